What follows belongs to an exercise in optimizing a design on an open flow for small area; a production flow would make more cautious choices. Where RTL was checked, it was by simulation tests only, not by an equivalence proof against the original. Order is by start time. A run may have started before the one above it ended, and the first run may already hold edits. The series may have gaps, and a smaller design here may also do less where the tests do not look. For runs 2, 3 and 6, only the layout was checked, not whether the RTL still works. The flow treats the clock pin as an ideal source, which a real chip does not have. Power is estimated from default activity; no workload was simulated.

### run.sh
#!/bin/bash
# synth_recipe.tcl (not shown) runs the flow's synth.tcl, then flattens the netlist and writes it again
# the make line also repeats each setting of config.mk as NAME=value (left out here)
make -C /OpenROAD-flow-scripts/flow DESIGN_CONFIG=/design/flow/config.mk WORK_HOME=/design/flow/orfs CLKGATE_MAP_FILE= SYNTH_SCRIPT=/design/flow/synth_recipe.tcl finish
### config.mk
export PLATFORM = sky130hd
export DESIGN_NAME = sdram
export DESIGN_NICKNAME = sdram
export VERILOG_FILES = /design/flow/design.v
export SDC_FILE = /design/flow/constraint.sdc
export NUM_CORES = 4
export LEC_CHECK = 0
export CAP_MARGIN = 20
export CORE_MARGIN = 2
export CORE_UTILIZATION = 40
export SLEW_MARGIN = 20
### constraint.sdc
create_clock -name core_clock -period 20.0 [get_ports {clk}]
set_input_delay 4.0000 -clock core_clock [delete_from_list [all_inputs] [get_ports {clk}]]
set_output_delay 4.0000 -clock core_clock [all_outputs]
set_load 0.01 [all_outputs]
### design.v
module sdram #(parameter FREQ = 50000000) (
  input  logic clk,
  input  logic reset,
  input  logic        read,
  input  logic        write,
  input  logic [1:0]  wr_strb,
  input  logic [25:0] addr,   
  output logic        cmd_ready,
  input  logic [15:0] data_write,
  output logic [15:0] data_read,
  output logic        data_read_val,
  output logic        sdram_cs,         
  output logic [1:0]  sdram_bank,       
  output logic [12:0] sdram_addr,       
  output logic        sdram_ras,        
  output logic        sdram_cas,        
  output logic        sdram_we,         
  input  logic [15:0] sdram_data_in,    
  output logic [15:0] sdram_data_out,   
  output logic        sdram_drive_data  
);
  localparam [12:0] MODE = 13'h0223;
  localparam [4:0]
    S_IDLE  = 5'd0,
    S_PRE   = 5'd1,    
    S_PW    = 5'd2,    
    S_ACT   = 5'd3,    
    S_AW    = 5'd4,    
    S_RD    = 5'd5,
    S_RB    = 5'd6,    
    S_WR    = 5'd7,
    S_P0    = 5'd8,    
    S_P1    = 5'd9,    
    S_F0    = 5'd10,   
    S_F1    = 5'd11,   
    S_W3    = 5'd12,   
    S_IP    = 5'd16,   
    S_POD   = 5'd17,   
    S_IP0   = 5'd18,
    S_IP1   = 5'd19,
    S_IW1   = 5'd20,
    S_IM0   = 5'd21,
    S_IM1   = 5'd22,
    S_IW2   = 5'd23,
    S_IAR1  = 5'd24,
    S_IW3   = 5'd25,
    S_IAR2  = 5'd26;
  logic [4:0]  st;
  logic [4:0]  cnt;
  logic [8:0]  timer;
  logic        pending;
  logic        busy, rd_b;
  logic [25:0] addr_b;
  logic [15:0] data_b;
  logic [1:0]  strb_b;
  logic        op_b, hit_b;    
  logic [7:0]  open_rows;
  logic [12:0] rows [7:0];
  wire        chip_b = addr_b[25];
  wire [1:0]  bank_b = addr_b[24:23];
  wire [12:0] row_b  = addr_b[22:10];
  wire [9:0]  col_b  = addr_b[9:0];
  wire [2:0]  ib     = addr[25:23];
  wire poc  = ~st[4];
  wire done = (st == S_WR) | ((st == S_RB) & (cnt == 0));
  assign cmd_ready = (~busy | done) & poc;
  assign data_read = sdram_data_in;
  assign data_read_val = (st == S_RB) & (cnt == 5);
  wire live_op  = open_rows[ib];
  wire live_hit = rows[ib] == addr[22:10];
  wire idle = (st == S_IDLE);
  wire d_v  = idle ? busy  : (read | write);
  wire d_op = idle ? op_b  : live_op;
  wire d_h  = idle ? hit_b : live_hit;
  wire d_r  = idle ? rd_b  : read;
  logic [4:0] dec;
  always_comb begin
    if (pending)
      dec = (|open_rows) ? S_P0 : S_F0;
    else if (d_v)
      dec = ~d_op ? S_ACT : ~d_h ? S_PRE : d_r ? S_RD : S_WR;
    else
      dec = S_IDLE;
  end
  always_ff @(posedge clk) begin
    if (reset)
      st <= S_IP;
    else
      case (st)
        S_IDLE: st <= dec;
        S_PRE:  st <= S_PW;
        S_PW:   st <= S_ACT;
        S_ACT:  st <= S_AW;
        S_AW:   st <= rd_b ? S_RD : S_WR;
        S_RD:   st <= S_RB;
        S_RB:   if (cnt == 0) st <= dec;
        S_WR:   st <= dec;
        S_P0:   st <= S_P1;
        S_P1:   st <= S_F0;
        S_F0:   st <= S_F1;
        S_F1:   st <= S_W3;
        S_W3:   if (cnt == 0) st <= S_IDLE;
        S_IP:   st <= S_POD;
        S_POD:  if (cnt == 5'd25 && timer == 9'd165) st <= S_IP0;
        S_IP0:  st <= S_IP1;
        S_IP1:  st <= S_IW1;
        S_IW1:  st <= S_IM0;
        S_IM0:  st <= S_IM1;
        S_IM1:  st <= S_IW2;
        S_IW2:  st <= S_IAR1;
        S_IAR1: st <= S_IW3;
        S_IW3:  if (cnt == 0) st <= S_IAR2;
        S_IAR2: st <= S_W3;
        default: st <= S_IDLE;
      endcase
    case (st)
      S_IP:   cnt <= 0;
      S_POD:  if (timer == 0) cnt <= cnt + 1;
      S_RD:   cnt <= 6;
      S_F1, S_IAR1, S_IAR2: cnt <= 2;
      default: cnt <= cnt - 1;
    endcase
  end
  always_ff @(posedge clk) begin
    if (reset || timer == 0)
      timer <= 9'd390;
    else
      timer <= timer - 1;
    if (reset)
      pending <= 0;
    else if (timer == 0)
      pending <= 1;
    else if (st == S_F1)
      pending <= 0;
  end
  always_ff @(posedge clk) begin
    if (reset)
      busy <= 0;
    else if (cmd_ready)
      busy <= read | write;
    if (cmd_ready) begin
      rd_b   <= read;
      addr_b <= addr;
      data_b <= data_write;
      strb_b <= wr_strb;
      hit_b  <= live_hit;
    end
    if (st == S_P0 || st == S_P1)
      op_b <= 0;
    else if (cmd_ready)
      op_b <= live_op;
  end
  always_ff @(posedge clk) begin
    if (reset)
      open_rows <= '0;
    else
      case (st)
        S_ACT: open_rows[{chip_b, bank_b}] <= 1'b1;
        S_PRE: open_rows[{chip_b, bank_b}] <= 1'b0;
        S_P0:  open_rows[3:0] <= '0;
        S_P1:  open_rows[7:4] <= '0;
        default: ;
      endcase
    if (st == S_ACT)
      rows[{chip_b, bank_b}] <= row_b;
  end
  always_comb begin
    {sdram_ras, sdram_cas, sdram_we} = 3'b111;
    sdram_cs = 1'b0;
    sdram_bank = 2'b00;
    sdram_addr = 13'd0;
    sdram_drive_data = 1'b0;
    sdram_data_out = 16'd0;
    case (st)
      S_PRE: begin
        {sdram_ras, sdram_cas, sdram_we} = 3'b010;
        sdram_cs = chip_b;
        sdram_bank = bank_b;
      end
      S_ACT: begin
        {sdram_ras, sdram_cas, sdram_we} = 3'b011;
        sdram_cs = chip_b;
        sdram_bank = bank_b;
        sdram_addr = row_b;
      end
      S_RD: begin
        {sdram_ras, sdram_cas, sdram_we} = 3'b101;
        sdram_cs = chip_b;
        sdram_bank = bank_b;
        sdram_addr = {3'b000, col_b};
      end
      S_WR: begin
        {sdram_ras, sdram_cas, sdram_we} = 3'b100;
        sdram_cs = chip_b;
        sdram_bank = bank_b;
        sdram_addr = {strb_b, 1'b0, col_b};
        sdram_data_out = data_b;
        sdram_drive_data = 1'b1;
      end
      S_P0, S_IP0: begin
        {sdram_ras, sdram_cas, sdram_we} = 3'b010;
        sdram_addr[10] = 1'b1;
      end
      S_P1, S_IP1: begin
        {sdram_ras, sdram_cas, sdram_we} = 3'b010;
        sdram_cs = 1'b1;
        sdram_addr[10] = 1'b1;
      end
      S_F0, S_IAR1, S_IAR2: begin
        {sdram_ras, sdram_cas, sdram_we} = 3'b001;
      end
      S_F1: begin
        {sdram_ras, sdram_cas, sdram_we} = 3'b001;
        sdram_cs = 1'b1;
      end
      S_IM0: begin
        {sdram_ras, sdram_cas, sdram_we} = 3'b000;
        sdram_addr = MODE;
      end
      S_IM1: begin
        {sdram_ras, sdram_cas, sdram_we} = 3'b000;
        sdram_cs = 1'b1;
        sdram_addr = MODE;
      end
      default: ;
    endcase
  end
endmodule
==> qor.log, run 1 <==
qor: floorplanning.die_h 147 um
qor: global_route.via_count_of_the_first_global_routing_pass 5207
qor: synthesis.synthDominantAreaCellType sky130_fd_sc_hd__edfxtp_1
qor: global_route.grt_pass1_wl 28.6 mm
qor: setup_path.path_class primary input to output pin
qor: route.wl_per_cell 19.6 um
qor: cells_and_area.area_growth_syn_to_layout 20.3%
qor: clock_network.clock_latency 440 ps
qor: global_route.globalRouteOverflowTotal 0
qor: synthesis.ys.flop_type sky130_fd_sc_hd__edfxtp_1
qor: setup_path.cp_max_fo 1
qor: sta.slew_viol_final 0
qor: sta.timing_hold_violations_final 0
qor: floorplanning.num_rows 52
qor: floorplanning.die-area 21600 um^2
qor: synthesis.synth-edff-count 155
qor: setup_path.critPathCaptureType output pin
qor: setup_path.worst_setup_path_start_kind primary input
qor: clock_network.cts_resized 0
qor: power.max-vdd-ir-drop 0.0000708 V
qor: clock_network.tritoncts built
qor: setup_path.critPathRequiredTime 16000 ps
qor: power.cellLeakagePower 3.31 nW
qor: job.drv.max_cap_violation_count 0
qor: power.internal-power 772 uW
qor: clock_network.tritoncts.num_buffers 17
qor: sta.timing.fmax 125 MHz
qor: power.power.switching_fraction 0.306
qor: place.dp_hpwl 11.2 mm
qor: place.numPortBuffers 85
qor: sta.setup_viol_count_final 0
qor: cells_and_area.final_layout_size_suffix_gt1_frac 0.126
qor: clock_network.cts-root-buf sky130_fd_sc_hd__clkbuf_16
qor: sta.finalClockSkew 18.4 ps
qor: global_route.grt_start_max_net_pins 49
qor: synthesis.synth_seq_area_share 0.631
qor: floorplanning.initial_utilization 0.406
qor: power.relative_contribution_of_sequential_cells_to_total_power 0.452
qor: synthesis.count_of_mapped_cells_out_of_synthesis 567
qor: sta.post-route-min-period 8000 ps
qor: synthesis.yosys.cell_types.count 67
qor: sta.setup-tns-final 0 ps
qor: sta.worstMarginPinSlew 975 ps
qor: synthesis.avgSynthCellArea 14.4 um^2
qor: clock_network.cts.reportedPaths.clkPinSlew 70 ps
qor: place.dp_worst_setup_slack 12000 ps
qor: power.power.net_switching 340 uW
qor: route.total_number_of_vias 4997
qor: hold_path.worst_hold_path.num_cells 1
qor: sta.part_of_the_cycle_the_worst_path_needs 0.400
qor: hold_path.holdCritPathClass flop to flop
qor: power.power_frac_clock 0.309
qor: sta.fin_ws 12000 ps
qor: clock_network.max-clock-path-buffers 2
qor: route.via_per_inst 5.43
qor: hold_path.worstHoldEndpoint timer[0]
qor: synthesis.synthArstFlopShare 0
qor: synthesis.synthTopCellsByArea sky130_fd_sc_hd__edfxtp_1 57%, sky130_fd_sc_hd__dfxtp_1 6.1%, sky130_fd_sc_hd__mux4_2 5.5%, sky130_fd_sc_hd__mux4_1 2.6%, sky130_fd_sc_hd__xor2_1 2.3%
qor: setup_path.rr_worst_depth 7
qor: route.route.final.wire_length 18.0 mm
qor: clock_network.postCtsSetupBuffers 0
qor: cells_and_area.commonest_non_fill_non_tap_cells_in_the_layout 155 x sky130_fd_sc_hd__edfxtp_1, 84 x sky130_fd_sc_hd__clkdlybuf4s50_1, 36 x sky130_fd_sc_hd__nor2_1
qor: floorplanning.floorplan.core_area 20100 um^2
qor: synthesis.synth_top_cell_area_share 0.570
qor: route.drt_first_pass_iters 5
qor: cells_and_area.n_antenna_cell 0
qor: synthesis.synth.ff_latch_count 180
qor: route.remaining_number_of_nets_flagged_by_the_antenna_check_after_routing 0
qor: setup_path.worstReg2RegEnd rows[7][11]
qor: route.drcViolationCount 0
qor: route.drtIter0Drc 411
qor: floorplanning.die_w 147 um
qor: cells_and_area.finish.net_count 710
qor: sta.max_slew_margin 0.349
qor: setup_path.r2r_setup_slack 16890 ps
qor: floorplanning.ioPinCount 118
qor: sta.rsz0062_at_grt false
qor: cells_and_area.most_frequent_standard_cell_in_the_layout_excluding_fill_and_tap_cells sky130_fd_sc_hd__edfxtp_1
qor: hold_path.timing.hold.worst.start timer[0]
qor: global_route.tot_gr_track_use 0.175
qor: power.power.share.combinational 0.238
qor: run_status.status timing/DRC/antenna clean
qor: place.place.gp.congestion 0.834
qor: clock_network.level_count_of_the_clock_h_tree 4
qor: power.total_power 1.11 mW
qor: setup_path.worst_ep_arrival_time 4000 ps
qor: global_route.antenna_found_initial 0
qor: setup_path.r2r-start st[0]
qor: clock_network.cts.sinks 180
qor: clock_network.cts_hold_repair.buffers 0
qor: power.pwr_density_cell 113 nW/um^2
qor: synthesis.synth_area 8170 um^2
qor: synthesis.ys_warn_count 1
==> metrics by stage <==
| step | cells | hold slack, ps | instance area [um^2] | utilization |
|---|---|---|---|---|
| 2_1_floorplan | 567 | 452 | 8170 | - |
| 3_3_place_gp | 888 | 472 | 9200 | 0.458 |
| 3_5_place_dp | 888 | 486 | 9200 | 0.458 |
| 4_1_cts | 920 | 501 | 9820 | 0.488 |
| 5_1_grt | 920 | 524 | 9820 | 0.488 |
| 6_report | 920 | 508 | 9820 | 0.488 |
==> logic make-up (layout without fill, tap and decap cells) <==
group / after synthesis / after routing / share of synthesized area
AO/OA/AOI/OAI: 98 / 98 / 0.0815
multiplexers: 45 / 45 / 0.102
adder cells (fa/ha/maj): 9 / 9 / 0.0147
flip-flops: 180 / 180 / 0.631
buffers and inverters: 57 / 140 / 0.0403
AND/OR/NAND/NOR: 149 / 149 / 0.0993
XOR/XNOR: 29 / 29 / 0.0311
==> cell type report <==
cell class	count	area, um^2
Clock buffer	17	425
Clock inverter	15	186
Fill cell	1683	10300
Inverter	10	37.5
Multi-Input combinational cell	330	2740
Sequential cell	180	5150
Tap cell	270	338
Timing Repair Buffer	98	943
==> state kept, by name (all words and copies together), names as in the netlist <==
signal	count
op_b	1
st	5
open_rows	8
cnt	5
rd_b	1
timer	9
data_b	16
rows	104
strb_b	2
hit_b	1
busy	1
pending	1
addr_b	26
==> power groups by stage <==
stage	combinational, mW	sequential (mW)	clock (mW)
2_1_floorplan	0.188	0.502	0
3_3_place_gp	0.260	0.509	0
3_5_place_dp	0.264	0.511	0
4_1_cts	0.265	0.504	0.354
5_1_grt	0.293	0.509	0.370
6_report	0.265	0.503	0.344
==> worst max path at each step <==
stage | from | endpoint | slack [ps] | cells past startpoint
floorplan | sdram_data_in[0] | data_read[0] | 11880 | 1
global placement | sdram_data_in[10] | data_read[10] | 12000 | 0
detailed placement | sdram_data_in[10] | data_read[10] | 12000 | 0
CTS | sdram_data_in[10] | data_read[10] | 12000 | 0
global route | sdram_data_in[12] | data_read[12] | 12000 | 0
finish | sdram_data_in[12] | data_read[12] | 12000 | 0
==> layer usage <==
| metal | up-vias | GRT usage | routed length, um |
|---|---|---|---|
| li1 | 2327 | - | - |
| met1 | 2452 | 0.240 | 8210 |
| met2 | 192 | 0.266 | 8350 |
| met3 | 26 | 0.0543 | 1160 |
| met4 | 0 | 0.0617 | 325 |
| met5 | - | 0 | 0 |
==> cell usage after synthesis (all sizes together), types with 8 or more instances <==
cell,n
ha,8
xnor2,8
inv,10
mux2i,16
nand2b,10
edfxtp,155
xor2,21
nor3,15
buf,28
a21oi,30
dfxtp,25
o21ai,18
nand2,20
a22o,10
nor2,38
and2,18
mux4,28
clkbuf,19
==> run 2: changes to the inputs <==
--- a/design.v
+++ b/design.v
@@ -46,4 +46,5 @@
     S_IW3   = 5'd25,
     S_IAR2  = 5'd26;
+  localparam [8:0] T_END = 9'h005, T_POD = 9'h04b;
   logic [4:0]  st;
   logic [4:0]  cnt;
@@ -51,5 +52,6 @@
   logic        pending;
   logic        busy, rd_b;
-  logic [25:0] addr_b;
+  logic [2:0]  cb_b;      
+  logic [9:0]  col_b;
   logic [15:0] data_b;
   logic [1:0]  strb_b;
@@ -57,9 +59,8 @@
   logic [7:0]  open_rows;
   logic [12:0] rows [7:0];
-  wire        chip_b = addr_b[25];
-  wire [1:0]  bank_b = addr_b[24:23];
-  wire [12:0] row_b  = addr_b[22:10];
-  wire [9:0]  col_b  = addr_b[9:0];
+  wire        chip_b = cb_b[2];
+  wire [1:0]  bank_b = cb_b[1:0];
   wire [2:0]  ib     = addr[25:23];
+  wire tz   = (timer == T_END);
   wire poc  = ~st[4];
   wire done = (st == S_WR) | ((st == S_RB) & (cnt == 0));
@@ -67,6 +68,8 @@
   assign data_read = sdram_data_in;
   assign data_read_val = (st == S_RB) & (cnt == 5);
+  wire [2:0]  ridx = (st == S_ACT) ? cb_b : ib;
+  wire [12:0] rrow = rows[ridx];
   wire live_op  = open_rows[ib];
-  wire live_hit = rows[ib] == addr[22:10];
+  wire live_hit = rrow == addr[22:10];
   wire idle = (st == S_IDLE);
   wire d_v  = idle ? busy  : (read | write);
@@ -102,5 +105,5 @@
         S_W3:   if (cnt == 0) st <= S_IDLE;
         S_IP:   st <= S_POD;
-        S_POD:  if (cnt == 5'd25 && timer == 9'd165) st <= S_IP0;
+        S_POD:  if (cnt == 0 && timer == T_POD) st <= S_IP0;
         S_IP0:  st <= S_IP1;
         S_IP1:  st <= S_IW1;
@@ -115,6 +118,6 @@
       endcase
     case (st)
-      S_IP:   cnt <= 0;
-      S_POD:  if (timer == 0) cnt <= cnt + 1;
+      S_IP:   cnt <= 5'd25;
+      S_POD:  if (tz) cnt <= cnt - 1;
       S_RD:   cnt <= 6;
       S_F1, S_IAR1, S_IAR2: cnt <= 2;
@@ -123,11 +126,11 @@
   end
   always_ff @(posedge clk) begin
-    if (reset || timer == 0)
-      timer <= 9'd390;
-    else
-      timer <= timer - 1;
+    if (reset || tz)
+      timer <= 9'h1ff;
+    else
+      timer <= {timer[7:0], timer[8] ^ timer[4]};
     if (reset)
       pending <= 0;
-    else if (timer == 0)
+    else if (tz)
       pending <= 1;
     else if (st == S_F1)
@@ -141,5 +144,6 @@
     if (cmd_ready) begin
       rd_b   <= read;
-      addr_b <= addr;
+      cb_b   <= addr[25:23];
+      col_b  <= addr[9:0];
       data_b <= data_write;
       strb_b <= wr_strb;
@@ -156,12 +160,12 @@
     else
       case (st)
-        S_ACT: open_rows[{chip_b, bank_b}] <= 1'b1;
-        S_PRE: open_rows[{chip_b, bank_b}] <= 1'b0;
+        S_ACT: open_rows[cb_b] <= 1'b1;
+        S_PRE: open_rows[cb_b] <= 1'b0;
         S_P0:  open_rows[3:0] <= '0;
         S_P1:  open_rows[7:4] <= '0;
         default: ;
       endcase
-    if (st == S_ACT)
-      rows[{chip_b, bank_b}] <= row_b;
+    if (cmd_ready && (read || write))
+      rows[ib] <= addr[22:10];
   end
   always_comb begin
@@ -182,5 +186,5 @@
         sdram_cs = chip_b;
         sdram_bank = bank_b;
-        sdram_addr = row_b;
+        sdram_addr = rrow;
       end
       S_RD: begin
--- a/config.mk
+++ b/config.mk
@@ -6,6 +6,9 @@
 export NUM_CORES = 4
 export LEC_CHECK = 0
+export ABC_AREA = 1
 export CAP_MARGIN = 20
 export CORE_MARGIN = 2
 export CORE_UTILIZATION = 40
+export CTS_BUF_LIST = sky130_fd_sc_hd__clkbuf_8
+export CTS_CLUSTER_SIZE = 20
 export SLEW_MARGIN = 20
==> run 2 against run 1 <==
  * Highest routed layer unchanged
  * Sequential power fell by 18%
  * Hold slack worse by 75 ps
  * Fmax fell by 25%
  * Largest cell class unchanged
  * Area after synthesis is 4.2% lower
  * Power down 26%
  * Via count is 17% higher
  * Final cell count rose by 25%
  * Combinational power is 45% lower
==> qor.log, run 2 <==
qor: synthesis.synth.top_cells.by_count 197 x sky130_fd_sc_hd__nand2_1, 142 x sky130_fd_sc_hd__edfxtp_1, 95 x sky130_fd_sc_hd__nand3_1, 93 x sky130_fd_sc_hd__nor2_1, 86 x sky130_fd_sc_hd__inv_1 [was 155 x sky130_fd_sc_hd__edfxtp_1, 38 x sky130_fd_sc_hd__nor2_1, 30 x sky130_fd_sc_hd__a21oi_1, 25 x sky130_fd_sc_hd__dfxtp_1, 21 x sky130_fd_sc_hd__xor2_1]
qor: global_route.grt_pass1_wl 30.4 mm [was 28.6 mm]
qor: global_route.tot_gr_track_use 0.197 [was 0.175]
qor: synthesis.yosys.cell_types.count 41 [was 67]
qor: synthesis.ys.flop_type sky130_fd_sc_hd__edfxtp_1 [unchanged]
qor: sta.post-route-min-period 10710 ps [was 8000 ps]
qor: power.pwr_density_cell 89.2 nW/um^2 [was 113 nW/um^2]
qor: setup_path.critPathCaptureType output pin [unchanged]
qor: setup_path.critPathRequiredTime 16000 ps [about the same]
qor: clock_network.tritoncts built [unchanged]
qor: sta.setup_viol_count_final 0 [unchanged]
qor: synthesis.mux_contribution_to_synthesized_area 0 [was 0.102]
qor: route.remaining_number_of_nets_flagged_by_the_antenna_check_after_routing 0 [unchanged]
qor: run_status.status timing/DRC/antenna clean [unchanged]
qor: power.total_power 823 uW [was 1.11 mW]
qor: synthesis.synth-edff-count 142 [was 155]
qor: synthesis.synth_seq_area_share 0.609 [was 0.631]
qor: hold_path.holdCritPathClass flop to flop [unchanged]
qor: cells_and_area.commonest_non_fill_non_tap_cells_in_the_layout 197 x sky130_fd_sc_hd__nand2_1, 142 x sky130_fd_sc_hd__edfxtp_1, 95 x sky130_fd_sc_hd__nand3_1 [was 155 x sky130_fd_sc_hd__edfxtp_1, 84 x sky130_fd_sc_hd__clkdlybuf4s50_1, 36 x sky130_fd_sc_hd__nor2_1]
qor: sta.finalClockSkew 12.7 ps [was 18.4 ps]
qor: clock_network.max-clock-path-buffers 2 [unchanged]
qor: power.max-vdd-ir-drop 0.0000448 V [was 0.0000708 V]
qor: sta.timing.fmax 93.4 MHz [was 125 MHz]
qor: synthesis.count_of_mapped_cells_out_of_synthesis 802 [was 567]
qor: setup_path.worstPathCellList clkdlybuf4s50_1, inv_1, nand2_2, nand2_1, buf_4, nand2_1, nand3_1, nand3_1, nand2_1, nand2_1, o211ai_1, clkdlybuf4s50_1
qor: floorplanning.ioPinCount 118 [unchanged]
qor: clock_network.cts_resized 0 [unchanged]
qor: synthesis.avgSynthCellArea 9.75 um^2 [was 14.4 um^2]
qor: route.wl_per_cell 16.9 um [was 19.6 um]
qor: global_route.grt_start_max_net_pins 49 [unchanged]
qor: setup_path.slowest_delay 580 ps
qor: route.drtIter0Drc 429 [was 411]
qor: cells_and_area.n_antenna_cell 0 [unchanged]
qor: place.place.gp.congestion 0.898 [was 0.834]
qor: floorplanning.die_h 144 um [was 147 um]
qor: synthesis.synth_compound_gate_area_share 0.0597 [was 0.0815]
qor: synthesis.ys_warn_count 1 [unchanged]
qor: hold_path.timing.hold.worst.start timer[5] [was timer[0]]
qor: cells_and_area.fillerInstances 1812 [was 1683]
qor: route.drt_first_pass_iters 5 [unchanged]
qor: setup_path.r2r-start st[0] [unchanged]
qor: clock_network.postCtsSetupBuffers 0 [unchanged]
qor: cells_and_area.largest_register rows [unchanged]
qor: clock_network.clock_latency 470 ps [was 440 ps]
qor: floorplanning.die-area 20700 um^2 [was 21600 um^2]
qor: sta.part_of_the_cycle_the_worst_path_needs 0.535 [was 0.400]
qor: setup_path.worst_path_max_delay_cell sky130_fd_sc_hd__clkdlybuf4s50_1
qor: global_route.antenna_found_initial 0 [unchanged]
qor: setup_path.critPathLaunch addr[23] [was sdram_data_in[12]]
qor: floorplanning.floorplan.core_area 19300 um^2 [was 20100 um^2]
qor: synthesis.synthArstFlopShare 0 [unchanged]
qor: cells_and_area.most_frequent_standard_cell_in_the_layout_excluding_fill_and_tap_cells sky130_fd_sc_hd__nand2_1 [was sky130_fd_sc_hd__edfxtp_1]
qor: sta.timing_hold_violations_final 0 [unchanged]
qor: sta.slew_viol_final 0 [unchanged]
qor: job.drv.max_cap_violation_count 0 [unchanged]
qor: route.drcViolationCount 0 [unchanged]
qor: clock_network.cts-root-buf sky130_fd_sc_hd__clkbuf_8 [was sky130_fd_sc_hd__clkbuf_16]
qor: synthesis.synth_most_common_cell sky130_fd_sc_hd__nand2_1 [was sky130_fd_sc_hd__edfxtp_1]
qor: global_route.globalRouteOverflowTotal 0 [unchanged]
qor: clock_network.cts.reportedPaths.clkPinSlew 100 ps [was 70 ps]
qor: hold_path.worstHoldEndpoint timer[6] [was timer[0]]
qor: sta.max_slew_margin 0.313 [was 0.349]
qor: route.route.final.wire_length 19.4 mm [was 18.0 mm]
qor: cells_and_area.largest_register_ffs 104 [unchanged]
qor: synthesis.synthDominantAreaCellType sky130_fd_sc_hd__edfxtp_1 [unchanged]
qor: setup_path.r2r_setup_slack 15780 ps [was 16890 ps]
qor: global_route.via_count_of_the_first_global_routing_pass 5580 [was 5207]
qor: sta.rsz0062_at_grt false [unchanged]
qor: clock_network.level_count_of_the_clock_h_tree 4 [unchanged]
qor: cells_and_area.area_growth_syn_to_layout 18.0% [was 20.3%]
qor: power.cellLeakagePower 3.62 nW [was 3.31 nW]
qor: setup_path.worst_setup_path_start_kind primary input [unchanged]
qor: setup_path.cp_max_fo 48 [was 1]
qor: synthesis.yosys.area_share.xor_xnor 0.00448 [was 0.0311]
qor: synthesis.synth_top_cell_area_share 0.545 [was 0.570]
qor: setup_path.path_class primary input to output pin [unchanged]
qor: cells_and_area.final_layout_size_suffix_gt1_frac 0.0699 [was 0.126]
qor: route.total_number_of_vias 5837 [was 4997]
qor: setup_path.worstReg2RegEnd rows[3][12] [was rows[7][11]]
qor: synthesis.dominant_combinational_cell_family_by_area_after_synthesis simple AND/OR/NAND/NOR gates [was multiplexers]
qor: clock_network.tritoncts.num_buffers 17 [unchanged]
qor: floorplanning.die_w 144 um [was 147 um]
qor: synthesis.synthTopCellsByArea sky130_fd_sc_hd__edfxtp_1 55%, sky130_fd_sc_hd__nand2_1 9.5%, sky130_fd_sc_hd__dfxtp_1 6.4%, sky130_fd_sc_hd__nand3_1 6.1%, sky130_fd_sc_hd__nor2_1 4.5% [was sky130_fd_sc_hd__edfxtp_1 57%, sky130_fd_sc_hd__dfxtp_1 6.1%, sky130_fd_sc_hd__mux4_2 5.5%, sky130_fd_sc_hd__mux4_1 2.6%, sky130_fd_sc_hd__xor2_1 2.3%]
qor: clock_network.cts_hold_repair.buffers 0 [unchanged]
qor: place.dp_hpwl 12.9 mm [was 11.2 mm]
qor: synthesis.synth-simple-area-share 0.240 [was 0.0993]
qor: setup_path.worst_ep_arrival_time 6710 ps [was 4000 ps]
qor: hold_path.worst_hold_path.num_cells 2 [was 1]
qor: clock_network.cts.sinks 167 [was 180]
qor: floorplanning.initial_utilization 0.405 [was 0.406]
qor: synthesis.synth.ff_latch_count 167 [was 180]
qor: sta.worstMarginPinSlew 1030 ps [was 975 ps]
qor: synthesis.post_synth_fa_ha_maj_area_fraction 0.00960 [was 0.0147]
qor: setup_path.critical_path.most_common_cell sky130_fd_sc_hd__nand2_1
qor: synthesis.synth_area 7820 um^2 [was 8170 um^2]
qor: setup_path.rr_worst_depth 10 [was 7]
qor: route.via_per_inst 5.07 [was 5.43]
qor: place.numPortBuffers 85 [unchanged]
qor: cells_and_area.finish.net_count 944 [was 710]
qor: floorplanning.num_rows 51 [was 52]
qor: sta.setup-tns-final 0 ps [unchanged]
qor: cells_and_area.reg_top3 rows (104), data_b (16), col_b (10) [was rows (104), addr_b (26), data_b (16)]
[run 2: changes by cell type after synthesis, moves of 8 or more]
cell / change
sky130_fd_sc_hd__edfxtp_1: -13
sky130_fd_sc_hd__a21oi_1: -16
sky130_fd_sc_hd__mux4_1: -8
sky130_fd_sc_hd__nor2_1: +55
sky130_fd_sc_hd__nand2_1: +177
sky130_fd_sc_hd__and2_1: -17
sky130_fd_sc_hd__nand3_1: +89
sky130_fd_sc_hd__xor2_1: -20
sky130_fd_sc_hd__mux4_2: -20
sky130_fd_sc_hd__clkbuf_1: -12
sky130_fd_sc_hd__mux2i_1: -16
sky130_fd_sc_hd__nand2b_1: -10
sky130_fd_sc_hd__inv_1: +76
[run 2: area by class of cell]
cell class | count | area, um^2 | area share
well taps | 265 | 332 | 0.0359
clock inverters | 14 | 188 | 0.0203
clock buffers | 18 | 248 | 0.0268
multi-input cells | 508 | 2470 | 0.267
inverters | 88 | 330 | 0.0358
repair buffers | 92 | 903 | 0.0978
flip-flops and latches | 167 | 4760 | 0.516
[run 2: where the power goes]
group	switching (mW)	internal, mW	total (mW)	leakage, nW
Sequential	0.0126	0.402	0.414	1.48
Combinational	0.0914	0.0533	0.145	1.91
Clock	0.134	0.131	0.264	0.224
Total	0.238	0.586	0.823	3.62
[run 2: worst max-delay path, delay by kind of cell]
| kind | cells | cell delay [ps] |
|---|---|---|
| buffers and inverters | 4 | 1770 |
| AND/OR/NAND/NOR | 7 | 750 |
| AO/OA/AOI/OAI | 1 | 170 |
[run 2: metrics by stage]
stage | std cells | cell area, um^2 | worst slack [ps] | hold WS, ps | util
after global placement | 1120 | 8800 | 9370 | 413 | 0.455
after global routing | 1152 | 9230 | 9080 | 470 | 0.478
after CTS | 1152 | 9230 | 9330 | 438 | 0.478
after floorplan | 802 | 7820 | 10870 | 400 | -
final | 1152 | 9230 | 9290 | 433 | 0.478
after detailed placement | 1120 | 8800 | 9340 | 421 | 0.455
[run 2: per-layer routing]
layer / vias to the layer above / track usage / part of all wire
met5: - / 0 / 0
met4: 0 / 0.0645 / 0.015
met3: 31 / 0.0457 / 0.057
met2: 188 / 0.327 / 0.48
met1: 2770 / 0.257 / 0.45
li1: 2848 / - / -
[run 2: how the worst max path moves through the flow]
stage          slack [ps]        endpoint
2_1_floorplan       10870   sdram_addr[0]
3_3_place_gp         9370  sdram_addr[10]
3_5_place_dp         9340  sdram_addr[10]
4_1_cts              9330  sdram_addr[10]
5_1_grt              9080  sdram_addr[10]
6_report             9290  sdram_addr[10]
[run 2: cells by family (layout without fill, tap and decap cells)]
| logic type | after synthesis | count (layout) |
|---|---|---|
| and+or+nand+nor | 432 | 432 |
| adders and majority gates | 6 | 6 |
| AOI/OAI and AO/OA | 66 | 66 |
| DFF | 167 | 167 |
| xor gates and xnor gates | 4 | 4 |
| buffers and inverters | 127 | 212 |
==> run 3: changes to the inputs <==
==> flow/run.sh (new file) <==
#!/bin/bash
# Standard ORFS layout (standard.sh), with two changes:
#  - port buffers use the smallest buffer cell instead of the one
#    buffer_ports picks by default;
#  - CTS without dummy loads, built from clkbuf_8.
set -o pipefail
export BUFFER_PORTS_ARGS="-buffer_cell sky130_fd_sc_hd__buf_1"
export CTS_ARGS="-sink_clustering_enable -repair_clock_nets -buf_list sky130_fd_sc_hd__clkbuf_8 -sink_clustering_size 20 -dont_use_dummy_load"
bash standard.sh finish > standard.log 2>&1
==> standard.sh (new file) <==
#!/bin/bash
# synth_recipe.tcl (not shown) runs the flow's synth.tcl, then flattens the netlist and writes it again
# the make line also repeats each setting of config.mk as NAME=value (left out here)
make -C /OpenROAD-flow-scripts/flow DESIGN_CONFIG=/design/flow/config.mk WORK_HOME=/design/flow/orfs CLKGATE_MAP_FILE= SYNTH_SCRIPT=/design/flow/synth_recipe.tcl "${@:-finish}"
removed: run.sh
==> run 3 against run 2 <==
  * Sequential power about the same
  * Non-clock buffer count increased by 4
  * Final cell count decreased by 0.95%
  * Critical endpoint is now sdram_addr[9]
  * Register-to-register slack got worse by 170 ps
  * Clock skew increased by 21 ps
  * Synthesized cell count unchanged
  * Sequential cell count unchanged
  * Via count decreased by 1.3%
==> qor.log, run 3 <==
qor: cells_and_area.reg_top3 rows (104), data_b (16), col_b (10) [unchanged]
qor: cells_and_area.most_frequent_standard_cell_in_the_layout_excluding_fill_and_tap_cells sky130_fd_sc_hd__nand2_1 [unchanged]
qor: synthesis.synth-edff-count 142 [unchanged]
qor: sta.worstMarginPinSlew 852 ps [was 1030 ps]
qor: power.internal-power 517 uW [was 586 uW]
qor: place.numPortBuffers 85 [unchanged]
qor: power.power_frac_clock 0.246 [was 0.321]
qor: route.drtIter0Drc 401 [was 429]
qor: run_status.status timing/DRC/antenna clean [unchanged]
qor: synthesis.count_of_mapped_cells_out_of_synthesis 802 [unchanged]
qor: floorplanning.floorplan.core_area 19300 um^2 [unchanged]
qor: clock_network.cts-root-buf sky130_fd_sc_hd__clkbuf_8 [unchanged]
qor: route.via_per_inst 5.05 [was 5.07]
qor: synthesis.synth.top_cells.by_count 197 x sky130_fd_sc_hd__nand2_1, 142 x sky130_fd_sc_hd__edfxtp_1, 95 x sky130_fd_sc_hd__nand3_1, 93 x sky130_fd_sc_hd__nor2_1, 86 x sky130_fd_sc_hd__inv_1 [unchanged]
qor: floorplanning.initial_utilization 0.405 [unchanged]
qor: hold_path.holdCritPathClass flop to flop [unchanged]
qor: power.max-vdd-ir-drop 0.0000450 V [was 0.0000448 V]
qor: floorplanning.num_rows 51 [unchanged]
qor: synthesis.avgSynthCellArea 9.75 um^2 [unchanged]
qor: global_route.via_count_of_the_first_global_routing_pass 5539 [was 5580]
qor: clock_network.cts_resized 0 [unchanged]
qor: route.drcViolationCount 0 [unchanged]
qor: job.drv.max_cap_violation_count 0 [unchanged]
qor: clock_network.clock_latency 450 ps [was 470 ps]
qor: setup_path.worst_path_max_delay_cell sky130_fd_sc_hd__a221o_1 [was sky130_fd_sc_hd__clkdlybuf4s50_1]
qor: sta.rsz0062_at_grt false [unchanged]
qor: power.power.share.combinational 0.182 [was 0.176]
qor: setup_path.slowest_delay 320 ps [was 580 ps]
qor: cells_and_area.largest_register rows [unchanged]
qor: synthesis.synth_most_common_cell sky130_fd_sc_hd__nand2_1 [unchanged]
qor: global_route.globalRouteOverflowTotal 0 [unchanged]
qor: route.wl_per_cell 17.0 um [was 16.9 um]
qor: place.placement.cell_area 8290 um^2 [was 8800 um^2]
qor: cells_and_area.largest_register_ffs 104 [unchanged]
qor: sta.timing_hold_violations_final 0 [unchanged]
qor: cells_and_area.n_antenna_cell 0 [unchanged]
qor: synthesis.synthDominantAreaCellType sky130_fd_sc_hd__edfxtp_1 [unchanged]
qor: route.drt_first_pass_iters 7 [was 5]
qor: sta.setup_viol_count_final 0 [unchanged]
qor: clock_network.max-clock-path-buffers 2 [unchanged]
qor: synthesis.ys.flop_type sky130_fd_sc_hd__edfxtp_1 [unchanged]
qor: synthesis.synth_top_cell_area_share 0.545 [unchanged]
qor: clock_network.tritoncts.num_buffers 17 [unchanged]
qor: synthesis.synth_seq_area_share 0.609 [unchanged]
qor: synthesis.synth_area 7820 um^2 [unchanged]
qor: setup_path.critPathCaptureType output pin [unchanged]
qor: synthesis.synthArstFlopShare 0 [unchanged]
qor: sta.max_slew_margin 0.430 [was 0.313]
qor: power.pwr_density_cell 85.0 nW/um^2 [was 89.2 nW/um^2]
qor: setup_path.worst_setup_path_start_kind primary input [unchanged]
qor: floorplanning.ioPinCount 118 [unchanged]
qor: sta.setup-tns-final 0 ps [unchanged]
qor: power.cellLeakagePower 3.33 nW [was 3.62 nW]
qor: synthesis.synthTopCellsByArea sky130_fd_sc_hd__edfxtp_1 55%, sky130_fd_sc_hd__nand2_1 9.5%, sky130_fd_sc_hd__dfxtp_1 6.4%, sky130_fd_sc_hd__nand3_1 6.1%, sky130_fd_sc_hd__nor2_1 4.5% [unchanged]
qor: sta.post-route-min-period 9900 ps [was 10710 ps]
qor: power.relative_contribution_of_sequential_cells_to_total_power 0.572 [was 0.503]
qor: clock_network.cts.reportedPaths.clkPinSlew 90 ps [was 100 ps]
qor: route.route.final.wire_length 19.4 mm [about the same]
qor: cells_and_area.final_layout_size_suffix_gt1_frac 0.0537 [was 0.0699]
qor: clock_network.cts.sinks 167 [unchanged]
qor: route.total_number_of_vias 5759 [was 5837]
qor: setup_path.cp_max_fo 48 [unchanged]
qor: cells_and_area.finish.net_count 948 [was 944]
qor: synthesis.yosys.cell_types.count 41 [unchanged]
qor: clock_network.postCtsSetupBuffers 0 [unchanged]
qor: clock_network.tritoncts built [unchanged]
qor: place.place.gp.congestion 0.894 [was 0.898]
qor: sta.slew_viol_final 0 [unchanged]
qor: power.power.net_switching 207 uW [was 238 uW]
qor: synthesis.ys_warn_count 1 [unchanged]
qor: setup_path.r2r_setup_slack 15610 ps [was 15780 ps]
qor: setup_path.worst_ep_arrival_time 5900 ps [was 6710 ps]
qor: sta.timing.fmax 101 MHz [was 93.4 MHz]
qor: sta.finalClockSkew 33.9 ps [was 12.7 ps]
qor: route.remaining_number_of_nets_flagged_by_the_antenna_check_after_routing 0 [unchanged]
qor: power.power.switching_fraction 0.286 [was 0.289]
qor: cells_and_area.commonest_non_fill_non_tap_cells_in_the_layout 197 x sky130_fd_sc_hd__nand2_1, 142 x sky130_fd_sc_hd__edfxtp_1, 95 x sky130_fd_sc_hd__nand3_1 [unchanged]
qor: setup_path.critical_path.most_common_cell sky130_fd_sc_hd__nand2_1 [unchanged]
qor: global_route.antenna_found_initial 0 [unchanged]
qor: setup_path.worstPathCellList buf_1, inv_1, nand2_2, nand2_1, buf_4, nand2_1, nand3_1, nand3_1, nand2_1, a221o_1, buf_1 [was clkdlybuf4s50_1, inv_1, nand2_2, nand2_1, buf_4, nand2_1, nand3_1, nand3_1, nand2_1, nand2_1, o211ai_1, clkdlybuf4s50_1]
qor: floorplanning.die_h 144 um [unchanged]
qor: floorplanning.die_w 144 um [unchanged]
qor: cells_and_area.final_area 8520 um^2 [was 9230 um^2]
qor: global_route.grt_start_max_net_pins 49 [unchanged]
qor: place.dp_hpwl 13.2 mm [was 12.9 mm]
qor: setup_path.path_class primary input to output pin [unchanged]
qor: clock_network.cts_hold_repair.buffers 0 [unchanged]
qor: synthesis.synth.ff_latch_count 167 [unchanged]
qor: floorplanning.die-area 20700 um^2 [unchanged]
qor: sta.part_of_the_cycle_the_worst_path_needs 0.495 [was 0.535]
qor: setup_path.critPathRequiredTime 16000 ps [about the same]
qor: cells_and_area.area_growth_syn_to_layout 8.91% [was 18.0%]
qor: clock_network.level_count_of_the_clock_h_tree 4 [unchanged]
qor: global_route.tot_gr_track_use 0.196 [was 0.197]
qor: global_route.grt_pass1_wl 30.4 mm [about the same]
run 3: cell counts after synthesis:
No cell type changed its count.
run 3: layer usage:
layer	global-route usage	part of all wire	up-vias
li1	-	-	2835
met1	0.257	0.45	2728
met2	0.326	0.48	166
met3	0.0380	0.048	30
met4	0.0676	0.022	0
met5	0	0	-
run 3: cells by family after synthesis:
group                      after synthesis  synth area share
adders and majority gates                6           0.00960
DFF                                    167             0.609
buffers and inverters                  127            0.0768
and+or+nand+nor                        432             0.240
AOI/OAI and AO/OA                       66            0.0597
xor gates and xnor gates                 4           0.00448
run 3: power groups by stage:
| stage | clock network, mW | registers (mW) | logic [mW] |
|---|---|---|---|
| 2_1_floorplan | 0 | 0.418 | 0.0970 |
| 3_3_place_gp | 0 | 0.422 | 0.131 |
| 3_5_place_dp | 0 | 0.422 | 0.131 |
| 4_1_cts | 0.183 | 0.415 | 0.132 |
| 5_1_grt | 0.193 | 0.417 | 0.150 |
| 6_report | 0.178 | 0.415 | 0.132 |
run 3: final timing paths:
check	startpoint	to	depth (start not counted)
min reg2reg	timer[7]	timer[8]	2
max reg2reg	st[0]	rows[1][2]	11
min	timer[7]	timer[8]	2
max	addr[23]	sdram_addr[9]	11
run 3: critical path: cells and delay by family:
family	cells	cell delay, ps
buffers and inverters	4	870
AOI/OAI and AO/OA	1	320
and+or+nand+nor	6	660
run 3: area by class of cell:
class                      count  area, um^2
multi-input combinational    508        2460
tap                          265         332
clock buffer                  17         234
inverter                      88         330
timing repair buffer          96         402
fill                        1878       10800
sequential                   167        4760
run 3: metrics by stage:
stage	setup slack (ps)	utilization	hold WS (ps)	total power, mW	cells
finish	10100	0.441	445	0.724	1141
global placement	10140	0.429	410	0.554	1124
floorplan	10870	-	400	0.515	802
detailed placement	10100	0.429	416	0.554	1124
global route	9800	0.441	477	0.760	1141
CTS	10110	0.441	449	0.729	1141
==> run 4: changes to the inputs <==
==> design.v (replaced) <==
module sdram_rowbit (
  input  logic [7:0] sel,
  input  logic [7:0] d,
  input  logic       r,
  output logic       m,
  output logic       eq
);
  assign m  = |(sel & d);
  assign eq = ~(m ^ r);
endmodule
module sdram #(parameter FREQ = 50000000) (
  input  logic clk,
  input  logic reset,
  input  logic        read,
  input  logic        write,
  input  logic [1:0]  wr_strb,
  input  logic [25:0] addr,   
  output logic        cmd_ready,
  input  logic [15:0] data_write,
  output logic [15:0] data_read,
  output logic        data_read_val,
  output logic        sdram_cs,         
  output logic [1:0]  sdram_bank,       
  output logic [12:0] sdram_addr,       
  output logic        sdram_ras,        
  output logic        sdram_cas,        
  output logic        sdram_we,         
  input  logic [15:0] sdram_data_in,    
  output logic [15:0] sdram_data_out,   
  output logic        sdram_drive_data  
);
  localparam [12:0] MODE = 13'h0223;
  localparam [4:0]
    S_IDLE = 5'b00000,
    S_PW   = 5'b00001,    
    S_AW   = 5'b00010,    
    S_RB   = 5'b00011,    
    S_PRE  = 5'b00100,
    S_ACT  = 5'b00101,
    S_RD   = 5'b00110,
    S_WR   = 5'b00111,
    S_P0   = 5'b01000,    
    S_P1   = 5'b01001,    
    S_F0   = 5'b01010,    
    S_F1   = 5'b01011,    
    S_IPR  = 5'b01100,
    S_IA   = 5'b01101,
    S_IR   = 5'b01110,
    S_W3   = 5'b01111,    
    S_IP   = 5'b10000,    
    S_POD  = 5'b10001,    
    S_IP0  = 5'b11000,
    S_IP1  = 5'b11001,
    S_IW1  = 5'b10010,
    S_IM0  = 5'b10100,
    S_IM1  = 5'b10101,
    S_IW2  = 5'b10011,
    S_IAR1 = 5'b11010,
    S_IW3  = 5'b10110,
    S_IAR2 = 5'b11011;
  localparam [8:0] T_END = 9'h005, T_POD = 9'h04b;
  logic [4:0]  st;
  logic [4:0]  cnt;
  logic [8:0]  timer;
  logic        pending;
  logic        busy, rd_b;
  logic [2:0]  cb_b;      
  logic [9:0]  col_b;
  logic [15:0] data_b;
  logic [1:0]  strb_b;    
  logic [7:0]  open_rows;
  logic [12:0] rows [7:0];
  wire tz   = (timer == T_END);
  wire poc  = ~st[4];
  wire done = (st == S_WR) | ((st == S_RB) & (cnt == 0));
  wire take = cmd_ready & (read | write);
  assign cmd_ready = (~busy | done) & poc;
  assign data_read = sdram_data_in;
  assign data_read_val = (st == S_RB) & (cnt == 5);
  wire        bsel = (st == S_ACT) | (st == S_PRE);
  wire [2:0]  ridx = bsel ? cb_b : addr[25:23];
  logic [7:0] sel;
  always_comb
    for (int i = 0; i < 8; i++)
      sel[i] = (ridx == i);
  logic [12:0] rrow, req;
  for (genvar g = 0; g < 13; g++) begin : g_row
    sdram_rowbit u_bit (
      .sel(sel),
      .d({rows[7][g], rows[6][g], rows[5][g], rows[4][g],
          rows[3][g], rows[2][g], rows[1][g], rows[0][g]}),
      .r(addr[10 + g]),
      .m(rrow[g]),
      .eq(req[g])
    );
  end
  wire live_op  = |(sel & open_rows);
  wire live_hit = &req;
  logic [4:0] dec;
  always_comb begin
    if (pending)
      dec = (|open_rows) ? S_P0 : S_F0;
    else if (read | write)
      dec = ~live_op ? S_ACT : ~live_hit ? S_PRE : read ? S_RD : S_WR;
    else
      dec = S_IDLE;
  end
  always_ff @(posedge clk) begin
    if (reset)
      st <= S_IP;
    else
      case (st)
        S_IDLE: st <= (~pending & (read | write)) ? (dec[1] ? S_IR : (dec | 5'b01000)) : dec;
        S_IPR, S_IA, S_IR:
                if (pending) st <= (|open_rows) ? S_P0 : S_F0;
                else if (st == S_IR) st <= rd_b ? S_RD : S_WR;
                else st <= st & 5'b10111;
        S_PRE:  st <= S_PW;
        S_PW:   st <= S_ACT;
        S_ACT:  st <= S_AW;
        S_AW:   st <= rd_b ? S_RD : S_WR;
        S_RD:   st <= S_RB;
        S_RB:   if (cnt == 0) st <= dec;
        S_WR:   st <= dec;
        S_P0:   st <= S_P1;
        S_P1:   st <= S_F0;
        S_F0:   st <= S_F1;
        S_F1:   st <= S_W3;
        S_W3:   if (cnt == 0) st <= (busy | take) ? S_IA : S_IDLE;
        S_IP:   st <= S_POD;
        S_POD:  if (cnt == 0 && timer == T_POD) st <= S_IP0;
        S_IP0:  st <= S_IP1;
        S_IP1:  st <= S_IW1;
        S_IW1:  st <= S_IM0;
        S_IM0:  st <= S_IM1;
        S_IM1:  st <= S_IW2;
        S_IW2:  st <= S_IAR1;
        S_IAR1: st <= S_IW3;
        S_IW3:  if (cnt == 0) st <= S_IAR2;
        S_IAR2: st <= S_W3;
        default: st <= S_IDLE;
      endcase
    case (st)
      S_IP:   cnt <= 5'd25;
      S_POD:  if (tz) cnt <= cnt - 1;
      S_RD:   cnt <= 5'd6;
      S_F1, S_IAR1, S_IAR2: cnt <= 5'd2;
      default: cnt <= cnt - 1;
    endcase
  end
  always_ff @(posedge clk) begin
    if (reset || tz)
      timer <= 9'h1ff;
    else
      timer <= {timer[7:0], timer[8] ^ timer[4]};
    if (reset)
      pending <= 0;
    else if (tz)
      pending <= 1;
    else if (st == S_F1)
      pending <= 0;
  end
  always_ff @(posedge clk) begin
    if (reset)
      busy <= 0;
    else if (cmd_ready)
      busy <= read | write;
    if (cmd_ready) begin
      rd_b   <= read;
      cb_b   <= addr[25:23];
      col_b  <= addr[9:0];
      data_b <= data_write;
      strb_b <= read ? 2'b00 : wr_strb;
    end
  end
  always_ff @(posedge clk) begin
    if (reset)
      open_rows <= '0;
    else
      for (int i = 0; i < 8; i++)
        if (st == S_ACT && sel[i])
          open_rows[i] <= 1'b1;
        else if ((st == S_PRE && sel[i]) || (st == S_P0 && i < 4) || (st == S_P1 && i >= 4))
          open_rows[i] <= 1'b0;
    for (int i = 0; i < 8; i++)
      if (take && sel[i])
        rows[i] <= addr[22:10];
  end
  wire s_act = (st == S_ACT);
  wire s_rw  = (st == S_RD) | (st == S_WR);
  wire s_wr  = (st == S_WR);
  wire s_bc  = (st[4:2] == 3'b001);                        
  wire s_pa  = (st == S_P0) | (st == S_P1) | (st == S_IP0) | (st == S_IP1);
  wire s_rf  = (st == S_F0) | (st == S_F1) | (st == S_IAR1) | (st == S_IAR2);
  wire s_md  = (st == S_IM0) | (st == S_IM1);
  wire s_cs1 = (st == S_P1) | (st == S_IP1) | (st == S_F1) | (st == S_IM1);
  assign sdram_ras = ~((st == S_PRE) | s_act | s_pa | s_rf | s_md);
  assign sdram_cas = ~(s_rw | s_rf | s_md);
  assign sdram_we  = ~((st == S_PRE) | s_pa | s_wr | s_md);
  assign sdram_cs  = s_bc ? cb_b[2] : s_cs1;
  assign sdram_bank = s_bc ? cb_b[1:0] : 2'b00;
  assign sdram_addr = s_act ? rrow :
                      s_rw  ? {strb_b, 1'b0, col_b} :
                      s_md  ? MODE :
                      {2'b00, s_pa, 10'd0};
  assign sdram_data_out = s_wr ? data_b : 16'd0;
  assign sdram_drive_data = s_wr;
endmodule
==> flow/run.sh (replaced) <==
#!/bin/bash
# Standard ORFS layout (standard.sh) with these changes:
#  - port buffers use the smallest buffer cell instead of the one
#    buffer_ports picks by default;
#  - before placement's repair_design, every combinational cell is swapped
#    for the smallest cell of its family (flow/downsize.tcl); repair_design
#    then fixes any slew or load violation this causes;
#  - CTS without dummy loads, built from clkbuf_8.
# Each tool's output goes to standard.log here (ORFS keeps per-step logs
# under orfs/logs).
set -o pipefail
here=$(pwd)
export BUFFER_PORTS_ARGS="-buffer_cell sky130_fd_sc_hd__buf_1"
export PRE_RESIZE_TCL="$here/flow/downsize.tcl"
export CTS_ARGS="-sink_clustering_enable -repair_clock_nets -buf_list sky130_fd_sc_hd__clkbuf_8 -sink_clustering_size 20 -dont_use_dummy_load"
bash standard.sh finish > standard.log 2>&1
==> flow/downsize.tcl (new file) <==
# Swap each combinational cell for the smallest cell of its family (same
# function, lower drive); repair_design afterwards fixes slew and load.
set db [ord::get_db]
proc ds_dont_use {name} {
  foreach p $::env(DONT_USE_CELLS) { if {[string match $p $name]} { return 1 } }
  return 0
}
array set ds_best {}
foreach lib [$db getLibs] {
  foreach m [$lib getMasters] {
    set n [$m getName]
    if {![regexp {^(sky130_fd_sc_hd__[a-z0-9]+)_([0-9]+)$} $n -> base drv]} continue
    if {[ds_dont_use $n]} continue
    set a [expr {[$m getWidth] * [$m getHeight]}]
    if {![info exists ds_best($base)] || $a < [lindex $ds_best($base) 1]} {
      set ds_best($base) [list $n $a]
    }
  }
}
set ds_count 0
foreach inst [[ord::get_db_block] getInsts] {
  set m [$inst getMaster]
  set n [$m getName]
  if {![regexp {^(sky130_fd_sc_hd__[a-z0-9]+)_([0-9]+)$} $n -> base drv]} continue
  if {[regexp {^sky130_fd_sc_hd__(df|edf|sdf|dl|tap|conb|fill|decap|diode|clk)} $n]} continue
  if {![info exists ds_best($base)]} continue
  lassign $ds_best($base) bn ba
  if {$bn ne $n && $ba < [$m getWidth] * [$m getHeight]} {
    replace_cell [$inst getName] $bn
    incr ds_count
  }
}
puts "downsize: replaced $ds_count cells"
--- a/config.mk
+++ b/config.mk
@@ -6,9 +6,8 @@
 export NUM_CORES = 4
 export LEC_CHECK = 0
-export ABC_AREA = 1
 export CAP_MARGIN = 20
 export CORE_MARGIN = 2
 export CORE_UTILIZATION = 40
-export CTS_BUF_LIST = sky130_fd_sc_hd__clkbuf_8
-export CTS_CLUSTER_SIZE = 20
 export SLEW_MARGIN = 20
+export SYNTH_HIERARCHICAL = 1
+export SYNTH_MINIMUM_KEEP_SIZE = 0
==> run 4 against run 3 <==
  * Sequential power fell by 2%
  * Synthesized cell count fell by 28%
  * First-iteration DRC count rose by 41%
  * Final area fell by 5.9%
  * Critical endpoint is now sdram_addr[1]
  * Wire length fell by 0.60%
  * Non-clock buffer count rose by 9
==> qor.log, run 4 <==
qor: run_status.status timing/DRC/antenna clean [unchanged]
qor: place.numPortBuffers 85 [unchanged]
qor: global_route.grt_start_max_net_pins 32 [was 49]
qor: cells_and_area.reg_top3 rows (104), data_b (16), col_b (10) [unchanged]
qor: global_route.globalRouteOverflowTotal 0 [unchanged]
qor: floorplanning.initial_utilization 0.409 [was 0.405]
qor: cells_and_area.area_growth_syn_to_layout 4.55% [was 8.91%]
qor: floorplanning.num_rows 50 [was 51]
qor: sta.finalClockSkew 26.3 ps [was 33.9 ps]
qor: route.wl_per_cell 21.7 um [was 17.0 um]
qor: setup_path.path_class primary input to output pin [unchanged]
qor: route.route.final.wire_length 19.3 mm [was 19.4 mm]
qor: synthesis.synth.top_cells.by_count 141 x sky130_fd_sc_hd__edfxtp_1, 52 x sky130_fd_sc_hd__a22oi_2, 41 x sky130_fd_sc_hd__nor2_1, 36 x sky130_fd_sc_hd__nand2_1, 24 x sky130_fd_sc_hd__dfxtp_1 [was 197 x sky130_fd_sc_hd__nand2_1, 142 x sky130_fd_sc_hd__edfxtp_1, 95 x sky130_fd_sc_hd__nand3_1, 93 x sky130_fd_sc_hd__nor2_1, 86 x sky130_fd_sc_hd__inv_1]
qor: setup_path.r2r_setup_slack 15030 ps [was 15610 ps]
qor: route.via_per_inst 5.85 [was 5.05]
qor: clock_network.level_count_of_the_clock_h_tree 4 [unchanged]
qor: setup_path.worst_setup_path_start_kind primary input [unchanged]
qor: power.total_power 732 uW [was 724 uW]
qor: cells_and_area.final_area 8020 um^2 [was 8520 um^2]
qor: power.internal-power 518 uW [was 517 uW]
qor: hold_path.holdCritPathClass flop to flop [unchanged]
qor: sta.timing.hold.ws 473 ps [was 445 ps]
qor: floorplanning.die_h 142 um [was 144 um]
qor: setup_path.worstPathCellList buf_1, nand2_1, mux2_2, nor2_1, buf_1, a22oi_1, nand4_1, a22oi_1, nand2_1, buf_1 [was buf_1, inv_1, nand2_2, nand2_1, buf_4, nand2_1, nand3_1, nand3_1, nand2_1, a221o_1, buf_1]
qor: clock_network.tritoncts built [unchanged]
qor: power.cellLeakagePower 2.43 nW [was 3.33 nW]
qor: cells_and_area.multiInputGateArea 2310 um^2 [was 2460 um^2]
qor: power.relative_contribution_of_sequential_cells_to_total_power 0.558 [was 0.572]
qor: setup_path.cp_max_fo 10 [was 48]
qor: global_route.antenna_found_initial 0 [unchanged]
qor: synthesis.count_of_mapped_cells_out_of_synthesis 576 [was 802]
qor: synthesis.synthTopCellsByArea sky130_fd_sc_hd__edfxtp_1 55%, sky130_fd_sc_hd__a22oi_2 8.5%, sky130_fd_sc_hd__dfxtp_1 6.3%, sky130_fd_sc_hd__nand4_2 2.1%, sky130_fd_sc_hd__nor2_1 2.0% [was sky130_fd_sc_hd__edfxtp_1 55%, sky130_fd_sc_hd__nand2_1 9.5%, sky130_fd_sc_hd__dfxtp_1 6.4%, sky130_fd_sc_hd__nand3_1 6.1%, sky130_fd_sc_hd__nor2_1 4.5%]
qor: cells_and_area.largest_register_ffs 104 [unchanged]
qor: clock_network.cts.reportedPaths.clkPinSlew 60 ps [was 90 ps]
qor: power.pwr_density_cell 91.3 nW/um^2 [was 85.0 nW/um^2]
qor: cells_and_area.commonest_non_fill_non_tap_cells_in_the_layout 141 x sky130_fd_sc_hd__edfxtp_1, 100 x sky130_fd_sc_hd__buf_1, 57 x sky130_fd_sc_hd__a22oi_1 [was 197 x sky130_fd_sc_hd__nand2_1, 142 x sky130_fd_sc_hd__edfxtp_1, 95 x sky130_fd_sc_hd__nand3_1]
qor: route.drcViolationCount 0 [unchanged]
qor: synthesis.synthDominantAreaCellType sky130_fd_sc_hd__edfxtp_1 [unchanged]
qor: setup_path.critPathRequiredTime 16000 ps [about the same]
qor: route.total_number_of_vias 5212 [was 5759]
qor: sta.post-route-min-period 10630 ps [was 9900 ps]
qor: global_route.grt_pass1_wl 29.6 mm [was 30.4 mm]
qor: sta.timing.fmax 94.1 MHz [was 101 MHz]
qor: clock_network.cts.sinks 165 [was 167]
qor: cells_and_area.layout.core_utilization 0.427 [was 0.441]
qor: sta.max_slew_margin 0.275 [was 0.430]
qor: setup_path.slowest_delay 740 ps [was 320 ps]
qor: cells_and_area.seqCellArea 4710 um^2 [was 4760 um^2]
qor: floorplanning.ioPinCount 118 [unchanged]
qor: sta.setup-tns-final 0 ps [unchanged]
qor: place.placement.cell_area 7780 um^2 [was 8290 um^2]
qor: global_route.via_count_of_the_first_global_routing_pass 5227 [was 5539]
qor: sta.setup_viol_count_final 0 [unchanged]
qor: synthesis.synthArstFlopShare 0 [unchanged]
qor: sta.fin_ws 9370 ps [was 10100 ps]
qor: clock_network.tritoncts.num_buffers 17 [unchanged]
qor: sta.slew_viol_final 0 [unchanged]
qor: clock_network.cts-root-buf sky130_fd_sc_hd__clkbuf_8 [unchanged]
qor: cells_and_area.n_antenna_cell 0 [unchanged]
qor: synthesis.synth_top_cell_area_share 0.552 [was 0.545]
qor: synthesis.synth.ff_latch_count 165 [was 167]
qor: global_route.tot_gr_track_use 0.193 [was 0.196]
qor: setup_path.worst_path_max_delay_cell sky130_fd_sc_hd__nor2_1 [was sky130_fd_sc_hd__a221o_1]
qor: route.drt_first_pass_iters 5 [was 7]
qor: synthesis.ys.flop_type sky130_fd_sc_hd__edfxtp_1 [unchanged]
qor: setup_path.worst-path-buf-inv 3 [was 4]
qor: synthesis.synth-edff-count 141 [was 142]
qor: place.place.detailed.instances 874 [was 1124]
qor: job.drv.max_cap_violation_count 0 [unchanged]
qor: clock_network.cts_hold_repair.buffers 0 [unchanged]
qor: sta.rsz0062_at_grt false [unchanged]
qor: sta.timing_hold_violations_final 0 [unchanged]
qor: clock_network.cts_resized 0 [unchanged]
qor: clock_network.postCtsSetupBuffers 0 [unchanged]
qor: place.dp_worst_setup_slack 9470 ps [was 10100 ps]
qor: synthesis.ys_warn_count 8 [was 1]
qor: clock_network.max-clock-path-buffers 2 [unchanged]
qor: cells_and_area.largest_register rows [unchanged]
qor: cells_and_area.fillerInstances 1782 [was 1878]
qor: floorplanning.floorplan.core_area 18800 um^2 [was 19300 um^2]
qor: power.max-vdd-ir-drop 0.0000485 V [was 0.0000450 V]
qor: sta.part_of_the_cycle_the_worst_path_needs 0.531 [was 0.495]
qor: synthesis.synth_most_common_cell sky130_fd_sc_hd__edfxtp_1 [was sky130_fd_sc_hd__nand2_1]
qor: sta.worstMarginPinSlew 1060 ps [was 852 ps]
qor: floorplanning.die-area 20300 um^2 [was 20700 um^2]
qor: setup_path.worst_path_dominant_cell_family simple AND/OR/NAND/NOR gates [was buffers and inverters]
qor: place.dp_hpwl 13.1 mm [was 13.2 mm]
qor: power.power.net_switching 214 uW [was 207 uW]
qor: cells_and_area.most_frequent_standard_cell_in_the_layout_excluding_fill_and_tap_cells sky130_fd_sc_hd__edfxtp_1 [was sky130_fd_sc_hd__nand2_1]
qor: floorplanning.die_w 142 um [was 144 um]
qor: power.power.switching_fraction 0.293 [was 0.286]
qor: cells_and_area.post_layout_instance_count_excluding_filler_cells 891 [was 1141]
qor: setup_path.critPathCaptureType output pin [unchanged]
qor: clock_network.clock_latency 460 ps [was 450 ps]
qor: route.remaining_number_of_nets_flagged_by_the_antenna_check_after_routing 0 [unchanged]
qor: place.place.gp.congestion 0.893 [was 0.894]
qor: synthesis.avgSynthCellArea 13.3 um^2 [was 9.75 um^2]
qor: power.power_frac_clock 0.245 [was 0.246]
qor: synthesis.synth_area 7670 um^2 [was 7820 um^2]
qor: cells_and_area.final_layout_size_suffix_gt1_frac 0.0487 [was 0.0537]
qor: route.drtIter0Drc 566 [was 401]
qor: setup_path.critical_path.most_common_cell sky130_fd_sc_hd__buf_1 [was sky130_fd_sc_hd__nand2_1]
qor: synthesis.yosys.cell_types.count 65 [was 41]
qor: setup_path.worst_ep_arrival_time 6630 ps [was 5900 ps]
qor: synthesis.synth_seq_area_share 0.615 [was 0.609]
qor: power.power.share.combinational 0.197 [was 0.182]
qor: cells_and_area.finish.net_count 725 [was 948]
## run 4: final cells by class
| type | count | area share |
|---|---|---|
| Timing Repair Buffer | 105 | 0.0531 |
| Sequential cell | 165 | 0.588 |
| Multi-Input combinational cell | 360 | 0.288 |
| Tap cell | 234 | 0.0365 |
| Clock buffer | 17 | 0.0292 |
| Inverter | 10 | 0.00468 |
## run 4: worst paths after layout
path            start            end  cells past startpoint
max          addr[24]  sdram_addr[1]                     10
min          timer[2]       timer[3]                      1
max reg2reg     st[4]          st[0]                     16
min reg2reg  timer[2]       timer[3]                      1
## run 4: cell families (layout without fill, tap and decap cells)
logic type / Yosys count / after routing / synth area share
AND/OR/NAND/NOR: 184 / 184 / 0.139
adder cells (fa/ha/maj): 3 / 3 / 0.00457
AO/OA/AOI/OAI: 147 / 147 / 0.175
multiplexers: 9 / 9 / 0.0137
buffers and inverters: 51 / 132 / 0.0341
XOR/XNOR: 17 / 17 / 0.0194
flip-flops: 165 / 165 / 0.615
## run 4: modules after synthesis, one instance, submodules excluded
module | cells | copies in the design | cell area [um^2] | flip-flops and latches
sdram | 498 | 1 | 6740 | 165
sdram_rowbit | 6 | 13 | 71.3 | 0
## run 4: power groups by stage
stage | Combinational, mW | Sequential [mW] | Clock (mW)
6_report | 0.145 | 0.408 | 0.179
5_1_grt | 0.159 | 0.410 | 0.197
4_1_cts | 0.143 | 0.407 | 0.183
3_5_place_dp | 0.142 | 0.415 | 0
3_3_place_gp | 0.148 | 0.415 | 0
2_1_floorplan | 0.117 | 0.406 | 0
## run 4: per-layer routing
layer | wire length [um] | vias to the layer above | track usage
li1 | - | 2376 | -
met4 | 535 | 0 | 0.0771
met5 | 0 | - | 0
met1 | 8230 | 2567 | 0.253
met2 | 9390 | 221 | 0.309
met3 | 1170 | 48 | 0.0481
## run 4: worst reg2reg max path: cells and delay by family, from the launching register on
family,cells,cell delay (ps)
compound gates,3,450
xor+xnor,1,170
simple gates,7,2250
flops,1,300
buf+inv,4,1260
mux,1,420
==> run 5: changes to the inputs <==
==> flow/run.sh (replaced) <==
#!/bin/bash
# Standard ORFS layout (standard.sh) with these changes:
#  - port buffers use the smallest buffer cell instead of the one
#    buffer_ports picks by default;
#  - before placement's repair_design, every combinational cell is swapped
#    for the smallest cell of its family (flow/downsize.tcl); repair_design
#    then fixes any slew or load violation this causes;
#  - CTS without dummy loads, built from clkbuf_4 and clkbuf_8;
#  - the buffers synthesis inserted are removed at floorplan.
# Each tool's output goes to standard.log here (ORFS keeps per-step logs
# under orfs/logs).
set -o pipefail
here=$(pwd)
export BUFFER_PORTS_ARGS="-buffer_cell sky130_fd_sc_hd__buf_1"
export PRE_RESIZE_TCL="$here/flow/downsize.tcl"
export CTS_ARGS='-sink_clustering_enable -repair_clock_nets -buf_list {sky130_fd_sc_hd__clkbuf_4 sky130_fd_sc_hd__clkbuf_8} -sink_clustering_size 16 -dont_use_dummy_load'
export REMOVE_ABC_BUFFERS=1
bash standard.sh finish > standard.log 2>&1
--- a/config.mk
+++ b/config.mk
@@ -6,8 +6,8 @@
 export NUM_CORES = 4
 export LEC_CHECK = 0
-export CAP_MARGIN = 20
+export CAP_MARGIN = 10
 export CORE_MARGIN = 2
 export CORE_UTILIZATION = 40
-export SLEW_MARGIN = 20
+export SLEW_MARGIN = 10
 export SYNTH_HIERARCHICAL = 1
 export SYNTH_MINIMUM_KEEP_SIZE = 0
==> run 5 against run 4 <==
  * Power decreased by 0.47%
  * Sequential power decreased by 2%
  * Fmax increased by 1.8%
  * Die area unchanged
==> qor.log, run 5 <==
qor: synthesis.synth_seq_area_share 0.615 [unchanged]
qor: sta.timing_hold_violations_final 0 [unchanged]
qor: cells_and_area.reg_top3 rows (104), data_b (16), col_b (10) [unchanged]
qor: setup_path.r2r-start st[2] [was st[4]]
qor: sta.setup-tns-final 0 ps [unchanged]
qor: sta.part_of_the_cycle_the_worst_path_needs 0.522 [was 0.531]
qor: power.power.net_switching 211 uW [was 214 uW]
qor: power.internal-power 517 uW [was 518 uW]
qor: sta.setup_viol_count_final 0 [unchanged]
qor: global_route.tot_gr_track_use 0.186 [was 0.193]
qor: clock_network.max-clock-path-buffers 2 [unchanged]
qor: hold_path.worst_hold_path.num_cells 1 [unchanged]
qor: setup_path.worstReg2RegEnd st[0] [unchanged]
qor: floorplanning.ioPinCount 118 [unchanged]
qor: synthesis.synthArstFlopShare 0 [unchanged]
qor: route.route.final.wire_length 18.6 mm [was 19.3 mm]
qor: sta.slew_viol_final 0 [unchanged]
qor: floorplanning.num_rows 50 [unchanged]
qor: global_route.antenna_found_initial 0 [unchanged]
qor: setup_path.rr_worst_depth 14 [was 16]
qor: synthesis.synth.ff_latch_count 165 [unchanged]
qor: setup_path.worst_setup_path_start_kind primary input [unchanged]
qor: global_route.globalRouteOverflowTotal 0 [unchanged]
qor: synthesis.post_synth_fa_ha_maj_area_fraction 0.00457 [unchanged]
qor: run_status.status timing/DRC/antenna clean [unchanged]
qor: synthesis.synth_compound_gate_area_share 0.175 [unchanged]
qor: floorplanning.floorplan.core_area 18800 um^2 [unchanged]
qor: clock_network.cts.sinks 165 [unchanged]
qor: place.place.gp.congestion 0.847 [was 0.893]
qor: clock_network.tritoncts.num_buffers 17 [unchanged]
qor: cells_and_area.most_frequent_standard_cell_in_the_layout_excluding_fill_and_tap_cells sky130_fd_sc_hd__edfxtp_1 [unchanged]
qor: clock_network.cts-root-buf sky130_fd_sc_hd__clkbuf_8 [unchanged]
qor: hold_path.holdCritPathClass flop to flop [unchanged]
qor: cells_and_area.largest_register rows [unchanged]
qor: synthesis.synthTopCellsByArea sky130_fd_sc_hd__edfxtp_1 55%, sky130_fd_sc_hd__a22oi_2 8.5%, sky130_fd_sc_hd__dfxtp_1 6.3%, sky130_fd_sc_hd__nand4_2 2.1%, sky130_fd_sc_hd__nor2_1 2.0% [unchanged]
qor: power.power.share.combinational 0.205 [was 0.197]
qor: route.via_per_inst 5.72 [was 5.85]
qor: route.drt_first_pass_iters 5 [unchanged]
qor: cells_and_area.area_growth_syn_to_layout 4.36% [was 4.55%]
qor: sta.finalClockSkew 36.6 ps [was 26.3 ps]
qor: synthesis.synth-edff-count 141 [unchanged]
qor: hold_path.worstHoldEndpoint timer[6] [was timer[3]]
qor: global_route.via_count_of_the_first_global_routing_pass 4923 [was 5227]
qor: power.power.switching_fraction 0.290 [was 0.293]
qor: synthesis.mux_contribution_to_synthesized_area 0.0137 [unchanged]
qor: route.drtIter0Drc 423 [was 566]
qor: clock_network.cts_resized 0 [unchanged]
qor: synthesis.dominant_combinational_cell_family_by_area_after_synthesis compound AO/OA/AOI/OAI gates [unchanged]
qor: clock_network.cts_hold_repair.buffers 0 [unchanged]
qor: global_route.grt_pass1_wl 28.5 mm [was 29.6 mm]
qor: setup_path.path_class primary input to output pin [unchanged]
qor: floorplanning.die-area 20300 um^2 [unchanged]
qor: power.pwr_density_cell 91.1 nW/um^2 [was 91.3 nW/um^2]
qor: cells_and_area.commonest_non_fill_non_tap_cells_in_the_layout 141 x sky130_fd_sc_hd__edfxtp_1, 104 x sky130_fd_sc_hd__buf_1, 57 x sky130_fd_sc_hd__a22oi_1 [was 141 x sky130_fd_sc_hd__edfxtp_1, 100 x sky130_fd_sc_hd__buf_1, 57 x sky130_fd_sc_hd__a22oi_1]
qor: setup_path.critPathCaptureType output pin [unchanged]
qor: floorplanning.initial_utilization 0.409 [unchanged]
qor: sta.post-route-min-period 10440 ps [was 10630 ps]
qor: cells_and_area.largest_register_ffs 104 [unchanged]
qor: floorplanning.die_h 142 um [unchanged]
qor: hold_path.timing.hold.worst.start timer[5] [was timer[2]]
qor: place.dp_hpwl 12.1 mm [was 13.1 mm]
qor: setup_path.cp_max_fo 15 [was 10]
qor: setup_path.worst_ep_arrival_time 6440 ps [was 6630 ps]
qor: floorplanning.die_w 142 um [unchanged]
qor: synthesis.ys.flop_type sky130_fd_sc_hd__edfxtp_1 [unchanged]
qor: cells_and_area.n_antenna_cell 0 [unchanged]
qor: global_route.grt_start_max_net_pins 35 [was 32]
qor: route.drcViolationCount 0 [unchanged]
qor: job.drv.max_cap_violation_count 0 [unchanged]
qor: clock_network.tritoncts built [unchanged]
qor: synthesis.synth_top_cell_area_share 0.552 [unchanged]
qor: synthesis.yosys.cell_types.count 65 [unchanged]
qor: synthesis.ys_warn_count 8 [unchanged]
qor: power.cellLeakagePower 2.42 nW [was 2.43 nW]
qor: clock_network.cts.reportedPaths.clkPinSlew 80 ps [was 60 ps]
qor: synthesis.yosys.area_share.xor_xnor 0.0194 [unchanged]
qor: cells_and_area.final_layout_size_suffix_gt1_frac 0.0441 [was 0.0487]
qor: power.max-vdd-ir-drop 0.0000490 V [was 0.0000485 V]
qor: synthesis.synth_most_common_cell sky130_fd_sc_hd__edfxtp_1 [unchanged]
qor: place.numPortBuffers 85 [unchanged]
qor: route.remaining_number_of_nets_flagged_by_the_antenna_check_after_routing 0 [unchanged]
qor: setup_path.critPathRequiredTime 16000 ps [about the same]
qor: clock_network.clock_latency 460 ps [about the same]
qor: power.relative_contribution_of_sequential_cells_to_total_power 0.551 [was 0.558]
qor: cells_and_area.finish.net_count 726 [was 725]
qor: power.total_power 729 uW [was 732 uW]
qor: synthesis.count_of_mapped_cells_out_of_synthesis 576 [unchanged]
qor: synthesis.synthDominantAreaCellType sky130_fd_sc_hd__edfxtp_1 [unchanged]
qor: synthesis.synth_area 7670 um^2 [unchanged]
qor: route.total_number_of_vias 5098 [was 5212]
qor: setup_path.r2r_setup_slack 14270 ps [was 15030 ps]
qor: clock_network.postCtsSetupBuffers 0 [unchanged]
qor: synthesis.synth.top_cells.by_count 141 x sky130_fd_sc_hd__edfxtp_1, 52 x sky130_fd_sc_hd__a22oi_2, 41 x sky130_fd_sc_hd__nor2_1, 36 x sky130_fd_sc_hd__nand2_1, 24 x sky130_fd_sc_hd__dfxtp_1 [unchanged]
qor: sta.worstMarginPinSlew 1270 ps [was 1060 ps]
qor: clock_network.level_count_of_the_clock_h_tree 4 [unchanged]
qor: power.power_frac_clock 0.245 [about the same]
qor: cells_and_area.fillerInstances 1798 [was 1782]
qor: sta.timing.fmax 95.8 MHz [was 94.1 MHz]
qor: synthesis.synth-simple-area-share 0.139 [unchanged]
qor: route.wl_per_cell 20.8 um [was 21.7 um]
qor: cells_and_area.layout.core_utilization 0.426 [was 0.427]
qor: sta.rsz0062_at_grt false [unchanged]
qor: sta.max_slew_margin 0.153 [was 0.275]
qor: synthesis.avgSynthCellArea 13.3 um^2 [unchanged]
==> run 5: cell families after synthesis <==
family | Yosys count
and+or+nand+nor | 184
AOI/OAI and AO/OA | 147
xor gates and xnor gates | 17
muxes | 9
buffers and inverters | 51
adders and majority gates | 3
DFF | 165
==> run 5: cell type report <==
class / count / area (um^2) / area share
repair buffers: 106 / 410 / 0.0513
inverters: 10 / 37.5 / 0.00469
multi-input cells: 360 / 2310 / 0.289
well taps: 234 / 293 / 0.0366
flip-flops and latches: 165 / 4710 / 0.589
clock buffers: 17 / 234 / 0.0292
==> run 5: per-stage QoR <==
| stage | worst slack [ps] | hold WS [ps] | instance area, um^2 | cells |
|---|---|---|---|---|
| after CTS | 9570 | 449 | 8000 | 892 |
| after floorplan | 10280 | 411 | 7440 | 535 |
| final | 9560 | 443 | 8000 | 892 |
| after global routing | 9340 | 461 | 8000 | 892 |
| after detailed placement | 9600 | 434 | 7770 | 875 |
| after global placement | 9800 | 425 | 8240 | 874 |
==> run 5: power by group through the flow <==
stage	logic (mW)	clock network, mW	registers, mW
2_1_floorplan	0.100	0	0.415
3_3_place_gp	0.155	0	0.409
3_5_place_dp	0.147	0	0.409
4_1_cts	0.148	0.184	0.401
5_1_grt	0.164	0.196	0.403
6_report	0.149	0.178	0.401
==> run 5: worst max path at each step <==
| stage | start | endpoint | slack (ps) |
|---|---|---|---|
| final | addr[24] | sdram_addr[9] | 9560 |
| after global routing | addr[23] | sdram_addr[9] | 9340 |
| after CTS | addr[24] | sdram_addr[9] | 9570 |
| after detailed placement | addr[24] | sdram_addr[10] | 9600 |
| after global placement | addr[24] | sdram_addr[9] | 9800 |
| after floorplan | addr[25] | sdram_addr[0] | 10280 |
==> run 5: per-module statistics from Yosys (local to each module, per instance) <==
module	flops+latches	area, um^2	times used	cells
sdram	165	6740	1	498
sdram_rowbit	0	71.3	13	6
==> run 5: worst max-delay path, cell delays in order <==
cell and delay, ps:
sky130_fd_sc_hd__buf_1 310, sky130_fd_sc_hd__nor2b_1 190, sky130_fd_sc_hd__mux2i_1 150, sky130_fd_sc_hd__nor2_1 150, sky130_fd_sc_hd__buf_1 780, sky130_fd_sc_hd__a22oi_1 270, sky130_fd_sc_hd__nand4_1 210, sky130_fd_sc_hd__a22oi_1 90
sky130_fd_sc_hd__nand2_1 120, sky130_fd_sc_hd__buf_1 170
==> run 5: layer usage <==
metal  track usage  wire length, um
met1         0.258             8490
met2         0.292             8720
met3        0.0461             1170
met4        0.0516              204
met5             0                0
==> run 6: changes to the inputs <==
--- a/design.v
+++ b/design.v
@@ -1,2 +1,8 @@
+module sdram_aoi222 (input logic a, b, c, d, e, f, output logic y);
+  assign y = ~((a & b) | (c & d) | (e & f));
+endmodule
+module sdram_aoi22 (input logic a, b, c, d, output logic y);
+  assign y = ~((a & b) | (c & d));
+endmodule
 module sdram_rowbit (
   input  logic [7:0] sel,
@@ -6,5 +12,9 @@
   output logic       eq
 );
-  assign m  = |(sel & d);
+  logic y0, y1, y2;
+  sdram_aoi222 u0 (.a(sel[0]), .b(d[0]), .c(sel[1]), .d(d[1]), .e(sel[2]), .f(d[2]), .y(y0));
+  sdram_aoi222 u1 (.a(sel[3]), .b(d[3]), .c(sel[4]), .d(d[4]), .e(sel[5]), .f(d[5]), .y(y1));
+  sdram_aoi22  u2 (.a(sel[6]), .b(d[6]), .c(sel[7]), .d(d[7]), .y(y2));
+  assign m  = ~(y0 & y1 & y2);
   assign eq = ~(m ^ r);
 endmodule
@@ -32,34 +42,36 @@
   localparam [12:0] MODE = 13'h0223;
   localparam [4:0]
-    S_IDLE = 5'b00000,
-    S_PW   = 5'b00001,    
-    S_AW   = 5'b00010,    
-    S_RB   = 5'b00011,    
-    S_PRE  = 5'b00100,
-    S_ACT  = 5'b00101,
-    S_RD   = 5'b00110,
-    S_WR   = 5'b00111,
-    S_P0   = 5'b01000,    
-    S_P1   = 5'b01001,    
-    S_F0   = 5'b01010,    
-    S_F1   = 5'b01011,    
-    S_IPR  = 5'b01100,
-    S_IA   = 5'b01101,
-    S_IR   = 5'b01110,
-    S_W3   = 5'b01111,    
-    S_IP   = 5'b10000,    
-    S_POD  = 5'b10001,    
-    S_IP0  = 5'b11000,
-    S_IP1  = 5'b11001,
-    S_IW1  = 5'b10010,
-    S_IM0  = 5'b10100,
-    S_IM1  = 5'b10101,
-    S_IW2  = 5'b10011,
-    S_IAR1 = 5'b11010,
-    S_IW3  = 5'b10110,
-    S_IAR2 = 5'b11011;
+    S_IDLE = 5'd0,
+    S_PW = 5'd1,
+    S_AW = 5'd2,
+    S_RB = 5'd3,
+    S_PRE = 5'd4,
+    S_ACT = 5'd5,
+    S_RD = 5'd6,
+    S_WR = 5'd7,
+    S_P0 = 5'd8,
+    S_P1 = 5'd9,
+    S_F0 = 5'd10,
+    S_F1 = 5'd11,
+    S_IPR = 5'd12,
+    S_IA = 5'd13,
+    S_IR = 5'd14,
+    S_W3 = 5'd15,
+    S_IP = 5'd16,
+    S_POD = 5'd17,
+    S_IP0 = 5'd24,
+    S_IP1 = 5'd25,
+    S_IW1 = 5'd18,
+    S_IM0 = 5'd20,
+    S_IM1 = 5'd22,
+    S_IW2 = 5'd19,
+    S_IAR1 = 5'd26,
+    S_IW3 = 5'd21,
+    S_IAR2 = 5'd27;
   localparam [8:0] T_END = 9'h005, T_POD = 9'h04b;
   logic [4:0]  st;
+  localparam [4:0] C_END = 5'd1, C_VAL = 5'd21, C_2 = 5'd8, C_6 = 5'd26, C_25 = 5'd11;
   logic [4:0]  cnt;
+  wire  [4:0]  cstep = {cnt[3:0], cnt[4] ^ cnt[2]};
   logic [8:0]  timer;
   logic        pending;
@@ -72,11 +84,13 @@
   logic [12:0] rows [7:0];
   wire tz   = (timer == T_END);
-  wire poc  = ~st[4];
-  wire done = (st == S_WR) | ((st == S_RB) & (cnt == 0));
+  wire poc  = ~((st == S_IP) | (st == S_POD) | (st == S_IP0) | (st == S_IP1) |
+                (st == S_IW1) | (st == S_IM0) | (st == S_IM1) | (st == S_IW2) |
+                (st == S_IAR1) | (st == S_IW3) | (st == S_IAR2));
+  wire done = (st == S_WR) | ((st == S_RB) & (cnt == C_END));
   wire take = cmd_ready & (read | write);
   assign cmd_ready = (~busy | done) & poc;
   assign data_read = sdram_data_in;
-  assign data_read_val = (st == S_RB) & (cnt == 5);
-  wire        bsel = (st == S_ACT) | (st == S_PRE);
+  assign data_read_val = (st == S_RB) & (cnt == C_VAL);
+  wire        bsel = (st == S_ACT);
   wire [2:0]  ridx = bsel ? cb_b : addr[25:23];
   logic [7:0] sel;
@@ -111,9 +125,10 @@
     else
       case (st)
-        S_IDLE: st <= (~pending & (read | write)) ? (dec[1] ? S_IR : (dec | 5'b01000)) : dec;
-        S_IPR, S_IA, S_IR:
-                if (pending) st <= (|open_rows) ? S_P0 : S_F0;
-                else if (st == S_IR) st <= rd_b ? S_RD : S_WR;
-                else st <= st & 5'b10111;
+        S_IDLE: st <= pending ? dec :
+                      ~(read | write) ? S_IDLE :
+                      ~live_op ? S_IA : ~live_hit ? S_IPR : S_IR;
+        S_IA:   st <= pending ? ((|open_rows) ? S_P0 : S_F0) : S_ACT;
+        S_IPR:  st <= pending ? ((|open_rows) ? S_P0 : S_F0) : S_PRE;
+        S_IR:   st <= pending ? ((|open_rows) ? S_P0 : S_F0) : rd_b ? S_RD : S_WR;
         S_PRE:  st <= S_PW;
         S_PW:   st <= S_ACT;
@@ -121,5 +136,5 @@
         S_AW:   st <= rd_b ? S_RD : S_WR;
         S_RD:   st <= S_RB;
-        S_RB:   if (cnt == 0) st <= dec;
+        S_RB:   if (cnt == C_END) st <= dec;
         S_WR:   st <= dec;
         S_P0:   st <= S_P1;
@@ -127,7 +142,7 @@
         S_F0:   st <= S_F1;
         S_F1:   st <= S_W3;
-        S_W3:   if (cnt == 0) st <= (busy | take) ? S_IA : S_IDLE;
+        S_W3:   if (cnt == C_END) st <= (busy | take) ? S_IA : S_IDLE;
         S_IP:   st <= S_POD;
-        S_POD:  if (cnt == 0 && timer == T_POD) st <= S_IP0;
+        S_POD:  if (cnt == C_END && timer == T_POD) st <= S_IP0;
         S_IP0:  st <= S_IP1;
         S_IP1:  st <= S_IW1;
@@ -137,14 +152,14 @@
         S_IW2:  st <= S_IAR1;
         S_IAR1: st <= S_IW3;
-        S_IW3:  if (cnt == 0) st <= S_IAR2;
+        S_IW3:  if (cnt == C_END) st <= S_IAR2;
         S_IAR2: st <= S_W3;
         default: st <= S_IDLE;
       endcase
     case (st)
-      S_IP:   cnt <= 5'd25;
-      S_POD:  if (tz) cnt <= cnt - 1;
-      S_RD:   cnt <= 5'd6;
-      S_F1, S_IAR1, S_IAR2: cnt <= 5'd2;
-      default: cnt <= cnt - 1;
+      S_IP:   cnt <= C_25;
+      S_POD:  if (tz) cnt <= cstep;
+      S_RD:   cnt <= C_6;
+      S_F1, S_IAR1, S_IAR2: cnt <= C_2;
+      default: cnt <= cstep;
     endcase
   end
@@ -181,5 +196,5 @@
         if (st == S_ACT && sel[i])
           open_rows[i] <= 1'b1;
-        else if ((st == S_PRE && sel[i]) || (st == S_P0 && i < 4) || (st == S_P1 && i >= 4))
+        else if ((st == S_P0 && i < 4) || (st == S_P1 && i >= 4))
           open_rows[i] <= 1'b0;
     for (int i = 0; i < 8; i++)
@@ -190,5 +205,5 @@
   wire s_rw  = (st == S_RD) | (st == S_WR);
   wire s_wr  = (st == S_WR);
-  wire s_bc  = (st[4:2] == 3'b001);                        
+  wire s_bc  = (st == S_PRE) | s_act | s_rw;                 
   wire s_pa  = (st == S_P0) | (st == S_P1) | (st == S_IP0) | (st == S_IP1);
   wire s_rf  = (st == S_F0) | (st == S_F1) | (st == S_IAR1) | (st == S_IAR2);
==> run 6 against run 5 <==
  * Still clean on timing, DRC and antenna
  * Die area shrank 5.3%
  * Via count shrank 1.6%
  * Register-to-register slack gained 250 ps
  * Utilization grew 1.0 points
  * Global-route usage grew 0.58 points
  * Largest power group unchanged
  * Sequential cell count is the same
  * Fmax shrank 1.6%
  * Synthesized cell count shrank 5.9%
==> qor.log, run 6 <==
qor: cells_and_area.largest_register_ffs 104 [unchanged]
qor: setup_path.critPathCaptureType output pin [unchanged]
qor: clock_network.cts_resized 0 [unchanged]
qor: job.drv.max_cap_violation_count 0 [unchanged]
qor: floorplanning.die-area 19200 um^2 [was 20300 um^2]
qor: synthesis.avgSynthCellArea 13.4 um^2 [was 13.3 um^2]
qor: synthesis.synthArstFlopShare 0 [unchanged]
qor: setup_path.worst_path_max_delay_cell sky130_fd_sc_hd__nor2_1 [was sky130_fd_sc_hd__buf_1]
qor: route.total_number_of_vias 5014 [was 5098]
qor: floorplanning.die_h 139 um [was 142 um]
qor: power.pwr_density_cell 105 nW/um^2 [was 91.1 nW/um^2]
qor: floorplanning.floorplan.core_area 17800 um^2 [was 18800 um^2]
qor: route.wl_per_cell 21.6 um [was 20.8 um]
qor: synthesis.synthDominantAreaCellType sky130_fd_sc_hd__edfxtp_1 [unchanged]
qor: sta.max_slew_margin 0.133 [was 0.153]
qor: route.via_per_inst 5.93 [was 5.72]
qor: setup_path.slowest_delay 1050 ps [was 780 ps]
qor: cells_and_area.largest_register rows [unchanged]
qor: setup_path.r2r-start st[2] [unchanged]
qor: place.dp_hpwl 12.2 mm [was 12.1 mm]
qor: floorplanning.initial_utilization 0.406 [was 0.409]
qor: sta.part_of_the_cycle_the_worst_path_needs 0.531 [was 0.522]
qor: cells_and_area.n_antenna_cell 0 [unchanged]
qor: global_route.grt_start_max_net_pins 33 [was 35]
qor: synthesis.yosys.area_share.xor_xnor 0.0181 [was 0.0194]
qor: synthesis.synth_seq_area_share 0.650 [was 0.615]
qor: setup_path.cp_max_fo 13 [was 15]
qor: synthesis.synth.ff_latch_count 165 [unchanged]
qor: clock_network.level_count_of_the_clock_h_tree 4 [unchanged]
qor: setup_path.critPathRequiredTime 16000 ps [about the same]
qor: setup_path.worstPathCellList buf_1, nor3b_1, a31oi_1, nor2_1, a222oi_1, nand3_1, a22o_1, a21oi_1, nor2_1, buf_1 [was buf_1, nor2b_1, mux2i_1, nor2_1, buf_1, a22oi_1, nand4_1, a22oi_1, nand2_1, buf_1]
qor: synthesis.synth_compound_gate_area_share 0.146 [was 0.175]
qor: cells_and_area.multiInputGateArea 2130 um^2 [was 2310 um^2]
qor: cells_and_area.area_growth_syn_to_layout 7.41% [was 4.36%]
qor: clock_network.max-clock-path-buffers 2 [unchanged]
qor: global_route.globalRouteOverflowTotal 0 [unchanged]
qor: synthesis.synth.top_cells.by_count 141 x sky130_fd_sc_hd__edfxtp_1, 51 x sky130_fd_sc_hd__nor2_1, 29 x sky130_fd_sc_hd__a21oi_1, 26 x sky130_fd_sc_hd__a222oi_1, 26 x sky130_fd_sc_hd__nand2_1 [was 141 x sky130_fd_sc_hd__edfxtp_1, 52 x sky130_fd_sc_hd__a22oi_2, 41 x sky130_fd_sc_hd__nor2_1, 36 x sky130_fd_sc_hd__nand2_1, 24 x sky130_fd_sc_hd__dfxtp_1]
qor: sta.timing_hold_violations_final 0 [unchanged]
qor: place.numPortBuffers 85 [unchanged]
qor: synthesis.synth_area 7250 um^2 [was 7670 um^2]
qor: floorplanning.ioPinCount 118 [unchanged]
qor: global_route.antenna_found_initial 0 [unchanged]
qor: setup_path.worst_ep_arrival_time 6620 ps [was 6440 ps]
qor: synthesis.ys_warn_count 8 [unchanged]
qor: floorplanning.die_w 139 um [was 142 um]
qor: hold_path.timing.hold.worst.start timer[7] [was timer[5]]
qor: synthesis.synth_top_cell_area_share 0.584 [was 0.552]
qor: route.route.final.wire_length 18.3 mm [was 18.6 mm]
qor: clock_network.tritoncts.num_buffers 17 [unchanged]
qor: synthesis.ys.flop_type sky130_fd_sc_hd__edfxtp_1 [unchanged]
qor: synthesis.synth_most_common_cell sky130_fd_sc_hd__edfxtp_1 [unchanged]
qor: setup_path.path_class primary input to output pin [unchanged]
qor: synthesis.synth-simple-area-share 0.130 [was 0.139]
qor: clock_network.cts-root-buf sky130_fd_sc_hd__clkbuf_8 [unchanged]
qor: floorplanning.num_rows 49 [was 50]
qor: clock_network.tritoncts built [unchanged]
qor: synthesis.synthTopCellsByArea sky130_fd_sc_hd__edfxtp_1 58%, sky130_fd_sc_hd__dfxtp_1 6.6%, sky130_fd_sc_hd__a222oi_1 3.6%, sky130_fd_sc_hd__nor2_1 2.6%, sky130_fd_sc_hd__a22oi_2 2.2% [was sky130_fd_sc_hd__edfxtp_1 55%, sky130_fd_sc_hd__a22oi_2 8.5%, sky130_fd_sc_hd__dfxtp_1 6.3%, sky130_fd_sc_hd__nand4_2 2.1%, sky130_fd_sc_hd__nor2_1 2.0%]
qor: cells_and_area.seqCellArea 4710 um^2 [unchanged]
qor: cells_and_area.finish.net_count 683 [was 726]
qor: synthesis.dominant_combinational_cell_family_by_area_after_synthesis compound AO/OA/AOI/OAI gates [unchanged]
qor: sta.worstMarginPinSlew 1300 ps [was 1270 ps]
qor: setup_path.critPathLaunch addr[23] [was addr[24]]
qor: sta.post-route-min-period 10620 ps [was 10440 ps]
qor: power.cellLeakagePower 2.42 nW [about the same]
qor: global_route.via_count_of_the_first_global_routing_pass 4940 [was 4923]
qor: sta.rsz0062_at_grt false [unchanged]
qor: run_status.status timing/DRC/antenna clean [unchanged]
qor: sta.setup_viol_count_final 0 [unchanged]
qor: route.drcViolationCount 0 [unchanged]
qor: sta.timing.fmax 94.2 MHz [was 95.8 MHz]
qor: clock_network.cts.reportedPaths.clkPinSlew 100 ps [was 80 ps]
qor: sta.setup-tns-final 0 ps [unchanged]
qor: sta.slew_viol_final 0 [unchanged]
qor: synthesis.yosys.cell_types.count 62 [was 65]
qor: cells_and_area.final_layout_size_suffix_gt1_frac 0.0519 [was 0.0441]
qor: global_route.grt_pass1_wl 28.2 mm [was 28.5 mm]
qor: global_route.tot_gr_track_use 0.192 [was 0.186]
qor: cells_and_area.fillerInstances 1636 [was 1798]
qor: clock_network.clock_latency 460 ps [about the same]
qor: setup_path.worst_setup_path_start_kind primary input [unchanged]
qor: synthesis.mux_contribution_to_synthesized_area 0.0192 [was 0.0137]
qor: synthesis.synth-edff-count 141 [unchanged]
qor: clock_network.postCtsSetupBuffers 0 [unchanged]
qor: place.place.gp.congestion 0.885 [was 0.847]
qor: route.drt_first_pass_iters 6 [was 5]
qor: power.max-vdd-ir-drop 0.0000665 V [was 0.0000490 V]
qor: power.total_power 819 uW [was 729 uW]
qor: cells_and_area.most_frequent_standard_cell_in_the_layout_excluding_fill_and_tap_cells sky130_fd_sc_hd__edfxtp_1 [unchanged]
qor: synthesis.count_of_mapped_cells_out_of_synthesis 542 [was 576]
qor: synthesis.post_synth_fa_ha_maj_area_fraction 0 [was 0.00457]
qor: clock_network.cts_hold_repair.buffers 0 [unchanged]
qor: clock_network.cts.sinks 165 [unchanged]
qor: sta.finalClockSkew 34.7 ps [was 36.6 ps]
qor: cells_and_area.commonest_non_fill_non_tap_cells_in_the_layout 141 x sky130_fd_sc_hd__edfxtp_1, 95 x sky130_fd_sc_hd__buf_1, 49 x sky130_fd_sc_hd__nor2_1 [was 141 x sky130_fd_sc_hd__edfxtp_1, 104 x sky130_fd_sc_hd__buf_1, 57 x sky130_fd_sc_hd__a22oi_1]
qor: route.remaining_number_of_nets_flagged_by_the_antenna_check_after_routing 0 [unchanged]
qor: route.drtIter0Drc 599 [was 423]
qor: hold_path.holdCritPathClass flop to flop [unchanged]
qor: cells_and_area.reg_top3 rows (104), data_b (16), col_b (10) [unchanged]
==> run 6: report_power, final <==
part	internal [mW]	leakage, nW	switching [mW]
combinational	0.0667	0.818	0.137
clock	0.0750	0.122	0.101
sequential	0.415	1.48	0.0246
==> run 6: kinds of logic (layout without fill, tap and decap cells) <==
group                     Yosys count  count (layout)
DFF                               165             165
xor gates and xnor gates           15              15
AOI/OAI and AO/OA                 134             134
muxes                               8               8
and+or+nand+nor                   172             172
buffers and inverters              48             123
==> run 6: per-stage QoR <==
stage / util / std cells / hold WS, ps / area (um^2) / worst slack [ps]
after floorplan: - / 502 / 416 / 7020 / 10240
after global placement: 0.433 / 827 / 425 / 7720 / 9580
after detailed placement: 0.423 / 829 / 443 / 7550 / 9480
after CTS: 0.436 / 846 / 465 / 7780 / 9460
after global routing: 0.436 / 846 / 477 / 7780 / 9200
final: 0.436 / 846 / 463 / 7780 / 9380
==> run 6: path summary, 6_finish.rpt <==
check	endpoint	slack, ps	cells after the start
max	sdram_addr[5]	9380	10
min	timer[8]	460	1
max reg2reg	st[1]	14520	12
min reg2reg	timer[8]	460	1
==> run 6: metal layers <==
layer | wire length [um] | GRT usage
met1 | 7870 | 0.269
met3 | 1510 | 0.0525
met5 | 0 | 0
met2 | 8640 | 0.295
met4 | 296 | 0.0601
==> run 6: layout make-up <==
type / count / share of cell area
Clock buffer: 17 / 0.0301
Multi-Input combinational cell: 329 / 0.273
Inverter: 8 / 0.00386
Tap cell: 229 / 0.0368
Timing Repair Buffer: 98 / 0.0503
Sequential cell: 165 / 0.606
==> run 6: critical path, delay by kind of cell <==
kind,cells,cell delay [ps]
buf+inv,2,400
compound gates,4,610
simple gates,4,1590
==> run 6: per-module statistics from Yosys (local to each module, per instance) <==
module        area, um^2  flops+latches
sdram_aoi222        10.0              0
sdram               6580            165
sdram_rowbit        18.8              0
sdram_aoi22         12.5              0
==> run 7: changes to the inputs <==
--- a/design.v
+++ b/design.v
@@ -190,5 +190,5 @@
   end
   always_ff @(posedge clk) begin
-    if (reset)
+    if (reset || st == S_P0)
       open_rows <= '0;
     else
@@ -196,6 +196,4 @@
         if (st == S_ACT && sel[i])
           open_rows[i] <= 1'b1;
-        else if ((st == S_P0 && i < 4) || (st == S_P1 && i >= 4))
-          open_rows[i] <= 1'b0;
     for (int i = 0; i < 8; i++)
       if (take && sel[i])
==> run 7 against run 6 <==
  * Global-route usage grew 0.087 points
  * Via count fell by 0.18%
  * Clock power about the same
  * Still clean
  * Combinational power is 24% lower
  * Clock skew fell by 11 ps
  * Die area decreased by 0.92%
  * Largest power group unchanged
  * Final cell count fell by 0.83%
  * Wire length down 2.1%
  * Hold slack lost 12 ps
  * Sequential share of layout area grew 0.088 points
  * Critical path type unchanged
  * Area after synthesis down 0.95%
  * Register-to-register slack lost 430 ps
==> qor.log, run 7 <==
qor: run_status.status timing/DRC/antenna clean [unchanged]
qor: clock_network.level_count_of_the_clock_h_tree 4 [unchanged]
qor: sta.part_of_the_cycle_the_worst_path_needs 0.525 [was 0.531]
qor: synthesis.yosys.cell_types.count 59 [was 62]
qor: sta.setup_viol_count_final 0 [unchanged]
qor: setup_path.cp_max_fo 13 [unchanged]
qor: global_route.globalRouteOverflowTotal 0 [unchanged]
qor: global_route.antenna_found_initial 0 [unchanged]
qor: global_route.tot_gr_track_use 0.193 [was 0.192]
qor: global_route.grt_start_max_net_pins 33 [unchanged]
qor: sta.timing_hold_violations_final 0 [unchanged]
qor: hold_path.worst_hold_path.num_cells 1 [unchanged]
qor: setup_path.path_class primary input to output pin [unchanged]
qor: cells_and_area.final_layout_size_suffix_gt1_frac 0.0570 [was 0.0519]
qor: setup_path.critPathLaunch addr[23] [unchanged]
qor: floorplanning.die_w 138 um [was 139 um]
qor: sta.finalClockSkew 24.2 ps [was 34.7 ps]
qor: setup_path.worst-path-buf-inv 2 [unchanged]
qor: clock_network.tritoncts.num_buffers 17 [unchanged]
qor: synthesis.synth.ff_latch_count 165 [unchanged]
qor: route.drt_first_pass_iters 5 [was 6]
qor: synthesis.synth_seq_area_share 0.657 [was 0.650]
qor: synthesis.synthDominantAreaCellType sky130_fd_sc_hd__edfxtp_1 [unchanged]
qor: clock_network.postCtsSetupBuffers 0 [unchanged]
qor: floorplanning.ioPinCount 118 [unchanged]
qor: setup_path.r2r-start st[2] [unchanged]
qor: clock_network.clock_latency 450 ps [was 460 ps]
qor: place.place.detailed.instances 822 [was 829]
qor: setup_path.worst_path_max_delay_cell sky130_fd_sc_hd__nor2_1 [unchanged]
qor: clock_network.cts.reportedPaths.clkPinSlew 70 ps [was 100 ps]
qor: cells_and_area.commonest_non_fill_non_tap_cells_in_the_layout 141 x sky130_fd_sc_hd__edfxtp_1, 98 x sky130_fd_sc_hd__buf_1, 52 x sky130_fd_sc_hd__nor2_1 [was 141 x sky130_fd_sc_hd__edfxtp_1, 95 x sky130_fd_sc_hd__buf_1, 49 x sky130_fd_sc_hd__nor2_1]
qor: sta.setup-tns-final 0 ps [unchanged]
qor: synthesis.synth.top_cells.by_count 141 x sky130_fd_sc_hd__edfxtp_1, 54 x sky130_fd_sc_hd__nor2_1, 26 x sky130_fd_sc_hd__a222oi_1, 24 x sky130_fd_sc_hd__dfxtp_1, 19 x sky130_fd_sc_hd__and2_1 [was 141 x sky130_fd_sc_hd__edfxtp_1, 51 x sky130_fd_sc_hd__nor2_1, 29 x sky130_fd_sc_hd__a21oi_1, 26 x sky130_fd_sc_hd__a222oi_1, 26 x sky130_fd_sc_hd__nand2_1]
qor: setup_path.worst_ep_arrival_time 6490 ps [was 6620 ps]
qor: cells_and_area.most_frequent_standard_cell_in_the_layout_excluding_fill_and_tap_cells sky130_fd_sc_hd__edfxtp_1 [unchanged]
qor: cells_and_area.reg_top3 rows (104), data_b (16), col_b (10) [unchanged]
qor: route.drtIter0Drc 689 [was 599]
qor: clock_network.max-clock-path-buffers 2 [unchanged]
qor: floorplanning.die-area 19000 um^2 [was 19200 um^2]
qor: hold_path.timing.hold.worst.start timer[5] [was timer[7]]
qor: setup_path.critPathCaptureType output pin [unchanged]
qor: synthesis.count_of_mapped_cells_out_of_synthesis 531 [was 542]
qor: power.cellLeakagePower 2.42 nW [about the same]
qor: route.via_per_inst 5.97 [was 5.93]
qor: synthesis.ys_warn_count 8 [unchanged]
qor: cells_and_area.layout.core_utilization 0.446 [was 0.436]
qor: synthesis.synthArstFlopShare 0 [unchanged]
qor: route.drcViolationCount 0 [unchanged]
qor: place.numPortBuffers 85 [unchanged]
qor: clock_network.cts.sinks 165 [unchanged]
qor: clock_network.cts-root-buf sky130_fd_sc_hd__clkbuf_8 [unchanged]
qor: cells_and_area.post_layout_instance_count_excluding_filler_cells 839 [was 846]
qor: setup_path.worst_path_dominant_cell_family simple AND/OR/NAND/NOR gates [unchanged]
qor: hold_path.holdCritPathClass flop to flop [unchanged]
qor: route.remaining_number_of_nets_flagged_by_the_antenna_check_after_routing 0 [unchanged]
qor: sta.slew_viol_final 0 [unchanged]
qor: setup_path.worstPathCellList buf_1, nor3b_1, a31oi_1, nor2_1, a222oi_1, nand3_1, nand3_1, a21oi_1, buf_1 [was buf_1, nor3b_1, a31oi_1, nor2_1, a222oi_1, nand3_1, a22o_1, a21oi_1, nor2_1, buf_1]
qor: clock_network.cts_hold_repair.buffers 0 [unchanged]
qor: cells_and_area.n_antenna_cell 0 [unchanged]
qor: floorplanning.num_rows 48 [was 49]
qor: clock_network.cts_resized 0 [unchanged]
qor: synthesis.synth_area 7180 um^2 [was 7250 um^2]
qor: setup_path.rr_worst_depth 14 [was 12]
qor: place.dp_hpwl 12.0 mm [was 12.2 mm]
qor: sta.timing.fmax 95.3 MHz [was 94.2 MHz]
qor: floorplanning.die_h 138 um [was 139 um]
qor: synthesis.synth-edff-count 141 [unchanged]
qor: synthesis.ys.flop_type sky130_fd_sc_hd__edfxtp_1 [unchanged]
qor: route.route.final.wire_length 17.9 mm [was 18.3 mm]
qor: synthesis.synth_top_cell_area_share 0.590 [was 0.584]
qor: cells_and_area.largest_register_ffs 104 [unchanged]
qor: power.pwr_density_cell 97.1 nW/um^2 [was 105 nW/um^2]
qor: cells_and_area.largest_register rows [unchanged]
qor: global_route.via_count_of_the_first_global_routing_pass 4712 [was 4940]
qor: floorplanning.floorplan.core_area 17400 um^2 [was 17800 um^2]
qor: setup_path.critPathRequiredTime 16000 ps [about the same]
qor: sta.rsz0062_at_grt false [unchanged]
qor: power.total_power 755 uW [was 819 uW]
qor: setup_path.worst_setup_path_start_kind primary input [unchanged]
qor: sta.worstMarginPinSlew 1270 ps [was 1300 ps]
qor: clock_network.tritoncts built [unchanged]
qor: power.max-vdd-ir-drop 0.0000418 V [was 0.0000665 V]
qor: cells_and_area.finish.net_count 680 [was 683]
qor: synthesis.synthTopCellsByArea sky130_fd_sc_hd__edfxtp_1 59%, sky130_fd_sc_hd__dfxtp_1 6.7%, sky130_fd_sc_hd__a222oi_1 3.6%, sky130_fd_sc_hd__nor2_1 2.8%, sky130_fd_sc_hd__a22oi_2 2.3% [was sky130_fd_sc_hd__edfxtp_1 58%, sky130_fd_sc_hd__dfxtp_1 6.6%, sky130_fd_sc_hd__a222oi_1 3.6%, sky130_fd_sc_hd__nor2_1 2.6%, sky130_fd_sc_hd__a22oi_2 2.2%]
qor: place.place.gp.congestion 0.838 [was 0.885]
qor: synthesis.synth_most_common_cell sky130_fd_sc_hd__edfxtp_1 [unchanged]
qor: route.wl_per_cell 21.4 um [was 21.6 um]
qor: synthesis.avgSynthCellArea 13.5 um^2 [was 13.4 um^2]
qor: setup_path.number_of_logic_stages_on_the_critical_path_including_buffering 9 [was 10]
qor: route.total_number_of_vias 5005 [was 5014]
qor: setup_path.slowest_delay 1000 ps [was 1050 ps]
qor: sta.max_slew_margin 0.151 [was 0.133]
qor: job.drv.max_cap_violation_count 0 [unchanged]
qor: cells_and_area.area_growth_syn_to_layout 8.28% [was 7.41%]
qor: global_route.grt_pass1_wl 27.0 mm [was 28.2 mm]
qor: floorplanning.initial_utilization 0.412 [was 0.406]
qor: sta.post-route-min-period 10490 ps [was 10620 ps]
run 7: cell types whose count changed in the layout (fill, tap and decap cells not counted), sizes merged, moves of 4 or more:
cell	delta
a21oi	-12
a221o	+4
a22o	-4
a22oi	-4
buf	+5
mux4	-4
nand2	-12
nand2b	+6
nor2b	+4
nor3	+5
nor4	-5
o22ai	+4
or3	-4
run 7: final cells by class:
| class | instances | area [um^2] |
|---|---|---|
| flip-flops and latches | 165 | 4710 |
| inverters | 6 | 22.5 |
| well taps | 225 | 282 |
| multi-input cells | 322 | 2100 |
| fillers | 1598 | 9640 |
| clock buffers | 17 | 234 |
| repair buffers | 104 | 425 |
run 7: layer usage:
metal / wire length (um) / track usage / share of wire / vias to the layer above
met2: 8420 / 0.291 / 0.47 / 244
li1: - / - / - / 2243
met3: 1390 / 0.0493 / 0.077 / 34
met4: 435 / 0.0862 / 0.024 / 0
met1: 7690 / 0.263 / 0.43 / 2484
met5: 0 / 0 / 0 / -
run 7: logic make-up after synthesis:
logic type	after synthesis	share of synthesized area
multiplexers	9	0.0132
XOR/XNOR	16	0.0195
flip-flops	165	0.657
AO/OA/AOI/OAI	136	0.153
buffers and inverters	44	0.0319
AND/OR/NAND/NOR	161	0.126
run 7: per-module statistics from Yosys (local to each module, per instance):
module / copies in the design / cells / cell area, um^2
sdram_aoi22: 13 / 1 / 12.5
sdram_rowbit: 13 / 2 / 18.8
sdram_aoi222: 26 / 1 / 10.0
sdram: 1 / 466 / 6510
run 7: worst paths after layout:
kind                                  endpoint  slack [ps]
worst max-delay path            sdram_addr[10]        9510
worst min-delay path                  timer[6]         450
worst max register to register           st[1]       14090
worst min register to register        timer[6]         450
run 7: power by group:
group	internal, mW	switching, mW	total, mW
Sequential	0.401	0.0230	0.424
Clock	0.0750	0.100	0.175
Combinational	0.0554	0.100	0.156
Total	0.531	0.223	0.755
run 7: through the flow:
stage	setup slack (ps)	hold slack (ps)	cell area, um^2
final	9510	451	7770
after CTS	9560	454	7770
after global routing	9270	483	7770
after detailed placement	9570	432	7540
after floorplan	10260	412	6970
after global placement	9730	421	7720
run 7: worst reg2reg max path: stages (launching register included):
cell	delay [ps]
sky130_fd_sc_hd__dfxtp_1	310
sky130_fd_sc_hd__buf_1	700
sky130_fd_sc_hd__nand2b_1	450
sky130_fd_sc_hd__nor4_1	260
sky130_fd_sc_hd__buf_2	650
sky130_fd_sc_hd__and3_1	330
sky130_fd_sc_hd__nor2_1	120
sky130_fd_sc_hd__nor2_1	920
sky130_fd_sc_hd__a222oi_1	300
sky130_fd_sc_hd__nand3_1	190
sky130_fd_sc_hd__xnor2_1	160
sky130_fd_sc_hd__nand4_1	180
sky130_fd_sc_hd__or4_1	620
sky130_fd_sc_hd__or4_1	500
sky130_fd_sc_hd__a21oi_1	150
==> run 8: changes to the inputs <==
==> design.v (replaced) <==
module sdram_a211o (A1, A2, B1, C1, X);
  input A1;
  input A2;
  input B1;
  input C1;
  output X;
  assign X = (A1&A2) | (B1) | (C1);
endmodule
module sdram_a211oi (A1, A2, B1, C1, Y);
  input A1;
  input A2;
  input B1;
  input C1;
  output Y;
  assign Y = (~A1&~B1&~C1) | (~A2&~B1&~C1);
endmodule
module sdram_a21o (A1, A2, B1, X);
  input A1;
  input A2;
  input B1;
  output X;
  assign X = (A1&A2) | (B1);
endmodule
module sdram_a21oi (A1, A2, B1, Y);
  input A1;
  input A2;
  input B1;
  output Y;
  assign Y = (~A1&~B1) | (~A2&~B1);
endmodule
module sdram_a221oi (A1, A2, B1, B2, C1, Y);
  input A1;
  input A2;
  input B1;
  input B2;
  input C1;
  output Y;
  assign Y = (~A1&~B1&~C1) | (~A1&~B2&~C1) | (~A2&~B1&~C1) | (~A2&~B2&~C1);
endmodule
module sdram_a222oi (A1, A2, B1, B2, C1, C2, Y);
  input A1;
  input A2;
  input B1;
  input B2;
  input C1;
  input C2;
  output Y;
  assign Y = (~A1&~B1&~C1) | (~A1&~B1&~C2) | (~A1&~B2&~C1) | (~A2&~B1&~C1) | (~A1&~B2&~C2) | (~A2&~B1&~C2) | (~A2&~B2&~C1) | (~A2&~B2&~C2);
endmodule
module sdram_a22oi (A1, A2, B1, B2, Y);
  input A1;
  input A2;
  input B1;
  input B2;
  output Y;
  assign Y = (~A1&~B1) | (~A1&~B2) | (~A2&~B1) | (~A2&~B2);
endmodule
module sdram_a311oi (A1, A2, A3, B1, C1, Y);
  input A1;
  input A2;
  input A3;
  input B1;
  input C1;
  output Y;
  assign Y = (~A1&~B1&~C1) | (~A2&~B1&~C1) | (~A3&~B1&~C1);
endmodule
module sdram_a31o (A1, A2, A3, B1, X);
  input A1;
  input A2;
  input A3;
  input B1;
  output X;
  assign X = (A1&A2&A3) | (B1);
endmodule
module sdram_a31oi (A1, A2, A3, B1, Y);
  input A1;
  input A2;
  input A3;
  input B1;
  output Y;
  assign Y = (~A1&~B1) | (~A2&~B1) | (~A3&~B1);
endmodule
module sdram_and2 (A, B, X);
  input A;
  input B;
  output X;
  assign X = (A&B);
endmodule
module sdram_and3 (A, B, C, X);
  input A;
  input B;
  input C;
  output X;
  assign X = (A&B&C);
endmodule
module sdram_and4 (A, B, C, D, X);
  input A;
  input B;
  input C;
  input D;
  output X;
  assign X = (A&B&C&D);
endmodule
module sdram_and4b (A_N, B, C, D, X);
  input A_N;
  input B;
  input C;
  input D;
  output X;
  assign X = (~A_N&B&C&D);
endmodule
module sdram_clkinv (A, Y);
  input A;
  output Y;
  assign Y = (~A);
endmodule
module sdram_mux2i (A0, A1, S, Y);
  input A0;
  input A1;
  input S;
  output Y;
  assign Y = (~A0&~S) | (~A1&S);
endmodule
module sdram_nand2 (A, B, Y);
  input A;
  input B;
  output Y;
  assign Y = (~A) | (~B);
endmodule
module sdram_nand2b (A_N, B, Y);
  input A_N;
  input B;
  output Y;
  assign Y = (A_N) | (~B);
endmodule
module sdram_nand3 (A, B, C, Y);
  input A;
  input B;
  input C;
  output Y;
  assign Y = (~A) | (~B) | (~C);
endmodule
module sdram_nand3b (A_N, B, C, Y);
  input A_N;
  input B;
  input C;
  output Y;
  assign Y = (A_N) | (~B) | (~C);
endmodule
module sdram_nand4 (A, B, C, D, Y);
  input A;
  input B;
  input C;
  input D;
  output Y;
  assign Y = (~A) | (~B) | (~C) | (~D);
endmodule
module sdram_nor2 (A, B, Y);
  input A;
  input B;
  output Y;
  assign Y = (~A&~B);
endmodule
module sdram_nor2b (A, B_N, Y);
  input A;
  input B_N;
  output Y;
  assign Y = (~A&B_N);
endmodule
module sdram_nor3 (A, B, C, Y);
  input A;
  input B;
  input C;
  output Y;
  assign Y = (~A&~B&~C);
endmodule
module sdram_nor3b (A, B, C_N, Y);
  input A;
  input B;
  input C_N;
  output Y;
  assign Y = (~A&~B&C_N);
endmodule
module sdram_nor4 (A, B, C, D, Y);
  input A;
  input B;
  input C;
  input D;
  output Y;
  assign Y = (~A&~B&~C&~D);
endmodule
module sdram_o211ai (A1, A2, B1, C1, Y);
  input A1;
  input A2;
  input B1;
  input C1;
  output Y;
  assign Y = (~A1&~A2) | (~B1) | (~C1);
endmodule
module sdram_o21ai (A1, A2, B1, Y);
  input A1;
  input A2;
  input B1;
  output Y;
  assign Y = (~A1&~A2) | (~B1);
endmodule
module sdram_o21bai (A1, A2, B1_N, Y);
  input A1;
  input A2;
  input B1_N;
  output Y;
  assign Y = (~A1&~A2) | (B1_N);
endmodule
module sdram_o22ai (A1, A2, B1, B2, Y);
  input A1;
  input A2;
  input B1;
  input B2;
  output Y;
  assign Y = (~B1&~B2) | (~A1&~A2);
endmodule
module sdram_o311ai (A1, A2, A3, B1, C1, Y);
  input A1;
  input A2;
  input A3;
  input B1;
  input C1;
  output Y;
  assign Y = (~A1&~A2&~A3) | (~B1) | (~C1);
endmodule
module sdram_or2 (A, B, X);
  input A;
  input B;
  output X;
  assign X = (A) | (B);
endmodule
module sdram_or3 (A, B, C, X);
  input A;
  input B;
  input C;
  output X;
  assign X = (A) | (B) | (C);
endmodule
module sdram_or4 (A, B, C, D, X);
  input A;
  input B;
  input C;
  input D;
  output X;
  assign X = (A) | (B) | (C) | (D);
endmodule
module sdram_xnor2 (A, B, Y);
  input A;
  input B;
  output Y;
  assign Y = (~A&~B) | (A&B);
endmodule
module sdram_xor2 (A, B, X);
  input A;
  input B;
  output X;
  assign X = (A&~B) | (~A&B);
endmodule
module sdram #(parameter FREQ = 50000000) (clk, reset, read, write, wr_strb, addr, cmd_ready, data_write, data_read, data_read_val, sdram_cs, sdram_bank, sdram_addr, sdram_ras, sdram_cas, sdram_we, sdram_data_in, sdram_data_out, sdram_drive_data);
  input clk;
  wire clk;
  input reset;
  wire reset;
  input read;
  wire read;
  input write;
  wire write;
  input [1:0] wr_strb;
  wire [1:0] wr_strb;
  input [25:0] addr;
  wire [25:0] addr;
  output cmd_ready;
  wire cmd_ready;
  input [15:0] data_write;
  wire [15:0] data_write;
  output [15:0] data_read;
  wire [15:0] data_read;
  output data_read_val;
  wire data_read_val;
  output sdram_cs;
  wire sdram_cs;
  output [1:0] sdram_bank;
  wire [1:0] sdram_bank;
  output [12:0] sdram_addr;
  wire [12:0] sdram_addr;
  output sdram_ras;
  wire sdram_ras;
  output sdram_cas;
  wire sdram_cas;
  output sdram_we;
  wire sdram_we;
  input [15:0] sdram_data_in;
  wire [15:0] sdram_data_in;
  output [15:0] sdram_data_out;
  wire [15:0] sdram_data_out;
  output sdram_drive_data;
  wire sdram_drive_data;
  wire _000_;
  wire _001_;
  wire _002_;
  wire _003_;
  wire _004_;
  wire _005_;
  wire _006_;
  wire _007_;
  wire _008_;
  wire _009_;
  wire _010_;
  wire _011_;
  wire _012_;
  wire _013_;
  wire _014_;
  wire _015_;
  wire _016_;
  wire _017_;
  wire _018_;
  wire _019_;
  wire _020_;
  wire _021_;
  wire _022_;
  wire _023_;
  wire _024_;
  wire _025_;
  wire _026_;
  wire _027_;
  wire _028_;
  wire _029_;
  wire _030_;
  wire _031_;
  wire _032_;
  wire _033_;
  wire _034_;
  wire _035_;
  wire _036_;
  wire _037_;
  wire _038_;
  wire _039_;
  wire _040_;
  wire _041_;
  wire _042_;
  wire _043_;
  wire _044_;
  wire _045_;
  wire _046_;
  wire _047_;
  wire _048_;
  wire _049_;
  wire _050_;
  wire _051_;
  wire _052_;
  wire _053_;
  wire _054_;
  wire _055_;
  wire _056_;
  wire _057_;
  wire _058_;
  wire _059_;
  wire _060_;
  wire _061_;
  wire _062_;
  wire _063_;
  wire _064_;
  wire _065_;
  wire _066_;
  wire _067_;
  wire _068_;
  wire _069_;
  wire _070_;
  wire _071_;
  wire _072_;
  wire _073_;
  wire _074_;
  wire _075_;
  wire _076_;
  wire _077_;
  wire _078_;
  wire _079_;
  wire _080_;
  wire _081_;
  wire _082_;
  wire _083_;
  wire _084_;
  wire _085_;
  wire _086_;
  wire _087_;
  wire _088_;
  wire _089_;
  wire _090_;
  wire _091_;
  wire _092_;
  wire _093_;
  wire _094_;
  wire _095_;
  wire _096_;
  wire _097_;
  wire _098_;
  wire _099_;
  wire _100_;
  wire _101_;
  wire _102_;
  wire _103_;
  wire _104_;
  wire _105_;
  wire _106_;
  wire _107_;
  wire _108_;
  wire _109_;
  wire _110_;
  wire _111_;
  wire _112_;
  wire _113_;
  wire _114_;
  wire _115_;
  wire _116_;
  wire _117_;
  wire _118_;
  wire _119_;
  wire _120_;
  wire _121_;
  wire _122_;
  wire _123_;
  wire _124_;
  wire _125_;
  wire _126_;
  wire _127_;
  wire _128_;
  wire _129_;
  wire _130_;
  wire _131_;
  wire _132_;
  wire _133_;
  wire _134_;
  wire _135_;
  wire _136_;
  wire _137_;
  wire _138_;
  wire _139_;
  wire _140_;
  wire _141_;
  wire _142_;
  wire _143_;
  wire _144_;
  wire _145_;
  wire _146_;
  wire _147_;
  wire _148_;
  wire _149_;
  wire _150_;
  wire _151_;
  wire _152_;
  wire _153_;
  wire _154_;
  wire _155_;
  wire _156_;
  wire _157_;
  wire _158_;
  wire _159_;
  wire _160_;
  wire _161_;
  wire _162_;
  wire _163_;
  wire _164_;
  wire _165_;
  wire _166_;
  wire _167_;
  wire _168_;
  wire _169_;
  wire _170_;
  wire _171_;
  wire _172_;
  wire _173_;
  wire _174_;
  wire _175_;
  wire _176_;
  wire _177_;
  wire _178_;
  wire _179_;
  wire _180_;
  wire _181_;
  wire _182_;
  wire _183_;
  wire _184_;
  wire _185_;
  wire _186_;
  wire _187_;
  wire _188_;
  wire _189_;
  wire _190_;
  wire _191_;
  wire _192_;
  wire _193_;
  wire _194_;
  wire _195_;
  wire _196_;
  wire _197_;
  wire _198_;
  wire _199_;
  wire _200_;
  wire _201_;
  wire _202_;
  wire _203_;
  wire _204_;
  wire _205_;
  wire _206_;
  wire _207_;
  wire _208_;
  wire _209_;
  wire _210_;
  wire _211_;
  wire _212_;
  wire _213_;
  wire _214_;
  wire _215_;
  wire _216_;
  wire _217_;
  wire _218_;
  wire _219_;
  wire _220_;
  wire _221_;
  wire _222_;
  wire _223_;
  wire _224_;
  wire _225_;
  wire _226_;
  wire _227_;
  wire _228_;
  wire _229_;
  wire _230_;
  wire _231_;
  wire _232_;
  wire _233_;
  wire _234_;
  wire _235_;
  wire _236_;
  wire _237_;
  wire _238_;
  wire _239_;
  wire _240_;
  wire _241_;
  wire _242_;
  wire _243_;
  wire _244_;
  wire _245_;
  wire _246_;
  wire _247_;
  wire _248_;
  wire _249_;
  wire _250_;
  wire _251_;
  wire _252_;
  wire _253_;
  wire _254_;
  wire _255_;
  wire _256_;
  wire _257_;
  wire _258_;
  wire _259_;
  wire _260_;
  wire _261_;
  wire _262_;
  wire _263_;
  wire _264_;
  wire [4:0] _265_;
  logic busy;
  logic [2:0] cb_b;
  logic [4:0] cnt;
  logic [9:0] col_b;
  logic [15:0] data_b;
  logic [3:0] dec;
  logic [7:0] \g_row[0].u_bit.d ;
  logic [7:0] \g_row[10].u_bit.d ;
  logic [7:0] \g_row[11].u_bit.d ;
  logic [7:0] \g_row[12].u_bit.d ;
  logic [7:0] \g_row[1].u_bit.d ;
  logic [7:0] \g_row[2].u_bit.d ;
  logic [7:0] \g_row[3].u_bit.d ;
  logic [7:0] \g_row[4].u_bit.d ;
  logic [7:0] \g_row[5].u_bit.d ;
  logic [7:0] \g_row[6].u_bit.d ;
  logic [7:0] \g_row[7].u_bit.d ;
  logic [7:0] \g_row[8].u_bit.d ;
  logic [7:0] \g_row[9].u_bit.d ;
  logic [7:0] open_rows;
  logic rd_b;
  logic [4:0] st;
  logic [1:0] strb_b;
  logic [8:0] timer;
  sdram_clkinv _266_ (.A(dec[3]), .Y(_035_));
  sdram_clkinv _267_ (.A(st[2]), .Y(_036_));
  sdram_nor2 _268_ (.A(st[0]), .B(st[1]), .Y(_037_));
  sdram_nor2b _269_ (.A(st[2]), .B_N(st[3]), .Y(_038_));
  sdram_nand2 _270_ (.A(_036_), .B(st[3]), .Y(_039_));
  sdram_nand2 _271_ (.A(st[4]), .B(_038_), .Y(_040_));
  sdram_nand2 _272_ (.A(_037_), .B(_038_), .Y(_041_));
  sdram_nor2 _273_ (.A(st[2]), .B(st[3]), .Y(_042_));
  sdram_nand2 _274_ (.A(st[4]), .B(_042_), .Y(_043_));
  sdram_nand2b _275_ (.A_N(st[1]), .B(st[0]), .Y(_044_));
  sdram_nor2 _276_ (.A(_043_), .B(_044_), .Y(_045_));
  sdram_a31oi _277_ (.A1(st[4]), .A2(_036_), .A3(_037_), .B1(_045_), .Y(_046_));
  sdram_nor2 _278_ (.A(_036_), .B(st[3]), .Y(_047_));
  sdram_nand2b _279_ (.A_N(st[3]), .B(st[2]), .Y(_048_));
  sdram_nand2 _280_ (.A(st[4]), .B(_047_), .Y(_049_));
  sdram_nand2b _281_ (.A_N(st[0]), .B(st[1]), .Y(_050_));
  sdram_nor2 _282_ (.A(_049_), .B(_050_), .Y(_051_));
  sdram_nor2 _283_ (.A(st[0]), .B(_049_), .Y(_052_));
  sdram_o22ai _284_ (.A1(_040_), .A2(_044_), .B1(_049_), .B2(st[0]), .Y(_053_));
  sdram_nor2 _285_ (.A(_044_), .B(_049_), .Y(_054_));
  sdram_nand2 _286_ (.A(st[0]), .B(st[1]), .Y(_055_));
  sdram_nor2 _287_ (.A(_043_), .B(_055_), .Y(_056_));
  sdram_nor2 _288_ (.A(_054_), .B(_056_), .Y(_057_));
  sdram_nor3b _289_ (.A(st[2]), .B(_050_), .C_N(st[4]), .Y(_058_));
  sdram_nor2 _290_ (.A(_053_), .B(_058_), .Y(_059_));
  sdram_nand3 _291_ (.A(_046_), .B(_057_), .C(_059_), .Y(_060_));
  sdram_nor2 _292_ (.A(st[4]), .B(_055_), .Y(_061_));
  sdram_or3 _293_ (.A(st[4]), .B(st[3]), .C(_055_), .X(_062_));
  sdram_nand2b _294_ (.A_N(cnt[1]), .B(cnt[0]), .Y(_063_));
  sdram_or4 _295_ (.A(cnt[4]), .B(cnt[2]), .C(cnt[3]), .D(_063_), .X(_064_));
  sdram_nand2 _296_ (.A(_042_), .B(_061_), .Y(_065_));
  sdram_nand2 _297_ (.A(_047_), .B(_061_), .Y(_066_));
  sdram_clkinv _298_ (.A(_066_), .Y(sdram_drive_data));
  sdram_o211ai _299_ (.A1(_064_), .A2(_065_), .B1(_066_), .C1(busy), .Y(_067_));
  sdram_nand3 _300_ (.A(st[0]), .B(st[1]), .C(_038_), .Y(_068_));
  sdram_o21ai _301_ (.A1(_040_), .A2(_055_), .B1(_067_), .Y(_069_));
  sdram_nor2 _302_ (.A(_060_), .B(_069_), .Y(cmd_ready));
  sdram_o211ai _303_ (.A1(st[4]), .A2(st[0]), .B1(st[1]), .C1(_038_), .Y(_070_));
  sdram_or2 _304_ (.A(st[4]), .B(_050_), .X(_071_));
  sdram_nor2 _305_ (.A(_048_), .B(_071_), .Y(_072_));
  sdram_a31oi _306_ (.A1(st[4]), .A2(_037_), .A3(_042_), .B1(_072_), .Y(_073_));
  sdram_and2 _307_ (.A(_070_), .B(_073_), .X(_074_));
  sdram_nand2 _308_ (.A(cnt[4]), .B(cnt[2]), .Y(_075_));
  sdram_o21ai _309_ (.A1(cnt[4]), .A2(cnt[2]), .B1(_074_), .Y(_076_));
  sdram_a21oi _310_ (.A1(cnt[4]), .A2(cnt[2]), .B1(_076_), .Y(_077_));
  sdram_a31o _311_ (.A1(st[4]), .A2(_037_), .A3(_042_), .B1(_077_), .X(_265_[0]));
  sdram_and3 _312_ (.A(cnt[1]), .B(_070_), .C(_073_), .X(_265_[2]));
  sdram_a21o _313_ (.A1(cnt[3]), .A2(_074_), .B1(_072_), .X(_265_[4]));
  sdram_nand2b _314_ (.A_N(cnt[2]), .B(_074_), .Y(_265_[3]));
  sdram_and3 _315_ (.A(data_b[14]), .B(_047_), .C(_061_), .X(sdram_data_out[14]));
  sdram_and3 _316_ (.A(data_b[13]), .B(_047_), .C(_061_), .X(sdram_data_out[13]));
  sdram_and3 _317_ (.A(data_b[12]), .B(_047_), .C(_061_), .X(sdram_data_out[12]));
  sdram_and3 _318_ (.A(data_b[11]), .B(_047_), .C(_061_), .X(sdram_data_out[11]));
  sdram_and3 _319_ (.A(data_b[10]), .B(_047_), .C(_061_), .X(sdram_data_out[10]));
  sdram_and3 _320_ (.A(data_b[9]), .B(_047_), .C(_061_), .X(sdram_data_out[9]));
  sdram_and3 _321_ (.A(data_b[8]), .B(_047_), .C(_061_), .X(sdram_data_out[8]));
  sdram_and3 _322_ (.A(data_b[7]), .B(_047_), .C(_061_), .X(sdram_data_out[7]));
  sdram_and3 _323_ (.A(data_b[6]), .B(_047_), .C(_061_), .X(sdram_data_out[6]));
  sdram_and3 _324_ (.A(data_b[5]), .B(_047_), .C(_061_), .X(sdram_data_out[5]));
  sdram_and3 _325_ (.A(data_b[4]), .B(_047_), .C(_061_), .X(sdram_data_out[4]));
  sdram_and3 _326_ (.A(data_b[3]), .B(_047_), .C(_061_), .X(sdram_data_out[3]));
  sdram_and3 _327_ (.A(data_b[2]), .B(_047_), .C(_061_), .X(sdram_data_out[2]));
  sdram_and3 _328_ (.A(data_b[1]), .B(_047_), .C(_061_), .X(sdram_data_out[1]));
  sdram_and3 _329_ (.A(data_b[0]), .B(_047_), .C(_061_), .X(sdram_data_out[0]));
  sdram_nor2 _330_ (.A(st[4]), .B(_044_), .Y(_078_));
  sdram_nor3 _331_ (.A(st[4]), .B(_044_), .C(_048_), .Y(_079_));
  sdram_nand2 _332_ (.A(_047_), .B(_078_), .Y(_080_));
  sdram_o21ai _333_ (.A1(_048_), .A2(_071_), .B1(_066_), .Y(_081_));
  sdram_nand2 _334_ (.A(strb_b[0]), .B(_081_), .Y(_082_));
  sdram_nand2 _335_ (.A(cb_b[2]), .B(_079_), .Y(_083_));
  sdram_nand2 _336_ (.A(addr[25]), .B(_080_), .Y(_084_));
  sdram_mux2i _337_ (.A0(addr[25]), .A1(cb_b[2]), .S(_079_), .Y(_085_));
  sdram_nand2 _338_ (.A(_083_), .B(_084_), .Y(_086_));
  sdram_mux2i _339_ (.A0(addr[23]), .A1(cb_b[0]), .S(_079_), .Y(_087_));
  sdram_mux2i _340_ (.A0(addr[24]), .A1(cb_b[1]), .S(_079_), .Y(_088_));
  sdram_nor3 _341_ (.A(_085_), .B(_087_), .C(_088_), .Y(_089_));
  sdram_nand2b _342_ (.A_N(_088_), .B(_087_), .Y(_090_));
  sdram_nor2 _343_ (.A(_085_), .B(_090_), .Y(_091_));
  sdram_a22oi _344_ (.A1(\g_row[11].u_bit.d [7]), .A2(_089_), .B1(_091_), .B2(\g_row[11].u_bit.d [6]), .Y(_092_));
  sdram_nor2 _345_ (.A(_086_), .B(_090_), .Y(_093_));
  sdram_nand2b _346_ (.A_N(_087_), .B(_088_), .Y(_094_));
  sdram_nor2 _347_ (.A(_085_), .B(_094_), .Y(_095_));
  sdram_nand2 _348_ (.A(_087_), .B(_088_), .Y(_096_));
  sdram_nor2 _349_ (.A(_086_), .B(_096_), .Y(_097_));
  sdram_nor2 _350_ (.A(_086_), .B(_094_), .Y(_098_));
  sdram_nor2 _351_ (.A(_085_), .B(_096_), .Y(_099_));
  sdram_nor3 _352_ (.A(_086_), .B(_087_), .C(_088_), .Y(_100_));
  sdram_a222oi _353_ (.A1(\g_row[11].u_bit.d [0]), .A2(_097_), .B1(_098_), .B2(\g_row[11].u_bit.d [1]), .C1(\g_row[11].u_bit.d [2]), .C2(_093_), .Y(_101_));
  sdram_a222oi _354_ (.A1(\g_row[11].u_bit.d [5]), .A2(_095_), .B1(_099_), .B2(\g_row[11].u_bit.d [4]), .C1(\g_row[11].u_bit.d [3]), .C2(_100_), .Y(_102_));
  sdram_and3 _355_ (.A(_092_), .B(_101_), .C(_102_), .X(_103_));
  sdram_o21ai _356_ (.A1(_080_), .A2(_103_), .B1(_082_), .Y(sdram_addr[11]));
  sdram_a22oi _357_ (.A1(\g_row[10].u_bit.d [7]), .A2(_089_), .B1(_091_), .B2(\g_row[10].u_bit.d [6]), .Y(_104_));
  sdram_a222oi _358_ (.A1(\g_row[10].u_bit.d [0]), .A2(_097_), .B1(_098_), .B2(\g_row[10].u_bit.d [1]), .C1(\g_row[10].u_bit.d [2]), .C2(_093_), .Y(_105_));
  sdram_a222oi _359_ (.A1(\g_row[10].u_bit.d [5]), .A2(_095_), .B1(_099_), .B2(\g_row[10].u_bit.d [4]), .C1(\g_row[10].u_bit.d [3]), .C2(_100_), .Y(_106_));
  sdram_and3 _360_ (.A(_104_), .B(_105_), .C(_106_), .X(_107_));
  sdram_nor2 _361_ (.A(st[1]), .B(_039_), .Y(_108_));
  sdram_o22ai _362_ (.A1(st[1]), .A2(_039_), .B1(_080_), .B2(_107_), .Y(sdram_addr[10]));
  sdram_a21oi _363_ (.A1(col_b[9]), .A2(_081_), .B1(_052_), .Y(_109_));
  sdram_a22oi _364_ (.A1(\g_row[9].u_bit.d [7]), .A2(_089_), .B1(_091_), .B2(\g_row[9].u_bit.d [6]), .Y(_110_));
  sdram_a222oi _365_ (.A1(\g_row[9].u_bit.d [0]), .A2(_097_), .B1(_098_), .B2(\g_row[9].u_bit.d [1]), .C1(\g_row[9].u_bit.d [2]), .C2(_093_), .Y(_111_));
  sdram_a222oi _366_ (.A1(\g_row[9].u_bit.d [5]), .A2(_095_), .B1(_099_), .B2(\g_row[9].u_bit.d [4]), .C1(\g_row[9].u_bit.d [3]), .C2(_100_), .Y(_112_));
  sdram_and3 _367_ (.A(_110_), .B(_111_), .C(_112_), .X(_113_));
  sdram_o21ai _368_ (.A1(_080_), .A2(_113_), .B1(_109_), .Y(sdram_addr[9]));
  sdram_nand2 _369_ (.A(col_b[8]), .B(_081_), .Y(_114_));
  sdram_a22oi _370_ (.A1(\g_row[8].u_bit.d [7]), .A2(_089_), .B1(_091_), .B2(\g_row[8].u_bit.d [6]), .Y(_115_));
  sdram_a222oi _371_ (.A1(\g_row[8].u_bit.d [0]), .A2(_097_), .B1(_098_), .B2(\g_row[8].u_bit.d [1]), .C1(\g_row[8].u_bit.d [2]), .C2(_093_), .Y(_116_));
  sdram_a222oi _372_ (.A1(\g_row[8].u_bit.d [5]), .A2(_095_), .B1(_099_), .B2(\g_row[8].u_bit.d [4]), .C1(\g_row[8].u_bit.d [3]), .C2(_100_), .Y(_117_));
  sdram_and3 _373_ (.A(_115_), .B(_116_), .C(_117_), .X(_118_));
  sdram_o21ai _374_ (.A1(_080_), .A2(_118_), .B1(_114_), .Y(sdram_addr[8]));
  sdram_nand2 _375_ (.A(col_b[7]), .B(_081_), .Y(_119_));
  sdram_a22oi _376_ (.A1(\g_row[7].u_bit.d [7]), .A2(_089_), .B1(_091_), .B2(\g_row[7].u_bit.d [6]), .Y(_120_));
  sdram_a222oi _377_ (.A1(\g_row[7].u_bit.d [0]), .A2(_097_), .B1(_098_), .B2(\g_row[7].u_bit.d [1]), .C1(\g_row[7].u_bit.d [2]), .C2(_093_), .Y(_121_));
  sdram_a222oi _378_ (.A1(\g_row[7].u_bit.d [5]), .A2(_095_), .B1(_099_), .B2(\g_row[7].u_bit.d [4]), .C1(\g_row[7].u_bit.d [3]), .C2(_100_), .Y(_122_));
  sdram_and3 _379_ (.A(_120_), .B(_121_), .C(_122_), .X(_123_));
  sdram_o21ai _380_ (.A1(_080_), .A2(_123_), .B1(_119_), .Y(sdram_addr[7]));
  sdram_nand2 _381_ (.A(col_b[6]), .B(_081_), .Y(_124_));
  sdram_a222oi _382_ (.A1(\g_row[6].u_bit.d [0]), .A2(_097_), .B1(_098_), .B2(\g_row[6].u_bit.d [1]), .C1(\g_row[6].u_bit.d [2]), .C2(_093_), .Y(_125_));
  sdram_a222oi _383_ (.A1(\g_row[6].u_bit.d [5]), .A2(_095_), .B1(_099_), .B2(\g_row[6].u_bit.d [4]), .C1(\g_row[6].u_bit.d [3]), .C2(_100_), .Y(_126_));
  sdram_nand2 _384_ (.A(_125_), .B(_126_), .Y(_127_));
  sdram_a221oi _385_ (.A1(\g_row[6].u_bit.d [7]), .A2(_089_), .B1(_091_), .B2(\g_row[6].u_bit.d [6]), .C1(_127_), .Y(_128_));
  sdram_o21ai _386_ (.A1(_080_), .A2(_128_), .B1(_124_), .Y(sdram_addr[6]));
  sdram_a21oi _387_ (.A1(col_b[5]), .A2(_081_), .B1(_052_), .Y(_129_));
  sdram_a222oi _388_ (.A1(\g_row[5].u_bit.d [0]), .A2(_097_), .B1(_098_), .B2(\g_row[5].u_bit.d [1]), .C1(\g_row[5].u_bit.d [2]), .C2(_093_), .Y(_130_));
  sdram_a222oi _389_ (.A1(\g_row[5].u_bit.d [5]), .A2(_095_), .B1(_099_), .B2(\g_row[5].u_bit.d [4]), .C1(\g_row[5].u_bit.d [3]), .C2(_100_), .Y(_131_));
  sdram_nand2 _390_ (.A(_130_), .B(_131_), .Y(_132_));
  sdram_a221oi _391_ (.A1(\g_row[5].u_bit.d [7]), .A2(_089_), .B1(_091_), .B2(\g_row[5].u_bit.d [6]), .C1(_132_), .Y(_133_));
  sdram_o21ai _392_ (.A1(_080_), .A2(_133_), .B1(_129_), .Y(sdram_addr[5]));
  sdram_nand2 _393_ (.A(col_b[4]), .B(_081_), .Y(_134_));
  sdram_a22oi _394_ (.A1(\g_row[4].u_bit.d [7]), .A2(_089_), .B1(_091_), .B2(\g_row[4].u_bit.d [6]), .Y(_135_));
  sdram_a222oi _395_ (.A1(\g_row[4].u_bit.d [0]), .A2(_097_), .B1(_098_), .B2(\g_row[4].u_bit.d [1]), .C1(\g_row[4].u_bit.d [2]), .C2(_093_), .Y(_136_));
  sdram_a222oi _396_ (.A1(\g_row[4].u_bit.d [5]), .A2(_095_), .B1(_099_), .B2(\g_row[4].u_bit.d [4]), .C1(\g_row[4].u_bit.d [3]), .C2(_100_), .Y(_137_));
  sdram_and3 _397_ (.A(_135_), .B(_136_), .C(_137_), .X(_138_));
  sdram_o21ai _398_ (.A1(_080_), .A2(_138_), .B1(_134_), .Y(sdram_addr[4]));
  sdram_nand2 _399_ (.A(col_b[3]), .B(_081_), .Y(_139_));
  sdram_a22oi _400_ (.A1(\g_row[3].u_bit.d [7]), .A2(_089_), .B1(_091_), .B2(\g_row[3].u_bit.d [6]), .Y(_140_));
  sdram_a222oi _401_ (.A1(\g_row[3].u_bit.d [0]), .A2(_097_), .B1(_098_), .B2(\g_row[3].u_bit.d [1]), .C1(\g_row[3].u_bit.d [2]), .C2(_093_), .Y(_141_));
  sdram_a222oi _402_ (.A1(\g_row[3].u_bit.d [5]), .A2(_095_), .B1(_099_), .B2(\g_row[3].u_bit.d [4]), .C1(\g_row[3].u_bit.d [3]), .C2(_100_), .Y(_142_));
  sdram_and3 _403_ (.A(_140_), .B(_141_), .C(_142_), .X(_143_));
  sdram_o21ai _404_ (.A1(_080_), .A2(_143_), .B1(_139_), .Y(sdram_addr[3]));
  sdram_nand2 _405_ (.A(col_b[2]), .B(_081_), .Y(_144_));
  sdram_a22oi _406_ (.A1(\g_row[2].u_bit.d [7]), .A2(_089_), .B1(_091_), .B2(\g_row[2].u_bit.d [6]), .Y(_145_));
  sdram_a222oi _407_ (.A1(\g_row[2].u_bit.d [0]), .A2(_097_), .B1(_098_), .B2(\g_row[2].u_bit.d [1]), .C1(\g_row[2].u_bit.d [2]), .C2(_093_), .Y(_146_));
  sdram_a222oi _408_ (.A1(\g_row[2].u_bit.d [5]), .A2(_095_), .B1(_099_), .B2(\g_row[2].u_bit.d [4]), .C1(\g_row[2].u_bit.d [3]), .C2(_100_), .Y(_147_));
  sdram_and3 _409_ (.A(_145_), .B(_146_), .C(_147_), .X(_148_));
  sdram_o21ai _410_ (.A1(_080_), .A2(_148_), .B1(_144_), .Y(sdram_addr[2]));
  sdram_a21oi _411_ (.A1(col_b[1]), .A2(_081_), .B1(_052_), .Y(_149_));
  sdram_a222oi _412_ (.A1(\g_row[1].u_bit.d [0]), .A2(_097_), .B1(_098_), .B2(\g_row[1].u_bit.d [1]), .C1(\g_row[1].u_bit.d [2]), .C2(_093_), .Y(_150_));
  sdram_a222oi _413_ (.A1(\g_row[1].u_bit.d [5]), .A2(_095_), .B1(_099_), .B2(\g_row[1].u_bit.d [4]), .C1(\g_row[1].u_bit.d [3]), .C2(_100_), .Y(_151_));
  sdram_nand2 _414_ (.A(_150_), .B(_151_), .Y(_152_));
  sdram_a221oi _415_ (.A1(\g_row[1].u_bit.d [7]), .A2(_089_), .B1(_091_), .B2(\g_row[1].u_bit.d [6]), .C1(_152_), .Y(_153_));
  sdram_o21ai _416_ (.A1(_080_), .A2(_153_), .B1(_149_), .Y(sdram_addr[1]));
  sdram_a21oi _417_ (.A1(col_b[0]), .A2(_081_), .B1(_052_), .Y(_154_));
  sdram_a222oi _418_ (.A1(\g_row[0].u_bit.d [0]), .A2(_097_), .B1(_098_), .B2(\g_row[0].u_bit.d [1]), .C1(\g_row[0].u_bit.d [2]), .C2(_093_), .Y(_155_));
  sdram_a222oi _419_ (.A1(\g_row[0].u_bit.d [5]), .A2(_095_), .B1(_099_), .B2(\g_row[0].u_bit.d [4]), .C1(\g_row[0].u_bit.d [3]), .C2(_100_), .Y(_156_));
  sdram_nand2 _420_ (.A(_155_), .B(_156_), .Y(_157_));
  sdram_a221oi _421_ (.A1(\g_row[0].u_bit.d [7]), .A2(_089_), .B1(_091_), .B2(\g_row[0].u_bit.d [6]), .C1(_157_), .Y(_158_));
  sdram_o21ai _422_ (.A1(_080_), .A2(_158_), .B1(_154_), .Y(sdram_addr[0]));
  sdram_nor4 _423_ (.A(st[4]), .B(st[0]), .C(st[1]), .D(_048_), .Y(_159_));
  sdram_nor2 _424_ (.A(st[4]), .B(_048_), .Y(_160_));
  sdram_and2 _425_ (.A(cb_b[0]), .B(_160_), .X(sdram_bank[0]));
  sdram_nand2 _426_ (.A(cnt[0]), .B(_070_), .Y(_161_));
  sdram_nand2 _427_ (.A(_073_), .B(_161_), .Y(_265_[1]));
  sdram_and3 _428_ (.A(data_b[15]), .B(_047_), .C(_061_), .X(sdram_data_out[15]));
  sdram_nand2 _429_ (.A(strb_b[1]), .B(_081_), .Y(_162_));
  sdram_a22oi _430_ (.A1(\g_row[12].u_bit.d [6]), .A2(_091_), .B1(_093_), .B2(\g_row[12].u_bit.d [2]), .Y(_163_));
  sdram_a222oi _431_ (.A1(\g_row[12].u_bit.d [7]), .A2(_089_), .B1(_099_), .B2(\g_row[12].u_bit.d [4]), .C1(\g_row[12].u_bit.d [3]), .C2(_100_), .Y(_164_));
  sdram_a222oi _432_ (.A1(\g_row[12].u_bit.d [0]), .A2(_097_), .B1(_098_), .B2(\g_row[12].u_bit.d [1]), .C1(\g_row[12].u_bit.d [5]), .C2(_095_), .Y(_165_));
  sdram_and3 _433_ (.A(_163_), .B(_164_), .C(_165_), .X(_166_));
  sdram_o21ai _434_ (.A1(_080_), .A2(_166_), .B1(_162_), .Y(sdram_addr[12]));
  sdram_and2 _435_ (.A(cb_b[1]), .B(_160_), .X(sdram_bank[1]));
  sdram_o22ai _436_ (.A1(_039_), .A2(_044_), .B1(_068_), .B2(st[4]), .Y(_167_));
  sdram_a211o _437_ (.A1(cb_b[2]), .A2(_160_), .B1(_167_), .C1(_051_), .X(sdram_cs));
  sdram_nor4 _438_ (.A(_052_), .B(sdram_drive_data), .C(_108_), .D(_159_), .Y(sdram_we));
  sdram_a211oi _439_ (.A1(st[1]), .A2(_038_), .B1(_052_), .C1(_081_), .Y(sdram_cas));
  sdram_nor4 _440_ (.A(_038_), .B(_052_), .C(_079_), .D(_159_), .Y(sdram_ras));
  sdram_nor2 _441_ (.A(write), .B(read), .Y(_168_));
  sdram_o21ai _442_ (.A1(write), .A2(read), .B1(cmd_ready), .Y(_169_));
  sdram_clkinv _443_ (.A(_169_), .Y(_170_));
  sdram_nor4 _444_ (.A(_085_), .B(_087_), .C(_088_), .D(_169_), .Y(_008_));
  sdram_nor3 _445_ (.A(_085_), .B(_090_), .C(_169_), .Y(_007_));
  sdram_nor3 _446_ (.A(_085_), .B(_094_), .C(_169_), .Y(_006_));
  sdram_nor3 _447_ (.A(_085_), .B(_096_), .C(_169_), .Y(_005_));
  sdram_nor4 _448_ (.A(_086_), .B(_087_), .C(_088_), .D(_169_), .Y(_004_));
  sdram_nor3 _449_ (.A(_086_), .B(_090_), .C(_169_), .Y(_003_));
  sdram_nor3 _450_ (.A(_086_), .B(_094_), .C(_169_), .Y(_002_));
  sdram_nor3 _451_ (.A(_086_), .B(_096_), .C(_169_), .Y(_001_));
  sdram_nor3 _452_ (.A(timer[6]), .B(timer[7]), .C(timer[8]), .Y(_171_));
  sdram_nand2 _453_ (.A(timer[0]), .B(timer[2]), .Y(_172_));
  sdram_nor3 _454_ (.A(timer[1]), .B(timer[3]), .C(_172_), .Y(_173_));
  sdram_nor2 _455_ (.A(timer[5]), .B(timer[4]), .Y(_174_));
  sdram_nand3 _456_ (.A(_171_), .B(_173_), .C(_174_), .Y(_175_));
  sdram_nand2 _457_ (.A(_045_), .B(_175_), .Y(_000_));
  sdram_nor4 _458_ (.A(cnt[3]), .B(_063_), .C(_065_), .D(_075_), .Y(data_read_val));
  sdram_a21oi _459_ (.A1(_079_), .A2(_097_), .B1(open_rows[0]), .Y(_176_));
  sdram_o21bai _460_ (.A1(st[4]), .A2(_041_), .B1_N(reset), .Y(_177_));
  sdram_nor2 _461_ (.A(_176_), .B(_177_), .Y(_009_));
  sdram_a21oi _462_ (.A1(_079_), .A2(_098_), .B1(open_rows[1]), .Y(_178_));
  sdram_nor2 _463_ (.A(_177_), .B(_178_), .Y(_010_));
  sdram_a21oi _464_ (.A1(_079_), .A2(_093_), .B1(open_rows[2]), .Y(_179_));
  sdram_nor2 _465_ (.A(_177_), .B(_179_), .Y(_011_));
  sdram_a21oi _466_ (.A1(_079_), .A2(_100_), .B1(open_rows[3]), .Y(_180_));
  sdram_nor2 _467_ (.A(_177_), .B(_180_), .Y(_012_));
  sdram_a21oi _468_ (.A1(_079_), .A2(_099_), .B1(open_rows[4]), .Y(_181_));
  sdram_nor2 _469_ (.A(_177_), .B(_181_), .Y(_013_));
  sdram_a21oi _470_ (.A1(_079_), .A2(_095_), .B1(open_rows[5]), .Y(_182_));
  sdram_nor2 _471_ (.A(_177_), .B(_182_), .Y(_014_));
  sdram_a21oi _472_ (.A1(_079_), .A2(_091_), .B1(open_rows[6]), .Y(_183_));
  sdram_nor2 _473_ (.A(_177_), .B(_183_), .Y(_015_));
  sdram_nor2b _474_ (.A(read), .B_N(wr_strb[0]), .Y(_016_));
  sdram_a31oi _475_ (.A1(_171_), .A2(_173_), .A3(_174_), .B1(reset), .Y(_184_));
  sdram_nand2b _476_ (.A_N(timer[6]), .B(_184_), .Y(_017_));
  sdram_nand2b _477_ (.A_N(timer[5]), .B(_184_), .Y(_018_));
  sdram_nand2b _478_ (.A_N(timer[4]), .B(_184_), .Y(_019_));
  sdram_nand2b _479_ (.A_N(timer[3]), .B(_184_), .Y(_020_));
  sdram_nand2b _480_ (.A_N(timer[2]), .B(_184_), .Y(_021_));
  sdram_nand2b _481_ (.A_N(timer[1]), .B(_184_), .Y(_022_));
  sdram_nand2b _482_ (.A_N(timer[0]), .B(_184_), .Y(_023_));
  sdram_xnor2 _483_ (.A(timer[4]), .B(timer[8]), .Y(_185_));
  sdram_nand2 _484_ (.A(_184_), .B(_185_), .Y(_024_));
  sdram_nor3b _485_ (.A(timer[7]), .B(timer[8]), .C_N(timer[6]), .Y(_186_));
  sdram_and4b _486_ (.A_N(timer[2]), .B(timer[3]), .C(timer[0]), .D(timer[1]), .X(_187_));
  sdram_nand3 _487_ (.A(_174_), .B(_186_), .C(_187_), .Y(_188_));
  sdram_a21oi _488_ (.A1(_045_), .A2(_188_), .B1(_064_), .Y(_189_));
  sdram_nand2 _489_ (.A(st[2]), .B(st[3]), .Y(_190_));
  sdram_nor3 _490_ (.A(st[4]), .B(_055_), .C(_190_), .Y(_191_));
  sdram_nor3 _491_ (.A(_045_), .B(_054_), .C(_191_), .Y(_192_));
  sdram_a21oi _492_ (.A1(_065_), .A2(_192_), .B1(_189_), .Y(_193_));
  sdram_nand2 _493_ (.A(_064_), .B(_191_), .Y(_194_));
  sdram_o21ai _494_ (.A1(busy), .A2(_170_), .B1(_191_), .Y(_195_));
  sdram_nor3 _495_ (.A(st[4]), .B(st[1]), .C(_190_), .Y(_196_));
  sdram_nor2 _496_ (.A(_071_), .B(_190_), .Y(_197_));
  sdram_or2 _497_ (.A(_196_), .B(_197_), .X(_198_));
  sdram_nand3b _498_ (.A_N(st[4]), .B(_037_), .C(_042_), .Y(_199_));
  sdram_nand2 _499_ (.A(_062_), .B(_199_), .Y(_200_));
  sdram_o21ai _500_ (.A1(_198_), .A2(_200_), .B1(dec[3]), .Y(_201_));
  sdram_nand2 _501_ (.A(_057_), .B(_068_), .Y(_202_));
  sdram_a21oi _502_ (.A1(_044_), .A2(_050_), .B1(st[4]), .Y(_203_));
  sdram_nand2 _503_ (.A(_038_), .B(_203_), .Y(_204_));
  sdram_a21oi _504_ (.A1(_037_), .A2(_038_), .B1(_045_), .Y(_205_));
  sdram_o211ai _505_ (.A1(_168_), .A2(_199_), .B1(_204_), .C1(_205_), .Y(_206_));
  sdram_nor2 _506_ (.A(_202_), .B(_206_), .Y(_207_));
  sdram_o211ai _507_ (.A1(st[3]), .A2(_071_), .B1(_080_), .C1(_204_), .Y(_208_));
  sdram_nand2 _508_ (.A(_042_), .B(_078_), .Y(_209_));
  sdram_a31o _509_ (.A1(_195_), .A2(_201_), .A3(_207_), .B1(_193_), .X(_210_));
  sdram_a21oi _510_ (.A1(_194_), .A2(_210_), .B1(reset), .Y(_025_));
  sdram_nand2 _511_ (.A(st[2]), .B(_193_), .Y(_211_));
  sdram_o311ai _512_ (.A1(st[2]), .A2(st[3]), .A3(_050_), .B1(_070_), .C1(_209_), .Y(_212_));
  sdram_nor3 _513_ (.A(dec[3]), .B(_062_), .C(_168_), .Y(_213_));
  sdram_a311oi _514_ (.A1(st[4]), .A2(_037_), .A3(_047_), .B1(_212_), .C1(_213_), .Y(_214_));
  sdram_nor3 _515_ (.A(dec[3]), .B(_168_), .C(_199_), .Y(_215_));
  sdram_a21oi _516_ (.A1(_035_), .A2(_198_), .B1(_215_), .Y(_216_));
  sdram_a31o _517_ (.A1(_195_), .A2(_214_), .A3(_216_), .B1(_193_), .X(_217_));
  sdram_a21oi _518_ (.A1(_211_), .A2(_217_), .B1(reset), .Y(_026_));
  sdram_nor4 _519_ (.A(open_rows[3]), .B(open_rows[2]), .C(open_rows[1]), .D(open_rows[0]), .Y(_218_));
  sdram_nor4 _520_ (.A(open_rows[7]), .B(open_rows[6]), .C(open_rows[5]), .D(open_rows[4]), .Y(_219_));
  sdram_nand2 _521_ (.A(_218_), .B(_219_), .Y(_220_));
  sdram_a21oi _522_ (.A1(dec[3]), .A2(_196_), .B1(_197_), .Y(_221_));
  sdram_nor2 _523_ (.A(_035_), .B(_220_), .Y(_222_));
  sdram_a21oi _524_ (.A1(dec[3]), .A2(_220_), .B1(_221_), .Y(_223_));
  sdram_nor4 _525_ (.A(_053_), .B(_202_), .C(_208_), .D(_223_), .Y(_224_));
  sdram_xnor2 _526_ (.A(addr[17]), .B(_123_), .Y(_225_));
  sdram_xnor2 _527_ (.A(addr[10]), .B(_158_), .Y(_226_));
  sdram_xnor2 _528_ (.A(addr[13]), .B(_143_), .Y(_227_));
  sdram_xnor2 _529_ (.A(addr[12]), .B(_148_), .Y(_228_));
  sdram_xnor2 _530_ (.A(addr[14]), .B(_138_), .Y(_229_));
  sdram_xnor2 _531_ (.A(addr[11]), .B(_153_), .Y(_230_));
  sdram_xnor2 _532_ (.A(addr[18]), .B(_118_), .Y(_231_));
  sdram_xnor2 _533_ (.A(addr[19]), .B(_113_), .Y(_232_));
  sdram_xnor2 _534_ (.A(addr[15]), .B(_133_), .Y(_233_));
  sdram_xnor2 _535_ (.A(addr[20]), .B(_107_), .Y(_234_));
  sdram_xnor2 _536_ (.A(addr[21]), .B(_103_), .Y(_235_));
  sdram_xor2 _537_ (.A(addr[22]), .B(_166_), .X(_236_));
  sdram_xnor2 _538_ (.A(addr[16]), .B(_128_), .Y(_237_));
  sdram_nor4 _539_ (.A(_231_), .B(_232_), .C(_234_), .D(_235_), .Y(_238_));
  sdram_nor4 _540_ (.A(_225_), .B(_229_), .C(_233_), .D(_237_), .Y(_239_));
  sdram_nor4 _541_ (.A(_226_), .B(_227_), .C(_228_), .D(_230_), .Y(_240_));
  sdram_nand4 _542_ (.A(_236_), .B(_238_), .C(_239_), .D(_240_), .Y(_241_));
  sdram_a22oi _543_ (.A1(open_rows[2]), .A2(_093_), .B1(_100_), .B2(open_rows[3]), .Y(_242_));
  sdram_a22oi _544_ (.A1(open_rows[0]), .A2(_097_), .B1(_098_), .B2(open_rows[1]), .Y(_243_));
  sdram_nand2 _545_ (.A(open_rows[4]), .B(_099_), .Y(_244_));
  sdram_a222oi _546_ (.A1(open_rows[7]), .A2(_089_), .B1(_091_), .B2(open_rows[6]), .C1(_095_), .C2(open_rows[5]), .Y(_245_));
  sdram_and4 _547_ (.A(_242_), .B(_243_), .C(_244_), .D(_245_), .X(_246_));
  sdram_nor4 _548_ (.A(dec[3]), .B(_168_), .C(_241_), .D(_246_), .Y(_247_));
  sdram_o21ai _549_ (.A1(_222_), .A2(_247_), .B1(_200_), .Y(_248_));
  sdram_a21oi _550_ (.A1(_224_), .A2(_248_), .B1(_193_), .Y(_249_));
  sdram_a21oi _551_ (.A1(st[1]), .A2(_193_), .B1(_249_), .Y(_250_));
  sdram_nor2 _552_ (.A(reset), .B(_250_), .Y(_027_));
  sdram_nor2 _553_ (.A(read), .B(_241_), .Y(_251_));
  sdram_o21ai _554_ (.A1(_246_), .A2(_251_), .B1(_213_), .Y(_252_));
  sdram_nor2 _555_ (.A(rd_b), .B(_071_), .Y(_253_));
  sdram_nor2 _556_ (.A(dec[3]), .B(_190_), .Y(_254_));
  sdram_o22ai _557_ (.A1(_078_), .A2(_253_), .B1(_254_), .B2(_042_), .Y(_255_));
  sdram_a211oi _558_ (.A1(st[4]), .A2(st[1]), .B1(_039_), .C1(st[0]), .Y(_256_));
  sdram_a21oi _559_ (.A1(_044_), .A2(_050_), .B1(_049_), .Y(_257_));
  sdram_nor3 _560_ (.A(_159_), .B(_256_), .C(_257_), .Y(_258_));
  sdram_nand3 _561_ (.A(_074_), .B(_255_), .C(_258_), .Y(_259_));
  sdram_a21oi _562_ (.A1(_215_), .A2(_246_), .B1(_259_), .Y(_260_));
  sdram_nand3 _563_ (.A(_195_), .B(_252_), .C(_260_), .Y(_261_));
  sdram_nor2 _564_ (.A(_193_), .B(_261_), .Y(_262_));
  sdram_nor2 _565_ (.A(reset), .B(_262_), .Y(_028_));
  sdram_or2 _566_ (.A(reset), .B(_060_), .X(_029_));
  sdram_o21ai _567_ (.A1(st[4]), .A2(_068_), .B1(dec[3]), .Y(_263_));
  sdram_a21oi _568_ (.A1(_175_), .A2(_263_), .B1(reset), .Y(_030_));
  sdram_nand2b _569_ (.A_N(timer[7]), .B(_184_), .Y(_031_));
  sdram_nor2b _570_ (.A(read), .B_N(wr_strb[1]), .Y(_032_));
  sdram_a21oi _571_ (.A1(_067_), .A2(_169_), .B1(reset), .Y(_033_));
  sdram_a21oi _572_ (.A1(_079_), .A2(_089_), .B1(open_rows[7]), .Y(_264_));
  sdram_nor2 _573_ (.A(_177_), .B(_264_), .Y(_034_));
  assign data_read = sdram_data_in;
  always_ff @(posedge clk) begin
    if (_000_) cnt[0] <= _265_[0];
    if (_000_) cnt[1] <= _265_[1];
    if (_000_) cnt[2] <= _265_[2];
    if (_000_) cnt[3] <= _265_[3];
    if (_000_) cnt[4] <= _265_[4];
    st[0] <= _028_;
    st[1] <= _027_;
    st[2] <= _026_;
    st[3] <= _025_;
    st[4] <= _029_;
    dec[3] <= _030_;
    timer[0] <= _024_;
    timer[1] <= _023_;
    timer[2] <= _022_;
    timer[3] <= _021_;
    timer[4] <= _020_;
    timer[5] <= _019_;
    timer[6] <= _018_;
    timer[7] <= _017_;
    timer[8] <= _031_;
    if (cmd_ready) strb_b[0] <= _016_;
    if (cmd_ready) strb_b[1] <= _032_;
    if (cmd_ready) data_b[0] <= data_write[0];
    if (cmd_ready) data_b[1] <= data_write[1];
    if (cmd_ready) data_b[2] <= data_write[2];
    if (cmd_ready) data_b[3] <= data_write[3];
    if (cmd_ready) data_b[4] <= data_write[4];
    if (cmd_ready) data_b[5] <= data_write[5];
    if (cmd_ready) data_b[6] <= data_write[6];
    if (cmd_ready) data_b[7] <= data_write[7];
    if (cmd_ready) data_b[8] <= data_write[8];
    if (cmd_ready) data_b[9] <= data_write[9];
    if (cmd_ready) data_b[10] <= data_write[10];
    if (cmd_ready) data_b[11] <= data_write[11];
    if (cmd_ready) data_b[12] <= data_write[12];
    if (cmd_ready) data_b[13] <= data_write[13];
    if (cmd_ready) data_b[14] <= data_write[14];
    if (cmd_ready) data_b[15] <= data_write[15];
    if (cmd_ready) col_b[0] <= addr[0];
    if (cmd_ready) col_b[1] <= addr[1];
    if (cmd_ready) col_b[2] <= addr[2];
    if (cmd_ready) col_b[3] <= addr[3];
    if (cmd_ready) col_b[4] <= addr[4];
    if (cmd_ready) col_b[5] <= addr[5];
    if (cmd_ready) col_b[6] <= addr[6];
    if (cmd_ready) col_b[7] <= addr[7];
    if (cmd_ready) col_b[8] <= addr[8];
    if (cmd_ready) col_b[9] <= addr[9];
    if (cmd_ready) cb_b[0] <= addr[23];
    if (cmd_ready) cb_b[1] <= addr[24];
    if (cmd_ready) cb_b[2] <= addr[25];
    if (cmd_ready) rd_b <= read;
    busy <= _033_;
    if (_008_) \g_row[0].u_bit.d [7] <= addr[10];
    if (_008_) \g_row[1].u_bit.d [7] <= addr[11];
    if (_008_) \g_row[2].u_bit.d [7] <= addr[12];
    if (_008_) \g_row[3].u_bit.d [7] <= addr[13];
    if (_008_) \g_row[4].u_bit.d [7] <= addr[14];
    if (_008_) \g_row[5].u_bit.d [7] <= addr[15];
    if (_008_) \g_row[6].u_bit.d [7] <= addr[16];
    if (_008_) \g_row[7].u_bit.d [7] <= addr[17];
    if (_008_) \g_row[8].u_bit.d [7] <= addr[18];
    if (_008_) \g_row[9].u_bit.d [7] <= addr[19];
    if (_008_) \g_row[10].u_bit.d [7] <= addr[20];
    if (_008_) \g_row[11].u_bit.d [7] <= addr[21];
    if (_008_) \g_row[12].u_bit.d [7] <= addr[22];
    if (_007_) \g_row[0].u_bit.d [6] <= addr[10];
    if (_007_) \g_row[1].u_bit.d [6] <= addr[11];
    if (_007_) \g_row[2].u_bit.d [6] <= addr[12];
    if (_007_) \g_row[3].u_bit.d [6] <= addr[13];
    if (_007_) \g_row[4].u_bit.d [6] <= addr[14];
    if (_007_) \g_row[5].u_bit.d [6] <= addr[15];
    if (_007_) \g_row[6].u_bit.d [6] <= addr[16];
    if (_007_) \g_row[7].u_bit.d [6] <= addr[17];
    if (_007_) \g_row[8].u_bit.d [6] <= addr[18];
    if (_007_) \g_row[9].u_bit.d [6] <= addr[19];
    if (_007_) \g_row[10].u_bit.d [6] <= addr[20];
    if (_007_) \g_row[11].u_bit.d [6] <= addr[21];
    if (_007_) \g_row[12].u_bit.d [6] <= addr[22];
    if (_006_) \g_row[0].u_bit.d [5] <= addr[10];
    if (_006_) \g_row[1].u_bit.d [5] <= addr[11];
    if (_006_) \g_row[2].u_bit.d [5] <= addr[12];
    if (_006_) \g_row[3].u_bit.d [5] <= addr[13];
    if (_006_) \g_row[4].u_bit.d [5] <= addr[14];
    if (_006_) \g_row[5].u_bit.d [5] <= addr[15];
    if (_006_) \g_row[6].u_bit.d [5] <= addr[16];
    if (_006_) \g_row[7].u_bit.d [5] <= addr[17];
    if (_006_) \g_row[8].u_bit.d [5] <= addr[18];
    if (_006_) \g_row[9].u_bit.d [5] <= addr[19];
    if (_006_) \g_row[10].u_bit.d [5] <= addr[20];
    if (_006_) \g_row[11].u_bit.d [5] <= addr[21];
    if (_006_) \g_row[12].u_bit.d [5] <= addr[22];
    if (_005_) \g_row[0].u_bit.d [4] <= addr[10];
    if (_005_) \g_row[1].u_bit.d [4] <= addr[11];
    if (_005_) \g_row[2].u_bit.d [4] <= addr[12];
    if (_005_) \g_row[3].u_bit.d [4] <= addr[13];
    if (_005_) \g_row[4].u_bit.d [4] <= addr[14];
    if (_005_) \g_row[5].u_bit.d [4] <= addr[15];
    if (_005_) \g_row[6].u_bit.d [4] <= addr[16];
    if (_005_) \g_row[7].u_bit.d [4] <= addr[17];
    if (_005_) \g_row[8].u_bit.d [4] <= addr[18];
    if (_005_) \g_row[9].u_bit.d [4] <= addr[19];
    if (_005_) \g_row[10].u_bit.d [4] <= addr[20];
    if (_005_) \g_row[11].u_bit.d [4] <= addr[21];
    if (_005_) \g_row[12].u_bit.d [4] <= addr[22];
    if (_004_) \g_row[0].u_bit.d [3] <= addr[10];
    if (_004_) \g_row[1].u_bit.d [3] <= addr[11];
    if (_004_) \g_row[2].u_bit.d [3] <= addr[12];
    if (_004_) \g_row[3].u_bit.d [3] <= addr[13];
    if (_004_) \g_row[4].u_bit.d [3] <= addr[14];
    if (_004_) \g_row[5].u_bit.d [3] <= addr[15];
    if (_004_) \g_row[6].u_bit.d [3] <= addr[16];
    if (_004_) \g_row[7].u_bit.d [3] <= addr[17];
    if (_004_) \g_row[8].u_bit.d [3] <= addr[18];
    if (_004_) \g_row[9].u_bit.d [3] <= addr[19];
    if (_004_) \g_row[10].u_bit.d [3] <= addr[20];
    if (_004_) \g_row[11].u_bit.d [3] <= addr[21];
    if (_004_) \g_row[12].u_bit.d [3] <= addr[22];
    if (_003_) \g_row[0].u_bit.d [2] <= addr[10];
    if (_003_) \g_row[1].u_bit.d [2] <= addr[11];
    if (_003_) \g_row[2].u_bit.d [2] <= addr[12];
    if (_003_) \g_row[3].u_bit.d [2] <= addr[13];
    if (_003_) \g_row[4].u_bit.d [2] <= addr[14];
    if (_003_) \g_row[5].u_bit.d [2] <= addr[15];
    if (_003_) \g_row[6].u_bit.d [2] <= addr[16];
    if (_003_) \g_row[7].u_bit.d [2] <= addr[17];
    if (_003_) \g_row[8].u_bit.d [2] <= addr[18];
    if (_003_) \g_row[9].u_bit.d [2] <= addr[19];
    if (_003_) \g_row[10].u_bit.d [2] <= addr[20];
    if (_003_) \g_row[11].u_bit.d [2] <= addr[21];
    if (_003_) \g_row[12].u_bit.d [2] <= addr[22];
    if (_002_) \g_row[0].u_bit.d [1] <= addr[10];
    if (_002_) \g_row[1].u_bit.d [1] <= addr[11];
    if (_002_) \g_row[2].u_bit.d [1] <= addr[12];
    if (_002_) \g_row[3].u_bit.d [1] <= addr[13];
    if (_002_) \g_row[4].u_bit.d [1] <= addr[14];
    if (_002_) \g_row[5].u_bit.d [1] <= addr[15];
    if (_002_) \g_row[6].u_bit.d [1] <= addr[16];
    if (_002_) \g_row[7].u_bit.d [1] <= addr[17];
    if (_002_) \g_row[8].u_bit.d [1] <= addr[18];
    if (_002_) \g_row[9].u_bit.d [1] <= addr[19];
    if (_002_) \g_row[10].u_bit.d [1] <= addr[20];
    if (_002_) \g_row[11].u_bit.d [1] <= addr[21];
    if (_002_) \g_row[12].u_bit.d [1] <= addr[22];
    if (_001_) \g_row[0].u_bit.d [0] <= addr[10];
    if (_001_) \g_row[1].u_bit.d [0] <= addr[11];
    if (_001_) \g_row[2].u_bit.d [0] <= addr[12];
    if (_001_) \g_row[3].u_bit.d [0] <= addr[13];
    if (_001_) \g_row[4].u_bit.d [0] <= addr[14];
    if (_001_) \g_row[5].u_bit.d [0] <= addr[15];
    if (_001_) \g_row[6].u_bit.d [0] <= addr[16];
    if (_001_) \g_row[7].u_bit.d [0] <= addr[17];
    if (_001_) \g_row[8].u_bit.d [0] <= addr[18];
    if (_001_) \g_row[9].u_bit.d [0] <= addr[19];
    if (_001_) \g_row[10].u_bit.d [0] <= addr[20];
    if (_001_) \g_row[11].u_bit.d [0] <= addr[21];
    if (_001_) \g_row[12].u_bit.d [0] <= addr[22];
    open_rows[7] <= _034_;
    open_rows[6] <= _015_;
    open_rows[5] <= _014_;
    open_rows[4] <= _013_;
    open_rows[3] <= _012_;
    open_rows[2] <= _011_;
    open_rows[1] <= _010_;
    open_rows[0] <= _009_;
  end
endmodule
==> run 8 against run 7 <==
  * First-iteration DRC count decreased by 30%
  * Sequential power up 17%
  * Setup slack lost 110 ps
  * Clock power about the same
  * Still clean
  * Utilization shrank 1.3 points
  * Highest routed layer unchanged
  * Register-to-register slack improved by 60 ps
  * Via count is 8.2% lower
  * Hold slack got worse by 13 ps
  * Fmax fell by 1.0%
  * Wire length down 8.0%
  * Sequential cell count unchanged
  * Clock-buffer cell count unchanged
==> qor.log, run 8 <==
qor: run_status.status timing/DRC/antenna clean [unchanged]
qor: synthesis.synth_area 7080 um^2 [was 7180 um^2]
qor: sta.worstMarginPinSlew 1100 ps [was 1270 ps]
qor: clock_network.postCtsSetupBuffers 0 [unchanged]
qor: setup_path.path_class primary input to output pin [unchanged]
qor: cells_and_area.fillerInstances 1626 [was 1598]
qor: global_route.globalRouteOverflowTotal 0 [unchanged]
qor: cells_and_area.largest_register_ffs 104 [unchanged]
qor: cells_and_area.largest_register g_row.u_bit.d [was rows]
qor: clock_network.cts.reportedPaths.clkPinSlew 60 ps [was 70 ps]
qor: power.max-vdd-ir-drop 0.0000645 V [was 0.0000418 V]
qor: cells_and_area.layout.core_utilization 0.433 [was 0.446]
qor: route.remaining_number_of_nets_flagged_by_the_antenna_check_after_routing 0 [unchanged]
qor: synthesis.ys_warn_count 7 [was 8]
qor: route.wl_per_cell 20.1 um [was 21.4 um]
qor: power.total_power 878 uW [was 755 uW]
qor: synthesis.post_synth_fa_ha_maj_area_fraction 0 [unchanged]
qor: place.numPortBuffers 85 [unchanged]
qor: place.placement.cell_area 7260 um^2 [was 7540 um^2]
qor: sta.post-route-min-period 10600 ps [was 10490 ps]
qor: cells_and_area.commonest_non_fill_non_tap_cells_in_the_layout 141 x sky130_fd_sc_hd__edfxtp_1, 100 x sky130_fd_sc_hd__buf_1, 41 x sky130_fd_sc_hd__nor2_1 [was 141 x sky130_fd_sc_hd__edfxtp_1, 98 x sky130_fd_sc_hd__buf_1, 52 x sky130_fd_sc_hd__nor2_1]
qor: synthesis.synth_top_cell_area_share 0.598 [was 0.590]
qor: sta.setup_viol_count_final 0 [unchanged]
qor: route.total_number_of_vias 4594 [was 5005]
qor: setup_path.cp_max_fo 11 [was 13]
qor: cells_and_area.final_layout_size_suffix_gt1_frac 0.0404 [was 0.0570]
qor: synthesis.synth_most_common_cell sky130_fd_sc_hd__edfxtp_1 [unchanged]
qor: clock_network.cts-root-buf sky130_fd_sc_hd__clkbuf_8 [unchanged]
qor: clock_network.cts.sinks 165 [unchanged]
qor: clock_network.max-clock-path-buffers 2 [unchanged]
qor: sta.timing.fmax 94.4 MHz [was 95.3 MHz]
qor: power.cellLeakagePower 2.35 nW [was 2.42 nW]
qor: synthesis.synthDominantAreaCellType sky130_fd_sc_hd__edfxtp_1 [unchanged]
qor: synthesis.synth-edff-count 141 [unchanged]
qor: global_route.grt_start_max_net_pins 34 [was 33]
qor: cells_and_area.most_frequent_standard_cell_in_the_layout_excluding_fill_and_tap_cells sky130_fd_sc_hd__edfxtp_1 [unchanged]
qor: sta.timing.hold.ws 439 ps [was 451 ps]
qor: synthesis.synthArstFlopShare 0 [unchanged]
qor: sta.max_slew_margin 0.264 [was 0.151]
qor: global_route.antenna_found_initial 0 [unchanged]
qor: clock_network.cts_resized 0 [unchanged]
qor: floorplanning.die-area 18800 um^2 [was 19000 um^2]
qor: synthesis.synth-simple-area-share 0.152 [was 0.126]
qor: cells_and_area.area_growth_syn_to_layout 5.80% [was 8.28%]
qor: power.pwr_density_cell 117 nW/um^2 [was 97.1 nW/um^2]
qor: sta.setup-tns-final 0 ps [unchanged]
qor: clock_network.clock_latency 460 ps [was 450 ps]
qor: synthesis.count_of_mapped_cells_out_of_synthesis 489 [was 531]
qor: cells_and_area.post_layout_instance_count_excluding_filler_cells 819 [was 839]
qor: sta.finalClockSkew 39.1 ps [was 24.2 ps]
qor: place.dp_worst_setup_slack 9430 ps [was 9570 ps]
qor: clock_network.tritoncts.num_buffers 17 [unchanged]
qor: hold_path.holdCritPathClass flop to flop [unchanged]
qor: floorplanning.die_h 137 um [was 138 um]
qor: floorplanning.die_w 137 um [was 138 um]
qor: cells_and_area.finish.net_count 660 [was 680]
qor: route.drt_first_pass_iters 5 [unchanged]
qor: synthesis.ys.flop_type sky130_fd_sc_hd__edfxtp_1 [unchanged]
qor: global_route.tot_gr_track_use 0.181 [was 0.193]
qor: floorplanning.ioPinCount 118 [unchanged]
qor: route.via_per_inst 5.61 [was 5.97]
qor: clock_network.level_count_of_the_clock_h_tree 4 [unchanged]
qor: synthesis.dominant_combinational_cell_family_by_area_after_synthesis simple AND/OR/NAND/NOR gates [was compound AO/OA/AOI/OAI gates]
qor: sta.fin_ws 9400 ps [was 9510 ps]
qor: setup_path.worst_ep_arrival_time 6600 ps [was 6490 ps]
qor: place.place.detailed.instances 802 [was 822]
qor: clock_network.cts_hold_repair.buffers 0 [unchanged]
qor: synthesis.synth_seq_area_share 0.666 [was 0.657]
qor: synthesis.yosys.cell_types.count 39 [was 59]
qor: floorplanning.floorplan.core_area 17300 um^2 [was 17400 um^2]
qor: synthesis.yosys.area_share.xor_xnor 0.0173 [was 0.0195]
qor: sta.slew_viol_final 0 [unchanged]
qor: global_route.grt_pass1_wl 25.0 mm [was 27.0 mm]
qor: synthesis.synthTopCellsByArea sky130_fd_sc_hd__edfxtp_1 60%, sky130_fd_sc_hd__dfxtp_1 6.8%, sky130_fd_sc_hd__a222oi_1 3.8%, sky130_fd_sc_hd__a21oi_2 3.5%, sky130_fd_sc_hd__nor3_2 2.4% [was sky130_fd_sc_hd__edfxtp_1 59%, sky130_fd_sc_hd__dfxtp_1 6.7%, sky130_fd_sc_hd__a222oi_1 3.6%, sky130_fd_sc_hd__nor2_1 2.8%, sky130_fd_sc_hd__a22oi_2 2.3%]
qor: clock_network.tritoncts built [unchanged]
qor: synthesis.synth.ff_latch_count 165 [unchanged]
qor: sta.part_of_the_cycle_the_worst_path_needs 0.530 [was 0.525]
qor: job.drv.max_cap_violation_count 0 [unchanged]
qor: sta.timing_hold_violations_final 0 [unchanged]
qor: route.drtIter0Drc 480 [was 689]
qor: setup_path.critPathCaptureType output pin [unchanged]
qor: cells_and_area.reg_top3 g_row.u_bit.d (104), data_b (16), col_b (10) [was rows (104), data_b (16), col_b (10)]
qor: sta.rsz0062_at_grt false [unchanged]
qor: synthesis.synth.top_cells.by_count 141 x sky130_fd_sc_hd__edfxtp_1, 41 x sky130_fd_sc_hd__nor2_1, 40 x sky130_fd_sc_hd__nand2_1, 28 x sky130_fd_sc_hd__a21oi_2, 27 x sky130_fd_sc_hd__a222oi_1 [was 141 x sky130_fd_sc_hd__edfxtp_1, 54 x sky130_fd_sc_hd__nor2_1, 26 x sky130_fd_sc_hd__a222oi_1, 24 x sky130_fd_sc_hd__dfxtp_1, 19 x sky130_fd_sc_hd__and2_1]
qor: setup_path.worst_setup_path_start_kind primary input [unchanged]
qor: setup_path.critPathRequiredTime 16000 ps [about the same]
qor: place.place.gp.congestion 0.834 [was 0.838]
qor: floorplanning.num_rows 48 [unchanged]
qor: synthesis.synth_compound_gate_area_share 0.142 [was 0.153]
qor: place.dp_hpwl 11.3 mm [was 12.0 mm]
qor: cells_and_area.n_antenna_cell 0 [unchanged]
qor: floorplanning.initial_utilization 0.409 [was 0.412]
qor: cells_and_area.final_area 7490 um^2 [was 7770 um^2]
qor: global_route.via_count_of_the_first_global_routing_pass 4570 [was 4712]
qor: synthesis.mux_contribution_to_synthesized_area 0.00424 [was 0.0132]
qor: route.route.final.wire_length 16.5 mm [was 17.9 mm]
qor: route.drcViolationCount 0 [unchanged]
qor: synthesis.avgSynthCellArea 14.5 um^2 [was 13.5 um^2]
## run 8: routing by layer
metal	vias to the layer above	part of all wire	global-route usage
met4	0	0.024	0.0659
met1	2229	0.42	0.234
met3	30	0.083	0.0656
met2	201	0.47	0.282
met5	-	0	0
li1	2134	-	-
## run 8: logic make-up (layout without fill, tap and decap cells)
logic type             after synthesis  count (layout)
AO/OA/AOI/OAI                      112             112
XOR/XNOR                            14              14
buffers and inverters               20             125
flip-flops                         165             165
multiplexers                         3               3
AND/OR/NAND/NOR                    175             175
## run 8: path summary, 6_finish.rpt
check	startpoint	depth (start not counted)	endpoint	slack (ps)
setup reg to reg	st[2]	17	st[1]	14150
setup / recovery	addr[24]	9	sdram_addr[10]	9400
hold / removal	timer[5]	1	timer[6]	440
hold reg to reg	timer[5]	1	timer[6]	440
## run 8: report_power, final
group	total, mW	switching (mW)	internal [mW]
combinational	0.209	0.149	0.0595
sequential	0.496	0.0307	0.465
clock	0.173	0.0985	0.0749
total	0.878	0.279	0.600
## run 8: area by class of cell
type	instances	area (um^2)	area share
multi-input cells	304	1830	0.245
clock buffers	17	234	0.0312
repair buffers	104	414	0.0553
flip-flops and latches	165	4710	0.629
inverters	4	15.0	0.00200
well taps	225	282	0.0376
## run 8: worst max-delay path, cell delays in order
cell and delay (ps):
sky130_fd_sc_hd__buf_1 80, sky130_fd_sc_hd__mux2i_1 380, sky130_fd_sc_hd__nand2b_1 200, sky130_fd_sc_hd__nor2_1 360, sky130_fd_sc_hd__buf_1 630, sky130_fd_sc_hd__a222oi_1 210, sky130_fd_sc_hd__and3_1 290, sky130_fd_sc_hd__o22ai_1 240
sky130_fd_sc_hd__buf_1 200
## run 8: Yosys stat by module, one instance, submodules excluded, a selection
module,copies in the design,cells,area (um^2)
sdram,1,181,4830
sdram_xor2,1,1,8.76
sdram_or4,1,1,7.51
sdram_o21bai,1,1,7.51
sdram_and3,26,1,6.26
sdram_nor3b,2,1,12.5
sdram_nand3,6,1,5.00
sdram_xnor2,13,1,8.76
sdram_o22ai,4,1,6.26
sdram_a311oi,1,1,8.76
sdram_a31o,3,1,8.76
sdram_a21o,1,1,7.51
sdram_nor4,13,1,12.5
==> run 9: changes to the inputs <==
==> design.v: back to that of run 7 <==
--- a/config.mk
+++ b/config.mk
@@ -8,5 +8,5 @@
 export CAP_MARGIN = 10
 export CORE_MARGIN = 2
-export CORE_UTILIZATION = 40
+export CORE_UTILIZATION = 65
 export SLEW_MARGIN = 10
 export SYNTH_HIERARCHICAL = 1
==> run 9 against run 8 <==
  * Clock power barely moved
  * Final area rose by 1.9%
  * Area after synthesis rose by 1.4%
  * Sequential cell count did not move
  * Utilization rose by 27 points
  * Hold slack improved by 3.4 ps
  * Via count rose by 8.3%
  * Synthesized cell count rose by 8.6%
  * Critical path depth did not move
  * Largest cell class unchanged
  * Largest power group unchanged
==> qor.log, run 9 <==
qor: floorplanning.floorplan.core_area 10800 um^2 [was 17300 um^2]
qor: setup_path.setup.worst_path.end sdram_addr[10] [unchanged]
qor: place.place.detailed.instances 732 [was 802]
qor: cells_and_area.finish.net_count 676 [was 660]
qor: floorplanning.die_h 109 um [was 137 um]
qor: cells_and_area.n_antenna_cell 0 [unchanged]
qor: hold_path.holdCritPathClass flop to flop [unchanged]
qor: route.met3WireLength 1.95 mm [was 1.36 mm]
qor: synthesis.synth_top_cell_area_share 0.590 [was 0.598]
qor: synthesis.synthArstFlopShare 0 [unchanged]
qor: clock_network.clock_latency 440 ps [was 460 ps]
qor: sta.rsz0062_at_grt false [unchanged]
qor: hold_path.worst_hold_path.num_cells 1 [unchanged]
qor: clock_network.level_count_of_the_clock_h_tree 4 [unchanged]
qor: setup_path.worst-path-buf-inv 2 [was 3]
qor: synthesis.ys_warn_count 8 [was 7]
qor: place.numPortBuffers 85 [unchanged]
qor: cells_and_area.most_frequent_standard_cell_in_the_layout_excluding_fill_and_tap_cells sky130_fd_sc_hd__edfxtp_1 [unchanged]
qor: route.total_number_of_vias 4974 [was 4594]
qor: cells_and_area.reg_top3 rows (104), data_b (16), col_b (10) [was g_row.u_bit.d (104), data_b (16), col_b (10)]
qor: clock_network.postCtsSetupBuffers 0 [unchanged]
qor: setup_path.number_of_logic_stages_on_the_critical_path_including_buffering 9 [unchanged]
qor: clock_network.max-clock-path-buffers 2 [unchanged]
qor: synthesis.synthTopCellsByArea sky130_fd_sc_hd__edfxtp_1 59%, sky130_fd_sc_hd__dfxtp_1 6.7%, sky130_fd_sc_hd__a222oi_1 3.6%, sky130_fd_sc_hd__nor2_1 2.8%, sky130_fd_sc_hd__a22oi_2 2.3% [was sky130_fd_sc_hd__edfxtp_1 60%, sky130_fd_sc_hd__dfxtp_1 6.8%, sky130_fd_sc_hd__a222oi_1 3.8%, sky130_fd_sc_hd__a21oi_2 3.5%, sky130_fd_sc_hd__nor3_2 2.4%]
qor: synthesis.avgSynthCellArea 13.5 um^2 [was 14.5 um^2]
qor: clock_network.tritoncts built [unchanged]
qor: synthesis.synth-edff-count 141 [unchanged]
qor: route.top_layer met4 [unchanged]
qor: clock_network.cts.reportedPaths.clkPinSlew 70 ps [was 60 ps]
qor: setup_path.r2r_setup_slack 14410 ps [was 14150 ps]
qor: setup_path.slowest_delay 920 ps [was 630 ps]
qor: setup_path.worst_ep_arrival_time 6440 ps [was 6600 ps]
qor: route.wl_per_cell 22.2 um [was 20.1 um]
qor: power.pwr_density_cell 98.3 nW/um^2 [was 117 nW/um^2]
qor: sta.worstMarginPinSlew 1190 ps [was 1100 ps]
qor: route.drcViolationCount 0 [unchanged]
qor: sta.part_of_the_cycle_the_worst_path_needs 0.522 [was 0.530]
qor: floorplanning.initial_utilization 0.665 [was 0.409]
qor: setup_path.worstPathCellList buf_1, nor2b_1, mux2i_1, nor2_1, a222oi_1, nand3_1, nand3_1, a21oi_1, buf_1 [was buf_1, mux2i_1, nand2b_1, nor2_1, buf_1, a222oi_1, and3_1, o22ai_1, buf_1]
qor: floorplanning.ioPinCount 118 [unchanged]
qor: synthesis.synth_area 7180 um^2 [was 7080 um^2]
qor: sta.timing.fmax 95.8 MHz [was 94.4 MHz]
qor: cells_and_area.post_layout_instance_count_excluding_filler_cells 750 [was 819]
qor: route.routed-wl-met2 7.53 mm [was 7.83 mm]
qor: cells_and_area.layout.core_utilization 0.707 [was 0.433]
qor: power.cellLeakagePower 2.40 nW [was 2.35 nW]
qor: route.route.final.wire_length 16.7 mm [was 16.5 mm]
qor: sta.slew_viol_final 0 [unchanged]
qor: setup_path.cp_max_fo 13 [was 11]
qor: cells_and_area.area_growth_syn_to_layout 6.31% [was 5.80%]
qor: setup_path.worst_path_dominant_cell_family simple AND/OR/NAND/NOR gates [was buffers and inverters]
qor: sta.post-route-min-period 10440 ps [was 10600 ps]
qor: clock_network.cts.sinks 165 [unchanged]
qor: cells_and_area.largest_register_ffs 104 [unchanged]
qor: setup_path.critPathRequiredTime 16000 ps [about the same]
qor: synthesis.synth.top_cells.by_count 141 x sky130_fd_sc_hd__edfxtp_1, 54 x sky130_fd_sc_hd__nor2_1, 26 x sky130_fd_sc_hd__a222oi_1, 24 x sky130_fd_sc_hd__dfxtp_1, 19 x sky130_fd_sc_hd__and2_1 [was 141 x sky130_fd_sc_hd__edfxtp_1, 41 x sky130_fd_sc_hd__nor2_1, 40 x sky130_fd_sc_hd__nand2_1, 28 x sky130_fd_sc_hd__a21oi_2, 27 x sky130_fd_sc_hd__a222oi_1]
qor: clock_network.cts_hold_repair.buffers 0 [unchanged]
qor: route.via_per_inst 6.63 [was 5.61]
qor: setup_path.critPathCaptureType output pin [unchanged]
qor: sta.timing_hold_violations_final 0 [unchanged]
qor: setup_path.rr_worst_depth 13 [was 17]
qor: global_route.grt_start_max_net_pins 36 [was 34]
qor: cells_and_area.commonest_non_fill_non_tap_cells_in_the_layout 141 x sky130_fd_sc_hd__edfxtp_1, 96 x sky130_fd_sc_hd__buf_1, 52 x sky130_fd_sc_hd__nor2_1 [was 141 x sky130_fd_sc_hd__edfxtp_1, 100 x sky130_fd_sc_hd__buf_1, 41 x sky130_fd_sc_hd__nor2_1]
qor: setup_path.worst_path_max_delay_cell sky130_fd_sc_hd__nor2_1 [was sky130_fd_sc_hd__buf_1]
qor: global_route.tot_gr_track_use 0.288 [was 0.181]
qor: sta.finalClockSkew 21.0 ps [was 39.1 ps]
qor: synthesis.synthDominantAreaCellType sky130_fd_sc_hd__edfxtp_1 [unchanged]
qor: synthesis.yosys.cell_types.count 59 [was 39]
qor: route.routedLengthMet1 6.93 mm [was 6.90 mm]
qor: power.max-vdd-ir-drop 0.0000617 V [was 0.0000645 V]
qor: global_route.antenna_found_initial 0 [unchanged]
qor: job.drv.max_cap_violation_count 0 [unchanged]
qor: place.place.gp.congestion 0.942 [was 0.834]
qor: route.drt_first_pass_iters 6 [was 5]
qor: cells_and_area.final_layout_size_suffix_gt1_frac 0.0541 [was 0.0404]
qor: synthesis.ys.flop_type sky130_fd_sc_hd__edfxtp_1 [unchanged]
qor: run_status.status timing/DRC/antenna clean [unchanged]
qor: sta.setup-tns-final 0 ps [unchanged]
qor: clock_network.cts_resized 0 [unchanged]
qor: floorplanning.die-area 11900 um^2 [was 18800 um^2]
qor: sta.timing.hold.ws 442 ps [was 439 ps]
qor: floorplanning.die_w 109 um [was 137 um]
qor: global_route.via_count_of_the_first_global_routing_pass 4728 [was 4570]
qor: synthesis.synth.ff_latch_count 165 [unchanged]
qor: synthesis.synth_most_common_cell sky130_fd_sc_hd__edfxtp_1 [unchanged]
qor: place.dp_hpwl 10.8 mm [was 11.3 mm]
qor: setup_path.worst_setup_path_start_kind primary input [unchanged]
qor: sta.max_slew_margin 0.202 [was 0.264]
qor: clock_network.tritoncts.num_buffers 17 [unchanged]
qor: synthesis.count_of_mapped_cells_out_of_synthesis 531 [was 489]
qor: route.drtIter0Drc 803 [was 480]
qor: clock_network.cts-root-buf sky130_fd_sc_hd__clkbuf_8 [unchanged]
qor: setup_path.r2r-start st[2] [unchanged]
qor: route.remaining_number_of_nets_flagged_by_the_antenna_check_after_routing 0 [unchanged]
qor: cells_and_area.largest_register rows [was g_row.u_bit.d]
qor: setup_path.critPathLaunch addr[24] [unchanged]
qor: global_route.grt_pass1_wl 25.2 mm [was 25.0 mm]
qor: global_route.globalRouteOverflowTotal 0 [unchanged]
qor: synthesis.synth_seq_area_share 0.657 [was 0.666]
qor: floorplanning.num_rows 38 [was 48]
qor: setup_path.path_class primary input to output pin [unchanged]
qor: setup_path.worstReg2RegEnd st[1] [unchanged]
qor: sta.setup_viol_count_final 0 [unchanged]
## run 9: layout make-up
type,instances,area [um^2]
clock buffers,17,234
fillers,747,3160
inverters,6,22.5
multi-input cells,322,2100
flip-flops and latches,165,4710
well taps,140,175
repair buffers,100,390
## run 9: how the worst min path moves through the flow
| stage | endpoint | start |
|---|---|---|
| 2_1_floorplan | timer[6] | timer[5] |
| 3_3_place_gp | timer[6] | timer[5] |
| 3_5_place_dp | timer[8] | timer[7] |
| 4_1_cts | timer[6] | timer[5] |
| 5_1_grt | timer[6] | timer[5] |
| 6_report | timer[6] | timer[5] |
## run 9: modules after synthesis, one instance, submodules excluded
module,cell area [um^2],flops+latches,times used
sdram,6510,165,1
sdram_aoi22,12.5,0,13
sdram_aoi222,10.0,0,26
sdram_rowbit,18.8,0,13
## run 9: logic make-up (layout without fill, tap and decap cells)
logic type,count (synthesis),count (layout),share of synthesized area
compound gates,136,136,0.153
mux,9,9,0.0132
simple gates,161,161,0.126
flops,165,165,0.657
xor+xnor,16,16,0.0195
buf+inv,44,123,0.0319
## run 9: where the power goes
| part | switching, mW | leakage, nW | total (mW) | internal [mW] |
|---|---|---|---|---|
| Clock | 0.0983 | 0.122 | 0.173 | 0.0750 |
| Sequential | 0.0193 | 1.47 | 0.420 | 0.401 |
| Combinational | 0.103 | 0.812 | 0.157 | 0.0543 |
| Total | 0.220 | 2.40 | 0.751 | 0.530 |
## run 9: routing by layer
| layer | track usage | up-vias |
|---|---|---|
| met5 | 0 | - |
| met4 | 0.0788 | 0 |
| met3 | 0.0992 | 22 |
| met2 | 0.427 | 334 |
| met1 | 0.409 | 2381 |
| li1 | - | 2237 |
## run 9: through the flow
stage	cell area (um^2)	setup slack, ps	total power [mW]
2_1_floorplan	6970	10260	0.532
3_3_place_gp	7600	9700	0.583
3_5_place_dp	7380	9650	0.578
4_1_cts	7620	9600	0.749
5_1_grt	7630	9380	0.783
6_report	7630	9560	0.751
==> run 10: changes to the inputs <==
==> design.v: back to that of run 8 <==
==> run 10 against run 9 <==
  * Clock skew is 9.1 ps higher
  * Sequential share of layout area is 2.2 points higher
  * Highest routed layer unchanged
  * Synthesized cell count is 7.9% lower
  * Utilization decreased by 2.2 points
  * Global-route usage decreased by 1.1 points
  * Power is 16% higher
  * Final cell count shrank 2.3%
  * Combinational power grew 29%
  * Clock-buffer cell count stayed put
==> qor.log, run 10 <==
qor: sta.timing_hold_violations_final 0 [unchanged]
qor: route.remaining_number_of_nets_flagged_by_the_antenna_check_after_routing 0 [unchanged]
qor: cells_and_area.commonest_non_fill_non_tap_cells_in_the_layout 141 x sky130_fd_sc_hd__edfxtp_1, 100 x sky130_fd_sc_hd__buf_1, 41 x sky130_fd_sc_hd__nor2_1 [was 141 x sky130_fd_sc_hd__edfxtp_1, 96 x sky130_fd_sc_hd__buf_1, 52 x sky130_fd_sc_hd__nor2_1]
qor: cells_and_area.final_area 7360 um^2 [was 7630 um^2]
qor: power.max-vdd-ir-drop 0.0000786 V [was 0.0000617 V]
qor: hold_path.worst_hold_path.num_cells 1 [unchanged]
qor: sta.worstMarginPinSlew 1070 ps [was 1190 ps]
qor: place.dp_hpwl 10.5 mm [was 10.8 mm]
qor: global_route.grt_pass1_wl 23.5 mm [was 25.2 mm]
qor: synthesis.synthArstFlopShare 0 [unchanged]
qor: clock_network.level_count_of_the_clock_h_tree 4 [unchanged]
qor: setup_path.path_class primary input to output pin [unchanged]
qor: clock_network.cts_resized 0 [unchanged]
qor: cells_and_area.layout.core_utilization 0.685 [was 0.707]
qor: place.placement.cell_area 7130 um^2 [was 7380 um^2]
qor: setup_path.worst_setup_path_start_kind primary input [unchanged]
qor: clock_network.postCtsSetupBuffers 0 [unchanged]
qor: route.drcViolationCount 0 [unchanged]
qor: sta.part_of_the_cycle_the_worst_path_needs 0.527 [was 0.522]
qor: power.cellLeakagePower 2.34 nW [was 2.40 nW]
qor: setup_path.worst_ep_arrival_time 6550 ps [was 6440 ps]
qor: synthesis.avgSynthCellArea 14.5 um^2 [was 13.5 um^2]
qor: sta.timing.hold.ws 443 ps [was 442 ps]
qor: route.drtIter0Drc 538 [was 803]
qor: synthesis.synthDominantAreaCellType sky130_fd_sc_hd__edfxtp_1 [unchanged]
qor: route.total_number_of_vias 4648 [was 4974]
qor: setup_path.rr_worst_depth 17 [was 13]
qor: floorplanning.num_rows 38 [unchanged]
qor: place.numPortBuffers 85 [unchanged]
qor: global_route.antenna_found_initial 0 [unchanged]
qor: setup_path.worstPathCellList buf_1, mux2i_1, nand2b_1, nor2_1, buf_1, a222oi_1, nand2_1, a221oi_1, o21ai_1, buf_1 [was buf_1, nor2b_1, mux2i_1, nor2_1, a222oi_1, nand3_1, nand3_1, a21oi_1, buf_1]
qor: clock_network.tritoncts built [unchanged]
qor: synthesis.synth.ff_latch_count 165 [unchanged]
qor: synthesis.synth_seq_area_share 0.666 [was 0.657]
qor: cells_and_area.n_antenna_cell 0 [unchanged]
qor: global_route.globalRouteOverflowTotal 0 [unchanged]
qor: synthesis.synth-edff-count 141 [unchanged]
qor: hold_path.worstHoldEndpoint timer[6] [unchanged]
qor: setup_path.worst-path-buf-inv 3 [was 2]
qor: route.via_per_inst 6.34 [was 6.63]
qor: setup_path.critPathRequiredTime 16000 ps [about the same]
qor: setup_path.cp_max_fo 15 [was 13]
qor: clock_network.cts-root-buf sky130_fd_sc_hd__clkbuf_8 [unchanged]
qor: sta.max_slew_margin 0.283 [was 0.202]
qor: global_route.via_count_of_the_first_global_routing_pass 4442 [was 4728]
qor: hold_path.timing.hold.worst.start timer[5] [unchanged]
qor: cells_and_area.finish.net_count 659 [was 676]
qor: setup_path.slowest_delay 510 ps [was 920 ps]
qor: route.wl_per_cell 21.1 um [was 22.2 um]
qor: clock_network.cts.sinks 165 [unchanged]
qor: cells_and_area.largest_register_ffs 104 [unchanged]
qor: setup_path.critPathCaptureType output pin [unchanged]
qor: setup_path.worst_path_dominant_cell_family compound AO/OA/AOI/OAI gates [was simple AND/OR/NAND/NOR gates]
qor: power.pwr_density_cell 118 nW/um^2 [was 98.3 nW/um^2]
qor: synthesis.yosys.cell_types.count 39 [was 59]
qor: route.drt_first_pass_iters 6 [unchanged]
qor: sta.setup-tns-final 0 ps [unchanged]
qor: sta.finalClockSkew 30.2 ps [was 21.0 ps]
qor: setup_path.r2r_setup_slack 14400 ps [was 14410 ps]
qor: sta.setup_viol_count_final 0 [unchanged]
qor: floorplanning.die_h 108 um [was 109 um]
qor: cells_and_area.most_frequent_standard_cell_in_the_layout_excluding_fill_and_tap_cells sky130_fd_sc_hd__edfxtp_1 [unchanged]
qor: cells_and_area.largest_register g_row.u_bit.d [was rows]
qor: synthesis.synth_most_common_cell sky130_fd_sc_hd__edfxtp_1 [unchanged]
qor: sta.timing.fmax 94.8 MHz [was 95.8 MHz]
qor: place.place.gp.congestion 0.932 [was 0.942]
qor: clock_network.max-clock-path-buffers 2 [unchanged]
qor: synthesis.ys_warn_count 7 [was 8]
qor: clock_network.clock_latency 440 ps [about the same]
qor: sta.post-route-min-period 10550 ps [was 10440 ps]
qor: floorplanning.die-area 11700 um^2 [was 11900 um^2]
qor: hold_path.holdCritPathClass flop to flop [unchanged]
qor: setup_path.worstReg2RegEnd st[1] [unchanged]
qor: synthesis.synthTopCellsByArea sky130_fd_sc_hd__edfxtp_1 60%, sky130_fd_sc_hd__dfxtp_1 6.8%, sky130_fd_sc_hd__a222oi_1 3.8%, sky130_fd_sc_hd__a21oi_2 3.5%, sky130_fd_sc_hd__nor3_2 2.4% [was sky130_fd_sc_hd__edfxtp_1 59%, sky130_fd_sc_hd__dfxtp_1 6.7%, sky130_fd_sc_hd__a222oi_1 3.6%, sky130_fd_sc_hd__nor2_1 2.8%, sky130_fd_sc_hd__a22oi_2 2.3%]
qor: job.drv.max_cap_violation_count 0 [unchanged]
qor: sta.rsz0062_at_grt false [unchanged]
qor: global_route.tot_gr_track_use 0.277 [was 0.288]
qor: clock_network.tritoncts.num_buffers 17 [unchanged]
qor: synthesis.count_of_mapped_cells_out_of_synthesis 489 [was 531]
qor: setup_path.r2r-start st[2] [unchanged]
qor: setup_path.critical_path.most_common_cell sky130_fd_sc_hd__buf_1
qor: floorplanning.ioPinCount 118 [unchanged]
qor: floorplanning.floorplan.core_area 10700 um^2 [was 10800 um^2]
qor: route.route.final.wire_length 15.5 mm [was 16.7 mm]
qor: clock_network.cts.reportedPaths.clkPinSlew 60 ps [was 70 ps]
qor: floorplanning.initial_utilization 0.659 [was 0.665]
qor: setup_path.worst_path_max_delay_cell sky130_fd_sc_hd__a221oi_1 [was sky130_fd_sc_hd__nor2_1]
qor: synthesis.synth.top_cells.by_count 141 x sky130_fd_sc_hd__edfxtp_1, 41 x sky130_fd_sc_hd__nor2_1, 40 x sky130_fd_sc_hd__nand2_1, 28 x sky130_fd_sc_hd__a21oi_2, 27 x sky130_fd_sc_hd__a222oi_1 [was 141 x sky130_fd_sc_hd__edfxtp_1, 54 x sky130_fd_sc_hd__nor2_1, 26 x sky130_fd_sc_hd__a222oi_1, 24 x sky130_fd_sc_hd__dfxtp_1, 19 x sky130_fd_sc_hd__and2_1]
qor: cells_and_area.area_growth_syn_to_layout 4.01% [was 6.31%]
qor: cells_and_area.reg_top3 g_row.u_bit.d (104), data_b (16), col_b (10) [was rows (104), data_b (16), col_b (10)]
qor: global_route.grt_start_max_net_pins 34 [was 36]
qor: run_status.status timing/DRC/antenna clean [unchanged]
qor: clock_network.cts_hold_repair.buffers 0 [unchanged]
qor: synthesis.ys.flop_type sky130_fd_sc_hd__edfxtp_1 [unchanged]
qor: synthesis.synth_top_cell_area_share 0.598 [was 0.590]
qor: synthesis.synth_area 7080 um^2 [was 7180 um^2]
qor: floorplanning.die_w 108 um [was 109 um]
qor: cells_and_area.final_layout_size_suffix_gt1_frac 0.0371 [was 0.0541]
qor: sta.slew_viol_final 0 [unchanged]
-- run 10: worst max-delay path by stage --
stage	start	to	depth (start not counted)
after floorplan	addr[23]	sdram_addr[12]	6
after global placement	addr[23]	sdram_addr[10]	9
after detailed placement	addr[23]	sdram_addr[1]	10
after CTS	addr[23]	sdram_addr[1]	10
after global routing	addr[23]	sdram_addr[0]	10
final	addr[23]	sdram_addr[1]	10
-- run 10: area by class of cell --
| type | instances | area, um^2 |
|---|---|---|
| Sequential cell | 165 | 4710 |
| Fill cell | 825 | 3380 |
| Multi-Input combinational cell | 304 | 1830 |
| Timing Repair Buffer | 103 | 399 |
| Clock buffer | 17 | 234 |
| Tap cell | 140 | 175 |
| Inverter | 4 | 15.0 |
-- run 10: power breakdown --
group / internal (mW) / switching [mW]
Clock: 0.0749 / 0.0968
Sequential: 0.465 / 0.0305
Combinational: 0.0588 / 0.143
Total: 0.599 / 0.271
-- run 10: per-layer routing --
metal | track usage | wire length (um) | share of wire
met1 | 0.358 | 6080 | 0.39
met2 | 0.440 | 7550 | 0.49
met3 | 0.0983 | 1550 | 0.10
met4 | 0.0962 | 303 | 0.020
met5 | 0 | 0 | 0
-- run 10: cells by family (layout without fill, tap and decap cells) --
family	Yosys count	after routing	share of synthesized area
AND/OR/NAND/NOR	175	175	0.152
flip-flops	165	165	0.666
AO/OA/AOI/OAI	112	112	0.142
buffers and inverters	20	124	0.0191
XOR/XNOR	14	14	0.0173
multiplexers	3	3	0.00424
-- run 10: metrics by stage --
| stage | power [mW] | setup WS [ps] | instances |
|---|---|---|---|
| 2_1_floorplan | 0.662 | 9850 | 473 |
| 3_3_place_gp | 0.732 | 9600 | 714 |
| 3_5_place_dp | 0.704 | 9460 | 716 |
| 4_1_cts | 0.872 | 9400 | 733 |
| 5_1_grt | 0.915 | 9250 | 733 |
| 6_report | 0.869 | 9450 | 733 |
-- run 10: per-module statistics from Yosys, one instance, submodules excluded, a selection --
module,flops+latches,copies in the design,cells
sdram_o311ai,0,1,1
sdram_nand2,0,40,1
sdram_a311oi,0,1,1
sdram_a31oi,0,3,1
sdram_and3,0,26,1
sdram_o211ai,0,4,1
sdram_nor2,0,41,1
sdram_nor4,0,13,1
sdram,165,1,181
sdram_nand3b,0,1,1
==> run 11: changes to the inputs <==
==> design.v (replaced) <==
module sdram_a2111o (A1, A2, B1, C1, D1, X);
  input A1;
  input A2;
  input B1;
  input C1;
  input D1;
  output X;
  assign X = (A1&A2) | (B1) | (C1) | (D1);
endmodule
module sdram_a21o (A1, A2, B1, X);
  input A1;
  input A2;
  input B1;
  output X;
  assign X = (A1&A2) | (B1);
endmodule
module sdram_a21oi (A1, A2, B1, Y);
  input A1;
  input A2;
  input B1;
  output Y;
  assign Y = (~A1&~B1) | (~A2&~B1);
endmodule
module sdram_a221oi (A1, A2, B1, B2, C1, Y);
  input A1;
  input A2;
  input B1;
  input B2;
  input C1;
  output Y;
  assign Y = (~A1&~B1&~C1) | (~A1&~B2&~C1) | (~A2&~B1&~C1) | (~A2&~B2&~C1);
endmodule
module sdram_a222oi (A1, A2, B1, B2, C1, C2, Y);
  input A1;
  input A2;
  input B1;
  input B2;
  input C1;
  input C2;
  output Y;
  assign Y = (~A1&~B1&~C1) | (~A1&~B1&~C2) | (~A1&~B2&~C1) | (~A2&~B1&~C1) | (~A1&~B2&~C2) | (~A2&~B1&~C2) | (~A2&~B2&~C1) | (~A2&~B2&~C2);
endmodule
module sdram_a22o (A1, A2, B1, B2, X);
  input A1;
  input A2;
  input B1;
  input B2;
  output X;
  assign X = (B1&B2) | (A1&A2);
endmodule
module sdram_a22oi (A1, A2, B1, B2, Y);
  input A1;
  input A2;
  input B1;
  input B2;
  output Y;
  assign Y = (~A1&~B1) | (~A1&~B2) | (~A2&~B1) | (~A2&~B2);
endmodule
module sdram_a31o (A1, A2, A3, B1, X);
  input A1;
  input A2;
  input A3;
  input B1;
  output X;
  assign X = (A1&A2&A3) | (B1);
endmodule
module sdram_a31oi (A1, A2, A3, B1, Y);
  input A1;
  input A2;
  input A3;
  input B1;
  output Y;
  assign Y = (~A1&~B1) | (~A2&~B1) | (~A3&~B1);
endmodule
module sdram_and2 (A, B, X);
  input A;
  input B;
  output X;
  assign X = (A&B);
endmodule
module sdram_and3 (A, B, C, X);
  input A;
  input B;
  input C;
  output X;
  assign X = (A&B&C);
endmodule
module sdram_and4 (A, B, C, D, X);
  input A;
  input B;
  input C;
  input D;
  output X;
  assign X = (A&B&C&D);
endmodule
module sdram_clkinv (A, Y);
  input A;
  output Y;
  assign Y = (~A);
endmodule
module sdram_mux2i (A0, A1, S, Y);
  input A0;
  input A1;
  input S;
  output Y;
  assign Y = (~A0&~S) | (~A1&S);
endmodule
module sdram_nand2 (A, B, Y);
  input A;
  input B;
  output Y;
  assign Y = (~A) | (~B);
endmodule
module sdram_nand2b (A_N, B, Y);
  input A_N;
  input B;
  output Y;
  assign Y = (A_N) | (~B);
endmodule
module sdram_nand3 (A, B, C, Y);
  input A;
  input B;
  input C;
  output Y;
  assign Y = (~A) | (~B) | (~C);
endmodule
module sdram_nand4 (A, B, C, D, Y);
  input A;
  input B;
  input C;
  input D;
  output Y;
  assign Y = (~A) | (~B) | (~C) | (~D);
endmodule
module sdram_nor2 (A, B, Y);
  input A;
  input B;
  output Y;
  assign Y = (~A&~B);
endmodule
module sdram_nor2b (A, B_N, Y);
  input A;
  input B_N;
  output Y;
  assign Y = (~A&B_N);
endmodule
module sdram_nor3 (A, B, C, Y);
  input A;
  input B;
  input C;
  output Y;
  assign Y = (~A&~B&~C);
endmodule
module sdram_nor4 (A, B, C, D, Y);
  input A;
  input B;
  input C;
  input D;
  output Y;
  assign Y = (~A&~B&~C&~D);
endmodule
module sdram_nor4bb (A, B, C_N, D_N, Y);
  input A;
  input B;
  input C_N;
  input D_N;
  output Y;
  assign Y = (~A&~B&C_N&D_N);
endmodule
module sdram_o211ai (A1, A2, B1, C1, Y);
  input A1;
  input A2;
  input B1;
  input C1;
  output Y;
  assign Y = (~A1&~A2) | (~B1) | (~C1);
endmodule
module sdram_o21ai (A1, A2, B1, Y);
  input A1;
  input A2;
  input B1;
  output Y;
  assign Y = (~A1&~A2) | (~B1);
endmodule
module sdram_o21bai (A1, A2, B1_N, Y);
  input A1;
  input A2;
  input B1_N;
  output Y;
  assign Y = (~A1&~A2) | (B1_N);
endmodule
module sdram_o22ai (A1, A2, B1, B2, Y);
  input A1;
  input A2;
  input B1;
  input B2;
  output Y;
  assign Y = (~B1&~B2) | (~A1&~A2);
endmodule
module sdram_or2 (A, B, X);
  input A;
  input B;
  output X;
  assign X = (A) | (B);
endmodule
module sdram_or3 (A, B, C, X);
  input A;
  input B;
  input C;
  output X;
  assign X = (A) | (B) | (C);
endmodule
module sdram_or4 (A, B, C, D, X);
  input A;
  input B;
  input C;
  input D;
  output X;
  assign X = (A) | (B) | (C) | (D);
endmodule
module sdram_xnor2 (A, B, Y);
  input A;
  input B;
  output Y;
  assign Y = (~A&~B) | (A&B);
endmodule
module sdram_xor2 (A, B, X);
  input A;
  input B;
  output X;
  assign X = (A&~B) | (~A&B);
endmodule
module sdram #(parameter FREQ = 50000000) (clk, reset, read, write, wr_strb, addr, cmd_ready, data_write, data_read, data_read_val, sdram_cs, sdram_bank, sdram_addr, sdram_ras, sdram_cas, sdram_we, sdram_data_in, sdram_data_out, sdram_drive_data);
  input clk;
  wire clk;
  input reset;
  wire reset;
  input read;
  wire read;
  input write;
  wire write;
  input [1:0] wr_strb;
  wire [1:0] wr_strb;
  input [25:0] addr;
  wire [25:0] addr;
  output cmd_ready;
  wire cmd_ready;
  input [15:0] data_write;
  wire [15:0] data_write;
  output [15:0] data_read;
  wire [15:0] data_read;
  output data_read_val;
  wire data_read_val;
  output sdram_cs;
  wire sdram_cs;
  output [1:0] sdram_bank;
  wire [1:0] sdram_bank;
  output [12:0] sdram_addr;
  wire [12:0] sdram_addr;
  output sdram_ras;
  wire sdram_ras;
  output sdram_cas;
  wire sdram_cas;
  output sdram_we;
  wire sdram_we;
  input [15:0] sdram_data_in;
  wire [15:0] sdram_data_in;
  output [15:0] sdram_data_out;
  wire [15:0] sdram_data_out;
  output sdram_drive_data;
  wire sdram_drive_data;
  wire _000_;
  wire _001_;
  wire _002_;
  wire _003_;
  wire _004_;
  wire _005_;
  wire _006_;
  wire _007_;
  wire _008_;
  wire _009_;
  wire _010_;
  wire _011_;
  wire _012_;
  wire _013_;
  wire _014_;
  wire _015_;
  wire _016_;
  wire _017_;
  wire _018_;
  wire _019_;
  wire _020_;
  wire _021_;
  wire _022_;
  wire _023_;
  wire _024_;
  wire _025_;
  wire _026_;
  wire _027_;
  wire _028_;
  wire _029_;
  wire _030_;
  wire _031_;
  wire _032_;
  wire _033_;
  wire _034_;
  wire _035_;
  wire _036_;
  wire _037_;
  wire _038_;
  wire _039_;
  wire _040_;
  wire _041_;
  wire _042_;
  wire _043_;
  wire _044_;
  wire _045_;
  wire _046_;
  wire _047_;
  wire _048_;
  wire _049_;
  wire _050_;
  wire _051_;
  wire _052_;
  wire _053_;
  wire _054_;
  wire _055_;
  wire _056_;
  wire _057_;
  wire _058_;
  wire _059_;
  wire _060_;
  wire _061_;
  wire _062_;
  wire _063_;
  wire _064_;
  wire _065_;
  wire _066_;
  wire _067_;
  wire _068_;
  wire _069_;
  wire _070_;
  wire _071_;
  wire _072_;
  wire _073_;
  wire _074_;
  wire _075_;
  wire _076_;
  wire _077_;
  wire _078_;
  wire _079_;
  wire _080_;
  wire _081_;
  wire _082_;
  wire _083_;
  wire _084_;
  wire _085_;
  wire _086_;
  wire _087_;
  wire _088_;
  wire _089_;
  wire _090_;
  wire _091_;
  wire _092_;
  wire _093_;
  wire _094_;
  wire _095_;
  wire _096_;
  wire _097_;
  wire _098_;
  wire _099_;
  wire _100_;
  wire _101_;
  wire _102_;
  wire _103_;
  wire _104_;
  wire _105_;
  wire _106_;
  wire _107_;
  wire _108_;
  wire _109_;
  wire _110_;
  wire _111_;
  wire _112_;
  wire _113_;
  wire _114_;
  wire _115_;
  wire _116_;
  wire _117_;
  wire _118_;
  wire _119_;
  wire _120_;
  wire _121_;
  wire _122_;
  wire _123_;
  wire _124_;
  wire _125_;
  wire _126_;
  wire _127_;
  wire _128_;
  wire _129_;
  wire _130_;
  wire _131_;
  wire _132_;
  wire _133_;
  wire _134_;
  wire _135_;
  wire _136_;
  wire _137_;
  wire _138_;
  wire _139_;
  wire _140_;
  wire _141_;
  wire _142_;
  wire _143_;
  wire _144_;
  wire _145_;
  wire _146_;
  wire _147_;
  wire _148_;
  wire _149_;
  wire _150_;
  wire _151_;
  wire _152_;
  wire _153_;
  wire _154_;
  wire _155_;
  wire _156_;
  wire _157_;
  wire _158_;
  wire _159_;
  wire _160_;
  wire _161_;
  wire _162_;
  wire _163_;
  wire _164_;
  wire _165_;
  wire _166_;
  wire _167_;
  wire _168_;
  wire _169_;
  wire _170_;
  wire _171_;
  wire _172_;
  wire _173_;
  wire _174_;
  wire _175_;
  wire _176_;
  wire _177_;
  wire _178_;
  wire _179_;
  wire _180_;
  wire _181_;
  wire _182_;
  wire _183_;
  wire _184_;
  wire _185_;
  wire _186_;
  wire _187_;
  wire _188_;
  wire _189_;
  wire _190_;
  wire _191_;
  wire _192_;
  wire _193_;
  wire _194_;
  wire _195_;
  wire _196_;
  wire _197_;
  wire _198_;
  wire _199_;
  wire _200_;
  wire _201_;
  wire _202_;
  wire _203_;
  wire _204_;
  wire _205_;
  wire _206_;
  wire _207_;
  wire _208_;
  wire _209_;
  wire _210_;
  wire _211_;
  wire _212_;
  wire _213_;
  wire _214_;
  wire _215_;
  wire _216_;
  wire _217_;
  wire _218_;
  wire _219_;
  wire _220_;
  wire _221_;
  wire _222_;
  wire _223_;
  wire _224_;
  wire _225_;
  wire _226_;
  wire _227_;
  wire _228_;
  wire _229_;
  wire _230_;
  wire _231_;
  wire _232_;
  wire _233_;
  wire _234_;
  wire _235_;
  wire _236_;
  wire _237_;
  wire _238_;
  wire _239_;
  wire _240_;
  wire _241_;
  wire _242_;
  wire _243_;
  wire _244_;
  wire _245_;
  wire _246_;
  wire _247_;
  wire _248_;
  wire _249_;
  wire _250_;
  wire _251_;
  wire _252_;
  wire _253_;
  wire _254_;
  wire _255_;
  wire [4:0] _256_;
  logic busy;
  logic [2:0] cb_b;
  logic [4:0] cnt;
  logic [9:0] col_b;
  logic [15:0] data_b;
  logic [3:0] dec;
  logic [7:0] \g_row[0].u_bit.d ;
  logic [7:0] \g_row[10].u_bit.d ;
  logic [7:0] \g_row[11].u_bit.d ;
  logic [7:0] \g_row[12].u_bit.d ;
  logic [7:0] \g_row[1].u_bit.d ;
  logic [7:0] \g_row[2].u_bit.d ;
  logic [7:0] \g_row[3].u_bit.d ;
  logic [7:0] \g_row[4].u_bit.d ;
  logic [7:0] \g_row[5].u_bit.d ;
  logic [7:0] \g_row[6].u_bit.d ;
  logic [7:0] \g_row[7].u_bit.d ;
  logic [7:0] \g_row[8].u_bit.d ;
  logic [7:0] \g_row[9].u_bit.d ;
  logic [7:0] open_rows;
  logic rd_b;
  logic [4:0] st;
  logic [1:0] strb_b;
  logic [8:0] timer;
  sdram_nand2 _257_ (.A(st[0]), .B(st[1]), .Y(_035_));
  sdram_nor3 _258_ (.A(st[4]), .B(st[3]), .C(_035_), .Y(_036_));
  sdram_or2 _259_ (.A(cnt[4]), .B(cnt[2]), .X(_037_));
  sdram_nand2b _260_ (.A_N(cnt[1]), .B(cnt[0]), .Y(_038_));
  sdram_or3 _261_ (.A(cnt[3]), .B(_037_), .C(_038_), .X(_039_));
  sdram_nor2 _262_ (.A(st[2]), .B(st[3]), .Y(_040_));
  sdram_nand2b _263_ (.A_N(st[2]), .B(_036_), .Y(_041_));
  sdram_nor2b _264_ (.A(st[3]), .B_N(st[2]), .Y(_042_));
  sdram_nand2b _265_ (.A_N(st[3]), .B(st[2]), .Y(_043_));
  sdram_nand2 _266_ (.A(st[2]), .B(_036_), .Y(_044_));
  sdram_clkinv _267_ (.A(_044_), .Y(sdram_drive_data));
  sdram_o211ai _268_ (.A1(_039_), .A2(_041_), .B1(_044_), .C1(busy), .Y(_045_));
  sdram_nor2b _269_ (.A(st[0]), .B_N(st[1]), .Y(_046_));
  sdram_nand2 _270_ (.A(st[4]), .B(_040_), .Y(_047_));
  sdram_nand2b _271_ (.A_N(st[1]), .B(st[0]), .Y(_048_));
  sdram_nor2 _272_ (.A(_047_), .B(_048_), .Y(_049_));
  sdram_nor3 _273_ (.A(st[0]), .B(st[1]), .C(_047_), .Y(_050_));
  sdram_nor2 _274_ (.A(_046_), .B(_047_), .Y(_051_));
  sdram_nor2b _275_ (.A(st[2]), .B_N(st[3]), .Y(_052_));
  sdram_nand2b _276_ (.A_N(st[2]), .B(st[3]), .Y(_053_));
  sdram_nor2 _277_ (.A(_048_), .B(_053_), .Y(_054_));
  sdram_nand2 _278_ (.A(st[4]), .B(_054_), .Y(_055_));
  sdram_nand2 _279_ (.A(st[4]), .B(_042_), .Y(_056_));
  sdram_nand2 _280_ (.A(st[4]), .B(_046_), .Y(_057_));
  sdram_nor2 _281_ (.A(_043_), .B(_057_), .Y(_058_));
  sdram_nor2 _282_ (.A(st[0]), .B(_056_), .Y(_059_));
  sdram_nor2 _283_ (.A(_048_), .B(_056_), .Y(_060_));
  sdram_nand3 _284_ (.A(st[4]), .B(st[0]), .C(_042_), .Y(_061_));
  sdram_o211ai _285_ (.A1(st[2]), .A2(_057_), .B1(_056_), .C1(_055_), .Y(_062_));
  sdram_nor2 _286_ (.A(_051_), .B(_062_), .Y(_063_));
  sdram_nand3 _287_ (.A(st[0]), .B(st[1]), .C(_052_), .Y(_064_));
  sdram_nand4 _288_ (.A(st[4]), .B(st[0]), .C(st[1]), .D(_052_), .Y(_065_));
  sdram_and3 _289_ (.A(_045_), .B(_063_), .C(_065_), .X(cmd_ready));
  sdram_nand2b _290_ (.A_N(st[4]), .B(_046_), .Y(_066_));
  sdram_nor2 _291_ (.A(_043_), .B(_066_), .Y(_067_));
  sdram_nor2 _292_ (.A(_050_), .B(_067_), .Y(_068_));
  sdram_nor2 _293_ (.A(st[4]), .B(_064_), .Y(_069_));
  sdram_a31oi _294_ (.A1(st[4]), .A2(st[1]), .A3(_052_), .B1(_069_), .Y(_070_));
  sdram_clkinv _295_ (.A(_070_), .Y(_071_));
  sdram_nand2 _296_ (.A(cnt[0]), .B(_070_), .Y(_072_));
  sdram_nor3 _297_ (.A(_050_), .B(_067_), .C(_071_), .Y(_073_));
  sdram_nand2 _298_ (.A(_068_), .B(_072_), .Y(_256_[1]));
  sdram_nand2 _299_ (.A(cnt[4]), .B(cnt[2]), .Y(_074_));
  sdram_a31o _300_ (.A1(_037_), .A2(_073_), .A3(_074_), .B1(_050_), .X(_256_[0]));
  sdram_and3 _301_ (.A(cnt[1]), .B(_068_), .C(_070_), .X(_256_[2]));
  sdram_a21o _302_ (.A1(cnt[3]), .A2(_073_), .B1(_067_), .X(_256_[4]));
  sdram_nand2b _303_ (.A_N(cnt[2]), .B(_073_), .Y(_256_[3]));
  sdram_and2 _304_ (.A(data_b[14]), .B(sdram_drive_data), .X(sdram_data_out[14]));
  sdram_and2 _305_ (.A(data_b[13]), .B(sdram_drive_data), .X(sdram_data_out[13]));
  sdram_and2 _306_ (.A(data_b[12]), .B(sdram_drive_data), .X(sdram_data_out[12]));
  sdram_and2 _307_ (.A(data_b[11]), .B(sdram_drive_data), .X(sdram_data_out[11]));
  sdram_and2 _308_ (.A(data_b[10]), .B(sdram_drive_data), .X(sdram_data_out[10]));
  sdram_and2 _309_ (.A(data_b[9]), .B(sdram_drive_data), .X(sdram_data_out[9]));
  sdram_and2 _310_ (.A(data_b[8]), .B(sdram_drive_data), .X(sdram_data_out[8]));
  sdram_and2 _311_ (.A(data_b[7]), .B(sdram_drive_data), .X(sdram_data_out[7]));
  sdram_and2 _312_ (.A(data_b[6]), .B(sdram_drive_data), .X(sdram_data_out[6]));
  sdram_and2 _313_ (.A(data_b[5]), .B(sdram_drive_data), .X(sdram_data_out[5]));
  sdram_and2 _314_ (.A(data_b[4]), .B(sdram_drive_data), .X(sdram_data_out[4]));
  sdram_and2 _315_ (.A(data_b[3]), .B(sdram_drive_data), .X(sdram_data_out[3]));
  sdram_and2 _316_ (.A(data_b[2]), .B(sdram_drive_data), .X(sdram_data_out[2]));
  sdram_and2 _317_ (.A(data_b[1]), .B(sdram_drive_data), .X(sdram_data_out[1]));
  sdram_and2 _318_ (.A(data_b[0]), .B(sdram_drive_data), .X(sdram_data_out[0]));
  sdram_o21ai _319_ (.A1(_043_), .A2(_066_), .B1(_044_), .Y(_075_));
  sdram_nand2 _320_ (.A(strb_b[0]), .B(_075_), .Y(_076_));
  sdram_nor2 _321_ (.A(st[4]), .B(_048_), .Y(_077_));
  sdram_nor3 _322_ (.A(st[4]), .B(_043_), .C(_048_), .Y(_078_));
  sdram_nand2 _323_ (.A(_042_), .B(_077_), .Y(_079_));
  sdram_nor2 _324_ (.A(addr[25]), .B(_078_), .Y(_080_));
  sdram_nor2 _325_ (.A(cb_b[2]), .B(_079_), .Y(_081_));
  sdram_nor2 _326_ (.A(_080_), .B(_081_), .Y(_082_));
  sdram_or2 _327_ (.A(_080_), .B(_081_), .X(_083_));
  sdram_mux2i _328_ (.A0(addr[23]), .A1(cb_b[0]), .S(_078_), .Y(_084_));
  sdram_mux2i _329_ (.A0(addr[24]), .A1(cb_b[1]), .S(_078_), .Y(_085_));
  sdram_nor3 _330_ (.A(_083_), .B(_084_), .C(_085_), .Y(_086_));
  sdram_nand2b _331_ (.A_N(_085_), .B(_084_), .Y(_087_));
  sdram_nor2 _332_ (.A(_083_), .B(_087_), .Y(_088_));
  sdram_a22oi _333_ (.A1(\g_row[11].u_bit.d [7]), .A2(_086_), .B1(_088_), .B2(\g_row[11].u_bit.d [6]), .Y(_089_));
  sdram_nor2 _334_ (.A(_082_), .B(_087_), .Y(_090_));
  sdram_nand2b _335_ (.A_N(_084_), .B(_085_), .Y(_091_));
  sdram_nor2 _336_ (.A(_083_), .B(_091_), .Y(_092_));
  sdram_nand2 _337_ (.A(_084_), .B(_085_), .Y(_093_));
  sdram_nor2 _338_ (.A(_082_), .B(_093_), .Y(_094_));
  sdram_nor2 _339_ (.A(_082_), .B(_091_), .Y(_095_));
  sdram_nor2 _340_ (.A(_083_), .B(_093_), .Y(_096_));
  sdram_nor3 _341_ (.A(_082_), .B(_084_), .C(_085_), .Y(_097_));
  sdram_a222oi _342_ (.A1(\g_row[11].u_bit.d [0]), .A2(_094_), .B1(_095_), .B2(\g_row[11].u_bit.d [1]), .C1(\g_row[11].u_bit.d [2]), .C2(_090_), .Y(_098_));
  sdram_a222oi _343_ (.A1(\g_row[11].u_bit.d [5]), .A2(_092_), .B1(_096_), .B2(\g_row[11].u_bit.d [4]), .C1(\g_row[11].u_bit.d [3]), .C2(_097_), .Y(_099_));
  sdram_and3 _344_ (.A(_089_), .B(_098_), .C(_099_), .X(_100_));
  sdram_o21ai _345_ (.A1(_079_), .A2(_100_), .B1(_076_), .Y(sdram_addr[11]));
  sdram_a22oi _346_ (.A1(\g_row[10].u_bit.d [7]), .A2(_086_), .B1(_088_), .B2(\g_row[10].u_bit.d [6]), .Y(_101_));
  sdram_a222oi _347_ (.A1(\g_row[10].u_bit.d [0]), .A2(_094_), .B1(_095_), .B2(\g_row[10].u_bit.d [1]), .C1(\g_row[10].u_bit.d [2]), .C2(_090_), .Y(_102_));
  sdram_a222oi _348_ (.A1(\g_row[10].u_bit.d [5]), .A2(_092_), .B1(_096_), .B2(\g_row[10].u_bit.d [4]), .C1(\g_row[10].u_bit.d [3]), .C2(_097_), .Y(_103_));
  sdram_and3 _349_ (.A(_101_), .B(_102_), .C(_103_), .X(_104_));
  sdram_or3 _350_ (.A(st[4]), .B(st[0]), .C(st[1]), .X(_105_));
  sdram_nor2 _351_ (.A(_053_), .B(_105_), .Y(_106_));
  sdram_o22ai _352_ (.A1(_035_), .A2(_047_), .B1(_053_), .B2(_105_), .Y(_107_));
  sdram_or2 _353_ (.A(_054_), .B(_107_), .X(_108_));
  sdram_o21bai _354_ (.A1(_079_), .A2(_104_), .B1_N(_108_), .Y(sdram_addr[10]));
  sdram_a21oi _355_ (.A1(col_b[9]), .A2(_075_), .B1(_059_), .Y(_109_));
  sdram_a22oi _356_ (.A1(\g_row[9].u_bit.d [7]), .A2(_086_), .B1(_088_), .B2(\g_row[9].u_bit.d [6]), .Y(_110_));
  sdram_a222oi _357_ (.A1(\g_row[9].u_bit.d [0]), .A2(_094_), .B1(_095_), .B2(\g_row[9].u_bit.d [1]), .C1(\g_row[9].u_bit.d [2]), .C2(_090_), .Y(_111_));
  sdram_a222oi _358_ (.A1(\g_row[9].u_bit.d [5]), .A2(_092_), .B1(_096_), .B2(\g_row[9].u_bit.d [4]), .C1(\g_row[9].u_bit.d [3]), .C2(_097_), .Y(_112_));
  sdram_and3 _359_ (.A(_110_), .B(_111_), .C(_112_), .X(_113_));
  sdram_o21ai _360_ (.A1(_079_), .A2(_113_), .B1(_109_), .Y(sdram_addr[9]));
  sdram_nand2 _361_ (.A(col_b[8]), .B(_075_), .Y(_114_));
  sdram_a22oi _362_ (.A1(\g_row[8].u_bit.d [7]), .A2(_086_), .B1(_088_), .B2(\g_row[8].u_bit.d [6]), .Y(_115_));
  sdram_a222oi _363_ (.A1(\g_row[8].u_bit.d [0]), .A2(_094_), .B1(_095_), .B2(\g_row[8].u_bit.d [1]), .C1(\g_row[8].u_bit.d [2]), .C2(_090_), .Y(_116_));
  sdram_a222oi _364_ (.A1(\g_row[8].u_bit.d [5]), .A2(_092_), .B1(_096_), .B2(\g_row[8].u_bit.d [4]), .C1(\g_row[8].u_bit.d [3]), .C2(_097_), .Y(_117_));
  sdram_and3 _365_ (.A(_115_), .B(_116_), .C(_117_), .X(_118_));
  sdram_o21ai _366_ (.A1(_079_), .A2(_118_), .B1(_114_), .Y(sdram_addr[8]));
  sdram_nand2 _367_ (.A(col_b[7]), .B(_075_), .Y(_119_));
  sdram_a22oi _368_ (.A1(\g_row[7].u_bit.d [7]), .A2(_086_), .B1(_088_), .B2(\g_row[7].u_bit.d [6]), .Y(_120_));
  sdram_a222oi _369_ (.A1(\g_row[7].u_bit.d [0]), .A2(_094_), .B1(_095_), .B2(\g_row[7].u_bit.d [1]), .C1(\g_row[7].u_bit.d [2]), .C2(_090_), .Y(_121_));
  sdram_a222oi _370_ (.A1(\g_row[7].u_bit.d [5]), .A2(_092_), .B1(_096_), .B2(\g_row[7].u_bit.d [4]), .C1(\g_row[7].u_bit.d [3]), .C2(_097_), .Y(_122_));
  sdram_and3 _371_ (.A(_120_), .B(_121_), .C(_122_), .X(_123_));
  sdram_o21ai _372_ (.A1(_079_), .A2(_123_), .B1(_119_), .Y(sdram_addr[7]));
  sdram_nand2 _373_ (.A(col_b[6]), .B(_075_), .Y(_124_));
  sdram_a222oi _374_ (.A1(\g_row[6].u_bit.d [0]), .A2(_094_), .B1(_095_), .B2(\g_row[6].u_bit.d [1]), .C1(\g_row[6].u_bit.d [2]), .C2(_090_), .Y(_125_));
  sdram_a222oi _375_ (.A1(\g_row[6].u_bit.d [5]), .A2(_092_), .B1(_096_), .B2(\g_row[6].u_bit.d [4]), .C1(\g_row[6].u_bit.d [3]), .C2(_097_), .Y(_126_));
  sdram_nand2 _376_ (.A(_125_), .B(_126_), .Y(_127_));
  sdram_a221oi _377_ (.A1(\g_row[6].u_bit.d [7]), .A2(_086_), .B1(_088_), .B2(\g_row[6].u_bit.d [6]), .C1(_127_), .Y(_128_));
  sdram_o21ai _378_ (.A1(_079_), .A2(_128_), .B1(_124_), .Y(sdram_addr[6]));
  sdram_a21oi _379_ (.A1(col_b[5]), .A2(_075_), .B1(_059_), .Y(_129_));
  sdram_a22oi _380_ (.A1(\g_row[5].u_bit.d [7]), .A2(_086_), .B1(_088_), .B2(\g_row[5].u_bit.d [6]), .Y(_130_));
  sdram_a222oi _381_ (.A1(\g_row[5].u_bit.d [0]), .A2(_094_), .B1(_095_), .B2(\g_row[5].u_bit.d [1]), .C1(\g_row[5].u_bit.d [2]), .C2(_090_), .Y(_131_));
  sdram_a222oi _382_ (.A1(\g_row[5].u_bit.d [5]), .A2(_092_), .B1(_096_), .B2(\g_row[5].u_bit.d [4]), .C1(\g_row[5].u_bit.d [3]), .C2(_097_), .Y(_132_));
  sdram_and3 _383_ (.A(_130_), .B(_131_), .C(_132_), .X(_133_));
  sdram_o21ai _384_ (.A1(_079_), .A2(_133_), .B1(_129_), .Y(sdram_addr[5]));
  sdram_nand2 _385_ (.A(col_b[4]), .B(_075_), .Y(_134_));
  sdram_a22oi _386_ (.A1(\g_row[4].u_bit.d [7]), .A2(_086_), .B1(_088_), .B2(\g_row[4].u_bit.d [6]), .Y(_135_));
  sdram_a222oi _387_ (.A1(\g_row[4].u_bit.d [0]), .A2(_094_), .B1(_095_), .B2(\g_row[4].u_bit.d [1]), .C1(\g_row[4].u_bit.d [2]), .C2(_090_), .Y(_136_));
  sdram_a222oi _388_ (.A1(\g_row[4].u_bit.d [5]), .A2(_092_), .B1(_096_), .B2(\g_row[4].u_bit.d [4]), .C1(\g_row[4].u_bit.d [3]), .C2(_097_), .Y(_137_));
  sdram_and3 _389_ (.A(_135_), .B(_136_), .C(_137_), .X(_138_));
  sdram_o21ai _390_ (.A1(_079_), .A2(_138_), .B1(_134_), .Y(sdram_addr[4]));
  sdram_nand2 _391_ (.A(col_b[3]), .B(_075_), .Y(_139_));
  sdram_a22oi _392_ (.A1(\g_row[3].u_bit.d [7]), .A2(_086_), .B1(_088_), .B2(\g_row[3].u_bit.d [6]), .Y(_140_));
  sdram_a222oi _393_ (.A1(\g_row[3].u_bit.d [0]), .A2(_094_), .B1(_095_), .B2(\g_row[3].u_bit.d [1]), .C1(\g_row[3].u_bit.d [2]), .C2(_090_), .Y(_141_));
  sdram_a222oi _394_ (.A1(\g_row[3].u_bit.d [5]), .A2(_092_), .B1(_096_), .B2(\g_row[3].u_bit.d [4]), .C1(\g_row[3].u_bit.d [3]), .C2(_097_), .Y(_142_));
  sdram_and3 _395_ (.A(_140_), .B(_141_), .C(_142_), .X(_143_));
  sdram_o21ai _396_ (.A1(_079_), .A2(_143_), .B1(_139_), .Y(sdram_addr[3]));
  sdram_nand2 _397_ (.A(col_b[2]), .B(_075_), .Y(_144_));
  sdram_a22oi _398_ (.A1(\g_row[2].u_bit.d [7]), .A2(_086_), .B1(_088_), .B2(\g_row[2].u_bit.d [6]), .Y(_145_));
  sdram_a222oi _399_ (.A1(\g_row[2].u_bit.d [0]), .A2(_094_), .B1(_095_), .B2(\g_row[2].u_bit.d [1]), .C1(\g_row[2].u_bit.d [2]), .C2(_090_), .Y(_146_));
  sdram_a222oi _400_ (.A1(\g_row[2].u_bit.d [5]), .A2(_092_), .B1(_096_), .B2(\g_row[2].u_bit.d [4]), .C1(\g_row[2].u_bit.d [3]), .C2(_097_), .Y(_147_));
  sdram_and3 _401_ (.A(_145_), .B(_146_), .C(_147_), .X(_148_));
  sdram_o21ai _402_ (.A1(_079_), .A2(_148_), .B1(_144_), .Y(sdram_addr[2]));
  sdram_a21oi _403_ (.A1(col_b[1]), .A2(_075_), .B1(_059_), .Y(_149_));
  sdram_a222oi _404_ (.A1(\g_row[1].u_bit.d [0]), .A2(_094_), .B1(_095_), .B2(\g_row[1].u_bit.d [1]), .C1(\g_row[1].u_bit.d [2]), .C2(_090_), .Y(_150_));
  sdram_a222oi _405_ (.A1(\g_row[1].u_bit.d [5]), .A2(_092_), .B1(_096_), .B2(\g_row[1].u_bit.d [4]), .C1(\g_row[1].u_bit.d [3]), .C2(_097_), .Y(_151_));
  sdram_nand2 _406_ (.A(_150_), .B(_151_), .Y(_152_));
  sdram_a221oi _407_ (.A1(\g_row[1].u_bit.d [7]), .A2(_086_), .B1(_088_), .B2(\g_row[1].u_bit.d [6]), .C1(_152_), .Y(_153_));
  sdram_o21ai _408_ (.A1(_079_), .A2(_153_), .B1(_149_), .Y(sdram_addr[1]));
  sdram_a21oi _409_ (.A1(col_b[0]), .A2(_075_), .B1(_059_), .Y(_154_));
  sdram_a222oi _410_ (.A1(\g_row[0].u_bit.d [0]), .A2(_094_), .B1(_095_), .B2(\g_row[0].u_bit.d [1]), .C1(\g_row[0].u_bit.d [2]), .C2(_090_), .Y(_155_));
  sdram_a222oi _411_ (.A1(\g_row[0].u_bit.d [5]), .A2(_092_), .B1(_096_), .B2(\g_row[0].u_bit.d [4]), .C1(\g_row[0].u_bit.d [3]), .C2(_097_), .Y(_156_));
  sdram_nand2 _412_ (.A(_155_), .B(_156_), .Y(_157_));
  sdram_a221oi _413_ (.A1(\g_row[0].u_bit.d [7]), .A2(_086_), .B1(_088_), .B2(\g_row[0].u_bit.d [6]), .C1(_157_), .Y(_158_));
  sdram_o21ai _414_ (.A1(_079_), .A2(_158_), .B1(_154_), .Y(sdram_addr[0]));
  sdram_nor2 _415_ (.A(_043_), .B(_105_), .Y(_159_));
  sdram_nor2 _416_ (.A(st[4]), .B(_043_), .Y(_160_));
  sdram_and2 _417_ (.A(cb_b[0]), .B(_160_), .X(sdram_bank[0]));
  sdram_and2 _418_ (.A(data_b[15]), .B(sdram_drive_data), .X(sdram_data_out[15]));
  sdram_nand2 _419_ (.A(strb_b[1]), .B(_075_), .Y(_161_));
  sdram_a22oi _420_ (.A1(\g_row[12].u_bit.d [7]), .A2(_086_), .B1(_090_), .B2(\g_row[12].u_bit.d [2]), .Y(_162_));
  sdram_a222oi _421_ (.A1(\g_row[12].u_bit.d [6]), .A2(_088_), .B1(_096_), .B2(\g_row[12].u_bit.d [4]), .C1(\g_row[12].u_bit.d [3]), .C2(_097_), .Y(_163_));
  sdram_a222oi _422_ (.A1(\g_row[12].u_bit.d [0]), .A2(_094_), .B1(_095_), .B2(\g_row[12].u_bit.d [1]), .C1(\g_row[12].u_bit.d [5]), .C2(_092_), .Y(_164_));
  sdram_and3 _423_ (.A(_162_), .B(_163_), .C(_164_), .X(_165_));
  sdram_o21ai _424_ (.A1(_079_), .A2(_165_), .B1(_161_), .Y(sdram_addr[12]));
  sdram_and2 _425_ (.A(cb_b[1]), .B(_160_), .X(sdram_bank[1]));
  sdram_a2111o _426_ (.A1(cb_b[2]), .A2(_160_), .B1(_069_), .C1(_058_), .D1(_054_), .X(sdram_cs));
  sdram_nor4 _427_ (.A(sdram_drive_data), .B(_059_), .C(_108_), .D(_159_), .Y(sdram_we));
  sdram_a21o _428_ (.A1(st[1]), .A2(_052_), .B1(_059_), .X(_166_));
  sdram_nor2 _429_ (.A(_075_), .B(_166_), .Y(sdram_cas));
  sdram_nor4 _430_ (.A(_078_), .B(_108_), .C(_159_), .D(_166_), .Y(sdram_ras));
  sdram_nor2 _431_ (.A(read), .B(write), .Y(_167_));
  sdram_clkinv _432_ (.A(_167_), .Y(_168_));
  sdram_nand2 _433_ (.A(cmd_ready), .B(_168_), .Y(_169_));
  sdram_clkinv _434_ (.A(_169_), .Y(_170_));
  sdram_and3 _435_ (.A(cmd_ready), .B(_086_), .C(_168_), .X(_008_));
  sdram_nor3 _436_ (.A(_083_), .B(_087_), .C(_169_), .Y(_007_));
  sdram_nor3 _437_ (.A(_083_), .B(_091_), .C(_169_), .Y(_006_));
  sdram_nor3 _438_ (.A(_083_), .B(_093_), .C(_169_), .Y(_005_));
  sdram_and3 _439_ (.A(cmd_ready), .B(_097_), .C(_168_), .X(_004_));
  sdram_nor3 _440_ (.A(_082_), .B(_087_), .C(_169_), .Y(_003_));
  sdram_nor3 _441_ (.A(_082_), .B(_091_), .C(_169_), .Y(_002_));
  sdram_nor3 _442_ (.A(_082_), .B(_093_), .C(_169_), .Y(_001_));
  sdram_nor4bb _443_ (.A(timer[3]), .B(timer[6]), .C_N(timer[7]), .D_N(timer[0]), .Y(_171_));
  sdram_and3 _444_ (.A(timer[4]), .B(timer[8]), .C(_171_), .X(_172_));
  sdram_nand4 _445_ (.A(timer[1]), .B(timer[2]), .C(timer[5]), .D(_172_), .Y(_173_));
  sdram_nand2 _446_ (.A(_049_), .B(_173_), .Y(_000_));
  sdram_nor4 _447_ (.A(cnt[3]), .B(_038_), .C(_041_), .D(_074_), .Y(data_read_val));
  sdram_a21oi _448_ (.A1(_078_), .A2(_094_), .B1(open_rows[0]), .Y(_174_));
  sdram_nor3 _449_ (.A(reset), .B(_106_), .C(_174_), .Y(_009_));
  sdram_a21oi _450_ (.A1(_078_), .A2(_095_), .B1(open_rows[1]), .Y(_175_));
  sdram_nor3 _451_ (.A(reset), .B(_106_), .C(_175_), .Y(_010_));
  sdram_a21oi _452_ (.A1(_078_), .A2(_090_), .B1(open_rows[2]), .Y(_176_));
  sdram_nor3 _453_ (.A(reset), .B(_106_), .C(_176_), .Y(_011_));
  sdram_a21oi _454_ (.A1(_078_), .A2(_097_), .B1(open_rows[3]), .Y(_177_));
  sdram_nor3 _455_ (.A(reset), .B(_106_), .C(_177_), .Y(_012_));
  sdram_a21oi _456_ (.A1(_078_), .A2(_096_), .B1(open_rows[4]), .Y(_178_));
  sdram_nor3 _457_ (.A(reset), .B(_106_), .C(_178_), .Y(_013_));
  sdram_a21oi _458_ (.A1(_078_), .A2(_092_), .B1(open_rows[5]), .Y(_179_));
  sdram_nor3 _459_ (.A(reset), .B(_106_), .C(_179_), .Y(_014_));
  sdram_a21oi _460_ (.A1(_078_), .A2(_088_), .B1(open_rows[6]), .Y(_180_));
  sdram_nor3 _461_ (.A(reset), .B(_106_), .C(_180_), .Y(_015_));
  sdram_nor2b _462_ (.A(read), .B_N(wr_strb[0]), .Y(_016_));
  sdram_nor2b _463_ (.A(reset), .B_N(_173_), .Y(_181_));
  sdram_nor2b _464_ (.A(reset), .B_N(timer[6]), .Y(_017_));
  sdram_and2 _465_ (.A(timer[5]), .B(_181_), .X(_018_));
  sdram_nand2b _466_ (.A_N(timer[4]), .B(_181_), .Y(_019_));
  sdram_and2 _467_ (.A(timer[3]), .B(_181_), .X(_020_));
  sdram_or2 _468_ (.A(timer[2]), .B(reset), .X(_021_));
  sdram_or2 _469_ (.A(timer[1]), .B(reset), .X(_022_));
  sdram_nand2b _470_ (.A_N(timer[0]), .B(_181_), .Y(_023_));
  sdram_xnor2 _471_ (.A(timer[4]), .B(timer[8]), .Y(_182_));
  sdram_nand2 _472_ (.A(_181_), .B(_182_), .Y(_024_));
  sdram_nor3 _473_ (.A(timer[1]), .B(timer[2]), .C(timer[5]), .Y(_183_));
  sdram_nand2 _474_ (.A(_172_), .B(_183_), .Y(_184_));
  sdram_nand2 _475_ (.A(st[2]), .B(st[3]), .Y(_185_));
  sdram_nor3 _476_ (.A(st[4]), .B(_035_), .C(_185_), .Y(_186_));
  sdram_nor3 _477_ (.A(_049_), .B(_060_), .C(_186_), .Y(_187_));
  sdram_nand2 _478_ (.A(_041_), .B(_187_), .Y(_188_));
  sdram_a22oi _479_ (.A1(_049_), .A2(_184_), .B1(_188_), .B2(_039_), .Y(_189_));
  sdram_o21ai _480_ (.A1(busy), .A2(_170_), .B1(_186_), .Y(_190_));
  sdram_nor3 _481_ (.A(st[2]), .B(st[3]), .C(_105_), .Y(_191_));
  sdram_a21oi _482_ (.A1(_168_), .A2(_191_), .B1(dec[3]), .Y(_192_));
  sdram_nor3 _483_ (.A(st[4]), .B(st[1]), .C(_185_), .Y(_193_));
  sdram_nor2 _484_ (.A(_066_), .B(_185_), .Y(_194_));
  sdram_nor2 _485_ (.A(_193_), .B(_194_), .Y(_195_));
  sdram_nor2 _486_ (.A(_036_), .B(_191_), .Y(_196_));
  sdram_a21oi _487_ (.A1(_195_), .A2(_196_), .B1(_192_), .Y(_197_));
  sdram_nand2 _488_ (.A(_061_), .B(_064_), .Y(_198_));
  sdram_nor2 _489_ (.A(_053_), .B(_066_), .Y(_199_));
  sdram_a21o _490_ (.A1(_052_), .A2(_077_), .B1(_199_), .X(_200_));
  sdram_nor4 _491_ (.A(_107_), .B(_197_), .C(_198_), .D(_200_), .Y(_201_));
  sdram_nand2 _492_ (.A(_190_), .B(_201_), .Y(_202_));
  sdram_o21ai _493_ (.A1(st[3]), .A2(_066_), .B1(_079_), .Y(_203_));
  sdram_nand2 _494_ (.A(_040_), .B(_077_), .Y(_204_));
  sdram_a22oi _495_ (.A1(_039_), .A2(_186_), .B1(_189_), .B2(_202_), .Y(_205_));
  sdram_nor2 _496_ (.A(reset), .B(_205_), .Y(_025_));
  sdram_a21oi _497_ (.A1(_040_), .A2(_046_), .B1(_059_), .Y(_206_));
  sdram_nor2 _498_ (.A(dec[3]), .B(_167_), .Y(_207_));
  sdram_o21ai _499_ (.A1(_036_), .A2(_191_), .B1(_207_), .Y(_208_));
  sdram_and4 _500_ (.A(_070_), .B(_204_), .C(_206_), .D(_208_), .X(_209_));
  sdram_o211ai _501_ (.A1(dec[3]), .A2(_195_), .B1(_209_), .C1(_190_), .Y(_210_));
  sdram_mux2i _502_ (.A0(st[2]), .A1(_210_), .S(_189_), .Y(_211_));
  sdram_nor2 _503_ (.A(reset), .B(_211_), .Y(_026_));
  sdram_nor4 _504_ (.A(open_rows[3]), .B(open_rows[2]), .C(open_rows[1]), .D(open_rows[0]), .Y(_212_));
  sdram_nor4 _505_ (.A(open_rows[7]), .B(open_rows[6]), .C(open_rows[5]), .D(open_rows[4]), .Y(_213_));
  sdram_nand2 _506_ (.A(_212_), .B(_213_), .Y(_214_));
  sdram_a21oi _507_ (.A1(dec[3]), .A2(_193_), .B1(_194_), .Y(_215_));
  sdram_a21oi _508_ (.A1(dec[3]), .A2(_214_), .B1(_215_), .Y(_216_));
  sdram_or4 _509_ (.A(_049_), .B(_054_), .C(_059_), .D(_199_), .X(_217_));
  sdram_nor4 _510_ (.A(_198_), .B(_203_), .C(_216_), .D(_217_), .Y(_218_));
  sdram_xnor2 _511_ (.A(addr[17]), .B(_123_), .Y(_219_));
  sdram_xnor2 _512_ (.A(addr[10]), .B(_158_), .Y(_220_));
  sdram_xnor2 _513_ (.A(addr[13]), .B(_143_), .Y(_221_));
  sdram_xnor2 _514_ (.A(addr[12]), .B(_148_), .Y(_222_));
  sdram_xnor2 _515_ (.A(addr[14]), .B(_138_), .Y(_223_));
  sdram_xnor2 _516_ (.A(addr[11]), .B(_153_), .Y(_224_));
  sdram_xnor2 _517_ (.A(addr[18]), .B(_118_), .Y(_225_));
  sdram_xnor2 _518_ (.A(addr[19]), .B(_113_), .Y(_226_));
  sdram_xnor2 _519_ (.A(addr[15]), .B(_133_), .Y(_227_));
  sdram_xnor2 _520_ (.A(addr[20]), .B(_104_), .Y(_228_));
  sdram_xnor2 _521_ (.A(addr[21]), .B(_100_), .Y(_229_));
  sdram_xor2 _522_ (.A(addr[22]), .B(_165_), .X(_230_));
  sdram_xnor2 _523_ (.A(addr[16]), .B(_128_), .Y(_231_));
  sdram_nor4 _524_ (.A(_225_), .B(_226_), .C(_228_), .D(_229_), .Y(_232_));
  sdram_nor4 _525_ (.A(_219_), .B(_223_), .C(_227_), .D(_231_), .Y(_233_));
  sdram_nor4 _526_ (.A(_220_), .B(_221_), .C(_222_), .D(_224_), .Y(_234_));
  sdram_nand4 _527_ (.A(_230_), .B(_232_), .C(_233_), .D(_234_), .Y(_235_));
  sdram_nand2 _528_ (.A(open_rows[4]), .B(_096_), .Y(_236_));
  sdram_a222oi _529_ (.A1(open_rows[7]), .A2(_086_), .B1(_088_), .B2(open_rows[6]), .C1(_092_), .C2(open_rows[5]), .Y(_237_));
  sdram_a22o _530_ (.A1(open_rows[2]), .A2(_090_), .B1(_097_), .B2(open_rows[3]), .X(_238_));
  sdram_a221oi _531_ (.A1(open_rows[0]), .A2(_094_), .B1(_095_), .B2(open_rows[1]), .C1(_238_), .Y(_239_));
  sdram_and3 _532_ (.A(_236_), .B(_237_), .C(_239_), .X(_240_));
  sdram_nor4 _533_ (.A(dec[3]), .B(_167_), .C(_235_), .D(_240_), .Y(_241_));
  sdram_a31oi _534_ (.A1(dec[3]), .A2(_212_), .A3(_213_), .B1(_241_), .Y(_242_));
  sdram_o21ai _535_ (.A1(_196_), .A2(_242_), .B1(_218_), .Y(_243_));
  sdram_mux2i _536_ (.A0(st[1]), .A1(_243_), .S(_189_), .Y(_244_));
  sdram_nor2 _537_ (.A(reset), .B(_244_), .Y(_027_));
  sdram_nor2 _538_ (.A(read), .B(_235_), .Y(_245_));
  sdram_o211ai _539_ (.A1(_240_), .A2(_245_), .B1(_036_), .C1(_207_), .Y(_246_));
  sdram_nor2 _540_ (.A(rd_b), .B(_066_), .Y(_247_));
  sdram_nor2 _541_ (.A(dec[3]), .B(_185_), .Y(_248_));
  sdram_o22ai _542_ (.A1(_077_), .A2(_247_), .B1(_248_), .B2(_040_), .Y(_249_));
  sdram_nor4 _543_ (.A(_058_), .B(_060_), .C(_159_), .D(_199_), .Y(_250_));
  sdram_nor4 _544_ (.A(_051_), .B(_067_), .C(_071_), .D(_106_), .Y(_251_));
  sdram_nand4 _545_ (.A(_190_), .B(_249_), .C(_250_), .D(_251_), .Y(_252_));
  sdram_a31oi _546_ (.A1(_191_), .A2(_207_), .A3(_240_), .B1(_252_), .Y(_253_));
  sdram_a31oi _547_ (.A1(_189_), .A2(_246_), .A3(_253_), .B1(reset), .Y(_028_));
  sdram_or3 _548_ (.A(reset), .B(_051_), .C(_062_), .X(_029_));
  sdram_o21ai _549_ (.A1(st[4]), .A2(_064_), .B1(dec[3]), .Y(_254_));
  sdram_a21oi _550_ (.A1(_173_), .A2(_254_), .B1(reset), .Y(_030_));
  sdram_and2 _551_ (.A(timer[7]), .B(_181_), .X(_031_));
  sdram_nor2b _552_ (.A(read), .B_N(wr_strb[1]), .Y(_032_));
  sdram_a21oi _553_ (.A1(_045_), .A2(_169_), .B1(reset), .Y(_033_));
  sdram_a21oi _554_ (.A1(_078_), .A2(_086_), .B1(open_rows[7]), .Y(_255_));
  sdram_nor3 _555_ (.A(reset), .B(_106_), .C(_255_), .Y(_034_));
  assign data_read = sdram_data_in;
  always_ff @(posedge clk) begin
    if (_000_) cnt[0] <= _256_[0];
    if (_000_) cnt[1] <= _256_[1];
    if (_000_) cnt[2] <= _256_[2];
    if (_000_) cnt[3] <= _256_[3];
    if (_000_) cnt[4] <= _256_[4];
    st[0] <= _028_;
    st[1] <= _027_;
    st[2] <= _026_;
    st[3] <= _025_;
    st[4] <= _029_;
    dec[3] <= _030_;
    timer[0] <= _024_;
    timer[1] <= _023_;
    timer[2] <= _022_;
    timer[3] <= _021_;
    timer[4] <= _020_;
    timer[5] <= _019_;
    timer[6] <= _018_;
    timer[7] <= _017_;
    timer[8] <= _031_;
    if (cmd_ready) strb_b[0] <= _016_;
    if (cmd_ready) strb_b[1] <= _032_;
    if (cmd_ready) data_b[0] <= data_write[0];
    if (cmd_ready) data_b[1] <= data_write[1];
    if (cmd_ready) data_b[2] <= data_write[2];
    if (cmd_ready) data_b[3] <= data_write[3];
    if (cmd_ready) data_b[4] <= data_write[4];
    if (cmd_ready) data_b[5] <= data_write[5];
    if (cmd_ready) data_b[6] <= data_write[6];
    if (cmd_ready) data_b[7] <= data_write[7];
    if (cmd_ready) data_b[8] <= data_write[8];
    if (cmd_ready) data_b[9] <= data_write[9];
    if (cmd_ready) data_b[10] <= data_write[10];
    if (cmd_ready) data_b[11] <= data_write[11];
    if (cmd_ready) data_b[12] <= data_write[12];
    if (cmd_ready) data_b[13] <= data_write[13];
    if (cmd_ready) data_b[14] <= data_write[14];
    if (cmd_ready) data_b[15] <= data_write[15];
    if (cmd_ready) col_b[0] <= addr[0];
    if (cmd_ready) col_b[1] <= addr[1];
    if (cmd_ready) col_b[2] <= addr[2];
    if (cmd_ready) col_b[3] <= addr[3];
    if (cmd_ready) col_b[4] <= addr[4];
    if (cmd_ready) col_b[5] <= addr[5];
    if (cmd_ready) col_b[6] <= addr[6];
    if (cmd_ready) col_b[7] <= addr[7];
    if (cmd_ready) col_b[8] <= addr[8];
    if (cmd_ready) col_b[9] <= addr[9];
    if (cmd_ready) cb_b[0] <= addr[23];
    if (cmd_ready) cb_b[1] <= addr[24];
    if (cmd_ready) cb_b[2] <= addr[25];
    if (cmd_ready) rd_b <= read;
    busy <= _033_;
    if (_008_) \g_row[0].u_bit.d [7] <= addr[10];
    if (_008_) \g_row[1].u_bit.d [7] <= addr[11];
    if (_008_) \g_row[2].u_bit.d [7] <= addr[12];
    if (_008_) \g_row[3].u_bit.d [7] <= addr[13];
    if (_008_) \g_row[4].u_bit.d [7] <= addr[14];
    if (_008_) \g_row[5].u_bit.d [7] <= addr[15];
    if (_008_) \g_row[6].u_bit.d [7] <= addr[16];
    if (_008_) \g_row[7].u_bit.d [7] <= addr[17];
    if (_008_) \g_row[8].u_bit.d [7] <= addr[18];
    if (_008_) \g_row[9].u_bit.d [7] <= addr[19];
    if (_008_) \g_row[10].u_bit.d [7] <= addr[20];
    if (_008_) \g_row[11].u_bit.d [7] <= addr[21];
    if (_008_) \g_row[12].u_bit.d [7] <= addr[22];
    if (_007_) \g_row[0].u_bit.d [6] <= addr[10];
    if (_007_) \g_row[1].u_bit.d [6] <= addr[11];
    if (_007_) \g_row[2].u_bit.d [6] <= addr[12];
    if (_007_) \g_row[3].u_bit.d [6] <= addr[13];
    if (_007_) \g_row[4].u_bit.d [6] <= addr[14];
    if (_007_) \g_row[5].u_bit.d [6] <= addr[15];
    if (_007_) \g_row[6].u_bit.d [6] <= addr[16];
    if (_007_) \g_row[7].u_bit.d [6] <= addr[17];
    if (_007_) \g_row[8].u_bit.d [6] <= addr[18];
    if (_007_) \g_row[9].u_bit.d [6] <= addr[19];
    if (_007_) \g_row[10].u_bit.d [6] <= addr[20];
    if (_007_) \g_row[11].u_bit.d [6] <= addr[21];
    if (_007_) \g_row[12].u_bit.d [6] <= addr[22];
    if (_006_) \g_row[0].u_bit.d [5] <= addr[10];
    if (_006_) \g_row[1].u_bit.d [5] <= addr[11];
    if (_006_) \g_row[2].u_bit.d [5] <= addr[12];
    if (_006_) \g_row[3].u_bit.d [5] <= addr[13];
    if (_006_) \g_row[4].u_bit.d [5] <= addr[14];
    if (_006_) \g_row[5].u_bit.d [5] <= addr[15];
    if (_006_) \g_row[6].u_bit.d [5] <= addr[16];
    if (_006_) \g_row[7].u_bit.d [5] <= addr[17];
    if (_006_) \g_row[8].u_bit.d [5] <= addr[18];
    if (_006_) \g_row[9].u_bit.d [5] <= addr[19];
    if (_006_) \g_row[10].u_bit.d [5] <= addr[20];
    if (_006_) \g_row[11].u_bit.d [5] <= addr[21];
    if (_006_) \g_row[12].u_bit.d [5] <= addr[22];
    if (_005_) \g_row[0].u_bit.d [4] <= addr[10];
    if (_005_) \g_row[1].u_bit.d [4] <= addr[11];
    if (_005_) \g_row[2].u_bit.d [4] <= addr[12];
    if (_005_) \g_row[3].u_bit.d [4] <= addr[13];
    if (_005_) \g_row[4].u_bit.d [4] <= addr[14];
    if (_005_) \g_row[5].u_bit.d [4] <= addr[15];
    if (_005_) \g_row[6].u_bit.d [4] <= addr[16];
    if (_005_) \g_row[7].u_bit.d [4] <= addr[17];
    if (_005_) \g_row[8].u_bit.d [4] <= addr[18];
    if (_005_) \g_row[9].u_bit.d [4] <= addr[19];
    if (_005_) \g_row[10].u_bit.d [4] <= addr[20];
    if (_005_) \g_row[11].u_bit.d [4] <= addr[21];
    if (_005_) \g_row[12].u_bit.d [4] <= addr[22];
    if (_004_) \g_row[0].u_bit.d [3] <= addr[10];
    if (_004_) \g_row[1].u_bit.d [3] <= addr[11];
    if (_004_) \g_row[2].u_bit.d [3] <= addr[12];
    if (_004_) \g_row[3].u_bit.d [3] <= addr[13];
    if (_004_) \g_row[4].u_bit.d [3] <= addr[14];
    if (_004_) \g_row[5].u_bit.d [3] <= addr[15];
    if (_004_) \g_row[6].u_bit.d [3] <= addr[16];
    if (_004_) \g_row[7].u_bit.d [3] <= addr[17];
    if (_004_) \g_row[8].u_bit.d [3] <= addr[18];
    if (_004_) \g_row[9].u_bit.d [3] <= addr[19];
    if (_004_) \g_row[10].u_bit.d [3] <= addr[20];
    if (_004_) \g_row[11].u_bit.d [3] <= addr[21];
    if (_004_) \g_row[12].u_bit.d [3] <= addr[22];
    if (_003_) \g_row[0].u_bit.d [2] <= addr[10];
    if (_003_) \g_row[1].u_bit.d [2] <= addr[11];
    if (_003_) \g_row[2].u_bit.d [2] <= addr[12];
    if (_003_) \g_row[3].u_bit.d [2] <= addr[13];
    if (_003_) \g_row[4].u_bit.d [2] <= addr[14];
    if (_003_) \g_row[5].u_bit.d [2] <= addr[15];
    if (_003_) \g_row[6].u_bit.d [2] <= addr[16];
    if (_003_) \g_row[7].u_bit.d [2] <= addr[17];
    if (_003_) \g_row[8].u_bit.d [2] <= addr[18];
    if (_003_) \g_row[9].u_bit.d [2] <= addr[19];
    if (_003_) \g_row[10].u_bit.d [2] <= addr[20];
    if (_003_) \g_row[11].u_bit.d [2] <= addr[21];
    if (_003_) \g_row[12].u_bit.d [2] <= addr[22];
    if (_002_) \g_row[0].u_bit.d [1] <= addr[10];
    if (_002_) \g_row[1].u_bit.d [1] <= addr[11];
    if (_002_) \g_row[2].u_bit.d [1] <= addr[12];
    if (_002_) \g_row[3].u_bit.d [1] <= addr[13];
    if (_002_) \g_row[4].u_bit.d [1] <= addr[14];
    if (_002_) \g_row[5].u_bit.d [1] <= addr[15];
    if (_002_) \g_row[6].u_bit.d [1] <= addr[16];
    if (_002_) \g_row[7].u_bit.d [1] <= addr[17];
    if (_002_) \g_row[8].u_bit.d [1] <= addr[18];
    if (_002_) \g_row[9].u_bit.d [1] <= addr[19];
    if (_002_) \g_row[10].u_bit.d [1] <= addr[20];
    if (_002_) \g_row[11].u_bit.d [1] <= addr[21];
    if (_002_) \g_row[12].u_bit.d [1] <= addr[22];
    if (_001_) \g_row[0].u_bit.d [0] <= addr[10];
    if (_001_) \g_row[1].u_bit.d [0] <= addr[11];
    if (_001_) \g_row[2].u_bit.d [0] <= addr[12];
    if (_001_) \g_row[3].u_bit.d [0] <= addr[13];
    if (_001_) \g_row[4].u_bit.d [0] <= addr[14];
    if (_001_) \g_row[5].u_bit.d [0] <= addr[15];
    if (_001_) \g_row[6].u_bit.d [0] <= addr[16];
    if (_001_) \g_row[7].u_bit.d [0] <= addr[17];
    if (_001_) \g_row[8].u_bit.d [0] <= addr[18];
    if (_001_) \g_row[9].u_bit.d [0] <= addr[19];
    if (_001_) \g_row[10].u_bit.d [0] <= addr[20];
    if (_001_) \g_row[11].u_bit.d [0] <= addr[21];
    if (_001_) \g_row[12].u_bit.d [0] <= addr[22];
    open_rows[7] <= _034_;
    open_rows[6] <= _015_;
    open_rows[5] <= _014_;
    open_rows[4] <= _013_;
    open_rows[3] <= _012_;
    open_rows[2] <= _011_;
    open_rows[1] <= _010_;
    open_rows[0] <= _009_;
  end
endmodule
==> flow/run.sh (replaced) <==
#!/bin/bash
# Standard ORFS layout (standard.sh) with these changes:
#  - port buffers use the smallest buffer cell instead of the one
#    buffer_ports picks by default;
#  - before placement's repair_design, every combinational cell is swapped
#    for the smallest cell of its family (flow/downsize.tcl); repair_design
#    then fixes any slew or load violation this causes;
#  - CTS without dummy loads, built from clkbuf_4; after CTS, flow/clkfix.tcl
#    swaps a leaf clkbuf_4 for a clkbuf_8 where its flip-flops would see a
#    clock slew over 105 ps (estimated), then re-legalises the placement;
#  - the buffers synthesis inserted are removed at floorplan.
# Each tool's output goes to standard.log here (ORFS keeps per-step logs
# under orfs/logs).
set -o pipefail
here=$(pwd)
export BUFFER_PORTS_ARGS="-buffer_cell sky130_fd_sc_hd__buf_1"
export PRE_RESIZE_TCL="$here/flow/downsize.tcl"
export POST_CTS_TCL="$here/flow/clkfix.tcl"
export CTS_ARGS='-sink_clustering_enable -repair_clock_nets -buf_list sky130_fd_sc_hd__clkbuf_4 -dont_use_dummy_load'
export REMOVE_ABC_BUFFERS=1
bash standard.sh finish > standard.log 2>&1
==> flow/clkfix.tcl (new file) <==
set clkfix_count 0
for {set round 0} {$round < 6} {incr round} {
 estimate_parasitics -placement
 set changed 0
 foreach inst [get_cells *] {
  if {![string match *__clkbuf_4 [get_property $inst ref_name]]} continue
  set worst 0
  foreach p [get_pins -of_objects [get_nets -of_objects [get_pins [get_full_name $inst]/X]]] {
    if {[get_property $p direction] ne "input"} continue
    if {[string match *clkbuf* [get_property [get_cells -of_objects $p] ref_name]]} continue
    set s [get_property $p slew_max]
    if {$s > $worst} { set worst $s }
  }
  if {$worst > 0.105} {
    replace_cell [get_full_name $inst] sky130_fd_sc_hd__clkbuf_8
    incr clkfix_count
    incr changed
  }
 }
 if {$changed == 0} break
}
puts "clkfix: upsized $clkfix_count clock buffers"
if {$clkfix_count > 0} {
  detailed_placement
  check_placement -verbose
}
==> run 11 against run 10 <==
  * Still clean on timing, DRC and antenna
  * Clock skew rose by 1.9 ps
  * Sequential share of layout area rose by 0.89 points
  * Non-clock buffer count fell by 1
  * Critical path type unchanged
  * Largest cell class unchanged
  * Largest power group unchanged
==> qor.log, run 11 <==
qor: synthesis.count_of_mapped_cells_out_of_synthesis 480 [was 489]
qor: route.remaining_number_of_nets_flagged_by_the_antenna_check_after_routing 0 [unchanged]
qor: global_route.grt_start_max_net_pins 37 [was 34]
qor: hold_path.worstHoldEndpoint timer[1] [was timer[6]]
qor: route.via_per_inst 6.35 [was 6.34]
qor: sta.slew_viol_final 0 [unchanged]
qor: sta.rsz0062_at_grt false [unchanged]
qor: route.drt_first_pass_iters 5 [was 6]
qor: setup_path.worst_path_dominant_cell_family compound AO/OA/AOI/OAI gates [unchanged]
qor: clock_network.cts.sinks 165 [unchanged]
qor: hold_path.holdCritPathClass flop to flop [unchanged]
qor: floorplanning.ioPinCount 118 [unchanged]
qor: place.place.detailed.instances 706 [was 716]
qor: synthesis.avgSynthCellArea 14.8 um^2 [was 14.5 um^2]
qor: setup_path.slowest_delay 480 ps [was 510 ps]
qor: cells_and_area.final_layout_size_suffix_gt1_frac 0.0326 [was 0.0371]
qor: floorplanning.num_rows 38 [unchanged]
qor: run_status.status timing/DRC/antenna clean [unchanged]
qor: hold_path.timing.hold.worst.start timer[0] [was timer[5]]
qor: synthesis.synthArstFlopShare 0 [unchanged]
qor: synthesis.synth_seq_area_share 0.666 [about the same]
qor: cells_and_area.finish.net_count 649 [was 659]
qor: hold_path.worst_hold_path.num_cells 1 [unchanged]
qor: setup_path.worstReg2RegEnd st[1] [unchanged]
qor: cells_and_area.fillerInstances 790 [was 825]
qor: route.total_number_of_vias 4594 [was 4648]
qor: synthesis.synth_most_common_cell sky130_fd_sc_hd__edfxtp_1 [unchanged]
qor: clock_network.clock_latency 570 ps [was 440 ps]
qor: floorplanning.die-area 11700 um^2 [about the same]
qor: place.place.gp.congestion 0.937 [was 0.932]
qor: setup_path.r2r_setup_slack 14680 ps [was 14400 ps]
qor: sta.timing.fmax 95.9 MHz [was 94.8 MHz]
qor: setup_path.worstPathCellList buf_1, mux2i_1, nand2b_1, nor2_1, buf_1, a222oi_1, nand2_1, a221oi_1, o21ai_1, buf_1 [unchanged]
qor: clock_network.cts.reportedPaths.clkPinSlew 100 ps [was 60 ps]
qor: global_route.antenna_found_initial 0 [unchanged]
qor: synthesis.yosys.cell_types.count 35 [was 39]
qor: setup_path.r2r-start st[2] [unchanged]
qor: route.drtIter0Drc 415 [was 538]
qor: sta.part_of_the_cycle_the_worst_path_needs 0.521 [was 0.527]
qor: cells_and_area.largest_register_ffs 104 [unchanged]
qor: clock_network.tritoncts built [unchanged]
qor: setup_path.critPathRequiredTime 16000 ps [about the same]
qor: setup_path.worst_path_max_delay_cell sky130_fd_sc_hd__a222oi_1 [was sky130_fd_sc_hd__a221oi_1]
qor: sta.post-route-min-period 10430 ps [was 10550 ps]
qor: synthesis.synth.ff_latch_count 165 [unchanged]
qor: floorplanning.floorplan.core_area 10700 um^2 [unchanged]
qor: sta.max_slew_margin 0.325 [was 0.283]
qor: floorplanning.die_w 108 um [about the same]
qor: global_route.via_count_of_the_first_global_routing_pass 4491 [was 4442]
qor: power.max-vdd-ir-drop 0.0000854 V [was 0.0000786 V]
qor: job.drv.max_cap_violation_count 0 [unchanged]
qor: synthesis.ys.flop_type sky130_fd_sc_hd__edfxtp_1 [unchanged]
qor: place.dp_hpwl 10.4 mm [was 10.5 mm]
qor: synthesis.synth.top_cells.by_count 141 x sky130_fd_sc_hd__edfxtp_1, 37 x sky130_fd_sc_hd__nor2_1, 33 x sky130_fd_sc_hd__nand2_1, 27 x sky130_fd_sc_hd__a222oi_1, 25 x sky130_fd_sc_hd__nor3_2 [was 141 x sky130_fd_sc_hd__edfxtp_1, 41 x sky130_fd_sc_hd__nor2_1, 40 x sky130_fd_sc_hd__nand2_1, 28 x sky130_fd_sc_hd__a21oi_2, 27 x sky130_fd_sc_hd__a222oi_1]
qor: cells_and_area.post_layout_instance_count_excluding_filler_cells 723 [was 733]
qor: global_route.globalRouteOverflowTotal 0 [unchanged]
qor: sta.timing_hold_violations_final 0 [unchanged]
qor: synthesis.synthTopCellsByArea sky130_fd_sc_hd__edfxtp_1 60%, sky130_fd_sc_hd__dfxtp_1 6.8%, sky130_fd_sc_hd__a222oi_1 3.8%, sky130_fd_sc_hd__nor3_2 3.5%, sky130_fd_sc_hd__a21oi_2 2.3% [was sky130_fd_sc_hd__edfxtp_1 60%, sky130_fd_sc_hd__dfxtp_1 6.8%, sky130_fd_sc_hd__a222oi_1 3.8%, sky130_fd_sc_hd__a21oi_2 3.5%, sky130_fd_sc_hd__nor3_2 2.4%]
qor: route.wl_per_cell 22.0 um [was 21.1 um]
qor: setup_path.worst_ep_arrival_time 6430 ps [was 6550 ps]
qor: cells_and_area.largest_register g_row.u_bit.d [unchanged]
qor: cells_and_area.commonest_non_fill_non_tap_cells_in_the_layout 141 x sky130_fd_sc_hd__edfxtp_1, 102 x sky130_fd_sc_hd__buf_1, 37 x sky130_fd_sc_hd__nor2_1 [was 141 x sky130_fd_sc_hd__edfxtp_1, 100 x sky130_fd_sc_hd__buf_1, 41 x sky130_fd_sc_hd__nor2_1]
qor: floorplanning.die_h 108 um [about the same]
qor: setup_path.rr_worst_depth 18 [was 17]
qor: setup_path.path_class primary input to output pin [unchanged]
qor: sta.worstMarginPinSlew 1010 ps [was 1070 ps]
qor: setup_path.worst_setup_path_start_kind primary input [unchanged]
qor: route.route.final.wire_length 15.9 mm [was 15.5 mm]
qor: global_route.grt_pass1_wl 24.1 mm [was 23.5 mm]
qor: power.cellLeakagePower 2.29 nW [was 2.34 nW]
qor: sta.setup-tns-final 0 ps [unchanged]
qor: setup_path.critPathCaptureType output pin [unchanged]
qor: global_route.tot_gr_track_use 0.283 [was 0.277]
qor: sta.setup_viol_count_final 0 [unchanged]
qor: power.pwr_density_cell 110 nW/um^2 [was 118 nW/um^2]
qor: synthesis.synthDominantAreaCellType sky130_fd_sc_hd__edfxtp_1 [unchanged]
qor: synthesis.synth_area 7080 um^2 [about the same]
qor: setup_path.critical_path.most_common_cell sky130_fd_sc_hd__buf_1 [unchanged]
qor: synthesis.synth_top_cell_area_share 0.598 [about the same]
qor: setup_path.cp_max_fo 15 [unchanged]
qor: sta.finalClockSkew 32.1 ps [was 30.2 ps]
qor: floorplanning.initial_utilization 0.659 [about the same]
qor: place.numPortBuffers 85 [unchanged]
qor: cells_and_area.most_frequent_standard_cell_in_the_layout_excluding_fill_and_tap_cells sky130_fd_sc_hd__edfxtp_1 [unchanged]
qor: cells_and_area.reg_top3 g_row.u_bit.d (104), data_b (16), col_b (10) [unchanged]
qor: route.drcViolationCount 0 [unchanged]
qor: synthesis.synth-edff-count 141 [unchanged]
qor: synthesis.ys_warn_count 7 [unchanged]
qor: setup_path.worst-path-buf-inv 3 [unchanged]
qor: cells_and_area.n_antenna_cell 0 [unchanged]
qor: cells_and_area.area_growth_syn_to_layout 2.56% [was 4.01%]
==> run 11: where the power goes <==
group | leakage (nW) | switching (mW) | internal, mW | total, mW
Sequential | 1.48 | 0.0263 | 0.451 | 0.478
Clock | 0.0989 | 0.0937 | 0.0555 | 0.149
Combinational | 0.715 | 0.118 | 0.0503 | 0.169
Total | 2.29 | 0.238 | 0.557 | 0.795
==> run 11: worst max path at each step <==
stage | start | cells past startpoint | slack (ps) | endpoint
after global placement | addr[23] | 9 | 9800 | sdram_addr[7]
after global routing | addr[23] | 10 | 9370 | sdram_addr[0]
after floorplan | addr[23] | 6 | 10020 | sdram_addr[12]
after detailed placement | addr[23] | 10 | 9510 | sdram_addr[0]
final | addr[23] | 10 | 9570 | sdram_addr[0]
==> run 11: cell type report <==
type                       count  area (um^2)  area share
inverter                       4         15.0     0.00207
multi-input combinational    295         1800       0.248
sequential                   165         4710       0.649
timing repair buffer         102          383      0.0527
tap                          140          175      0.0241
clock buffer                  17          178      0.0245
==> run 11: through the flow <==
stage | cell area, um^2 | setup slack (ps) | utilization | hold WS, ps | total power, mW
final | 7260 | 9570 | 0.676 | 470 | 0.795
after global routing | 7260 | 9370 | 0.676 | 504 | 0.833
after detailed placement | 7090 | 9510 | 0.659 | 437 | 0.652
after global placement | 7580 | 9800 | 0.706 | 434 | 0.675
after floorplan | 6960 | 10020 | - | 402 | 0.614
==> run 11: metal layers <==
metal | part of all wire | routed length (um) | track usage | up-vias
li1 | - | - | - | 2096
met2 | 0.49 | 7830 | 0.453 | 265
met3 | 0.097 | 1540 | 0.0856 | 26
met4 | 0.016 | 261 | 0.104 | 0
met5 | 0 | 0 | 0 | -
met1 | 0.39 | 6280 | 0.369 | 2207
==> run 11: modules after synthesis (local to each module, per instance), a selection <==
module / copies in the design / flip-flops and latches / cells inside / cell area (um^2)
sdram_a221oi: 4 / 0 / 1 / 15.0
sdram_nor2b: 7 / 0 / 1 / 13.8
sdram_a22oi: 12 / 0 / 1 / 12.5
sdram_nor4: 13 / 0 / 1 / 12.5
sdram_o211ai: 4 / 0 / 1 / 12.5
sdram_a222oi: 27 / 0 / 1 / 10.0
sdram_a21oi: 19 / 0 / 1 / 8.76
sdram_o21bai: 1 / 0 / 1 / 7.51
sdram_and3: 16 / 0 / 1 / 6.26
sdram_a31oi: 4 / 0 / 1 / 6.26
sdram_nand4: 4 / 0 / 1 / 6.26
sdram_and2: 21 / 0 / 1 / 6.26
sdram_nand3: 2 / 0 / 1 / 5.00
sdram_nand2: 33 / 0 / 1 / 3.75
sdram_nor2: 37 / 0 / 1 / 3.75
==> run 11: cells by family (layout without fill, tap and decap cells) <==
kind of cell / count (synthesis) / in the layout / share of synthesized area
multiplexers: 4 / 4 / 0.00565
XOR/XNOR: 14 / 14 / 0.0173
flip-flops: 165 / 165 / 0.666
AND/OR/NAND/NOR: 180 / 180 / 0.167
AO/OA/AOI/OAI: 97 / 97 / 0.125
buffers and inverters: 20 / 123 / 0.0191
==> run 12: changes to the inputs <==
--- a/config.mk
+++ b/config.mk
@@ -6,8 +6,8 @@
 export NUM_CORES = 4
 export LEC_CHECK = 0
-export CAP_MARGIN = 10
+export CAP_MARGIN = 0
 export CORE_MARGIN = 2
 export CORE_UTILIZATION = 65
-export SLEW_MARGIN = 10
+export SLEW_MARGIN = 0
 export SYNTH_HIERARCHICAL = 1
 export SYNTH_MINIMUM_KEEP_SIZE = 0
==> run 12 against run 11 <==
  * Global-route usage unchanged
  * Non-clock buffer count is the same
  * Die area is the same
  * Via count unchanged
  * Still clean on timing, DRC and antenna
  * Combinational power about the same
  * Area after synthesis is the same
  * Clock skew unchanged
  * Fmax did not move
  * Setup slack unchanged
  * Sequential power about the same
  * Register-to-register slack barely moved
  * Clock power hardly changed
==> qor.log, run 12 <==
qor: synthesis.synthDominantAreaCellType sky130_fd_sc_hd__edfxtp_1 [unchanged]
qor: synthesis.count_of_mapped_cells_out_of_synthesis 480 [unchanged]
qor: synthesis.synth-edff-count 141 [unchanged]
qor: route.drtIter0Drc 415 [unchanged]
qor: route.total_number_of_vias 4594 [unchanged]
qor: global_route.tot_gr_track_use 0.283 [unchanged]
qor: global_route.via_count_of_the_first_global_routing_pass 4491 [unchanged]
qor: route.via_per_inst 6.35 [unchanged]
qor: cells_and_area.n_antenna_cell 0 [unchanged]
qor: cells_and_area.seqCellArea 4710 um^2 [unchanged]
qor: power.power.switching_fraction 0.300 [unchanged]
qor: setup_path.r2r-start st[2] [unchanged]
qor: sta.finalClockSkew 32.1 ps [unchanged]
qor: floorplanning.die_w 108 um [unchanged]
qor: setup_path.critical_path.most_common_cell sky130_fd_sc_hd__buf_1 [unchanged]
qor: cells_and_area.commonest_non_fill_non_tap_cells_in_the_layout 141 x sky130_fd_sc_hd__edfxtp_1, 102 x sky130_fd_sc_hd__buf_1, 37 x sky130_fd_sc_hd__nor2_1 [unchanged]
qor: setup_path.critPathRequiredTime 16000 ps [about the same]
qor: synthesis.synth.ff_latch_count 165 [unchanged]
qor: sta.part_of_the_cycle_the_worst_path_needs 0.521 [unchanged]
qor: floorplanning.floorplan.core_area 10700 um^2 [unchanged]
qor: hold_path.timing.hold.worst.start timer[0] [unchanged]
qor: floorplanning.die-area 11700 um^2 [unchanged]
qor: sta.max_slew_margin 0.325 [unchanged]
qor: setup_path.critPathCaptureType output pin [unchanged]
qor: synthesis.synthTopCellsByArea sky130_fd_sc_hd__edfxtp_1 60%, sky130_fd_sc_hd__dfxtp_1 6.8%, sky130_fd_sc_hd__a222oi_1 3.8%, sky130_fd_sc_hd__nor3_2 3.5%, sky130_fd_sc_hd__a21oi_2 2.3% [unchanged]
qor: synthesis.avgSynthCellArea 14.8 um^2 [unchanged]
qor: power.relative_contribution_of_sequential_cells_to_total_power 0.600 [about the same]
qor: setup_path.worst_setup_path_start_kind primary input [unchanged]
qor: cells_and_area.largest_register_ffs 104 [unchanged]
qor: power.power_frac_clock 0.188 [about the same]
qor: run_status.status timing/DRC/antenna clean [unchanged]
qor: synthesis.yosys.cell_types.count 35 [unchanged]
qor: clock_network.tritoncts built [unchanged]
qor: synthesis.synth_top_cell_area_share 0.598 [unchanged]
qor: cells_and_area.reg_top3 g_row.u_bit.d (104), data_b (16), col_b (10) [unchanged]
qor: cells_and_area.multiInputGateArea 1800 um^2 [unchanged]
qor: place.place.gp.congestion 0.937 [unchanged]
qor: power.internal-power 557 uW [unchanged]
qor: route.drt_first_pass_iters 5 [unchanged]
qor: clock_network.cts.sinks 165 [unchanged]
qor: setup_path.path_class primary input to output pin [unchanged]
qor: global_route.antenna_found_initial 0 [unchanged]
qor: power.cellLeakagePower 2.29 nW [unchanged]
qor: cells_and_area.most_frequent_standard_cell_in_the_layout_excluding_fill_and_tap_cells sky130_fd_sc_hd__edfxtp_1 [unchanged]
qor: clock_network.clock_latency 570 ps [about the same]
qor: sta.post-route-min-period 10430 ps [unchanged]
qor: floorplanning.ioPinCount 118 [unchanged]
qor: power.max-vdd-ir-drop 0.0000854 V [unchanged]
qor: setup_path.worstPathCellList buf_1, mux2i_1, nand2b_1, nor2_1, buf_1, a222oi_1, nand2_1, a221oi_1, o21ai_1, buf_1 [unchanged]
qor: route.wl_per_cell 22.0 um [unchanged]
qor: cells_and_area.finish.net_count 649 [unchanged]
qor: job.drv.max_cap_violation_count 0 [unchanged]
qor: floorplanning.initial_utilization 0.659 [unchanged]
qor: floorplanning.die_h 108 um [unchanged]
qor: sta.setup_viol_count_final 0 [unchanged]
qor: synthesis.ys.flop_type sky130_fd_sc_hd__edfxtp_1 [unchanged]
qor: global_route.grt_pass1_wl 24.1 mm [unchanged]
qor: cells_and_area.final_layout_size_suffix_gt1_frac 0.0326 [unchanged]
qor: cells_and_area.largest_register g_row.u_bit.d [unchanged]
qor: clock_network.cts.reportedPaths.clkPinSlew 100 ps [about the same]
qor: synthesis.synthArstFlopShare 0 [unchanged]
qor: setup_path.worst_ep_arrival_time 6430 ps [about the same]
qor: route.drcViolationCount 0 [unchanged]
qor: sta.fin_ws 9570 ps [unchanged]
qor: sta.setup-tns-final 0 ps [unchanged]
qor: setup_path.cp_max_fo 15 [unchanged]
qor: setup_path.worst_path_dominant_cell_family compound AO/OA/AOI/OAI gates [unchanged]
qor: cells_and_area.fillerInstances 790 [unchanged]
qor: synthesis.synth_most_common_cell sky130_fd_sc_hd__edfxtp_1 [unchanged]
qor: synthesis.ys_warn_count 7 [unchanged]
qor: sta.worstMarginPinSlew 1010 ps [unchanged]
qor: synthesis.synth_area 7080 um^2 [unchanged]
qor: sta.slew_viol_final 0 [unchanged]
qor: sta.rsz0062_at_grt false [unchanged]
qor: power.pwr_density_cell 110 nW/um^2 [unchanged]
qor: power.power.share.combinational 0.212 [about the same]
qor: route.route.final.wire_length 15.9 mm [unchanged]
qor: setup_path.critPathLaunch addr[23] [unchanged]
qor: setup_path.slowest_delay 480 ps [about the same]
qor: global_route.globalRouteOverflowTotal 0 [unchanged]
qor: global_route.grt_start_max_net_pins 37 [unchanged]
qor: synthesis.synth.top_cells.by_count 141 x sky130_fd_sc_hd__edfxtp_1, 37 x sky130_fd_sc_hd__nor2_1, 33 x sky130_fd_sc_hd__nand2_1, 27 x sky130_fd_sc_hd__a222oi_1, 25 x sky130_fd_sc_hd__nor3_2 [unchanged]
qor: cells_and_area.area_growth_syn_to_layout 2.56% [unchanged]
qor: route.remaining_number_of_nets_flagged_by_the_antenna_check_after_routing 0 [unchanged]
qor: setup_path.worst-path-buf-inv 3 [unchanged]
qor: place.dp_hpwl 10.4 mm [unchanged]
qor: floorplanning.num_rows 38 [unchanged]
qor: place.numPortBuffers 85 [unchanged]
qor: setup_path.worst_path_max_delay_cell sky130_fd_sc_hd__a222oi_1 [unchanged]
qor: synthesis.synth_seq_area_share 0.666 [unchanged]
qor: power.power.net_switching 238 uW [unchanged]
qor: hold_path.holdCritPathClass flop to flop [unchanged]
qor: sta.timing.fmax 95.9 MHz [unchanged]
qor: sta.timing_hold_violations_final 0 [unchanged]
qor: place.dp_worst_setup_slack 9510 ps [unchanged]
-- run 12: cell counts after synthesis --
No cell type changed its count.
-- run 12: modules after synthesis, one instance, submodules excluded, excerpt --
| module | times used | flops+latches | cell area, um^2 | cells |
|---|---|---|---|---|
| sdram | 1 | 165 | 4830 | 181 |
| sdram_nor2b | 7 | 0 | 13.8 | 1 |
| sdram_or4 | 1 | 0 | 7.51 | 1 |
| sdram_o21bai | 1 | 0 | 7.51 | 1 |
| sdram_a21o | 3 | 0 | 7.51 | 1 |
| sdram_and3 | 16 | 0 | 6.26 | 1 |
| sdram_a21oi | 19 | 0 | 8.76 | 1 |
| sdram_mux2i | 4 | 0 | 10.0 | 1 |
| sdram_a22oi | 12 | 0 | 12.5 | 1 |
| sdram_nand3 | 2 | 0 | 5.00 | 1 |
| sdram_o211ai | 4 | 0 | 12.5 | 1 |
| sdram_a2111o | 1 | 0 | 11.3 | 1 |
| sdram_nand2b | 11 | 0 | 6.26 | 1 |
| sdram_a31o | 1 | 0 | 8.76 | 1 |
-- run 12: cells by family after synthesis --
family                    count (synthesis)  share of synthesized area
buffers and inverters                    20                     0.0191
and+or+nand+nor                         180                      0.167
xor gates and xnor gates                 14                     0.0173
AOI/OAI and AO/OA                        97                      0.125
muxes                                     4                    0.00565
DFF                                     165                      0.666
-- run 12: power groups by stage --
stage / Sequential [mW] / Clock (mW) / Combinational, mW
global placement: 0.487 / 0 / 0.188
detailed placement: 0.485 / 0 / 0.167
floorplan: 0.480 / 0 / 0.134
finish: 0.478 / 0.149 / 0.169
global route: 0.484 / 0.165 / 0.184
-- run 12: metal layers --
| metal | vias up | global-route usage | wire (um) |
|---|---|---|---|
| met3 | 26 | 0.0856 | 1540 |
| met1 | 2207 | 0.369 | 6280 |
| li1 | 2096 | - | - |
| met4 | 0 | 0.104 | 261 |
| met5 | - | 0 | 0 |
| met2 | 265 | 0.453 | 7830 |
-- run 12: final cells by class --
| class | count | share of cell area |
|---|---|---|
| repair buffers | 102 | 0.0527 |
| well taps | 140 | 0.0241 |
| clock buffers | 17 | 0.0245 |
| inverters | 4 | 0.00207 |
| multi-input cells | 295 | 0.248 |
| flip-flops and latches | 165 | 0.649 |
-- run 12: stage by stage --
stage / power (mW) / hold WS (ps) / cell area [um^2] / instances / util
global route: 0.833 / 504 / 7260 / 723 / 0.676
floorplan: 0.614 / 402 / 6960 / 464 / -
detailed placement: 0.652 / 437 / 7090 / 706 / 0.659
global placement: 0.675 / 434 / 7580 / 706 / 0.706
finish: 0.795 / 470 / 7260 / 723 / 0.676
-- run 12: path summary, 6_finish.rpt --
| kind | end | slack (ps) | depth (start not counted) |
|---|---|---|---|
| worst max-delay path | sdram_addr[0] | 9570 | 10 |
| worst min-delay path | timer[1] | 470 | 1 |
| worst min register to register | timer[1] | 470 | 1 |
| worst max register to register | st[1] | 14680 | 18 |
==> run 13: changes to the inputs <==
--- a/config.mk
+++ b/config.mk
@@ -6,8 +6,9 @@
 export NUM_CORES = 4
 export LEC_CHECK = 0
-export CAP_MARGIN = 0
+export CAP_MARGIN = 10
 export CORE_MARGIN = 2
 export CORE_UTILIZATION = 65
-export SLEW_MARGIN = 0
+export GPL_TIMING_DRIVEN = 0
+export SLEW_MARGIN = 10
 export SYNTH_HIERARCHICAL = 1
 export SYNTH_MINIMUM_KEEP_SIZE = 0
==> run 13 against run 12 <==
  * Final area increased by 1.5%
  * Still clean on timing, DRC and antenna
  * Fmax increased by 0.29%
  * Setup slack improved by 30 ps
  * Synthesized cell count unchanged
  * Largest cell class unchanged
  * Utilization increased by 1.0 points
  * Critical endpoint unchanged
==> qor.log, run 13 <==
qor: place.dp_hpwl 10.5 mm [was 10.4 mm]
qor: cells_and_area.most_frequent_standard_cell_in_the_layout_excluding_fill_and_tap_cells sky130_fd_sc_hd__edfxtp_1 [unchanged]
qor: global_route.grt_pass1_wl 23.0 mm [was 24.1 mm]
qor: synthesis.ys_warn_count 7 [unchanged]
qor: synthesis.avgSynthCellArea 14.8 um^2 [unchanged]
qor: sta.timing_hold_violations_final 0 [unchanged]
qor: power.power.net_switching 242 uW [was 238 uW]
qor: sta.part_of_the_cycle_the_worst_path_needs 0.520 [was 0.521]
qor: synthesis.count_of_mapped_cells_out_of_synthesis 480 [unchanged]
qor: setup_path.worst_ep_arrival_time 6400 ps [was 6430 ps]
qor: route.total_number_of_vias 4456 [was 4594]
qor: cells_and_area.finish.net_count 642 [was 649]
qor: cells_and_area.post_layout_instance_count_excluding_filler_cells 716 [was 723]
qor: clock_network.tritoncts built [unchanged]
qor: setup_path.worst_setup_path_start_kind primary input [unchanged]
qor: setup_path.path_class primary input to output pin [unchanged]
qor: global_route.grt_start_max_net_pins 37 [unchanged]
qor: floorplanning.num_rows 38 [unchanged]
qor: sta.worstMarginPinSlew 929 ps [was 1010 ps]
qor: power.internal-power 561 uW [was 557 uW]
qor: setup_path.critPathCaptureType output pin [unchanged]
qor: sta.setup-tns-final 0 ps [unchanged]
qor: route.drcViolationCount 0 [unchanged]
qor: route.drtIter0Drc 462 [was 415]
qor: sta.rsz0062_at_grt false [unchanged]
qor: clock_network.cts.reportedPaths.clkPinSlew 90 ps [was 100 ps]
qor: place.place.detailed.instances 698 [was 706]
qor: setup_path.cp_max_fo 15 [unchanged]
qor: power.total_power 803 uW [was 795 uW]
qor: power.power.switching_fraction 0.301 [was 0.300]
qor: setup_path.critPathRequiredTime 16000 ps [about the same]
qor: clock_network.cts.sinks 165 [unchanged]
qor: cells_and_area.n_antenna_cell 0 [unchanged]
qor: synthesis.yosys.cell_types.count 35 [unchanged]
qor: synthesis.synthArstFlopShare 0 [unchanged]
qor: setup_path.setup.worst_path.end sdram_addr[0] [unchanged]
qor: sta.slew_viol_final 0 [unchanged]
qor: setup_path.r2r-start st[2] [unchanged]
qor: floorplanning.ioPinCount 118 [unchanged]
qor: cells_and_area.commonest_non_fill_non_tap_cells_in_the_layout 141 x sky130_fd_sc_hd__edfxtp_1, 85 x sky130_fd_sc_hd__buf_1, 33 x sky130_fd_sc_hd__nand2_1, 33 x sky130_fd_sc_hd__nor2_1, 27 x sky130_fd_sc_hd__a222oi_1 [was 141 x sky130_fd_sc_hd__edfxtp_1, 102 x sky130_fd_sc_hd__buf_1, 37 x sky130_fd_sc_hd__nor2_1]
qor: setup_path.critPathLaunch addr[25] [was addr[23]]
qor: global_route.via_count_of_the_first_global_routing_pass 4280 [was 4491]
qor: floorplanning.floorplan.core_area 10700 um^2 [unchanged]
qor: setup_path.rr_worst_depth 17 [was 18]
qor: synthesis.synth_area 7080 um^2 [unchanged]
qor: global_route.globalRouteOverflowTotal 0 [unchanged]
qor: power.power_frac_clock 0.193 [was 0.188]
qor: sta.timing.fmax 96.2 MHz [was 95.9 MHz]
qor: power.power.share.combinational 0.213 [was 0.212]
qor: cells_and_area.largest_register_ffs 104 [unchanged]
qor: route.via_per_inst 6.22 [was 6.35]
qor: global_route.tot_gr_track_use 0.272 [was 0.283]
qor: cells_and_area.reg_top3 g_row.u_bit.d (104), data_b (16), col_b (10) [unchanged]
qor: route.route.final.wire_length 15.4 mm [was 15.9 mm]
qor: cells_and_area.layout.core_utilization 0.686 [was 0.676]
qor: route.wl_per_cell 21.5 um [was 22.0 um]
qor: setup_path.worst_path_max_delay_cell sky130_fd_sc_hd__nor2_1 [was sky130_fd_sc_hd__a222oi_1]
qor: synthesis.synth_most_common_cell sky130_fd_sc_hd__edfxtp_1 [unchanged]
qor: synthesis.synth-edff-count 141 [unchanged]
qor: cells_and_area.seqCellArea 4710 um^2 [unchanged]
qor: synthesis.synth_seq_area_share 0.666 [unchanged]
qor: clock_network.clock_latency 570 ps [about the same]
qor: cells_and_area.fillerInstances 821 [was 790]
qor: hold_path.timing.hold.worst.start timer[0] [unchanged]
qor: global_route.antenna_found_initial 0 [unchanged]
qor: sta.timing.hold.ws 458 ps [was 470 ps]
qor: cells_and_area.largest_register g_row.u_bit.d [unchanged]
qor: setup_path.worstReg2RegEnd st[1] [unchanged]
qor: floorplanning.die_h 108 um [unchanged]
qor: synthesis.synthDominantAreaCellType sky130_fd_sc_hd__edfxtp_1 [unchanged]
qor: route.drt_first_pass_iters 5 [unchanged]
qor: power.pwr_density_cell 109 nW/um^2 [was 110 nW/um^2]
qor: setup_path.worstPathCellList buf_1, nor2_1, nor2_1, nor2_2, a222oi_1, nand2_1, a221oi_1, o21ai_1, buf_1 [was buf_1, mux2i_1, nand2b_1, nor2_1, buf_1, a222oi_1, nand2_1, a221oi_1, o21ai_1, buf_1]
qor: run_status.status timing/DRC/antenna clean [unchanged]
qor: cells_and_area.multiInputGateArea 1860 um^2 [was 1800 um^2]
qor: synthesis.synth_top_cell_area_share 0.598 [unchanged]
qor: floorplanning.die_w 108 um [unchanged]
qor: route.remaining_number_of_nets_flagged_by_the_antenna_check_after_routing 0 [unchanged]
qor: synthesis.synth.top_cells.by_count 141 x sky130_fd_sc_hd__edfxtp_1, 37 x sky130_fd_sc_hd__nor2_1, 33 x sky130_fd_sc_hd__nand2_1, 27 x sky130_fd_sc_hd__a222oi_1, 25 x sky130_fd_sc_hd__nor3_2 [unchanged]
qor: power.relative_contribution_of_sequential_cells_to_total_power 0.594 [was 0.600]
qor: job.drv.max_cap_violation_count 0 [unchanged]
qor: floorplanning.initial_utilization 0.659 [unchanged]
qor: cells_and_area.final_layout_size_suffix_gt1_frac 0.0747 [was 0.0326]
qor: place.numPortBuffers 85 [unchanged]
qor: synthesis.ys.flop_type sky130_fd_sc_hd__edfxtp_1 [unchanged]
qor: sta.finalClockSkew 30.6 ps [was 32.1 ps]
qor: sta.setup_viol_count_final 0 [unchanged]
qor: power.max-vdd-ir-drop 0.0000875 V [was 0.0000854 V]
qor: synthesis.synth.ff_latch_count 165 [unchanged]
qor: setup_path.slowest_delay 550 ps [was 480 ps]
qor: sta.max_slew_margin 0.377 [was 0.325]
qor: sta.post-route-min-period 10400 ps [was 10430 ps]
qor: synthesis.synthTopCellsByArea sky130_fd_sc_hd__edfxtp_1 60%, sky130_fd_sc_hd__dfxtp_1 6.8%, sky130_fd_sc_hd__a222oi_1 3.8%, sky130_fd_sc_hd__nor3_2 3.5%, sky130_fd_sc_hd__a21oi_2 2.3% [unchanged]
qor: setup_path.r2r_setup_slack 14580 ps [was 14680 ps]
qor: power.cellLeakagePower 2.34 nW [was 2.29 nW]
qor: place.place.gp.congestion 0.916 [was 0.937]
qor: floorplanning.die-area 11700 um^2 [unchanged]
qor: hold_path.holdCritPathClass flop to flop [unchanged]
qor: cells_and_area.area_growth_syn_to_layout 4.12% [was 2.56%]
## run 13: cell types whose count changed in the layout (fill, tap and decap cells not counted)
cell,before,now
sky130_fd_sc_hd__nor2_1,37,33
sky130_fd_sc_hd__clkbuf_8,8,9
sky130_fd_sc_hd__nor2_2,0,4
sky130_fd_sc_hd__clkbuf_4,9,8
sky130_fd_sc_hd__o21ai_1,18,17
sky130_fd_sc_hd__buf_4,0,1
sky130_fd_sc_hd__o21ai_2,0,1
sky130_fd_sc_hd__buf_6,0,9
sky130_fd_sc_hd__buf_1,102,85
sky130_fd_sc_hd__nor3_1,25,16
sky130_fd_sc_hd__nor3_2,0,9
## run 13: how the worst min path moves through the flow
stage	slack (ps)	cells past startpoint	endpoint
6_report	460	1	timer[1]
3_5_place_dp	450	1	timer[1]
5_1_grt	490	1	timer[8]
3_3_place_gp	430	1	timer[1]
2_1_floorplan	400	1	timer[1]
## run 13: cell families after synthesis
kind of cell / after synthesis / share of synthesized area
muxes: 4 / 0.00565
xor gates and xnor gates: 14 / 0.0173
and+or+nand+nor: 180 / 0.167
DFF: 165 / 0.666
buffers and inverters: 20 / 0.0191
AOI/OAI and AO/OA: 97 / 0.125
## run 13: stage by stage
stage / instance area (um^2) / worst slack, ps
floorplan: 6960 / 10020
global placement: 7460 / 9140
detailed placement: 7180 / 9330
global route: 7370 / 9430
finish: 7370 / 9600
## run 13: power groups by stage
stage / Combinational, mW / Clock [mW] / Sequential [mW]
2_1_floorplan: 0.134 / 0 / 0.480
3_5_place_dp: 0.172 / 0 / 0.484
6_report: 0.171 / 0.155 / 0.477
5_1_grt: 0.188 / 0.168 / 0.482
3_3_place_gp: 0.182 / 0 / 0.488
## run 13: Yosys stat by module (local to each module, per instance), a selection
module | flip-flops and latches | cells inside | area [um^2]
sdram_a31oi | 0 | 1 | 6.26
sdram_nand2b | 0 | 1 | 6.26
sdram_nor3 | 0 | 1 | 10.0
sdram_or2 | 0 | 1 | 6.26
sdram_nor2 | 0 | 1 | 3.75
sdram_nor4bb | 0 | 1 | 12.5
sdram_nand2 | 0 | 1 | 3.75
sdram_clkinv | 0 | 1 | 3.75
sdram_o21bai | 0 | 1 | 7.51
sdram | 165 | 181 | 4830
## run 13: critical path, delay by kind of cell
kind | cells | cell delay, ps
buffers and inverters | 2 | 250
AOI/OAI and AO/OA | 3 | 1100
and+or+nand+nor | 4 | 1050
## run 13: layer usage
layer / GRT usage / up-vias / wire, um
met5: 0 / - / 0
met2: 0.442 / 231 / 7510
met3: 0.0934 / 27 / 1460
met1: 0.347 / 2123 / 6100
li1: - / 2075 / -
met4: 0.0870 / 0 / 289
## run 13: layout make-up
type,count,area share
inverters,4,0.00204
multi-input cells,295,0.252
flip-flops and latches,165,0.639
repair buffers,95,0.0580
clock buffers,17,0.0249
well taps,140,0.0238
==> run 14: changes to the inputs <==
--- a/config.mk
+++ b/config.mk
@@ -8,6 +8,5 @@
 export CAP_MARGIN = 10
 export CORE_MARGIN = 2
-export CORE_UTILIZATION = 65
-export GPL_TIMING_DRIVEN = 0
+export CORE_UTILIZATION = 58
 export SLEW_MARGIN = 10
 export SYNTH_HIERARCHICAL = 1
==> run 14 against run 13 <==
  * Sequential power barely moved
  * Final cell count rose by 2.0%
  * Wire length rose by 6.2%
  * Hold slack got worse by 20 ps
  * Clock power fell by 5%
  * Clock skew rose by 6.5 ps
  * Die area rose by 12%
==> qor.log, run 14 <==
qor: run_status.status timing/DRC/antenna clean [unchanged]
qor: sta.max_slew_margin 0.288 [was 0.377]
qor: cells_and_area.area_growth_syn_to_layout 2.67% [was 4.12%]
qor: global_route.globalRouteOverflowTotal 0 [unchanged]
qor: place.placement.cell_area 7100 um^2 [was 7180 um^2]
qor: floorplanning.ioPinCount 118 [unchanged]
qor: synthesis.synthArstFlopShare 0 [unchanged]
qor: route.wl_per_cell 22.3 um [was 21.5 um]
qor: sta.timing.fmax 95.7 MHz [was 96.2 MHz]
qor: job.drv.max_cap_violation_count 0 [unchanged]
qor: synthesis.synth.top_cells.by_count 141 x sky130_fd_sc_hd__edfxtp_1, 37 x sky130_fd_sc_hd__nor2_1, 33 x sky130_fd_sc_hd__nand2_1, 27 x sky130_fd_sc_hd__a222oi_1, 25 x sky130_fd_sc_hd__nor3_2 [unchanged]
qor: power.max-vdd-ir-drop 0.0000943 V [was 0.0000875 V]
qor: synthesis.synth.ff_latch_count 165 [unchanged]
qor: sta.setup-tns-final 0 ps [unchanged]
qor: synthesis.avgSynthCellArea 14.8 um^2 [unchanged]
qor: hold_path.worst_hold_path.num_cells 1 [unchanged]
qor: cells_and_area.largest_register_ffs 104 [unchanged]
qor: sta.timing.hold.ws 438 ps [was 458 ps]
qor: setup_path.worstPathCellList buf_1, nor2_1, nor2_1, nor3_1, buf_1, a222oi_1, nand2_1, a221oi_1, o21ai_1, buf_1 [was buf_1, nor2_1, nor2_1, nor2_2, a222oi_1, nand2_1, a221oi_1, o21ai_1, buf_1]
qor: power.total_power 799 uW [was 803 uW]
qor: global_route.grt_start_max_net_pins 36 [was 37]
qor: sta.slew_viol_final 0 [unchanged]
qor: place.place.detailed.instances 713 [was 698]
qor: synthesis.synth_area 7080 um^2 [unchanged]
qor: global_route.grt_pass1_wl 24.8 mm [was 23.0 mm]
qor: cells_and_area.most_frequent_standard_cell_in_the_layout_excluding_fill_and_tap_cells sky130_fd_sc_hd__edfxtp_1 [unchanged]
qor: route.route.final.wire_length 16.3 mm [was 15.4 mm]
qor: route.drcViolationCount 0 [unchanged]
qor: power.pwr_density_cell 110 nW/um^2 [was 109 nW/um^2]
qor: floorplanning.die-area 13100 um^2 [was 11700 um^2]
qor: setup_path.slowest_delay 500 ps [was 550 ps]
qor: setup_path.rr_worst_depth 17 [unchanged]
qor: synthesis.synthTopCellsByArea sky130_fd_sc_hd__edfxtp_1 60%, sky130_fd_sc_hd__dfxtp_1 6.8%, sky130_fd_sc_hd__a222oi_1 3.8%, sky130_fd_sc_hd__nor3_2 3.5%, sky130_fd_sc_hd__a21oi_2 2.3% [unchanged]
qor: global_route.via_count_of_the_first_global_routing_pass 4389 [was 4280]
qor: sta.fin_ws 9550 ps [was 9600 ps]
qor: cells_and_area.commonest_non_fill_non_tap_cells_in_the_layout 141 x sky130_fd_sc_hd__edfxtp_1, 101 x sky130_fd_sc_hd__buf_1, 37 x sky130_fd_sc_hd__nor2_1 [was 141 x sky130_fd_sc_hd__edfxtp_1, 85 x sky130_fd_sc_hd__buf_1, 33 x sky130_fd_sc_hd__nand2_1, 33 x sky130_fd_sc_hd__nor2_1, 27 x sky130_fd_sc_hd__a222oi_1]
qor: cells_and_area.finish.net_count 649 [was 642]
qor: floorplanning.num_rows 40 [was 38]
qor: sta.worstMarginPinSlew 1070 ps [was 929 ps]
qor: synthesis.synth_seq_area_share 0.666 [unchanged]
qor: sta.part_of_the_cycle_the_worst_path_needs 0.523 [was 0.520]
qor: place.numPortBuffers 85 [unchanged]
qor: cells_and_area.largest_register g_row.u_bit.d [unchanged]
qor: floorplanning.die_w 115 um [was 108 um]
qor: sta.post-route-min-period 10450 ps [was 10400 ps]
qor: synthesis.synth-edff-count 141 [unchanged]
qor: route.via_per_inst 6.23 [was 6.22]
qor: cells_and_area.final_area 7270 um^2 [was 7370 um^2]
qor: synthesis.ys_warn_count 7 [unchanged]
qor: synthesis.synth_top_cell_area_share 0.598 [unchanged]
qor: cells_and_area.layout.core_utilization 0.608 [was 0.686]
qor: synthesis.count_of_mapped_cells_out_of_synthesis 480 [unchanged]
qor: clock_network.cts.reportedPaths.clkPinSlew 100 ps [was 90 ps]
qor: synthesis.yosys.cell_types.count 35 [unchanged]
qor: sta.timing_hold_violations_final 0 [unchanged]
qor: floorplanning.die_h 115 um [was 108 um]
qor: global_route.antenna_found_initial 0 [unchanged]
qor: setup_path.cp_max_fo 16 [was 15]
qor: synthesis.synthDominantAreaCellType sky130_fd_sc_hd__edfxtp_1 [unchanged]
qor: cells_and_area.post_layout_instance_count_excluding_filler_cells 730 [was 716]
qor: synthesis.synth_most_common_cell sky130_fd_sc_hd__edfxtp_1 [unchanged]
qor: power.cellLeakagePower 2.29 nW [was 2.34 nW]
qor: setup_path.worst_setup_path_start_kind primary input [unchanged]
qor: place.dp_worst_setup_slack 9530 ps [was 9330 ps]
qor: route.drtIter0Drc 530 [was 462]
qor: route.drt_first_pass_iters 7 [was 5]
qor: setup_path.critPathCaptureType output pin [unchanged]
qor: setup_path.worst_ep_arrival_time 6450 ps [was 6400 ps]
qor: cells_and_area.final_layout_size_suffix_gt1_frac 0.0343 [was 0.0747]
qor: clock_network.cts.sinks 165 [unchanged]
qor: route.total_number_of_vias 4550 [was 4456]
qor: setup_path.critical_path.most_common_cell sky130_fd_sc_hd__buf_1
qor: cells_and_area.n_antenna_cell 0 [unchanged]
qor: sta.setup_viol_count_final 0 [unchanged]
qor: global_route.tot_gr_track_use 0.262 [was 0.272]
qor: setup_path.path_class primary input to output pin [unchanged]
qor: synthesis.ys.flop_type sky130_fd_sc_hd__edfxtp_1 [unchanged]
qor: place.dp_hpwl 10.7 mm [was 10.5 mm]
qor: place.place.gp.congestion 0.894 [was 0.916]
qor: cells_and_area.reg_top3 g_row.u_bit.d (104), data_b (16), col_b (10) [unchanged]
qor: sta.finalClockSkew 37.2 ps [was 30.6 ps]
qor: setup_path.worst_path_max_delay_cell sky130_fd_sc_hd__a222oi_1 [was sky130_fd_sc_hd__nor2_1]
qor: setup_path.critPathRequiredTime 16000 ps [about the same]
qor: floorplanning.initial_utilization 0.592 [was 0.659]
qor: hold_path.holdCritPathClass flop to flop [unchanged]
qor: clock_network.tritoncts built [unchanged]
qor: floorplanning.floorplan.core_area 12000 um^2 [was 10700 um^2]
qor: sta.rsz0062_at_grt false [unchanged]
qor: clock_network.clock_latency 560 ps [was 570 ps]
qor: route.remaining_number_of_nets_flagged_by_the_antenna_check_after_routing 0 [unchanged]
run 14: cell types whose count changed in the layout (fill, tap and decap cells not counted), sizes merged:
cell	delta
buf	+7
run 14: kinds of logic (layout without fill, tap and decap cells):
logic type,count (synthesis),after routing,synth area share
compound gates,97,97,0.125
buf+inv,20,123,0.0191
flops,165,165,0.666
mux,4,4,0.00565
xor+xnor,14,14,0.0173
simple gates,180,180,0.167
run 14: critical path: cells and delay by family:
| family | cells | cell delay, ps |
|---|---|---|
| buffers and inverters | 3 | 720 |
| and+or+nand+nor | 4 | 610 |
| AOI/OAI and AO/OA | 3 | 1120 |
run 14: report_power, final:
group / total, mW / internal, mW / leakage, nW / switching [mW]
Sequential: 0.480 / 0.451 / 1.48 / 0.0285
Combinational: 0.172 / 0.0510 / 0.719 / 0.121
Clock: 0.148 / 0.0534 / 0.0963 / 0.0942
Total: 0.799 / 0.556 / 2.29 / 0.243
run 14: area by class of cell:
class	count	area, um^2
Sequential cell	165	4710
Clock buffer	17	171
Tap cell	147	184
Timing Repair Buffer	102	384
Inverter	4	15.0
Multi-Input combinational cell	295	1800
Fill cell	980	4690
run 14: routing by layer:
metal,part of all wire,wire [um],up-vias,global-route usage
li1,-,-,2094,-
met1,0.41,6740,2212,0.355
met2,0.48,7830,217,0.404
met3,0.086,1400,27,0.0821
met4,0.021,336,0,0.0902
met5,0,0,-,0
run 14: worst paths after layout:
| check | slack (ps) | from | end |
|---|---|---|---|
| max | 9550 | addr[25] | sdram_addr[0] |
| min | 440 | timer[0] | timer[1] |
| max reg2reg | 14570 | st[2] | st[1] |
| min reg2reg | 440 | timer[0] | timer[1] |
run 14: Yosys stat by module, one instance, submodules excluded, a selection:
module	cells	flops+latches	times used
sdram_mux2i	1	0	4
sdram_or3	1	0	3
sdram_clkinv	1	0	4
sdram_nor2b	1	0	7
sdram_a2111o	1	0	1
sdram_nand2b	1	0	11
sdram_and3	1	0	16
sdram_a222oi	1	0	27
sdram_xor2	1	0	1
==> run 15: changes to the inputs <==
--- a/config.mk
+++ b/config.mk
@@ -8,5 +8,5 @@
 export CAP_MARGIN = 10
 export CORE_MARGIN = 2
-export CORE_UTILIZATION = 58
+export CORE_UTILIZATION = 70
 export SLEW_MARGIN = 10
 export SYNTH_HIERARCHICAL = 1
==> run 15 against run 14 <==
  * Final cell count fell by 1.9%
  * Synthesized cell count did not move
  * Setup slack improved by 76 ps
  * Power rose by 0.13%
  * Global-route usage rose by 4.0 points
  * Final area fell by 0.15%
==> qor.log, run 15 <==
qor: synthesis.synthTopCellsByArea sky130_fd_sc_hd__edfxtp_1 60%, sky130_fd_sc_hd__dfxtp_1 6.8%, sky130_fd_sc_hd__a222oi_1 3.8%, sky130_fd_sc_hd__nor3_2 3.5%, sky130_fd_sc_hd__a21oi_2 2.3% [unchanged]
qor: place.dp_worst_setup_slack 9690 ps [was 9530 ps]
qor: cells_and_area.largest_register_ffs 104 [unchanged]
qor: synthesis.synth_seq_area_share 0.666 [unchanged]
qor: route.wl_per_cell 21.8 um [was 22.3 um]
qor: sta.finalClockSkew 37.7 ps [was 37.2 ps]
qor: sta.setup-tns-final 0 ps [unchanged]
qor: synthesis.synth.ff_latch_count 165 [unchanged]
qor: cells_and_area.final_layout_size_suffix_gt1_frac 0.0343 [unchanged]
qor: sta.fin_ws 9630 ps [was 9550 ps]
qor: synthesis.synthArstFlopShare 0 [unchanged]
qor: setup_path.worst_ep_arrival_time 6370 ps [was 6450 ps]
qor: place.dp_hpwl 10.4 mm [was 10.7 mm]
qor: cells_and_area.commonest_non_fill_non_tap_cells_in_the_layout 141 x sky130_fd_sc_hd__edfxtp_1, 101 x sky130_fd_sc_hd__buf_1, 37 x sky130_fd_sc_hd__nor2_1 [unchanged]
qor: cells_and_area.n_antenna_cell 0 [unchanged]
qor: cells_and_area.reg_top3 g_row.u_bit.d (104), data_b (16), col_b (10) [unchanged]
qor: place.numPortBuffers 85 [unchanged]
qor: sta.worstMarginPinSlew 1090 ps [was 1070 ps]
qor: floorplanning.initial_utilization 0.721 [was 0.592]
qor: job.drv.max_cap_violation_count 0 [unchanged]
qor: synthesis.avgSynthCellArea 14.8 um^2 [unchanged]
qor: synthesis.synth-simple-area-share 0.167 [unchanged]
qor: synthesis.ys_warn_count 7 [unchanged]
qor: clock_network.cts.sinks 165 [unchanged]
qor: route.drtIter0Drc 546 [was 530]
qor: cells_and_area.largest_register g_row.u_bit.d [unchanged]
qor: setup_path.critPathLaunch addr[25] [unchanged]
qor: cells_and_area.post_layout_instance_count_excluding_filler_cells 716 [was 730]
qor: synthesis.synth_area 7080 um^2 [unchanged]
qor: synthesis.synth.top_cells.by_count 141 x sky130_fd_sc_hd__edfxtp_1, 37 x sky130_fd_sc_hd__nor2_1, 33 x sky130_fd_sc_hd__nand2_1, 27 x sky130_fd_sc_hd__a222oi_1, 25 x sky130_fd_sc_hd__nor3_2 [unchanged]
qor: sta.slew_viol_final 0 [unchanged]
qor: global_route.grt_start_max_net_pins 36 [unchanged]
qor: synthesis.ys.flop_type sky130_fd_sc_hd__edfxtp_1 [unchanged]
qor: cells_and_area.layout.core_utilization 0.739 [was 0.608]
qor: cells_and_area.finish.net_count 649 [unchanged]
qor: setup_path.worst_setup_path_start_kind primary input [unchanged]
qor: clock_network.tritoncts built [unchanged]
qor: power.pwr_density_cell 110 nW/um^2 [about the same]
qor: sta.timing.hold.ws 459 ps [was 438 ps]
qor: setup_path.cp_max_fo 16 [unchanged]
qor: floorplanning.die_h 105 um [was 115 um]
qor: global_route.tot_gr_track_use 0.302 [was 0.262]
qor: sta.part_of_the_cycle_the_worst_path_needs 0.519 [was 0.523]
qor: synthesis.synth_top_cell_area_share 0.598 [unchanged]
qor: setup_path.critPathCaptureType output pin [unchanged]
qor: route.route.final.wire_length 15.6 mm [was 16.3 mm]
qor: sta.post-route-min-period 10370 ps [was 10450 ps]
qor: setup_path.critPathRequiredTime 16000 ps [about the same]
qor: synthesis.synth_most_common_cell sky130_fd_sc_hd__edfxtp_1 [unchanged]
qor: power.cellLeakagePower 2.30 nW [was 2.29 nW]
qor: hold_path.holdCritPathClass flop to flop [unchanged]
qor: place.place.detailed.instances 699 [was 713]
qor: sta.timing_hold_violations_final 0 [unchanged]
qor: sta.timing.fmax 96.4 MHz [was 95.7 MHz]
qor: floorplanning.die-area 10900 um^2 [was 13100 um^2]
qor: floorplanning.die_w 105 um [was 115 um]
qor: route.via_per_inst 6.52 [was 6.23]
qor: sta.rsz0062_at_grt false [unchanged]
qor: global_route.via_count_of_the_first_global_routing_pass 4584 [was 4389]
qor: sta.max_slew_margin 0.276 [was 0.288]
qor: floorplanning.floorplan.core_area 9820 um^2 [was 12000 um^2]
qor: setup_path.r2r-start st[2] [unchanged]
qor: run_status.status timing/DRC/antenna clean [unchanged]
qor: route.drcViolationCount 0 [unchanged]
qor: route.total_number_of_vias 4670 [was 4550]
qor: route.drt_first_pass_iters 7 [unchanged]
qor: floorplanning.ioPinCount 118 [unchanged]
qor: route.remaining_number_of_nets_flagged_by_the_antenna_check_after_routing 0 [unchanged]
qor: synthesis.count_of_mapped_cells_out_of_synthesis 480 [unchanged]
qor: global_route.grt_pass1_wl 24.6 mm [was 24.8 mm]
qor: setup_path.path_class primary input to output pin [unchanged]
qor: global_route.globalRouteOverflowTotal 0 [unchanged]
qor: clock_network.clock_latency 570 ps [was 560 ps]
qor: synthesis.synthDominantAreaCellType sky130_fd_sc_hd__edfxtp_1 [unchanged]
qor: hold_path.timing.hold.worst.start timer[0] [unchanged]
qor: power.max-vdd-ir-drop 0.0000728 V [was 0.0000943 V]
qor: synthesis.dominant_combinational_cell_family_by_area_after_synthesis simple AND/OR/NAND/NOR gates [unchanged]
qor: power.total_power 800 uW [was 799 uW]
qor: cells_and_area.final_area 7260 um^2 [was 7270 um^2]
qor: synthesis.post_synth_fa_ha_maj_area_fraction 0 [unchanged]
qor: clock_network.cts.reportedPaths.clkPinSlew 70 ps [was 100 ps]
qor: sta.setup_viol_count_final 0 [unchanged]
qor: synthesis.yosys.area_share.xor_xnor 0.0173 [unchanged]
qor: synthesis.synth-edff-count 141 [unchanged]
qor: synthesis.yosys.cell_types.count 35 [unchanged]
qor: place.placement.cell_area 7080 um^2 [was 7100 um^2]
qor: cells_and_area.area_growth_syn_to_layout 2.51% [was 2.67%]
qor: cells_and_area.most_frequent_standard_cell_in_the_layout_excluding_fill_and_tap_cells sky130_fd_sc_hd__edfxtp_1 [unchanged]
qor: place.place.gp.congestion 0.867 [was 0.894]
qor: global_route.antenna_found_initial 0 [unchanged]
qor: synthesis.synth_compound_gate_area_share 0.125 [unchanged]
qor: floorplanning.num_rows 36 [was 40]
qor: synthesis.mux_contribution_to_synthesized_area 0.00565 [unchanged]
-- run 15: cell types whose count changed in the layout (fill, tap and decap cells not counted) --
cell,previous run,this run
sky130_fd_sc_hd__clkbuf_8,7,8
sky130_fd_sc_hd__clkbuf_4,10,9
-- run 15: cell type report --
class | count | area, um^2
sequential | 165 | 4710
fill | 647 | 2560
multi-input combinational | 295 | 1800
timing repair buffer | 102 | 384
clock buffer | 17 | 178
tap | 133 | 166
inverter | 4 | 15.0
-- run 15: kinds of logic (layout without fill, tap and decap cells) --
kind of cell	after synthesis	count (layout)
and+or+nand+nor	180	180
buffers and inverters	20	123
xor gates and xnor gates	14	14
muxes	4	4
DFF	165	165
AOI/OAI and AO/OA	97	97
-- run 15: report_power, final --
part           switching (mW)  leakage (nW)  internal (mW)
clock network          0.0955        0.0989         0.0555
registers              0.0272          1.48          0.451
logic                   0.120         0.719         0.0510
-- run 15: final timing paths --
path	endpoint	slack (ps)	depth (start not counted)
min reg2reg	timer[1]	460	1
min	timer[1]	460	1
max	sdram_addr[0]	9630	10
max reg2reg	st[1]	14750	17
-- run 15: worst max-delay path, stage by stage --
cell and delay, ps:
sky130_fd_sc_hd__buf_1 110, sky130_fd_sc_hd__nor2_1 60, sky130_fd_sc_hd__nor2_1 380, sky130_fd_sc_hd__nor3_1 100, sky130_fd_sc_hd__buf_1 410, sky130_fd_sc_hd__a222oi_1 540
sky130_fd_sc_hd__nand2_1 100, sky130_fd_sc_hd__a221oi_1 400, sky130_fd_sc_hd__o21ai_1 130, sky130_fd_sc_hd__buf_1 150
-- run 15: layer usage --
layer	up-vias	routed length, um	global-route usage
li1	2095	-	-
met1	2231	6400	0.428
met2	312	7340	0.453
met3	32	1580	0.0886
met4	0	313	0.105
met5	-	0	0
-- run 15: Yosys stat by module, one instance, submodules excluded, excerpt --
module        flops+latches  cell area [um^2]  cells inside  copies in the design
sdram_nor2                0              3.75             1                    37
sdram_a21oi               0              8.76             1                    19
sdram_a31o                0              8.76             1                     1
sdram_nand3               0              5.00             1                     2
sdram_o21bai              0              7.51             1                     1
sdram_o21ai               0              5.00             1                    18
sdram_mux2i               0              10.0             1                     4
sdram_nand2               0              3.75             1                    33
sdram_a221oi              0              15.0             1                     4
sdram_or2                 0              6.26             1                     5
sdram_a22o                0              8.76             1                     1

[static timing again, ports no longer ideal]
In the flow no input, the clock included, has a driving cell. The finished layouts below were timed again as built, in two steps.
Step 1 assumes that a clkbuf_16 drives the clock port and a buf_2 every other input.
Step 2 also shifts input and output timing later by t, the mid clock arrival at the registers, as if the neighbouring blocks saw the same clock.
Three values: ideal, step 1, step 2; two values: the first two.
run	t, ns	slack for setup (ns)	hold slack, ns	clock arrival spread, ns	slew at the worst register clock pin (ns)
run 1	0.469	12.000 / 11.950 / 11.950	0.508 / 0.508 / 0.508	0.021 / 0.020	0.08 / 0.08
run 2	0.502	9.294 / 9.272 / 9.272	0.433 / 0.433 / 0.433	0.014 / 0.014	0.10 / 0.10
run 3	0.469	10.097 / 10.073 / 10.073	0.445 / 0.445 / 0.445	0.044 / 0.044	0.09 / 0.09
run 4	0.477	9.370 / 9.340 / 9.340	0.473 / 0.473 / 0.473	0.031 / 0.030	0.09 / 0.09
run 5	0.472	9.559 / 9.502 / 9.502	0.443 / 0.443 / 0.443	0.038 / 0.038	0.10 / 0.10
run 6	0.479	9.384 / 9.360 / 9.360	0.463 / 0.463 / 0.463	0.035 / 0.035	0.10 / 0.10
run 7	0.474	9.509 / 9.485 / 9.485	0.451 / 0.451 / 0.451	0.024 / 0.024	0.09 / 0.09
run 8	0.471	9.403 / 9.372 / 9.372	0.439 / 0.439 / 0.439	0.039 / 0.039	0.09 / 0.09
run 9	0.459	9.561 / 9.534 / 9.534	0.442 / 0.442 / 0.442	0.021 / 0.021	0.08 / 0.08
run 10	0.463	9.451 / 9.419 / 9.419	0.443 / 0.443 / 0.443	0.030 / 0.030	0.08 / 0.08
run 11	0.584	9.571 / 9.547 / 9.547	0.470 / 0.470 / 0.470	0.035 / 0.036	0.10 / 0.10
run 12	0.584	9.571 / 9.547 / 9.547	0.470 / 0.470 / 0.470	0.035 / 0.036	0.10 / 0.10
run 13	0.589	9.601 / 9.564 / 9.564	0.458 / 0.458 / 0.458	0.034 / 0.034	0.10 / 0.10
run 14	0.572	9.549 / 9.527 / 9.527	0.438 / 0.438 / 0.438	0.038 / 0.038	0.10 / 0.10
run 15	0.582	9.625 / 9.597 / 9.597	0.459 / 0.459 / 0.459	0.037 / 0.038	0.11 / 0.11
After both steps setup and hold are still met in every run listed. The setup slack of run 5, which loses most, moves by -0.057 ns with the drivers and by -0.057 ns with both steps.
